This is an optimization exercise on Yosys and OpenROAD, whose aim is small area, a short achievable clock period and few clock cycles, not a production implementation.
Where RTL was checked, it was by simulation tests only, not by an equivalence proof against the original.
Runs are listed by start time; runs that overlapped did not see each other's results, and the first one shown may already differ from the original design.
The series may have gaps, and a smaller design here may also do less where the tests do not look.
Function not checked in runs 3 to 13, 19 and 22: the RTL went through the layout flow alone.
Power and IR drop assume default switching activity.

[design/flow/config.mk]
export PLATFORM = sky130hd
export DESIGN_NAME = GenTrianglePoints
export DESIGN_NICKNAME = GenTrianglePoints
export VERILOG_FILES = /design/flow/design.v
export SDC_FILE = /design/flow/constraint.sdc
export NUM_CORES = 4
export LEC_CHECK = 0
export CAP_MARGIN = 30
export CORE_MARGIN = 2
export CORE_UTILIZATION = 30
export SLEW_MARGIN = 20
[design/flow/constraint.sdc]
create_clock -name core_clock -period 24.0 [get_ports {i_clk}]
set_input_delay 4.8000 -clock core_clock [delete_from_list [all_inputs] [get_ports {i_clk}]]
set_output_delay 4.8000 -clock core_clock [all_outputs]
set_load 0.01 [all_outputs]
[design/flow/design.v]
`default_nettype none
module GenTrianglePoints(
						 i_clk, i_rst, i_start, i_v1, i_v2, i_v3,
						 o_write, o_done, o_point
);
   parameter SCREEN_WIDTH = 640;
   parameter SCREEN_HEIGHT = 480;
   input	 i_clk, i_rst, i_start;
   input [63:0]	i_v1, i_v2, i_v3;  
   output reg	o_write, o_done;
   output reg [31:0] o_point;  
   reg signed [31:0] x1, x2, x3;
   reg signed [31:0] y1, y2, y3;
   reg signed [31:0] next_x1, next_x2, next_x3;
   reg signed [31:0] next_y1, next_y2, next_y3;
   wire				 order_expr;
   reg [3:0]		 state;
   reg [3:0]		 next_state;
   wire				 point_inside;
   reg				 next_o_write;
   reg				 next_o_done;
   reg [31:0]		 next_o_point;
   wire signed [31:0] minxf, minyf, maxxf, maxyf;
   wire signed [31:0] minx, miny, maxx, maxy;
   wire signed [31:0] dx21, dx32, dx13, dy21, dy32, dy13;
   wire signed [31:0] fdx21, fdx32, fdx13, fdy21, fdy32, fdy13;
   wire signed [31:0] eq1init, eq2init, eq3init;
   wire signed [31:0] eq1xinc, eq2xinc, eq3xinc;
   wire signed [31:0] eq1yinc, eq2yinc, eq3yinc;
   reg signed [31:0]  eq1y, eq2y, eq3y, eq1x, eq2x, eq3x;
   reg signed [31:0]  next_eq1y, next_eq2y, next_eq3y, next_eq1x, next_eq2x, next_eq3x;
   reg signed [31:0]  x, y;
   reg signed [31:0]  next_x, next_y;
   always @(posedge i_clk) begin
	  state <= next_state;
	  o_done <= next_o_done;
	  o_write <= next_o_write;
	  x1 <= next_x1;
	  x2 <= next_x2;
	  x3 <= next_x3;
	  y1 <= next_y1;
	  y2 <= next_y2;
	  y3 <= next_y3;
	  x <= next_x;
	  y <= next_y;
	  eq1y <= next_eq1y;
	  eq2y <= next_eq2y;
	  eq3y <= next_eq3y;
	  eq1x <= next_eq1x;
	  eq2x <= next_eq2x;
	  eq3x <= next_eq3x;
	  o_point <= next_o_point;
      if (i_start && state == 0) begin
		 state <= 1;
		 o_done <= 0;
		 o_write <= 0;
		 x1 <= i_v1[31:0];
		 x2 <= i_v2[31:0];
		 x3 <= i_v3[31:0];
		 y1 <= i_v1[63:32];
		 y2 <= i_v2[63:32];
		 y3 <= i_v3[63:32];
      end
      if (i_rst) begin
		 state <= 0;
		 o_done <= 1;
		 o_write <= 0;
      end
   end
   always @(*)  begin
	  if      (state == 1)   next_state = 2;
	  else if (state == 2)   next_state = 3;
	  else if (state == 3) next_state = 4;
	  else if (state == 4) begin
		 if (x + 1 >= maxx && y + 1 >= maxy) next_state = 0;
		 else                               next_state = 4;
	  end
	  else next_state = state;
   end
   assign point_inside = (eq1x > 0 && eq2x > 0 && eq3x > 0);
   always @(*) begin
	  if (state == 0 || (state == 4 && x + 1 >= maxx && y + 1 >= maxy))
		next_o_done = 1;
	  else next_o_done = 0;
	  if (state == 4 && point_inside) next_o_write = 1;
	  else next_o_write = 0;
	  if (state == 4 && point_inside) next_o_point = {y[15:0], x[15:0]};
	  else next_o_point = o_point;
   end 
   assign minxf = ((((x1) < (x2) ? (x1) : (x2))) < (x3) ? (((x1) < (x2) ? (x1) : (x2))) : (x3));
   assign minx = (((minxf + 32'sh0F) >>> 4) > (0) ? ((minxf + 32'sh0F) >>> 4) : (0));
   assign minyf = ((((y1) < (y2) ? (y1) : (y2))) < (y3) ? (((y1) < (y2) ? (y1) : (y2))) : (y3));
   assign miny = (((minyf + 32'sh0F) >>> 4) > (0) ? ((minyf + 32'sh0F) >>> 4) : (0));
   assign maxxf = ((((x1) > (x2) ? (x1) : (x2))) > (x3) ? (((x1) > (x2) ? (x1) : (x2))) : (x3));
   assign maxx = (((maxxf + 32'sh0F) >>> 4) < (SCREEN_WIDTH) ? ((maxxf + 32'sh0F) >>> 4) : (SCREEN_WIDTH));
   assign maxyf = ((((y1) > (y2) ? (y1) : (y2))) > (y3) ? (((y1) > (y2) ? (y1) : (y2))) : (y3));
   assign maxy = (((maxyf + 32'sh0F) >>> 4) < (SCREEN_HEIGHT) ? ((maxyf + 32'sh0F) >>> 4) : (SCREEN_HEIGHT));
   assign dx21 = x2 - x1;
   assign dx32 = x3 - x2;
   assign dx13 = x1 - x3;
   assign dy21 = y2 - y1;
   assign dy32 = y3 - y2;
   assign dy13 = y1 - y3;
   assign fdx21 = dx21 <<< 4;
   assign fdx32 = dx32 <<< 4;
   assign fdx13 = dx13 <<< 4;
   assign fdy21 = dy21 <<< 4;
   assign fdy32 = dy32 <<< 4;
   assign fdy13 = dy13 <<< 4;
   assign eq1xinc = eq1x - fdy21;
   assign eq2xinc = eq2x - fdy32;
   assign eq3xinc = eq3x - fdy13;
   assign eq1yinc = eq1y + fdx21;
   assign eq2yinc = eq2y + fdx32;
   assign eq3yinc = eq3y + fdx13;
   assign eq1init = dx21*((miny <<< 4) - y1) - dy21 * ((minx <<< 4) - x1);
   assign eq2init = dx32*((miny <<< 4) - y2) - dy32 * ((minx <<< 4) - x2);
   assign eq3init = dx13*((miny <<< 4) - y3) - dy13 * ((minx <<< 4) - x3);
   always @(*) begin
	  if (state == 3) begin 
		 next_x = minx;
		 next_y = miny;
		 next_eq1y = eq1init;
		 next_eq2y = eq2init;
		 next_eq3y = eq3init;
		 next_eq1x = eq1init;
		 next_eq2x = eq2init;
		 next_eq3x = eq3init;
	  end
	  else if (state == 4 && x + 1 >= maxx) begin
		 next_x = minx;
		 next_y = y + 1;
		 next_eq1y = eq1yinc;
		 next_eq2y = eq2yinc;
		 next_eq3y = eq3yinc;
		 next_eq1x = eq1yinc;
		 next_eq2x = eq2yinc;
		 next_eq3x = eq3yinc;
	  end
	  else if (state == 4) begin
		 next_x = x + 1;
		 next_y = y;
		 next_eq1y = eq1y;
		 next_eq2y = eq2y;
		 next_eq3y = eq3y;
		 next_eq1x = eq1xinc;
		 next_eq2x = eq2xinc;
		 next_eq3x = eq3xinc;
	  end
	  else begin
		 next_x = x;
		 next_y = y;
		 next_eq1y = eq1y;
		 next_eq2y = eq2y;
		 next_eq3y = eq3y;
		 next_eq1x = eq1x;
		 next_eq2x = eq2x;
		 next_eq3x = eq3x;
	  end
   end
   assign order_expr = (y2 - y1) * (x3 - x2) - (x2 - x1) * (y3 - y2) > 0;
   always @(*) begin
	  next_x1 = x1;
	  next_y1 = y1;
	  if (state == 2 && order_expr) begin
		 next_x2 = x3;
		 next_x3 = x2;
		 next_y2 = y3;
		 next_y3 = y2;
	  end
	  else begin
		 next_x2 = x2;
		 next_x3 = x3;
		 next_y2 = y2;
		 next_y3 = y3;
	  end
   end
endmodule
[design/flow/run.sh]
#!/bin/bash
# synth_recipe.tcl (not shown) runs the flow's synth.tcl, then flattens the netlist and writes it again
# the make line also repeats each setting of config.mk as NAME=value (left out here)
make -C /OpenROAD-flow-scripts/flow DESIGN_CONFIG=/design/flow/config.mk WORK_HOME=/design/flow/orfs CLKGATE_MAP_FILE= SYNTH_SCRIPT=/design/flow/synth_recipe.tcl finish
==> report_table.html, run 1 <==
<table>
<tr><th>Metric</th><th>Value</th></tr>
<tr><th colspan="2">Clock tree</th></tr>
<tr><td>Clk Tree Root Cell</td><td>clkbuf_16</td></tr>
<tr><td>TritonCTS clock tree</td><td>yes</td></tr>
<tr><td>Number of buffers created by CTS</td><td>77</td></tr>
<tr><td>Max Buffers Root-to-Sink</td><td>4</td></tr>
<tr><td>Clk sink count</td><td>485</td></tr>
<tr><td>Maximum level of the CTS H-tree</td><td>3</td></tr>
<tr><td>Latest clock arrival within the worst-skew pair</td><td>between 800 and 900 ps</td></tr>
<tr><td>Register clock-pin slew on the reported worst setup and hold paths</td><td>70 ps</td></tr>
<tr><th colspan="2">Layout</th></tr>
<tr><td>Filler cell count</td><td>61800</td></tr>
<tr><td>Layout Utilization</td><td>33.1%</td></tr>
<tr><td>Most common library cell in the layout ignoring fill and taps</td><td>inv_1</td></tr>
<tr><td>Ratio of cells with drive above 1 in the final layout</td><td>5.14%</td></tr>
<tr><td>Most used cells in the layout excluding fill and tap cells</td><td>inv_1 (4166), fa_1 (3519), nor2_1 (2710)</td></tr>
<tr><td>Register Area</td><td>14500 um^2</td></tr>
<tr><td>Total number of nets in the final design</td><td>roughly 26000</td></tr>
<tr><td>Filler-free cell count of the finished design</td><td>approximately 29000</td></tr>
<tr><td>Area of combinational cells with multiple inputs</td><td>147000 um^2</td></tr>
<tr><td>Synthesis-to-layout area growth</td><td>9.98%</td></tr>
<tr><th colspan="2">Floorplanning</th></tr>
<tr><td>Width of the die</td><td>776 um</td></tr>
<tr><td>Area of the core</td><td>a little under 600000 um^2</td></tr>
<tr><td>Vertical die dimension</td><td>776 um</td></tr>
<tr><td>Starting density of the core</td><td>30.1%</td></tr>
<tr><td>Top-Level Pins</td><td>229</td></tr>
<tr><td>Die Footprint</td><td>~600000 um^2</td></tr>
<tr><td>Number of standard-cell rows in the floorplan</td><td>around 280</td></tr>
<tr><th colspan="2">Logic synthesis</th></tr>
<tr><td>Count of flip-flops with a built-in enable after synthesis</td><td>480</td></tr>
<tr><td>Combined area of all synthesized cells</td><td>around 180000 um^2</td></tr>
<tr><td>Ys flop type</td><td>edfxtp_1</td></tr>
<tr><td>Cell types occupying the most area after synthesis</td><td>fa_1 (39%), ha_1 (12%), inv_1 (8.8%), edfxtp_1 (8.1%), nor2_1 (5.7%)</td></tr>
<tr><td>Fraction of post-synthesis cell area in the top cell type by area</td><td>roughly two fifths</td></tr>
<tr><td>Number of distinct library cells after synthesis</td><td>102</td></tr>
<tr><td>Asr flop ratio synth</td><td>0%</td></tr>
<tr><td>Mapped Cells</td><td>20600</td></tr>
<tr><td>Library cell with the largest summed area after synthesis</td><td>fa_1</td></tr>
<tr><td>Avg Synthesized Cell Area</td><td>~8.7 um^2</td></tr>
<tr><td>Portion of the post-synthesis area used by sequential elements</td><td>8.12%</td></tr>
<tr><td>Number of synthesized register bits</td><td>485</td></tr>
<tr><td>Total of warnings raised by yosys</td><td>1</td></tr>
<tr><th colspan="2">Setup path</th></tr>
<tr><td>Worst Path Required</td><td>24670 ps</td></tr>
<tr><td>Critical Path Slowest Stage Cell</td><td>xnor2_1</td></tr>
<tr><td>Crit path top cell by count</td><td>xnor2_1</td></tr>
<tr><td>Path type of the worst setup path</td><td>register to register</td></tr>
<tr><td>Setup crit start kind</td><td>register</td></tr>
<tr><td>Nature of the critical path endpoint</td><td>register</td></tr>
<tr><td>Crit-path max FO</td><td>30</td></tr>
<tr><td>CP peak stage delay</td><td>780 ps</td></tr>
<tr><td>CP Data Arrival Time</td><td>23590 ps</td></tr>
<tr><th colspan="2">Run status</th></tr>
<tr><td>Result of the run</td><td>timing/DRC/antenna clean</td></tr>
<tr><th colspan="2">Drt</th></tr>
<tr><td>Post-DRT Antenna Nets</td><td>0</td></tr>
<tr><td>Vias per cell</td><td>5.32</td></tr>
<tr><td>Via count</td><td>152000</td></tr>
<tr><td>Routed wire length</td><td>around 820000 um</td></tr>
<tr><td>Average wire per standard cell</td><td>28.5 um</td></tr>
<tr><td>Number of design-rule violations left by the first detailed-router iteration</td><td>16600</td></tr>
<tr><td>DR DRC count</td><td>0</td></tr>
<tr><td>Number of iterations in the first detailed-routing pass</td><td>6</td></tr>
<tr><th colspan="2">STA</th></tr>
<tr><td>Period Utilization, post-route</td><td>95.5%</td></tr>
<tr><td>Actual slew at the worst max-slew pin</td><td>1160 ps</td></tr>
<tr><td>Upper clock frequency limit</td><td>43.6 MHz</td></tr>
<tr><td>Rel. slew slack</td><td>between 20 and 25%</td></tr>
<tr><td>Final TNS setup</td><td>0 ps</td></tr>
<tr><td>Count of endpoints failing setup in the final report</td><td>0</td></tr>
<tr><td>Pins Over Slew Limit</td><td>0</td></tr>
<tr><td>Period minus WS final</td><td>approximately 23000 ps</td></tr>
<tr><td>Final hold violations</td><td>0</td></tr>
<tr><td>Worst clock skew on the final layout</td><td>104 ps</td></tr>
<tr><td>Worst Hold Margin</td><td>490 ps</td></tr>
<tr><td>Unrepaired setup endpoints after global routing</td><td>no</td></tr>
<tr><th colspan="2">Place</th></tr>
<tr><td>Final HPWL from detailed placement</td><td>673000 um</td></tr>
<tr><td>Number of instances in the placed design</td><td>~28000</td></tr>
<tr><td>Number of port buffers</td><td>228</td></tr>
<tr><td>Final GP Congestion</td><td>between 1 and 1.5</td></tr>
<tr><th colspan="2">Min path</th></tr>
<tr><td>Tightest Hold Check Type</td><td>register to register</td></tr>
<tr><th colspan="2">Global route</th></tr>
<tr><td>Overall overflow remaining after global route</td><td>0</td></tr>
<tr><td>Vias in the first global route</td><td>between 150k and 200k</td></tr>
<tr><td>Global routing met1 resource utilization</td><td>34.5%</td></tr>
<tr><td>Global-route usage over all layers</td><td>a little over a quarter</td></tr>
<tr><td>Largest net degree at the start of global routing</td><td>110</td></tr>
<tr><td>Global-route wire length before repair</td><td>1160000 um</td></tr>
<tr><td>Number of antenna violations at the first check in global routing</td><td>86</td></tr>
<tr><td>Fraction of met2 tracks used by global routing</td><td>around 42%</td></tr>
<tr><td>Most used routing layer in global routing</td><td>met2</td></tr>
<tr><td>Fraction of met3 tracks used by global routing</td><td>6.55%</td></tr>
<tr><th colspan="2">Run</th></tr>
<tr><td>Number of violations of the max-capacitance limit</td><td>0</td></tr>
</table>
final cells by class:
| class | instances | share of cell area (%) |
|---|---|---|
| flip-flops and latches | 485 | 7.38 |
| well taps | 7837 | 4.99 |
| inverters | 4229 | 8.08 |
| clock inverters | 46 | 0.248 |
| clock buffers | 88 | 1.02 |
| multi-input cells | 15100 | 74.8 |
| repair buffers | 821 | 3.50 |
| diodes | 26 | 0.0331 |
metal layers:
metal / vias up / part of all wire (%)
met1: 77900 / 39
met3: 2005 / 11
li1: 63500 / -
met2: 8934 / 43
met5: - / 0.041
met4: 36 / 7.0
repair_timing:
item / 4_1_cts / 5_1_grt
buffers inserted: 0 / 1
resized for setup: 0 / 1
endpoints found under the setup margin: 0 / 2
hold buffers: 0 / 0
stage by stage:
step / cell area [um^2] / setup slack [ps]
2_1_floorplan: 179000 / 2220
3_3_place_gp: 194000 / 1080
3_5_place_dp: 194000 / 1190
4_1_cts: 196000 / 1120
5_1_grt: 197000 / 100
6_report: 197000 / 1080
worst max-delay path, delay by kind of cell, from the launching register on:
family / cells / cell delay, ps
XOR/XNOR: 19 / 4900
AND/OR/NAND/NOR: 14 / 4760
flip-flops: 1 / 390
AO/OA/AOI/OAI: 21 / 5520
adder cells (fa/ha/maj): 14 / 6410
buffers and inverters: 4 / 710
cell families (layout without fill, tap and decap cells):
family / Yosys count / in the layout / share of synthesized area [%]
AO/OA/AOI/OAI: 2064 / 2064 / 7.20
XOR/XNOR: 1223 / 1223 / 6.45
adder cells (fa/ha/maj): 5260 / 5260 / 51.6
buffers and inverters: 5019 / 5184 / 10.5
flip-flops: 485 / 485 / 8.12
multiplexers: 100 / 100 / 0.569
other: 0 / 26 / 0
AND/OR/NAND/NOR: 6481 / 6481 / 15.5
synth_stat cells (22+ instances only):
cell	n
a211oi_1	44
a21boi_0	34
a21o_1	218
a21oi_1	524
a31o_2	22
a31oi_1	91
and2_1	298
and3_1	98
buf_1	45
clkbuf_1	738
clkinv_1	44
edfxtp_1	480
fa_1	3520
ha_1	1740
inv_1	4176
mux2i_1	87
nand2_1	2313
nand2b_1	182
nand3_1	168
nand4_1	100
nor2_1	2724
nor2b_1	108
nor3_1	181
nor3b_1	24
nor4_1	60
o211ai_1	37
o21a_1	72
o21ai_0	612
o21bai_1	91
o31ai_1	87
or2_2	60
or3_1	87
xnor2_1	837
xnor3_1	54
xor2_1	325
path summary, 6_finish.rpt:
path	start	endpoint	slack [ps]	cells past startpoint
hold / removal	x[14]$_DFFE_PN_	o_point[14]$_DFFE_PP_	490	0
hold reg to reg	x[14]$_DFFE_PN_	o_point[14]$_DFFE_PP_	490	0
setup reg to reg	x2[0]$_DFFE_PP_	eq1y[31]$_DFFE_PP_	1080	72
setup / recovery	x2[0]$_DFFE_PP_	eq1y[31]$_DFFE_PP_	1080	72
Testbench counts, summed over its fixed seeds: cycles 431,620.
Power of run 1 is not shown: default switching activity piles up to over one toggle a cycle in this logic, so the estimate is an artifact.
==> run 2: changes to the inputs <==
==> design/flow/design.v (replaced) <==
`default_nettype none
module GenTrianglePoints(
   i_clk, i_rst, i_start, i_v1, i_v2, i_v3,
   o_write, o_done, o_point
);
   parameter SCREEN_WIDTH = 640;
   parameter SCREEN_HEIGHT = 480;
   input         i_clk, i_rst, i_start;
   input [63:0]  i_v1, i_v2, i_v3;  
   output        o_write, o_done;
   output [31:0] o_point;           
   localparam S_IDLE  = 3'd0;
   localparam S_BOX   = 3'd1;
   localparam S_MUL   = 3'd2;
   localparam S_SHIFT = 3'd3;
   localparam S_ROW   = 3'd4;
   localparam S_WALK  = 3'd5;
   localparam S_SWEEP = 3'd6;
   localparam S_DOWN  = 3'd7;
   reg [2:0]  state;
   reg        ldown;      
   reg        dir;        
   reg        aflag;      
   reg        hb;         
   reg [3:0]  pos;        
   reg signed [14:0] vx0, vx1, vx2, vy0, vy1, vy2;
   reg [10:0] x, y, xlo, xhi, yhi;
   reg signed [19:0] mx0, mx1, mx2, my0, my1, my2;    
   reg signed [31:0] e0, e1, e2;
   wire signed [14:0] minxf = (vx0 < vx1) ? ((vx0 < vx2) ? vx0 : vx2) : ((vx1 < vx2) ? vx1 : vx2);
   wire signed [14:0] maxxf = (vx0 > vx1) ? ((vx0 > vx2) ? vx0 : vx2) : ((vx1 > vx2) ? vx1 : vx2);
   wire signed [14:0] minyf = (vy0 < vy1) ? ((vy0 < vy2) ? vy0 : vy2) : ((vy1 < vy2) ? vy1 : vy2);
   wire signed [14:0] maxyf = (vy0 > vy1) ? ((vy0 > vy2) ? vy0 : vy2) : ((vy1 > vy2) ? vy1 : vy2);
   wire signed [14:0] fminx = minxf >>> 4;
   wire signed [11:0] cminx = fminx[11:0] + {11'd0, |minxf[3:0]};
   wire signed [14:0] fmaxx = maxxf >>> 4;
   wire signed [11:0] cmaxx = fmaxx[11:0] + {11'd0, |maxxf[3:0]};
   wire signed [14:0] fminy = minyf >>> 4;
   wire signed [11:0] cminy = fminy[11:0] + {11'd0, |minyf[3:0]};
   wire signed [14:0] fmaxy = maxyf >>> 4;
   wire signed [11:0] cmaxy = fmaxy[11:0] + {11'd0, |maxyf[3:0]};
   wire signed [11:0] bx0 = cminx[11] ? 12'sd0 : cminx;
   wire signed [11:0] by0 = cminy[11] ? 12'sd0 : cminy;
   wire signed [11:0] mxx = (cmaxx > SCREEN_WIDTH)  ? SCREEN_WIDTH  : cmaxx;
   wire signed [11:0] mxy = (cmaxy > SCREEN_HEIGHT) ? SCREEN_HEIGHT : cmaxy;
   wire signed [11:0] bx1 = (mxx > bx0) ? mxx - 12'sd1 : bx0;
   wire signed [11:0] by1 = (mxy > by0) ? mxy - 12'sd1 : by0;
   wire top  = (pos == 4'd14);
   wire abit = hb ? (x[10] & (pos >= 4'd4)) : (y[10] & (pos >= 4'd4));
   wire b0 = hb ? vx0[14] : vy0[14];
   wire b1 = hb ? vx1[14] : vy1[14];
   wire b2 = hb ? vx2[14] : vy2[14];
   wire dp0 = top ? (abit | b0) : (abit & ~b0);
   wire dp1 = top ? (abit | b1) : (abit & ~b1);
   wire dp2 = top ? (abit | b2) : (abit & ~b2);
   wire dn0 = ~top & ~abit & b0;
   wire dn1 = ~top & ~abit & b1;
   wire dn2 = ~top & ~abit & b2;
   wire in_mul = (state == S_MUL);
   reg op_back, op_down;
   wire usey = in_mul ? hb : ~op_down;              
   wire tneg = op_down ? 1'b0 : (op_back ? ~dir : dir);
   wire g0 = in_mul ? (dp0 | dn0) : 1'b1;
   wire g1 = in_mul ? (dp1 | dn1) : 1'b1;
   wire g2 = in_mul ? (dp2 | dn2) : 1'b1;
   wire n0 = in_mul ? (hb ? dp0 : dn0) : tneg;
   wire n1 = in_mul ? (hb ? dp1 : dn1) : tneg;
   wire n2 = in_mul ? (hb ? dp2 : dn2) : tneg;
   wire clr = in_mul & ~hb & top;
   wire dbl = in_mul & ~hb;
   wire signed [31:0] a0 = clr ? 32'sd0 : (dbl ? {e0[30:0], 1'b0} : e0);
   wire signed [31:0] a1 = clr ? 32'sd0 : (dbl ? {e1[30:0], 1'b0} : e1);
   wire signed [31:0] a2 = clr ? 32'sd0 : (dbl ? {e2[30:0], 1'b0} : e2);
   wire signed [31:0] m0 = usey ? {{12{my0[19]}}, my0} : {{12{mx0[19]}}, mx0};
   wire signed [31:0] m1 = usey ? {{12{my1[19]}}, my1} : {{12{mx1[19]}}, mx1};
   wire signed [31:0] m2 = usey ? {{12{my2[19]}}, my2} : {{12{mx2[19]}}, mx2};
   wire signed [31:0] s0 = a0 + ((g0 ? (n0 ? ~m0 : m0) : 32'sd0) + {31'd0, g0 & n0});
   wire signed [31:0] s1 = a1 + ((g1 ? (n1 ? ~m1 : m1) : 32'sd0) + {31'd0, g1 & n1});
   wire signed [31:0] s2 = a2 + ((g2 ? (n2 ? ~m2 : m2) : 32'sd0) + {31'd0, g2 & n2});
   wire dyp0 = ~my0[19] & (|my0);
   wire dyp1 = ~my1[19] & (|my1);
   wire dyp2 = ~my2[19] & (|my2);
   wire dyn0 = my0[19];
   wire dyn1 = my1[19];
   wire dyn2 = my2[19];
   function out_test;
      input signed [31:0] f0, f1, f2;
      input               towards;    
      input               p0, p1, p2, q0, q1, q2;  
      reg le0, le1, le2, ge0, ge1, ge2, nd0, nd1, nd2, ni0, ni1, ni2;
      begin
         le0 = f0[31] | (f0 == 0);  ge0 = ~f0[31];
         le1 = f1[31] | (f1 == 0);  ge1 = ~f1[31];
         le2 = f2[31] | (f2 == 0);  ge2 = ~f2[31];
         nd0 = towards ? ~q0 : ~p0;  ni0 = towards ? ~p0 : ~q0;
         nd1 = towards ? ~q1 : ~p1;  ni1 = towards ? ~p1 : ~q1;
         nd2 = towards ? ~q2 : ~p2;  ni2 = towards ? ~p2 : ~q2;
         out_test = ((le0 & nd0) | (le1 & nd1) | (le2 & nd2)) &
                    ((ge0 & ni0) | (ge1 & ni1) | (ge2 & ni2));
      end
   endfunction
   wire is_in = ((e0 > 0) & (e1 > 0) & (e2 > 0)) | (e0[31] & e1[31] & e2[31]);
   wire [10:0] xb = dir ? xlo : xhi;           
   wire [10:0] xa = dir ? xhi : xlo;           
   wire at_b = (x == xb);
   wire at_a = (x == xa);
   wire last_row = (y == yhi);
   wire bo_here = out_test(e0, e1, e2, ~dir, dyp0, dyp1, dyp2, dyn0, dyn1, dyn2);
   wire ao_here = out_test(e0, e1, e2,  dir, dyp0, dyp1, dyp2, dyn0, dyn1, dyn2);
   wire bo_sum  = out_test(s0, s1, s2, ~dir, dyp0, dyp1, dyp2, dyn0, dyn1, dyn2);
   wire ao_sum  = out_test(s0, s1, s2,  dir, dyp0, dyp1, dyp2, dyn0, dyn1, dyn2);
   wire row_sweep = (state == S_ROW) & (at_b | bo_here);
   always @(*) begin
      op_back = 1'b0;
      op_down = 1'b0;
      case (state)
        S_ROW:   op_back = ~(at_b | bo_here);
        S_WALK:  op_back = 1'b1;
        S_DOWN:  op_down = 1'b1;
        default: ;
      endcase
   end
   wire sweeping = (state == S_SWEEP) | row_sweep;
   wire emit = is_in & (sweeping | ((state == S_DOWN) & ldown));
   assign o_write = emit;
   assign o_done  = (state == S_IDLE);
   assign o_point = {5'd0, y, 5'd0, x};
   wire fwd_ok  = ~at_a & ~ao_sum;
   wire walk_stop = at_b | bo_sum;
   always @(posedge i_clk) begin
      case (state)
        S_IDLE: begin
           if (i_start) begin
              vx0 <= i_v1[14:0];  vy0 <= i_v1[46:32];
              vx1 <= i_v2[14:0];  vy1 <= i_v2[46:32];
              vx2 <= i_v3[14:0];  vy2 <= i_v3[46:32];
              state <= S_BOX;
           end
        end
        S_BOX: begin
           xlo <= bx0[10:0];  x <= bx0[10:0];  xhi <= bx1[10:0];
           y <= by0[10:0];  yhi <= by1[10:0];
           mx0 <= vx1 - vx0;  mx1 <= vx2 - vx1;  mx2 <= vx0 - vx2;
           my0 <= vy1 - vy0;  my1 <= vy2 - vy1;  my2 <= vy0 - vy2;
           pos <= 4'd14;
           hb <= 1'b0;
           state <= S_MUL;
        end
        S_MUL: begin
           e0 <= s0;  e1 <= s1;  e2 <= s2;
           hb <= ~hb;
           if (~hb) begin
              vy0 <= vy0 << 1;  vy1 <= vy1 << 1;  vy2 <= vy2 << 1;
              if (pos >= 4'd4) y <= {y[9:0], y[10]};
           end else begin
              vx0 <= vx0 << 1;  vx1 <= vx1 << 1;  vx2 <= vx2 << 1;
              if (pos >= 4'd4) x <= {x[9:0], x[10]};
              pos <= pos - 4'd1;
              if (pos == 4'd0) state <= S_SHIFT;
           end
        end
        S_SHIFT: begin
           mx0 <= mx0 <<< 4;  mx1 <= mx1 <<< 4;  mx2 <= mx2 <<< 4;
           my0 <= my0 <<< 4;  my1 <= my1 <<< 4;  my2 <= my2 <<< 4;
           dir <= 1'b1;
           state <= S_ROW;
        end
        S_ROW: begin
           if (at_b | bo_here) begin
              if (fwd_ok) begin
                 e0 <= s0;  e1 <= s1;  e2 <= s2;
                 x <= dir ? x + 11'd1 : x - 11'd1;
                 state <= S_SWEEP;
              end else begin
                 ldown <= 1'b0;
                 state <= last_row ? S_IDLE : S_DOWN;
              end
           end else if (bo_sum) begin
              state <= S_SWEEP;            
           end else begin
              e0 <= s0;  e1 <= s1;  e2 <= s2;
              x <= dir ? x - 11'd1 : x + 11'd1;
              aflag <= ao_here;
              state <= S_WALK;
           end
        end
        S_WALK: begin
           if (walk_stop) begin
              if (aflag) begin
                 ldown <= 1'b1;
                 state <= S_DOWN;          
              end else
                state <= S_SWEEP;
           end else begin
              e0 <= s0;  e1 <= s1;  e2 <= s2;
              x <= dir ? x - 11'd1 : x + 11'd1;
              aflag <= ao_here;
           end
        end
        S_SWEEP: begin
           if (fwd_ok) begin
              e0 <= s0;  e1 <= s1;  e2 <= s2;
              x <= dir ? x + 11'd1 : x - 11'd1;
           end else begin
              ldown <= 1'b0;
              state <= last_row ? S_IDLE : S_DOWN;
           end
        end
        S_DOWN: begin
           if (ldown & last_row) begin
              state <= S_IDLE;
           end else begin
              e0 <= s0;  e1 <= s1;  e2 <= s2;
              y <= y + 11'd1;
              dir <= ~dir;
              ldown <= 1'b0;
              state <= S_ROW;
           end
        end
        default: state <= S_IDLE;
      endcase
      if (i_rst) state <= S_IDLE;
   end
endmodule
==> report_table.html, run 2 <==
<table>
<tr><th>Metric</th><th>Value</th></tr>
<tr><th colspan="2">Layout</th></tr>
<tr><td>Filler cell count</td><td>11800 (was 61800)</td></tr>
<tr><td>Most used cells in the layout excluding fill and tap cells</td><td>nand2_1 (713), o21ai_0 (371), edfxtp_1 (369) (was inv_1 (4166), fa_1 (3519), nor2_1 (2710))</td></tr>
<tr><td>Biggest regs</td><td>e0: 32 flops, e1: 32 flops, e2: 32 flops</td></tr>
<tr><td>Most common library cell in the layout ignoring fill and taps</td><td>nand2_1 (was inv_1)</td></tr>
<tr><td>Register Area</td><td>11100 um^2 (was 14500 um^2)</td></tr>
<tr><td>Area of combinational cells with multiple inputs</td><td>21300 um^2 (was 147000 um^2)</td></tr>
<tr><td>Post-Layout Inst Area</td><td>38100 um^2 (was 197000 um^2)</td></tr>
<tr><td>Ratio of cells with drive above 1 in the final layout</td><td>5.61% (was 5.14%)</td></tr>
<tr><td>Total number of nets in the final design</td><td>4525 (was 26200)</td></tr>
<tr><td>Synthesis-to-layout area growth</td><td>11.7% (was 9.98%)</td></tr>
<tr><th colspan="2">Clock tree</th></tr>
<tr><td>Latest clock arrival within the worst-skew pair</td><td>610 ps (was 880 ps)</td></tr>
<tr><td>Number of buffers created by CTS</td><td>48 (was 77)</td></tr>
<tr><td>Clk Tree Root Cell</td><td>clkbuf_16 (unchanged)</td></tr>
<tr><td>Register clock-pin slew on the reported worst setup and hold paths</td><td>60 ps (was 70 ps)</td></tr>
<tr><td>Hold Buf Count CTS</td><td>0 (unchanged)</td></tr>
<tr><td>Setup Buffers After CTS</td><td>0 (unchanged)</td></tr>
<tr><td>Max Buffers Root-to-Sink</td><td>3 (was 4)</td></tr>
<tr><td>Maximum level of the CTS H-tree</td><td>2 (was 3)</td></tr>
<tr><td>TritonCTS clock tree</td><td>yes (unchanged)</td></tr>
<tr><td>CTS-repair resized insts</td><td>0 (unchanged)</td></tr>
<tr><td>Clk sink count</td><td>372 (was 485)</td></tr>
<tr><th colspan="2">Setup path</th></tr>
<tr><td>Worst R2R Start</td><td>dir$_SDFFCE_PN1P_ (was x2[0]$_DFFE_PP_)</td></tr>
<tr><td>Crit-path max FO</td><td>59 (was 30)</td></tr>
<tr><td>Launching instance or port of the critical path</td><td>dir$_SDFFCE_PN1P_ (was x2[0]$_DFFE_PP_)</td></tr>
<tr><td>Critical Path Slowest Stage Cell</td><td>edfxtp_1 (was xnor2_1)</td></tr>
<tr><td>Worst Path Required</td><td>24340 ps (was 24670 ps)</td></tr>
<tr><td>CP Data Arrival Time</td><td>10860 ps (was 23590 ps)</td></tr>
<tr><td>Path type of the worst setup path</td><td>register to register (unchanged)</td></tr>
<tr><td>R2R cell count</td><td>27 (was 72)</td></tr>
<tr><td>Worst reg-to-reg setup slack</td><td>13480 ps (was 1080 ps)</td></tr>
<tr><td>Depth of the critical timing path with buffers and inverters included</td><td>27 (was 72)</td></tr>
<tr><td>Buf/Inv on CP</td><td>4 (unchanged)</td></tr>
<tr><td>CP peak stage delay</td><td>710 ps (was 780 ps)</td></tr>
<tr><td>Critical Path Sink</td><td>e0[17]$_DFFE_PP_ (was eq1y[31]$_DFFE_PP_)</td></tr>
<tr><td>Setup crit start kind</td><td>register (unchanged)</td></tr>
<tr><td>Endpoint of the lowest-slack register-to-register path</td><td>e0[17]$_DFFE_PP_ (was eq1y[31]$_DFFE_PP_)</td></tr>
<tr><td>Nature of the critical path endpoint</td><td>register (unchanged)</td></tr>
<tr><td>CP delay by family, top</td><td>compound AO/OA/AOI/OAI gates (was adder cells)</td></tr>
<tr><th colspan="2">Logic synthesis</th></tr>
<tr><td>Ys flop type</td><td>edfxtp_1 (unchanged)</td></tr>
<tr><td>Fraction of post-synthesis cell area in the top cell type by area</td><td>32.5% (was 39.4%)</td></tr>
<tr><td>Asr flop ratio synth</td><td>0% (unchanged)</td></tr>
<tr><td>Combined area of all synthesized cells</td><td>34100 um^2 (was 179000 um^2)</td></tr>
<tr><td>Number of synthesized register bits</td><td>372 (was 485)</td></tr>
<tr><td>Avg Synthesized Cell Area</td><td>8.32 um^2 (was 8.66 um^2)</td></tr>
<tr><td>Most frequent cells after synthesis</td><td>nand2_1 (717), o21ai_0 (371), edfxtp_1 (369), nor2_1 (309), a21oi_1 (241) (was inv_1 (4176), fa_1 (3520), nor2_1 (2724), nand2_1 (2313), ha_1 (1740))</td></tr>
<tr><td>Library cell with the largest summed area after synthesis</td><td>edfxtp_1 (was fa_1)</td></tr>
<tr><td>Portion of the post-synthesis area used by sequential elements</td><td>32.7% (was 8.12%)</td></tr>
<tr><td>Count of flip-flops with a built-in enable after synthesis</td><td>369 (was 480)</td></tr>
<tr><td>Number of distinct library cells after synthesis</td><td>131 (was 102)</td></tr>
<tr><td>Mapped Cells</td><td>4103 (was 20600)</td></tr>
<tr><td>Total of warnings raised by yosys</td><td>1 (unchanged)</td></tr>
<tr><td>Most common cell in the synthesized netlist</td><td>nand2_1 (was inv_1)</td></tr>
<tr><td>Cell types occupying the most area after synthesis</td><td>edfxtp_1 (32%), ha_1 (8.0%), nand2_1 (7.9%), o21ai_0 (5.4%), xnor2_1 (3.8%) (was fa_1 (39%), ha_1 (12%), inv_1 (8.8%), edfxtp_1 (8.1%), nor2_1 (5.7%))</td></tr>
<tr><th colspan="2">STA</th></tr>
<tr><td>Period minus WS final</td><td>10520 ps (was 22920 ps)</td></tr>
<tr><td>Unrepaired setup endpoints after global routing</td><td>no (unchanged)</td></tr>
<tr><td>Period Utilization, post-route</td><td>43.8% (was 95.5%)</td></tr>
<tr><td>Count of endpoints failing setup in the final report</td><td>0 (unchanged)</td></tr>
<tr><td>Actual slew at the worst max-slew pin</td><td>1030 ps (was 1160 ps)</td></tr>
<tr><td>Final hold violations</td><td>0 (unchanged)</td></tr>
<tr><td>Final TNS setup</td><td>0 ps (unchanged)</td></tr>
<tr><td>Worst clock skew on the final layout</td><td>25.0 ps (was 104 ps)</td></tr>
<tr><td>Upper clock frequency limit</td><td>95.1 MHz (was 43.6 MHz)</td></tr>
<tr><td>Rel. slew slack</td><td>31.1% (was 22.1%)</td></tr>
<tr><td>Pins Over Slew Limit</td><td>0 (unchanged)</td></tr>
<tr><th colspan="2">Global route</th></tr>
<tr><td>Number of antenna violations at the first check in global routing</td><td>2 (was 86)</td></tr>
<tr><td>Largest net degree at the start of global routing</td><td>103 (was 110)</td></tr>
<tr><td>Vias in the first global route</td><td>28400 (was 157000)</td></tr>
<tr><td>Global-route usage over all layers</td><td>18.1% (was 26.9%)</td></tr>
<tr><td>Global-route wire length before repair</td><td>167000 um (was 1160000 um)</td></tr>
<tr><td>Overall overflow remaining after global route</td><td>0 (unchanged)</td></tr>
<tr><th colspan="2">Floorplanning</th></tr>
<tr><td>Top-Level Pins</td><td>229 (unchanged)</td></tr>
<tr><td>Die Footprint</td><td>116000 um^2 (was 602000 um^2)</td></tr>
<tr><td>Number of standard-cell rows in the floorplan</td><td>123 (was 283)</td></tr>
<tr><td>Area of the core</td><td>113000 um^2 (was 594000 um^2)</td></tr>
<tr><td>Starting density of the core</td><td>30.3% (was 30.1%)</td></tr>
<tr><td>Width of the die</td><td>341 um (was 776 um)</td></tr>
<tr><td>Vertical die dimension</td><td>341 um (was 776 um)</td></tr>
<tr><th colspan="2">Drt</th></tr>
<tr><td>Number of iterations in the first detailed-routing pass</td><td>6 (unchanged)</td></tr>
<tr><td>DR DRC count</td><td>0 (unchanged)</td></tr>
<tr><td>Vias per cell</td><td>5.40 (was 5.32)</td></tr>
<tr><td>Post-DRT Antenna Nets</td><td>0 (unchanged)</td></tr>
<tr><td>Via count</td><td>30400 (was 152000)</td></tr>
<tr><td>Routed wire length</td><td>110000 um (was 818000 um)</td></tr>
<tr><td>Average wire per standard cell</td><td>19.5 um (was 28.5 um)</td></tr>
<tr><td>Number of design-rule violations left by the first detailed-router iteration</td><td>2805 (was 16600)</td></tr>
<tr><th colspan="2">Run</th></tr>
<tr><td>Number of violations of the max-capacitance limit</td><td>0 (unchanged)</td></tr>
<tr><th colspan="2">Place</th></tr>
<tr><td>Final GP Congestion</td><td>0.915 (was 1.03)</td></tr>
<tr><td>Total placed instance area</td><td>36500 um^2 (was 194000 um^2)</td></tr>
<tr><td>Number of port buffers</td><td>116 (was 228)</td></tr>
<tr><td>Final HPWL from detailed placement</td><td>84100 um (was 673000 um)</td></tr>
<tr><th colspan="2">Min path</th></tr>
<tr><td>Tightest Hold Check Type</td><td>register to register (unchanged)</td></tr>
<tr><td>Startpoint of the most critical hold path</td><td>mx1[15]$_DFFE_PP_ (was x[14]$_DFFE_PN_)</td></tr>
<tr><th colspan="2">Run status</th></tr>
<tr><td>Result of the run</td><td>timing/DRC/antenna clean (unchanged)</td></tr>
</table>
## run 2: cell count changes in the layout (fill, tap and decap cells not counted), moves of 153 or more
cell      previous run  this run
buf_4              566        29
ha_1              1734       217
nand2_1           2309       713
nor2_1            2710       307
xnor2_1            751       148
a21o_1             217        37
a21oi_1            524       241
and2_1             297        19
inv_1             4166       209
nand2b_1           182        29
o21ai_0            610       371
fa_1              3519        12
## run 2: final cells by class
cell class / instances / area share (%)
diodes: 1 / 0.00657
clock buffers: 53 / 3.20
clock inverters: 33 / 0.992
inverters: 212 / 2.09
multi-input cells: 3319 / 55.9
flip-flops and latches: 372 / 29.2
well taps: 1500 / 4.93
repair buffers: 148 / 3.67
## run 2: per-stage QoR
stage	setup slack, ps	hold slack [ps]	cells	util [%]
after floorplan	13070	509	4112	-
after global placement	13360	540	5546	32.4
after detailed placement	13430	550	5549	32.4
after CTS	13420	561	5635	33.8
after global routing	12760	588	5638	33.8
final	13480	570	5638	33.8
## run 2: per-layer routing
metal | wire [um] | global-route usage [%]
met5 | 13 | 0
met4 | 3890 | 6.08
met2 | 50000 | 29.3
met3 | 6410 | 2.19
met1 | 49500 | 25.0
## run 2: worst min-delay path by stage
stage | to | slack (ps) | cells past startpoint
final | mx1[19]$_DFFE_PP_ | 570 | 1
after global routing | mx1[11]$_DFFE_PP_ | 590 | 2
after CTS | mx1[19]$_DFFE_PP_ | 560 | 1
after detailed placement | mx1[19]$_DFFE_PP_ | 550 | 1
after global placement | mx1[18]$_DFFE_PP_ | 540 | 1
after floorplan | mx2[11]$_DFFE_PP_ | 510 | 2
## run 2: kinds of logic after synthesis
group	Yosys count	share of synthesized area, %
AOI/OAI and AO/OA	1130	21.7
xor gates and xnor gates	276	7.13
DFF	372	32.7
muxes	116	3.45
and+or+nand+nor	1558	21.1
adders and majority gates	229	8.66
other	1	0.0110
buffers and inverters	421	5.31
Testbench counts for the RTL of run 2, summed over its fixed seeds: cycles 174,622.
Power of run 2 is left out for the same reason.
==> run 3: changes to the inputs <==
==> design/flow/design.v (replaced) <==
`default_nettype none
module GenTrianglePoints(
   i_clk, i_rst, i_start, i_v1, i_v2, i_v3,
   o_write, o_done, o_point
);
   parameter SCREEN_WIDTH = 640;
   parameter SCREEN_HEIGHT = 480;
   input         i_clk, i_rst, i_start;
   input [63:0]  i_v1, i_v2, i_v3;  
   output        o_write, o_done;
   output [31:0] o_point;           
   localparam S_IDLE  = 3'd0;
   localparam S_BOX   = 3'd1;
   localparam S_MUL   = 3'd2;
   localparam S_ROW   = 3'd4;
   localparam S_WALK  = 3'd5;
   localparam S_SWEEP = 3'd6;
   localparam S_DOWN  = 3'd7;
   reg [2:0]  state;
   reg        ldown;      
   reg        dir;        
   reg        aflag;      
   reg        rsf;        
   reg        hb;         
   reg [3:0]  pos;        
   reg signed [14:0] vx0, vx1, vx2, vy0, vy1, vy2;
   reg [10:0] x, y, xlo, xhi, yhi;
   reg signed [15:0] mx0, mx1, mx2, my0, my1, my2;    
   reg signed [31:0] e0, e1, e2;
   wire st_idle  = (state == S_IDLE);
   wire st_box   = (state == S_BOX);
   wire st_mul   = (state == S_MUL);
   wire st_row   = (state == S_ROW);
   wire st_walk  = (state == S_WALK);
   wire st_sweep = (state == S_SWEEP);
   wire st_down  = (state == S_DOWN);
   wire trav     = state[2];
   wire signed [14:0] minxf = (vx0 < vx1) ? ((vx0 < vx2) ? vx0 : vx2) : ((vx1 < vx2) ? vx1 : vx2);
   wire signed [14:0] maxxf = (vx0 > vx1) ? ((vx0 > vx2) ? vx0 : vx2) : ((vx1 > vx2) ? vx1 : vx2);
   wire signed [14:0] minyf = (vy0 < vy1) ? ((vy0 < vy2) ? vy0 : vy2) : ((vy1 < vy2) ? vy1 : vy2);
   wire signed [14:0] maxyf = (vy0 > vy1) ? ((vy0 > vy2) ? vy0 : vy2) : ((vy1 > vy2) ? vy1 : vy2);
   wire signed [14:0] fminx = minxf >>> 4;
   wire signed [14:0] fmaxx = maxxf >>> 4;
   wire signed [14:0] fminy = minyf >>> 4;
   wire signed [14:0] fmaxy = maxyf >>> 4;
   wire signed [11:0] cminx = fminx[11:0] + {11'd0, |minxf[3:0]};
   wire signed [11:0] cmaxx = fmaxx[11:0] + {11'd0, |maxxf[3:0]};
   wire signed [11:0] cminy = fminy[11:0] + {11'd0, |minyf[3:0]};
   wire signed [11:0] cmaxy = fmaxy[11:0] + {11'd0, |maxyf[3:0]};
   wire signed [11:0] bx0 = cminx[11] ? 12'sd0 : cminx;
   wire signed [11:0] by0 = cminy[11] ? 12'sd0 : cminy;
   wire signed [11:0] mxx = (cmaxx > SCREEN_WIDTH)  ? SCREEN_WIDTH  : cmaxx;
   wire signed [11:0] mxy = (cmaxy > SCREEN_HEIGHT) ? SCREEN_HEIGHT : cmaxy;
   wire signed [11:0] bx1 = (mxx > bx0) ? mxx - 12'sd1 : bx0;
   wire signed [11:0] by1 = (mxy > by0) ? mxy - 12'sd1 : by0;
   wire top  = (pos == 4'd14);
   wire hi   = (pos >= 4'd4);
   wire abit = (hb ? x[10] : y[10]) & hi;
   wire b0 = hb ? vx0[14] : vy0[14];
   wire b1 = hb ? vx1[14] : vy1[14];
   wire b2 = hb ? vx2[14] : vy2[14];
   wire dp0 = top ? (abit | b0) : (abit & ~b0);
   wire dp1 = top ? (abit | b1) : (abit & ~b1);
   wire dp2 = top ? (abit | b2) : (abit & ~b2);
   wire dn0 = ~top & ~abit & b0;
   wire dn1 = ~top & ~abit & b1;
   wire dn2 = ~top & ~abit & b2;
   wire [10:0] xb = dir ? xlo : xhi;           
   wire [10:0] xa = dir ? xhi : xlo;           
   wire at_b = (x == xb);
   wire at_a = (x == xa);
   wire last_row = (y == yhi);
   wire op_back = (st_row & ~rsf) | st_walk;
   wire op_down = st_down;
   wire usey = st_mul ? hb : ~op_down;              
   wire tneg = ~op_down & (op_back ^ dir);          
   wire g0 = ~st_mul | dp0 | dn0;
   wire g1 = ~st_mul | dp1 | dn1;
   wire g2 = ~st_mul | dp2 | dn2;
   wire n0 = st_mul ? (hb ? dp0 : dn0) : tneg;
   wire n1 = st_mul ? (hb ? dp1 : dn1) : tneg;
   wire n2 = st_mul ? (hb ? dp2 : dn2) : tneg;
   wire dbl  = st_mul & ~hb & ~top;
   wire pass = ~(st_mul & ~hb);
   wire [15:0] mm0 = usey ? my0 : mx0;
   wire [15:0] mm1 = usey ? my1 : mx1;
   wire [15:0] mm2 = usey ? my2 : mx2;
   wire [19:0] ml0 = trav ? {mm0, 4'd0} : {{4{mm0[15]}}, mm0};
   wire [19:0] ml1 = trav ? {mm1, 4'd0} : {{4{mm1[15]}}, mm1};
   wire [19:0] ml2 = trav ? {mm2, 4'd0} : {{4{mm2[15]}}, mm2};
   wire [19:0] mb0 = (ml0 ^ {20{n0}}) & {20{g0}};
   wire [19:0] mb1 = (ml1 ^ {20{n1}}) & {20{g1}};
   wire [19:0] mb2 = (ml2 ^ {20{n2}}) & {20{g2}};
   wire [31:0] a0 = ({e0[30:0], 1'b0} & {32{dbl}}) | (e0 & {32{pass}});
   wire [31:0] a1 = ({e1[30:0], 1'b0} & {32{dbl}}) | (e1 & {32{pass}});
   wire [31:0] a2 = ({e2[30:0], 1'b0} & {32{dbl}}) | (e2 & {32{pass}});
   wire c0 = g0 & n0;
   wire c1 = g1 & n1;
   wire c2 = g2 & n2;
   wire [32:0] t0 = {a0, c0} + {{12{mb0[19]}}, mb0, c0};
   wire [32:0] t1 = {a1, c1} + {{12{mb1[19]}}, mb1, c1};
   wire [32:0] t2 = {a2, c2} + {{12{mb2[19]}}, mb2, c2};
   wire signed [31:0] s0 = t0[32:1];
   wire signed [31:0] s1 = t1[32:1];
   wire signed [31:0] s2 = t2[32:1];
   wire dyp0 = ~my0[15] & (|my0);
   wire dyp1 = ~my1[15] & (|my1);
   wire dyp2 = ~my2[15] & (|my2);
   wire dyn0 = my0[15];
   wire dyn1 = my1[15];
   wire dyn2 = my2[15];
   function out_test;
      input [31:0] f0, f1, f2;
      input        towards;    
      input        p0, p1, p2, q0, q1, q2;  
      reg le0, le1, le2, ge0, ge1, ge2, nd0, nd1, nd2, ni0, ni1, ni2;
      begin
         le0 = f0[31] | ~(|f0);  ge0 = ~f0[31];
         le1 = f1[31] | ~(|f1);  ge1 = ~f1[31];
         le2 = f2[31] | ~(|f2);  ge2 = ~f2[31];
         nd0 = towards ? ~q0 : ~p0;  ni0 = towards ? ~p0 : ~q0;
         nd1 = towards ? ~q1 : ~p1;  ni1 = towards ? ~p1 : ~q1;
         nd2 = towards ? ~q2 : ~p2;  ni2 = towards ? ~p2 : ~q2;
         out_test = ((le0 & nd0) | (le1 & nd1) | (le2 & nd2)) &
                    ((ge0 & ni0) | (ge1 & ni1) | (ge2 & ni2));
      end
   endfunction
   wire is_in = (~e0[31] & (|e0) & ~e1[31] & (|e1) & ~e2[31] & (|e2)) |
                (e0[31] & e1[31] & e2[31]);
   wire ao_here = out_test(e0, e1, e2,  dir, dyp0, dyp1, dyp2, dyn0, dyn1, dyn2);
   wire bo_sum  = out_test(s0, s1, s2, ~dir, dyp0, dyp1, dyp2, dyn0, dyn1, dyn2);
   wire ao_sum  = out_test(s0, s1, s2,  dir, dyp0, dyp1, dyp2, dyn0, dyn1, dyn2);
   wire fwd_ok    = ~at_a & ~ao_sum;
   wire walk_stop = at_b | bo_sum;
   wire emit = is_in & (st_sweep | (st_row & rsf) | (st_down & ldown));
   assign o_write = emit;
   assign o_done  = st_idle;
   assign o_point = {5'd0, y, 5'd0, x};
   wire row_fwd  = st_row & rsf & fwd_ok;
   wire row_back = st_row & ~rsf & ~bo_sum;
   wire walk_mv  = st_walk & ~walk_stop;
   wire sw_fwd   = st_sweep & fwd_ok;
   wire down_mv  = st_down & ~(ldown & last_row);
   wire row_end  = (st_row & rsf & ~fwd_ok) | (st_sweep & ~fwd_ok);
   wire e_en  = st_mul | row_fwd | row_back | walk_mv | sw_fwd | down_mv;
   wire x_mv  = row_fwd | row_back | walk_mv | sw_fwd;
   wire x_up  = (row_fwd | sw_fwd) ? dir : ~dir;
   wire [10:0] x_step = x + {{10{~x_up}}, 1'b1};
   always @(posedge i_clk) begin
      if (e_en) begin
         e0 <= s0;  e1 <= s1;  e2 <= s2;
      end
      if (st_idle) begin
         vx0 <= i_v1[14:0];  vy0 <= i_v1[46:32];
         vx1 <= i_v2[14:0];  vy1 <= i_v2[46:32];
         vx2 <= i_v3[14:0];  vy2 <= i_v3[46:32];
      end else if (st_mul) begin
         if (~hb) begin
            vy0 <= vy0 << 1;  vy1 <= vy1 << 1;  vy2 <= vy2 << 1;
         end else begin
            vx0 <= vx0 << 1;  vx1 <= vx1 << 1;  vx2 <= vx2 << 1;
         end
      end
      if (st_box) begin
         mx0 <= vx1 - vx0;  mx1 <= vx2 - vx1;  mx2 <= vx0 - vx2;
         my0 <= vy1 - vy0;  my1 <= vy2 - vy1;  my2 <= vy0 - vy2;
         xlo <= bx0[10:0];  xhi <= bx1[10:0];  yhi <= by1[10:0];
      end
      if (st_box)
        x <= bx0[10:0];
      else if (st_mul & hb & hi)
        x <= {x[9:0], x[10]};
      else if (x_mv)
        x <= x_step;
      if (st_box)
        y <= by0[10:0];
      else if (st_mul & ~hb & hi)
        y <= {y[9:0], y[10]};
      else if (down_mv)
        y <= y + 11'd1;
      if (st_box) begin
         pos <= 4'd14;
         hb <= 1'b0;
      end else if (st_mul) begin
         hb <= ~hb;
         if (hb) pos <= pos - 4'd1;
      end
      if (st_mul | st_down) dir <= st_mul | ~dir;
      if (st_mul | st_down) rsf <= st_mul | at_a | ao_sum;
      if (st_row | st_walk) aflag <= ao_here;
      if (st_walk) ldown <= walk_stop & aflag;
      else if (st_down | row_end) ldown <= 1'b0;
      case (state)
        S_IDLE:  if (i_start) state <= S_BOX;
        S_BOX:   state <= S_MUL;
        S_MUL:   if (hb && pos == 4'd0) state <= S_ROW;
        S_ROW:   if (rsf) begin
                    if (~fwd_ok) state <= last_row ? S_IDLE : S_DOWN;
                    else state <= S_SWEEP;
                 end else if (bo_sum) state <= S_SWEEP;
                 else state <= S_WALK;
        S_WALK:  if (walk_stop) state <= aflag ? S_DOWN : S_SWEEP;
        S_SWEEP: if (~fwd_ok) state <= last_row ? S_IDLE : S_DOWN;
        S_DOWN:  state <= (ldown & last_row) ? S_IDLE : S_ROW;
        default: state <= S_IDLE;
      endcase
      if (i_rst) state <= S_IDLE;
   end
endmodule
==> report_table.html, run 3 <==
<table>
<tr><th>Metric</th><th>Value</th></tr>
<tr><th colspan="2">Logic synthesis</th></tr>
<tr><td>Combined area of all synthesized cells</td><td>31800 um^2 (was 34100 um^2)</td></tr>
<tr><td>Cell types occupying the most area after synthesis</td><td>edfxtp_1 (32%), ha_1 (9.1%), mux2i_1 (4.1%), o21ai_0 (3.9%), nand2_1 (3.8%) (was edfxtp_1 (32%), ha_1 (8.0%), nand2_1 (7.9%), o21ai_0 (5.4%), xnor2_1 (3.8%))</td></tr>
<tr><td>Most common cell in the synthesized netlist</td><td>edfxtp_1 (was nand2_1)</td></tr>
<tr><td>Number of synthesized register bits</td><td>349 (was 372)</td></tr>
<tr><td>Library cell with the largest summed area after synthesis</td><td>edfxtp_1 (unchanged)</td></tr>
<tr><td>Asr flop ratio synth</td><td>0% (unchanged)</td></tr>
<tr><td>Count of flip-flops with a built-in enable after synthesis</td><td>341 (was 369)</td></tr>
<tr><td>Number of distinct library cells after synthesis</td><td>106 (was 131)</td></tr>
<tr><td>Portion of the post-synthesis area used by sequential elements</td><td>32.7% (about the same)</td></tr>
<tr><td>Ys flop type</td><td>edfxtp_1 (unchanged)</td></tr>
<tr><td>Avg Synthesized Cell Area</td><td>8.81 um^2 (was 8.32 um^2)</td></tr>
<tr><td>Fraction of post-synthesis cell area in the top cell type by area</td><td>32.2% (was 32.5%)</td></tr>
<tr><td>Total of warnings raised by yosys</td><td>1 (unchanged)</td></tr>
<tr><td>Most frequent cells after synthesis</td><td>edfxtp_1 (341), nand2_1 (319), nor2_1 (278), o21ai_0 (249), a21oi_1 (232) (was nand2_1 (717), o21ai_0 (371), edfxtp_1 (369), nor2_1 (309), a21oi_1 (241))</td></tr>
<tr><td>Mapped Cells</td><td>3612 (was 4103)</td></tr>
<tr><th colspan="2">Drt</th></tr>
<tr><td>Vias per cell</td><td>5.54 (was 5.40)</td></tr>
<tr><td>Post-DRT Antenna Nets</td><td>0 (unchanged)</td></tr>
<tr><td>Number of iterations in the first detailed-routing pass</td><td>6 (unchanged)</td></tr>
<tr><td>DR DRC count</td><td>0 (unchanged)</td></tr>
<tr><td>Routed wire length</td><td>103000 um (was 110000 um)</td></tr>
<tr><td>Via count</td><td>28100 (was 30400)</td></tr>
<tr><td>Number of design-rule violations left by the first detailed-router iteration</td><td>2409 (was 2805)</td></tr>
<tr><td>Average wire per standard cell</td><td>20.3 um (was 19.5 um)</td></tr>
<tr><th colspan="2">Run status</th></tr>
<tr><td>Result of the run</td><td>timing/DRC/antenna clean (unchanged)</td></tr>
<tr><th colspan="2">Setup path</th></tr>
<tr><td>CP Data Arrival Time</td><td>11210 ps (was 10860 ps)</td></tr>
<tr><td>Nature of the critical path endpoint</td><td>register (unchanged)</td></tr>
<tr><td>Critical Path Slowest Stage Cell</td><td>edfxtp_1 (unchanged)</td></tr>
<tr><td>Crit path top cell by count</td><td>a21oi_1</td></tr>
<tr><td>Buf/Inv on CP</td><td>3 (was 4)</td></tr>
<tr><td>CP delay by family, top</td><td>compound AO/OA/AOI/OAI gates (unchanged)</td></tr>
<tr><td>Setup crit start kind</td><td>register (unchanged)</td></tr>
<tr><td>Crit-path max FO</td><td>27 (was 59)</td></tr>
<tr><td>Worst Path Required</td><td>24450 ps (was 24340 ps)</td></tr>
<tr><td>Path type of the worst setup path</td><td>register to register (unchanged)</td></tr>
<tr><td>CP peak stage delay</td><td>800 ps (was 710 ps)</td></tr>
<tr><th colspan="2">Clock tree</th></tr>
<tr><td>Hold Buf Count CTS</td><td>0 (unchanged)</td></tr>
<tr><td>Clk sink count</td><td>349 (was 372)</td></tr>
<tr><td>CTS-repair resized insts</td><td>0 (unchanged)</td></tr>
<tr><td>Maximum level of the CTS H-tree</td><td>2 (unchanged)</td></tr>
<tr><td>Number of buffers created by CTS</td><td>44 (was 48)</td></tr>
<tr><td>TritonCTS clock tree</td><td>yes (unchanged)</td></tr>
<tr><td>Max Buffers Root-to-Sink</td><td>3 (unchanged)</td></tr>
<tr><td>Register clock-pin slew on the reported worst setup and hold paths</td><td>60 ps (about the same)</td></tr>
<tr><td>Setup Buffers After CTS</td><td>0 (unchanged)</td></tr>
<tr><td>Latest clock arrival within the worst-skew pair</td><td>620 ps (was 610 ps)</td></tr>
<tr><td>Clk Tree Root Cell</td><td>clkbuf_16 (unchanged)</td></tr>
<tr><th colspan="2">Global route</th></tr>
<tr><td>Largest net degree at the start of global routing</td><td>102 (was 103)</td></tr>
<tr><td>Global routing met1 resource utilization</td><td>24.5% (was 25.0%)</td></tr>
<tr><td>Global-route usage over all layers</td><td>18.5% (was 18.1%)</td></tr>
<tr><td>Number of antenna violations at the first check in global routing</td><td>2 (unchanged)</td></tr>
<tr><td>Most used routing layer in global routing</td><td>met2 (unchanged)</td></tr>
<tr><td>Global-route wire length before repair</td><td>157000 um (was 167000 um)</td></tr>
<tr><td>Fraction of met2 tracks used by global routing</td><td>30.9% (was 29.3%)</td></tr>
<tr><td>Vias in the first global route</td><td>26600 (was 28400)</td></tr>
<tr><td>Overall overflow remaining after global route</td><td>0 (unchanged)</td></tr>
<tr><td>Fraction of met3 tracks used by global routing</td><td>2.02% (was 2.19%)</td></tr>
<tr><th colspan="2">STA</th></tr>
<tr><td>Count of endpoints failing setup in the final report</td><td>0 (unchanged)</td></tr>
<tr><td>Final TNS setup</td><td>0 ps (unchanged)</td></tr>
<tr><td>Rel. slew slack</td><td>33.5% (was 31.1%)</td></tr>
<tr><td>Period Utilization, post-route</td><td>44.8% (was 43.8%)</td></tr>
<tr><td>Period minus WS final</td><td>10760 ps (was 10520 ps)</td></tr>
<tr><td>Worst clock skew on the final layout</td><td>50.5 ps (was 25.0 ps)</td></tr>
<tr><td>Worst Hold Margin</td><td>549 ps (was 570 ps)</td></tr>
<tr><td>Upper clock frequency limit</td><td>92.9 MHz (was 95.1 MHz)</td></tr>
<tr><td>Unrepaired setup endpoints after global routing</td><td>no (unchanged)</td></tr>
<tr><td>Pins Over Slew Limit</td><td>0 (unchanged)</td></tr>
<tr><td>Actual slew at the worst max-slew pin</td><td>988 ps (was 1030 ps)</td></tr>
<tr><td>Final hold violations</td><td>0 (unchanged)</td></tr>
<tr><th colspan="2">Floorplanning</th></tr>
<tr><td>Vertical die dimension</td><td>330 um (was 341 um)</td></tr>
<tr><td>Number of standard-cell rows in the floorplan</td><td>119 (was 123)</td></tr>
<tr><td>Die Footprint</td><td>109000 um^2 (was 116000 um^2)</td></tr>
<tr><td>Area of the core</td><td>105000 um^2 (was 113000 um^2)</td></tr>
<tr><td>Starting density of the core</td><td>30.2% (was 30.3%)</td></tr>
<tr><td>Width of the die</td><td>330 um (was 341 um)</td></tr>
<tr><td>Top-Level Pins</td><td>229 (unchanged)</td></tr>
<tr><th colspan="2">Layout</th></tr>
<tr><td>Most common library cell in the layout ignoring fill and taps</td><td>edfxtp_1 (was nand2_1)</td></tr>
<tr><td>Total number of nets in the final design</td><td>4094 (was 4525)</td></tr>
<tr><td>Most used cells in the layout excluding fill and tap cells</td><td>edfxtp_1 (341), nand2_1 (318), nor2_1 (277) (was nand2_1 (713), o21ai_0 (371), edfxtp_1 (369))</td></tr>
<tr><td>Filler cell count</td><td>10800 (was 11800)</td></tr>
<tr><td>Synthesis-to-layout area growth</td><td>12.9% (was 11.7%)</td></tr>
<tr><td>Ratio of cells with drive above 1 in the final layout</td><td>5.47% (was 5.61%)</td></tr>
<tr><td>Filler-free cell count of the finished design</td><td>5084 (was 5638)</td></tr>
<tr><td>Antenna fix cells</td><td>0 (was 1)</td></tr>
<tr><td>Biggest regs</td><td>e0: 32 flops, e1: 32 flops, e2: 32 flops (unchanged)</td></tr>
<tr><th colspan="2">Place</th></tr>
<tr><td>Number of port buffers</td><td>116 (unchanged)</td></tr>
<tr><td>Final GP Congestion</td><td>0.938 (was 0.915)</td></tr>
<tr><td>Number of instances in the placed design</td><td>5001 (was 5549)</td></tr>
<tr><td>Final HPWL from detailed placement</td><td>81800 um (was 84100 um)</td></tr>
<tr><th colspan="2">Run</th></tr>
<tr><td>Number of violations of the max-capacitance limit</td><td>0 (unchanged)</td></tr>
<tr><th colspan="2">Min path</th></tr>
<tr><td>Tightest Hold Check Type</td><td>register to register (unchanged)</td></tr>
</table>
run 3: tightest hold or removal path: cells and delay by family (launching register included):
kind | cells | cell delay [ps]
flip-flops | 1 | 340
AO/OA/AOI/OAI | 1 | 80
AND/OR/NAND/NOR | 1 | 60
run 3: layer usage:
metal | vias up | wire length, um
li1 | 13600 | -
met1 | 13500 | 45800
met2 | 879 | 48000
met3 | 180 | 5410
met4 | 0 | 4190
met5 | - | 0
run 3: final timing paths:
kind                                           from                  end  slack [ps]  depth (start not counted)
worst max-delay path                  dir$_DFFE_PP_      x[10]$_DFFE_PP_       13240                         36
worst min-delay path            pos[1]$_SDFFE_PP1P_  pos[1]$_SDFFE_PP1P_         550                          2
worst max register to register        dir$_DFFE_PP_      x[10]$_DFFE_PP_       13240                         36
worst min register to register  pos[1]$_SDFFE_PP1P_  pos[1]$_SDFFE_PP1P_         550                          2
run 3: per-stage QoR:
step	worst slack (ps)	area, um^2	util [%]
global placement	13330	34400	32.6
CTS	13230	35900	34.1
finish	13240	35900	34.1
global route	12570	35900	34.1
detailed placement	13220	34400	32.7
floorplan	15540	31800	-
run 3: logic make-up after synthesis:
family	after synthesis	synth area share (%)
flip-flops	349	32.7
adder cells (fa/ha/maj)	241	9.71
multiplexers	149	4.77
buffers and inverters	375	4.62
XOR/XNOR	261	7.27
AO/OA/AOI/OAI	1107	23.6
other	1	0.0118
AND/OR/NAND/NOR	1129	17.3
run 3: layout make-up:
type | count | area, um^2 | share of cell area (%)
multi-input cells | 2897 | 20000 | 55.8
flip-flops and latches | 349 | 10400 | 29.0
well taps | 1391 | 1740 | 4.85
repair buffers | 149 | 1410 | 3.94
clock buffers | 48 | 1120 | 3.11
inverters | 217 | 820 | 2.28
clock inverters | 33 | 387 | 1.08
Power of run 3 is left out for the same reason.
==> run 4: changes to the inputs <==
--- a/design/flow/design.v
+++ b/design/flow/design.v
@@ -9,14 +9,8 @@
    input [63:0]  i_v1, i_v2, i_v3;  
    output        o_write, o_done;
    output [31:0] o_point;           
-   localparam S_IDLE  = 3'd0;
-   localparam S_BOX   = 3'd1;
-   localparam S_MUL   = 3'd2;
-   localparam S_ROW   = 3'd4;
-   localparam S_WALK  = 3'd5;
-   localparam S_SWEEP = 3'd6;
-   localparam S_DOWN  = 3'd7;
-   reg [2:0]  state;
+   reg st_idle, st_box, st_mul, st_row, st_walk, st_sweep, st_down;
+   reg tneg;       
    reg        ldown;      
    reg        dir;        
    reg        aflag;      
@@ -27,14 +21,7 @@
    reg [10:0] x, y, xlo, xhi, yhi;
    reg signed [15:0] mx0, mx1, mx2, my0, my1, my2;    
    reg signed [31:0] e0, e1, e2;
-   wire st_idle  = (state == S_IDLE);
-   wire st_box   = (state == S_BOX);
-   wire st_mul   = (state == S_MUL);
-   wire st_row   = (state == S_ROW);
-   wire st_walk  = (state == S_WALK);
-   wire st_sweep = (state == S_SWEEP);
-   wire st_down  = (state == S_DOWN);
-   wire trav     = state[2];
+   wire trav = st_row | st_walk | st_sweep | st_down;
    wire signed [14:0] minxf = (vx0 < vx1) ? ((vx0 < vx2) ? vx0 : vx2) : ((vx1 < vx2) ? vx1 : vx2);
    wire signed [14:0] maxxf = (vx0 > vx1) ? ((vx0 > vx2) ? vx0 : vx2) : ((vx1 > vx2) ? vx1 : vx2);
    wire signed [14:0] minyf = (vy0 < vy1) ? ((vy0 < vy2) ? vy0 : vy2) : ((vy1 < vy2) ? vy1 : vy2);
@@ -73,13 +60,12 @@
    wire op_back = (st_row & ~rsf) | st_walk;
    wire op_down = st_down;
    wire usey = st_mul ? hb : ~op_down;              
-   wire tneg = ~op_down & (op_back ^ dir);          
    wire g0 = ~st_mul | dp0 | dn0;
    wire g1 = ~st_mul | dp1 | dn1;
    wire g2 = ~st_mul | dp2 | dn2;
-   wire n0 = st_mul ? (hb ? dp0 : dn0) : tneg;
-   wire n1 = st_mul ? (hb ? dp1 : dn1) : tneg;
-   wire n2 = st_mul ? (hb ? dp2 : dn2) : tneg;
+   wire n0 = st_mul ? (hb ? dp0 : dn0) : (tneg & ~st_down);
+   wire n1 = st_mul ? (hb ? dp1 : dn1) : (tneg & ~st_down);
+   wire n2 = st_mul ? (hb ? dp2 : dn2) : (tneg & ~st_down);
    wire dbl  = st_mul & ~hb & ~top;
    wire pass = ~(st_mul & ~hb);
    wire [15:0] mm0 = usey ? my0 : mx0;
@@ -103,6 +89,15 @@
    wire signed [31:0] s0 = t0[32:1];
    wire signed [31:0] s1 = t1[32:1];
    wire signed [31:0] s2 = t2[32:1];
+   wire [31:0] b0w = {{12{mb0[19]}}, mb0};
+   wire [31:0] b1w = {{12{mb1[19]}}, mb1};
+   wire [31:0] b2w = {{12{mb2[19]}}, mb2};
+   wire [31:0] p0w = a0 ^ b0w;
+   wire [31:0] p1w = a1 ^ b1w;
+   wire [31:0] p2w = a2 ^ b2w;
+   wire z0 = (p0w[0] == c0) & (&(p0w[31:1] ~^ (a0[30:0] | b0w[30:0])));
+   wire z1 = (p1w[0] == c1) & (&(p1w[31:1] ~^ (a1[30:0] | b1w[30:0])));
+   wire z2 = (p2w[0] == c2) & (&(p2w[31:1] ~^ (a2[30:0] | b2w[30:0])));
    wire dyp0 = ~my0[15] & (|my0);
    wire dyp1 = ~my1[15] & (|my1);
    wire dyp2 = ~my2[15] & (|my2);
@@ -110,14 +105,14 @@
    wire dyn1 = my1[15];
    wire dyn2 = my2[15];
    function out_test;
-      input [31:0] f0, f1, f2;
+      input        sg0, sg1, sg2, zr0, zr1, zr2;   
       input        towards;    
       input        p0, p1, p2, q0, q1, q2;  
       reg le0, le1, le2, ge0, ge1, ge2, nd0, nd1, nd2, ni0, ni1, ni2;
       begin
-         le0 = f0[31] | ~(|f0);  ge0 = ~f0[31];
-         le1 = f1[31] | ~(|f1);  ge1 = ~f1[31];
-         le2 = f2[31] | ~(|f2);  ge2 = ~f2[31];
+         le0 = sg0 | zr0;  ge0 = ~sg0;
+         le1 = sg1 | zr1;  ge1 = ~sg1;
+         le2 = sg2 | zr2;  ge2 = ~sg2;
          nd0 = towards ? ~q0 : ~p0;  ni0 = towards ? ~p0 : ~q0;
          nd1 = towards ? ~q1 : ~p1;  ni1 = towards ? ~p1 : ~q1;
          nd2 = towards ? ~q2 : ~p2;  ni2 = towards ? ~p2 : ~q2;
@@ -127,9 +122,9 @@
    endfunction
    wire is_in = (~e0[31] & (|e0) & ~e1[31] & (|e1) & ~e2[31] & (|e2)) |
                 (e0[31] & e1[31] & e2[31]);
-   wire ao_here = out_test(e0, e1, e2,  dir, dyp0, dyp1, dyp2, dyn0, dyn1, dyn2);
-   wire bo_sum  = out_test(s0, s1, s2, ~dir, dyp0, dyp1, dyp2, dyn0, dyn1, dyn2);
-   wire ao_sum  = out_test(s0, s1, s2,  dir, dyp0, dyp1, dyp2, dyn0, dyn1, dyn2);
+   wire ao_here = out_test(e0[31], e1[31], e2[31], ~(|e0), ~(|e1), ~(|e2),  dir, dyp0, dyp1, dyp2, dyn0, dyn1, dyn2);
+   wire bo_sum  = out_test(s0[31], s1[31], s2[31], z0, z1, z2, ~dir, dyp0, dyp1, dyp2, dyn0, dyn1, dyn2);
+   wire ao_sum  = out_test(s0[31], s1[31], s2[31], z0, z1, z2,  dir, dyp0, dyp1, dyp2, dyn0, dyn1, dyn2);
    wire fwd_ok    = ~at_a & ~ao_sum;
    wire walk_stop = at_b | bo_sum;
    wire emit = is_in & (st_sweep | (st_row & rsf) | (st_down & ldown));
@@ -190,20 +185,21 @@
       if (st_row | st_walk) aflag <= ao_here;
       if (st_walk) ldown <= walk_stop & aflag;
       else if (st_down | row_end) ldown <= 1'b0;
-      case (state)
-        S_IDLE:  if (i_start) state <= S_BOX;
-        S_BOX:   state <= S_MUL;
-        S_MUL:   if (hb && pos == 4'd0) state <= S_ROW;
-        S_ROW:   if (rsf) begin
-                    if (~fwd_ok) state <= last_row ? S_IDLE : S_DOWN;
-                    else state <= S_SWEEP;
-                 end else if (bo_sum) state <= S_SWEEP;
-                 else state <= S_WALK;
-        S_WALK:  if (walk_stop) state <= aflag ? S_DOWN : S_SWEEP;
-        S_SWEEP: if (~fwd_ok) state <= last_row ? S_IDLE : S_DOWN;
-        S_DOWN:  state <= (ldown & last_row) ? S_IDLE : S_ROW;
-        default: state <= S_IDLE;
-      endcase
-      if (i_rst) state <= S_IDLE;
+      st_box   <= st_idle & i_start;
+      st_mul   <= st_box | (st_mul & ~(hb & (pos == 4'd0)));
+      st_row   <= (st_mul & hb & (pos == 4'd0)) | (st_down & ~(ldown & last_row));
+      st_walk  <= (st_row & ~rsf & ~bo_sum) | (st_walk & ~walk_stop);
+      st_sweep <= (st_row & rsf & fwd_ok) | (st_row & ~rsf & bo_sum) |
+                  (st_walk & walk_stop & ~aflag) | (st_sweep & fwd_ok);
+      st_down  <= (row_end & ~last_row) | (st_walk & walk_stop & aflag);
+      st_idle  <= (st_idle & ~i_start) | (row_end & last_row) | (st_down & ldown & last_row);
+      tneg <= (st_mul & hb & (pos == 4'd0)) ? 1'b1 :                  
+              st_down ? ~(at_a | ao_sum) ^ ~dir :                        
+              (st_row & ~rsf & ~bo_sum) | (st_walk & ~walk_stop) ? ~dir :  
+              dir;                                                       
+      if (i_rst) begin
+         st_idle <= 1'b1;  st_box <= 1'b0;  st_mul <= 1'b0;  st_row <= 1'b0;
+         st_walk <= 1'b0;  st_sweep <= 1'b0;  st_down <= 1'b0;
+      end
    end
 endmodule
==> report_table.html, run 4 <==
<table>
<tr><th>Metric</th><th>Value</th></tr>
<tr><th colspan="2">STA</th></tr>
<tr><td>Worst clock skew on the final layout</td><td>35.4 ps (was 50.5 ps)</td></tr>
<tr><td>Upper clock frequency limit</td><td>107 MHz (was 92.9 MHz)</td></tr>
<tr><td>Pins Over Slew Limit</td><td>0 (unchanged)</td></tr>
<tr><td>Worst Hold Margin</td><td>525 ps (was 549 ps)</td></tr>
<tr><td>Unrepaired setup endpoints after global routing</td><td>no (unchanged)</td></tr>
<tr><td>Period minus WS final</td><td>9330 ps (was 10760 ps)</td></tr>
<tr><td>Count of endpoints failing setup in the final report</td><td>0 (unchanged)</td></tr>
<tr><td>Actual slew at the worst max-slew pin</td><td>958 ps (was 988 ps)</td></tr>
<tr><td>Final hold violations</td><td>0 (unchanged)</td></tr>
<tr><td>Final TNS setup</td><td>0 ps (unchanged)</td></tr>
<tr><td>Period Utilization, post-route</td><td>38.9% (was 44.8%)</td></tr>
<tr><td>Rel. slew slack</td><td>36.1% (was 33.5%)</td></tr>
<tr><td>Slack of the critical path</td><td>14670 ps (was 13240 ps)</td></tr>
<tr><th colspan="2">Drt</th></tr>
<tr><td>Met2 wire length</td><td>47200 um (was 48000 um)</td></tr>
<tr><td>Number of iterations in the first detailed-routing pass</td><td>6 (unchanged)</td></tr>
<tr><td>Highest metal layer with signal wires</td><td>met5 (was met4)</td></tr>
<tr><td>Average wire per standard cell</td><td>18.8 um (was 20.3 um)</td></tr>
<tr><td>Vias per cell</td><td>5.15 (was 5.54)</td></tr>
<tr><td>Post-DRT Antenna Nets</td><td>0 (unchanged)</td></tr>
<tr><td>Number of design-rule violations left by the first detailed-router iteration</td><td>2276 (was 2409)</td></tr>
<tr><td>Met1 routed wirelength after detailed routing</td><td>45800 um (about the same)</td></tr>
<tr><td>DR DRC count</td><td>0 (unchanged)</td></tr>
<tr><td>Via count</td><td>27700 (was 28100)</td></tr>
<tr><td>Total met3 wirelength after detailed routing</td><td>4400 um (was 5410 um)</td></tr>
<tr><td>Routed wire length</td><td>101000 um (was 103000 um)</td></tr>
<tr><th colspan="2">Setup path</th></tr>
<tr><td>Launching instance or port of the critical path</td><td>st_mul$_SDFF_PP0_ (was dir$_DFFE_PP_)</td></tr>
<tr><td>R2R cell count</td><td>26 (was 36)</td></tr>
<tr><td>Endpoint of the lowest-slack register-to-register path</td><td>x[10]$_DFFE_PP_ (unchanged)</td></tr>
<tr><td>Worst R2R Start</td><td>st_mul$_SDFF_PP0_ (was dir$_DFFE_PP_)</td></tr>
<tr><td>Path type of the worst setup path</td><td>register to register (unchanged)</td></tr>
<tr><td>CP Data Arrival Time</td><td>9660 ps (was 11210 ps)</td></tr>
<tr><td>Worst reg-to-reg setup slack</td><td>14670 ps (was 13240 ps)</td></tr>
<tr><td>Crit-path max FO</td><td>93 (was 27)</td></tr>
<tr><td>Setup crit start kind</td><td>register (unchanged)</td></tr>
<tr><td>Critical Path Sink</td><td>x[10]$_DFFE_PP_ (unchanged)</td></tr>
<tr><td>Worst Path Required</td><td>24340 ps (was 24450 ps)</td></tr>
<tr><td>Nature of the critical path endpoint</td><td>register (unchanged)</td></tr>
<tr><th colspan="2">Floorplanning</th></tr>
<tr><td>Die Footprint</td><td>113000 um^2 (was 109000 um^2)</td></tr>
<tr><td>Width of the die</td><td>336 um (was 330 um)</td></tr>
<tr><td>Starting density of the core</td><td>30.3% (was 30.2%)</td></tr>
<tr><td>Top-Level Pins</td><td>229 (unchanged)</td></tr>
<tr><td>Vertical die dimension</td><td>336 um (was 330 um)</td></tr>
<tr><td>Number of standard-cell rows in the floorplan</td><td>121 (was 119)</td></tr>
<tr><td>Area of the core</td><td>109000 um^2 (was 105000 um^2)</td></tr>
<tr><th colspan="2">Min path</th></tr>
<tr><td>Tightest Hold Check Type</td><td>register to register (unchanged)</td></tr>
<tr><th colspan="2">Clock tree</th></tr>
<tr><td>Hold Buf Count CTS</td><td>0 (unchanged)</td></tr>
<tr><td>Max Buffers Root-to-Sink</td><td>3 (unchanged)</td></tr>
<tr><td>Clk Tree Root Cell</td><td>clkbuf_16 (unchanged)</td></tr>
<tr><td>Setup Buffers After CTS</td><td>0 (unchanged)</td></tr>
<tr><td>Clk sink count</td><td>354 (was 349)</td></tr>
<tr><td>CTS-repair resized insts</td><td>0 (unchanged)</td></tr>
<tr><td>Number of buffers created by CTS</td><td>44 (unchanged)</td></tr>
<tr><td>Register clock-pin slew on the reported worst setup and hold paths</td><td>60 ps (about the same)</td></tr>
<tr><td>Latest clock arrival within the worst-skew pair</td><td>600 ps (was 620 ps)</td></tr>
<tr><td>Maximum level of the CTS H-tree</td><td>2 (unchanged)</td></tr>
<tr><td>TritonCTS clock tree</td><td>yes (unchanged)</td></tr>
<tr><th colspan="2">Logic synthesis</th></tr>
<tr><td>Number of synthesized register bits</td><td>354 (was 349)</td></tr>
<tr><td>Ys flop type</td><td>edfxtp_1 (unchanged)</td></tr>
<tr><td>Total of warnings raised by yosys</td><td>1 (unchanged)</td></tr>
<tr><td>Most common cell in the synthesized netlist</td><td>nand2_1 (was edfxtp_1)</td></tr>
<tr><td>Number of distinct library cells after synthesis</td><td>96 (was 106)</td></tr>
<tr><td>Asr flop ratio synth</td><td>0% (unchanged)</td></tr>
<tr><td>Mapped Cells</td><td>3858 (was 3612)</td></tr>
<tr><td>Combined area of all synthesized cells</td><td>33200 um^2 (was 31800 um^2)</td></tr>
<tr><td>Count of flip-flops with a built-in enable after synthesis</td><td>341 (unchanged)</td></tr>
<tr><td>Library cell with the largest summed area after synthesis</td><td>edfxtp_1 (unchanged)</td></tr>
<tr><td>Avg Synthesized Cell Area</td><td>8.59 um^2 (was 8.81 um^2)</td></tr>
<tr><td>Portion of the post-synthesis area used by sequential elements</td><td>31.7% (was 32.7%)</td></tr>
<tr><td>Fraction of post-synthesis cell area in the top cell type by area</td><td>30.9% (was 32.2%)</td></tr>
<tr><td>Most frequent cells after synthesis</td><td>nand2_1 (472), inv_1 (346), edfxtp_1 (341), o21ai_0 (323), ha_1 (316) (was edfxtp_1 (341), nand2_1 (319), nor2_1 (278), o21ai_0 (249), a21oi_1 (232))</td></tr>
<tr><td>Cell types occupying the most area after synthesis</td><td>edfxtp_1 (31%), ha_1 (12%), xnor2_1 (5.5%), nand2_1 (5.3%), o21ai_0 (4.9%) (was edfxtp_1 (32%), ha_1 (9.1%), mux2i_1 (4.1%), o21ai_0 (3.9%), nand2_1 (3.8%))</td></tr>
<tr><th colspan="2">Layout</th></tr>
<tr><td>Synthesis-to-layout area growth</td><td>11.8% (was 12.9%)</td></tr>
<tr><td>Antenna fix cells</td><td>0 (unchanged)</td></tr>
<tr><td>Most used cells in the layout excluding fill and tap cells</td><td>nand2_1 (469), inv_1 (346), edfxtp_1 (341) (was edfxtp_1 (341), nand2_1 (318), nor2_1 (277))</td></tr>
<tr><td>Most common library cell in the layout ignoring fill and taps</td><td>nand2_1 (was edfxtp_1)</td></tr>
<tr><td>Biggest regs</td><td>e0: 32 flops, e1: 32 flops, e2: 32 flops (unchanged)</td></tr>
<tr><td>Post-Layout Inst Area</td><td>37100 um^2 (was 35900 um^2)</td></tr>
<tr><td>Total number of nets in the final design</td><td>4396 (was 4094)</td></tr>
<tr><td>Filler-free cell count of the finished design</td><td>5382 (was 5084)</td></tr>
<tr><td>Layout Utilization</td><td>33.9% (was 34.1%)</td></tr>
<tr><td>Ratio of cells with drive above 1 in the final layout</td><td>3.87% (was 5.47%)</td></tr>
<tr><th colspan="2">Pwr</th></tr>
<tr><td>PD cells</td><td>105 nW/um^2</td></tr>
<tr><td>Power after layout</td><td>3.87 mW</td></tr>
<tr><td>Static power due to leakage</td><td>15.2 nW</td></tr>
<tr><td>IR Drop Worst-Case VDD</td><td>approximately 0.056 mV</td></tr>
<tr><th colspan="2">Global route</th></tr>
<tr><td>Global-route wire length before repair</td><td>153000 um (was 157000 um)</td></tr>
<tr><td>Largest net degree at the start of global routing</td><td>101 (was 102)</td></tr>
<tr><td>Number of antenna violations at the first check in global routing</td><td>2 (unchanged)</td></tr>
<tr><td>Global-route usage over all layers</td><td>17.3% (was 18.5%)</td></tr>
<tr><td>Overall overflow remaining after global route</td><td>0 (unchanged)</td></tr>
<tr><td>Vias in the first global route</td><td>26100 (was 26600)</td></tr>
<tr><th colspan="2">Run status</th></tr>
<tr><td>Result of the run</td><td>timing/DRC/antenna clean (unchanged)</td></tr>
<tr><th colspan="2">Place</th></tr>
<tr><td>Number of port buffers</td><td>116 (unchanged)</td></tr>
<tr><td>Worst slack after detailed placement</td><td>14820 ps (was 13220 ps)</td></tr>
<tr><td>Total placed instance area</td><td>35700 um^2 (was 34400 um^2)</td></tr>
<tr><td>Final HPWL from detailed placement</td><td>79300 um (was 81800 um)</td></tr>
<tr><td>Final GP Congestion</td><td>0.961 (was 0.938)</td></tr>
<tr><td>Number of instances in the placed design</td><td>5304 (was 5001)</td></tr>
<tr><th colspan="2">Run</th></tr>
<tr><td>Number of violations of the max-capacitance limit</td><td>0 (unchanged)</td></tr>
</table>
run 4: changes by cell type after synthesis, moves of 74 or more:
cell / previous run / this run
a22o_1: 92 / 4
ha_1: 231 / 316
inv_1: 214 / 346
nand2_1: 319 / 472
nor2_1: 278 / 176
o21ai_0: 249 / 323
run 4: cell type report:
| cell class | instances | area [um^2] |
|---|---|---|
| timing repair buffer | 142 | 1350 |
| multi-input combinational | 2985 | 20700 |
| tap | 1476 | 1850 |
| clock inverter | 21 | 180 |
| sequential | 354 | 10500 |
| fill | 11400 | 72200 |
| inverter | 349 | 1310 |
| clock buffer | 55 | 1190 |
run 4: worst max-delay path, stage by stage (launching register included):
cell,delay [ps]
dfxtp_1,740
nand2b_4,600
o21ai_4,190
buf_4,640
mux2_1,440
a21oi_1,250
or3_1,560
inv_1,400
ha_1,500
a21o_1,210
a21o_1,180
a21oi_1,220
nand2_1,90
o21ai_0,640
nand3_1,230
a31oi_1,260
o211a_1,240
o21bai_2,130
xnor2_4,580
xnor2_1,130
ha_1,310
nor4b_1,670
nor3_1,90
mux2i_1,180
xnor2_1,90
a211oi_1,270
o22ai_1,120
run 4: worst min-delay path by stage:
stage,start,endpoint,slack (ps),cells past startpoint
3_3_place_gp,pos[1]$_SDFFE_PP1P_,pos[1]$_SDFFE_PP1P_,510,2
2_1_floorplan,pos[1]$_SDFFE_PP1P_,pos[1]$_SDFFE_PP1P_,500,2
6_report,pos[1]$_SDFFE_PP1P_,pos[1]$_SDFFE_PP1P_,530,2
5_1_grt,pos[1]$_SDFFE_PP1P_,pos[1]$_SDFFE_PP1P_,560,2
4_1_cts,pos[1]$_SDFFE_PP1P_,pos[1]$_SDFFE_PP1P_,530,2
3_5_place_dp,pos[1]$_SDFFE_PP1P_,pos[1]$_SDFFE_PP1P_,520,2
run 4: logic make-up (layout without fill, tap and decap cells):
kind of cell / after synthesis / after routing / share of synthesized area, %
buf+inv: 528 / 567 / 6.20
other cells: 1 / 10 / 0.0113
compound gates: 951 / 951 / 17.9
flops: 354 / 354 / 31.7
mux: 146 / 146 / 4.50
xor+xnor: 383 / 383 / 10.2
simple gates: 1170 / 1170 / 17.1
fa+ha+maj: 325 / 325 / 12.5
run 4: where the power goes:
group | switching, mW | internal, mW
clock network | 0.281 | 0.374
logic | 1.37 | 0.883
registers | 0.0946 | 0.874
total | 1.74 | 2.13
run 4: per-layer routing:
metal  global-route usage (%)  up-vias
li1                         -    13700
met1                     23.1    13200
met2                     29.1      709
met3                     1.74      150
met4                     5.97        2
met5                        0        -
==> run 5: changes to the inputs <==
==> design/flow/design.v (replaced) <==
`default_nettype none
module GenTrianglePoints(
   i_clk, i_rst, i_start, i_v1, i_v2, i_v3,
   o_write, o_done, o_point
);
   parameter SCREEN_WIDTH = 640;
   parameter SCREEN_HEIGHT = 480;
   input         i_clk, i_rst, i_start;
   input [63:0]  i_v1, i_v2, i_v3;  
   output        o_write, o_done;
   output [31:0] o_point;           
   reg st_idle, st_box, st_mul, st_row, st_walk, st_sweep, st_down;
   reg        ldown;      
   reg        dir;        
   reg        aflag;      
   reg        rsf;        
   reg        hb;         
   reg [3:0]  pos;        
   reg        trav;       
   reg        cy0, cy1, cy2;      
   reg        cn0, cn1, cn2;      
   reg        cg0, cg1, cg2;      
   reg        cdbl, cpass;        
   reg signed [14:0] vx0, vx1, vx2, vy0, vy1, vy2;
   reg [10:0] x, y, xlo, xhi, yhi;
   reg signed [15:0] mx0, mx1, mx2, my0, my1, my2;    
   reg signed [31:0] e0, e1, e2;
   wire signed [14:0] minxf = (vx0 < vx1) ? ((vx0 < vx2) ? vx0 : vx2) : ((vx1 < vx2) ? vx1 : vx2);
   wire signed [14:0] maxxf = (vx0 > vx1) ? ((vx0 > vx2) ? vx0 : vx2) : ((vx1 > vx2) ? vx1 : vx2);
   wire signed [14:0] minyf = (vy0 < vy1) ? ((vy0 < vy2) ? vy0 : vy2) : ((vy1 < vy2) ? vy1 : vy2);
   wire signed [14:0] maxyf = (vy0 > vy1) ? ((vy0 > vy2) ? vy0 : vy2) : ((vy1 > vy2) ? vy1 : vy2);
   wire signed [14:0] fminx = minxf >>> 4;
   wire signed [14:0] fmaxx = maxxf >>> 4;
   wire signed [14:0] fminy = minyf >>> 4;
   wire signed [14:0] fmaxy = maxyf >>> 4;
   wire signed [11:0] cminx = fminx[11:0] + {11'd0, |minxf[3:0]};
   wire signed [11:0] cmaxx = fmaxx[11:0] + {11'd0, |maxxf[3:0]};
   wire signed [11:0] cminy = fminy[11:0] + {11'd0, |minyf[3:0]};
   wire signed [11:0] cmaxy = fmaxy[11:0] + {11'd0, |maxyf[3:0]};
   wire signed [11:0] bx0 = cminx[11] ? 12'sd0 : cminx;
   wire signed [11:0] by0 = cminy[11] ? 12'sd0 : cminy;
   wire signed [11:0] mxx = (cmaxx > SCREEN_WIDTH)  ? SCREEN_WIDTH  : cmaxx;
   wire signed [11:0] mxy = (cmaxy > SCREEN_HEIGHT) ? SCREEN_HEIGHT : cmaxy;
   wire signed [11:0] bx1 = (mxx > bx0) ? mxx - 12'sd1 : bx0;
   wire signed [11:0] by1 = (mxy > by0) ? mxy - 12'sd1 : by0;
   wire [15:0] mm0 = cy0 ? my0 : mx0;
   wire [15:0] mm1 = cy1 ? my1 : mx1;
   wire [15:0] mm2 = cy2 ? my2 : mx2;
   wire [19:0] ml0 = trav ? {mm0, 4'd0} : {{4{mm0[15]}}, mm0};
   wire [19:0] ml1 = trav ? {mm1, 4'd0} : {{4{mm1[15]}}, mm1};
   wire [19:0] ml2 = trav ? {mm2, 4'd0} : {{4{mm2[15]}}, mm2};
   wire [19:0] mb0 = (ml0 ^ {20{cn0}}) & {20{cg0}};
   wire [19:0] mb1 = (ml1 ^ {20{cn1}}) & {20{cg1}};
   wire [19:0] mb2 = (ml2 ^ {20{cn2}}) & {20{cg2}};
   wire [31:0] a0 = ({e0[30:0], 1'b0} & {32{cdbl}}) | (e0 & {32{cpass}});
   wire [31:0] a1 = ({e1[30:0], 1'b0} & {32{cdbl}}) | (e1 & {32{cpass}});
   wire [31:0] a2 = ({e2[30:0], 1'b0} & {32{cdbl}}) | (e2 & {32{cpass}});
   wire c0 = cg0 & cn0;
   wire c1 = cg1 & cn1;
   wire c2 = cg2 & cn2;
   wire [31:0] b0w = {{12{mb0[19]}}, mb0};
   wire [31:0] b1w = {{12{mb1[19]}}, mb1};
   wire [31:0] b2w = {{12{mb2[19]}}, mb2};
   wire [32:0] t0 = {a0, c0} + {b0w, c0};
   wire [32:0] t1 = {a1, c1} + {b1w, c1};
   wire [32:0] t2 = {a2, c2} + {b2w, c2};
   wire signed [31:0] s0 = t0[32:1];
   wire signed [31:0] s1 = t1[32:1];
   wire signed [31:0] s2 = t2[32:1];
   wire [31:0] p0w = a0 ^ b0w;
   wire [31:0] p1w = a1 ^ b1w;
   wire [31:0] p2w = a2 ^ b2w;
   wire z0 = (p0w[0] == c0) & (&(p0w[31:1] ~^ (a0[30:0] | b0w[30:0])));
   wire z1 = (p1w[0] == c1) & (&(p1w[31:1] ~^ (a1[30:0] | b1w[30:0])));
   wire z2 = (p2w[0] == c2) & (&(p2w[31:1] ~^ (a2[30:0] | b2w[30:0])));
   wire dyp0 = ~my0[15] & (|my0);
   wire dyp1 = ~my1[15] & (|my1);
   wire dyp2 = ~my2[15] & (|my2);
   wire dyn0 = my0[15];
   wire dyn1 = my1[15];
   wire dyn2 = my2[15];
   function out_test;
      input        sg0, sg1, sg2, zr0, zr1, zr2;   
      input        towards;    
      input        p0, p1, p2, q0, q1, q2;  
      reg le0, le1, le2, ge0, ge1, ge2, nd0, nd1, nd2, ni0, ni1, ni2;
      begin
         le0 = sg0 | zr0;  ge0 = ~sg0;
         le1 = sg1 | zr1;  ge1 = ~sg1;
         le2 = sg2 | zr2;  ge2 = ~sg2;
         nd0 = towards ? ~q0 : ~p0;  ni0 = towards ? ~p0 : ~q0;
         nd1 = towards ? ~q1 : ~p1;  ni1 = towards ? ~p1 : ~q1;
         nd2 = towards ? ~q2 : ~p2;  ni2 = towards ? ~p2 : ~q2;
         out_test = ((le0 & nd0) | (le1 & nd1) | (le2 & nd2)) &
                    ((ge0 & ni0) | (ge1 & ni1) | (ge2 & ni2));
      end
   endfunction
   wire ze0 = ~(|e0);
   wire ze1 = ~(|e1);
   wire ze2 = ~(|e2);
   wire is_in = (~e0[31] & ~ze0 & ~e1[31] & ~ze1 & ~e2[31] & ~ze2) |
                (e0[31] & e1[31] & e2[31]);
   wire ao_here = out_test(e0[31], e1[31], e2[31], ze0, ze1, ze2, dir,
                           dyp0, dyp1, dyp2, dyn0, dyn1, dyn2);
   wire bo_sum  = out_test(s0[31], s1[31], s2[31], z0, z1, z2, ~dir,
                           dyp0, dyp1, dyp2, dyn0, dyn1, dyn2);
   wire ao_sum  = out_test(s0[31], s1[31], s2[31], z0, z1, z2, dir,
                           dyp0, dyp1, dyp2, dyn0, dyn1, dyn2);
   wire [10:0] xb = dir ? xlo : xhi;           
   wire [10:0] xa = dir ? xhi : xlo;           
   wire at_b = (x == xb);
   wire at_a = (x == xa);
   wire last_row = (y == yhi);
   wire fwd_ok    = ~at_a & ~ao_sum;
   wire walk_stop = at_b | bo_sum;
   wire emit = is_in & (st_sweep | (st_row & rsf) | (st_down & ldown));
   assign o_write = emit;
   assign o_done  = st_idle;
   assign o_point = {5'd0, y, 5'd0, x};
   wire mul_end  = st_mul & hb & (pos == 4'd0);
   wire row_fwd  = st_row & rsf & fwd_ok;
   wire row_back = st_row & ~rsf & ~bo_sum;
   wire walk_mv  = st_walk & ~walk_stop;
   wire sw_fwd   = st_sweep & fwd_ok;
   wire down_mv  = st_down & ~(ldown & last_row);
   wire row_end  = (st_row & rsf & ~fwd_ok) | (st_sweep & ~fwd_ok);
   wire n_box   = st_idle & i_start;
   wire n_mul   = st_box | (st_mul & ~mul_end);
   wire n_row   = mul_end | down_mv;
   wire n_walk  = row_back | walk_mv;
   wire n_sweep = row_fwd | (st_row & ~rsf & bo_sum) | (st_walk & walk_stop & ~aflag) | sw_fwd;
   wire n_down  = (row_end & ~last_row) | (st_walk & walk_stop & aflag);
   wire n_idle  = (st_idle & ~i_start) | (row_end & last_row) | (st_down & ldown & last_row);
   wire n_dir = st_mul | (st_down ? ~dir : dir);
   wire n_rsf = st_mul | (st_down ? (at_a | ao_sum) : rsf);
   wire n_back = n_walk | (n_row & ~n_rsf);
   wire n_hb  = st_mul & ~hb;
   wire [3:0] n_pos = st_box ? 4'd14 : (hb ? pos - 4'd1 : pos);
   wire n_top = (n_pos == 4'd14);
   wire n_hi  = (n_pos >= 4'd4);
   wire nabit = (st_box ? by0[10] : (hb ? y[10] : x[10])) & n_hi;
   wire nb0 = hb | st_box ? vy0[14] : vx0[14];
   wire nb1 = hb | st_box ? vy1[14] : vx1[14];
   wire nb2 = hb | st_box ? vy2[14] : vx2[14];
   wire ndp0 = n_top ? (nabit | nb0) : (nabit & ~nb0);
   wire ndp1 = n_top ? (nabit | nb1) : (nabit & ~nb1);
   wire ndp2 = n_top ? (nabit | nb2) : (nabit & ~nb2);
   wire ndn0 = ~n_top & ~nabit & nb0;
   wire ndn1 = ~n_top & ~nabit & nb1;
   wire ndn2 = ~n_top & ~nabit & nb2;
   wire e_en  = st_mul | row_fwd | row_back | walk_mv | sw_fwd | down_mv;
   wire [10:0] x_inc = x + 11'd1;
   wire [10:0] x_dec = x - 11'd1;
   wire x_fwd_mv  = row_fwd | sw_fwd;
   wire x_back_mv = row_back | walk_mv;
   always @(posedge i_clk) begin
      if (e_en) begin
         e0 <= s0;  e1 <= s1;  e2 <= s2;
      end
      if (st_idle) begin
         vx0 <= i_v1[14:0];  vy0 <= i_v1[46:32];
         vx1 <= i_v2[14:0];  vy1 <= i_v2[46:32];
         vx2 <= i_v3[14:0];  vy2 <= i_v3[46:32];
      end else if (st_mul) begin
         if (~hb) begin
            vy0 <= vy0 << 1;  vy1 <= vy1 << 1;  vy2 <= vy2 << 1;
         end else begin
            vx0 <= vx0 << 1;  vx1 <= vx1 << 1;  vx2 <= vx2 << 1;
         end
      end
      if (st_box) begin
         mx0 <= vx1 - vx0;  mx1 <= vx2 - vx1;  mx2 <= vx0 - vx2;
         my0 <= vy1 - vy0;  my1 <= vy2 - vy1;  my2 <= vy0 - vy2;
         xlo <= bx0[10:0];  xhi <= bx1[10:0];  yhi <= by1[10:0];
      end
      if (st_box)
        x <= bx0[10:0];
      else if (st_mul & hb & (pos >= 4'd4))
        x <= {x[9:0], x[10]};
      else if (x_fwd_mv | x_back_mv)
        x <= (x_fwd_mv ^ dir) ? x_dec : x_inc;
      if (st_box)
        y <= by0[10:0];
      else if (st_mul & ~hb & (pos >= 4'd4))
        y <= {y[9:0], y[10]};
      else if (down_mv)
        y <= y + 11'd1;
      if (st_box | st_mul) begin
         pos <= n_pos;
         hb <= n_hb;
      end
      dir <= n_dir;
      rsf <= n_rsf;
      trav <= ~(n_idle | n_box | n_mul);
      if (st_row | st_walk) aflag <= ao_here;
      if (st_walk) ldown <= walk_stop & aflag;
      else if (st_down | row_end) ldown <= 1'b0;
      if (n_mul) begin
         cy0 <= n_hb;  cy1 <= n_hb;  cy2 <= n_hb;
         cg0 <= ndp0 | ndn0;  cg1 <= ndp1 | ndn1;  cg2 <= ndp2 | ndn2;
         cn0 <= n_hb ? ndp0 : ndn0;
         cn1 <= n_hb ? ndp1 : ndn1;
         cn2 <= n_hb ? ndp2 : ndn2;
         cdbl  <= ~n_hb & ~n_top;
         cpass <= n_hb;
      end else begin
         cy0 <= ~n_down;  cy1 <= ~n_down;  cy2 <= ~n_down;
         cg0 <= 1'b1;  cg1 <= 1'b1;  cg2 <= 1'b1;
         cn0 <= ~n_down & (n_back ^ n_dir);
         cn1 <= ~n_down & (n_back ^ n_dir);
         cn2 <= ~n_down & (n_back ^ n_dir);
         cdbl  <= 1'b0;
         cpass <= 1'b1;
      end
      st_box   <= n_box;
      st_mul   <= n_mul;
      st_row   <= n_row;
      st_walk  <= n_walk;
      st_sweep <= n_sweep;
      st_down  <= n_down;
      st_idle  <= n_idle;
      if (i_rst) begin
         st_idle <= 1'b1;  st_box <= 1'b0;  st_mul <= 1'b0;  st_row <= 1'b0;
         st_walk <= 1'b0;  st_sweep <= 1'b0;  st_down <= 1'b0;
      end
   end
endmodule
==> report_table.html, run 5 <==
<table>
<tr><th>Metric</th><th>Value</th></tr>
<tr><th colspan="2">Layout</th></tr>
<tr><td>Synthesis-to-layout area growth</td><td>12.7% (was 11.8%)</td></tr>
<tr><td>Filler cell count</td><td>11000 (was 11400)</td></tr>
<tr><td>Antenna fix cells</td><td>0 (unchanged)</td></tr>
<tr><td>Biggest regs</td><td>e0: 32 flops, e1: 32 flops, e2: 32 flops (unchanged)</td></tr>
<tr><td>Most common library cell in the layout ignoring fill and taps</td><td>inv_1 (was nand2_1)</td></tr>
<tr><td>Most used cells in the layout excluding fill and tap cells</td><td>inv_1 (364), edfxtp_1 (344), ha_1 (320) (was nand2_1 (469), inv_1 (346), edfxtp_1 (341))</td></tr>
<tr><td>Total number of nets in the final design</td><td>4109 (was 4396)</td></tr>
<tr><td>Ratio of cells with drive above 1 in the final layout</td><td>6.11% (was 3.87%)</td></tr>
<tr><td>Post-Layout Inst Area</td><td>36800 um^2 (was 37100 um^2)</td></tr>
<tr><th colspan="2">Drt</th></tr>
<tr><td>Average wire per standard cell</td><td>19.1 um (was 18.8 um)</td></tr>
<tr><td>Post-DRT Antenna Nets</td><td>0 (unchanged)</td></tr>
<tr><td>Number of iterations in the first detailed-routing pass</td><td>5 (was 6)</td></tr>
<tr><td>DR DRC count</td><td>0 (unchanged)</td></tr>
<tr><td>Vias per cell</td><td>5.20 (was 5.15)</td></tr>
<tr><td>Number of design-rule violations left by the first detailed-router iteration</td><td>1931 (was 2276)</td></tr>
<tr><td>Routed wire length</td><td>96000 um (was 101000 um)</td></tr>
<tr><td>Via count</td><td>26100 (was 27700)</td></tr>
<tr><th colspan="2">Clock tree</th></tr>
<tr><td>Register clock-pin slew on the reported worst setup and hold paths</td><td>60 ps (about the same)</td></tr>
<tr><td>Number of buffers created by CTS</td><td>46 (was 44)</td></tr>
<tr><td>CTS-repair resized insts</td><td>0 (unchanged)</td></tr>
<tr><td>Setup Buffers After CTS</td><td>0 (unchanged)</td></tr>
<tr><td>TritonCTS clock tree</td><td>yes (unchanged)</td></tr>
<tr><td>Max Buffers Root-to-Sink</td><td>3 (unchanged)</td></tr>
<tr><td>Latest clock arrival within the worst-skew pair</td><td>630 ps (was 600 ps)</td></tr>
<tr><td>Clk sink count</td><td>363 (was 354)</td></tr>
<tr><td>Hold Buf Count CTS</td><td>0 (unchanged)</td></tr>
<tr><td>Maximum level of the CTS H-tree</td><td>2 (unchanged)</td></tr>
<tr><td>Clk Tree Root Cell</td><td>clkbuf_16 (unchanged)</td></tr>
<tr><th colspan="2">Global route</th></tr>
<tr><td>Global-route usage over all layers</td><td>16.8% (was 17.3%)</td></tr>
<tr><td>Number of antenna violations at the first check in global routing</td><td>4 (was 2)</td></tr>
<tr><td>Vias in the first global route</td><td>25400 (was 26100)</td></tr>
<tr><td>Overall overflow remaining after global route</td><td>0 (unchanged)</td></tr>
<tr><td>Global-route wire length before repair</td><td>148000 um (was 153000 um)</td></tr>
<tr><td>Largest net degree at the start of global routing</td><td>102 (was 101)</td></tr>
<tr><th colspan="2">Min path</th></tr>
<tr><td>Startpoint of the most critical hold path</td><td>rsf$_DFF_P_ (was pos[1]$_SDFFE_PP1P_)</td></tr>
<tr><td>Terminating pin of the worst hold path</td><td>rsf$_DFF_P_ (was pos[1]$_SDFFE_PP1P_)</td></tr>
<tr><td>Tightest Hold Check Type</td><td>register to register (unchanged)</td></tr>
<tr><td>Number of stages on the worst hold path</td><td>1 (was 2)</td></tr>
<tr><th colspan="2">Place</th></tr>
<tr><td>Number of port buffers</td><td>116 (unchanged)</td></tr>
<tr><td>Total placed instance area</td><td>35200 um^2 (was 35700 um^2)</td></tr>
<tr><td>Final GP Congestion</td><td>0.942 (was 0.961)</td></tr>
<tr><td>Final HPWL from detailed placement</td><td>76200 um (was 79300 um)</td></tr>
<tr><td>Worst slack after detailed placement</td><td>14740 ps (was 14820 ps)</td></tr>
<tr><th colspan="2">Logic synthesis</th></tr>
<tr><td>Avg Synthesized Cell Area</td><td>9.26 um^2 (was 8.59 um^2)</td></tr>
<tr><td>Most common cell in the synthesized netlist</td><td>inv_1 (was nand2_1)</td></tr>
<tr><td>Most frequent cells after synthesis</td><td>inv_1 (364), edfxtp_1 (344), ha_1 (320), nand2_1 (253), xnor2_1 (233) (was nand2_1 (472), inv_1 (346), edfxtp_1 (341), o21ai_0 (323), ha_1 (316))</td></tr>
<tr><td>Fraction of post-synthesis cell area in the top cell type by area</td><td>31.7% (was 30.9%)</td></tr>
<tr><td>Portion of the post-synthesis area used by sequential elements</td><td>32.8% (was 31.7%)</td></tr>
<tr><td>Ys flop type</td><td>edfxtp_1 (unchanged)</td></tr>
<tr><td>Count of flip-flops with a built-in enable after synthesis</td><td>344 (was 341)</td></tr>
<tr><td>Cell types occupying the most area after synthesis</td><td>edfxtp_1 (32%), ha_1 (12%), xnor2_1 (6.3%), inv_1 (4.2%), xor2_1 (4.0%) (was edfxtp_1 (31%), ha_1 (12%), xnor2_1 (5.5%), nand2_1 (5.3%), o21ai_0 (4.9%))</td></tr>
<tr><td>Total of warnings raised by yosys</td><td>1 (unchanged)</td></tr>
<tr><td>Number of synthesized register bits</td><td>363 (was 354)</td></tr>
<tr><td>Mapped Cells</td><td>3523 (was 3858)</td></tr>
<tr><td>Asr flop ratio synth</td><td>0% (unchanged)</td></tr>
<tr><td>Combined area of all synthesized cells</td><td>32600 um^2 (was 33200 um^2)</td></tr>
<tr><td>Library cell with the largest summed area after synthesis</td><td>edfxtp_1 (unchanged)</td></tr>
<tr><td>Number of distinct library cells after synthesis</td><td>112 (was 96)</td></tr>
<tr><th colspan="2">Setup path</th></tr>
<tr><td>Worst R2R Start</td><td>cy2$_DFF_P_ (was st_mul$_SDFF_PP0_)</td></tr>
<tr><td>Worst Path Required</td><td>24310 ps (was 24340 ps)</td></tr>
<tr><td>R2R cell count</td><td>32 (was 26)</td></tr>
<tr><td>Setup crit start kind</td><td>register (unchanged)</td></tr>
<tr><td>CP peak stage delay</td><td>750 ps (was 740 ps)</td></tr>
<tr><td>Endpoint of the lowest-slack register-to-register path</td><td>x[10]$_DFFE_PP_ (unchanged)</td></tr>
<tr><td>Critical Path Slowest Stage Cell</td><td>a221oi_1 (was dfxtp_1)</td></tr>
<tr><td>Nature of the critical path endpoint</td><td>register (unchanged)</td></tr>
<tr><td>Crit-path max FO</td><td>26 (was 93)</td></tr>
<tr><td>Path type of the worst setup path</td><td>register to register (unchanged)</td></tr>
<tr><td>Worst reg-to-reg setup slack</td><td>15080 ps (was 14670 ps)</td></tr>
<tr><td>CP Data Arrival Time</td><td>9230 ps (was 9660 ps)</td></tr>
<tr><th colspan="2">Run status</th></tr>
<tr><td>Result of the run</td><td>timing/DRC/antenna clean (unchanged)</td></tr>
<tr><th colspan="2">STA</th></tr>
<tr><td>Final TNS setup</td><td>0 ps (unchanged)</td></tr>
<tr><td>Worst Hold Margin</td><td>532 ps (was 525 ps)</td></tr>
<tr><td>Upper clock frequency limit</td><td>112 MHz (was 107 MHz)</td></tr>
<tr><td>Period Utilization, post-route</td><td>37.2% (was 38.9%)</td></tr>
<tr><td>Worst clock skew on the final layout</td><td>50.2 ps (was 35.4 ps)</td></tr>
<tr><td>Pins Over Slew Limit</td><td>0 (unchanged)</td></tr>
<tr><td>Actual slew at the worst max-slew pin</td><td>898 ps (was 958 ps)</td></tr>
<tr><td>Final hold violations</td><td>0 (unchanged)</td></tr>
<tr><td>Slack of the critical path</td><td>15080 ps (was 14670 ps)</td></tr>
<tr><td>Count of endpoints failing setup in the final report</td><td>0 (unchanged)</td></tr>
<tr><td>Rel. slew slack</td><td>39.6% (was 36.1%)</td></tr>
<tr><td>Unrepaired setup endpoints after global routing</td><td>no (unchanged)</td></tr>
<tr><td>Period minus WS final</td><td>8920 ps (was 9330 ps)</td></tr>
<tr><th colspan="2">Run</th></tr>
<tr><td>Number of violations of the max-capacitance limit</td><td>0 (unchanged)</td></tr>
<tr><th colspan="2">Floorplanning</th></tr>
<tr><td>Area of the core</td><td>108000 um^2 (was 109000 um^2)</td></tr>
<tr><td>Number of standard-cell rows in the floorplan</td><td>120 (was 121)</td></tr>
<tr><td>Width of the die</td><td>334 um (was 336 um)</td></tr>
<tr><td>Die Footprint</td><td>111000 um^2 (was 113000 um^2)</td></tr>
<tr><td>Top-Level Pins</td><td>229 (unchanged)</td></tr>
<tr><td>Starting density of the core</td><td>30.4% (was 30.3%)</td></tr>
<tr><td>Vertical die dimension</td><td>334 um (was 336 um)</td></tr>
<tr><th colspan="2">Pwr</th></tr>
<tr><td>Static power due to leakage</td><td>15.2 nW (about the same)</td></tr>
<tr><td>PD cells</td><td>109 nW/um^2 (was 105 nW/um^2)</td></tr>
<tr><td>IR Drop Worst-Case VDD</td><td>0.0566 mV (was 0.0556 mV)</td></tr>
</table>
==> run 5: cell types whose count changed after synthesis, moves of 26 or more <==
| cell | before | now |
|---|---|---|
| nor2b_1 | 31 | 58 |
| clkbuf_1 | 138 | 110 |
| nand2_1 | 472 | 253 |
| a22o_1 | 4 | 93 |
| a21oi_1 | 213 | 181 |
| and2_1 | 89 | 63 |
| nor2_1 | 176 | 223 |
| o21ai_0 | 323 | 213 |
| mux2i_1 | 129 | 72 |
| mux4_2 | 0 | 45 |
==> run 5: cells by family (layout without fill, tap and decap cells) <==
logic type | count (synthesis) | after routing | synth area share, %
DFF | 363 | 363 | 32.8
buffers and inverters | 505 | 591 | 6.08
and+or+nand+nor | 980 | 980 | 15.1
other | 1 | 10 | 0.0115
adders and majority gates | 331 | 331 | 12.9
xor gates and xnor gates | 383 | 383 | 10.3
muxes | 129 | 129 | 5.74
AOI/OAI and AO/OA | 831 | 831 | 17.0
==> run 5: report_power, final <==
group          switching (mW)  internal [mW]  leakage [nW]  total (mW)
clock                   0.296          0.418         0.725       0.714
sequential              0.108          0.906          3.44        1.01
combinational            1.33          0.964          11.0        2.30
==> run 5: critical path: cells and delay by family (launching register included) <==
| family | cells | cell delay, ps |
|---|---|---|
| compound gates | 15 | 3920 |
| xor+xnor | 4 | 870 |
| buf+inv | 2 | 790 |
| mux | 1 | 280 |
| flops | 1 | 630 |
| fa+ha+maj | 2 | 670 |
| simple gates | 8 | 1440 |
==> run 5: worst max-delay path by stage <==
stage	startpoint	endpoint	slack, ps
final	cy2$_DFF_P_	x[10]$_DFFE_PP_	15080
after global routing	cy2$_DFF_P_	x[10]$_DFFE_PP_	14270
after CTS	cy2$_DFF_P_	x[10]$_DFFE_PP_	14690
after detailed placement	cy2$_DFF_P_	x[10]$_DFFE_PP_	14740
after global placement	cy2$_DFF_P_	x[10]$_DFFE_PP_	14830
after floorplan	cy2$_DFF_P_	e0[0]$_DFFE_PP_	14970
==> run 5: metrics by stage <==
step	util (%)	instances	power [mW]
2_1_floorplan	-	3532	2.74
3_3_place_gp	32.7	4934	3.26
3_5_place_dp	32.7	4935	3.30
4_1_cts	34.1	5017	4.03
5_1_grt	34.2	5021	4.33
6_report	34.2	5021	4.02
==> run 5: final cells by class <==
class                      instances  area [um^2]  share of cell area (%)
tap                             1403         1760                    4.77
multi-input combinational       2664        20000                    54.3
clock buffer                      50         1170                    3.17
timing repair buffer             145         1410                    3.84
inverter                         364         1370                    3.72
clock inverter                    32          358                   0.973
sequential                       363        10700                    29.2
==> run 5: per-layer routing <==
| layer | GRT usage [%] | vias to the layer above | share of wire (%) |
|---|---|---|---|
| met5 | 0 | - | 0 |
| li1 | - | 12800 | - |
| met1 | 21.8 | 12400 | 44 |
| met4 | 6.93 | 0 | 4.4 |
| met2 | 27.8 | 789 | 46 |
| met3 | 2.47 | 190 | 5.7 |
==> run 6: changes to the inputs <==
--- a/design/flow/design.v
+++ b/design/flow/design.v
@@ -10,9 +10,8 @@
    output        o_write, o_done;
    output [31:0] o_point;           
    reg st_idle, st_box, st_mul, st_row, st_walk, st_sweep, st_down;
-   reg        ldown;      
+   reg        inr;        
    reg        dir;        
-   reg        aflag;      
    reg        rsf;        
    reg        hb;         
    reg [3:0]  pos;        
@@ -95,13 +94,8 @@
                     ((ge0 & ni0) | (ge1 & ni1) | (ge2 & ni2));
       end
    endfunction
-   wire ze0 = ~(|e0);
-   wire ze1 = ~(|e1);
-   wire ze2 = ~(|e2);
-   wire is_in = (~e0[31] & ~ze0 & ~e1[31] & ~ze1 & ~e2[31] & ~ze2) |
-                (e0[31] & e1[31] & e2[31]);
-   wire ao_here = out_test(e0[31], e1[31], e2[31], ze0, ze1, ze2, dir,
-                           dyp0, dyp1, dyp2, dyn0, dyn1, dyn2);
+   wire s_in = (~s0[31] & ~z0 & ~s1[31] & ~z1 & ~s2[31] & ~z2) |
+               (s0[31] & s1[31] & s2[31]);
    wire bo_sum  = out_test(s0[31], s1[31], s2[31], z0, z1, z2, ~dir,
                            dyp0, dyp1, dyp2, dyn0, dyn1, dyn2);
    wire ao_sum  = out_test(s0[31], s1[31], s2[31], z0, z1, z2, dir,
@@ -113,24 +107,25 @@
    wire last_row = (y == yhi);
    wire fwd_ok    = ~at_a & ~ao_sum;
    wire walk_stop = at_b | bo_sum;
-   wire emit = is_in & (st_sweep | (st_row & rsf) | (st_down & ldown));
+   wire emit = inr & (st_sweep | (st_row & rsf));
    assign o_write = emit;
    assign o_done  = st_idle;
    assign o_point = {5'd0, y, 5'd0, x};
    wire mul_end  = st_mul & hb & (pos == 4'd0);
-   wire row_fwd  = st_row & rsf & fwd_ok;
-   wire row_back = st_row & ~rsf & ~bo_sum;
-   wire walk_mv  = st_walk & ~walk_stop;
-   wire sw_fwd   = st_sweep & fwd_ok;
-   wire down_mv  = st_down & ~(ldown & last_row);
+   wire row_fwd  = st_row & rsf & ~at_a;
+   wire row_back = st_row & ~rsf;
+   wire walk_mv  = st_walk & ~at_b;
+   wire sw_fwd   = st_sweep & ~at_a;
+   wire down_mv  = st_down;
    wire row_end  = (st_row & rsf & ~fwd_ok) | (st_sweep & ~fwd_ok);
    wire n_box   = st_idle & i_start;
    wire n_mul   = st_box | (st_mul & ~mul_end);
    wire n_row   = mul_end | down_mv;
-   wire n_walk  = row_back | walk_mv;
-   wire n_sweep = row_fwd | (st_row & ~rsf & bo_sum) | (st_walk & walk_stop & ~aflag) | sw_fwd;
-   wire n_down  = (row_end & ~last_row) | (st_walk & walk_stop & aflag);
-   wire n_idle  = (st_idle & ~i_start) | (row_end & last_row) | (st_down & ldown & last_row);
+   wire n_walk  = (st_row & ~rsf & ~bo_sum) | (st_walk & ~walk_stop);
+   wire n_sweep = (st_row & rsf & fwd_ok) | (st_row & ~rsf & bo_sum) | (st_walk & walk_stop) |
+                  (st_sweep & fwd_ok);
+   wire n_down  = (row_end & ~last_row);
+   wire n_idle  = (st_idle & ~i_start) | (row_end & last_row);
    wire n_dir = st_mul | (st_down ? ~dir : dir);
    wire n_rsf = st_mul | (st_down ? (at_a | ao_sum) : rsf);
    wire n_back = n_walk | (n_row & ~n_rsf);
@@ -192,9 +187,7 @@
       dir <= n_dir;
       rsf <= n_rsf;
       trav <= ~(n_idle | n_box | n_mul);
-      if (st_row | st_walk) aflag <= ao_here;
-      if (st_walk) ldown <= walk_stop & aflag;
-      else if (st_down | row_end) ldown <= 1'b0;
+      if (e_en) inr <= s_in;
       if (n_mul) begin
          cy0 <= n_hb;  cy1 <= n_hb;  cy2 <= n_hb;
          cg0 <= ndp0 | ndn0;  cg1 <= ndp1 | ndn1;  cg2 <= ndp2 | ndn2;
==> report_table.html, run 6 <==
<table>
<tr><th>Metric</th><th>Value</th></tr>
<tr><th colspan="2">Setup path</th></tr>
<tr><td>CP delay by family, top</td><td>compound AO/OA/AOI/OAI gates (unchanged)</td></tr>
<tr><td>Endpoint of the lowest-slack register-to-register path</td><td>yhi[7]$_DFFE_PP_ (was x[10]$_DFFE_PP_)</td></tr>
<tr><td>Setup crit start kind</td><td>register (unchanged)</td></tr>
<tr><td>CP Data Arrival Time</td><td>8930 ps (was 9230 ps)</td></tr>
<tr><td>Worst R2R Start</td><td>vy1[14]$_DFFE_PP_ (was cy2$_DFF_P_)</td></tr>
<tr><td>Worst reg-to-reg setup slack</td><td>15410 ps (was 15080 ps)</td></tr>
<tr><td>Crit path top cell by count</td><td>ha_1</td></tr>
<tr><td>Buf/Inv on CP</td><td>2 (unchanged)</td></tr>
<tr><td>Critical Path Slowest Stage Cell</td><td>a211oi_1 (was a221oi_1)</td></tr>
<tr><td>R2R cell count</td><td>29 (was 32)</td></tr>
<tr><td>Critical Path Sink</td><td>yhi[7]$_DFFE_PP_ (was x[10]$_DFFE_PP_)</td></tr>
<tr><td>Nature of the critical path endpoint</td><td>register (unchanged)</td></tr>
<tr><td>Launching instance or port of the critical path</td><td>vy1[14]$_DFFE_PP_ (was cy2$_DFF_P_)</td></tr>
<tr><td>Crit-path max FO</td><td>11 (was 26)</td></tr>
<tr><td>Worst Path Required</td><td>24330 ps (was 24310 ps)</td></tr>
<tr><td>Depth of the critical timing path with buffers and inverters included</td><td>29 (was 32)</td></tr>
<tr><td>CP peak stage delay</td><td>580 ps (was 750 ps)</td></tr>
<tr><td>Path type of the worst setup path</td><td>register to register (unchanged)</td></tr>
<tr><th colspan="2">STA</th></tr>
<tr><td>Count of endpoints failing setup in the final report</td><td>0 (unchanged)</td></tr>
<tr><td>Slack of the critical path</td><td>15410 ps (was 15080 ps)</td></tr>
<tr><td>Unrepaired setup endpoints after global routing</td><td>no (unchanged)</td></tr>
<tr><td>Actual slew at the worst max-slew pin</td><td>935 ps (was 898 ps)</td></tr>
<tr><td>Period minus WS final</td><td>8600 ps (was 8920 ps)</td></tr>
<tr><td>Rel. slew slack</td><td>37.7% (was 39.6%)</td></tr>
<tr><td>Worst Hold Margin</td><td>522 ps (was 532 ps)</td></tr>
<tr><td>Final TNS setup</td><td>0 ps (unchanged)</td></tr>
<tr><td>Upper clock frequency limit</td><td>116 MHz (was 112 MHz)</td></tr>
<tr><td>Period Utilization, post-route</td><td>35.8% (was 37.2%)</td></tr>
<tr><td>Worst clock skew on the final layout</td><td>28.7 ps (was 50.2 ps)</td></tr>
<tr><td>Final hold violations</td><td>0 (unchanged)</td></tr>
<tr><td>Pins Over Slew Limit</td><td>0 (unchanged)</td></tr>
<tr><th colspan="2">Logic synthesis</th></tr>
<tr><td>Ys flop type</td><td>edfxtp_1 (unchanged)</td></tr>
<tr><td>Number of distinct library cells after synthesis</td><td>103 (was 112)</td></tr>
<tr><td>Basic-gate share of the synthesized area counting and, or, nand and nor cells</td><td>15.5% (was 15.1%)</td></tr>
<tr><td>Most common cell in the synthesized netlist</td><td>inv_1 (unchanged)</td></tr>
<tr><td>Portion of the post-synthesis area used by sequential elements</td><td>32.2% (was 32.8%)</td></tr>
<tr><td>Share of cell area taken by muxes after synthesis</td><td>5.84% (was 5.74%)</td></tr>
<tr><td>Largest family of logic cells by synthesized area</td><td>compound AO/OA/AOI/OAI gates (unchanged)</td></tr>
<tr><td>Mapped Cells</td><td>3614 (was 3523)</td></tr>
<tr><td>Cell types occupying the most area after synthesis</td><td>edfxtp_1 (31%), ha_1 (12%), xnor2_1 (6.1%), inv_1 (3.9%), xor2_1 (3.8%) (was edfxtp_1 (32%), ha_1 (12%), xnor2_1 (6.3%), inv_1 (4.2%), xor2_1 (4.0%))</td></tr>
<tr><td>Most frequent cells after synthesis</td><td>inv_1 (349), edfxtp_1 (343), ha_1 (318), nand2_1 (289), nor2_1 (255) (was inv_1 (364), edfxtp_1 (344), ha_1 (320), nand2_1 (253), xnor2_1 (233))</td></tr>
<tr><td>Avg Synthesized Cell Area</td><td>9.19 um^2 (was 9.26 um^2)</td></tr>
<tr><td>Combined area of all synthesized cells</td><td>33200 um^2 (was 32600 um^2)</td></tr>
<tr><td>Number of synthesized register bits</td><td>362 (was 363)</td></tr>
<tr><td>Count of flip-flops with a built-in enable after synthesis</td><td>343 (was 344)</td></tr>
<tr><td>Synthesized-area fraction occupied by ao, oa, aoi and oai cells</td><td>18.1% (was 17.0%)</td></tr>
<tr><td>Post-Synth Adder-Cell Area</td><td>12.6% (was 12.9%)</td></tr>
<tr><td>Total of warnings raised by yosys</td><td>1 (unchanged)</td></tr>
<tr><td>Library cell with the largest summed area after synthesis</td><td>edfxtp_1 (unchanged)</td></tr>
<tr><td>Xor-xnor portion of the synthesized cell area</td><td>9.97% (was 10.3%)</td></tr>
<tr><td>Asr flop ratio synth</td><td>0% (unchanged)</td></tr>
<tr><td>Fraction of post-synthesis cell area in the top cell type by area</td><td>31.0% (was 31.7%)</td></tr>
<tr><th colspan="2">Clock tree</th></tr>
<tr><td>Clk sink count</td><td>362 (was 363)</td></tr>
<tr><td>Clk Tree Root Cell</td><td>clkbuf_16 (unchanged)</td></tr>
<tr><td>Maximum level of the CTS H-tree</td><td>2 (unchanged)</td></tr>
<tr><td>Hold Buf Count CTS</td><td>0 (unchanged)</td></tr>
<tr><td>Number of buffers created by CTS</td><td>46 (unchanged)</td></tr>
<tr><td>Max Buffers Root-to-Sink</td><td>3 (unchanged)</td></tr>
<tr><td>Latest clock arrival within the worst-skew pair</td><td>600 ps (was 630 ps)</td></tr>
<tr><td>Setup Buffers After CTS</td><td>0 (unchanged)</td></tr>
<tr><td>CTS-repair resized insts</td><td>0 (unchanged)</td></tr>
<tr><td>Register clock-pin slew on the reported worst setup and hold paths</td><td>60 ps (about the same)</td></tr>
<tr><td>TritonCTS clock tree</td><td>yes (unchanged)</td></tr>
<tr><th colspan="2">Drt</th></tr>
<tr><td>Post-DRT Antenna Nets</td><td>0 (unchanged)</td></tr>
<tr><td>Routed wire length</td><td>97800 um (was 96000 um)</td></tr>
<tr><td>DR DRC count</td><td>0 (unchanged)</td></tr>
<tr><td>Number of iterations in the first detailed-routing pass</td><td>5 (unchanged)</td></tr>
<tr><td>Average wire per standard cell</td><td>18.8 um (was 19.1 um)</td></tr>
<tr><td>Via count</td><td>27000 (was 26100)</td></tr>
<tr><td>Vias per cell</td><td>5.20 (about the same)</td></tr>
<tr><td>Number of design-rule violations left by the first detailed-router iteration</td><td>1843 (was 1931)</td></tr>
<tr><th colspan="2">Floorplanning</th></tr>
<tr><td>Vertical die dimension</td><td>337 um (was 334 um)</td></tr>
<tr><td>Starting density of the core</td><td>30.1% (was 30.4%)</td></tr>
<tr><td>Top-Level Pins</td><td>229 (unchanged)</td></tr>
<tr><td>Area of the core</td><td>110000 um^2 (was 108000 um^2)</td></tr>
<tr><td>Width of the die</td><td>337 um (was 334 um)</td></tr>
<tr><td>Number of standard-cell rows in the floorplan</td><td>122 (was 120)</td></tr>
<tr><td>Die Footprint</td><td>113000 um^2 (was 111000 um^2)</td></tr>
<tr><th colspan="2">Run status</th></tr>
<tr><td>Result of the run</td><td>timing/DRC/antenna clean (unchanged)</td></tr>
<tr><th colspan="2">Layout</th></tr>
<tr><td>Biggest regs</td><td>e0: 32 flops, e1: 32 flops, e2: 32 flops (unchanged)</td></tr>
<tr><td>Total number of nets in the final design</td><td>4187 (was 4109)</td></tr>
<tr><td>Area of combinational cells with multiple inputs</td><td>20600 um^2 (was 20000 um^2)</td></tr>
<tr><td>Synthesis-to-layout area growth</td><td>12.6% (was 12.7%)</td></tr>
<tr><td>Register Area</td><td>10700 um^2 (about the same)</td></tr>
<tr><td>Ratio of cells with drive above 1 in the final layout</td><td>5.84% (was 6.11%)</td></tr>
<tr><td>Most used cells in the layout excluding fill and tap cells</td><td>inv_1 (349), edfxtp_1 (343), ha_1 (318) (was inv_1 (364), edfxtp_1 (344), ha_1 (320))</td></tr>
<tr><td>Layout Utilization</td><td>33.9% (was 34.2%)</td></tr>
<tr><td>Filler cell count</td><td>11500 (was 11000)</td></tr>
<tr><td>Most common library cell in the layout ignoring fill and taps</td><td>inv_1 (unchanged)</td></tr>
<tr><th colspan="2">Global route</th></tr>
<tr><td>Overall overflow remaining after global route</td><td>0 (unchanged)</td></tr>
<tr><td>Fraction of met2 tracks used by global routing</td><td>28.9% (was 27.8%)</td></tr>
<tr><td>Global-route wire length before repair</td><td>151000 um (was 148000 um)</td></tr>
<tr><td>Fraction of met3 tracks used by global routing</td><td>1.92% (was 2.47%)</td></tr>
<tr><td>Number of antenna violations at the first check in global routing</td><td>1 (was 4)</td></tr>
<tr><td>Most used routing layer in global routing</td><td>met2 (unchanged)</td></tr>
<tr><td>Vias in the first global route</td><td>26100 (was 25400)</td></tr>
<tr><td>Global-route usage over all layers</td><td>17.0% (was 16.8%)</td></tr>
<tr><td>Global routing met1 resource utilization</td><td>22.1% (was 21.8%)</td></tr>
<tr><td>Largest net degree at the start of global routing</td><td>96 (was 102)</td></tr>
<tr><th colspan="2">Run</th></tr>
<tr><td>Number of violations of the max-capacitance limit</td><td>0 (unchanged)</td></tr>
<tr><th colspan="2">Place</th></tr>
<tr><td>Number of port buffers</td><td>116 (unchanged)</td></tr>
<tr><td>Final GP Congestion</td><td>0.973 (was 0.942)</td></tr>
<tr><td>Final HPWL from detailed placement</td><td>76800 um (was 76200 um)</td></tr>
<tr><td>Worst slack after detailed placement</td><td>15560 ps (was 14740 ps)</td></tr>
<tr><th colspan="2">Pwr</th></tr>
<tr><td>PD cells</td><td>109 nW/um^2 (about the same)</td></tr>
<tr><td>Power after layout</td><td>4.06 mW (was 4.02 mW)</td></tr>
<tr><td>Static power due to leakage</td><td>15.3 nW (was 15.2 nW)</td></tr>
<tr><td>IR Drop Worst-Case VDD</td><td>0.0493 mV (was 0.0566 mV)</td></tr>
<tr><th colspan="2">Min path</th></tr>
<tr><td>Tightest Hold Check Type</td><td>register to register (unchanged)</td></tr>
<tr><td>Number of stages on the worst hold path</td><td>2 (was 1)</td></tr>
</table>
run 6: kinds of logic after synthesis:
logic type / Yosys count
and+or+nand+nor: 1036
DFF: 362
muxes: 135
xor gates and xnor gates: 378
buffers and inverters: 496
adders and majority gates: 328
AOI/OAI and AO/OA: 878
other: 1
run 6: report_power, final:
group / switching [mW] / internal (mW) / leakage, nW
Clock: 0.304 / 0.417 / 0.737
Combinational: 1.39 / 0.966 / 11.2
Sequential: 0.0914 / 0.898 / 3.43
Total: 1.78 / 2.28 / 15.3
run 6: worst min path at each step:
stage | start | endpoint | slack (ps)
2_1_floorplan | st_walk$_SDFF_PP0_ | st_sweep$_SDFF_PP0_ | 510
4_1_cts | st_idle$_SDFF_PP1_ | st_box$_SDFF_PP0_ | 520
5_1_grt | st_idle$_SDFF_PP1_ | st_box$_SDFF_PP0_ | 540
3_5_place_dp | st_idle$_SDFF_PP1_ | st_box$_SDFF_PP0_ | 510
6_report | st_idle$_SDFF_PP1_ | st_box$_SDFF_PP0_ | 520
3_3_place_gp | st_idle$_SDFF_PP1_ | st_box$_SDFF_PP0_ | 510
run 6: area by class of cell:
cell class / count / share of cell area, %
multi-input cells: 2765 / 55.2
flip-flops and latches: 362 / 28.6
well taps: 1488 / 4.98
repair buffers: 138 / 3.55
inverters: 351 / 3.52
clock buffers: 53 / 3.21
clock inverters: 31 / 0.904
diodes: 2 / 0.0134
run 6: layer usage:
metal / up-vias / share of wire [%] / wire length [um]
li1: 13100 / - / -
met1: 12900 / 44 / 42800
met2: 781 / 48 / 46600
met3: 160 / 5.0 / 4930
met4: 0 / 3.6 / 3490
met5: - / 0 / 0
run 6: tightest hold or removal path, delay by kind of cell, from the launching register on:
kind             cells  cell delay, ps
flip-flops           1             390
AND/OR/NAND/NOR      2             100
run 6: stage by stage:
stage	area, um^2	cells
final	37400	5190
after global routing	37400	5188
after CTS	37400	5187
after detailed placement	35800	5103
after global placement	35800	5102
after floorplan	33200	3623
==> run 7: changes to the inputs <==
--- a/design/flow/design.v
+++ b/design/flow/design.v
@@ -72,12 +72,46 @@
    wire z0 = (p0w[0] == c0) & (&(p0w[31:1] ~^ (a0[30:0] | b0w[30:0])));
    wire z1 = (p1w[0] == c1) & (&(p1w[31:1] ~^ (a1[30:0] | b1w[30:0])));
    wire z2 = (p2w[0] == c2) & (&(p2w[31:1] ~^ (a2[30:0] | b2w[30:0])));
+   wire sg0 = p0w[31] ^ carry31(a0[30:0], b0w[30:0], c0);
+   wire sg1 = p1w[31] ^ carry31(a1[30:0], b1w[30:0], c1);
+   wire sg2 = p2w[31] ^ carry31(a2[30:0], b2w[30:0], c2);
    wire dyp0 = ~my0[15] & (|my0);
    wire dyp1 = ~my1[15] & (|my1);
    wire dyp2 = ~my2[15] & (|my2);
    wire dyn0 = my0[15];
    wire dyn1 = my1[15];
    wire dyn2 = my2[15];
+   function carry31;
+      input [30:0] fa, fb;
+      input        fc;
+      reg [31:0] g, p;
+      reg [15:0] g1, p1;
+      reg [7:0]  g2, p2;
+      reg [3:0]  g3, p3;
+      reg [1:0]  g4, p4;
+      integer i;
+      begin
+         g = {fa & fb, fc};
+         p = {fa ^ fb, 1'b0};
+         for (i = 0; i < 16; i = i + 1) begin
+            g1[i] = g[2*i+1] | (p[2*i+1] & g[2*i]);
+            p1[i] = p[2*i+1] & p[2*i];
+         end
+         for (i = 0; i < 8; i = i + 1) begin
+            g2[i] = g1[2*i+1] | (p1[2*i+1] & g1[2*i]);
+            p2[i] = p1[2*i+1] & p1[2*i];
+         end
+         for (i = 0; i < 4; i = i + 1) begin
+            g3[i] = g2[2*i+1] | (p2[2*i+1] & g2[2*i]);
+            p3[i] = p2[2*i+1] & p2[2*i];
+         end
+         for (i = 0; i < 2; i = i + 1) begin
+            g4[i] = g3[2*i+1] | (p3[2*i+1] & g3[2*i]);
+            p4[i] = p3[2*i+1] & p3[2*i];
+         end
+         carry31 = g4[1] | (p4[1] & g4[0]);
+      end
+   endfunction
    function out_test;
       input        sg0, sg1, sg2, zr0, zr1, zr2;   
       input        towards;    
@@ -94,11 +128,11 @@
                     ((ge0 & ni0) | (ge1 & ni1) | (ge2 & ni2));
       end
    endfunction
-   wire s_in = (~s0[31] & ~z0 & ~s1[31] & ~z1 & ~s2[31] & ~z2) |
-               (s0[31] & s1[31] & s2[31]);
-   wire bo_sum  = out_test(s0[31], s1[31], s2[31], z0, z1, z2, ~dir,
+   wire s_in = (~sg0 & ~z0 & ~sg1 & ~z1 & ~sg2 & ~z2) |
+               (sg0 & sg1 & sg2);
+   wire bo_sum  = out_test(sg0, sg1, sg2, z0, z1, z2, ~dir,
                            dyp0, dyp1, dyp2, dyn0, dyn1, dyn2);
-   wire ao_sum  = out_test(s0[31], s1[31], s2[31], z0, z1, z2, dir,
+   wire ao_sum  = out_test(sg0, sg1, sg2, z0, z1, z2, dir,
                            dyp0, dyp1, dyp2, dyn0, dyn1, dyn2);
    wire [10:0] xb = dir ? xlo : xhi;           
    wire [10:0] xa = dir ? xhi : xlo;           
==> report_table.html, run 7 <==
<table>
<tr><th>Metric</th><th>Value</th></tr>
<tr><th colspan="2">Run status</th></tr>
<tr><td>Result of the run</td><td>timing/DRC/antenna clean (unchanged)</td></tr>
<tr><th colspan="2">Logic synthesis</th></tr>
<tr><td>Cell types occupying the most area after synthesis</td><td>edfxtp_1 (31%), ha_1 (12%), xnor2_1 (5.7%), xor2_1 (4.3%), inv_1 (4.1%) (was edfxtp_1 (31%), ha_1 (12%), xnor2_1 (6.1%), inv_1 (3.9%), xor2_1 (3.8%))</td></tr>
<tr><td>Mapped Cells</td><td>3545 (was 3614)</td></tr>
<tr><td>Library cell with the largest summed area after synthesis</td><td>edfxtp_1 (unchanged)</td></tr>
<tr><td>Most common cell in the synthesized netlist</td><td>inv_1 (unchanged)</td></tr>
<tr><td>Synthesized-area fraction occupied by ao, oa, aoi and oai cells</td><td>18.6% (was 18.1%)</td></tr>
<tr><td>Avg Synthesized Cell Area</td><td>9.24 um^2 (was 9.19 um^2)</td></tr>
<tr><td>Number of synthesized register bits</td><td>362 (unchanged)</td></tr>
<tr><td>Most frequent cells after synthesis</td><td>inv_1 (361), edfxtp_1 (343), ha_1 (320), nand2_1 (273), o21ai_0 (230) (was inv_1 (349), edfxtp_1 (343), ha_1 (318), nand2_1 (289), nor2_1 (255))</td></tr>
<tr><td>Largest family of logic cells by synthesized area</td><td>compound AO/OA/AOI/OAI gates (unchanged)</td></tr>
<tr><td>Asr flop ratio synth</td><td>0% (unchanged)</td></tr>
<tr><td>Count of flip-flops with a built-in enable after synthesis</td><td>343 (unchanged)</td></tr>
<tr><td>Fraction of post-synthesis cell area in the top cell type by area</td><td>31.4% (was 31.0%)</td></tr>
<tr><td>Xor-xnor portion of the synthesized cell area</td><td>10.0% (was 9.97%)</td></tr>
<tr><td>Post-Synth Adder-Cell Area</td><td>12.8% (was 12.6%)</td></tr>
<tr><td>Share of cell area taken by muxes after synthesis</td><td>5.82% (was 5.84%)</td></tr>
<tr><td>Total of warnings raised by yosys</td><td>1 (unchanged)</td></tr>
<tr><td>Basic-gate share of the synthesized area counting and, or, nand and nor cells</td><td>13.9% (was 15.5%)</td></tr>
<tr><td>Number of distinct library cells after synthesis</td><td>95 (was 103)</td></tr>
<tr><td>Portion of the post-synthesis area used by sequential elements</td><td>32.6% (was 32.2%)</td></tr>
<tr><td>Ys flop type</td><td>edfxtp_1 (unchanged)</td></tr>
<tr><td>Combined area of all synthesized cells</td><td>32800 um^2 (was 33200 um^2)</td></tr>
<tr><th colspan="2">STA</th></tr>
<tr><td>Final TNS setup</td><td>0 ps (unchanged)</td></tr>
<tr><td>Worst Hold Margin</td><td>529 ps (was 522 ps)</td></tr>
<tr><td>Count of endpoints failing setup in the final report</td><td>0 (unchanged)</td></tr>
<tr><td>Upper clock frequency limit</td><td>118 MHz (was 116 MHz)</td></tr>
<tr><td>Unrepaired setup endpoints after global routing</td><td>no (unchanged)</td></tr>
<tr><td>Period minus WS final</td><td>8510 ps (was 8600 ps)</td></tr>
<tr><td>Worst clock skew on the final layout</td><td>30.8 ps (was 28.7 ps)</td></tr>
<tr><td>Period Utilization, post-route</td><td>35.5% (was 35.8%)</td></tr>
<tr><td>Final hold violations</td><td>0 (unchanged)</td></tr>
<tr><td>Pins Over Slew Limit</td><td>0 (unchanged)</td></tr>
<tr><td>Rel. slew slack</td><td>32.1% (was 37.7%)</td></tr>
<tr><td>Actual slew at the worst max-slew pin</td><td>1000 ps (was 935 ps)</td></tr>
<tr><th colspan="2">Place</th></tr>
<tr><td>Final GP Congestion</td><td>0.904 (was 0.973)</td></tr>
<tr><td>Number of port buffers</td><td>116 (unchanged)</td></tr>
<tr><td>Final HPWL from detailed placement</td><td>73000 um (was 76800 um)</td></tr>
<tr><th colspan="2">Drt</th></tr>
<tr><td>Vias per cell</td><td>5.21 (was 5.20)</td></tr>
<tr><td>DR DRC count</td><td>0 (unchanged)</td></tr>
<tr><td>Routed wire length</td><td>93400 um (was 97800 um)</td></tr>
<tr><td>Post-DRT Antenna Nets</td><td>0 (unchanged)</td></tr>
<tr><td>Number of design-rule violations left by the first detailed-router iteration</td><td>2100 (was 1843)</td></tr>
<tr><td>Via count</td><td>26200 (was 27000)</td></tr>
<tr><td>Average wire per standard cell</td><td>18.6 um (was 18.8 um)</td></tr>
<tr><td>Number of iterations in the first detailed-routing pass</td><td>6 (was 5)</td></tr>
<tr><th colspan="2">Layout</th></tr>
<tr><td>Biggest regs</td><td>e0: 32 flops, e1: 32 flops, e2: 32 flops (unchanged)</td></tr>
<tr><td>Most common library cell in the layout ignoring fill and taps</td><td>inv_1 (unchanged)</td></tr>
<tr><td>Synthesis-to-layout area growth</td><td>12.8% (was 12.6%)</td></tr>
<tr><td>Total number of nets in the final design</td><td>4108 (was 4187)</td></tr>
<tr><td>Filler cell count</td><td>11000 (was 11500)</td></tr>
<tr><td>Ratio of cells with drive above 1 in the final layout</td><td>6.27% (was 5.84%)</td></tr>
<tr><td>Most used cells in the layout excluding fill and tap cells</td><td>inv_1 (361), edfxtp_1 (343), ha_1 (320) (was inv_1 (349), edfxtp_1 (343), ha_1 (318))</td></tr>
<tr><td>Antenna fix cells</td><td>0 (was 2)</td></tr>
<tr><th colspan="2">Setup path</th></tr>
<tr><td>Path type of the worst setup path</td><td>register to register (unchanged)</td></tr>
<tr><td>Worst reg-to-reg setup slack</td><td>15490 ps (was 15410 ps)</td></tr>
<tr><td>Critical Path Sink</td><td>xhi[2]$_DFFE_PP_ (was yhi[7]$_DFFE_PP_)</td></tr>
<tr><td>Launching instance or port of the critical path</td><td>vx0[0]$_SDFFCE_PN0P_ (was vy1[14]$_DFFE_PP_)</td></tr>
<tr><td>Worst Path Required</td><td>24310 ps (was 24330 ps)</td></tr>
<tr><td>CP peak stage delay</td><td>550 ps (was 580 ps)</td></tr>
<tr><td>Endpoint of the lowest-slack register-to-register path</td><td>xhi[2]$_DFFE_PP_ (was yhi[7]$_DFFE_PP_)</td></tr>
<tr><td>CP Data Arrival Time</td><td>8820 ps (was 8930 ps)</td></tr>
<tr><td>Setup crit start kind</td><td>register (unchanged)</td></tr>
<tr><td>Worst R2R Start</td><td>vx0[0]$_SDFFCE_PN0P_ (was vy1[14]$_DFFE_PP_)</td></tr>
<tr><td>Nature of the critical path endpoint</td><td>register (unchanged)</td></tr>
<tr><td>Critical Path Slowest Stage Cell</td><td>ha_1 (was a211oi_1)</td></tr>
<tr><td>R2R cell count</td><td>35 (was 29)</td></tr>
<tr><td>Crit-path max FO</td><td>19 (was 11)</td></tr>
<tr><th colspan="2">Pwr</th></tr>
<tr><td>Power after layout</td><td>4.07 mW (was 4.06 mW)</td></tr>
<tr><td>Static power due to leakage</td><td>15.3 nW (about the same)</td></tr>
<tr><td>IR Drop Worst-Case VDD</td><td>0.0768 mV (was 0.0493 mV)</td></tr>
<tr><td>PD cells</td><td>110 nW/um^2 (was 109 nW/um^2)</td></tr>
<tr><th colspan="2">Clock tree</th></tr>
<tr><td>TritonCTS clock tree</td><td>yes (unchanged)</td></tr>
<tr><td>CTS-repair resized insts</td><td>0 (unchanged)</td></tr>
<tr><td>Register clock-pin slew on the reported worst setup and hold paths</td><td>60 ps (about the same)</td></tr>
<tr><td>Hold Buf Count CTS</td><td>0 (unchanged)</td></tr>
<tr><td>Latest clock arrival within the worst-skew pair</td><td>600 ps (about the same)</td></tr>
<tr><td>Number of buffers created by CTS</td><td>45 (was 46)</td></tr>
<tr><td>Clk Tree Root Cell</td><td>clkbuf_16 (unchanged)</td></tr>
<tr><td>Clk sink count</td><td>362 (unchanged)</td></tr>
<tr><td>Max Buffers Root-to-Sink</td><td>3 (unchanged)</td></tr>
<tr><td>Maximum level of the CTS H-tree</td><td>2 (unchanged)</td></tr>
<tr><td>Setup Buffers After CTS</td><td>0 (unchanged)</td></tr>
<tr><th colspan="2">Floorplanning</th></tr>
<tr><td>Die Footprint</td><td>112000 um^2 (was 113000 um^2)</td></tr>
<tr><td>Area of the core</td><td>109000 um^2 (was 110000 um^2)</td></tr>
<tr><td>Top-Level Pins</td><td>229 (unchanged)</td></tr>
<tr><td>Width of the die</td><td>334 um (was 337 um)</td></tr>
<tr><td>Vertical die dimension</td><td>334 um (was 337 um)</td></tr>
<tr><td>Number of standard-cell rows in the floorplan</td><td>121 (was 122)</td></tr>
<tr><td>Starting density of the core</td><td>30.2% (was 30.1%)</td></tr>
<tr><th colspan="2">Global route</th></tr>
<tr><td>Overall overflow remaining after global route</td><td>0 (unchanged)</td></tr>
<tr><td>Global-route wire length before repair</td><td>144000 um (was 151000 um)</td></tr>
<tr><td>Vias in the first global route</td><td>25200 (was 26100)</td></tr>
<tr><td>Largest net degree at the start of global routing</td><td>96 (unchanged)</td></tr>
<tr><td>Number of antenna violations at the first check in global routing</td><td>0 (was 1)</td></tr>
<tr><td>Global-route usage over all layers</td><td>16.2% (was 17.0%)</td></tr>
<tr><th colspan="2">Run</th></tr>
<tr><td>Number of violations of the max-capacitance limit</td><td>0 (unchanged)</td></tr>
<tr><th colspan="2">Min path</th></tr>
<tr><td>Tightest Hold Check Type</td><td>register to register (unchanged)</td></tr>
</table>
==> run 7: changes by cell type in the layout (fill, tap and decap cells not counted), sizes merged, moves of 12 or more <==
cell,delta
xor2,+15
o21ai,+25
a21o,+14
nand2,-15
xnor2,-19
nand3,-12
inv,+14
nor2b,-12
nor2,-33
a2111oi,-13
==> run 7: layer usage <==
layer,part of all wire [%],track usage (%),vias to the layer above
met5,0,0,-
met4,3.6,5.66,0
met3,4.9,1.86,152
met2,47,27.2,716
met1,45,21.6,12500
li1,-,-,12900
==> run 7: worst min-delay path by stage <==
stage,startpoint,endpoint,slack [ps],cells after the start
floorplan,st_walk$_SDFF_PP0_,st_sweep$_SDFF_PP0_,470,2
global placement,st_walk$_SDFF_PP0_,st_sweep$_SDFF_PP0_,520,2
detailed placement,st_walk$_SDFF_PP0_,st_sweep$_SDFF_PP0_,500,2
CTS,st_walk$_SDFF_PP0_,st_sweep$_SDFF_PP0_,520,2
global route,st_walk$_SDFF_PP0_,st_sweep$_SDFF_PP0_,530,2
finish,st_walk$_SDFF_PP0_,st_sweep$_SDFF_PP0_,530,2
==> run 7: cell families (layout without fill, tap and decap cells) <==
| family | Yosys count | in the layout |
|---|---|---|
| DFF | 362 | 362 |
| muxes | 132 | 132 |
| other | 1 | 10 |
| buffers and inverters | 518 | 583 |
| adders and majority gates | 330 | 330 |
| and+or+nand+nor | 941 | 941 |
| AOI/OAI and AO/OA | 887 | 887 |
| xor gates and xnor gates | 374 | 374 |
==> run 7: power by group <==
group          switching [mW]  internal, mW
logic                    1.35         0.939
clock network           0.306         0.486
registers              0.0932         0.895
total                    1.75          2.32
==> run 7: layout make-up <==
cell class | count | area (um^2) | area share [%]
Inverter | 362 | 1360 | 3.68
Timing Repair Buffer | 138 | 1340 | 3.62
Sequential cell | 362 | 10700 | 29.0
Multi-Input combinational cell | 2674 | 20100 | 54.4
Clock inverter | 35 | 548 | 1.48
Tap cell | 1414 | 1770 | 4.79
Clock buffer | 48 | 1160 | 3.13
==> run 7: critical path, delay by kind of cell, from the launching register on <==
family	cells	cell delay (ps)
xor gates and xnor gates	1	230
buffers and inverters	2	370
and+or+nand+nor	9	1730
adders and majority gates	5	1670
AOI/OAI and AO/OA	18	3740
DFF	1	450
==> run 7: per-stage QoR <==
step / utilization, % / setup slack (ps) / cell area [um^2] / instances
after floorplan: - / 17490 / 32800 / 3554
after global placement: 32.4 / 15790 / 35200 / 4947
after detailed placement: 32.5 / 15780 / 35300 / 4949
after CTS: 34.0 / 15740 / 37000 / 5032
after global routing: 34.1 / 15100 / 37000 / 5033
final: 34.1 / 15490 / 37000 / 5033
==> run 8: changes to the inputs <==
--- a/design/flow/design.v
+++ b/design/flow/design.v
@@ -9,7 +9,7 @@
    input [63:0]  i_v1, i_v2, i_v3;  
    output        o_write, o_done;
    output [31:0] o_point;           
-   reg st_idle, st_box, st_mul, st_row, st_walk, st_sweep, st_down;
+   reg st_idle, st_dx, st_dy, st_box, st_mul, st_row, st_walk, st_sweep, st_down;
    reg        inr;        
    reg        dir;        
    reg        rsf;        
@@ -20,27 +20,47 @@
    reg        cn0, cn1, cn2;      
    reg        cg0, cg1, cg2;      
    reg        cdbl, cpass;        
-   reg signed [14:0] vx0, vx1, vx2, vy0, vy1, vy2;
+   reg        cdel;               
+   reg [32:0] w0, w1, w2;
+   function [32:0] ilv;
+      input [14:0] fy, fx;
+      integer i;
+      begin
+         ilv[32:30] = 3'b000;
+         for (i = 0; i < 15; i = i + 1) begin
+            ilv[2*i+1] = fy[i];
+            ilv[2*i]   = fx[i];
+         end
+      end
+   endfunction
+   function [14:0] dly;    
+      input [32:0] fw;
+      integer i;
+      for (i = 0; i < 15; i = i + 1) dly[i] = fw[2*i+3];
+   endfunction
+   function [14:0] dlx;    
+      input [32:0] fw;
+      integer i;
+      for (i = 0; i < 15; i = i + 1) dlx[i] = fw[2*i+2];
+   endfunction
+   wire signed [14:0] vx0 = dlx(w0), vx1 = dlx(w1), vx2 = dlx(w2);
+   wire signed [14:0] vy0 = dly(w0), vy1 = dly(w1), vy2 = dly(w2);
    reg [10:0] x, y, xlo, xhi, yhi;
    reg signed [15:0] mx0, mx1, mx2, my0, my1, my2;    
    reg signed [31:0] e0, e1, e2;
-   wire signed [14:0] minxf = (vx0 < vx1) ? ((vx0 < vx2) ? vx0 : vx2) : ((vx1 < vx2) ? vx1 : vx2);
-   wire signed [14:0] maxxf = (vx0 > vx1) ? ((vx0 > vx2) ? vx0 : vx2) : ((vx1 > vx2) ? vx1 : vx2);
-   wire signed [14:0] minyf = (vy0 < vy1) ? ((vy0 < vy2) ? vy0 : vy2) : ((vy1 < vy2) ? vy1 : vy2);
-   wire signed [14:0] maxyf = (vy0 > vy1) ? ((vy0 > vy2) ? vy0 : vy2) : ((vy1 > vy2) ? vy1 : vy2);
+   wire signed [14:0] minxf = (~mx0[15] & mx2[15]) ? vx0 : ((mx0[15] & ~mx1[15]) ? vx1 : vx2);
+   wire signed [14:0] minyf = (~my0[15] & my2[15]) ? vy0 : ((my0[15] & ~my1[15]) ? vy1 : vy2);
+   wire signed [14:0] maxyf = (my0[15] & ~my2[15]) ? vy0 : ((~my0[15] & my1[15]) ? vy1 : vy2);
    wire signed [14:0] fminx = minxf >>> 4;
-   wire signed [14:0] fmaxx = maxxf >>> 4;
    wire signed [14:0] fminy = minyf >>> 4;
    wire signed [14:0] fmaxy = maxyf >>> 4;
    wire signed [11:0] cminx = fminx[11:0] + {11'd0, |minxf[3:0]};
-   wire signed [11:0] cmaxx = fmaxx[11:0] + {11'd0, |maxxf[3:0]};
    wire signed [11:0] cminy = fminy[11:0] + {11'd0, |minyf[3:0]};
    wire signed [11:0] cmaxy = fmaxy[11:0] + {11'd0, |maxyf[3:0]};
    wire signed [11:0] bx0 = cminx[11] ? 12'sd0 : cminx;
    wire signed [11:0] by0 = cminy[11] ? 12'sd0 : cminy;
-   wire signed [11:0] mxx = (cmaxx > SCREEN_WIDTH)  ? SCREEN_WIDTH  : cmaxx;
+   wire signed [11:0] bx1 = (bx0 > SCREEN_WIDTH - 1) ? bx0 : SCREEN_WIDTH - 1;
    wire signed [11:0] mxy = (cmaxy > SCREEN_HEIGHT) ? SCREEN_HEIGHT : cmaxy;
-   wire signed [11:0] bx1 = (mxx > bx0) ? mxx - 12'sd1 : bx0;
    wire signed [11:0] by1 = (mxy > by0) ? mxy - 12'sd1 : by0;
    wire [15:0] mm0 = cy0 ? my0 : mx0;
    wire [15:0] mm1 = cy1 ? my1 : mx1;
@@ -51,9 +71,12 @@
    wire [19:0] mb0 = (ml0 ^ {20{cn0}}) & {20{cg0}};
    wire [19:0] mb1 = (ml1 ^ {20{cn1}}) & {20{cg1}};
    wire [19:0] mb2 = (ml2 ^ {20{cn2}}) & {20{cg2}};
-   wire [31:0] a0 = ({e0[30:0], 1'b0} & {32{cdbl}}) | (e0 & {32{cpass}});
-   wire [31:0] a1 = ({e1[30:0], 1'b0} & {32{cdbl}}) | (e1 & {32{cpass}});
-   wire [31:0] a2 = ({e2[30:0], 1'b0} & {32{cdbl}}) | (e2 & {32{cpass}});
+   wire [31:0] a0 = ({e0[30:0], 1'b0} & {32{cdbl}}) | (e0 & {32{cpass}}) |
+                    ({{16{mm1[15]}}, mm1} & {32{cdel}});
+   wire [31:0] a1 = ({e1[30:0], 1'b0} & {32{cdbl}}) | (e1 & {32{cpass}}) |
+                    ({{16{mm2[15]}}, mm2} & {32{cdel}});
+   wire [31:0] a2 = ({e2[30:0], 1'b0} & {32{cdbl}}) | (e2 & {32{cpass}}) |
+                    ({{16{mm0[15]}}, mm0} & {32{cdel}});
    wire c0 = cg0 & cn0;
    wire c1 = cg1 & cn1;
    wire c2 = cg2 & cn2;
@@ -69,9 +92,9 @@
    wire [31:0] p0w = a0 ^ b0w;
    wire [31:0] p1w = a1 ^ b1w;
    wire [31:0] p2w = a2 ^ b2w;
-   wire z0 = (p0w[0] == c0) & (&(p0w[31:1] ~^ (a0[30:0] | b0w[30:0])));
-   wire z1 = (p1w[0] == c1) & (&(p1w[31:1] ~^ (a1[30:0] | b1w[30:0])));
-   wire z2 = (p2w[0] == c2) & (&(p2w[31:1] ~^ (a2[30:0] | b2w[30:0])));
+   wire z0 = ~(|s0);
+   wire z1 = ~(|s1);
+   wire z2 = ~(|s2);
    wire sg0 = p0w[31] ^ carry31(a0[30:0], b0w[30:0], c0);
    wire sg1 = p1w[31] ^ carry31(a1[30:0], b1w[30:0], c1);
    wire sg2 = p2w[31] ^ carry31(a2[30:0], b2w[30:0], c2);
@@ -113,14 +136,14 @@
       end
    endfunction
    function out_test;
-      input        sg0, sg1, sg2, zr0, zr1, zr2;   
+      input        sg0, sg1, sg2;   
       input        towards;    
       input        p0, p1, p2, q0, q1, q2;  
       reg le0, le1, le2, ge0, ge1, ge2, nd0, nd1, nd2, ni0, ni1, ni2;
       begin
-         le0 = sg0 | zr0;  ge0 = ~sg0;
-         le1 = sg1 | zr1;  ge1 = ~sg1;
-         le2 = sg2 | zr2;  ge2 = ~sg2;
+         le0 = sg0;  ge0 = ~sg0;
+         le1 = sg1;  ge1 = ~sg1;
+         le2 = sg2;  ge2 = ~sg2;
          nd0 = towards ? ~q0 : ~p0;  ni0 = towards ? ~p0 : ~q0;
          nd1 = towards ? ~q1 : ~p1;  ni1 = towards ? ~p1 : ~q1;
          nd2 = towards ? ~q2 : ~p2;  ni2 = towards ? ~p2 : ~q2;
@@ -130,9 +153,9 @@
    endfunction
    wire s_in = (~sg0 & ~z0 & ~sg1 & ~z1 & ~sg2 & ~z2) |
                (sg0 & sg1 & sg2);
-   wire bo_sum  = out_test(sg0, sg1, sg2, z0, z1, z2, ~dir,
+   wire bo_sum  = out_test(sg0, sg1, sg2, ~dir,
                            dyp0, dyp1, dyp2, dyn0, dyn1, dyn2);
-   wire ao_sum  = out_test(sg0, sg1, sg2, z0, z1, z2, dir,
+   wire ao_sum  = out_test(sg0, sg1, sg2, dir,
                            dyp0, dyp1, dyp2, dyn0, dyn1, dyn2);
    wire [10:0] xb = dir ? xlo : xhi;           
    wire [10:0] xa = dir ? xhi : xlo;           
@@ -152,7 +175,9 @@
    wire sw_fwd   = st_sweep & ~at_a;
    wire down_mv  = st_down;
    wire row_end  = (st_row & rsf & ~fwd_ok) | (st_sweep & ~fwd_ok);
-   wire n_box   = st_idle & i_start;
+   wire n_dx    = st_idle & i_start;
+   wire n_dy    = st_dx;
+   wire n_box   = st_dy;
    wire n_mul   = st_box | (st_mul & ~mul_end);
    wire n_row   = mul_end | down_mv;
    wire n_walk  = (st_row & ~rsf & ~bo_sum) | (st_walk & ~walk_stop);
@@ -160,6 +185,7 @@
                   (st_sweep & fwd_ok);
    wire n_down  = (row_end & ~last_row);
    wire n_idle  = (st_idle & ~i_start) | (row_end & last_row);
+   wire n_setup = n_dx | n_dy | n_box | n_mul;
    wire n_dir = st_mul | (st_down ? ~dir : dir);
    wire n_rsf = st_mul | (st_down ? (at_a | ao_sum) : rsf);
    wire n_back = n_walk | (n_row & ~n_rsf);
@@ -168,9 +194,9 @@
    wire n_top = (n_pos == 4'd14);
    wire n_hi  = (n_pos >= 4'd4);
    wire nabit = (st_box ? by0[10] : (hb ? y[10] : x[10])) & n_hi;
-   wire nb0 = hb | st_box ? vy0[14] : vx0[14];
-   wire nb1 = hb | st_box ? vy1[14] : vx1[14];
-   wire nb2 = hb | st_box ? vy2[14] : vx2[14];
+   wire nb0 = w0[31];
+   wire nb1 = w1[31];
+   wire nb2 = w2[31];
    wire ndp0 = n_top ? (nabit | nb0) : (nabit & ~nb0);
    wire ndp1 = n_top ? (nabit | nb1) : (nabit & ~nb1);
    wire ndp2 = n_top ? (nabit | nb2) : (nabit & ~nb2);
@@ -186,20 +212,24 @@
       if (e_en) begin
          e0 <= s0;  e1 <= s1;  e2 <= s2;
       end
+      if (st_idle | st_dx) begin
+         mx0 <= st_idle ? {i_v1[14], i_v1[14:0]} : s0[15:0];
+         mx1 <= st_idle ? {i_v2[14], i_v2[14:0]} : s1[15:0];
+         mx2 <= st_idle ? {i_v3[14], i_v3[14:0]} : s2[15:0];
+      end
+      if (st_idle | st_dy) begin
+         my0 <= st_idle ? {i_v1[46], i_v1[46:32]} : s0[15:0];
+         my1 <= st_idle ? {i_v2[46], i_v2[46:32]} : s1[15:0];
+         my2 <= st_idle ? {i_v3[46], i_v3[46:32]} : s2[15:0];
+      end
       if (st_idle) begin
-         vx0 <= i_v1[14:0];  vy0 <= i_v1[46:32];
-         vx1 <= i_v2[14:0];  vy1 <= i_v2[46:32];
-         vx2 <= i_v3[14:0];  vy2 <= i_v3[46:32];
-      end else if (st_mul) begin
-         if (~hb) begin
-            vy0 <= vy0 << 1;  vy1 <= vy1 << 1;  vy2 <= vy2 << 1;
-         end else begin
-            vx0 <= vx0 << 1;  vx1 <= vx1 << 1;  vx2 <= vx2 << 1;
-         end
+         w0 <= ilv(i_v1[46:32], i_v1[14:0]);
+         w1 <= ilv(i_v2[46:32], i_v2[14:0]);
+         w2 <= ilv(i_v3[46:32], i_v3[14:0]);
+      end else begin
+         w0 <= w0 << 1;  w1 <= w1 << 1;  w2 <= w2 << 1;
       end
       if (st_box) begin
-         mx0 <= vx1 - vx0;  mx1 <= vx2 - vx1;  mx2 <= vx0 - vx2;
-         my0 <= vy1 - vy0;  my1 <= vy2 - vy1;  my2 <= vy0 - vy2;
          xlo <= bx0[10:0];  xhi <= bx1[10:0];  yhi <= by1[10:0];
       end
       if (st_box)
@@ -220,9 +250,16 @@
       end
       dir <= n_dir;
       rsf <= n_rsf;
-      trav <= ~(n_idle | n_box | n_mul);
+      trav <= ~(n_idle | n_setup);
       if (e_en) inr <= s_in;
-      if (n_mul) begin
+      cdel <= n_dx | n_dy;
+      if (n_dx | n_dy) begin
+         cy0 <= n_dy;  cy1 <= n_dy;  cy2 <= n_dy;
+         cg0 <= 1'b1;  cg1 <= 1'b1;  cg2 <= 1'b1;
+         cn0 <= 1'b1;  cn1 <= 1'b1;  cn2 <= 1'b1;
+         cdbl  <= 1'b0;
+         cpass <= 1'b0;
+      end else if (n_mul) begin
          cy0 <= n_hb;  cy1 <= n_hb;  cy2 <= n_hb;
          cg0 <= ndp0 | ndn0;  cg1 <= ndp1 | ndn1;  cg2 <= ndp2 | ndn2;
          cn0 <= n_hb ? ndp0 : ndn0;
@@ -239,6 +276,8 @@
          cdbl  <= 1'b0;
          cpass <= 1'b1;
       end
+      st_dx    <= n_dx;
+      st_dy    <= n_dy;
       st_box   <= n_box;
       st_mul   <= n_mul;
       st_row   <= n_row;
@@ -247,7 +286,7 @@
       st_down  <= n_down;
       st_idle  <= n_idle;
       if (i_rst) begin
-         st_idle <= 1'b1;  st_box <= 1'b0;  st_mul <= 1'b0;  st_row <= 1'b0;
+         st_idle <= 1'b1;  st_dx <= 1'b0;  st_dy <= 1'b0;  st_box <= 1'b0;  st_mul <= 1'b0;  st_row <= 1'b0;
          st_walk <= 1'b0;  st_sweep <= 1'b0;  st_down <= 1'b0;
       end
    end
==> report_table.html, run 8 <==
<table>
<tr><th>Metric</th><th>Value</th></tr>
<tr><th colspan="2">Min path</th></tr>
<tr><td>Startpoint of the most critical hold path</td><td>w0[0]$_SDFF_PN0_ (was st_walk$_SDFF_PP0_)</td></tr>
<tr><td>Terminating pin of the worst hold path</td><td>w0[1]$_DFF_P_ (was st_sweep$_SDFF_PP0_)</td></tr>
<tr><td>Number of stages on the worst hold path</td><td>2 (unchanged)</td></tr>
<tr><td>Tightest Hold Check Type</td><td>register to register (unchanged)</td></tr>
<tr><th colspan="2">Setup path</th></tr>
<tr><td>Worst R2R Start</td><td>cy1$_DFF_P_ (was vx0[0]$_SDFFCE_PN0P_)</td></tr>
<tr><td>Critical Path Slowest Stage Cell</td><td>mux2i_1 (was ha_1)</td></tr>
<tr><td>Crit-path max FO</td><td>48 (was 19)</td></tr>
<tr><td>Setup crit start kind</td><td>register (unchanged)</td></tr>
<tr><td>CP delay by family, top</td><td>simple AND/OR/NAND/NOR gates (was compound AO/OA/AOI/OAI gates)</td></tr>
<tr><td>Chain of cells forming the critical path</td><td>buf_4 -&gt; mux2i_1 -&gt; nor2_2 -&gt; a221o_1 -&gt; ha_1 -&gt; nand4_1 -&gt; nor4_1 -&gt; o211ai_1 -&gt; nand3_1 -&gt; a31oi_1 -&gt; xor2_1 -&gt; inv_1 -&gt; nand3_1 -&gt; or4b_1 -&gt; or4_1 -&gt; or4b_1 -&gt; o211a_1</td></tr>
<tr><td>Worst reg-to-reg setup slack</td><td>17030 ps (was 15490 ps)</td></tr>
<tr><td>Depth of the critical timing path with buffers and inverters included</td><td>17 (was 35)</td></tr>
<tr><td>Endpoint of the lowest-slack register-to-register path</td><td>inr$_DFFE_PP_ (was xhi[2]$_DFFE_PP_)</td></tr>
<tr><td>Nature of the critical path endpoint</td><td>register (unchanged)</td></tr>
<tr><td>CP Data Arrival Time</td><td>7310 ps (was 8820 ps)</td></tr>
<tr><td>Path type of the worst setup path</td><td>register to register (unchanged)</td></tr>
<tr><td>Launching instance or port of the critical path</td><td>cy1$_DFF_P_ (was vx0[0]$_SDFFCE_PN0P_)</td></tr>
<tr><td>Buf/Inv on CP</td><td>2 (unchanged)</td></tr>
<tr><td>R2R cell count</td><td>17 (was 35)</td></tr>
<tr><td>Worst Path Required</td><td>24340 ps (was 24310 ps)</td></tr>
<tr><td>CP peak stage delay</td><td>810 ps (was 550 ps)</td></tr>
<tr><th colspan="2">Run</th></tr>
<tr><td>Number of violations of the max-capacitance limit</td><td>0 (unchanged)</td></tr>
<tr><th colspan="2">Global route</th></tr>
<tr><td>Vias in the first global route</td><td>19800 (was 25200)</td></tr>
<tr><td>Overall overflow remaining after global route</td><td>0 (unchanged)</td></tr>
<tr><td>Number of antenna violations at the first check in global routing</td><td>7 (was 0)</td></tr>
<tr><td>Largest net degree at the start of global routing</td><td>233 (was 96)</td></tr>
<tr><td>Global-route usage over all layers</td><td>18.0% (was 16.2%)</td></tr>
<tr><td>Global-route wire length before repair</td><td>121000 um (was 144000 um)</td></tr>
<tr><th colspan="2">Place</th></tr>
<tr><td>Final GP Congestion</td><td>0.899 (was 0.904)</td></tr>
<tr><td>Final HPWL from detailed placement</td><td>60800 um (was 73000 um)</td></tr>
<tr><td>Number of port buffers</td><td>116 (unchanged)</td></tr>
<tr><th colspan="2">STA</th></tr>
<tr><td>Final hold violations</td><td>0 (unchanged)</td></tr>
<tr><td>Count of endpoints failing setup in the final report</td><td>0 (unchanged)</td></tr>
<tr><td>Period minus WS final</td><td>6970 ps (was 8510 ps)</td></tr>
<tr><td>Period Utilization, post-route</td><td>29.0% (was 35.5%)</td></tr>
<tr><td>Worst clock skew on the final layout</td><td>22.7 ps (was 30.8 ps)</td></tr>
<tr><td>Upper clock frequency limit</td><td>143 MHz (was 118 MHz)</td></tr>
<tr><td>Pins Over Slew Limit</td><td>0 (unchanged)</td></tr>
<tr><td>Actual slew at the worst max-slew pin</td><td>1010 ps (was 1000 ps)</td></tr>
<tr><td>Rel. slew slack</td><td>32.7% (was 32.1%)</td></tr>
<tr><td>Final TNS setup</td><td>0 ps (unchanged)</td></tr>
<tr><td>Unrepaired setup endpoints after global routing</td><td>no (unchanged)</td></tr>
<tr><th colspan="2">Logic synthesis</th></tr>
<tr><td>Number of synthesized register bits</td><td>371 (was 362)</td></tr>
<tr><td>Asr flop ratio synth</td><td>0% (unchanged)</td></tr>
<tr><td>Avg Synthesized Cell Area</td><td>9.19 um^2 (was 9.24 um^2)</td></tr>
<tr><td>Ys flop type</td><td>edfxtp_1 (unchanged)</td></tr>
<tr><td>Post-Synth Adder-Cell Area</td><td>6.24% (was 12.8%)</td></tr>
<tr><td>Combined area of all synthesized cells</td><td>25500 um^2 (was 32800 um^2)</td></tr>
<tr><td>Number of distinct library cells after synthesis</td><td>90 (was 95)</td></tr>
<tr><td>Mapped Cells</td><td>2777 (was 3545)</td></tr>
<tr><td>Most common cell in the synthesized netlist</td><td>o21ai_0 (was inv_1)</td></tr>
<tr><td>Synthesized-area fraction occupied by ao, oa, aoi and oai cells</td><td>19.9% (was 18.6%)</td></tr>
<tr><td>Count of flip-flops with a built-in enable after synthesis</td><td>253 (was 343)</td></tr>
<tr><td>Total of warnings raised by yosys</td><td>1 (unchanged)</td></tr>
<tr><td>Fraction of post-synthesis cell area in the top cell type by area</td><td>29.8% (was 31.4%)</td></tr>
<tr><td>Library cell with the largest summed area after synthesis</td><td>edfxtp_1 (unchanged)</td></tr>
<tr><td>Largest family of logic cells by synthesized area</td><td>compound AO/OA/AOI/OAI gates (unchanged)</td></tr>
<tr><td>Most frequent cells after synthesis</td><td>o21ai_0 (262), nand2_1 (260), edfxtp_1 (253), inv_1 (189), a21oi_1 (173) (was inv_1 (361), edfxtp_1 (343), ha_1 (320), nand2_1 (273), o21ai_0 (230))</td></tr>
<tr><td>Xor-xnor portion of the synthesized cell area</td><td>7.33% (was 10.0%)</td></tr>
<tr><td>Cell types occupying the most area after synthesis</td><td>edfxtp_1 (30%), dfxtp_1 (9.3%), ha_1 (5.9%), mux2i_1 (5.6%), o21ai_0 (5.1%) (was edfxtp_1 (31%), ha_1 (12%), xnor2_1 (5.7%), xor2_1 (4.3%), inv_1 (4.1%))</td></tr>
<tr><td>Basic-gate share of the synthesized area counting and, or, nand and nor cells</td><td>14.7% (was 13.9%)</td></tr>
<tr><td>Share of cell area taken by muxes after synthesis</td><td>7.39% (was 5.82%)</td></tr>
<tr><td>Portion of the post-synthesis area used by sequential elements</td><td>39.0% (was 32.6%)</td></tr>
<tr><th colspan="2">Clock tree</th></tr>
<tr><td>Register clock-pin slew on the reported worst setup and hold paths</td><td>60 ps (about the same)</td></tr>
<tr><td>Hold Buf Count CTS</td><td>0 (unchanged)</td></tr>
<tr><td>Number of buffers created by CTS</td><td>44 (was 45)</td></tr>
<tr><td>Maximum level of the CTS H-tree</td><td>2 (unchanged)</td></tr>
<tr><td>Latest clock arrival within the worst-skew pair</td><td>590 ps (was 600 ps)</td></tr>
<tr><td>Setup Buffers After CTS</td><td>0 (unchanged)</td></tr>
<tr><td>Clk sink count</td><td>371 (was 362)</td></tr>
<tr><td>TritonCTS clock tree</td><td>yes (unchanged)</td></tr>
<tr><td>Max Buffers Root-to-Sink</td><td>3 (unchanged)</td></tr>
<tr><td>CTS-repair resized insts</td><td>0 (unchanged)</td></tr>
<tr><td>Clk Tree Root Cell</td><td>clkbuf_16 (unchanged)</td></tr>
<tr><th colspan="2">Floorplanning</th></tr>
<tr><td>Die Footprint</td><td>87400 um^2 (was 112000 um^2)</td></tr>
<tr><td>Number of standard-cell rows in the floorplan</td><td>106 (was 121)</td></tr>
<tr><td>Vertical die dimension</td><td>296 um (was 334 um)</td></tr>
<tr><td>Width of the die</td><td>296 um (was 334 um)</td></tr>
<tr><td>Starting density of the core</td><td>30.4% (was 30.2%)</td></tr>
<tr><td>Area of the core</td><td>84000 um^2 (was 109000 um^2)</td></tr>
<tr><td>Top-Level Pins</td><td>229 (unchanged)</td></tr>
<tr><th colspan="2">Drt</th></tr>
<tr><td>Average wire per standard cell</td><td>20.2 um (was 18.6 um)</td></tr>
<tr><td>Post-DRT Antenna Nets</td><td>0 (unchanged)</td></tr>
<tr><td>Via count</td><td>21500 (was 26200)</td></tr>
<tr><td>Number of iterations in the first detailed-routing pass</td><td>6 (unchanged)</td></tr>
<tr><td>Vias per cell</td><td>5.38 (was 5.21)</td></tr>
<tr><td>Routed wire length</td><td>80700 um (was 93400 um)</td></tr>
<tr><td>Number of design-rule violations left by the first detailed-router iteration</td><td>2362 (was 2100)</td></tr>
<tr><td>DR DRC count</td><td>0 (unchanged)</td></tr>
<tr><th colspan="2">Run status</th></tr>
<tr><td>Result of the run</td><td>timing/DRC/antenna clean (unchanged)</td></tr>
<tr><th colspan="2">Layout</th></tr>
<tr><td>Most used cells in the layout excluding fill and tap cells</td><td>o21ai_0 (262), nand2_1 (259), edfxtp_1 (253) (was inv_1 (361), edfxtp_1 (343), ha_1 (320))</td></tr>
<tr><td>Synthesis-to-layout area growth</td><td>14.6% (was 12.8%)</td></tr>
<tr><td>Ratio of cells with drive above 1 in the final layout</td><td>6.27% (about the same)</td></tr>
<tr><td>Filler cell count</td><td>8558 (was 11000)</td></tr>
<tr><td>Biggest regs</td><td>e0: 32 flops, e1: 32 flops, e2: 32 flops (unchanged)</td></tr>
<tr><td>Most common library cell in the layout ignoring fill and taps</td><td>o21ai_0 (was inv_1)</td></tr>
<tr><td>Total number of nets in the final design</td><td>3139 (was 4108)</td></tr>
<tr><td>Antenna fix cells</td><td>0 (unchanged)</td></tr>
</table>
==> run 8: cell count changes after synthesis, sizes merged, moves of 81 or more <==
cell,previous run,this run
a22o,91,2
dfxtp,19,118
edfxtp,343,253
ha,320,121
inv,361,191
nor2,222,132
xnor2,214,133
xor2,160,79
==> run 8: how the worst max path moves through the flow <==
stage | end | slack, ps
5_1_grt | inr$_DFFE_PP_ | 16660
6_report | inr$_DFFE_PP_ | 17030
3_5_place_dp | inr$_DFFE_PP_ | 17090
4_1_cts | inr$_DFFE_PP_ | 17060
2_1_floorplan | yhi[5]$_DFFE_PP_ | 18370
3_3_place_gp | inr$_DFFE_PP_ | 17040
==> run 8: cell families after synthesis <==
| kind of cell | after synthesis |
|---|---|
| buffers and inverters | 349 |
| muxes | 183 |
| other | 1 |
| adders and majority gates | 125 |
| AOI/OAI and AO/OA | 778 |
| DFF | 371 |
| and+or+nand+nor | 758 |
| xor gates and xnor gates | 212 |
==> run 8: routing by layer <==
layer	share of wire, %	up-vias	wire length (um)	track usage [%]
met5	0.012	-	10	0
met4	2.4	2	1930	4.36
met3	6.9	112	5590	2.74
met2	43	740	34600	27.5
met1	48	10400	38500	26.4
li1	-	10200	-	-
==> run 8: final cells by class <==
cell class	count	area, um^2	share of cell area (%)
repair buffers	144	1420	4.85
clock inverters	18	198	0.676
clock buffers	64	1270	4.34
multi-input cells	2066	14200	48.7
flip-flops and latches	371	9980	34.1
well taps	1134	1420	4.85
inverters	192	721	2.46
==> run 8: metrics by stage <==
stage                     hold slack, ps  cell area, um^2  std cells  setup WS [ps]  utilization, %
after floorplan                      415            25600       2786          18370               -
after global placement               428            27700       3903          17040            33.0
after detailed placement             430            27700       3903          17090            33.0
after CTS                            439            29200       3985          17060            34.8
after global routing                 466            29200       3989          16660            34.8
final                                436            29200       3989          17030            34.8
==> run 8: tightest hold or removal path, stage by stage (launching register included) <==
cell and delay [ps]:
dfxtp_1 290, inv_1 40, o21ai_0 50
Power of run 8 is not shown: the default activity estimate is doubtful for this run.
==> run 9: changes to the inputs <==
--- a/design/flow/design.v
+++ b/design/flow/design.v
@@ -46,6 +46,7 @@
    wire signed [14:0] vx0 = dlx(w0), vx1 = dlx(w1), vx2 = dlx(w2);
    wire signed [14:0] vy0 = dly(w0), vy1 = dly(w1), vy2 = dly(w2);
    reg [10:0] x, y, xlo, xhi, yhi;
+   reg        yhm;        
    reg signed [15:0] mx0, mx1, mx2, my0, my1, my2;    
    reg signed [31:0] e0, e1, e2;
    wire signed [14:0] minxf = (~mx0[15] & mx2[15]) ? vx0 : ((mx0[15] & ~mx1[15]) ? vx1 : vx2);
@@ -60,8 +61,9 @@
    wire signed [11:0] bx0 = cminx[11] ? 12'sd0 : cminx;
    wire signed [11:0] by0 = cminy[11] ? 12'sd0 : cminy;
    wire signed [11:0] bx1 = (bx0 > SCREEN_WIDTH - 1) ? bx0 : SCREEN_WIDTH - 1;
-   wire signed [11:0] mxy = (cmaxy > SCREEN_HEIGHT) ? SCREEN_HEIGHT : cmaxy;
-   wire signed [11:0] by1 = (mxy > by0) ? mxy - 12'sd1 : by0;
+   wire signed [11:0] ymx = {yhm, yhi};
+   wire signed [11:0] mxy = (ymx > SCREEN_HEIGHT) ? SCREEN_HEIGHT : ymx;
+   wire signed [11:0] by1 = (mxy > $signed({1'b0, y})) ? mxy - 12'sd1 : {1'b0, y};
    wire [15:0] mm0 = cy0 ? my0 : mx0;
    wire [15:0] mm1 = cy1 ? my1 : mx1;
    wire [15:0] mm2 = cy2 ? my2 : mx2;
@@ -176,6 +178,7 @@
    wire down_mv  = st_down;
    wire row_end  = (st_row & rsf & ~fwd_ok) | (st_sweep & ~fwd_ok);
    wire n_dx    = st_idle & i_start;
+   wire n_dxc   = st_idle;                
    wire n_dy    = st_dx;
    wire n_box   = st_dy;
    wire n_mul   = st_box | (st_mul & ~mul_end);
@@ -185,7 +188,7 @@
                   (st_sweep & fwd_ok);
    wire n_down  = (row_end & ~last_row);
    wire n_idle  = (st_idle & ~i_start) | (row_end & last_row);
-   wire n_setup = n_dx | n_dy | n_box | n_mul;
+   wire n_setup = st_idle | n_dy | n_box | n_mul;
    wire n_dir = st_mul | (st_down ? ~dir : dir);
    wire n_rsf = st_mul | (st_down ? (at_a | ao_sum) : rsf);
    wire n_back = n_walk | (n_row & ~n_rsf);
@@ -230,7 +233,7 @@
          w0 <= w0 << 1;  w1 <= w1 << 1;  w2 <= w2 << 1;
       end
       if (st_box) begin
-         xlo <= bx0[10:0];  xhi <= bx1[10:0];  yhi <= by1[10:0];
+         xlo <= bx0[10:0];  xhi <= bx1[10:0];  {yhm, yhi} <= cmaxy;
       end
       if (st_box)
         x <= bx0[10:0];
@@ -238,6 +241,7 @@
         x <= {x[9:0], x[10]};
       else if (x_fwd_mv | x_back_mv)
         x <= (x_fwd_mv ^ dir) ? x_dec : x_inc;
+      if (st_mul & ~hb & (pos == 4'd14)) yhi <= by1[10:0];
       if (st_box)
         y <= by0[10:0];
       else if (st_mul & ~hb & (pos >= 4'd4))
@@ -252,8 +256,8 @@
       rsf <= n_rsf;
       trav <= ~(n_idle | n_setup);
       if (e_en) inr <= s_in;
-      cdel <= n_dx | n_dy;
-      if (n_dx | n_dy) begin
+      cdel <= n_dxc | n_dy;
+      if (n_dxc | n_dy) begin
          cy0 <= n_dy;  cy1 <= n_dy;  cy2 <= n_dy;
          cg0 <= 1'b1;  cg1 <= 1'b1;  cg2 <= 1'b1;
          cn0 <= 1'b1;  cn1 <= 1'b1;  cn2 <= 1'b1;
--- a/design/flow/config.mk
+++ b/design/flow/config.mk
@@ -5,7 +5,9 @@
 export SDC_FILE = /design/flow/constraint.sdc
 export NUM_CORES = 4
 export LEC_CHECK = 0
-export CAP_MARGIN = 30
+export CAP_MARGIN = 20
 export CORE_MARGIN = 2
-export CORE_UTILIZATION = 30
+export CORE_UTILIZATION = 60
+export CTS_BUF_LIST = sky130_fd_sc_hd__clkbuf_8
+export CTS_CLUSTER_SIZE = 30
 export SLEW_MARGIN = 20
==> report_table.html, run 9 <==
<table>
<tr><th>Metric</th><th>Value</th></tr>
<tr><th colspan="2">Drt</th></tr>
<tr><td>Routed wire length</td><td>77300 um (was 80700 um)</td></tr>
<tr><td>DR DRC count</td><td>0 (unchanged)</td></tr>
<tr><td>Number of design-rule violations left by the first detailed-router iteration</td><td>2711 (was 2362)</td></tr>
<tr><td>Average wire per standard cell</td><td>22.8 um (was 20.2 um)</td></tr>
<tr><td>Via count</td><td>21600 (was 21500)</td></tr>
<tr><td>Vias per cell</td><td>6.37 (was 5.38)</td></tr>
<tr><td>Post-DRT Antenna Nets</td><td>0 (unchanged)</td></tr>
<tr><td>Number of iterations in the first detailed-routing pass</td><td>8 (was 6)</td></tr>
<tr><th colspan="2">Logic synthesis</th></tr>
<tr><td>Fraction of post-synthesis cell area in the top cell type by area</td><td>30.4% (was 29.8%)</td></tr>
<tr><td>Ys flop type</td><td>edfxtp_1 (unchanged)</td></tr>
<tr><td>Count of flip-flops with a built-in enable after synthesis</td><td>254 (was 253)</td></tr>
<tr><td>Most frequent cells after synthesis</td><td>o21ai_0 (265), nand2_1 (260), edfxtp_1 (254), inv_1 (198), a21oi_1 (186) (was o21ai_0 (262), nand2_1 (260), edfxtp_1 (253), inv_1 (189), a21oi_1 (173))</td></tr>
<tr><td>Total of warnings raised by yosys</td><td>1 (unchanged)</td></tr>
<tr><td>Avg Synthesized Cell Area</td><td>9.18 um^2 (was 9.19 um^2)</td></tr>
<tr><td>Mapped Cells</td><td>2734 (was 2777)</td></tr>
<tr><td>Cell types occupying the most area after synthesis</td><td>edfxtp_1 (30%), dfxtp_1 (9.4%), ha_1 (6.1%), o21ai_0 (5.3%), xnor2_1 (5.1%) (was edfxtp_1 (30%), dfxtp_1 (9.3%), ha_1 (5.9%), mux2i_1 (5.6%), o21ai_0 (5.1%))</td></tr>
<tr><td>Asr flop ratio synth</td><td>0% (unchanged)</td></tr>
<tr><td>Number of synthesized register bits</td><td>372 (was 371)</td></tr>
<tr><td>Library cell with the largest summed area after synthesis</td><td>edfxtp_1 (unchanged)</td></tr>
<tr><td>Most common cell in the synthesized netlist</td><td>o21ai_0 (unchanged)</td></tr>
<tr><td>Number of distinct library cells after synthesis</td><td>94 (was 90)</td></tr>
<tr><td>Portion of the post-synthesis area used by sequential elements</td><td>39.8% (was 39.0%)</td></tr>
<tr><td>Combined area of all synthesized cells</td><td>25100 um^2 (was 25500 um^2)</td></tr>
<tr><th colspan="2">Layout</th></tr>
<tr><td>Synthesis-to-layout area growth</td><td>11.0% (was 14.6%)</td></tr>
<tr><td>Most common library cell in the layout ignoring fill and taps</td><td>o21ai_0 (unchanged)</td></tr>
<tr><td>Register Area</td><td>10000 um^2 (was 9980 um^2)</td></tr>
<tr><td>Antenna fix cells</td><td>0 (unchanged)</td></tr>
<tr><td>Total number of nets in the final design</td><td>3132 (was 3139)</td></tr>
<tr><td>Biggest regs</td><td>e0: 32 flops, e1: 32 flops, e2: 32 flops (unchanged)</td></tr>
<tr><td>Area of combinational cells with multiple inputs</td><td>13700 um^2 (was 14200 um^2)</td></tr>
<tr><td>Ratio of cells with drive above 1 in the final layout</td><td>7.19% (was 6.27%)</td></tr>
<tr><td>Filler cell count</td><td>3383 (was 8558)</td></tr>
<tr><td>Most used cells in the layout excluding fill and tap cells</td><td>o21ai_0 (265), nand2_1 (259), edfxtp_1 (254) (was o21ai_0 (262), nand2_1 (259), edfxtp_1 (253))</td></tr>
<tr><th colspan="2">Global route</th></tr>
<tr><td>Global-route wire length before repair</td><td>117000 um (was 121000 um)</td></tr>
<tr><td>Global-route usage over all layers</td><td>35.0% (was 18.0%)</td></tr>
<tr><td>Largest net degree at the start of global routing</td><td>116 (was 233)</td></tr>
<tr><td>Overall overflow remaining after global route</td><td>0 (unchanged)</td></tr>
<tr><td>Vias in the first global route</td><td>20400 (was 19800)</td></tr>
<tr><td>Number of antenna violations at the first check in global routing</td><td>0 (was 7)</td></tr>
<tr><th colspan="2">STA</th></tr>
<tr><td>Worst clock skew on the final layout</td><td>38.2 ps (was 22.7 ps)</td></tr>
<tr><td>Pins Over Slew Limit</td><td>0 (unchanged)</td></tr>
<tr><td>Actual slew at the worst max-slew pin</td><td>1120 ps (was 1010 ps)</td></tr>
<tr><td>Final TNS setup</td><td>0 ps (unchanged)</td></tr>
<tr><td>Count of endpoints failing setup in the final report</td><td>0 (unchanged)</td></tr>
<tr><td>Unrepaired setup endpoints after global routing</td><td>no (unchanged)</td></tr>
<tr><td>Rel. slew slack</td><td>25.3% (was 32.7%)</td></tr>
<tr><td>Final hold violations</td><td>0 (unchanged)</td></tr>
<tr><td>Period minus WS final</td><td>6840 ps (was 6970 ps)</td></tr>
<tr><td>Upper clock frequency limit</td><td>146 MHz (was 143 MHz)</td></tr>
<tr><td>Period Utilization, post-route</td><td>28.5% (was 29.0%)</td></tr>
<tr><th colspan="2">Setup path</th></tr>
<tr><td>CP peak stage delay</td><td>740 ps (was 810 ps)</td></tr>
<tr><td>Worst Path Required</td><td>19200 ps (was 24340 ps)</td></tr>
<tr><td>Chain of cells forming the critical path</td><td>clkdlybuf4s50_1 (was buf_4 -&gt; mux2i_1 -&gt; nor2_2 -&gt; a221o_1 -&gt; ha_1 -&gt; nand4_1 -&gt; nor4_1 -&gt; o211ai_1 -&gt; nand3_1 -&gt; a31oi_1 -&gt; xor2_1 -&gt; inv_1 -&gt; nand3_1 -&gt; or4b_1 -&gt; or4_1 -&gt; or4b_1 -&gt; o211a_1)</td></tr>
<tr><td>Critical Path Slowest Stage Cell</td><td>dfxtp_4 (was mux2i_1)</td></tr>
<tr><td>CP Data Arrival Time</td><td>2040 ps (was 7310 ps)</td></tr>
<tr><td>Crit-path max FO</td><td>64 (was 48)</td></tr>
<tr><td>CP delay by family, top</td><td>flip-flops (was simple AND/OR/NAND/NOR gates)</td></tr>
<tr><td>Nature of the critical path endpoint</td><td>output pin (was register)</td></tr>
<tr><td>Path type of the worst setup path</td><td>register to output pin (was register to register)</td></tr>
<tr><td>Buf/Inv on CP</td><td>1 (was 2)</td></tr>
<tr><td>Setup crit start kind</td><td>register (unchanged)</td></tr>
<tr><th colspan="2">Clock tree</th></tr>
<tr><td>Latest clock arrival within the worst-skew pair</td><td>660 ps (was 590 ps)</td></tr>
<tr><td>Maximum level of the CTS H-tree</td><td>3 (was 2)</td></tr>
<tr><td>CTS-repair resized insts</td><td>0 (unchanged)</td></tr>
<tr><td>Max Buffers Root-to-Sink</td><td>3 (unchanged)</td></tr>
<tr><td>Hold Buf Count CTS</td><td>0 (unchanged)</td></tr>
<tr><td>Number of buffers created by CTS</td><td>70 (was 44)</td></tr>
<tr><td>Register clock-pin slew on the reported worst setup and hold paths</td><td>60 ps (about the same)</td></tr>
<tr><td>Clk sink count</td><td>372 (was 371)</td></tr>
<tr><td>Clk Tree Root Cell</td><td>clkbuf_8 (was clkbuf_16)</td></tr>
<tr><td>TritonCTS clock tree</td><td>yes (unchanged)</td></tr>
<tr><td>Setup Buffers After CTS</td><td>0 (unchanged)</td></tr>
<tr><th colspan="2">Place</th></tr>
<tr><td>Final GP Congestion</td><td>0.983 (was 0.899)</td></tr>
<tr><td>Final HPWL from detailed placement</td><td>58700 um (was 60800 um)</td></tr>
<tr><td>Number of port buffers</td><td>116 (unchanged)</td></tr>
<tr><th colspan="2">Floorplanning</th></tr>
<tr><td>Vertical die dimension</td><td>209 um (was 296 um)</td></tr>
<tr><td>Area of the core</td><td>41100 um^2 (was 84000 um^2)</td></tr>
<tr><td>Die Footprint</td><td>43500 um^2 (was 87400 um^2)</td></tr>
<tr><td>Top-Level Pins</td><td>229 (unchanged)</td></tr>
<tr><td>Starting density of the core</td><td>61.1% (was 30.4%)</td></tr>
<tr><td>Number of standard-cell rows in the floorplan</td><td>74 (was 106)</td></tr>
<tr><td>Width of the die</td><td>209 um (was 296 um)</td></tr>
<tr><th colspan="2">Run status</th></tr>
<tr><td>Result of the run</td><td>timing/DRC/antenna clean (unchanged)</td></tr>
<tr><th colspan="2">Min path</th></tr>
<tr><td>Tightest Hold Check Type</td><td>register to register (unchanged)</td></tr>
<tr><th colspan="2">Run</th></tr>
<tr><td>Number of violations of the max-capacitance limit</td><td>0 (unchanged)</td></tr>
</table>
==> run 9: kinds of logic after synthesis <==
family,synth area share (%)
muxes,5.32
adders and majority gates,6.45
and+or+nand+nor,14.3
DFF,39.8
AOI/OAI and AO/OA,20.9
buffers and inverters,5.60
xor gates and xnor gates,7.60
other,0.0149
==> run 9: final timing paths <==
| kind | start | end | slack [ps] | depth (start not counted) |
|---|---|---|---|---|
| setup / recovery | st_idle$_SDFF_PP1_ | o_done | 17160 | 1 |
| hold / removal | w1[0]$_SDFF_PN0_ | w1[1]$_DFF_P_ | 450 | 2 |
| setup reg to reg | cy2$_DFF_P_ | inr$_DFFE_PP_ | 17470 | 19 |
| hold reg to reg | w1[0]$_SDFF_PN0_ | w1[1]$_DFF_P_ | 450 | 2 |
==> run 9: final cells by class <==
cell class / count / area share (%)
multi-input cells: 2022 / 49.3
flip-flops and latches: 372 / 35.9
repair buffers: 143 / 4.89
clock buffers: 76 / 3.75
inverters: 201 / 2.71
well taps: 532 / 2.39
clock inverters: 50 / 1.02
==> run 9: metal layers <==
metal / GRT usage, % / up-vias / wire [um]
li1: - / 10100 / -
met1: 47.7 / 10400 / 32900
met2: 55.3 / 1010 / 35000
met3: 5.96 / 189 / 6160
met4: 14.8 / 0 / 3290
met5: 0 / - / 0
==> run 9: metrics by stage <==
step	area (um^2)	instances	hold WS, ps	setup WS [ps]	util [%]
final	27900	3396	446	17160	67.8
after global routing	27900	3396	474	17070	67.8
after CTS	27900	3396	450	17130	67.8
after detailed placement	26500	3270	442	17590	64.6
after global placement	26500	3270	429	17720	64.6
after floorplan	25100	2743	415	18490	-
Power of run 9 is not shown: the default activity estimate is doubtful for this run.
==> run 10: changes to the inputs <==
--- a/design/flow/design.v
+++ b/design/flow/design.v
@@ -7,20 +7,23 @@
    parameter SCREEN_HEIGHT = 480;
    input         i_clk, i_rst, i_start;
    input [63:0]  i_v1, i_v2, i_v3;  
-   output        o_write, o_done;
+   output reg    o_write;
+   output        o_done;
    output [31:0] o_point;           
    reg st_idle, st_dx, st_dy, st_box, st_mul, st_row, st_walk, st_sweep, st_down;
-   reg        inr;        
+   reg [10:0] px, py;     
    reg        dir;        
    reg        rsf;        
    reg        hb;         
    reg [3:0]  pos;        
    reg        trav;       
-   reg        cy0, cy1, cy2;      
+   reg        cxa0, cxa1, cxa2;   
+   reg        cya0, cya1, cya2;   
+   reg        cxr0, cxr1, cxr2;   
+   reg        cyr0, cyr1, cyr2;   
    reg        cn0, cn1, cn2;      
-   reg        cg0, cg1, cg2;      
    reg        cdbl, cpass;        
-   reg        cdel;               
+   reg        cdx, cdy;           
    reg [32:0] w0, w1, w2;
    function [32:0] ilv;
       input [14:0] fy, fx;
@@ -64,24 +67,24 @@
    wire signed [11:0] ymx = {yhm, yhi};
    wire signed [11:0] mxy = (ymx > SCREEN_HEIGHT) ? SCREEN_HEIGHT : ymx;
    wire signed [11:0] by1 = (mxy > $signed({1'b0, y})) ? mxy - 12'sd1 : {1'b0, y};
-   wire [15:0] mm0 = cy0 ? my0 : mx0;
-   wire [15:0] mm1 = cy1 ? my1 : mx1;
-   wire [15:0] mm2 = cy2 ? my2 : mx2;
-   wire [19:0] ml0 = trav ? {mm0, 4'd0} : {{4{mm0[15]}}, mm0};
-   wire [19:0] ml1 = trav ? {mm1, 4'd0} : {{4{mm1[15]}}, mm1};
-   wire [19:0] ml2 = trav ? {mm2, 4'd0} : {{4{mm2[15]}}, mm2};
-   wire [19:0] mb0 = (ml0 ^ {20{cn0}}) & {20{cg0}};
-   wire [19:0] mb1 = (ml1 ^ {20{cn1}}) & {20{cg1}};
-   wire [19:0] mb2 = (ml2 ^ {20{cn2}}) & {20{cg2}};
+   function [19:0] opnd;
+      input [15:0] fx, fy;
+      input        xa, ya, xr, yr;
+      opnd = ({fx, 4'd0} & {20{xa}}) | ({fy, 4'd0} & {20{ya}}) |
+             ({{4{fx[15]}}, fx} & {20{xr}}) | ({{4{fy[15]}}, fy} & {20{yr}});
+   endfunction
+   wire [19:0] mb0 = opnd(mx0, my0, cxa0, cya0, cxr0, cyr0) ^ {20{cn0}};
+   wire [19:0] mb1 = opnd(mx1, my1, cxa1, cya1, cxr1, cyr1) ^ {20{cn1}};
+   wire [19:0] mb2 = opnd(mx2, my2, cxa2, cya2, cxr2, cyr2) ^ {20{cn2}};
    wire [31:0] a0 = ({e0[30:0], 1'b0} & {32{cdbl}}) | (e0 & {32{cpass}}) |
-                    ({{16{mm1[15]}}, mm1} & {32{cdel}});
+                    ({{16{mx1[15]}}, mx1} & {32{cdx}}) | ({{16{my1[15]}}, my1} & {32{cdy}});
    wire [31:0] a1 = ({e1[30:0], 1'b0} & {32{cdbl}}) | (e1 & {32{cpass}}) |
-                    ({{16{mm2[15]}}, mm2} & {32{cdel}});
+                    ({{16{mx2[15]}}, mx2} & {32{cdx}}) | ({{16{my2[15]}}, my2} & {32{cdy}});
    wire [31:0] a2 = ({e2[30:0], 1'b0} & {32{cdbl}}) | (e2 & {32{cpass}}) |
-                    ({{16{mm0[15]}}, mm0} & {32{cdel}});
-   wire c0 = cg0 & cn0;
-   wire c1 = cg1 & cn1;
-   wire c2 = cg2 & cn2;
+                    ({{16{mx0[15]}}, mx0} & {32{cdx}}) | ({{16{my0[15]}}, my0} & {32{cdy}});
+   wire c0 = cn0;
+   wire c1 = cn1;
+   wire c2 = cn2;
    wire [31:0] b0w = {{12{mb0[19]}}, mb0};
    wire [31:0] b1w = {{12{mb1[19]}}, mb1};
    wire [31:0] b2w = {{12{mb2[19]}}, mb2};
@@ -94,9 +97,6 @@
    wire [31:0] p0w = a0 ^ b0w;
    wire [31:0] p1w = a1 ^ b1w;
    wire [31:0] p2w = a2 ^ b2w;
-   wire z0 = ~(|s0);
-   wire z1 = ~(|s1);
-   wire z2 = ~(|s2);
    wire sg0 = p0w[31] ^ carry31(a0[30:0], b0w[30:0], c0);
    wire sg1 = p1w[31] ^ carry31(a1[30:0], b1w[30:0], c1);
    wire sg2 = p2w[31] ^ carry31(a2[30:0], b2w[30:0], c2);
@@ -153,8 +153,8 @@
                     ((ge0 & ni0) | (ge1 & ni1) | (ge2 & ni2));
       end
    endfunction
-   wire s_in = (~sg0 & ~z0 & ~sg1 & ~z1 & ~sg2 & ~z2) |
-               (sg0 & sg1 & sg2);
+   wire is_in = (~e0[31] & (|e0) & ~e1[31] & (|e1) & ~e2[31] & (|e2)) |
+                (e0[31] & e1[31] & e2[31]);
    wire bo_sum  = out_test(sg0, sg1, sg2, ~dir,
                            dyp0, dyp1, dyp2, dyn0, dyn1, dyn2);
    wire ao_sum  = out_test(sg0, sg1, sg2, dir,
@@ -166,10 +166,9 @@
    wire last_row = (y == yhi);
    wire fwd_ok    = ~at_a & ~ao_sum;
    wire walk_stop = at_b | bo_sum;
-   wire emit = inr & (st_sweep | (st_row & rsf));
-   assign o_write = emit;
+   wire emit = is_in & (st_sweep | (st_row & rsf));
    assign o_done  = st_idle;
-   assign o_point = {5'd0, y, 5'd0, x};
+   assign o_point = {5'd0, py, 5'd0, px};
    wire mul_end  = st_mul & hb & (pos == 4'd0);
    wire row_fwd  = st_row & rsf & ~at_a;
    wire row_back = st_row & ~rsf;
@@ -255,25 +254,38 @@
       dir <= n_dir;
       rsf <= n_rsf;
       trav <= ~(n_idle | n_setup);
-      if (e_en) inr <= s_in;
-      cdel <= n_dxc | n_dy;
+      o_write <= emit & ~i_rst;
+      px <= x;
+      py <= y;
+      cdx <= n_dxc;
+      cdy <= n_dy;
       if (n_dxc | n_dy) begin
-         cy0 <= n_dy;  cy1 <= n_dy;  cy2 <= n_dy;
-         cg0 <= 1'b1;  cg1 <= 1'b1;  cg2 <= 1'b1;
-         cn0 <= 1'b1;  cn1 <= 1'b1;  cn2 <= 1'b1;
+         {cxa0, cxa1, cxa2} <= 3'b000;
+         {cya0, cya1, cya2} <= 3'b000;
+         {cxr0, cxr1, cxr2} <= {3{n_dxc}};
+         {cyr0, cyr1, cyr2} <= {3{n_dy}};
+         {cn0, cn1, cn2} <= 3'b111;
          cdbl  <= 1'b0;
          cpass <= 1'b0;
       end else if (n_mul) begin
-         cy0 <= n_hb;  cy1 <= n_hb;  cy2 <= n_hb;
-         cg0 <= ndp0 | ndn0;  cg1 <= ndp1 | ndn1;  cg2 <= ndp2 | ndn2;
+         {cxa0, cxa1, cxa2} <= 3'b000;
+         {cya0, cya1, cya2} <= 3'b000;
+         cxr0 <= ~n_hb & (ndp0 | ndn0);
+         cxr1 <= ~n_hb & (ndp1 | ndn1);
+         cxr2 <= ~n_hb & (ndp2 | ndn2);
+         cyr0 <= n_hb & (ndp0 | ndn0);
+         cyr1 <= n_hb & (ndp1 | ndn1);
+         cyr2 <= n_hb & (ndp2 | ndn2);
          cn0 <= n_hb ? ndp0 : ndn0;
          cn1 <= n_hb ? ndp1 : ndn1;
          cn2 <= n_hb ? ndp2 : ndn2;
          cdbl  <= ~n_hb & ~n_top;
          cpass <= n_hb;
       end else begin
-         cy0 <= ~n_down;  cy1 <= ~n_down;  cy2 <= ~n_down;
-         cg0 <= 1'b1;  cg1 <= 1'b1;  cg2 <= 1'b1;
+         {cxa0, cxa1, cxa2} <= {3{n_down}};
+         {cya0, cya1, cya2} <= {3{~n_down}};
+         {cxr0, cxr1, cxr2} <= 3'b000;
+         {cyr0, cyr1, cyr2} <= 3'b000;
          cn0 <= ~n_down & (n_back ^ n_dir);
          cn1 <= ~n_down & (n_back ^ n_dir);
          cn2 <= ~n_down & (n_back ^ n_dir);
==> design/flow/config.mk (replaced) <==
export PLATFORM = sky130hd
export DESIGN_NAME = GenTrianglePoints
export DESIGN_NICKNAME = GenTrianglePoints
export VERILOG_FILES = /design/flow/design.v
export SDC_FILE = /design/flow/constraint.sdc
export NUM_CORES = 4
export LEC_CHECK = 0
export CAP_MARGIN = 30
export CORE_MARGIN = 2
export CORE_UTILIZATION = 30
export SLEW_MARGIN = 20
==> report_table.html, run 10 <==
<table>
<tr><th>Metric</th><th>Value</th></tr>
<tr><th colspan="2">Run status</th></tr>
<tr><td>Result of the run</td><td>timing/DRC/antenna clean (unchanged)</td></tr>
<tr><th colspan="2">Place</th></tr>
<tr><td>Final HPWL from detailed placement</td><td>59100 um (was 58700 um)</td></tr>
<tr><td>Worst slack after detailed placement</td><td>17640 ps (was 17590 ps)</td></tr>
<tr><td>Final GP Congestion</td><td>0.915 (was 0.983)</td></tr>
<tr><td>Number of port buffers</td><td>116 (unchanged)</td></tr>
<tr><th colspan="2">Global route</th></tr>
<tr><td>Global routing met1 resource utilization</td><td>23.6% (was 47.7%)</td></tr>
<tr><td>Global-route usage over all layers</td><td>17.9% (was 35.0%)</td></tr>
<tr><td>Fraction of met2 tracks used by global routing</td><td>29.9% (was 55.3%)</td></tr>
<tr><td>Overall overflow remaining after global route</td><td>0 (unchanged)</td></tr>
<tr><td>Global-route wire length before repair</td><td>120000 um (was 117000 um)</td></tr>
<tr><td>Most used routing layer in global routing</td><td>met2 (unchanged)</td></tr>
<tr><td>Number of antenna violations at the first check in global routing</td><td>0 (unchanged)</td></tr>
<tr><td>Vias in the first global route</td><td>19800 (was 20400)</td></tr>
<tr><td>Largest net degree at the start of global routing</td><td>104 (was 116)</td></tr>
<tr><td>Fraction of met3 tracks used by global routing</td><td>2.36% (was 5.96%)</td></tr>
<tr><th colspan="2">Min path</th></tr>
<tr><td>Startpoint of the most critical hold path</td><td>w0[0]$_SDFF_PN0_ (was w1[0]$_SDFF_PN0_)</td></tr>
<tr><td>Tightest Hold Check Type</td><td>register to register (unchanged)</td></tr>
<tr><th colspan="2">Pwr</th></tr>
<tr><td>Clock network fraction of design power</td><td>between 15 and 20%</td></tr>
<tr><td>Power Internal</td><td>about 2.2 mW</td></tr>
<tr><td>Net Sw Power</td><td>1.62 mW</td></tr>
<tr><td>Combinational cell fraction of total power</td><td>51.6%</td></tr>
<tr><td>Switching Fraction</td><td>42.2%</td></tr>
<tr><td>Power after layout</td><td>approximately 3.8 mW</td></tr>
<tr><td>PD cells</td><td>132 nW/um^2</td></tr>
<tr><td>IR Drop Worst-Case VDD</td><td>0.0667 mV</td></tr>
<tr><td>Static power due to leakage</td><td>11.6 nW</td></tr>
<tr><td>Seq pwr share</td><td>28.5%</td></tr>
<tr><th colspan="2">Layout</th></tr>
<tr><td>Total number of nets in the final design</td><td>3047 (was 3132)</td></tr>
<tr><td>Most used cells in the layout excluding fill and tap cells</td><td>nand2_1 (290), edfxtp_1 (253), o21ai_0 (180) (was o21ai_0 (265), nand2_1 (259), edfxtp_1 (254))</td></tr>
<tr><td>Biggest regs</td><td>e0: 32 flops, e1: 32 flops, e2: 32 flops (unchanged)</td></tr>
<tr><td>Antenna fix cells</td><td>0 (unchanged)</td></tr>
<tr><td>Most common library cell in the layout ignoring fill and taps</td><td>nand2_1 (was o21ai_0)</td></tr>
<tr><td>Synthesis-to-layout area growth</td><td>15.1% (was 11.0%)</td></tr>
<tr><td>Ratio of cells with drive above 1 in the final layout</td><td>6.14% (was 7.19%)</td></tr>
<tr><th colspan="2">Setup path</th></tr>
<tr><td>Chain of cells forming the critical path</td><td>clkdlybuf4s50_1 (unchanged)</td></tr>
<tr><td>Worst Path Required</td><td>19200 ps (about the same)</td></tr>
<tr><td>Crit-path max FO</td><td>77 (was 64)</td></tr>
<tr><td>Critical Path Slowest Stage Cell</td><td>dfxtp_4 (unchanged)</td></tr>
<tr><td>CP delay by family, top</td><td>flip-flops (unchanged)</td></tr>
<tr><td>Nature of the critical path endpoint</td><td>output pin (unchanged)</td></tr>
<tr><td>Path type of the worst setup path</td><td>register to output pin (unchanged)</td></tr>
<tr><td>Setup crit start kind</td><td>register (unchanged)</td></tr>
<tr><td>CP Data Arrival Time</td><td>2100 ps (was 2040 ps)</td></tr>
<tr><td>Launching instance or port of the critical path</td><td>st_idle$_SDFF_PP1_ (unchanged)</td></tr>
<tr><td>Worst R2R Start</td><td>cpass$_SDFF_PP0_ (was cy2$_DFF_P_)</td></tr>
<tr><td>CP peak stage delay</td><td>810 ps (was 740 ps)</td></tr>
<tr><td>Buf/Inv on CP</td><td>1 (unchanged)</td></tr>
<tr><th colspan="2">STA</th></tr>
<tr><td>Period minus WS final</td><td>6900 ps (was 6840 ps)</td></tr>
<tr><td>Upper clock frequency limit</td><td>145 MHz (was 146 MHz)</td></tr>
<tr><td>Unrepaired setup endpoints after global routing</td><td>no (unchanged)</td></tr>
<tr><td>Final TNS setup</td><td>0 ps (unchanged)</td></tr>
<tr><td>Slack of the critical path</td><td>17100 ps (was 17160 ps)</td></tr>
<tr><td>Actual slew at the worst max-slew pin</td><td>1050 ps (was 1120 ps)</td></tr>
<tr><td>Worst clock skew on the final layout</td><td>30.9 ps (was 38.2 ps)</td></tr>
<tr><td>Count of endpoints failing setup in the final report</td><td>0 (unchanged)</td></tr>
<tr><td>Pins Over Slew Limit</td><td>0 (unchanged)</td></tr>
<tr><td>Rel. slew slack</td><td>29.5% (was 25.3%)</td></tr>
<tr><td>Final hold violations</td><td>0 (unchanged)</td></tr>
<tr><td>Period Utilization, post-route</td><td>28.8% (was 28.5%)</td></tr>
<tr><th colspan="2">Floorplanning</th></tr>
<tr><td>Starting density of the core</td><td>30.2% (was 61.1%)</td></tr>
<tr><td>Vertical die dimension</td><td>294 um (was 209 um)</td></tr>
<tr><td>Width of the die</td><td>294 um (was 209 um)</td></tr>
<tr><td>Die Footprint</td><td>86500 um^2 (was 43500 um^2)</td></tr>
<tr><td>Area of the core</td><td>83600 um^2 (was 41100 um^2)</td></tr>
<tr><td>Number of standard-cell rows in the floorplan</td><td>106 (was 74)</td></tr>
<tr><td>Top-Level Pins</td><td>229 (unchanged)</td></tr>
<tr><th colspan="2">Clock tree</th></tr>
<tr><td>TritonCTS clock tree</td><td>yes (unchanged)</td></tr>
<tr><td>Max Buffers Root-to-Sink</td><td>3 (unchanged)</td></tr>
<tr><td>Latest clock arrival within the worst-skew pair</td><td>600 ps (was 660 ps)</td></tr>
<tr><td>CTS-repair resized insts</td><td>0 (unchanged)</td></tr>
<tr><td>Clk Tree Root Cell</td><td>clkbuf_16 (was clkbuf_8)</td></tr>
<tr><td>Clk sink count</td><td>398 (was 372)</td></tr>
<tr><td>Number of buffers created by CTS</td><td>47 (was 70)</td></tr>
<tr><td>Register clock-pin slew on the reported worst setup and hold paths</td><td>60 ps (about the same)</td></tr>
<tr><td>Hold Buf Count CTS</td><td>0 (unchanged)</td></tr>
<tr><td>Setup Buffers After CTS</td><td>0 (unchanged)</td></tr>
<tr><td>Maximum level of the CTS H-tree</td><td>2 (was 3)</td></tr>
<tr><th colspan="2">Drt</th></tr>
<tr><td>Number of iterations in the first detailed-routing pass</td><td>5 (was 8)</td></tr>
<tr><td>Average wire per standard cell</td><td>20.5 um (was 22.8 um)</td></tr>
<tr><td>Number of design-rule violations left by the first detailed-router iteration</td><td>1820 (was 2711)</td></tr>
<tr><td>Via count</td><td>20800 (was 21600)</td></tr>
<tr><td>Post-DRT Antenna Nets</td><td>0 (unchanged)</td></tr>
<tr><td>Vias per cell</td><td>5.42 (was 6.37)</td></tr>
<tr><td>DR DRC count</td><td>0 (unchanged)</td></tr>
<tr><td>Routed wire length</td><td>79000 um (was 77300 um)</td></tr>
<tr><th colspan="2">Logic synthesis</th></tr>
<tr><td>Asr flop ratio synth</td><td>0% (unchanged)</td></tr>
<tr><td>Most common cell in the synthesized netlist</td><td>nand2_1 (was o21ai_0)</td></tr>
<tr><td>Number of synthesized register bits</td><td>398 (was 372)</td></tr>
<tr><td>Avg Synthesized Cell Area</td><td>9.43 um^2 (was 9.18 um^2)</td></tr>
<tr><td>Total of warnings raised by yosys</td><td>1 (unchanged)</td></tr>
<tr><td>Most frequent cells after synthesis</td><td>nand2_1 (290), edfxtp_1 (253), o21ai_0 (180), inv_1 (176), a21oi_1 (172) (was o21ai_0 (265), nand2_1 (260), edfxtp_1 (254), inv_1 (198), a21oi_1 (186))</td></tr>
<tr><td>Mapped Cells</td><td>2679 (was 2734)</td></tr>
<tr><td>Cell types occupying the most area after synthesis</td><td>edfxtp_1 (30%), dfxtp_1 (11%), ha_1 (6.1%), xnor2_1 (5.4%), nand2_1 (4.3%) (was edfxtp_1 (30%), dfxtp_1 (9.4%), ha_1 (6.1%), o21ai_0 (5.3%), xnor2_1 (5.1%))</td></tr>
<tr><td>Portion of the post-synthesis area used by sequential elements</td><td>41.6% (was 39.8%)</td></tr>
<tr><td>Combined area of all synthesized cells</td><td>25300 um^2 (was 25100 um^2)</td></tr>
<tr><td>Fraction of post-synthesis cell area in the top cell type by area</td><td>30.1% (was 30.4%)</td></tr>
<tr><td>Library cell with the largest summed area after synthesis</td><td>edfxtp_1 (unchanged)</td></tr>
<tr><td>Count of flip-flops with a built-in enable after synthesis</td><td>253 (was 254)</td></tr>
<tr><td>Number of distinct library cells after synthesis</td><td>86 (was 94)</td></tr>
<tr><td>Ys flop type</td><td>edfxtp_1 (unchanged)</td></tr>
<tr><th colspan="2">Run</th></tr>
<tr><td>Number of violations of the max-capacitance limit</td><td>0 (unchanged)</td></tr>
</table>
-- run 10: layout make-up --
type,instances,area (um^2)
Clock buffer,59,1270
Clock inverter,29,375
Tap cell,1080,1350
Multi-Input combinational cell,1962,13500
Inverter,176,661
Timing Repair Buffer,143,1360
Fill cell,8526,54500
Sequential cell,398,10500
-- run 10: power by group through the flow --
stage | combinational (mW) | clock [mW] | sequential (mW)
finish | 1.98 | 0.765 | 1.09
global placement | 1.93 | 0 | 1.10
global route | 2.19 | 0.802 | 1.10
detailed placement | 1.95 | 0 | 1.10
floorplan | 1.50 | 0 | 1.03
CTS | 1.96 | 0.776 | 1.09
-- run 10: worst paths after layout --
check	end	slack, ps	depth (start not counted)
max	o_done	17100	1
min	w0[1]$_DFF_P_	460	1
max reg2reg	cn2$_SDFF_PP1_	18680	16
min reg2reg	w0[1]$_DFF_P_	460	1
-- run 10: per-layer routing --
metal	routed length, um	share of wire, %
met5	0	0
met2	36900	47
met1	34700	44
met3	4200	5.3
met4	3190	4.0
-- run 10: per-stage QoR --
step | cells | hold WS [ps] | area, um^2 | utilization [%]
after floorplan | 2688 | 346 | 25300 | -
after global placement | 3759 | 438 | 27400 | 32.8
after detailed placement | 3759 | 443 | 27400 | 32.8
after CTS | 3847 | 451 | 29100 | 34.8
after global routing | 3847 | 466 | 29100 | 34.8
final | 3847 | 455 | 29100 | 34.8
-- run 10: cell families (layout without fill, tap and decap cells) --
kind of cell	after synthesis	after routing	share of synthesized area, %
mux	95	95	3.86
xor+xnor	234	234	8.17
compound gates	811	811	22.2
flops	398	398	41.6
buf+inv	328	407	5.03
simple gates	688	688	13.0
other cells	1	10	0.0148
fa+ha+maj	124	124	6.17
==> run 11: changes to the inputs <==
--- a/design/flow/design.v
+++ b/design/flow/design.v
@@ -16,7 +16,6 @@
    reg        rsf;        
    reg        hb;         
    reg [3:0]  pos;        
-   reg        trav;       
    reg        cxa0, cxa1, cxa2;   
    reg        cya0, cya1, cya2;   
    reg        cxr0, cxr1, cxr2;   
@@ -187,7 +186,6 @@
                   (st_sweep & fwd_ok);
    wire n_down  = (row_end & ~last_row);
    wire n_idle  = (st_idle & ~i_start) | (row_end & last_row);
-   wire n_setup = st_idle | n_dy | n_box | n_mul;
    wire n_dir = st_mul | (st_down ? ~dir : dir);
    wire n_rsf = st_mul | (st_down ? (at_a | ao_sum) : rsf);
    wire n_back = n_walk | (n_row & ~n_rsf);
@@ -205,6 +203,7 @@
    wire ndn0 = ~n_top & ~nabit & nb0;
    wire ndn1 = ~n_top & ~nabit & nb1;
    wire ndn2 = ~n_top & ~nabit & nb2;
+   wire cap = ~(st_dx | st_dy | st_box | st_mul | st_row | st_walk | st_sweep | st_down);
    wire e_en  = st_mul | row_fwd | row_back | walk_mv | sw_fwd | down_mv;
    wire [10:0] x_inc = x + 11'd1;
    wire [10:0] x_dec = x - 11'd1;
@@ -214,17 +213,17 @@
       if (e_en) begin
          e0 <= s0;  e1 <= s1;  e2 <= s2;
       end
-      if (st_idle | st_dx) begin
-         mx0 <= st_idle ? {i_v1[14], i_v1[14:0]} : s0[15:0];
-         mx1 <= st_idle ? {i_v2[14], i_v2[14:0]} : s1[15:0];
-         mx2 <= st_idle ? {i_v3[14], i_v3[14:0]} : s2[15:0];
-      end
-      if (st_idle | st_dy) begin
-         my0 <= st_idle ? {i_v1[46], i_v1[46:32]} : s0[15:0];
-         my1 <= st_idle ? {i_v2[46], i_v2[46:32]} : s1[15:0];
-         my2 <= st_idle ? {i_v3[46], i_v3[46:32]} : s2[15:0];
+      if (cap | st_dx) begin
+         mx0 <= cap ? {i_v1[14], i_v1[14:0]} : s0[15:0];
+         mx1 <= cap ? {i_v2[14], i_v2[14:0]} : s1[15:0];
+         mx2 <= cap ? {i_v3[14], i_v3[14:0]} : s2[15:0];
+      end
+      if (cap | st_dy) begin
+         my0 <= cap ? {i_v1[46], i_v1[46:32]} : s0[15:0];
+         my1 <= cap ? {i_v2[46], i_v2[46:32]} : s1[15:0];
+         my2 <= cap ? {i_v3[46], i_v3[46:32]} : s2[15:0];
       end
-      if (st_idle) begin
+      if (cap) begin
          w0 <= ilv(i_v1[46:32], i_v1[14:0]);
          w1 <= ilv(i_v2[46:32], i_v2[14:0]);
          w2 <= ilv(i_v3[46:32], i_v3[14:0]);
@@ -253,7 +252,6 @@
       end
       dir <= n_dir;
       rsf <= n_rsf;
-      trav <= ~(n_idle | n_setup);
       o_write <= emit & ~i_rst;
       px <= x;
       py <= y;
==> report_table.html, run 11 <==
<table>
<tr><th>Metric</th><th>Value</th></tr>
<tr><th colspan="2">Pwr</th></tr>
<tr><td>Static power due to leakage</td><td>11.8 nW (was 11.6 nW)</td></tr>
<tr><td>Switching Fraction</td><td>43.9% (was 42.2%)</td></tr>
<tr><td>Seq pwr share</td><td>27.4% (was 28.5%)</td></tr>
<tr><td>Power Internal</td><td>2.35 mW (was 2.22 mW)</td></tr>
<tr><td>Combinational cell fraction of total power</td><td>54.8% (was 51.6%)</td></tr>
<tr><td>Power after layout</td><td>4.18 mW (was 3.84 mW)</td></tr>
<tr><td>PD cells</td><td>142 nW/um^2 (was 132 nW/um^2)</td></tr>
<tr><td>IR Drop Worst-Case VDD</td><td>0.0757 mV (was 0.0667 mV)</td></tr>
<tr><td>Clock network fraction of design power</td><td>17.8% (was 19.9%)</td></tr>
<tr><td>Net Sw Power</td><td>1.84 mW (was 1.62 mW)</td></tr>
<tr><th colspan="2">Drt</th></tr>
<tr><td>Vias per cell</td><td>5.46 (was 5.42)</td></tr>
<tr><td>Number of iterations in the first detailed-routing pass</td><td>7 (was 5)</td></tr>
<tr><td>Post-DRT Antenna Nets</td><td>0 (unchanged)</td></tr>
<tr><td>Average wire per standard cell</td><td>21.5 um (was 20.5 um)</td></tr>
<tr><td>Number of design-rule violations left by the first detailed-router iteration</td><td>2407 (was 1820)</td></tr>
<tr><td>Routed wire length</td><td>85300 um (was 79000 um)</td></tr>
<tr><td>DR DRC count</td><td>0 (unchanged)</td></tr>
<tr><td>Via count</td><td>21600 (was 20800)</td></tr>
<tr><th colspan="2">Floorplanning</th></tr>
<tr><td>Number of standard-cell rows in the floorplan</td><td>107 (was 106)</td></tr>
<tr><td>Die Footprint</td><td>88000 um^2 (was 86500 um^2)</td></tr>
<tr><td>Starting density of the core</td><td>30.2% (about the same)</td></tr>
<tr><td>Top-Level Pins</td><td>229 (unchanged)</td></tr>
<tr><td>Area of the core</td><td>85000 um^2 (was 83600 um^2)</td></tr>
<tr><td>Vertical die dimension</td><td>297 um (was 294 um)</td></tr>
<tr><td>Width of the die</td><td>297 um (was 294 um)</td></tr>
<tr><th colspan="2">Logic synthesis</th></tr>
<tr><td>Asr flop ratio synth</td><td>0% (unchanged)</td></tr>
<tr><td>Library cell with the largest summed area after synthesis</td><td>edfxtp_1 (unchanged)</td></tr>
<tr><td>Most frequent cells after synthesis</td><td>nand2_1 (465), edfxtp_1 (253), xnor2_1 (180), dfxtp_1 (145), a21oi_1 (135) (was nand2_1 (290), edfxtp_1 (253), o21ai_0 (180), inv_1 (176), a21oi_1 (172))</td></tr>
<tr><td>Portion of the post-synthesis area used by sequential elements</td><td>40.9% (was 41.6%)</td></tr>
<tr><td>Ys flop type</td><td>edfxtp_1 (unchanged)</td></tr>
<tr><td>Most common cell in the synthesized netlist</td><td>nand2_1 (unchanged)</td></tr>
<tr><td>Combined area of all synthesized cells</td><td>25700 um^2 (was 25300 um^2)</td></tr>
<tr><td>Number of synthesized register bits</td><td>398 (unchanged)</td></tr>
<tr><td>Number of distinct library cells after synthesis</td><td>98 (was 86)</td></tr>
<tr><td>Avg Synthesized Cell Area</td><td>9.40 um^2 (was 9.43 um^2)</td></tr>
<tr><td>Mapped Cells</td><td>2734 (was 2679)</td></tr>
<tr><td>Fraction of post-synthesis cell area in the top cell type by area</td><td>29.6% (was 30.1%)</td></tr>
<tr><td>Cell types occupying the most area after synthesis</td><td>edfxtp_1 (30%), dfxtp_1 (11%), nand2_1 (6.8%), xnor2_1 (6.1%), ha_1 (6.0%) (was edfxtp_1 (30%), dfxtp_1 (11%), ha_1 (6.1%), xnor2_1 (5.4%), nand2_1 (4.3%))</td></tr>
<tr><td>Count of flip-flops with a built-in enable after synthesis</td><td>253 (unchanged)</td></tr>
<tr><td>Total of warnings raised by yosys</td><td>1 (unchanged)</td></tr>
<tr><th colspan="2">Place</th></tr>
<tr><td>Number of instances in the placed design</td><td>3875 (was 3759)</td></tr>
<tr><td>Final HPWL from detailed placement</td><td>63800 um (was 59100 um)</td></tr>
<tr><td>Number of port buffers</td><td>116 (unchanged)</td></tr>
<tr><td>Final GP Congestion</td><td>0.915 (about the same)</td></tr>
<tr><td>Worst slack after detailed placement</td><td>17940 ps (was 17640 ps)</td></tr>
<tr><td>Total placed instance area</td><td>27900 um^2 (was 27400 um^2)</td></tr>
<tr><th colspan="2">STA</th></tr>
<tr><td>Worst Hold Margin</td><td>422 ps (was 455 ps)</td></tr>
<tr><td>Count of endpoints failing setup in the final report</td><td>0 (unchanged)</td></tr>
<tr><td>Worst clock skew on the final layout</td><td>47.7 ps (was 30.9 ps)</td></tr>
<tr><td>Final TNS setup</td><td>0 ps (unchanged)</td></tr>
<tr><td>Pins Over Slew Limit</td><td>0 (unchanged)</td></tr>
<tr><td>Upper clock frequency limit</td><td>151 MHz (was 145 MHz)</td></tr>
<tr><td>Period Utilization, post-route</td><td>27.5% (was 28.8%)</td></tr>
<tr><td>Final hold violations</td><td>0 (unchanged)</td></tr>
<tr><td>Slack of the critical path</td><td>17390 ps (was 17100 ps)</td></tr>
<tr><td>Unrepaired setup endpoints after global routing</td><td>no (unchanged)</td></tr>
<tr><td>Actual slew at the worst max-slew pin</td><td>955 ps (was 1050 ps)</td></tr>
<tr><td>Period minus WS final</td><td>6610 ps (was 6900 ps)</td></tr>
<tr><td>Rel. slew slack</td><td>36.3% (was 29.5%)</td></tr>
<tr><th colspan="2">Layout</th></tr>
<tr><td>Filler cell count</td><td>8650 (was 8526)</td></tr>
<tr><td>Most used cells in the layout excluding fill and tap cells</td><td>nand2_1 (463), edfxtp_1 (253), xnor2_1 (179) (was nand2_1 (290), edfxtp_1 (253), o21ai_0 (180))</td></tr>
<tr><td>Filler-free cell count of the finished design</td><td>3958 (was 3847)</td></tr>
<tr><td>Post-Layout Inst Area</td><td>29600 um^2 (was 29100 um^2)</td></tr>
<tr><td>Layout Utilization</td><td>34.8% (about the same)</td></tr>
<tr><td>Antenna fix cells</td><td>0 (unchanged)</td></tr>
<tr><td>Most common library cell in the layout ignoring fill and taps</td><td>nand2_1 (unchanged)</td></tr>
<tr><td>Synthesis-to-layout area growth</td><td>15.0% (was 15.1%)</td></tr>
<tr><td>Total number of nets in the final design</td><td>3097 (was 3047)</td></tr>
<tr><td>Ratio of cells with drive above 1 in the final layout</td><td>6.11% (was 6.14%)</td></tr>
<tr><td>Biggest regs</td><td>e0: 32 flops, e1: 32 flops, e2: 32 flops (unchanged)</td></tr>
<tr><th colspan="2">Clock tree</th></tr>
<tr><td>TritonCTS clock tree</td><td>yes (unchanged)</td></tr>
<tr><td>Number of buffers created by CTS</td><td>44 (was 47)</td></tr>
<tr><td>Setup Buffers After CTS</td><td>0 (unchanged)</td></tr>
<tr><td>Max Buffers Root-to-Sink</td><td>3 (unchanged)</td></tr>
<tr><td>CTS-repair resized insts</td><td>0 (unchanged)</td></tr>
<tr><td>Register clock-pin slew on the reported worst setup and hold paths</td><td>60 ps (about the same)</td></tr>
<tr><td>Hold Buf Count CTS</td><td>0 (unchanged)</td></tr>
<tr><td>Clk sink count</td><td>398 (unchanged)</td></tr>
<tr><td>Maximum level of the CTS H-tree</td><td>2 (unchanged)</td></tr>
<tr><td>Clk Tree Root Cell</td><td>clkbuf_16 (unchanged)</td></tr>
<tr><td>Latest clock arrival within the worst-skew pair</td><td>610 ps (was 600 ps)</td></tr>
<tr><th colspan="2">Setup path</th></tr>
<tr><td>Buf/Inv on CP</td><td>1 (unchanged)</td></tr>
<tr><td>Critical Path Slowest Stage Cell</td><td>clkdlybuf4s50_1 (was dfxtp_4)</td></tr>
<tr><td>Worst Path Required</td><td>19200 ps (about the same)</td></tr>
<tr><td>CP Data Arrival Time</td><td>1810 ps (was 2100 ps)</td></tr>
<tr><td>Path type of the worst setup path</td><td>register to output pin (unchanged)</td></tr>
<tr><td>Setup crit start kind</td><td>register (unchanged)</td></tr>
<tr><td>CP peak stage delay</td><td>660 ps (was 810 ps)</td></tr>
<tr><td>Chain of cells forming the critical path</td><td>clkdlybuf4s50_1 (unchanged)</td></tr>
<tr><td>Nature of the critical path endpoint</td><td>output pin (unchanged)</td></tr>
<tr><td>CP delay by family, top</td><td>buffers and inverters (was flip-flops)</td></tr>
<tr><td>Crit-path max FO</td><td>10 (was 77)</td></tr>
<tr><th colspan="2">Global route</th></tr>
<tr><td>Fraction of met3 tracks used by global routing</td><td>3.38% (was 2.36%)</td></tr>
<tr><td>Vias in the first global route</td><td>20200 (was 19800)</td></tr>
<tr><td>Number of antenna violations at the first check in global routing</td><td>1 (was 0)</td></tr>
<tr><td>Global-route wire length before repair</td><td>128000 um (was 120000 um)</td></tr>
<tr><td>Overall overflow remaining after global route</td><td>0 (unchanged)</td></tr>
<tr><td>Global-route usage over all layers</td><td>19.1% (was 17.9%)</td></tr>
<tr><td>Global routing met1 resource utilization</td><td>26.0% (was 23.6%)</td></tr>
<tr><td>Largest net degree at the start of global routing</td><td>89 (was 104)</td></tr>
<tr><td>Fraction of met2 tracks used by global routing</td><td>30.3% (was 29.9%)</td></tr>
<tr><td>Most used routing layer in global routing</td><td>met2 (unchanged)</td></tr>
<tr><th colspan="2">Run</th></tr>
<tr><td>Number of violations of the max-capacitance limit</td><td>0 (unchanged)</td></tr>
<tr><th colspan="2">Run status</th></tr>
<tr><td>Result of the run</td><td>timing/DRC/antenna clean (unchanged)</td></tr>
<tr><th colspan="2">Min path</th></tr>
<tr><td>Tightest Hold Check Type</td><td>register to register (unchanged)</td></tr>
</table>
==> run 11: cell types whose count changed after synthesis, moves of 21 or more <==
cell      previous run  this run
and2_1              17        45
o21ai_0            180        68
a21o_1              63        97
xnor2_1            156       180
nand2_1            290       465
nand2b_1            49        28
inv_1              176        85
xor2_1              76        54
a21oi_1            172       135
==> run 11: cell families (layout without fill, tap and decap cells) <==
logic type / count (synthesis) / count (layout) / synth area share [%]
compound gates: 748 / 748 / 21.6
xor+xnor: 236 / 236 / 8.13
fa+ha+maj: 124 / 124 / 6.07
buf+inv: 245 / 316 / 3.86
flops: 398 / 398 / 40.9
mux: 91 / 91 / 3.57
other cells: 1 / 10 / 0.0146
simple gates: 891 / 891 / 15.9
==> run 11: power groups by stage <==
stage / Sequential [mW] / Combinational (mW) / Clock [mW]
2_1_floorplan: 1.08 / 1.70 / 0
3_5_place_dp: 1.15 / 2.24 / 0
6_report: 1.15 / 2.29 / 0.745
5_1_grt: 1.16 / 2.52 / 0.778
3_3_place_gp: 1.15 / 2.23 / 0
4_1_cts: 1.14 / 2.26 / 0.756
==> run 11: layout make-up <==
class                           instances  area [um^2]  share of cell area [%]
Multi-Input combinational cell       2100        14300                    48.3
Tap cell                             1144         1430                    4.84
Timing Repair Buffer                  148         1420                    4.79
Clock buffer                           57         1270                    4.31
Sequential cell                       398        10500                    35.6
Inverter                               86          323                    1.09
Clock inverter                         25          315                    1.07
==> run 11: final timing paths <==
check,slack (ps),endpoint,cells after the start,from
worst max-delay path,17390,o_done,1,st_idle$_SDFF_PP1_
worst min-delay path,420,vx1[0]$_DFF_P_,2,w1[1]$_DFF_P_
worst max register to register,18820,cn0$_SDFF_PP1_,15,cdx$_DFF_P_
worst min register to register,420,vx1[0]$_DFF_P_,2,w1[1]$_DFF_P_
==> run 11: routing by layer <==
metal  wire length [um]  vias to the layer above  part of all wire (%)
met5                 13                        -                 0.015
met4               3140                        2                   3.7
met3               6720                      138                   7.9
met2              38500                      852                    45
met1              36900                    10400                    43
li1                   -                    10200                     -
==> run 12: changes to the inputs <==
--- a/design/flow/config.mk
+++ b/design/flow/config.mk
@@ -5,7 +5,9 @@
 export SDC_FILE = /design/flow/constraint.sdc
 export NUM_CORES = 4
 export LEC_CHECK = 0
-export CAP_MARGIN = 30
+export CAP_MARGIN = 20
 export CORE_MARGIN = 2
-export CORE_UTILIZATION = 30
+export CORE_UTILIZATION = 60
+export CTS_BUF_LIST = sky130_fd_sc_hd__clkbuf_8
+export CTS_CLUSTER_SIZE = 30
 export SLEW_MARGIN = 20
==> report_table.html, run 12 <==
<table>
<tr><th>Metric</th><th>Value</th></tr>
<tr><th colspan="2">Run status</th></tr>
<tr><td>Result of the run</td><td>timing/DRC/antenna clean (unchanged)</td></tr>
<tr><th colspan="2">Setup path</th></tr>
<tr><td>CP Data Arrival Time</td><td>1850 ps (was 1810 ps)</td></tr>
<tr><td>Chain of cells forming the critical path</td><td>clkdlybuf4s50_1 (unchanged)</td></tr>
<tr><td>Nature of the critical path endpoint</td><td>output pin (unchanged)</td></tr>
<tr><td>Path type of the worst setup path</td><td>register to output pin (unchanged)</td></tr>
<tr><td>Critical Path Slowest Stage Cell</td><td>clkdlybuf4s50_1 (unchanged)</td></tr>
<tr><td>Worst Path Required</td><td>19200 ps (about the same)</td></tr>
<tr><td>CP delay by family, top</td><td>buffers and inverters (unchanged)</td></tr>
<tr><td>Buf/Inv on CP</td><td>1 (unchanged)</td></tr>
<tr><td>Crit-path max FO</td><td>10 (unchanged)</td></tr>
<tr><td>Setup crit start kind</td><td>register (unchanged)</td></tr>
<tr><td>CP peak stage delay</td><td>630 ps (was 660 ps)</td></tr>
<tr><th colspan="2">Layout</th></tr>
<tr><td>Biggest regs</td><td>e0: 32 flops, e1: 32 flops, e2: 32 flops (unchanged)</td></tr>
<tr><td>Total number of nets in the final design</td><td>3115 (was 3097)</td></tr>
<tr><td>Most common library cell in the layout ignoring fill and taps</td><td>nand2_1 (unchanged)</td></tr>
<tr><td>Ratio of cells with drive above 1 in the final layout</td><td>6.52% (was 6.11%)</td></tr>
<tr><td>Synthesis-to-layout area growth</td><td>11.2% (was 15.0%)</td></tr>
<tr><td>Most used cells in the layout excluding fill and tap cells</td><td>nand2_1 (463), edfxtp_1 (253), xnor2_1 (179) (unchanged)</td></tr>
<tr><td>Layout Utilization</td><td>67.8% (was 34.8%)</td></tr>
<tr><th colspan="2">Place</th></tr>
<tr><td>Number of port buffers</td><td>116 (unchanged)</td></tr>
<tr><td>Final GP Congestion</td><td>0.956 (was 0.915)</td></tr>
<tr><td>Final HPWL from detailed placement</td><td>61100 um (was 63800 um)</td></tr>
<tr><th colspan="2">Drt</th></tr>
<tr><td>Post-DRT Antenna Nets</td><td>0 (unchanged)</td></tr>
<tr><td>DR DRC count</td><td>0 (unchanged)</td></tr>
<tr><td>Via count</td><td>22500 (was 21600)</td></tr>
<tr><td>Number of design-rule violations left by the first detailed-router iteration</td><td>2760 (was 2407)</td></tr>
<tr><td>Met1 routed wirelength after detailed routing</td><td>34700 um (was 36900 um)</td></tr>
<tr><td>Vias per cell</td><td>6.64 (was 5.46)</td></tr>
<tr><td>Number of iterations in the first detailed-routing pass</td><td>6 (was 7)</td></tr>
<tr><td>Average wire per standard cell</td><td>24.3 um (was 21.5 um)</td></tr>
<tr><td>Total met3 wirelength after detailed routing</td><td>9040 um (was 6720 um)</td></tr>
<tr><td>Routed wire length</td><td>82500 um (was 85300 um)</td></tr>
<tr><td>Highest metal layer with signal wires</td><td>met4 (was met5)</td></tr>
<tr><td>Met2 wire length</td><td>35300 um (was 38500 um)</td></tr>
<tr><th colspan="2">Clock tree</th></tr>
<tr><td>Setup Buffers After CTS</td><td>0 (unchanged)</td></tr>
<tr><td>CTS-repair resized insts</td><td>0 (unchanged)</td></tr>
<tr><td>Latest clock arrival within the worst-skew pair</td><td>660 ps (was 610 ps)</td></tr>
<tr><td>Clk sink count</td><td>398 (unchanged)</td></tr>
<tr><td>Maximum level of the CTS H-tree</td><td>3 (was 2)</td></tr>
<tr><td>Clk Tree Root Cell</td><td>clkbuf_8 (was clkbuf_16)</td></tr>
<tr><td>Register clock-pin slew on the reported worst setup and hold paths</td><td>60 ps (about the same)</td></tr>
<tr><td>Number of buffers created by CTS</td><td>70 (was 44)</td></tr>
<tr><td>Hold Buf Count CTS</td><td>0 (unchanged)</td></tr>
<tr><td>Max Buffers Root-to-Sink</td><td>3 (unchanged)</td></tr>
<tr><td>TritonCTS clock tree</td><td>yes (unchanged)</td></tr>
<tr><th colspan="2">STA</th></tr>
<tr><td>Worst Hold Margin</td><td>423 ps (was 422 ps)</td></tr>
<tr><td>Upper clock frequency limit</td><td>150 MHz (was 151 MHz)</td></tr>
<tr><td>Worst clock skew on the final layout</td><td>43.0 ps (was 47.7 ps)</td></tr>
<tr><td>Rel. slew slack</td><td>22.9% (was 36.3%)</td></tr>
<tr><td>Count of endpoints failing setup in the final report</td><td>0 (unchanged)</td></tr>
<tr><td>Pins Over Slew Limit</td><td>0 (unchanged)</td></tr>
<tr><td>Period Utilization, post-route</td><td>27.7% (was 27.5%)</td></tr>
<tr><td>Final TNS setup</td><td>0 ps (unchanged)</td></tr>
<tr><td>Period minus WS final</td><td>6650 ps (was 6610 ps)</td></tr>
<tr><td>Final hold violations</td><td>0 (unchanged)</td></tr>
<tr><td>Actual slew at the worst max-slew pin</td><td>1150 ps (was 955 ps)</td></tr>
<tr><td>Unrepaired setup endpoints after global routing</td><td>no (unchanged)</td></tr>
<tr><th colspan="2">Floorplanning</th></tr>
<tr><td>Starting density of the core</td><td>61.0% (was 30.2%)</td></tr>
<tr><td>Area of the core</td><td>42100 um^2 (was 85000 um^2)</td></tr>
<tr><td>Vertical die dimension</td><td>211 um (was 297 um)</td></tr>
<tr><td>Number of standard-cell rows in the floorplan</td><td>75 (was 107)</td></tr>
<tr><td>Die Footprint</td><td>44500 um^2 (was 88000 um^2)</td></tr>
<tr><td>Width of the die</td><td>211 um (was 297 um)</td></tr>
<tr><td>Top-Level Pins</td><td>229 (unchanged)</td></tr>
<tr><th colspan="2">Logic synthesis</th></tr>
<tr><td>Combined area of all synthesized cells</td><td>25700 um^2 (unchanged)</td></tr>
<tr><td>Ys flop type</td><td>edfxtp_1 (unchanged)</td></tr>
<tr><td>Most frequent cells after synthesis</td><td>nand2_1 (465), edfxtp_1 (253), xnor2_1 (180), dfxtp_1 (145), a21oi_1 (135) (unchanged)</td></tr>
<tr><td>Cell types occupying the most area after synthesis</td><td>edfxtp_1 (30%), dfxtp_1 (11%), nand2_1 (6.8%), xnor2_1 (6.1%), ha_1 (6.0%) (unchanged)</td></tr>
<tr><td>Library cell with the largest summed area after synthesis</td><td>edfxtp_1 (unchanged)</td></tr>
<tr><td>Most common cell in the synthesized netlist</td><td>nand2_1 (unchanged)</td></tr>
<tr><td>Asr flop ratio synth</td><td>0% (unchanged)</td></tr>
<tr><td>Total of warnings raised by yosys</td><td>1 (unchanged)</td></tr>
<tr><td>Portion of the post-synthesis area used by sequential elements</td><td>40.9% (unchanged)</td></tr>
<tr><td>Number of distinct library cells after synthesis</td><td>98 (unchanged)</td></tr>
<tr><td>Fraction of post-synthesis cell area in the top cell type by area</td><td>29.6% (unchanged)</td></tr>
<tr><td>Avg Synthesized Cell Area</td><td>9.40 um^2 (unchanged)</td></tr>
<tr><td>Count of flip-flops with a built-in enable after synthesis</td><td>253 (unchanged)</td></tr>
<tr><td>Number of synthesized register bits</td><td>398 (unchanged)</td></tr>
<tr><td>Mapped Cells</td><td>2734 (unchanged)</td></tr>
<tr><th colspan="2">Global route</th></tr>
<tr><td>Global-route wire length before repair</td><td>125000 um (was 128000 um)</td></tr>
<tr><td>Overall overflow remaining after global route</td><td>0 (unchanged)</td></tr>
<tr><td>Vias in the first global route</td><td>21500 (was 20200)</td></tr>
<tr><td>Number of antenna violations at the first check in global routing</td><td>2 (was 1)</td></tr>
<tr><td>Largest net degree at the start of global routing</td><td>78 (was 89)</td></tr>
<tr><td>Global-route usage over all layers</td><td>37.0% (was 19.1%)</td></tr>
<tr><th colspan="2">Pwr</th></tr>
<tr><td>PD cells</td><td>143 nW/um^2 (was 142 nW/um^2)</td></tr>
<tr><td>IR Drop Worst-Case VDD</td><td>0.0727 mV (was 0.0757 mV)</td></tr>
<tr><td>Power after layout</td><td>4.09 mW (was 4.18 mW)</td></tr>
<tr><td>Static power due to leakage</td><td>11.8 nW (about the same)</td></tr>
<tr><th colspan="2">Run</th></tr>
<tr><td>Number of violations of the max-capacitance limit</td><td>0 (unchanged)</td></tr>
<tr><th colspan="2">Min path</th></tr>
<tr><td>Tightest Hold Check Type</td><td>register to register (unchanged)</td></tr>
</table>
==> run 12: cell count changes in the layout (fill, tap and decap cells not counted), moves of 9 or more <==
| cell | previous run | this run |
|---|---|---|
| inv_1 | 85 | 107 |
| clkbuf_8 | 4 | 80 |
| clkinv_1 | 1 | 10 |
| clkbuf_16 | 48 | 0 |
==> run 12: area by class of cell <==
type | instances | area, um^2
clock buffers | 80 | 1100
diodes | 5 | 12.5
repair buffers | 140 | 1340
fillers | 3389 | 13600
multi-input cells | 2100 | 14300
flip-flops and latches | 398 | 10500
well taps | 539 | 674
clock inverters | 48 | 312
inverters | 86 | 323
==> run 12: worst paths after layout <==
kind                       from               to  slack (ps)  depth (start not counted)
max          st_idle$_SDFF_PP1_           o_done       17350                          1
min               w1[1]$_DFF_P_   vx1[0]$_DFF_P_         420                          2
max reg2reg         dir$_DFF_P_  x[10]$_DFFE_PP_       18740                         18
min reg2reg       w1[1]$_DFF_P_   vx1[0]$_DFF_P_         420                          2
==> run 12: where the power goes <==
group	internal [mW]	switching, mW
clock network	0.348	0.296
registers	0.997	0.160
logic	0.914	1.38
==> run 12: layer usage <==
layer  GRT usage (%)  up-vias
li1                -    10300
met1            52.0    10800
met2            54.6     1279
met3            8.55      214
met4            16.6        0
met5               0        -
==> run 12: per-stage QoR <==
stage | setup WS [ps] | cells | instance area (um^2)
2_1_floorplan | 18640 | 2743 | 25700
3_3_place_gp | 18050 | 3263 | 27100
3_5_place_dp | 18040 | 3263 | 27100
4_1_cts | 17340 | 3391 | 28600
5_1_grt | 17290 | 3391 | 28600
6_report | 17350 | 3396 | 28600
==> run 12: logic make-up (layout without fill, tap and decap cells) <==
group	Yosys count	after routing	share of synthesized area [%]
DFF	398	398	40.9
other	1	15	0.0146
and+or+nand+nor	891	891	15.9
xor gates and xnor gates	236	236	8.13
AOI/OAI and AO/OA	748	748	21.6
adders and majority gates	124	124	6.07
buffers and inverters	245	354	3.86
muxes	91	91	3.57
==> run 13: changes to the inputs <==
--- a/design/flow/design.v
+++ b/design/flow/design.v
@@ -168,6 +168,7 @@
    wire emit = is_in & (st_sweep | (st_row & rsf));
    assign o_done  = st_idle;
    assign o_point = {5'd0, py, 5'd0, px};
+   wire cap = ~(st_dx | st_dy | st_box | st_mul | st_row | st_walk | st_sweep | st_down);
    wire mul_end  = st_mul & hb & (pos == 4'd0);
    wire row_fwd  = st_row & rsf & ~at_a;
    wire row_back = st_row & ~rsf;
@@ -175,8 +176,8 @@
    wire sw_fwd   = st_sweep & ~at_a;
    wire down_mv  = st_down;
    wire row_end  = (st_row & rsf & ~fwd_ok) | (st_sweep & ~fwd_ok);
-   wire n_dx    = st_idle & i_start;
-   wire n_dxc   = st_idle;                
+   wire n_dx    = cap & i_start;
+   wire n_dxc   = cap;                    
    wire n_dy    = st_dx;
    wire n_box   = st_dy;
    wire n_mul   = st_box | (st_mul & ~mul_end);
@@ -185,7 +186,7 @@
    wire n_sweep = (st_row & rsf & fwd_ok) | (st_row & ~rsf & bo_sum) | (st_walk & walk_stop) |
                   (st_sweep & fwd_ok);
    wire n_down  = (row_end & ~last_row);
-   wire n_idle  = (st_idle & ~i_start) | (row_end & last_row);
+   wire n_idle  = (cap & ~i_start) | (row_end & last_row);
    wire n_dir = st_mul | (st_down ? ~dir : dir);
    wire n_rsf = st_mul | (st_down ? (at_a | ao_sum) : rsf);
    wire n_back = n_walk | (n_row & ~n_rsf);
@@ -203,7 +204,6 @@
    wire ndn0 = ~n_top & ~nabit & nb0;
    wire ndn1 = ~n_top & ~nabit & nb1;
    wire ndn2 = ~n_top & ~nabit & nb2;
-   wire cap = ~(st_dx | st_dy | st_box | st_mul | st_row | st_walk | st_sweep | st_down);
    wire e_en  = st_mul | row_fwd | row_back | walk_mv | sw_fwd | down_mv;
    wire [10:0] x_inc = x + 11'd1;
    wire [10:0] x_dec = x - 11'd1;
==> design/flow/config.mk (replaced) <==
export PLATFORM = sky130hd
export DESIGN_NAME = GenTrianglePoints
export DESIGN_NICKNAME = GenTrianglePoints
export VERILOG_FILES = /design/flow/design.v
export SDC_FILE = /design/flow/constraint.sdc
export NUM_CORES = 4
export LEC_CHECK = 0
export CAP_MARGIN = 30
export CORE_MARGIN = 2
export CORE_UTILIZATION = 30
export SLEW_MARGIN = 20
==> report_table.html, run 13 <==
<table>
<tr><th>Metric</th><th>Value</th></tr>
<tr><th colspan="2">Global route</th></tr>
<tr><td>Global-route wire length before repair</td><td>126000 um (was 125000 um)</td></tr>
<tr><td>Overall overflow remaining after global route</td><td>0 (unchanged)</td></tr>
<tr><td>Global-route usage over all layers</td><td>18.7% (was 37.0%)</td></tr>
<tr><td>Vias in the first global route</td><td>20100 (was 21500)</td></tr>
<tr><td>Largest net degree at the start of global routing</td><td>86 (was 78)</td></tr>
<tr><td>Number of antenna violations at the first check in global routing</td><td>1 (was 2)</td></tr>
<tr><th colspan="2">Clock tree</th></tr>
<tr><td>TritonCTS clock tree</td><td>yes (unchanged)</td></tr>
<tr><td>Number of buffers created by CTS</td><td>44 (was 70)</td></tr>
<tr><td>Max Buffers Root-to-Sink</td><td>3 (unchanged)</td></tr>
<tr><td>Register clock-pin slew on the reported worst setup and hold paths</td><td>60 ps (about the same)</td></tr>
<tr><td>CTS-repair resized insts</td><td>0 (unchanged)</td></tr>
<tr><td>Setup Buffers After CTS</td><td>0 (unchanged)</td></tr>
<tr><td>Latest clock arrival within the worst-skew pair</td><td>600 ps (was 660 ps)</td></tr>
<tr><td>Clk Tree Root Cell</td><td>clkbuf_16 (was clkbuf_8)</td></tr>
<tr><td>Hold Buf Count CTS</td><td>0 (unchanged)</td></tr>
<tr><td>Clk sink count</td><td>398 (unchanged)</td></tr>
<tr><td>Maximum level of the CTS H-tree</td><td>2 (was 3)</td></tr>
<tr><th colspan="2">Run</th></tr>
<tr><td>Number of violations of the max-capacitance limit</td><td>0 (unchanged)</td></tr>
<tr><th colspan="2">Logic synthesis</th></tr>
<tr><td>Avg Synthesized Cell Area</td><td>9.39 um^2 (was 9.40 um^2)</td></tr>
<tr><td>Ys flop type</td><td>edfxtp_1 (unchanged)</td></tr>
<tr><td>Total of warnings raised by yosys</td><td>1 (unchanged)</td></tr>
<tr><td>Fraction of post-synthesis cell area in the top cell type by area</td><td>29.7% (was 29.6%)</td></tr>
<tr><td>Library cell with the largest summed area after synthesis</td><td>edfxtp_1 (unchanged)</td></tr>
<tr><td>Mapped Cells</td><td>2722 (was 2734)</td></tr>
<tr><td>Asr flop ratio synth</td><td>0% (unchanged)</td></tr>
<tr><td>Number of synthesized register bits</td><td>398 (unchanged)</td></tr>
<tr><td>Cell types occupying the most area after synthesis</td><td>edfxtp_1 (30%), dfxtp_1 (11%), nand2_1 (6.7%), xnor2_1 (6.0%), ha_1 (6.0%) (was edfxtp_1 (30%), dfxtp_1 (11%), nand2_1 (6.8%), xnor2_1 (6.1%), ha_1 (6.0%))</td></tr>
<tr><td>Combined area of all synthesized cells</td><td>25600 um^2 (was 25700 um^2)</td></tr>
<tr><td>Most frequent cells after synthesis</td><td>nand2_1 (453), edfxtp_1 (253), xnor2_1 (176), dfxtp_1 (145), a21oi_1 (135) (was nand2_1 (465), edfxtp_1 (253), xnor2_1 (180), dfxtp_1 (145), a21oi_1 (135))</td></tr>
<tr><td>Count of flip-flops with a built-in enable after synthesis</td><td>253 (unchanged)</td></tr>
<tr><td>Most common cell in the synthesized netlist</td><td>nand2_1 (unchanged)</td></tr>
<tr><td>Number of distinct library cells after synthesis</td><td>84 (was 98)</td></tr>
<tr><td>Portion of the post-synthesis area used by sequential elements</td><td>41.1% (was 40.9%)</td></tr>
<tr><th colspan="2">STA</th></tr>
<tr><td>Count of endpoints failing setup in the final report</td><td>0 (unchanged)</td></tr>
<tr><td>Worst Hold Margin</td><td>429 ps (was 423 ps)</td></tr>
<tr><td>Final hold violations</td><td>0 (unchanged)</td></tr>
<tr><td>Actual slew at the worst max-slew pin</td><td>952 ps (was 1150 ps)</td></tr>
<tr><td>Period Utilization, post-route</td><td>26.0% (was 27.7%)</td></tr>
<tr><td>Rel. slew slack</td><td>36.5% (was 22.9%)</td></tr>
<tr><td>Pins Over Slew Limit</td><td>0 (unchanged)</td></tr>
<tr><td>Period minus WS final</td><td>6250 ps (was 6650 ps)</td></tr>
<tr><td>Unrepaired setup endpoints after global routing</td><td>no (unchanged)</td></tr>
<tr><td>Final TNS setup</td><td>0 ps (unchanged)</td></tr>
<tr><td>Worst clock skew on the final layout</td><td>27.7 ps (was 43.0 ps)</td></tr>
<tr><td>Upper clock frequency limit</td><td>160 MHz (was 150 MHz)</td></tr>
<tr><th colspan="2">Drt</th></tr>
<tr><td>Routed wire length</td><td>83400 um (was 82500 um)</td></tr>
<tr><td>Via count</td><td>21500 (was 22500)</td></tr>
<tr><td>Number of iterations in the first detailed-routing pass</td><td>6 (unchanged)</td></tr>
<tr><td>Number of design-rule violations left by the first detailed-router iteration</td><td>2136 (was 2760)</td></tr>
<tr><td>Total met3 wirelength after detailed routing</td><td>5550 um (was 9040 um)</td></tr>
<tr><td>Vias per cell</td><td>5.44 (was 6.64)</td></tr>
<tr><td>Average wire per standard cell</td><td>21.1 um (was 24.3 um)</td></tr>
<tr><td>Post-DRT Antenna Nets</td><td>0 (unchanged)</td></tr>
<tr><td>DR DRC count</td><td>0 (unchanged)</td></tr>
<tr><td>Highest metal layer with signal wires</td><td>met4 (unchanged)</td></tr>
<tr><td>Met1 routed wirelength after detailed routing</td><td>35900 um (was 34700 um)</td></tr>
<tr><td>Met2 wire length</td><td>38000 um (was 35300 um)</td></tr>
<tr><th colspan="2">Floorplanning</th></tr>
<tr><td>Die Footprint</td><td>87600 um^2 (was 44500 um^2)</td></tr>
<tr><td>Width of the die</td><td>296 um (was 211 um)</td></tr>
<tr><td>Top-Level Pins</td><td>229 (unchanged)</td></tr>
<tr><td>Area of the core</td><td>84700 um^2 (was 42100 um^2)</td></tr>
<tr><td>Number of standard-cell rows in the floorplan</td><td>107 (was 75)</td></tr>
<tr><td>Vertical die dimension</td><td>296 um (was 211 um)</td></tr>
<tr><td>Starting density of the core</td><td>30.2% (was 61.0%)</td></tr>
<tr><th colspan="2">Place</th></tr>
<tr><td>Final GP Congestion</td><td>0.937 (was 0.956)</td></tr>
<tr><td>Number of port buffers</td><td>116 (unchanged)</td></tr>
<tr><td>Final HPWL from detailed placement</td><td>63000 um (was 61100 um)</td></tr>
<tr><th colspan="2">Layout</th></tr>
<tr><td>Filler cell count</td><td>8580 (was 3389)</td></tr>
<tr><td>Synthesis-to-layout area growth</td><td>15.1% (was 11.2%)</td></tr>
<tr><td>Antenna fix cells</td><td>0 (was 5)</td></tr>
<tr><td>Most used cells in the layout excluding fill and tap cells</td><td>nand2_1 (452), edfxtp_1 (253), xnor2_1 (176) (was nand2_1 (463), edfxtp_1 (253), xnor2_1 (179))</td></tr>
<tr><td>Total number of nets in the final design</td><td>3092 (was 3115)</td></tr>
<tr><td>Biggest regs</td><td>e0: 32 flops, e1: 32 flops, e2: 32 flops (unchanged)</td></tr>
<tr><td>Ratio of cells with drive above 1 in the final layout</td><td>5.98% (was 6.52%)</td></tr>
<tr><td>Most common library cell in the layout ignoring fill and taps</td><td>nand2_1 (unchanged)</td></tr>
<tr><td>Register Area</td><td>10500 um^2 (about the same)</td></tr>
<tr><td>Area of combinational cells with multiple inputs</td><td>14200 um^2 (was 14300 um^2)</td></tr>
<tr><th colspan="2">Min path</th></tr>
<tr><td>Tightest Hold Check Type</td><td>register to register (unchanged)</td></tr>
<tr><th colspan="2">Setup path</th></tr>
<tr><td>Chain of cells forming the critical path</td><td>clkdlybuf4s50_1 (unchanged)</td></tr>
<tr><td>Path type of the worst setup path</td><td>register to output pin (unchanged)</td></tr>
<tr><td>CP delay by family, top</td><td>buffers and inverters (unchanged)</td></tr>
<tr><td>Worst Path Required</td><td>19200 ps (about the same)</td></tr>
<tr><td>CP Data Arrival Time</td><td>1450 ps (was 1850 ps)</td></tr>
<tr><td>Nature of the critical path endpoint</td><td>output pin (unchanged)</td></tr>
<tr><td>Buf/Inv on CP</td><td>1 (unchanged)</td></tr>
<tr><td>Crit-path max FO</td><td>1 (was 10)</td></tr>
<tr><td>CP peak stage delay</td><td>550 ps (was 630 ps)</td></tr>
<tr><td>Setup crit start kind</td><td>register (unchanged)</td></tr>
<tr><td>Critical Path Slowest Stage Cell</td><td>clkdlybuf4s50_1 (unchanged)</td></tr>
<tr><th colspan="2">Run status</th></tr>
<tr><td>Result of the run</td><td>timing/DRC/antenna clean (unchanged)</td></tr>
</table>
[run 13: final timing paths]
path / start / end / slack, ps / depth (start not counted)
min: w1[1]$_DFF_P_ / vx1[0]$_DFF_P_ / 430 / 2
max: px[4]$_DFF_P_ / o_point[4] / 17750 / 1
min reg2reg: w1[1]$_DFF_P_ / vx1[0]$_DFF_P_ / 430 / 2
max reg2reg: dir$_DFF_P_ / x[10]$_DFFE_PP_ / 18550 / 21
[run 13: logic make-up after synthesis]
family,count (synthesis),synth area share [%]
simple gates,894,16.0
compound gates,745,21.2
mux,98,3.91
flops,398,41.1
other cells,1,0.0147
fa+ha+maj,124,6.10
buf+inv,231,3.66
xor+xnor,231,8.05
[run 13: cell type report]
type	instances	area share, %
multi-input cells	2102	48.2
flip-flops and latches	398	35.7
well taps	1144	4.86
repair buffers	152	4.85
clock buffers	62	4.36
clock inverters	20	1.04
inverters	75	0.965
[run 13: worst min-delay path: cells and delay by family, from the launching register on]
kind	cells	cell delay (ps)
simple gates	2	90
flops	1	310
[run 13: stage by stage]
stage	cells	utilization (%)	instance area (um^2)	worst slack [ps]
after floorplan	2731	-	25600	18730
after global placement	3870	32.9	27800	18100
after detailed placement	3871	32.9	27800	18080
after CTS	3953	34.7	29400	17690
after global routing	3953	34.7	29400	17670
final	3953	34.7	29400	17750
[run 13: per-layer routing]
| metal | vias to the layer above | global-route usage, % |
|---|---|---|
| li1 | 10200 | - |
| met1 | 10400 | 25.2 |
| met2 | 820 | 30.2 |
| met3 | 139 | 2.35 |
| met4 | 0 | 8.22 |
| met5 | - | 0 |
Power of run 13 is not shown: the default activity estimate is doubtful for this run.
==> run 14: changes to the inputs <==
--- a/design/flow/design.v
+++ b/design/flow/design.v
@@ -65,7 +65,8 @@
    wire signed [11:0] bx1 = (bx0 > SCREEN_WIDTH - 1) ? bx0 : SCREEN_WIDTH - 1;
    wire signed [11:0] ymx = {yhm, yhi};
    wire signed [11:0] mxy = (ymx > SCREEN_HEIGHT) ? SCREEN_HEIGHT : ymx;
-   wire signed [11:0] by1 = (mxy > $signed({1'b0, y})) ? mxy - 12'sd1 : {1'b0, y};
+   wire signed [11:0] y0s = {1'b0, y};
+   wire signed [11:0] by1 = (mxy > y0s) ? mxy - 12'sd1 : y0s;
    function [19:0] opnd;
       input [15:0] fx, fy;
       input        xa, ya, xr, yr;
==> report_table.html, run 14 <==
<table>
<tr><th>Metric</th><th>Value</th></tr>
<tr><th colspan="2">Layout</th></tr>
<tr><td>Filler cell count</td><td>8580 (unchanged)</td></tr>
<tr><td>Total number of nets in the final design</td><td>3092 (unchanged)</td></tr>
<tr><td>Biggest regs</td><td>e0: 32 flops, e1: 32 flops, e2: 32 flops (unchanged)</td></tr>
<tr><td>Most common library cell in the layout ignoring fill and taps</td><td>nand2_1 (unchanged)</td></tr>
<tr><td>Register Area</td><td>10500 um^2 (unchanged)</td></tr>
<tr><td>Synthesis-to-layout area growth</td><td>15.1% (unchanged)</td></tr>
<tr><td>Filler-free cell count of the finished design</td><td>3953 (unchanged)</td></tr>
<tr><td>Area of combinational cells with multiple inputs</td><td>14200 um^2 (unchanged)</td></tr>
<tr><td>Antenna fix cells</td><td>0 (unchanged)</td></tr>
<tr><td>Ratio of cells with drive above 1 in the final layout</td><td>5.98% (unchanged)</td></tr>
<tr><td>Most used cells in the layout excluding fill and tap cells</td><td>nand2_1 (452), edfxtp_1 (253), xnor2_1 (176) (unchanged)</td></tr>
<tr><th colspan="2">Clock tree</th></tr>
<tr><td>Register clock-pin slew on the reported worst setup and hold paths</td><td>60 ps (about the same)</td></tr>
<tr><td>Maximum level of the CTS H-tree</td><td>2 (unchanged)</td></tr>
<tr><td>Hold Buf Count CTS</td><td>0 (unchanged)</td></tr>
<tr><td>Setup Buffers After CTS</td><td>0 (unchanged)</td></tr>
<tr><td>Number of buffers created by CTS</td><td>44 (unchanged)</td></tr>
<tr><td>Clk sink count</td><td>398 (unchanged)</td></tr>
<tr><td>TritonCTS clock tree</td><td>yes (unchanged)</td></tr>
<tr><td>Latest clock arrival within the worst-skew pair</td><td>600 ps (about the same)</td></tr>
<tr><td>Max Buffers Root-to-Sink</td><td>3 (unchanged)</td></tr>
<tr><td>CTS-repair resized insts</td><td>0 (unchanged)</td></tr>
<tr><td>Clk Tree Root Cell</td><td>clkbuf_16 (unchanged)</td></tr>
<tr><th colspan="2">STA</th></tr>
<tr><td>Final hold violations</td><td>0 (unchanged)</td></tr>
<tr><td>Count of endpoints failing setup in the final report</td><td>0 (unchanged)</td></tr>
<tr><td>Rel. slew slack</td><td>36.5% (unchanged)</td></tr>
<tr><td>Pins Over Slew Limit</td><td>0 (unchanged)</td></tr>
<tr><td>Unrepaired setup endpoints after global routing</td><td>no (unchanged)</td></tr>
<tr><td>Upper clock frequency limit</td><td>160 MHz (unchanged)</td></tr>
<tr><td>Final TNS setup</td><td>0 ps (unchanged)</td></tr>
<tr><td>Period minus WS final</td><td>6250 ps (unchanged)</td></tr>
<tr><td>Worst clock skew on the final layout</td><td>27.7 ps (unchanged)</td></tr>
<tr><td>Period Utilization, post-route</td><td>26.0% (unchanged)</td></tr>
<tr><td>Actual slew at the worst max-slew pin</td><td>952 ps (unchanged)</td></tr>
<tr><th colspan="2">Drt</th></tr>
<tr><td>Vias per cell</td><td>5.44 (unchanged)</td></tr>
<tr><td>Post-DRT Antenna Nets</td><td>0 (unchanged)</td></tr>
<tr><td>Routed wire length</td><td>83400 um (unchanged)</td></tr>
<tr><td>Average wire per standard cell</td><td>21.1 um (unchanged)</td></tr>
<tr><td>DR DRC count</td><td>0 (unchanged)</td></tr>
<tr><td>Number of iterations in the first detailed-routing pass</td><td>6 (unchanged)</td></tr>
<tr><td>Number of design-rule violations left by the first detailed-router iteration</td><td>2136 (unchanged)</td></tr>
<tr><td>Via count</td><td>21500 (unchanged)</td></tr>
<tr><th colspan="2">Logic synthesis</th></tr>
<tr><td>Library cell with the largest summed area after synthesis</td><td>edfxtp_1 (unchanged)</td></tr>
<tr><td>Number of distinct library cells after synthesis</td><td>84 (unchanged)</td></tr>
<tr><td>Count of flip-flops with a built-in enable after synthesis</td><td>253 (unchanged)</td></tr>
<tr><td>Most frequent cells after synthesis</td><td>nand2_1 (453), edfxtp_1 (253), xnor2_1 (176), dfxtp_1 (145), a21oi_1 (135) (unchanged)</td></tr>
<tr><td>Portion of the post-synthesis area used by sequential elements</td><td>41.1% (unchanged)</td></tr>
<tr><td>Fraction of post-synthesis cell area in the top cell type by area</td><td>29.7% (unchanged)</td></tr>
<tr><td>Number of synthesized register bits</td><td>398 (unchanged)</td></tr>
<tr><td>Avg Synthesized Cell Area</td><td>9.39 um^2 (unchanged)</td></tr>
<tr><td>Total of warnings raised by yosys</td><td>1 (unchanged)</td></tr>
<tr><td>Most common cell in the synthesized netlist</td><td>nand2_1 (unchanged)</td></tr>
<tr><td>Asr flop ratio synth</td><td>0% (unchanged)</td></tr>
<tr><td>Mapped Cells</td><td>2722 (unchanged)</td></tr>
<tr><td>Ys flop type</td><td>edfxtp_1 (unchanged)</td></tr>
<tr><td>Combined area of all synthesized cells</td><td>25600 um^2 (unchanged)</td></tr>
<tr><td>Cell types occupying the most area after synthesis</td><td>edfxtp_1 (30%), dfxtp_1 (11%), nand2_1 (6.7%), xnor2_1 (6.0%), ha_1 (6.0%) (unchanged)</td></tr>
<tr><th colspan="2">Setup path</th></tr>
<tr><td>Worst Path Required</td><td>19200 ps (about the same)</td></tr>
<tr><td>Critical Path Slowest Stage Cell</td><td>clkdlybuf4s50_1 (unchanged)</td></tr>
<tr><td>Crit-path max FO</td><td>1 (unchanged)</td></tr>
<tr><td>Path type of the worst setup path</td><td>register to output pin (unchanged)</td></tr>
<tr><td>Buf/Inv on CP</td><td>1 (unchanged)</td></tr>
<tr><td>Setup crit start kind</td><td>register (unchanged)</td></tr>
<tr><td>CP delay by family, top</td><td>buffers and inverters (unchanged)</td></tr>
<tr><td>CP Data Arrival Time</td><td>1450 ps (about the same)</td></tr>
<tr><td>CP peak stage delay</td><td>550 ps (about the same)</td></tr>
<tr><td>Chain of cells forming the critical path</td><td>clkdlybuf4s50_1 (unchanged)</td></tr>
<tr><td>Nature of the critical path endpoint</td><td>output pin (unchanged)</td></tr>
<tr><td>Worst reg-to-reg setup slack</td><td>18550 ps (about the same)</td></tr>
<tr><th colspan="2">Run status</th></tr>
<tr><td>Result of the run</td><td>timing/DRC/antenna clean (unchanged)</td></tr>
<tr><th colspan="2">Run</th></tr>
<tr><td>Number of violations of the max-capacitance limit</td><td>0 (unchanged)</td></tr>
<tr><th colspan="2">Global route</th></tr>
<tr><td>Global-route usage over all layers</td><td>18.7% (unchanged)</td></tr>
<tr><td>Global-route wire length before repair</td><td>126000 um (unchanged)</td></tr>
<tr><td>Number of antenna violations at the first check in global routing</td><td>1 (unchanged)</td></tr>
<tr><td>Largest net degree at the start of global routing</td><td>86 (unchanged)</td></tr>
<tr><td>Overall overflow remaining after global route</td><td>0 (unchanged)</td></tr>
<tr><td>Vias in the first global route</td><td>20100 (unchanged)</td></tr>
<tr><th colspan="2">Floorplanning</th></tr>
<tr><td>Number of standard-cell rows in the floorplan</td><td>107 (unchanged)</td></tr>
<tr><td>Top-Level Pins</td><td>229 (unchanged)</td></tr>
<tr><td>Die Footprint</td><td>87600 um^2 (unchanged)</td></tr>
<tr><td>Width of the die</td><td>296 um (unchanged)</td></tr>
<tr><td>Area of the core</td><td>84700 um^2 (unchanged)</td></tr>
<tr><td>Vertical die dimension</td><td>296 um (unchanged)</td></tr>
<tr><td>Starting density of the core</td><td>30.2% (unchanged)</td></tr>
<tr><th colspan="2">Place</th></tr>
<tr><td>Number of port buffers</td><td>116 (unchanged)</td></tr>
<tr><td>Final HPWL from detailed placement</td><td>63000 um (unchanged)</td></tr>
<tr><td>Final GP Congestion</td><td>0.937 (unchanged)</td></tr>
<tr><td>Number of instances in the placed design</td><td>3871 (unchanged)</td></tr>
<tr><th colspan="2">Min path</th></tr>
<tr><td>Tightest Hold Check Type</td><td>register to register (unchanged)</td></tr>
</table>
-- run 14: cell counts in the layout (fill, tap and decap cells not counted) --
No cell type changed its count.
-- run 14: final timing paths --
kind / from / to / depth (start not counted)
hold / removal: w1[1]$_DFF_P_ / vx1[0]$_DFF_P_ / 2
hold reg to reg: w1[1]$_DFF_P_ / vx1[0]$_DFF_P_ / 2
setup reg to reg: dir$_DFF_P_ / x[10]$_DFFE_PP_ / 21
setup / recovery: px[4]$_DFF_P_ / o_point[4] / 1
-- run 14: kinds of logic (layout without fill, tap and decap cells) --
group / after synthesis / count (layout) / share of synthesized area [%]
AO/OA/AOI/OAI: 745 / 745 / 21.2
XOR/XNOR: 231 / 231 / 8.05
adder cells (fa/ha/maj): 124 / 124 / 6.10
buffers and inverters: 231 / 309 / 3.66
flip-flops: 398 / 398 / 41.1
multiplexers: 98 / 98 / 3.91
other: 1 / 10 / 0.0147
AND/OR/NAND/NOR: 894 / 894 / 16.0
-- run 14: area by class of cell --
class | count | share of cell area (%)
clock buffer | 62 | 4.36
timing repair buffer | 152 | 4.85
inverter | 75 | 0.965
clock inverter | 20 | 1.04
tap | 1144 | 4.86
multi-input combinational | 2102 | 48.2
sequential | 398 | 35.7
-- run 14: through the flow --
stage	worst slack [ps]	instance area (um^2)	utilization, %	hold slack (ps)
after floorplan	18730	25600	-	346
after global placement	18100	27800	32.9	411
after detailed placement	18080	27800	32.9	415
after CTS	17690	29400	34.7	430
after global routing	17670	29400	34.7	453
final	17750	29400	34.7	429
-- run 14: per-layer routing --
layer	GRT usage (%)	up-vias	share of wire [%]
met1	25.2	10400	43
met5	0	-	0
li1	-	10200	-
met3	2.35	139	6.7
met4	8.22	0	4.7
met2	30.2	820	46
Testbench counts for the RTL of run 14, summed over its fixed seeds: cycles 177,487.
Power of run 14 is not shown: the default activity estimate is doubtful for this run.
==> run 15: changes to the inputs <==
--- a/design/flow/design.v
+++ b/design/flow/design.v
@@ -47,7 +47,8 @@
    endfunction
    wire signed [14:0] vx0 = dlx(w0), vx1 = dlx(w1), vx2 = dlx(w2);
    wire signed [14:0] vy0 = dly(w0), vy1 = dly(w1), vy2 = dly(w2);
-   reg [10:0] x, y, xlo, xhi, yhi;
+   reg [10:0] x, y, xlo, yhi;
+   reg        xone;       
    reg        yhm;        
    reg signed [15:0] mx0, mx1, mx2, my0, my1, my2;    
    reg signed [31:0] e0, e1, e2;
@@ -62,7 +63,6 @@
    wire signed [11:0] cmaxy = fmaxy[11:0] + {11'd0, |maxyf[3:0]};
    wire signed [11:0] bx0 = cminx[11] ? 12'sd0 : cminx;
    wire signed [11:0] by0 = cminy[11] ? 12'sd0 : cminy;
-   wire signed [11:0] bx1 = (bx0 > SCREEN_WIDTH - 1) ? bx0 : SCREEN_WIDTH - 1;
    wire signed [11:0] ymx = {yhm, yhi};
    wire signed [11:0] mxy = (ymx > SCREEN_HEIGHT) ? SCREEN_HEIGHT : ymx;
    wire signed [11:0] y0s = {1'b0, y};
@@ -159,6 +159,7 @@
                            dyp0, dyp1, dyp2, dyn0, dyn1, dyn2);
    wire ao_sum  = out_test(sg0, sg1, sg2, dir,
                            dyp0, dyp1, dyp2, dyn0, dyn1, dyn2);
+   wire [10:0] xhi = xone ? xlo : SCREEN_WIDTH - 1;
    wire [10:0] xb = dir ? xlo : xhi;           
    wire [10:0] xa = dir ? xhi : xlo;           
    wire at_b = (x == xb);
@@ -232,7 +233,7 @@
          w0 <= w0 << 1;  w1 <= w1 << 1;  w2 <= w2 << 1;
       end
       if (st_box) begin
-         xlo <= bx0[10:0];  xhi <= bx1[10:0];  {yhm, yhi} <= cmaxy;
+         xlo <= bx0[10:0];  xone <= (bx0 > SCREEN_WIDTH - 1);  {yhm, yhi} <= cmaxy;
       end
       if (st_box)
         x <= bx0[10:0];
--- a/design/flow/config.mk
+++ b/design/flow/config.mk
@@ -8,4 +8,5 @@
 export CAP_MARGIN = 30
 export CORE_MARGIN = 2
 export CORE_UTILIZATION = 30
+export CTS_BUF_LIST = sky130_fd_sc_hd__clkbuf_4
 export SLEW_MARGIN = 20
==> report_table.html, run 15 <==
<table>
<tr><th>Metric</th><th>Value</th></tr>
<tr><th colspan="2">Run status</th></tr>
<tr><td>Result of the run</td><td>timing/DRC/antenna clean (unchanged)</td></tr>
<tr><th colspan="2">STA</th></tr>
<tr><td>Count of endpoints failing setup in the final report</td><td>0 (unchanged)</td></tr>
<tr><td>Actual slew at the worst max-slew pin</td><td>952 ps (about the same)</td></tr>
<tr><td>Worst clock skew on the final layout</td><td>85.6 ps (was 27.7 ps)</td></tr>
<tr><td>Slack of the critical path</td><td>17450 ps (was 17750 ps)</td></tr>
<tr><td>Unrepaired setup endpoints after global routing</td><td>no (unchanged)</td></tr>
<tr><td>Final TNS setup</td><td>0 ps (unchanged)</td></tr>
<tr><td>Rel. slew slack</td><td>36.0% (was 36.5%)</td></tr>
<tr><td>Final hold violations</td><td>0 (unchanged)</td></tr>
<tr><td>Pins Over Slew Limit</td><td>0 (unchanged)</td></tr>
<tr><td>Upper clock frequency limit</td><td>153 MHz (was 160 MHz)</td></tr>
<tr><td>Period minus WS final</td><td>6550 ps (was 6250 ps)</td></tr>
<tr><td>Period Utilization, post-route</td><td>27.3% (was 26.0%)</td></tr>
<tr><th colspan="2">Floorplanning</th></tr>
<tr><td>Area of the core</td><td>83400 um^2 (was 84700 um^2)</td></tr>
<tr><td>Starting density of the core</td><td>30.2% (about the same)</td></tr>
<tr><td>Die Footprint</td><td>86400 um^2 (was 87600 um^2)</td></tr>
<tr><td>Vertical die dimension</td><td>294 um (was 296 um)</td></tr>
<tr><td>Width of the die</td><td>294 um (was 296 um)</td></tr>
<tr><td>Number of standard-cell rows in the floorplan</td><td>106 (was 107)</td></tr>
<tr><td>Top-Level Pins</td><td>229 (unchanged)</td></tr>
<tr><th colspan="2">Logic synthesis</th></tr>
<tr><td>Avg Synthesized Cell Area</td><td>9.18 um^2 (was 9.39 um^2)</td></tr>
<tr><td>Ys flop type</td><td>edfxtp_1 (unchanged)</td></tr>
<tr><td>Combined area of all synthesized cells</td><td>25200 um^2 (was 25600 um^2)</td></tr>
<tr><td>Number of synthesized register bits</td><td>388 (was 398)</td></tr>
<tr><td>Fraction of post-synthesis cell area in the top cell type by area</td><td>29.0% (was 29.7%)</td></tr>
<tr><td>Library cell with the largest summed area after synthesis</td><td>edfxtp_1 (unchanged)</td></tr>
<tr><td>Total of warnings raised by yosys</td><td>1 (unchanged)</td></tr>
<tr><td>Mapped Cells</td><td>2746 (was 2722)</td></tr>
<tr><td>Asr flop ratio synth</td><td>0% (unchanged)</td></tr>
<tr><td>Portion of the post-synthesis area used by sequential elements</td><td>40.5% (was 41.1%)</td></tr>
<tr><td>Cell types occupying the most area after synthesis</td><td>edfxtp_1 (29%), dfxtp_1 (12%), nand2_1 (7.2%), ha_1 (5.9%), xnor2_1 (5.4%) (was edfxtp_1 (30%), dfxtp_1 (11%), nand2_1 (6.7%), xnor2_1 (6.0%), ha_1 (6.0%))</td></tr>
<tr><td>Count of flip-flops with a built-in enable after synthesis</td><td>243 (was 253)</td></tr>
<tr><td>Number of distinct library cells after synthesis</td><td>85 (was 84)</td></tr>
<tr><td>Most frequent cells after synthesis</td><td>nand2_1 (483), edfxtp_1 (243), xnor2_1 (154), dfxtp_1 (145), nor2_1 (142) (was nand2_1 (453), edfxtp_1 (253), xnor2_1 (176), dfxtp_1 (145), a21oi_1 (135))</td></tr>
<tr><td>Most common cell in the synthesized netlist</td><td>nand2_1 (unchanged)</td></tr>
<tr><th colspan="2">Setup path</th></tr>
<tr><td>Chain of cells forming the critical path</td><td>clkdlybuf4s50_1 (unchanged)</td></tr>
<tr><td>Nature of the critical path endpoint</td><td>output pin (unchanged)</td></tr>
<tr><td>Launching instance or port of the critical path</td><td>st_idle$_SDFF_PP1_ (was px[4]$_DFF_P_)</td></tr>
<tr><td>R2R cell count</td><td>20 (was 21)</td></tr>
<tr><td>CP delay by family, top</td><td>buffers and inverters (unchanged)</td></tr>
<tr><td>Worst Path Required</td><td>19200 ps (about the same)</td></tr>
<tr><td>Path type of the worst setup path</td><td>register to output pin (unchanged)</td></tr>
<tr><td>Buf/Inv on CP</td><td>1 (unchanged)</td></tr>
<tr><td>Worst R2R Start</td><td>dir$_DFF_P_ (unchanged)</td></tr>
<tr><td>Worst reg-to-reg setup slack</td><td>18530 ps (was 18550 ps)</td></tr>
<tr><td>CP Data Arrival Time</td><td>1750 ps (was 1450 ps)</td></tr>
<tr><td>Setup crit start kind</td><td>register (unchanged)</td></tr>
<tr><td>Critical Path Slowest Stage Cell</td><td>clkdlybuf4s50_1 (unchanged)</td></tr>
<tr><td>CP peak stage delay</td><td>550 ps (about the same)</td></tr>
<tr><td>Endpoint of the lowest-slack register-to-register path</td><td>x[10]$_DFFE_PP_ (unchanged)</td></tr>
<tr><td>Depth of the critical timing path with buffers and inverters included</td><td>1 (unchanged)</td></tr>
<tr><td>Crit-path max FO</td><td>1 (unchanged)</td></tr>
<tr><td>Critical Path Sink</td><td>o_done (was o_point[4])</td></tr>
<tr><th colspan="2">Global route</th></tr>
<tr><td>Largest net degree at the start of global routing</td><td>76 (was 86)</td></tr>
<tr><td>Number of antenna violations at the first check in global routing</td><td>4 (was 1)</td></tr>
<tr><td>Overall overflow remaining after global route</td><td>0 (unchanged)</td></tr>
<tr><td>Vias in the first global route</td><td>21100 (was 20100)</td></tr>
<tr><td>Global-route wire length before repair</td><td>129000 um (was 126000 um)</td></tr>
<tr><td>Global-route usage over all layers</td><td>19.5% (was 18.7%)</td></tr>
<tr><th colspan="2">Clock tree</th></tr>
<tr><td>TritonCTS clock tree</td><td>yes (unchanged)</td></tr>
<tr><td>Max Buffers Root-to-Sink</td><td>3 (unchanged)</td></tr>
<tr><td>Register clock-pin slew on the reported worst setup and hold paths</td><td>60 ps (about the same)</td></tr>
<tr><td>CTS-repair resized insts</td><td>0 (unchanged)</td></tr>
<tr><td>Number of buffers created by CTS</td><td>108 (was 44)</td></tr>
<tr><td>Maximum level of the CTS H-tree</td><td>3 (was 2)</td></tr>
<tr><td>Clk sink count</td><td>388 (was 398)</td></tr>
<tr><td>Setup Buffers After CTS</td><td>0 (unchanged)</td></tr>
<tr><td>Hold Buf Count CTS</td><td>0 (unchanged)</td></tr>
<tr><td>Latest clock arrival within the worst-skew pair</td><td>930 ps (was 600 ps)</td></tr>
<tr><td>Clk Tree Root Cell</td><td>clkbuf_4 (was clkbuf_16)</td></tr>
<tr><th colspan="2">Layout</th></tr>
<tr><td>Synthesis-to-layout area growth</td><td>14.7% (was 15.1%)</td></tr>
<tr><td>Ratio of cells with drive above 1 in the final layout</td><td>9.05% (was 5.98%)</td></tr>
<tr><td>Biggest regs</td><td>e0: 32 flops, e1: 32 flops, e2: 32 flops (unchanged)</td></tr>
<tr><td>Most common library cell in the layout ignoring fill and taps</td><td>nand2_1 (unchanged)</td></tr>
<tr><td>Most used cells in the layout excluding fill and tap cells</td><td>nand2_1 (482), edfxtp_1 (243), clkbuf_4 (166) (was nand2_1 (452), edfxtp_1 (253), xnor2_1 (176))</td></tr>
<tr><td>Total number of nets in the final design</td><td>3171 (was 3092)</td></tr>
<tr><td>Layout Utilization</td><td>34.6% (was 34.7%)</td></tr>
<tr><th colspan="2">Drt</th></tr>
<tr><td>Routed wire length</td><td>85200 um (was 83400 um)</td></tr>
<tr><td>DR DRC count</td><td>0 (unchanged)</td></tr>
<tr><td>Vias per cell</td><td>5.48 (was 5.44)</td></tr>
<tr><td>Post-DRT Antenna Nets</td><td>0 (unchanged)</td></tr>
<tr><td>Via count</td><td>22100 (was 21500)</td></tr>
<tr><td>Average wire per standard cell</td><td>21.1 um (about the same)</td></tr>
<tr><td>Number of iterations in the first detailed-routing pass</td><td>6 (unchanged)</td></tr>
<tr><td>Number of design-rule violations left by the first detailed-router iteration</td><td>2400 (was 2136)</td></tr>
<tr><th colspan="2">Place</th></tr>
<tr><td>Number of port buffers</td><td>116 (unchanged)</td></tr>
<tr><td>Final GP Congestion</td><td>0.927 (was 0.937)</td></tr>
<tr><td>Final HPWL from detailed placement</td><td>63400 um (was 63000 um)</td></tr>
<tr><td>Worst slack after detailed placement</td><td>18080 ps (about the same)</td></tr>
<tr><th colspan="2">Run</th></tr>
<tr><td>Number of violations of the max-capacitance limit</td><td>0 (unchanged)</td></tr>
<tr><th colspan="2">Min path</th></tr>
<tr><td>Tightest Hold Check Type</td><td>register to register (unchanged)</td></tr>
</table>
==> run 15: area by class of cell <==
cell class	count	area (um^2)
inverters	71	269
repair buffers	151	1450
diodes	2	5.00
flip-flops and latches	388	10200
fillers	8538	54500
clock inverters	37	208
clock buffers	166	1250
multi-input cells	2136	14200
well taps	1080	1350
==> run 15: worst min path at each step <==
stage | start | endpoint | depth (start not counted)
after global placement | w0[1]$_DFF_P_ | vx0[0]$_DFF_P_ | 2
after CTS | w0[1]$_DFF_P_ | vx0[0]$_DFF_P_ | 2
final | st_dx$_SDFF_PP0_ | cdy$_DFF_P_ | 0
after floorplan | x[10]$_DFFE_PP_ | px[10]$_DFF_P_ | 0
after detailed placement | w0[1]$_DFF_P_ | vx0[0]$_DFF_P_ | 2
after global routing | st_dx$_SDFF_PP0_ | cdy$_DFF_P_ | 0
==> run 15: per-layer routing <==
layer	vias up	global-route usage, %	share of wire, %
met5	-	0	0.015
li1	10500	-	-
met2	837	29.7	44
met3	175	3.46	7.4
met1	10600	26.9	45
met4	2	9.12	4.5
==> run 15: stage by stage <==
stage          area (um^2)  hold WS (ps)  std cells
2_1_floorplan        25200           346       2755
3_3_place_gp         27400           412       3824
3_5_place_dp         27400           415       3825
4_1_cts              28900           424       4028
5_1_grt              28900           434       4031
6_report             28900           424       4031
==> run 15: logic make-up (layout without fill, tap and decap cells) <==
group	Yosys count	in the layout	synth area share (%)
mux	86	86	3.49
fa+ha+maj	124	124	6.15
compound gates	765	765	21.7
flops	388	388	40.5
xor+xnor	218	218	7.68
simple gates	933	933	16.8
other cells	1	12	0.0149
buf+inv	231	425	3.62
Testbench counts for the RTL of run 15, summed over its fixed seeds: cycles 177,487.
Power of run 15 is not shown: the default activity estimate is doubtful for this run.
==> run 16: changes to the inputs <==
--- a/design/flow/design.v
+++ b/design/flow/design.v
@@ -211,6 +211,7 @@
    wire [10:0] x_dec = x - 11'd1;
    wire x_fwd_mv  = row_fwd | sw_fwd;
    wire x_back_mv = row_back | walk_mv;
+   wire x_up = dir ^ (st_walk | (st_row & ~rsf));
    always @(posedge i_clk) begin
       if (e_en) begin
          e0 <= s0;  e1 <= s1;  e2 <= s2;
@@ -240,7 +241,7 @@
       else if (st_mul & hb & (pos >= 4'd4))
         x <= {x[9:0], x[10]};
       else if (x_fwd_mv | x_back_mv)
-        x <= (x_fwd_mv ^ dir) ? x_dec : x_inc;
+        x <= x_up ? x_inc : x_dec;
       if (st_mul & ~hb & (pos == 4'd14)) yhi <= by1[10:0];
       if (st_box)
         y <= by0[10:0];
==> design/flow/flow/run.sh (new file) <==
#!/bin/bash
# The standard layout, with plain buffers (rather than delay buffers) on the ports.
set -euo pipefail
export BUFFER_PORTS_ARGS="-buffer_cell sky130_fd_sc_hd__buf_2"
bash standard.sh > standard.log 2>&1
==> design/flow/standard.sh (new file) <==
#!/bin/bash
# synth_recipe.tcl (not shown) runs the flow's synth.tcl, then flattens the netlist and writes it again
# the make line also repeats each setting of config.mk as NAME=value (left out here)
make -C /OpenROAD-flow-scripts/flow DESIGN_CONFIG=/design/flow/config.mk WORK_HOME=/design/flow/orfs CLKGATE_MAP_FILE= SYNTH_SCRIPT=/design/flow/synth_recipe.tcl "${@:-finish}"
--- a/design/flow/config.mk
+++ b/design/flow/config.mk
@@ -8,5 +8,4 @@
 export CAP_MARGIN = 30
 export CORE_MARGIN = 2
 export CORE_UTILIZATION = 30
-export CTS_BUF_LIST = sky130_fd_sc_hd__clkbuf_4
 export SLEW_MARGIN = 20
removed: design/flow/run.sh
==> report_table.html, run 16 <==
<table>
<tr><th>Metric</th><th>Value</th></tr>
<tr><th colspan="2">Drt</th></tr>
<tr><td>Post-DRT Antenna Nets</td><td>0 (unchanged)</td></tr>
<tr><td>Number of design-rule violations left by the first detailed-router iteration</td><td>2037 (was 2400)</td></tr>
<tr><td>Vias per cell</td><td>5.57 (was 5.48)</td></tr>
<tr><td>Average wire per standard cell</td><td>21.4 um (was 21.1 um)</td></tr>
<tr><td>Number of iterations in the first detailed-routing pass</td><td>8 (was 6)</td></tr>
<tr><td>Via count</td><td>21500 (was 22100)</td></tr>
<tr><td>DR DRC count</td><td>0 (unchanged)</td></tr>
<tr><td>Routed wire length</td><td>82500 um (was 85200 um)</td></tr>
<tr><th colspan="2">Layout</th></tr>
<tr><td>Synthesis-to-layout area growth</td><td>12.8% (was 14.7%)</td></tr>
<tr><td>Most used cells in the layout excluding fill and tap cells</td><td>nand2_1 (480), edfxtp_1 (243), xnor2_1 (156) (was nand2_1 (482), edfxtp_1 (243), clkbuf_4 (166))</td></tr>
<tr><td>Ratio of cells with drive above 1 in the final layout</td><td>9.87% (was 9.05%)</td></tr>
<tr><td>Biggest regs</td><td>e0: 32 flops, e1: 32 flops, e2: 32 flops (unchanged)</td></tr>
<tr><td>Most common library cell in the layout ignoring fill and taps</td><td>nand2_1 (unchanged)</td></tr>
<tr><td>Register Area</td><td>10200 um^2 (about the same)</td></tr>
<tr><td>Total number of nets in the final design</td><td>3060 (was 3171)</td></tr>
<tr><td>Filler cell count</td><td>8432 (was 8538)</td></tr>
<tr><td>Area of combinational cells with multiple inputs</td><td>13900 um^2 (was 14200 um^2)</td></tr>
<tr><td>Layout Utilization</td><td>34.2% (was 34.6%)</td></tr>
<tr><th colspan="2">Setup path</th></tr>
<tr><td>Launching instance or port of the critical path</td><td>cxa0$_SDFF_PP0_ (was st_idle$_SDFF_PP1_)</td></tr>
<tr><td>Crit-path max FO</td><td>48 (was 1)</td></tr>
<tr><td>Critical Path Sink</td><td>cn0$_SDFF_PP1_ (was o_done)</td></tr>
<tr><td>Chain of cells forming the critical path</td><td>buf_4 -&gt; o21ai_0 -&gt; a21o_1 -&gt; nand2_1 -&gt; clkinv_1 -&gt; ha_1 -&gt; and2_1 -&gt; o211ai_1 -&gt; a221oi_1 -&gt; o211ai_1 -&gt; and2_1 -&gt; o311a_1 -&gt; a22o_1 -&gt; a32oi_1 -&gt; a2bb2oi_2 -&gt; xnor2_1 -&gt; a311o_1 (was clkdlybuf4s50_1)</td></tr>
<tr><td>Worst R2R Start</td><td>cxa0$_SDFF_PP0_ (was dir$_DFF_P_)</td></tr>
<tr><td>CP Data Arrival Time</td><td>6770 ps (was 1750 ps)</td></tr>
<tr><td>Endpoint of the lowest-slack register-to-register path</td><td>cn0$_SDFF_PP1_ (was x[10]$_DFFE_PP_)</td></tr>
<tr><td>Depth of the critical timing path with buffers and inverters included</td><td>17 (was 1)</td></tr>
<tr><td>Buf/Inv on CP</td><td>2 (was 1)</td></tr>
<tr><td>Worst reg-to-reg setup slack</td><td>17680 ps (was 18530 ps)</td></tr>
<tr><td>Worst Path Required</td><td>24450 ps (was 19200 ps)</td></tr>
<tr><td>Setup crit start kind</td><td>register (unchanged)</td></tr>
<tr><td>Nature of the critical path endpoint</td><td>register (was output pin)</td></tr>
<tr><td>Path type of the worst setup path</td><td>register to register (was register to output pin)</td></tr>
<tr><td>CP delay by family, top</td><td>compound AO/OA/AOI/OAI gates (was buffers and inverters)</td></tr>
<tr><td>CP peak stage delay</td><td>640 ps (was 550 ps)</td></tr>
<tr><td>Critical Path Slowest Stage Cell</td><td>clkinv_1 (was clkdlybuf4s50_1)</td></tr>
<tr><td>R2R cell count</td><td>17 (was 20)</td></tr>
<tr><th colspan="2">Logic synthesis</th></tr>
<tr><td>Most frequent cells after synthesis</td><td>nand2_1 (482), edfxtp_1 (243), xnor2_1 (156), dfxtp_1 (145), a21oi_1 (141) (was nand2_1 (483), edfxtp_1 (243), xnor2_1 (154), dfxtp_1 (145), nor2_1 (142))</td></tr>
<tr><td>Fraction of post-synthesis cell area in the top cell type by area</td><td>29.3% (was 29.0%)</td></tr>
<tr><td>Count of flip-flops with a built-in enable after synthesis</td><td>243 (unchanged)</td></tr>
<tr><td>Number of distinct library cells after synthesis</td><td>82 (was 85)</td></tr>
<tr><td>Number of synthesized register bits</td><td>388 (unchanged)</td></tr>
<tr><td>Combined area of all synthesized cells</td><td>24900 um^2 (was 25200 um^2)</td></tr>
<tr><td>Library cell with the largest summed area after synthesis</td><td>edfxtp_1 (unchanged)</td></tr>
<tr><td>Asr flop ratio synth</td><td>0% (unchanged)</td></tr>
<tr><td>Mapped Cells</td><td>2701 (was 2746)</td></tr>
<tr><td>Avg Synthesized Cell Area</td><td>9.22 um^2 (was 9.18 um^2)</td></tr>
<tr><td>Total of warnings raised by yosys</td><td>1 (unchanged)</td></tr>
<tr><td>Portion of the post-synthesis area used by sequential elements</td><td>41.0% (was 40.5%)</td></tr>
<tr><td>Ys flop type</td><td>edfxtp_1 (unchanged)</td></tr>
<tr><td>Most common cell in the synthesized netlist</td><td>nand2_1 (unchanged)</td></tr>
<tr><td>Cell types occupying the most area after synthesis</td><td>edfxtp_1 (29%), dfxtp_1 (12%), nand2_1 (7.3%), ha_1 (5.8%), xnor2_1 (5.5%) (was edfxtp_1 (29%), dfxtp_1 (12%), nand2_1 (7.2%), ha_1 (5.9%), xnor2_1 (5.4%))</td></tr>
<tr><th colspan="2">STA</th></tr>
<tr><td>Final hold violations</td><td>0 (unchanged)</td></tr>
<tr><td>Count of endpoints failing setup in the final report</td><td>0 (unchanged)</td></tr>
<tr><td>Rel. slew slack</td><td>28.5% (was 36.0%)</td></tr>
<tr><td>Period Utilization, post-route</td><td>26.3% (was 27.3%)</td></tr>
<tr><td>Slack of the critical path</td><td>17680 ps (was 17450 ps)</td></tr>
<tr><td>Upper clock frequency limit</td><td>158 MHz (was 153 MHz)</td></tr>
<tr><td>Actual slew at the worst max-slew pin</td><td>1060 ps (was 952 ps)</td></tr>
<tr><td>Worst clock skew on the final layout</td><td>23.6 ps (was 85.6 ps)</td></tr>
<tr><td>Pins Over Slew Limit</td><td>0 (unchanged)</td></tr>
<tr><td>Unrepaired setup endpoints after global routing</td><td>no (unchanged)</td></tr>
<tr><td>Final TNS setup</td><td>0 ps (unchanged)</td></tr>
<tr><td>Period minus WS final</td><td>6320 ps (was 6550 ps)</td></tr>
<tr><th colspan="2">Clock tree</th></tr>
<tr><td>TritonCTS clock tree</td><td>yes (unchanged)</td></tr>
<tr><td>Hold Buf Count CTS</td><td>0 (unchanged)</td></tr>
<tr><td>Clk sink count</td><td>388 (unchanged)</td></tr>
<tr><td>Maximum level of the CTS H-tree</td><td>2 (was 3)</td></tr>
<tr><td>Number of buffers created by CTS</td><td>44 (was 108)</td></tr>
<tr><td>CTS-repair resized insts</td><td>0 (unchanged)</td></tr>
<tr><td>Clk Tree Root Cell</td><td>clkbuf_16 (was clkbuf_4)</td></tr>
<tr><td>Latest clock arrival within the worst-skew pair</td><td>580 ps (was 930 ps)</td></tr>
<tr><td>Register clock-pin slew on the reported worst setup and hold paths</td><td>60 ps (about the same)</td></tr>
<tr><td>Setup Buffers After CTS</td><td>0 (unchanged)</td></tr>
<tr><td>Max Buffers Root-to-Sink</td><td>3 (unchanged)</td></tr>
<tr><th colspan="2">Floorplanning</th></tr>
<tr><td>Die Footprint</td><td>85300 um^2 (was 86400 um^2)</td></tr>
<tr><td>Top-Level Pins</td><td>229 (unchanged)</td></tr>
<tr><td>Area of the core</td><td>82100 um^2 (was 83400 um^2)</td></tr>
<tr><td>Number of standard-cell rows in the floorplan</td><td>105 (was 106)</td></tr>
<tr><td>Vertical die dimension</td><td>292 um (was 294 um)</td></tr>
<tr><td>Width of the die</td><td>292 um (was 294 um)</td></tr>
<tr><td>Starting density of the core</td><td>30.3% (was 30.2%)</td></tr>
<tr><th colspan="2">Global route</th></tr>
<tr><td>Most used routing layer in global routing</td><td>met2 (unchanged)</td></tr>
<tr><td>Number of antenna violations at the first check in global routing</td><td>11 (was 4)</td></tr>
<tr><td>Global-route usage over all layers</td><td>18.8% (was 19.5%)</td></tr>
<tr><td>Fraction of met2 tracks used by global routing</td><td>29.1% (was 29.7%)</td></tr>
<tr><td>Global routing met1 resource utilization</td><td>25.4% (was 26.9%)</td></tr>
<tr><td>Global-route wire length before repair</td><td>124000 um (was 129000 um)</td></tr>
<tr><td>Largest net degree at the start of global routing</td><td>88 (was 76)</td></tr>
<tr><td>Overall overflow remaining after global route</td><td>0 (unchanged)</td></tr>
<tr><td>Vias in the first global route</td><td>20100 (was 21100)</td></tr>
<tr><td>Fraction of met3 tracks used by global routing</td><td>3.39% (was 3.46%)</td></tr>
<tr><th colspan="2">Place</th></tr>
<tr><td>Worst slack after detailed placement</td><td>17760 ps (was 18080 ps)</td></tr>
<tr><td>Final GP Congestion</td><td>0.926 (was 0.927)</td></tr>
<tr><td>Final HPWL from detailed placement</td><td>60700 um (was 63400 um)</td></tr>
<tr><td>Number of port buffers</td><td>116 (unchanged)</td></tr>
<tr><th colspan="2">Run status</th></tr>
<tr><td>Result of the run</td><td>timing/DRC/antenna clean (unchanged)</td></tr>
<tr><th colspan="2">Run</th></tr>
<tr><td>Number of violations of the max-capacitance limit</td><td>0 (unchanged)</td></tr>
<tr><th colspan="2">Min path</th></tr>
<tr><td>Tightest Hold Check Type</td><td>register to register (unchanged)</td></tr>
</table>
-- run 16: cell types whose count changed after synthesis, moves of 7 or more --
cell      previous run  this run
nor4_1              51        43
nor2b_1             37        45
o22ai_1             16        24
nor2_1             142       131
and3_1              17        25
a21o_1              73        93
o21a_1              35        25
a211oi_1            32        25
mux2i_1             71        59
o21ai_0            108        83
a21oi_1            128       141
-- run 16: layer usage --
metal	wire length [um]	part of all wire, %
met1	35700	43
met2	36300	44
met3	6090	7.4
met4	4390	5.3
met5	23	0.028
-- run 16: cell type report --
type,instances,area share [%]
Clock inverter,24,0.958
Sequential cell,388,36.4
Multi-Input combinational cell,2097,49.5
Clock buffer,58,4.40
Antenna cell,5,0.0446
Tap cell,1070,4.77
Timing Repair Buffer,150,3.04
Inverter,68,0.918
-- run 16: worst min-delay path by stage --
| stage | start | end | depth (start not counted) |
|---|---|---|---|
| after detailed placement | w1[1]$_DFF_P_ | vx1[0]$_DFF_P_ | 2 |
| after global routing | w0[0]$_SDFF_PN0_ | w0[1]$_DFF_P_ | 2 |
| after floorplan | y[2]$_DFFE_PP_ | py[2]$_DFF_P_ | 0 |
| after global placement | w0[0]$_SDFF_PN0_ | w0[1]$_DFF_P_ | 2 |
| after CTS | w0[0]$_SDFF_PN0_ | w0[1]$_DFF_P_ | 2 |
| final | w0[0]$_SDFF_PN0_ | w0[1]$_DFF_P_ | 2 |
-- run 16: per-stage QoR --
stage | cell area [um^2] | hold slack (ps) | instances
2_1_floorplan | 24900 | 346 | 2710
5_1_grt | 28100 | 453 | 3855
3_5_place_dp | 26500 | 413 | 3772
4_1_cts | 28000 | 434 | 3854
6_report | 28100 | 430 | 3860
3_3_place_gp | 26500 | 410 | 3771
-- run 16: worst min-delay path, stage by stage (launching register included) --
cell and delay (ps):
dfxtp_1 300, nand2_1 50, nand2_1 40
-- run 16: cells by family (layout without fill, tap and decap cells) --
group | count (synthesis) | after routing | synth area share (%)
simple gates | 921 | 921 | 16.8
compound gates | 756 | 756 | 21.9
flops | 388 | 388 | 41.0
buf+inv | 225 | 300 | 3.59
xor+xnor | 217 | 217 | 7.69
fa+ha+maj | 117 | 117 | 5.90
mux | 76 | 76 | 3.14
other cells | 1 | 15 | 0.0151
Testbench counts for the RTL of run 16, summed over its fixed seeds: cycles 177,487.
Power of run 16 is not shown: the default activity estimate is doubtful for this run.
==> run 17: changes to the inputs <==
--- a/design/flow/config.mk
+++ b/design/flow/config.mk
@@ -8,4 +8,6 @@
 export CAP_MARGIN = 30
 export CORE_MARGIN = 2
 export CORE_UTILIZATION = 30
+export CTS_CLUSTER_DIAMETER = 100
+export CTS_CLUSTER_SIZE = 30
 export SLEW_MARGIN = 20
==> report_table.html, run 17 <==
<table>
<tr><th>Metric</th><th>Value</th></tr>
<tr><th colspan="2">Global route</th></tr>
<tr><td>Overall overflow remaining after global route</td><td>0 (unchanged)</td></tr>
<tr><td>Vias in the first global route</td><td>19800 (was 20100)</td></tr>
<tr><td>Largest net degree at the start of global routing</td><td>88 (unchanged)</td></tr>
<tr><td>Global-route usage over all layers</td><td>18.6% (was 18.8%)</td></tr>
<tr><td>Number of antenna violations at the first check in global routing</td><td>11 (unchanged)</td></tr>
<tr><td>Global-route wire length before repair</td><td>123000 um (was 124000 um)</td></tr>
<tr><th colspan="2">Logic synthesis</th></tr>
<tr><td>Count of flip-flops with a built-in enable after synthesis</td><td>243 (unchanged)</td></tr>
<tr><td>Total of warnings raised by yosys</td><td>1 (unchanged)</td></tr>
<tr><td>Most frequent cells after synthesis</td><td>nand2_1 (482), edfxtp_1 (243), xnor2_1 (156), dfxtp_1 (145), a21oi_1 (141) (unchanged)</td></tr>
<tr><td>Avg Synthesized Cell Area</td><td>9.22 um^2 (unchanged)</td></tr>
<tr><td>Library cell with the largest summed area after synthesis</td><td>edfxtp_1 (unchanged)</td></tr>
<tr><td>Cell types occupying the most area after synthesis</td><td>edfxtp_1 (29%), dfxtp_1 (12%), nand2_1 (7.3%), ha_1 (5.8%), xnor2_1 (5.5%) (unchanged)</td></tr>
<tr><td>Asr flop ratio synth</td><td>0% (unchanged)</td></tr>
<tr><td>Mapped Cells</td><td>2701 (unchanged)</td></tr>
<tr><td>Fraction of post-synthesis cell area in the top cell type by area</td><td>29.3% (unchanged)</td></tr>
<tr><td>Number of synthesized register bits</td><td>388 (unchanged)</td></tr>
<tr><td>Most common cell in the synthesized netlist</td><td>nand2_1 (unchanged)</td></tr>
<tr><td>Combined area of all synthesized cells</td><td>24900 um^2 (unchanged)</td></tr>
<tr><td>Number of distinct library cells after synthesis</td><td>82 (unchanged)</td></tr>
<tr><td>Portion of the post-synthesis area used by sequential elements</td><td>41.0% (unchanged)</td></tr>
<tr><td>Ys flop type</td><td>edfxtp_1 (unchanged)</td></tr>
<tr><th colspan="2">Layout</th></tr>
<tr><td>Ratio of cells with drive above 1 in the final layout</td><td>8.52% (was 9.87%)</td></tr>
<tr><td>Area of combinational cells with multiple inputs</td><td>13900 um^2 (unchanged)</td></tr>
<tr><td>Total number of nets in the final design</td><td>3034 (was 3060)</td></tr>
<tr><td>Filler cell count</td><td>8512 (was 8432)</td></tr>
<tr><td>Register Area</td><td>10200 um^2 (unchanged)</td></tr>
<tr><td>Biggest regs</td><td>e0: 32 flops, e1: 32 flops, e2: 32 flops (unchanged)</td></tr>
<tr><td>Most common library cell in the layout ignoring fill and taps</td><td>nand2_1 (unchanged)</td></tr>
<tr><td>Most used cells in the layout excluding fill and tap cells</td><td>nand2_1 (480), edfxtp_1 (243), xnor2_1 (156) (unchanged)</td></tr>
<tr><td>Post-Layout Inst Area</td><td>27200 um^2 (was 28100 um^2)</td></tr>
<tr><td>Synthesis-to-layout area growth</td><td>9.08% (was 12.8%)</td></tr>
<tr><th colspan="2">Floorplanning</th></tr>
<tr><td>Width of the die</td><td>292 um (unchanged)</td></tr>
<tr><td>Die Footprint</td><td>85300 um^2 (unchanged)</td></tr>
<tr><td>Starting density of the core</td><td>30.3% (unchanged)</td></tr>
<tr><td>Vertical die dimension</td><td>292 um (unchanged)</td></tr>
<tr><td>Area of the core</td><td>82100 um^2 (unchanged)</td></tr>
<tr><td>Top-Level Pins</td><td>229 (unchanged)</td></tr>
<tr><td>Number of standard-cell rows in the floorplan</td><td>105 (unchanged)</td></tr>
<tr><th colspan="2">Run</th></tr>
<tr><td>Number of violations of the max-capacitance limit</td><td>0 (unchanged)</td></tr>
<tr><th colspan="2">STA</th></tr>
<tr><td>Period Utilization, post-route</td><td>26.5% (was 26.3%)</td></tr>
<tr><td>Worst clock skew on the final layout</td><td>37.2 ps (was 23.6 ps)</td></tr>
<tr><td>Worst Hold Margin</td><td>438 ps (was 430 ps)</td></tr>
<tr><td>Period minus WS final</td><td>6360 ps (was 6320 ps)</td></tr>
<tr><td>Final TNS setup</td><td>0 ps (unchanged)</td></tr>
<tr><td>Rel. slew slack</td><td>27.4% (was 28.5%)</td></tr>
<tr><td>Actual slew at the worst max-slew pin</td><td>1080 ps (was 1060 ps)</td></tr>
<tr><td>Count of endpoints failing setup in the final report</td><td>0 (unchanged)</td></tr>
<tr><td>Pins Over Slew Limit</td><td>0 (unchanged)</td></tr>
<tr><td>Final hold violations</td><td>0 (unchanged)</td></tr>
<tr><td>Slack of the critical path</td><td>17640 ps (was 17680 ps)</td></tr>
<tr><td>Unrepaired setup endpoints after global routing</td><td>no (unchanged)</td></tr>
<tr><td>Upper clock frequency limit</td><td>157 MHz (was 158 MHz)</td></tr>
<tr><th colspan="2">Setup path</th></tr>
<tr><td>Worst Path Required</td><td>24460 ps (was 24450 ps)</td></tr>
<tr><td>Crit-path max FO</td><td>48 (unchanged)</td></tr>
<tr><td>Nature of the critical path endpoint</td><td>register (unchanged)</td></tr>
<tr><td>CP Data Arrival Time</td><td>6810 ps (was 6770 ps)</td></tr>
<tr><td>Setup crit start kind</td><td>register (unchanged)</td></tr>
<tr><td>Path type of the worst setup path</td><td>register to register (unchanged)</td></tr>
<tr><th colspan="2">Drt</th></tr>
<tr><td>Number of iterations in the first detailed-routing pass</td><td>5 (was 8)</td></tr>
<tr><td>DR DRC count</td><td>0 (unchanged)</td></tr>
<tr><td>Post-DRT Antenna Nets</td><td>0 (unchanged)</td></tr>
<tr><td>Vias per cell</td><td>5.56 (was 5.57)</td></tr>
<tr><td>Average wire per standard cell</td><td>21.4 um (about the same)</td></tr>
<tr><td>Number of design-rule violations left by the first detailed-router iteration</td><td>1942 (was 2037)</td></tr>
<tr><td>Routed wire length</td><td>81600 um (was 82500 um)</td></tr>
<tr><td>Via count</td><td>21200 (was 21500)</td></tr>
<tr><th colspan="2">Min path</th></tr>
<tr><td>Tightest Hold Check Type</td><td>register to register (unchanged)</td></tr>
<tr><th colspan="2">Clock tree</th></tr>
<tr><td>CTS-repair resized insts</td><td>0 (unchanged)</td></tr>
<tr><td>Number of buffers created by CTS</td><td>19 (was 44)</td></tr>
<tr><td>TritonCTS clock tree</td><td>yes (unchanged)</td></tr>
<tr><td>Setup Buffers After CTS</td><td>0 (unchanged)</td></tr>
<tr><td>Maximum level of the CTS H-tree</td><td>1 (was 2)</td></tr>
<tr><td>Clk sink count</td><td>388 (unchanged)</td></tr>
<tr><td>Clk Tree Root Cell</td><td>clkbuf_16 (unchanged)</td></tr>
<tr><td>Register clock-pin slew on the reported worst setup and hold paths</td><td>120 ps (was 60 ps)</td></tr>
<tr><td>Max Buffers Root-to-Sink</td><td>3 (unchanged)</td></tr>
<tr><td>Latest clock arrival within the worst-skew pair</td><td>580 ps (about the same)</td></tr>
<tr><td>Hold Buf Count CTS</td><td>0 (unchanged)</td></tr>
<tr><th colspan="2">Place</th></tr>
<tr><td>Final HPWL from detailed placement</td><td>60700 um (unchanged)</td></tr>
<tr><td>Total placed instance area</td><td>26500 um^2 (unchanged)</td></tr>
<tr><td>Final GP Congestion</td><td>0.926 (unchanged)</td></tr>
<tr><td>Worst slack after detailed placement</td><td>17760 ps (unchanged)</td></tr>
<tr><td>Number of port buffers</td><td>116 (unchanged)</td></tr>
<tr><th colspan="2">Run status</th></tr>
<tr><td>Result of the run</td><td>timing/DRC/antenna clean (unchanged)</td></tr>
</table>
## run 17: cell counts after synthesis
No cell type changed its count.
## run 17: logic make-up (layout without fill, tap and decap cells)
kind of cell / Yosys count / after routing / share of synthesized area (%)
other: 1 / 13 / 0.0151
buffers and inverters: 225 / 250 / 3.59
xor gates and xnor gates: 217 / 217 / 7.69
and+or+nand+nor: 921 / 921 / 16.8
AOI/OAI and AO/OA: 756 / 756 / 21.9
DFF: 388 / 388 / 41.0
muxes: 76 / 76 / 3.14
adders and majority gates: 117 / 117 / 5.90
## run 17: layout make-up
cell class / instances / share of cell area [%]
antenna: 3 / 0.0276
clock buffer: 24 / 1.91
clock inverter: 9 / 0.378
inverter: 68 / 0.949
multi-input combinational: 2097 / 51.2
sequential: 388 / 37.6
tap: 1070 / 4.93
timing repair buffer: 149 / 3.04
## run 17: through the flow
stage | util (%) | std cells
after floorplan | - | 2710
after global placement | 32.3 | 3771
after detailed placement | 32.3 | 3772
after CTS | 33.1 | 3805
after global routing | 33.1 | 3805
final | 33.1 | 3808
## run 17: layer usage
metal	up-vias	routed length [um]	global-route usage (%)
met5	-	27	0
met4	6	3430	7.23
met3	142	6300	2.64
met2	796	36500	29.5
met1	10200	35300	25.4
li1	10000	-	-
## run 17: critical path: stages (launching register included)
cell and delay (ps):
dfxtp_1 320, buf_4 310, o21ai_0 480, nand3_1 340
nand2_1 520, clkinv_1 640, ha_1 630, and2_1 160
o211ai_1 100, a221oi_1 470, o211ai_1 250, and2_1 240
o311a_1 430, a22o_1 240, a32oi_1 400, a2bb2oi_2 120
xnor2_1 170, a311o_1 390
## run 17: path summary, 6_finish.rpt
kind                         start             end  cells after the start  slack (ps)
hold / removal    w0[0]$_SDFF_PN0_   w0[1]$_DFF_P_                      2         440
setup reg to reg   cxa0$_SDFF_PP0_  cn0$_SDFF_PP1_                     17       17640
hold reg to reg   w0[0]$_SDFF_PN0_   w0[1]$_DFF_P_                      2         440
setup / recovery   cxa0$_SDFF_PP0_  cn0$_SDFF_PP1_                     17       17640
Power of run 17 is not shown: the default activity estimate is doubtful for this run.
==> run 18: changes to the inputs <==
--- a/design/flow/design.v
+++ b/design/flow/design.v
@@ -211,7 +211,6 @@
    wire [10:0] x_dec = x - 11'd1;
    wire x_fwd_mv  = row_fwd | sw_fwd;
    wire x_back_mv = row_back | walk_mv;
-   wire x_up = dir ^ (st_walk | (st_row & ~rsf));
    always @(posedge i_clk) begin
       if (e_en) begin
          e0 <= s0;  e1 <= s1;  e2 <= s2;
@@ -241,7 +240,7 @@
       else if (st_mul & hb & (pos >= 4'd4))
         x <= {x[9:0], x[10]};
       else if (x_fwd_mv | x_back_mv)
-        x <= x_up ? x_inc : x_dec;
+        x <= (x_fwd_mv ^ dir) ? x_dec : x_inc;
       if (st_mul & ~hb & (pos == 4'd14)) yhi <= by1[10:0];
       if (st_box)
         y <= by0[10:0];
--- a/design/flow/config.mk
+++ b/design/flow/config.mk
@@ -8,6 +8,4 @@
 export CAP_MARGIN = 30
 export CORE_MARGIN = 2
 export CORE_UTILIZATION = 30
-export CTS_CLUSTER_DIAMETER = 100
-export CTS_CLUSTER_SIZE = 30
 export SLEW_MARGIN = 20
==> report_table.html, run 18 <==
<table>
<tr><th>Metric</th><th>Value</th></tr>
<tr><th colspan="2">Clock tree</th></tr>
<tr><td>Clk sink count</td><td>388 (unchanged)</td></tr>
<tr><td>Register clock-pin slew on the reported worst setup and hold paths</td><td>60 ps (was 120 ps)</td></tr>
<tr><td>CTS-repair resized insts</td><td>0 (unchanged)</td></tr>
<tr><td>TritonCTS clock tree</td><td>yes (unchanged)</td></tr>
<tr><td>Max Buffers Root-to-Sink</td><td>3 (unchanged)</td></tr>
<tr><td>Maximum level of the CTS H-tree</td><td>2 (was 1)</td></tr>
<tr><td>Latest clock arrival within the worst-skew pair</td><td>600 ps (was 580 ps)</td></tr>
<tr><td>Number of buffers created by CTS</td><td>46 (was 19)</td></tr>
<tr><td>Hold Buf Count CTS</td><td>0 (unchanged)</td></tr>
<tr><td>Clk Tree Root Cell</td><td>clkbuf_16 (unchanged)</td></tr>
<tr><td>Setup Buffers After CTS</td><td>0 (unchanged)</td></tr>
<tr><th colspan="2">STA</th></tr>
<tr><td>Final hold violations</td><td>0 (unchanged)</td></tr>
<tr><td>Worst clock skew on the final layout</td><td>30.9 ps (was 37.2 ps)</td></tr>
<tr><td>Rel. slew slack</td><td>35.9% (was 27.4%)</td></tr>
<tr><td>Period Utilization, post-route</td><td>24.3% (was 26.5%)</td></tr>
<tr><td>Unrepaired setup endpoints after global routing</td><td>no (unchanged)</td></tr>
<tr><td>Upper clock frequency limit</td><td>172 MHz (was 157 MHz)</td></tr>
<tr><td>Actual slew at the worst max-slew pin</td><td>948 ps (was 1080 ps)</td></tr>
<tr><td>Period minus WS final</td><td>5830 ps (was 6360 ps)</td></tr>
<tr><td>Final TNS setup</td><td>0 ps (unchanged)</td></tr>
<tr><td>Pins Over Slew Limit</td><td>0 (unchanged)</td></tr>
<tr><td>Count of endpoints failing setup in the final report</td><td>0 (unchanged)</td></tr>
<tr><th colspan="2">Layout</th></tr>
<tr><td>Biggest regs</td><td>e0: 32 flops, e1: 32 flops, e2: 32 flops (unchanged)</td></tr>
<tr><td>Ratio of cells with drive above 1 in the final layout</td><td>10.0% (was 8.52%)</td></tr>
<tr><td>Filler-free cell count of the finished design</td><td>3918 (was 3808)</td></tr>
<tr><td>Layout Utilization</td><td>34.2% (was 33.1%)</td></tr>
<tr><td>Most common library cell in the layout ignoring fill and taps</td><td>nand2_1 (unchanged)</td></tr>
<tr><td>Most used cells in the layout excluding fill and tap cells</td><td>nand2_1 (482), edfxtp_1 (243), xnor2_1 (154) (was nand2_1 (480), edfxtp_1 (243), xnor2_1 (156))</td></tr>
<tr><td>Synthesis-to-layout area growth</td><td>13.1% (was 9.08%)</td></tr>
<tr><td>Total number of nets in the final design</td><td>3109 (was 3034)</td></tr>
<tr><th colspan="2">Setup path</th></tr>
<tr><td>CP delay by family, top</td><td>flip-flops (was compound AO/OA/AOI/OAI gates)</td></tr>
<tr><td>Critical Path Slowest Stage Cell</td><td>dfxtp_1 (was clkinv_1)</td></tr>
<tr><td>CP peak stage delay</td><td>320 ps (was 640 ps)</td></tr>
<tr><td>Path type of the worst setup path</td><td>register to output pin (was register to register)</td></tr>
<tr><td>CP Data Arrival Time</td><td>1030 ps (was 6810 ps)</td></tr>
<tr><td>Nature of the critical path endpoint</td><td>output pin (was register)</td></tr>
<tr><td>Setup crit start kind</td><td>register (unchanged)</td></tr>
<tr><td>Worst reg-to-reg setup slack</td><td>18510 ps (was 17640 ps)</td></tr>
<tr><td>Worst Path Required</td><td>19200 ps (was 24460 ps)</td></tr>
<tr><td>Buf/Inv on CP</td><td>1 (was 2)</td></tr>
<tr><td>Chain of cells forming the critical path</td><td>buf_2 (was buf_4 -&gt; o21ai_0 -&gt; nand3_1 -&gt; nand2_1 -&gt; clkinv_1 -&gt; ha_1 -&gt; and2_1 -&gt; o211ai_1 -&gt; a221oi_1 -&gt; o211ai_1 -&gt; and2_1 -&gt; o311a_1 -&gt; a22o_1 -&gt; a32oi_1 -&gt; a2bb2oi_2 -&gt; xnor2_1 -&gt; a311o_1)</td></tr>
<tr><td>Crit-path max FO</td><td>1 (was 48)</td></tr>
<tr><th colspan="2">Global route</th></tr>
<tr><td>Overall overflow remaining after global route</td><td>0 (unchanged)</td></tr>
<tr><td>Global routing met1 resource utilization</td><td>26.3% (was 25.4%)</td></tr>
<tr><td>Number of antenna violations at the first check in global routing</td><td>7 (was 11)</td></tr>
<tr><td>Global-route wire length before repair</td><td>126000 um (was 123000 um)</td></tr>
<tr><td>Fraction of met3 tracks used by global routing</td><td>3.43% (was 2.64%)</td></tr>
<tr><td>Largest net degree at the start of global routing</td><td>82 (was 88)</td></tr>
<tr><td>Fraction of met2 tracks used by global routing</td><td>29.5% (about the same)</td></tr>
<tr><td>Vias in the first global route</td><td>20200 (was 19800)</td></tr>
<tr><td>Global-route usage over all layers</td><td>19.1% (was 18.6%)</td></tr>
<tr><td>Most used routing layer in global routing</td><td>met2 (unchanged)</td></tr>
<tr><th colspan="2">Logic synthesis</th></tr>
<tr><td>Most common cell in the synthesized netlist</td><td>nand2_1 (unchanged)</td></tr>
<tr><td>Share of cell area taken by muxes after synthesis</td><td>3.49% (was 3.14%)</td></tr>
<tr><td>Xor-xnor portion of the synthesized cell area</td><td>7.68% (was 7.69%)</td></tr>
<tr><td>Cell types occupying the most area after synthesis</td><td>edfxtp_1 (29%), dfxtp_1 (12%), nand2_1 (7.2%), ha_1 (5.9%), xnor2_1 (5.4%) (was edfxtp_1 (29%), dfxtp_1 (12%), nand2_1 (7.3%), ha_1 (5.8%), xnor2_1 (5.5%))</td></tr>
<tr><td>Most frequent cells after synthesis</td><td>nand2_1 (483), edfxtp_1 (243), xnor2_1 (154), dfxtp_1 (145), nor2_1 (142) (was nand2_1 (482), edfxtp_1 (243), xnor2_1 (156), dfxtp_1 (145), a21oi_1 (141))</td></tr>
<tr><td>Number of synthesized register bits</td><td>388 (unchanged)</td></tr>
<tr><td>Portion of the post-synthesis area used by sequential elements</td><td>40.5% (was 41.0%)</td></tr>
<tr><td>Mapped Cells</td><td>2746 (was 2701)</td></tr>
<tr><td>Number of distinct library cells after synthesis</td><td>85 (was 82)</td></tr>
<tr><td>Largest family of logic cells by synthesized area</td><td>compound AO/OA/AOI/OAI gates (unchanged)</td></tr>
<tr><td>Synthesized-area fraction occupied by ao, oa, aoi and oai cells</td><td>21.7% (was 21.9%)</td></tr>
<tr><td>Count of flip-flops with a built-in enable after synthesis</td><td>243 (unchanged)</td></tr>
<tr><td>Ys flop type</td><td>edfxtp_1 (unchanged)</td></tr>
<tr><td>Avg Synthesized Cell Area</td><td>9.18 um^2 (was 9.22 um^2)</td></tr>
<tr><td>Combined area of all synthesized cells</td><td>25200 um^2 (was 24900 um^2)</td></tr>
<tr><td>Asr flop ratio synth</td><td>0% (unchanged)</td></tr>
<tr><td>Fraction of post-synthesis cell area in the top cell type by area</td><td>29.0% (was 29.3%)</td></tr>
<tr><td>Library cell with the largest summed area after synthesis</td><td>edfxtp_1 (unchanged)</td></tr>
<tr><td>Post-Synth Adder-Cell Area</td><td>6.15% (was 5.90%)</td></tr>
<tr><td>Total of warnings raised by yosys</td><td>1 (unchanged)</td></tr>
<tr><td>Basic-gate share of the synthesized area counting and, or, nand and nor cells</td><td>16.8% (about the same)</td></tr>
<tr><th colspan="2">Floorplanning</th></tr>
<tr><td>Starting density of the core</td><td>30.2% (was 30.3%)</td></tr>
<tr><td>Width of the die</td><td>294 um (was 292 um)</td></tr>
<tr><td>Vertical die dimension</td><td>294 um (was 292 um)</td></tr>
<tr><td>Top-Level Pins</td><td>229 (unchanged)</td></tr>
<tr><td>Die Footprint</td><td>86400 um^2 (was 85300 um^2)</td></tr>
<tr><td>Area of the core</td><td>83400 um^2 (was 82100 um^2)</td></tr>
<tr><td>Number of standard-cell rows in the floorplan</td><td>106 (was 105)</td></tr>
<tr><th colspan="2">Drt</th></tr>
<tr><td>Routed wire length</td><td>84500 um (was 81600 um)</td></tr>
<tr><td>Vias per cell</td><td>5.51 (was 5.56)</td></tr>
<tr><td>Average wire per standard cell</td><td>21.6 um (was 21.4 um)</td></tr>
<tr><td>Post-DRT Antenna Nets</td><td>0 (unchanged)</td></tr>
<tr><td>Number of iterations in the first detailed-routing pass</td><td>5 (unchanged)</td></tr>
<tr><td>DR DRC count</td><td>0 (unchanged)</td></tr>
<tr><td>Via count</td><td>21600 (was 21200)</td></tr>
<tr><td>Number of design-rule violations left by the first detailed-router iteration</td><td>2185 (was 1942)</td></tr>
<tr><th colspan="2">Place</th></tr>
<tr><td>Number of port buffers</td><td>116 (unchanged)</td></tr>
<tr><td>Number of instances in the placed design</td><td>3824 (was 3772)</td></tr>
<tr><td>Final HPWL from detailed placement</td><td>62900 um (was 60700 um)</td></tr>
<tr><td>Final GP Congestion</td><td>0.922 (was 0.926)</td></tr>
<tr><th colspan="2">Min path</th></tr>
<tr><td>Tightest Hold Check Type</td><td>register to register (unchanged)</td></tr>
<tr><th colspan="2">Run status</th></tr>
<tr><td>Result of the run</td><td>timing/DRC/antenna clean (unchanged)</td></tr>
<tr><th colspan="2">Run</th></tr>
<tr><td>Number of violations of the max-capacitance limit</td><td>0 (unchanged)</td></tr>
</table>
run 18: final cells by class:
type / instances / area, um^2
Multi-Input combinational cell: 2136 / 14200
Sequential cell: 388 / 10200
Antenna cell: 6 / 15.0
Clock inverter: 23 / 282
Clock buffer: 63 / 1380
Timing Repair Buffer: 151 / 848
Fill cell: 8550 / 54900
Inverter: 71 / 269
Tap cell: 1080 / 1350
run 18: worst paths after layout:
kind                    startpoint                to  cells past startpoint
setup / recovery     py[5]$_DFF_P_       o_point[21]                      1
hold / removal       w0[1]$_DFF_P_    vx0[0]$_DFF_P_                      2
setup reg to reg  cpass$_SDFF_PP0_  e0[30]$_DFFE_PP_                     15
hold reg to reg      w0[1]$_DFF_P_    vx0[0]$_DFF_P_                      2
run 18: cell families after synthesis:
family / count (synthesis)
adder cells (fa/ha/maj): 124
buffers and inverters: 231
AO/OA/AOI/OAI: 765
XOR/XNOR: 218
flip-flops: 388
AND/OR/NAND/NOR: 933
other: 1
multiplexers: 86
run 18: layer usage:
layer,wire length (um),up-vias
li1,-,10300
met1,37400,10300
met2,37200,821
met3,6600,156
met4,3250,4
met5,16,-
run 18: per-stage QoR:
step | hold WS [ps] | instance area [um^2] | setup slack [ps]
5_1_grt | 437 | 28500 | 18120
3_5_place_dp | 407 | 26800 | 18460
2_1_floorplan | 346 | 25200 | 18740
4_1_cts | 425 | 28500 | 18130
6_report | 422 | 28500 | 18170
3_3_place_gp | 410 | 26800 | 18470
Testbench counts for the RTL of run 18, summed over its fixed seeds: cycles 177,487.
Power of run 18 is not shown: the default activity estimate is doubtful for this run.
==> run 19: changes to the inputs <==
--- a/design/flow/design.v
+++ b/design/flow/design.v
@@ -16,10 +16,9 @@
    reg        rsf;        
    reg        hb;         
    reg [3:0]  pos;        
-   reg        cxa0, cxa1, cxa2;   
-   reg        cya0, cya1, cya2;   
-   reg        cxr0, cxr1, cxr2;   
-   reg        cyr0, cyr1, cyr2;   
+   reg        trav;               
+   reg        cx0, cx1, cx2;      
+   reg        cy0, cy1, cy2;      
    reg        cn0, cn1, cn2;      
    reg        cdbl, cpass;        
    reg        cdx, cdy;           
@@ -51,7 +50,7 @@
    reg        xone;       
    reg        yhm;        
    reg signed [15:0] mx0, mx1, mx2, my0, my1, my2;    
-   reg signed [31:0] e0, e1, e2;
+   reg signed [30:0] e0, e1, e2;
    wire signed [14:0] minxf = (~mx0[15] & mx2[15]) ? vx0 : ((mx0[15] & ~mx1[15]) ? vx1 : vx2);
    wire signed [14:0] minyf = (~my0[15] & my2[15]) ? vy0 : ((my0[15] & ~my1[15]) ? vy1 : vy2);
    wire signed [14:0] maxyf = (my0[15] & ~my2[15]) ? vy0 : ((~my0[15] & my1[15]) ? vy1 : vy2);
@@ -67,39 +66,40 @@
    wire signed [11:0] mxy = (ymx > SCREEN_HEIGHT) ? SCREEN_HEIGHT : ymx;
    wire signed [11:0] y0s = {1'b0, y};
    wire signed [11:0] by1 = (mxy > y0s) ? mxy - 12'sd1 : y0s;
-   function [19:0] opnd;
-      input [15:0] fx, fy;
-      input        xa, ya, xr, yr;
-      opnd = ({fx, 4'd0} & {20{xa}}) | ({fy, 4'd0} & {20{ya}}) |
-             ({{4{fx[15]}}, fx} & {20{xr}}) | ({{4{fy[15]}}, fy} & {20{yr}});
+   function [19:0] algn;
+      input [15:0] f;
+      input        t;
+      algn = t ? {f, 4'd0} : {{4{f[15]}}, f};
    endfunction
-   wire [19:0] mb0 = opnd(mx0, my0, cxa0, cya0, cxr0, cyr0) ^ {20{cn0}};
-   wire [19:0] mb1 = opnd(mx1, my1, cxa1, cya1, cxr1, cyr1) ^ {20{cn1}};
-   wire [19:0] mb2 = opnd(mx2, my2, cxa2, cya2, cxr2, cyr2) ^ {20{cn2}};
-   wire [31:0] a0 = ({e0[30:0], 1'b0} & {32{cdbl}}) | (e0 & {32{cpass}}) |
-                    ({{16{mx1[15]}}, mx1} & {32{cdx}}) | ({{16{my1[15]}}, my1} & {32{cdy}});
-   wire [31:0] a1 = ({e1[30:0], 1'b0} & {32{cdbl}}) | (e1 & {32{cpass}}) |
-                    ({{16{mx2[15]}}, mx2} & {32{cdx}}) | ({{16{my2[15]}}, my2} & {32{cdy}});
-   wire [31:0] a2 = ({e2[30:0], 1'b0} & {32{cdbl}}) | (e2 & {32{cpass}}) |
-                    ({{16{mx0[15]}}, mx0} & {32{cdx}}) | ({{16{my0[15]}}, my0} & {32{cdy}});
+   wire [19:0] lx0 = algn(mx0, trav), lx1 = algn(mx1, trav), lx2 = algn(mx2, trav);
+   wire [19:0] ly0 = algn(my0, trav), ly1 = algn(my1, trav), ly2 = algn(my2, trav);
+   wire [19:0] mb0 = ((lx0 & {20{cx0}}) | (ly0 & {20{cy0}})) ^ {20{cn0}};
+   wire [19:0] mb1 = ((lx1 & {20{cx1}}) | (ly1 & {20{cy1}})) ^ {20{cn1}};
+   wire [19:0] mb2 = ((lx2 & {20{cx2}}) | (ly2 & {20{cy2}})) ^ {20{cn2}};
+   wire [30:0] a0 = ({e0[29:0], 1'b0} & {31{cdbl}}) | (e0 & {31{cpass}}) |
+                    ({{15{mx1[15]}}, mx1} & {31{cdx}}) | ({{15{my1[15]}}, my1} & {31{cdy}});
+   wire [30:0] a1 = ({e1[29:0], 1'b0} & {31{cdbl}}) | (e1 & {31{cpass}}) |
+                    ({{15{mx2[15]}}, mx2} & {31{cdx}}) | ({{15{my2[15]}}, my2} & {31{cdy}});
+   wire [30:0] a2 = ({e2[29:0], 1'b0} & {31{cdbl}}) | (e2 & {31{cpass}}) |
+                    ({{15{mx0[15]}}, mx0} & {31{cdx}}) | ({{15{my0[15]}}, my0} & {31{cdy}});
    wire c0 = cn0;
    wire c1 = cn1;
    wire c2 = cn2;
-   wire [31:0] b0w = {{12{mb0[19]}}, mb0};
-   wire [31:0] b1w = {{12{mb1[19]}}, mb1};
-   wire [31:0] b2w = {{12{mb2[19]}}, mb2};
-   wire [32:0] t0 = {a0, c0} + {b0w, c0};
-   wire [32:0] t1 = {a1, c1} + {b1w, c1};
-   wire [32:0] t2 = {a2, c2} + {b2w, c2};
-   wire signed [31:0] s0 = t0[32:1];
-   wire signed [31:0] s1 = t1[32:1];
-   wire signed [31:0] s2 = t2[32:1];
-   wire [31:0] p0w = a0 ^ b0w;
-   wire [31:0] p1w = a1 ^ b1w;
-   wire [31:0] p2w = a2 ^ b2w;
-   wire sg0 = p0w[31] ^ carry31(a0[30:0], b0w[30:0], c0);
-   wire sg1 = p1w[31] ^ carry31(a1[30:0], b1w[30:0], c1);
-   wire sg2 = p2w[31] ^ carry31(a2[30:0], b2w[30:0], c2);
+   wire [30:0] b0w = {{11{mb0[19]}}, mb0};
+   wire [30:0] b1w = {{11{mb1[19]}}, mb1};
+   wire [30:0] b2w = {{11{mb2[19]}}, mb2};
+   wire [31:0] t0 = {a0, c0} + {b0w, c0};
+   wire [31:0] t1 = {a1, c1} + {b1w, c1};
+   wire [31:0] t2 = {a2, c2} + {b2w, c2};
+   wire signed [30:0] s0 = t0[31:1];
+   wire signed [30:0] s1 = t1[31:1];
+   wire signed [30:0] s2 = t2[31:1];
+   wire [30:0] p0w = a0 ^ b0w;
+   wire [30:0] p1w = a1 ^ b1w;
+   wire [30:0] p2w = a2 ^ b2w;
+   wire sg0 = p0w[30] ^ carry31({1'b1, a0[29:0]}, {1'b0, b0w[29:0]}, c0);
+   wire sg1 = p1w[30] ^ carry31({1'b1, a1[29:0]}, {1'b0, b1w[29:0]}, c1);
+   wire sg2 = p2w[30] ^ carry31({1'b1, a2[29:0]}, {1'b0, b2w[29:0]}, c2);
    wire dyp0 = ~my0[15] & (|my0);
    wire dyp1 = ~my1[15] & (|my1);
    wire dyp2 = ~my2[15] & (|my2);
@@ -153,8 +153,8 @@
                     ((ge0 & ni0) | (ge1 & ni1) | (ge2 & ni2));
       end
    endfunction
-   wire is_in = (~e0[31] & (|e0) & ~e1[31] & (|e1) & ~e2[31] & (|e2)) |
-                (e0[31] & e1[31] & e2[31]);
+   wire is_in = (~e0[30] & (|e0) & ~e1[30] & (|e1) & ~e2[30] & (|e2)) |
+                (e0[30] & e1[30] & e2[30]);
    wire bo_sum  = out_test(sg0, sg1, sg2, ~dir,
                            dyp0, dyp1, dyp2, dyn0, dyn1, dyn2);
    wire ao_sum  = out_test(sg0, sg1, sg2, dir,
@@ -211,6 +211,7 @@
    wire [10:0] x_dec = x - 11'd1;
    wire x_fwd_mv  = row_fwd | sw_fwd;
    wire x_back_mv = row_back | walk_mv;
+   wire x_up = dir ^ (st_walk | (st_row & ~rsf));
    always @(posedge i_clk) begin
       if (e_en) begin
          e0 <= s0;  e1 <= s1;  e2 <= s2;
@@ -240,7 +241,7 @@
       else if (st_mul & hb & (pos >= 4'd4))
         x <= {x[9:0], x[10]};
       else if (x_fwd_mv | x_back_mv)
-        x <= (x_fwd_mv ^ dir) ? x_dec : x_inc;
+        x <= x_up ? x_inc : x_dec;
       if (st_mul & ~hb & (pos == 4'd14)) yhi <= by1[10:0];
       if (st_box)
         y <= by0[10:0];
@@ -259,33 +260,28 @@
       py <= y;
       cdx <= n_dxc;
       cdy <= n_dy;
+      trav <= mul_end | (trav & ~cap & ~(row_end & last_row));
       if (n_dxc | n_dy) begin
-         {cxa0, cxa1, cxa2} <= 3'b000;
-         {cya0, cya1, cya2} <= 3'b000;
-         {cxr0, cxr1, cxr2} <= {3{n_dxc}};
-         {cyr0, cyr1, cyr2} <= {3{n_dy}};
+         {cx0, cx1, cx2} <= {3{n_dxc}};
+         {cy0, cy1, cy2} <= {3{n_dy}};
          {cn0, cn1, cn2} <= 3'b111;
          cdbl  <= 1'b0;
          cpass <= 1'b0;
       end else if (n_mul) begin
-         {cxa0, cxa1, cxa2} <= 3'b000;
-         {cya0, cya1, cya2} <= 3'b000;
-         cxr0 <= ~n_hb & (ndp0 | ndn0);
-         cxr1 <= ~n_hb & (ndp1 | ndn1);
-         cxr2 <= ~n_hb & (ndp2 | ndn2);
-         cyr0 <= n_hb & (ndp0 | ndn0);
-         cyr1 <= n_hb & (ndp1 | ndn1);
-         cyr2 <= n_hb & (ndp2 | ndn2);
+         cx0 <= ~n_hb & (ndp0 | ndn0);
+         cx1 <= ~n_hb & (ndp1 | ndn1);
+         cx2 <= ~n_hb & (ndp2 | ndn2);
+         cy0 <= n_hb & (ndp0 | ndn0);
+         cy1 <= n_hb & (ndp1 | ndn1);
+         cy2 <= n_hb & (ndp2 | ndn2);
          cn0 <= n_hb ? ndp0 : ndn0;
          cn1 <= n_hb ? ndp1 : ndn1;
          cn2 <= n_hb ? ndp2 : ndn2;
          cdbl  <= ~n_hb & ~n_top;
          cpass <= n_hb;
       end else begin
-         {cxa0, cxa1, cxa2} <= {3{n_down}};
-         {cya0, cya1, cya2} <= {3{~n_down}};
-         {cxr0, cxr1, cxr2} <= 3'b000;
-         {cyr0, cyr1, cyr2} <= 3'b000;
+         {cx0, cx1, cx2} <= {3{n_down}};
+         {cy0, cy1, cy2} <= {3{~n_down}};
          cn0 <= ~n_down & (n_back ^ n_dir);
          cn1 <= ~n_down & (n_back ^ n_dir);
          cn2 <= ~n_down & (n_back ^ n_dir);
==> report_table.html, run 19 <==
<table>
<tr><th>Metric</th><th>Value</th></tr>
<tr><th colspan="2">Clock tree</th></tr>
<tr><td>Clk Tree Root Cell</td><td>clkbuf_16 (unchanged)</td></tr>
<tr><td>Maximum level of the CTS H-tree</td><td>2 (unchanged)</td></tr>
<tr><td>Setup Buffers After CTS</td><td>0 (unchanged)</td></tr>
<tr><td>TritonCTS clock tree</td><td>yes (unchanged)</td></tr>
<tr><td>Max Buffers Root-to-Sink</td><td>3 (unchanged)</td></tr>
<tr><td>Register clock-pin slew on the reported worst setup and hold paths</td><td>60 ps (about the same)</td></tr>
<tr><td>Clk sink count</td><td>384 (was 388)</td></tr>
<tr><td>CTS-repair resized insts</td><td>0 (unchanged)</td></tr>
<tr><td>Hold Buf Count CTS</td><td>0 (unchanged)</td></tr>
<tr><td>Number of buffers created by CTS</td><td>45 (was 46)</td></tr>
<tr><td>Latest clock arrival within the worst-skew pair</td><td>600 ps (about the same)</td></tr>
<tr><th colspan="2">STA</th></tr>
<tr><td>Actual slew at the worst max-slew pin</td><td>1020 ps (was 948 ps)</td></tr>
<tr><td>Rel. slew slack</td><td>31.3% (was 35.9%)</td></tr>
<tr><td>Unrepaired setup endpoints after global routing</td><td>no (unchanged)</td></tr>
<tr><td>Final hold violations</td><td>0 (unchanged)</td></tr>
<tr><td>Upper clock frequency limit</td><td>159 MHz (was 172 MHz)</td></tr>
<tr><td>Worst clock skew on the final layout</td><td>31.6 ps (was 30.9 ps)</td></tr>
<tr><td>Pins Over Slew Limit</td><td>0 (unchanged)</td></tr>
<tr><td>Count of endpoints failing setup in the final report</td><td>0 (unchanged)</td></tr>
<tr><td>Worst Hold Margin</td><td>428 ps (was 422 ps)</td></tr>
<tr><td>Period Utilization, post-route</td><td>26.1% (was 24.3%)</td></tr>
<tr><td>Period minus WS final</td><td>6270 ps (was 5830 ps)</td></tr>
<tr><td>Final TNS setup</td><td>0 ps (unchanged)</td></tr>
<tr><th colspan="2">Drt</th></tr>
<tr><td>Post-DRT Antenna Nets</td><td>0 (unchanged)</td></tr>
<tr><td>Highest metal layer with signal wires</td><td>met5 (unchanged)</td></tr>
<tr><td>Number of design-rule violations left by the first detailed-router iteration</td><td>2304 (was 2185)</td></tr>
<tr><td>DR DRC count</td><td>0 (unchanged)</td></tr>
<tr><td>Average wire per standard cell</td><td>20.8 um (was 21.6 um)</td></tr>
<tr><td>Total met3 wirelength after detailed routing</td><td>8510 um (was 6600 um)</td></tr>
<tr><td>Routed wire length</td><td>80600 um (was 84500 um)</td></tr>
<tr><td>Met2 wire length</td><td>32700 um (was 37200 um)</td></tr>
<tr><td>Via count</td><td>21000 (was 21600)</td></tr>
<tr><td>Vias per cell</td><td>5.41 (was 5.51)</td></tr>
<tr><td>Number of iterations in the first detailed-routing pass</td><td>8 (was 5)</td></tr>
<tr><td>Met1 routed wirelength after detailed routing</td><td>37900 um (was 37400 um)</td></tr>
<tr><th colspan="2">Floorplanning</th></tr>
<tr><td>Die Footprint</td><td>84300 um^2 (was 86400 um^2)</td></tr>
<tr><td>Area of the core</td><td>81600 um^2 (was 83400 um^2)</td></tr>
<tr><td>Starting density of the core</td><td>30.2% (about the same)</td></tr>
<tr><td>Number of standard-cell rows in the floorplan</td><td>105 (was 106)</td></tr>
<tr><td>Width of the die</td><td>290 um (was 294 um)</td></tr>
<tr><td>Vertical die dimension</td><td>290 um (was 294 um)</td></tr>
<tr><td>Top-Level Pins</td><td>229 (unchanged)</td></tr>
<tr><th colspan="2">Logic synthesis</th></tr>
<tr><td>Count of flip-flops with a built-in enable after synthesis</td><td>240 (was 243)</td></tr>
<tr><td>Library cell with the largest summed area after synthesis</td><td>edfxtp_1 (unchanged)</td></tr>
<tr><td>Portion of the post-synthesis area used by sequential elements</td><td>41.0% (was 40.5%)</td></tr>
<tr><td>Asr flop ratio synth</td><td>0% (unchanged)</td></tr>
<tr><td>Ys flop type</td><td>edfxtp_1 (unchanged)</td></tr>
<tr><td>Combined area of all synthesized cells</td><td>24600 um^2 (was 25200 um^2)</td></tr>
<tr><td>Number of distinct library cells after synthesis</td><td>77 (was 85)</td></tr>
<tr><td>Total of warnings raised by yosys</td><td>1 (unchanged)</td></tr>
<tr><td>Avg Synthesized Cell Area</td><td>9.04 um^2 (was 9.18 um^2)</td></tr>
<tr><td>Number of synthesized register bits</td><td>384 (was 388)</td></tr>
<tr><td>Most common cell in the synthesized netlist</td><td>nand2_1 (unchanged)</td></tr>
<tr><td>Fraction of post-synthesis cell area in the top cell type by area</td><td>29.3% (was 29.0%)</td></tr>
<tr><td>Cell types occupying the most area after synthesis</td><td>edfxtp_1 (29%), dfxtp_1 (12%), nand2_1 (8.1%), ha_1 (6.1%), xnor2_1 (4.9%) (was edfxtp_1 (29%), dfxtp_1 (12%), nand2_1 (7.2%), ha_1 (5.9%), xnor2_1 (5.4%))</td></tr>
<tr><td>Most frequent cells after synthesis</td><td>nand2_1 (530), edfxtp_1 (240), nor2_1 (164), dfxtp_1 (144) (was nand2_1 (483), edfxtp_1 (243), xnor2_1 (154), dfxtp_1 (145), nor2_1 (142))</td></tr>
<tr><td>Mapped Cells</td><td>2722 (was 2746)</td></tr>
<tr><th colspan="2">Place</th></tr>
<tr><td>Final GP Congestion</td><td>0.951 (was 0.922)</td></tr>
<tr><td>Final HPWL from detailed placement</td><td>61300 um (was 62900 um)</td></tr>
<tr><td>Number of port buffers</td><td>116 (unchanged)</td></tr>
<tr><th colspan="2">Layout</th></tr>
<tr><td>Most used cells in the layout excluding fill and tap cells</td><td>nand2_1 (529), edfxtp_1 (240), nor2_1 (164) (was nand2_1 (482), edfxtp_1 (243), xnor2_1 (154))</td></tr>
<tr><td>Biggest regs</td><td>e0: 31 flops, e1: 31 flops, e2: 31 flops (was e0: 32 flops, e1: 32 flops, e2: 32 flops)</td></tr>
<tr><td>Synthesis-to-layout area growth</td><td>12.9% (was 13.1%)</td></tr>
<tr><td>Antenna fix cells</td><td>0 (was 6)</td></tr>
<tr><td>Register Area</td><td>10100 um^2 (was 10200 um^2)</td></tr>
<tr><td>Most common library cell in the layout ignoring fill and taps</td><td>nand2_1 (unchanged)</td></tr>
<tr><td>Filler cell count</td><td>8350 (was 8550)</td></tr>
<tr><td>Area of combinational cells with multiple inputs</td><td>13700 um^2 (was 14200 um^2)</td></tr>
<tr><td>Ratio of cells with drive above 1 in the final layout</td><td>10.5% (was 10.0%)</td></tr>
<tr><td>Total number of nets in the final design</td><td>3089 (was 3109)</td></tr>
<tr><th colspan="2">Run</th></tr>
<tr><td>Number of violations of the max-capacitance limit</td><td>0 (unchanged)</td></tr>
<tr><th colspan="2">Run status</th></tr>
<tr><td>Result of the run</td><td>timing/DRC/antenna clean (unchanged)</td></tr>
<tr><th colspan="2">Pwr</th></tr>
<tr><td>PD cells</td><td>roughly 160 nW/um^2</td></tr>
<tr><td>Static power due to leakage</td><td>roughly 11 nW</td></tr>
<tr><td>Power after layout</td><td>between 4 and 5 mW</td></tr>
<tr><td>IR Drop Worst-Case VDD</td><td>slightly below 0.06 mV</td></tr>
<tr><th colspan="2">Setup path</th></tr>
<tr><td>Setup crit start kind</td><td>register (unchanged)</td></tr>
<tr><td>Worst reg-to-reg setup slack</td><td>17730 ps (was 18510 ps)</td></tr>
<tr><td>Worst Path Required</td><td>24410 ps (was 19200 ps)</td></tr>
<tr><td>CP Data Arrival Time</td><td>6680 ps (was 1030 ps)</td></tr>
<tr><td>Nature of the critical path endpoint</td><td>register (was output pin)</td></tr>
<tr><td>Endpoint of the lowest-slack register-to-register path</td><td>cn2$_SDFF_PP1_ (was e0[30]$_DFFE_PP_)</td></tr>
<tr><td>CP peak stage delay</td><td>760 ps (was 320 ps)</td></tr>
<tr><td>Worst R2R Start</td><td>cdbl$_SDFF_PP0_ (was cpass$_SDFF_PP0_)</td></tr>
<tr><td>Critical Path Slowest Stage Cell</td><td>dfxtp_2 (was dfxtp_1)</td></tr>
<tr><td>Crit-path max FO</td><td>60 (was 1)</td></tr>
<tr><td>Path type of the worst setup path</td><td>register to register (was register to output pin)</td></tr>
<tr><td>Launching instance or port of the critical path</td><td>cdbl$_SDFF_PP0_ (was py[5]$_DFF_P_)</td></tr>
<tr><td>R2R cell count</td><td>16 (was 15)</td></tr>
<tr><td>Critical Path Sink</td><td>cn2$_SDFF_PP1_ (was o_point[21])</td></tr>
<tr><td>Chain of cells forming the critical path</td><td>buf_4 -&gt; a221o_1 -&gt; ha_1 -&gt; and3_1 -&gt; a221oi_1 -&gt; nand3b_1 -&gt; a31oi_1 -&gt; a21bo_1 -&gt; a2111oi_2 -&gt; o21bai_2 -&gt; a211oi_2 -&gt; xnor2_1 -&gt; mux2_4 -&gt; or4_4 -&gt; and4_4 -&gt; nor3_1 (was buf_2)</td></tr>
<tr><th colspan="2">Global route</th></tr>
<tr><td>Vias in the first global route</td><td>19400 (was 20200)</td></tr>
<tr><td>Global-route usage over all layers</td><td>18.5% (was 19.1%)</td></tr>
<tr><td>Number of antenna violations at the first check in global routing</td><td>3 (was 7)</td></tr>
<tr><td>Overall overflow remaining after global route</td><td>0 (unchanged)</td></tr>
<tr><td>Largest net degree at the start of global routing</td><td>86 (was 82)</td></tr>
<tr><td>Global-route wire length before repair</td><td>120000 um (was 126000 um)</td></tr>
<tr><th colspan="2">Min path</th></tr>
<tr><td>Tightest Hold Check Type</td><td>register to register (unchanged)</td></tr>
<tr><td>Startpoint of the most critical hold path</td><td>w0[0]$_SDFF_PN0_ (was w0[1]$_DFF_P_)</td></tr>
</table>
-- run 19: changes by cell type in the layout (fill, tap and decap cells not counted), sizes merged, moves of 10 or more --
cell / delta
a22o: -43
mux2: +24
xnor2: -15
nor4: -11
nor2: +22
a221oi: -40
xor2: +15
nand2: +46
a21oi: +11
o211ai: -10
o22ai: +11
a22oi: +35
-- run 19: cells by family after synthesis --
logic type	synth area share, %
and+or+nand+nor	17.8
muxes	4.44
AOI/OAI and AO/OA	19.2
adders and majority gates	6.18
xor gates and xnor gates	7.69
buffers and inverters	3.64
other	0.0152
DFF	41.0
-- run 19: worst min path at each step --
stage,to,cells past startpoint,slack [ps]
detailed placement,w2[1]$_DFF_P_,2,410
global route,w0[1]$_DFF_P_,2,450
finish,w0[1]$_DFF_P_,2,430
CTS,vy2[1]$_DFF_P_,2,420
global placement,w0[1]$_DFF_P_,2,410
floorplan,px[10]$_DFF_P_,0,350
-- run 19: report_power, final --
| group | switching, mW | total, mW | internal, mW |
|---|---|---|---|
| Clock | 0.299 | 0.713 | 0.415 |
| Combinational | 1.51 | 2.54 | 1.04 |
| Sequential | 0.168 | 1.19 | 1.02 |
| Total | 1.97 | 4.45 | 2.47 |
-- run 19: area by class of cell --
| cell class | instances | share of cell area, % |
|---|---|---|
| clock buffer | 60 | 4.63 |
| clock inverter | 24 | 0.892 |
| inverter | 76 | 1.04 |
| multi-input combinational | 2120 | 49.2 |
| sequential | 384 | 36.4 |
| tap | 1070 | 4.82 |
| timing repair buffer | 146 | 3.03 |
-- run 19: worst max-delay path, delay by kind of cell (launching register included) --
kind / cells / cell delay (ps)
multiplexers: 1 / 360
adder cells (fa/ha/maj): 1 / 310
flip-flops: 1 / 760
AND/OR/NAND/NOR: 5 / 1760
AO/OA/AOI/OAI: 7 / 1840
buffers and inverters: 1 / 700
XOR/XNOR: 1 / 290
-- run 19: stage by stage --
step / util (%) / area [um^2] / std cells / worst slack, ps
global route: 34.0 / 27800 / 3880 / 17530
finish: 34.0 / 27800 / 3880 / 17730
global placement: 32.1 / 26200 / 3790 / 17680
CTS: 34.0 / 27700 / 3878 / 17620
floorplan: - / 24600 / 2731 / 18540
detailed placement: 32.1 / 26200 / 3794 / 17650
-- run 19: metal layers --
metal / track usage (%) / vias up
met5: 0 / -
met4: 4.23 / 4
met3: 4.40 / 108
met2: 26.1 / 876
met1: 28.0 / 10000
li1: - / 9990
==> run 20: changes to the inputs <==
--- a/design/flow/design.v
+++ b/design/flow/design.v
@@ -16,9 +16,10 @@
    reg        rsf;        
    reg        hb;         
    reg [3:0]  pos;        
-   reg        trav;               
-   reg        cx0, cx1, cx2;      
-   reg        cy0, cy1, cy2;      
+   reg        cxa0, cxa1, cxa2;   
+   reg        cya0, cya1, cya2;   
+   reg        cxr0, cxr1, cxr2;   
+   reg        cyr0, cyr1, cyr2;   
    reg        cn0, cn1, cn2;      
    reg        cdbl, cpass;        
    reg        cdx, cdy;           
@@ -66,16 +67,15 @@
    wire signed [11:0] mxy = (ymx > SCREEN_HEIGHT) ? SCREEN_HEIGHT : ymx;
    wire signed [11:0] y0s = {1'b0, y};
    wire signed [11:0] by1 = (mxy > y0s) ? mxy - 12'sd1 : y0s;
-   function [19:0] algn;
-      input [15:0] f;
-      input        t;
-      algn = t ? {f, 4'd0} : {{4{f[15]}}, f};
+   function [19:0] opnd;
+      input [15:0] fx, fy;
+      input        xa, ya, xr, yr;
+      opnd = ({fx, 4'd0} & {20{xa}}) | ({fy, 4'd0} & {20{ya}}) |
+             ({{4{fx[15]}}, fx} & {20{xr}}) | ({{4{fy[15]}}, fy} & {20{yr}});
    endfunction
-   wire [19:0] lx0 = algn(mx0, trav), lx1 = algn(mx1, trav), lx2 = algn(mx2, trav);
-   wire [19:0] ly0 = algn(my0, trav), ly1 = algn(my1, trav), ly2 = algn(my2, trav);
-   wire [19:0] mb0 = ((lx0 & {20{cx0}}) | (ly0 & {20{cy0}})) ^ {20{cn0}};
-   wire [19:0] mb1 = ((lx1 & {20{cx1}}) | (ly1 & {20{cy1}})) ^ {20{cn1}};
-   wire [19:0] mb2 = ((lx2 & {20{cx2}}) | (ly2 & {20{cy2}})) ^ {20{cn2}};
+   wire [19:0] mb0 = opnd(mx0, my0, cxa0, cya0, cxr0, cyr0) ^ {20{cn0}};
+   wire [19:0] mb1 = opnd(mx1, my1, cxa1, cya1, cxr1, cyr1) ^ {20{cn1}};
+   wire [19:0] mb2 = opnd(mx2, my2, cxa2, cya2, cxr2, cyr2) ^ {20{cn2}};
    wire [30:0] a0 = ({e0[29:0], 1'b0} & {31{cdbl}}) | (e0 & {31{cpass}}) |
                     ({{15{mx1[15]}}, mx1} & {31{cdx}}) | ({{15{my1[15]}}, my1} & {31{cdy}});
    wire [30:0] a1 = ({e1[29:0], 1'b0} & {31{cdbl}}) | (e1 & {31{cpass}}) |
@@ -211,7 +211,6 @@
    wire [10:0] x_dec = x - 11'd1;
    wire x_fwd_mv  = row_fwd | sw_fwd;
    wire x_back_mv = row_back | walk_mv;
-   wire x_up = dir ^ (st_walk | (st_row & ~rsf));
    always @(posedge i_clk) begin
       if (e_en) begin
          e0 <= s0;  e1 <= s1;  e2 <= s2;
@@ -241,7 +240,7 @@
       else if (st_mul & hb & (pos >= 4'd4))
         x <= {x[9:0], x[10]};
       else if (x_fwd_mv | x_back_mv)
-        x <= x_up ? x_inc : x_dec;
+        x <= (x_fwd_mv ^ dir) ? x_dec : x_inc;
       if (st_mul & ~hb & (pos == 4'd14)) yhi <= by1[10:0];
       if (st_box)
         y <= by0[10:0];
@@ -260,28 +259,33 @@
       py <= y;
       cdx <= n_dxc;
       cdy <= n_dy;
-      trav <= mul_end | (trav & ~cap & ~(row_end & last_row));
       if (n_dxc | n_dy) begin
-         {cx0, cx1, cx2} <= {3{n_dxc}};
-         {cy0, cy1, cy2} <= {3{n_dy}};
+         {cxa0, cxa1, cxa2} <= 3'b000;
+         {cya0, cya1, cya2} <= 3'b000;
+         {cxr0, cxr1, cxr2} <= {3{n_dxc}};
+         {cyr0, cyr1, cyr2} <= {3{n_dy}};
          {cn0, cn1, cn2} <= 3'b111;
          cdbl  <= 1'b0;
          cpass <= 1'b0;
       end else if (n_mul) begin
-         cx0 <= ~n_hb & (ndp0 | ndn0);
-         cx1 <= ~n_hb & (ndp1 | ndn1);
-         cx2 <= ~n_hb & (ndp2 | ndn2);
-         cy0 <= n_hb & (ndp0 | ndn0);
-         cy1 <= n_hb & (ndp1 | ndn1);
-         cy2 <= n_hb & (ndp2 | ndn2);
+         {cxa0, cxa1, cxa2} <= 3'b000;
+         {cya0, cya1, cya2} <= 3'b000;
+         cxr0 <= ~n_hb & (ndp0 | ndn0);
+         cxr1 <= ~n_hb & (ndp1 | ndn1);
+         cxr2 <= ~n_hb & (ndp2 | ndn2);
+         cyr0 <= n_hb & (ndp0 | ndn0);
+         cyr1 <= n_hb & (ndp1 | ndn1);
+         cyr2 <= n_hb & (ndp2 | ndn2);
          cn0 <= n_hb ? ndp0 : ndn0;
          cn1 <= n_hb ? ndp1 : ndn1;
          cn2 <= n_hb ? ndp2 : ndn2;
          cdbl  <= ~n_hb & ~n_top;
          cpass <= n_hb;
       end else begin
-         {cx0, cx1, cx2} <= {3{n_down}};
-         {cy0, cy1, cy2} <= {3{~n_down}};
+         {cxa0, cxa1, cxa2} <= {3{n_down}};
+         {cya0, cya1, cya2} <= {3{~n_down}};
+         {cxr0, cxr1, cxr2} <= 3'b000;
+         {cyr0, cyr1, cyr2} <= 3'b000;
          cn0 <= ~n_down & (n_back ^ n_dir);
          cn1 <= ~n_down & (n_back ^ n_dir);
          cn2 <= ~n_down & (n_back ^ n_dir);
--- a/design/flow/config.mk
+++ b/design/flow/config.mk
@@ -8,4 +8,5 @@
 export CAP_MARGIN = 30
 export CORE_MARGIN = 2
 export CORE_UTILIZATION = 30
+export PLACE_DENSITY = 0.8
 export SLEW_MARGIN = 20
==> report_table.html, run 20 <==
<table>
<tr><th>Metric</th><th>Value</th></tr>
<tr><th colspan="2">Logic synthesis</th></tr>
<tr><td>Number of synthesized register bits</td><td>385 (was 384)</td></tr>
<tr><td>Ys flop type</td><td>edfxtp_1 (unchanged)</td></tr>
<tr><td>Portion of the post-synthesis area used by sequential elements</td><td>41.0% (about the same)</td></tr>
<tr><td>Count of flip-flops with a built-in enable after synthesis</td><td>240 (unchanged)</td></tr>
<tr><td>Most frequent cells after synthesis</td><td>nand2_1 (484), edfxtp_1 (240), xnor2_1 (148), dfxtp_1 (145), nor2_1 (140) (was nand2_1 (530), edfxtp_1 (240), nor2_1 (164), dfxtp_1 (144))</td></tr>
<tr><td>Number of distinct library cells after synthesis</td><td>84 (was 77)</td></tr>
<tr><td>Asr flop ratio synth</td><td>0% (unchanged)</td></tr>
<tr><td>Mapped Cells</td><td>2682 (was 2722)</td></tr>
<tr><td>Total of warnings raised by yosys</td><td>1 (unchanged)</td></tr>
<tr><td>Cell types occupying the most area after synthesis</td><td>edfxtp_1 (29%), dfxtp_1 (12%), nand2_1 (7.4%), ha_1 (6.1%), xnor2_1 (5.3%) (was edfxtp_1 (29%), dfxtp_1 (12%), nand2_1 (8.1%), ha_1 (6.1%), xnor2_1 (4.9%))</td></tr>
<tr><td>Most common cell in the synthesized netlist</td><td>nand2_1 (unchanged)</td></tr>
<tr><td>Fraction of post-synthesis cell area in the top cell type by area</td><td>29.2% (was 29.3%)</td></tr>
<tr><td>Combined area of all synthesized cells</td><td>24700 um^2 (was 24600 um^2)</td></tr>
<tr><td>Avg Synthesized Cell Area</td><td>9.20 um^2 (was 9.04 um^2)</td></tr>
<tr><td>Library cell with the largest summed area after synthesis</td><td>edfxtp_1 (unchanged)</td></tr>
<tr><th colspan="2">STA</th></tr>
<tr><td>Upper clock frequency limit</td><td>171 MHz (was 159 MHz)</td></tr>
<tr><td>Final hold violations</td><td>0 (unchanged)</td></tr>
<tr><td>Actual slew at the worst max-slew pin</td><td>1120 ps (was 1020 ps)</td></tr>
<tr><td>Period minus WS final</td><td>5840 ps (was 6270 ps)</td></tr>
<tr><td>Rel. slew slack</td><td>25.0% (was 31.3%)</td></tr>
<tr><td>Count of endpoints failing setup in the final report</td><td>0 (unchanged)</td></tr>
<tr><td>Unrepaired setup endpoints after global routing</td><td>no (unchanged)</td></tr>
<tr><td>Worst Hold Margin</td><td>430 ps (was 428 ps)</td></tr>
<tr><td>Pins Over Slew Limit</td><td>0 (unchanged)</td></tr>
<tr><td>Final TNS setup</td><td>0 ps (unchanged)</td></tr>
<tr><td>Worst clock skew on the final layout</td><td>25.0 ps (was 31.6 ps)</td></tr>
<tr><td>Period Utilization, post-route</td><td>24.3% (was 26.1%)</td></tr>
<tr><th colspan="2">Floorplanning</th></tr>
<tr><td>Die Footprint</td><td>84600 um^2 (was 84300 um^2)</td></tr>
<tr><td>Top-Level Pins</td><td>229 (unchanged)</td></tr>
<tr><td>Width of the die</td><td>291 um (was 290 um)</td></tr>
<tr><td>Area of the core</td><td>81700 um^2 (was 81600 um^2)</td></tr>
<tr><td>Starting density of the core</td><td>30.2% (about the same)</td></tr>
<tr><td>Number of standard-cell rows in the floorplan</td><td>105 (unchanged)</td></tr>
<tr><td>Vertical die dimension</td><td>291 um (was 290 um)</td></tr>
<tr><th colspan="2">Drt</th></tr>
<tr><td>Number of design-rule violations left by the first detailed-router iteration</td><td>2584 (was 2304)</td></tr>
<tr><td>Post-DRT Antenna Nets</td><td>0 (unchanged)</td></tr>
<tr><td>Total met3 wirelength after detailed routing</td><td>7070 um (was 8510 um)</td></tr>
<tr><td>Number of iterations in the first detailed-routing pass</td><td>6 (was 8)</td></tr>
<tr><td>Met2 wire length</td><td>35700 um (was 32700 um)</td></tr>
<tr><td>Via count</td><td>21500 (was 21000)</td></tr>
<tr><td>Met1 routed wirelength after detailed routing</td><td>30000 um (was 37900 um)</td></tr>
<tr><td>Highest metal layer with signal wires</td><td>met5 (unchanged)</td></tr>
<tr><td>Vias per cell</td><td>5.61 (was 5.41)</td></tr>
<tr><td>DR DRC count</td><td>0 (unchanged)</td></tr>
<tr><td>Routed wire length</td><td>78100 um (was 80600 um)</td></tr>
<tr><td>Average wire per standard cell</td><td>20.4 um (was 20.8 um)</td></tr>
<tr><th colspan="2">Clock tree</th></tr>
<tr><td>Number of buffers created by CTS</td><td>39 (was 45)</td></tr>
<tr><td>Latest clock arrival within the worst-skew pair</td><td>560 ps (was 600 ps)</td></tr>
<tr><td>CTS-repair resized insts</td><td>0 (unchanged)</td></tr>
<tr><td>Clk sink count</td><td>385 (was 384)</td></tr>
<tr><td>Clk Tree Root Cell</td><td>clkbuf_16 (unchanged)</td></tr>
<tr><td>Max Buffers Root-to-Sink</td><td>3 (unchanged)</td></tr>
<tr><td>Hold Buf Count CTS</td><td>0 (unchanged)</td></tr>
<tr><td>TritonCTS clock tree</td><td>yes (unchanged)</td></tr>
<tr><td>Register clock-pin slew on the reported worst setup and hold paths</td><td>70 ps (was 60 ps)</td></tr>
<tr><td>Maximum level of the CTS H-tree</td><td>2 (unchanged)</td></tr>
<tr><td>Setup Buffers After CTS</td><td>0 (unchanged)</td></tr>
<tr><th colspan="2">Layout</th></tr>
<tr><td>Ratio of cells with drive above 1 in the final layout</td><td>9.57% (was 10.5%)</td></tr>
<tr><td>Biggest regs</td><td>e0: 31 flops, e1: 31 flops, e2: 31 flops (unchanged)</td></tr>
<tr><td>Total number of nets in the final design</td><td>3047 (was 3089)</td></tr>
<tr><td>Synthesis-to-layout area growth</td><td>12.0% (was 12.9%)</td></tr>
<tr><td>Most common library cell in the layout ignoring fill and taps</td><td>nand2_1 (unchanged)</td></tr>
<tr><td>Most used cells in the layout excluding fill and tap cells</td><td>nand2_1 (482), edfxtp_1 (240), xnor2_1 (148) (was nand2_1 (529), edfxtp_1 (240), nor2_1 (164))</td></tr>
<tr><td>Filler cell count</td><td>8238 (was 8350)</td></tr>
<tr><th colspan="2">Setup path</th></tr>
<tr><td>Crit-path max FO</td><td>1 (was 60)</td></tr>
<tr><td>Chain of cells forming the critical path</td><td>buf_2 (was buf_4 -&gt; a221o_1 -&gt; ha_1 -&gt; and3_1 -&gt; a221oi_1 -&gt; nand3b_1 -&gt; a31oi_1 -&gt; a21bo_1 -&gt; a2111oi_2 -&gt; o21bai_2 -&gt; a211oi_2 -&gt; xnor2_1 -&gt; mux2_4 -&gt; or4_4 -&gt; and4_4 -&gt; nor3_1)</td></tr>
<tr><td>CP peak stage delay</td><td>350 ps (was 760 ps)</td></tr>
<tr><td>Critical Path Slowest Stage Cell</td><td>dfxtp_1 (was dfxtp_2)</td></tr>
<tr><td>CP Data Arrival Time</td><td>1040 ps (was 6680 ps)</td></tr>
<tr><td>Buf/Inv on CP</td><td>1 (unchanged)</td></tr>
<tr><td>Setup crit start kind</td><td>register (unchanged)</td></tr>
<tr><td>Worst Path Required</td><td>19200 ps (was 24410 ps)</td></tr>
<tr><td>Path type of the worst setup path</td><td>register to output pin (was register to register)</td></tr>
<tr><td>Nature of the critical path endpoint</td><td>output pin (was register)</td></tr>
<tr><td>CP delay by family, top</td><td>flip-flops (was compound AO/OA/AOI/OAI gates)</td></tr>
<tr><th colspan="2">Place</th></tr>
<tr><td>Final HPWL from detailed placement</td><td>58800 um (was 61300 um)</td></tr>
<tr><td>Final GP Congestion</td><td>1.00 (was 0.951)</td></tr>
<tr><td>Number of port buffers</td><td>116 (unchanged)</td></tr>
<tr><th colspan="2">Global route</th></tr>
<tr><td>Global-route wire length before repair</td><td>119000 um (was 120000 um)</td></tr>
<tr><td>Vias in the first global route</td><td>20300 (was 19400)</td></tr>
<tr><td>Largest net degree at the start of global routing</td><td>92 (was 86)</td></tr>
<tr><td>Global-route usage over all layers</td><td>17.8% (was 18.5%)</td></tr>
<tr><td>Overall overflow remaining after global route</td><td>0 (unchanged)</td></tr>
<tr><td>Number of antenna violations at the first check in global routing</td><td>7 (was 3)</td></tr>
<tr><th colspan="2">Run status</th></tr>
<tr><td>Result of the run</td><td>timing/DRC/antenna clean (unchanged)</td></tr>
<tr><th colspan="2">Min path</th></tr>
<tr><td>Tightest Hold Check Type</td><td>register to register (unchanged)</td></tr>
<tr><th colspan="2">Run</th></tr>
<tr><td>Number of violations of the max-capacitance limit</td><td>0 (unchanged)</td></tr>
</table>
-- run 20: cell types whose count changed after synthesis, moves of 24 or more --
| cell | before | now |
|---|---|---|
| a22o_1 | 3 | 46 |
| a221oi_1 | 16 | 51 |
| nand2_1 | 530 | 484 |
| a22oi_1 | 134 | 96 |
| mux2_2 | 38 | 6 |
| nor2_1 | 164 | 140 |
-- run 20: kinds of logic after synthesis --
family | synth area share [%]
simple gates | 16.9
xor+xnor | 7.57
flops | 41.0
mux | 2.58
fa+ha+maj | 6.16
other cells | 0.0152
compound gates | 22.1
buf+inv | 3.75
-- run 20: stage by stage --
| stage | util, % | worst slack (ps) | cells | cell area [um^2] |
|---|---|---|---|---|
| detailed placement | 32.1 | 18470 | 3756 | 26300 |
| finish | 33.8 | 18160 | 3833 | 27600 |
| global route | 33.8 | 18110 | 3832 | 27600 |
| floorplan | - | 18650 | 2691 | 24700 |
| CTS | 33.7 | 18090 | 3826 | 27600 |
| global placement | 32.1 | 18470 | 3755 | 26300 |
-- run 20: layout make-up --
type	count	area, um^2	share of cell area (%)
multi-input cells	2079	13700	49.6
flip-flops and latches	385	10100	36.6
well taps	1070	1340	4.84
clock buffers	52	1120	4.05
repair buffers	152	891	3.22
inverters	74	280	1.01
clock inverters	18	175	0.634
diodes	3	7.51	0.0272
-- run 20: layer usage --
metal  vias to the layer above  track usage (%)
met5                         -                0
met3                       245             3.47
li1                       9995                -
met2                      1056             29.2
met4                        12             10.6
met1                     10200             21.6
-- run 20: worst paths after layout --
check | from | to | slack (ps) | cells past startpoint
setup / recovery | o_write$_DFF_P_ | o_write | 18160 | 1
hold / removal | w1[1]$_DFF_P_ | vx1[0]$_DFF_P_ | 430 | 2
setup reg to reg | cdbl$_SDFF_PP0_ | e2[30]$_DFFE_PP_ | 18660 | 16
hold reg to reg | w1[1]$_DFF_P_ | vx1[0]$_DFF_P_ | 430 | 2
Testbench counts for the RTL of run 20, summed over its fixed seeds: cycles 177,487.
Power of run 20 is not shown: the default activity estimate is doubtful for this run.
==> run 21: changes to the inputs <==
--- a/design/flow/config.mk
+++ b/design/flow/config.mk
@@ -8,5 +8,4 @@
 export CAP_MARGIN = 30
 export CORE_MARGIN = 2
 export CORE_UTILIZATION = 30
-export PLACE_DENSITY = 0.8
 export SLEW_MARGIN = 20
==> report_table.html, run 21 <==
<table>
<tr><th>Metric</th><th>Value</th></tr>
<tr><th colspan="2">Place</th></tr>
<tr><td>Number of port buffers</td><td>116 (unchanged)</td></tr>
<tr><td>Final HPWL from detailed placement</td><td>61500 um (was 58800 um)</td></tr>
<tr><td>Final GP Congestion</td><td>0.941 (was 1.00)</td></tr>
<tr><th colspan="2">Layout</th></tr>
<tr><td>Filler cell count</td><td>8497 (was 8238)</td></tr>
<tr><td>Ratio of cells with drive above 1 in the final layout</td><td>9.90% (was 9.57%)</td></tr>
<tr><td>Synthesis-to-layout area growth</td><td>12.6% (was 12.0%)</td></tr>
<tr><td>Most used cells in the layout excluding fill and tap cells</td><td>nand2_1 (482), edfxtp_1 (240), xnor2_1 (148) (unchanged)</td></tr>
<tr><td>Most common library cell in the layout ignoring fill and taps</td><td>nand2_1 (unchanged)</td></tr>
<tr><td>Total number of nets in the final design</td><td>3051 (was 3047)</td></tr>
<tr><td>Layout Utilization</td><td>34.0% (was 33.8%)</td></tr>
<tr><td>Biggest regs</td><td>e0: 31 flops, e1: 31 flops, e2: 31 flops (unchanged)</td></tr>
<tr><th colspan="2">STA</th></tr>
<tr><td>Worst Hold Margin</td><td>422 ps (was 430 ps)</td></tr>
<tr><td>Unrepaired setup endpoints after global routing</td><td>no (unchanged)</td></tr>
<tr><td>Rel. slew slack</td><td>41.1% (was 25.0%)</td></tr>
<tr><td>Worst clock skew on the final layout</td><td>28.7 ps (was 25.0 ps)</td></tr>
<tr><td>Final TNS setup</td><td>0 ps (unchanged)</td></tr>
<tr><td>Period Utilization, post-route</td><td>24.4% (was 24.3%)</td></tr>
<tr><td>Upper clock frequency limit</td><td>171 MHz (about the same)</td></tr>
<tr><td>Period minus WS final</td><td>5850 ps (was 5840 ps)</td></tr>
<tr><td>Count of endpoints failing setup in the final report</td><td>0 (unchanged)</td></tr>
<tr><td>Pins Over Slew Limit</td><td>0 (unchanged)</td></tr>
<tr><td>Actual slew at the worst max-slew pin</td><td>883 ps (was 1120 ps)</td></tr>
<tr><td>Final hold violations</td><td>0 (unchanged)</td></tr>
<tr><th colspan="2">Clock tree</th></tr>
<tr><td>Register clock-pin slew on the reported worst setup and hold paths</td><td>60 ps (was 70 ps)</td></tr>
<tr><td>Latest clock arrival within the worst-skew pair</td><td>590 ps (was 560 ps)</td></tr>
<tr><td>CTS-repair resized insts</td><td>0 (unchanged)</td></tr>
<tr><td>Max Buffers Root-to-Sink</td><td>3 (unchanged)</td></tr>
<tr><td>Hold Buf Count CTS</td><td>0 (unchanged)</td></tr>
<tr><td>Clk sink count</td><td>385 (unchanged)</td></tr>
<tr><td>Number of buffers created by CTS</td><td>42 (was 39)</td></tr>
<tr><td>Setup Buffers After CTS</td><td>0 (unchanged)</td></tr>
<tr><td>TritonCTS clock tree</td><td>yes (unchanged)</td></tr>
<tr><td>Clk Tree Root Cell</td><td>clkbuf_16 (unchanged)</td></tr>
<tr><td>Maximum level of the CTS H-tree</td><td>2 (unchanged)</td></tr>
<tr><th colspan="2">Drt</th></tr>
<tr><td>DR DRC count</td><td>0 (unchanged)</td></tr>
<tr><td>Routed wire length</td><td>81400 um (was 78100 um)</td></tr>
<tr><td>Average wire per standard cell</td><td>21.2 um (was 20.4 um)</td></tr>
<tr><td>Number of iterations in the first detailed-routing pass</td><td>5 (was 6)</td></tr>
<tr><td>Vias per cell</td><td>5.46 (was 5.61)</td></tr>
<tr><td>Post-DRT Antenna Nets</td><td>0 (unchanged)</td></tr>
<tr><td>Via count</td><td>21000 (was 21500)</td></tr>
<tr><td>Number of design-rule violations left by the first detailed-router iteration</td><td>1970 (was 2584)</td></tr>
<tr><th colspan="2">Floorplanning</th></tr>
<tr><td>Starting density of the core</td><td>30.2% (unchanged)</td></tr>
<tr><td>Area of the core</td><td>81700 um^2 (unchanged)</td></tr>
<tr><td>Number of standard-cell rows in the floorplan</td><td>105 (unchanged)</td></tr>
<tr><td>Vertical die dimension</td><td>291 um (unchanged)</td></tr>
<tr><td>Width of the die</td><td>291 um (unchanged)</td></tr>
<tr><td>Top-Level Pins</td><td>229 (unchanged)</td></tr>
<tr><td>Die Footprint</td><td>84600 um^2 (unchanged)</td></tr>
<tr><th colspan="2">Logic synthesis</th></tr>
<tr><td>Count of flip-flops with a built-in enable after synthesis</td><td>240 (unchanged)</td></tr>
<tr><td>Total of warnings raised by yosys</td><td>1 (unchanged)</td></tr>
<tr><td>Ys flop type</td><td>edfxtp_1 (unchanged)</td></tr>
<tr><td>Basic-gate share of the synthesized area counting and, or, nand and nor cells</td><td>16.9% (unchanged)</td></tr>
<tr><td>Xor-xnor portion of the synthesized cell area</td><td>7.57% (unchanged)</td></tr>
<tr><td>Post-Synth Adder-Cell Area</td><td>6.16% (unchanged)</td></tr>
<tr><td>Combined area of all synthesized cells</td><td>24700 um^2 (unchanged)</td></tr>
<tr><td>Mapped Cells</td><td>2682 (unchanged)</td></tr>
<tr><td>Synthesized-area fraction occupied by ao, oa, aoi and oai cells</td><td>22.1% (unchanged)</td></tr>
<tr><td>Most frequent cells after synthesis</td><td>nand2_1 (484), edfxtp_1 (240), xnor2_1 (148), dfxtp_1 (145), nor2_1 (140) (unchanged)</td></tr>
<tr><td>Number of synthesized register bits</td><td>385 (unchanged)</td></tr>
<tr><td>Asr flop ratio synth</td><td>0% (unchanged)</td></tr>
<tr><td>Cell types occupying the most area after synthesis</td><td>edfxtp_1 (29%), dfxtp_1 (12%), nand2_1 (7.4%), ha_1 (6.1%), xnor2_1 (5.3%) (unchanged)</td></tr>
<tr><td>Avg Synthesized Cell Area</td><td>9.20 um^2 (unchanged)</td></tr>
<tr><td>Share of cell area taken by muxes after synthesis</td><td>2.58% (unchanged)</td></tr>
<tr><td>Largest family of logic cells by synthesized area</td><td>compound AO/OA/AOI/OAI gates (unchanged)</td></tr>
<tr><td>Number of distinct library cells after synthesis</td><td>84 (unchanged)</td></tr>
<tr><td>Fraction of post-synthesis cell area in the top cell type by area</td><td>29.2% (unchanged)</td></tr>
<tr><td>Library cell with the largest summed area after synthesis</td><td>edfxtp_1 (unchanged)</td></tr>
<tr><td>Portion of the post-synthesis area used by sequential elements</td><td>41.0% (unchanged)</td></tr>
<tr><td>Most common cell in the synthesized netlist</td><td>nand2_1 (unchanged)</td></tr>
<tr><th colspan="2">Setup path</th></tr>
<tr><td>Path type of the worst setup path</td><td>register to output pin (unchanged)</td></tr>
<tr><td>CP peak stage delay</td><td>330 ps (was 350 ps)</td></tr>
<tr><td>Critical Path Slowest Stage Cell</td><td>dfxtp_1 (unchanged)</td></tr>
<tr><td>Worst Path Required</td><td>19200 ps (about the same)</td></tr>
<tr><td>Buf/Inv on CP</td><td>1 (unchanged)</td></tr>
<tr><td>Nature of the critical path endpoint</td><td>output pin (unchanged)</td></tr>
<tr><td>CP Data Arrival Time</td><td>1050 ps (was 1040 ps)</td></tr>
<tr><td>Chain of cells forming the critical path</td><td>buf_2 (unchanged)</td></tr>
<tr><td>CP delay by family, top</td><td>flip-flops (unchanged)</td></tr>
<tr><td>Setup crit start kind</td><td>register (unchanged)</td></tr>
<tr><td>Crit-path max FO</td><td>1 (unchanged)</td></tr>
<tr><th colspan="2">Run status</th></tr>
<tr><td>Result of the run</td><td>timing/DRC/antenna clean (unchanged)</td></tr>
<tr><th colspan="2">Min path</th></tr>
<tr><td>Tightest Hold Check Type</td><td>register to register (unchanged)</td></tr>
<tr><th colspan="2">Run</th></tr>
<tr><td>Number of violations of the max-capacitance limit</td><td>0 (unchanged)</td></tr>
<tr><th colspan="2">Global route</th></tr>
<tr><td>Overall overflow remaining after global route</td><td>0 (unchanged)</td></tr>
<tr><td>Number of antenna violations at the first check in global routing</td><td>1 (was 7)</td></tr>
<tr><td>Vias in the first global route</td><td>19600 (was 20300)</td></tr>
<tr><td>Global-route wire length before repair</td><td>122000 um (was 119000 um)</td></tr>
<tr><td>Global-route usage over all layers</td><td>18.7% (was 17.8%)</td></tr>
<tr><td>Largest net degree at the start of global routing</td><td>85 (was 92)</td></tr>
</table>
## run 21: cell counts after synthesis
Identical to the previous run, type by type.
## run 21: cell type report
cell class	count	area (um^2)	share of cell area (%)
multi-input cells	2079	13700	49.4
diodes	1	2.50	0.00900
repair buffers	153	887	3.19
flip-flops and latches	385	10100	36.4
clock inverters	23	259	0.931
well taps	1070	1340	4.81
clock buffers	55	1190	4.29
inverters	74	280	1.01
## run 21: final timing paths
path | start | to | slack (ps) | cells past startpoint
min | w0[0]$_SDFF_PN0_ | w0[1]$_DFF_P_ | 420 | 2
max | py[9]$_DFF_P_ | o_point[25] | 18150 | 1
min reg2reg | w0[0]$_SDFF_PN0_ | w0[1]$_DFF_P_ | 420 | 2
max reg2reg | dir$_DFF_P_ | x[10]$_DFFE_PP_ | 18730 | 21
## run 21: per-stage QoR
stage	cells	area, um^2	setup WS, ps
4_1_cts	3836	27800	18100
2_1_floorplan	2691	24700	18650
3_3_place_gp	3755	26300	18380
6_report	3840	27800	18150
3_5_place_dp	3758	26300	18380
5_1_grt	3839	27800	18110
## run 21: per-layer routing
metal | GRT usage (%) | vias to the layer above | wire [um]
met4 | 8.76 | 2 | 4140
met3 | 3.15 | 170 | 5770
met2 | 29.7 | 769 | 36600
li1 | - | 10000 | -
met5 | 0 | - | 8
met1 | 24.7 | 10000 | 34900
## run 21: kinds of logic after synthesis
logic type / after synthesis
and+or+nand+nor: 922
AOI/OAI and AO/OA: 753
DFF: 385
buffers and inverters: 227
xor gates and xnor gates: 210
adders and majority gates: 121
muxes: 63
other: 1
Power of run 21 is not shown: the default activity estimate is doubtful for this run.
==> run 22: changes to the inputs <==
--- a/design/flow/design.v
+++ b/design/flow/design.v
@@ -206,15 +206,17 @@
    wire ndn0 = ~n_top & ~nabit & nb0;
    wire ndn1 = ~n_top & ~nabit & nb1;
    wire ndn2 = ~n_top & ~nabit & nb2;
-   wire e_en  = st_mul | row_fwd | row_back | walk_mv | sw_fwd | down_mv;
    wire [10:0] x_inc = x + 11'd1;
    wire [10:0] x_dec = x - 11'd1;
    wire x_fwd_mv  = row_fwd | sw_fwd;
    wire x_back_mv = row_back | walk_mv;
+   wire [10:0] x_nx = st_box ? bx0[10:0] :
+                      (x_fwd_mv | x_back_mv) ? ((x_fwd_mv ^ dir) ? x_dec : x_inc) : x;
+   wire [10:0] xa_n = n_dir ? xhi : xlo;
+   wire [10:0] xb_n = n_dir ? xlo : xhi;
+   wire hz_n = ((n_sweep | (n_row & n_rsf)) & (x_nx == xa_n)) | (n_walk & (x_nx == xb_n));
    always @(posedge i_clk) begin
-      if (e_en) begin
-         e0 <= s0;  e1 <= s1;  e2 <= s2;
-      end
+      e0 <= s0;  e1 <= s1;  e2 <= s2;
       if (cap | st_dx) begin
          mx0 <= cap ? {i_v1[14], i_v1[14:0]} : s0[15:0];
          mx1 <= cap ? {i_v2[14], i_v2[14:0]} : s1[15:0];
@@ -283,7 +285,7 @@
          cpass <= n_hb;
       end else begin
          {cxa0, cxa1, cxa2} <= {3{n_down}};
-         {cya0, cya1, cya2} <= {3{~n_down}};
+         {cya0, cya1, cya2} <= {3{~n_down & ~hz_n}};
          {cxr0, cxr1, cxr2} <= 3'b000;
          {cyr0, cyr1, cyr2} <= 3'b000;
          cn0 <= ~n_down & (n_back ^ n_dir);
==> report_table.html, run 22 <==
<table>
<tr><th>Metric</th><th>Value</th></tr>
<tr><th colspan="2">Run status</th></tr>
<tr><td>Result of the run</td><td>timing/DRC/antenna clean (unchanged)</td></tr>
<tr><th colspan="2">Global route</th></tr>
<tr><td>Largest net degree at the start of global routing</td><td>75 (was 85)</td></tr>
<tr><td>Number of antenna violations at the first check in global routing</td><td>16 (was 1)</td></tr>
<tr><td>Global-route wire length before repair</td><td>130000 um (was 122000 um)</td></tr>
<tr><td>Vias in the first global route</td><td>20900 (was 19600)</td></tr>
<tr><td>Overall overflow remaining after global route</td><td>0 (unchanged)</td></tr>
<tr><td>Global-route usage over all layers</td><td>19.4% (was 18.7%)</td></tr>
<tr><th colspan="2">Logic synthesis</th></tr>
<tr><td>Fraction of post-synthesis cell area in the top cell type by area</td><td>19.8% (was 29.2%)</td></tr>
<tr><td>Count of flip-flops with a built-in enable after synthesis</td><td>136 (was 240)</td></tr>
<tr><td>Avg Synthesized Cell Area</td><td>8.58 um^2 (was 9.20 um^2)</td></tr>
<tr><td>Number of synthesized register bits</td><td>385 (unchanged)</td></tr>
<tr><td>Library cell with the largest summed area after synthesis</td><td>dfxtp_1 (was edfxtp_1)</td></tr>
<tr><td>Most common cell in the synthesized netlist</td><td>nand2_1 (unchanged)</td></tr>
<tr><td>Total of warnings raised by yosys</td><td>1 (unchanged)</td></tr>
<tr><td>Asr flop ratio synth</td><td>0% (unchanged)</td></tr>
<tr><td>Share of cell area taken by muxes after synthesis</td><td>3.58% (was 2.58%)</td></tr>
<tr><td>Synthesized-area fraction occupied by ao, oa, aoi and oai cells</td><td>23.1% (was 22.1%)</td></tr>
<tr><td>Portion of the post-synthesis area used by sequential elements</td><td>36.1% (was 41.0%)</td></tr>
<tr><td>Number of distinct library cells after synthesis</td><td>105 (was 84)</td></tr>
<tr><td>Cell types occupying the most area after synthesis</td><td>dfxtp_1 (20%), edfxtp_1 (16%), nand2_1 (7.6%), ha_1 (6.0%), xnor2_1 (5.7%) (was edfxtp_1 (29%), dfxtp_1 (12%), nand2_1 (7.4%), ha_1 (6.1%), xnor2_1 (5.3%))</td></tr>
<tr><td>Largest family of logic cells by synthesized area</td><td>compound AO/OA/AOI/OAI gates (unchanged)</td></tr>
<tr><td>Mapped Cells</td><td>2930 (was 2682)</td></tr>
<tr><td>Combined area of all synthesized cells</td><td>25100 um^2 (was 24700 um^2)</td></tr>
<tr><td>Most frequent cells after synthesis</td><td>nand2_1 (506), dfxtp_1 (249), nor2_1 (188), xnor2_1 (163), a21oi_1 (139) (was nand2_1 (484), edfxtp_1 (240), xnor2_1 (148), dfxtp_1 (145), nor2_1 (140))</td></tr>
<tr><td>Ys flop type</td><td>dfxtp_1 (was edfxtp_1)</td></tr>
<tr><td>Xor-xnor portion of the synthesized cell area</td><td>7.54% (was 7.57%)</td></tr>
<tr><td>Post-Synth Adder-Cell Area</td><td>6.05% (was 6.16%)</td></tr>
<tr><td>Basic-gate share of the synthesized area counting and, or, nand and nor cells</td><td>19.4% (was 16.9%)</td></tr>
<tr><th colspan="2">Drt</th></tr>
<tr><td>Vias per cell</td><td>5.56 (was 5.46)</td></tr>
<tr><td>DR DRC count</td><td>0 (unchanged)</td></tr>
<tr><td>Number of design-rule violations left by the first detailed-router iteration</td><td>2078 (was 1970)</td></tr>
<tr><td>Number of iterations in the first detailed-routing pass</td><td>6 (was 5)</td></tr>
<tr><td>Via count</td><td>22700 (was 21000)</td></tr>
<tr><td>Post-DRT Antenna Nets</td><td>0 (unchanged)</td></tr>
<tr><td>Average wire per standard cell</td><td>21.1 um (was 21.2 um)</td></tr>
<tr><td>Routed wire length</td><td>86000 um (was 81400 um)</td></tr>
<tr><th colspan="2">Setup path</th></tr>
<tr><td>Path type of the worst setup path</td><td>register to register (was register to output pin)</td></tr>
<tr><td>Setup crit start kind</td><td>register (unchanged)</td></tr>
<tr><td>Crit-path max FO</td><td>14 (was 1)</td></tr>
<tr><td>Crit path top cell by count</td><td>nor2b_1</td></tr>
<tr><td>CP peak stage delay</td><td>660 ps (was 330 ps)</td></tr>
<tr><td>Buf/Inv on CP</td><td>0 (was 1)</td></tr>
<tr><td>Worst reg-to-reg setup slack</td><td>17480 ps (was 18730 ps)</td></tr>
<tr><td>CP delay by family, top</td><td>compound AO/OA/AOI/OAI gates (was flip-flops)</td></tr>
<tr><td>R2R cell count</td><td>19 (was 21)</td></tr>
<tr><td>Critical Path Slowest Stage Cell</td><td>nor2b_1 (was dfxtp_1)</td></tr>
<tr><td>Worst Path Required</td><td>24520 ps (was 19200 ps)</td></tr>
<tr><td>CP Data Arrival Time</td><td>7040 ps (was 1050 ps)</td></tr>
<tr><td>Endpoint of the lowest-slack register-to-register path</td><td>cya0$_SDFF_PP0_ (was x[10]$_DFFE_PP_)</td></tr>
<tr><td>Chain of cells forming the critical path</td><td>nor2b_1 -&gt; o21ai_0 -&gt; o21a_1 -&gt; or3_4 -&gt; o211ai_2 -&gt; nand3_2 -&gt; ha_1 -&gt; nor2b_1 -&gt; o21ai_1 -&gt; a21oi_1 -&gt; a211o_1 -&gt; a41oi_1 -&gt; a311o_1 -&gt; o2111ai_1 -&gt; a311oi_2 -&gt; mux2_2 -&gt; or4_1 -&gt; a41o_1 -&gt; a31oi_1 (was buf_2)</td></tr>
<tr><td>Nature of the critical path endpoint</td><td>register (was output pin)</td></tr>
<tr><td>Worst R2R Start</td><td>dir$_DFF_P_ (unchanged)</td></tr>
<tr><th colspan="2">Floorplanning</th></tr>
<tr><td>Width of the die</td><td>294 um (was 291 um)</td></tr>
<tr><td>Number of standard-cell rows in the floorplan</td><td>106 (was 105)</td></tr>
<tr><td>Top-Level Pins</td><td>229 (unchanged)</td></tr>
<tr><td>Starting density of the core</td><td>30.2% (about the same)</td></tr>
<tr><td>Die Footprint</td><td>86200 um^2 (was 84600 um^2)</td></tr>
<tr><td>Vertical die dimension</td><td>294 um (was 291 um)</td></tr>
<tr><td>Area of the core</td><td>83300 um^2 (was 81700 um^2)</td></tr>
<tr><th colspan="2">STA</th></tr>
<tr><td>Actual slew at the worst max-slew pin</td><td>1030 ps (was 883 ps)</td></tr>
<tr><td>Unrepaired setup endpoints after global routing</td><td>no (unchanged)</td></tr>
<tr><td>Count of endpoints failing setup in the final report</td><td>0 (unchanged)</td></tr>
<tr><td>Slack of the critical path</td><td>17480 ps (was 18150 ps)</td></tr>
<tr><td>Period Utilization, post-route</td><td>27.2% (was 24.4%)</td></tr>
<tr><td>Period minus WS final</td><td>6520 ps (was 5850 ps)</td></tr>
<tr><td>Rel. slew slack</td><td>31.6% (was 41.1%)</td></tr>
<tr><td>Pins Over Slew Limit</td><td>0 (unchanged)</td></tr>
<tr><td>Final hold violations</td><td>0 (unchanged)</td></tr>
<tr><td>Worst clock skew on the final layout</td><td>27.8 ps (was 28.7 ps)</td></tr>
<tr><td>Upper clock frequency limit</td><td>153 MHz (was 171 MHz)</td></tr>
<tr><td>Final TNS setup</td><td>0 ps (unchanged)</td></tr>
<tr><th colspan="2">Layout</th></tr>
<tr><td>Layout Utilization</td><td>33.7% (was 34.0%)</td></tr>
<tr><td>Ratio of cells with drive above 1 in the final layout</td><td>9.32% (was 9.90%)</td></tr>
<tr><td>Register Area</td><td>9080 um^2 (was 10100 um^2)</td></tr>
<tr><td>Most common library cell in the layout ignoring fill and taps</td><td>nand2_1 (unchanged)</td></tr>
<tr><td>Most used cells in the layout excluding fill and tap cells</td><td>nand2_1 (505), dfxtp_1 (243), nor2_1 (188) (was nand2_1 (482), edfxtp_1 (240), xnor2_1 (148))</td></tr>
<tr><td>Filler cell count</td><td>8643 (was 8497)</td></tr>
<tr><td>Synthesis-to-layout area growth</td><td>11.6% (was 12.6%)</td></tr>
<tr><td>Total number of nets in the final design</td><td>3271 (was 3051)</td></tr>
<tr><td>Biggest regs</td><td>e0: 31 flops, e1: 31 flops, e2: 31 flops (unchanged)</td></tr>
<tr><td>Filler-free cell count of the finished design</td><td>4076 (was 3840)</td></tr>
<tr><td>Area of combinational cells with multiple inputs</td><td>15100 um^2 (was 13700 um^2)</td></tr>
<tr><th colspan="2">Clock tree</th></tr>
<tr><td>Max Buffers Root-to-Sink</td><td>3 (unchanged)</td></tr>
<tr><td>TritonCTS clock tree</td><td>yes (unchanged)</td></tr>
<tr><td>Hold Buf Count CTS</td><td>0 (unchanged)</td></tr>
<tr><td>CTS-repair resized insts</td><td>0 (unchanged)</td></tr>
<tr><td>Number of buffers created by CTS</td><td>46 (was 42)</td></tr>
<tr><td>Register clock-pin slew on the reported worst setup and hold paths</td><td>60 ps (about the same)</td></tr>
<tr><td>Clk sink count</td><td>385 (unchanged)</td></tr>
<tr><td>Setup Buffers After CTS</td><td>0 (unchanged)</td></tr>
<tr><td>Maximum level of the CTS H-tree</td><td>2 (unchanged)</td></tr>
<tr><td>Latest clock arrival within the worst-skew pair</td><td>610 ps (was 590 ps)</td></tr>
<tr><td>Clk Tree Root Cell</td><td>clkbuf_16 (unchanged)</td></tr>
<tr><th colspan="2">Min path</th></tr>
<tr><td>Number of stages on the worst hold path</td><td>2 (unchanged)</td></tr>
<tr><td>Tightest Hold Check Type</td><td>register to register (unchanged)</td></tr>
<tr><td>Startpoint of the most critical hold path</td><td>w2[1]$_DFF_P_ (was w0[0]$_SDFF_PN0_)</td></tr>
<tr><td>Terminating pin of the worst hold path</td><td>vx2[0]$_DFF_P_ (was w0[1]$_DFF_P_)</td></tr>
<tr><th colspan="2">Run</th></tr>
<tr><td>Number of violations of the max-capacitance limit</td><td>0 (unchanged)</td></tr>
<tr><th colspan="2">Place</th></tr>
<tr><td>Final HPWL from detailed placement</td><td>65200 um (was 61500 um)</td></tr>
<tr><td>Number of instances in the placed design</td><td>3986 (was 3758)</td></tr>
<tr><td>Worst slack after detailed placement</td><td>17520 ps (was 18380 ps)</td></tr>
<tr><td>Final GP Congestion</td><td>0.889 (was 0.941)</td></tr>
<tr><td>Number of port buffers</td><td>116 (unchanged)</td></tr>
</table>
[run 22: cell types whose count changed in the layout (fill, tap and decap cells not counted), moves of 15 or more]
cell      change
o21ai_0      +34
nor3_1       +18
edfxtp_1    -104
dfxtp_1     +103
a211oi_1     -17
nor2_1       +48
nand2_1      +23
xnor2_1      +15
[run 22: stage by stage]
step                hold slack [ps]  cell area [um^2]
floorplan                       326             25200
global placement                411             26600
detailed placement              409             26600
CTS                             424             28100
global route                    434             28100
finish                          425             28100
[run 22: cell type report]
class                      instances  area share, %
inverter                          71          0.958
tap                             1080           4.81
clock inverter                    18          0.588
timing repair buffer             150           2.95
clock buffer                      68           4.68
sequential                       385           32.3
antenna                            3         0.0267
multi-input combinational       2301           53.6
[run 22: worst max path at each step]
stage	startpoint	to	slack, ps	cells past startpoint
after global routing	dir$_DFF_P_	cya0$_SDFF_PP0_	17000	19
after detailed placement	dir$_DFF_P_	cya0$_SDFF_PP0_	17520	19
after CTS	dir$_DFF_P_	cya0$_SDFF_PP0_	17490	19
after global placement	dir$_DFF_P_	cya0$_SDFF_PP0_	17570	19
final	dir$_DFF_P_	cya0$_SDFF_PP0_	17480	19
after floorplan	i_rst	st_idle$_SDFF_PP1_	18680	2
[run 22: layer usage]
| metal | global-route usage [%] | part of all wire, % | vias up |
|---|---|---|---|
| met2 | 30.4 | 44 | 792 |
| met4 | 5.81 | 3.0 | 16 |
| li1 | - | - | 10800 |
| met1 | 27.1 | 45 | 10900 |
| met5 | 0 | 0.12 | - |
| met3 | 3.69 | 8.2 | 158 |
[run 22: logic make-up after synthesis]
| group | count (synthesis) |
|---|---|
| other | 1 |
| adder cells (fa/ha/maj) | 121 |
| AO/OA/AOI/OAI | 809 |
| AND/OR/NAND/NOR | 1061 |
| buffers and inverters | 253 |
| XOR/XNOR | 214 |
| flip-flops | 385 |
| multiplexers | 86 |
[run 22: worst reg2reg max path, delay by kind of cell (launching register included)]
kind	cells	cell delay [ps]
compound gates	12	2900
fa+ha+maj	1	460
flops	1	650
mux	1	410
simple gates	5	2020
Power of run 22 is not shown: the default activity estimate is doubtful for this run.
==> run 23: changes to the inputs <==
--- a/design/flow/design.v
+++ b/design/flow/design.v
@@ -206,17 +206,15 @@
    wire ndn0 = ~n_top & ~nabit & nb0;
    wire ndn1 = ~n_top & ~nabit & nb1;
    wire ndn2 = ~n_top & ~nabit & nb2;
+   wire e_en  = st_mul | row_fwd | row_back | walk_mv | sw_fwd | down_mv;
    wire [10:0] x_inc = x + 11'd1;
    wire [10:0] x_dec = x - 11'd1;
    wire x_fwd_mv  = row_fwd | sw_fwd;
    wire x_back_mv = row_back | walk_mv;
-   wire [10:0] x_nx = st_box ? bx0[10:0] :
-                      (x_fwd_mv | x_back_mv) ? ((x_fwd_mv ^ dir) ? x_dec : x_inc) : x;
-   wire [10:0] xa_n = n_dir ? xhi : xlo;
-   wire [10:0] xb_n = n_dir ? xlo : xhi;
-   wire hz_n = ((n_sweep | (n_row & n_rsf)) & (x_nx == xa_n)) | (n_walk & (x_nx == xb_n));
    always @(posedge i_clk) begin
-      e0 <= s0;  e1 <= s1;  e2 <= s2;
+      if (e_en) begin
+         e0 <= s0;  e1 <= s1;  e2 <= s2;
+      end
       if (cap | st_dx) begin
          mx0 <= cap ? {i_v1[14], i_v1[14:0]} : s0[15:0];
          mx1 <= cap ? {i_v2[14], i_v2[14:0]} : s1[15:0];
@@ -285,7 +283,7 @@
          cpass <= n_hb;
       end else begin
          {cxa0, cxa1, cxa2} <= {3{n_down}};
-         {cya0, cya1, cya2} <= {3{~n_down & ~hz_n}};
+         {cya0, cya1, cya2} <= {3{~n_down}};
          {cxr0, cxr1, cxr2} <= 3'b000;
          {cyr0, cyr1, cyr2} <= 3'b000;
          cn0 <= ~n_down & (n_back ^ n_dir);
--- a/design/flow/config.mk
+++ b/design/flow/config.mk
@@ -8,4 +8,7 @@
 export CAP_MARGIN = 30
 export CORE_MARGIN = 2
 export CORE_UTILIZATION = 30
+export CTS_CLUSTER_DIAMETER = 60
+export CTS_CLUSTER_SIZE = 20
+export PLACE_DENSITY = 0.8
 export SLEW_MARGIN = 20
==> report_table.html, run 23 <==
<table>
<tr><th>Metric</th><th>Value</th></tr>
<tr><th colspan="2">Logic synthesis</th></tr>
<tr><td>Asr flop ratio synth</td><td>0% (unchanged)</td></tr>
<tr><td>Most common cell in the synthesized netlist</td><td>nand2_1 (unchanged)</td></tr>
<tr><td>Count of flip-flops with a built-in enable after synthesis</td><td>240 (was 136)</td></tr>
<tr><td>Avg Synthesized Cell Area</td><td>9.20 um^2 (was 8.58 um^2)</td></tr>
<tr><td>Mapped Cells</td><td>2682 (was 2930)</td></tr>
<tr><td>Portion of the post-synthesis area used by sequential elements</td><td>41.0% (was 36.1%)</td></tr>
<tr><td>Number of distinct library cells after synthesis</td><td>84 (was 105)</td></tr>
<tr><td>Ys flop type</td><td>edfxtp_1 (was dfxtp_1)</td></tr>
<tr><td>Most frequent cells after synthesis</td><td>nand2_1 (484), edfxtp_1 (240), xnor2_1 (148), dfxtp_1 (145), nor2_1 (140) (was nand2_1 (506), dfxtp_1 (249), nor2_1 (188), xnor2_1 (163), a21oi_1 (139))</td></tr>
<tr><td>Library cell with the largest summed area after synthesis</td><td>edfxtp_1 (was dfxtp_1)</td></tr>
<tr><td>Fraction of post-synthesis cell area in the top cell type by area</td><td>29.2% (was 19.8%)</td></tr>
<tr><td>Combined area of all synthesized cells</td><td>24700 um^2 (was 25100 um^2)</td></tr>
<tr><td>Cell types occupying the most area after synthesis</td><td>edfxtp_1 (29%), dfxtp_1 (12%), nand2_1 (7.4%), ha_1 (6.1%), xnor2_1 (5.3%) (was dfxtp_1 (20%), edfxtp_1 (16%), nand2_1 (7.6%), ha_1 (6.0%), xnor2_1 (5.7%))</td></tr>
<tr><td>Number of synthesized register bits</td><td>385 (unchanged)</td></tr>
<tr><td>Total of warnings raised by yosys</td><td>1 (unchanged)</td></tr>
<tr><th colspan="2">Place</th></tr>
<tr><td>Number of port buffers</td><td>116 (unchanged)</td></tr>
<tr><td>Number of instances in the placed design</td><td>3756 (was 3986)</td></tr>
<tr><td>Final GP Congestion</td><td>1.00 (was 0.889)</td></tr>
<tr><td>Final HPWL from detailed placement</td><td>58800 um (was 65200 um)</td></tr>
<tr><th colspan="2">Global route</th></tr>
<tr><td>Largest net degree at the start of global routing</td><td>92 (was 75)</td></tr>
<tr><td>Vias in the first global route</td><td>20200 (was 20900)</td></tr>
<tr><td>Number of antenna violations at the first check in global routing</td><td>6 (was 16)</td></tr>
<tr><td>Global-route wire length before repair</td><td>118000 um (was 130000 um)</td></tr>
<tr><td>Global-route usage over all layers</td><td>17.6% (was 19.4%)</td></tr>
<tr><td>Overall overflow remaining after global route</td><td>0 (unchanged)</td></tr>
<tr><th colspan="2">Drt</th></tr>
<tr><td>Number of design-rule violations left by the first detailed-router iteration</td><td>2365 (was 2078)</td></tr>
<tr><td>Vias per cell</td><td>5.63 (was 5.56)</td></tr>
<tr><td>Average wire per standard cell</td><td>20.4 um (was 21.1 um)</td></tr>
<tr><td>Via count</td><td>21500 (was 22700)</td></tr>
<tr><td>Post-DRT Antenna Nets</td><td>0 (unchanged)</td></tr>
<tr><td>Routed wire length</td><td>77700 um (was 86000 um)</td></tr>
<tr><td>DR DRC count</td><td>0 (unchanged)</td></tr>
<tr><td>Number of iterations in the first detailed-routing pass</td><td>5 (was 6)</td></tr>
<tr><th colspan="2">Layout</th></tr>
<tr><td>Biggest regs</td><td>e0: 31 flops, e1: 31 flops, e2: 31 flops (unchanged)</td></tr>
<tr><td>Layout Utilization</td><td>33.4% (was 33.7%)</td></tr>
<tr><td>Ratio of cells with drive above 1 in the final layout</td><td>9.04% (was 9.32%)</td></tr>
<tr><td>Most used cells in the layout excluding fill and tap cells</td><td>nand2_1 (482), edfxtp_1 (240), xnor2_1 (148) (was nand2_1 (505), dfxtp_1 (243), nor2_1 (188))</td></tr>
<tr><td>Filler-free cell count of the finished design</td><td>3815 (was 4076)</td></tr>
<tr><td>Total number of nets in the final design</td><td>3036 (was 3271)</td></tr>
<tr><td>Most common library cell in the layout ignoring fill and taps</td><td>nand2_1 (unchanged)</td></tr>
<tr><td>Synthesis-to-layout area growth</td><td>10.6% (was 11.6%)</td></tr>
<tr><th colspan="2">Clock tree</th></tr>
<tr><td>Register clock-pin slew on the reported worst setup and hold paths</td><td>80 ps (was 60 ps)</td></tr>
<tr><td>Clk sink count</td><td>385 (unchanged)</td></tr>
<tr><td>TritonCTS clock tree</td><td>yes (unchanged)</td></tr>
<tr><td>Hold Buf Count CTS</td><td>0 (unchanged)</td></tr>
<tr><td>Max Buffers Root-to-Sink</td><td>3 (unchanged)</td></tr>
<tr><td>Setup Buffers After CTS</td><td>0 (unchanged)</td></tr>
<tr><td>Latest clock arrival within the worst-skew pair</td><td>630 ps (was 610 ps)</td></tr>
<tr><td>CTS-repair resized insts</td><td>0 (unchanged)</td></tr>
<tr><td>Clk Tree Root Cell</td><td>clkbuf_16 (unchanged)</td></tr>
<tr><td>Number of buffers created by CTS</td><td>30 (was 46)</td></tr>
<tr><td>Maximum level of the CTS H-tree</td><td>1 (was 2)</td></tr>
<tr><th colspan="2">STA</th></tr>
<tr><td>Actual slew at the worst max-slew pin</td><td>1130 ps (was 1030 ps)</td></tr>
<tr><td>Count of endpoints failing setup in the final report</td><td>0 (unchanged)</td></tr>
<tr><td>Rel. slew slack</td><td>24.8% (was 31.6%)</td></tr>
<tr><td>Upper clock frequency limit</td><td>170 MHz (was 153 MHz)</td></tr>
<tr><td>Worst clock skew on the final layout</td><td>45.8 ps (was 27.8 ps)</td></tr>
<tr><td>Worst Hold Margin</td><td>431 ps (was 425 ps)</td></tr>
<tr><td>Period minus WS final</td><td>5890 ps (was 6520 ps)</td></tr>
<tr><td>Final TNS setup</td><td>0 ps (unchanged)</td></tr>
<tr><td>Unrepaired setup endpoints after global routing</td><td>no (unchanged)</td></tr>
<tr><td>Final hold violations</td><td>0 (unchanged)</td></tr>
<tr><td>Period Utilization, post-route</td><td>24.5% (was 27.2%)</td></tr>
<tr><td>Pins Over Slew Limit</td><td>0 (unchanged)</td></tr>
<tr><th colspan="2">Setup path</th></tr>
<tr><td>Buf/Inv on CP</td><td>1 (was 0)</td></tr>
<tr><td>Nature of the critical path endpoint</td><td>output pin (was register)</td></tr>
<tr><td>Worst R2R Start</td><td>dir$_DFF_P_ (unchanged)</td></tr>
<tr><td>CP Data Arrival Time</td><td>1090 ps (was 7040 ps)</td></tr>
<tr><td>Crit-path max FO</td><td>1 (was 14)</td></tr>
<tr><td>Launching instance or port of the critical path</td><td>st_idle$_SDFF_PP1_ (was dir$_DFF_P_)</td></tr>
<tr><td>Critical Path Slowest Stage Cell</td><td>dfxtp_1 (was nor2b_1)</td></tr>
<tr><td>Chain of cells forming the critical path</td><td>buf_2 (was nor2b_1 -&gt; o21ai_0 -&gt; o21a_1 -&gt; or3_4 -&gt; o211ai_2 -&gt; nand3_2 -&gt; ha_1 -&gt; nor2b_1 -&gt; o21ai_1 -&gt; a21oi_1 -&gt; a211o_1 -&gt; a41oi_1 -&gt; a311o_1 -&gt; o2111ai_1 -&gt; a311oi_2 -&gt; mux2_2 -&gt; or4_1 -&gt; a41o_1 -&gt; a31oi_1)</td></tr>
<tr><td>CP delay by family, top</td><td>flip-flops (was compound AO/OA/AOI/OAI gates)</td></tr>
<tr><td>Setup crit start kind</td><td>register (unchanged)</td></tr>
<tr><td>Worst Path Required</td><td>19200 ps (was 24520 ps)</td></tr>
<tr><td>CP peak stage delay</td><td>360 ps (was 660 ps)</td></tr>
<tr><td>Path type of the worst setup path</td><td>register to output pin (was register to register)</td></tr>
<tr><th colspan="2">Floorplanning</th></tr>
<tr><td>Width of the die</td><td>291 um (was 294 um)</td></tr>
<tr><td>Die Footprint</td><td>84600 um^2 (was 86200 um^2)</td></tr>
<tr><td>Starting density of the core</td><td>30.2% (about the same)</td></tr>
<tr><td>Top-Level Pins</td><td>229 (unchanged)</td></tr>
<tr><td>Area of the core</td><td>81700 um^2 (was 83300 um^2)</td></tr>
<tr><td>Vertical die dimension</td><td>291 um (was 294 um)</td></tr>
<tr><td>Number of standard-cell rows in the floorplan</td><td>105 (was 106)</td></tr>
<tr><th colspan="2">Run</th></tr>
<tr><td>Number of violations of the max-capacitance limit</td><td>0 (unchanged)</td></tr>
<tr><th colspan="2">Run status</th></tr>
<tr><td>Result of the run</td><td>timing/DRC/antenna clean (unchanged)</td></tr>
<tr><th colspan="2">Min path</th></tr>
<tr><td>Startpoint of the most critical hold path</td><td>vy2[1]$_DFF_P_ (was w2[1]$_DFF_P_)</td></tr>
<tr><td>Tightest Hold Check Type</td><td>register to register (unchanged)</td></tr>
</table>
run 23: changes by cell type after synthesis, sizes merged, moves of 14 or more:
| cell | delta |
|---|---|
| a211oi | +17 |
| a21o | +14 |
| clkbuf | -16 |
| dfxtp | -104 |
| edfxtp | +104 |
| mux2i | -16 |
| nand2 | -24 |
| nor2 | -48 |
| nor3 | -18 |
| o21ai | -43 |
run 23: worst paths after layout:
path	endpoint	slack [ps]	depth (start not counted)
worst max-delay path	o_done	18110	1
worst min-delay path	vx2[2]$_DFF_P_	430	2
worst max register to register	x[10]$_DFFE_PP_	18640	21
worst min register to register	vx2[2]$_DFF_P_	430	2
run 23: kinds of logic after synthesis:
| family | share of synthesized area (%) |
|---|---|
| XOR/XNOR | 7.57 |
| buffers and inverters | 3.75 |
| multiplexers | 2.58 |
| flip-flops | 41.0 |
| AO/OA/AOI/OAI | 22.1 |
| adder cells (fa/ha/maj) | 6.16 |
| AND/OR/NAND/NOR | 16.9 |
| other | 0.0152 |
run 23: metrics by stage:
stage / area, um^2 / worst slack (ps)
2_1_floorplan: 24700 / 18650
3_3_place_gp: 26300 / 18470
3_5_place_dp: 26300 / 18470
4_1_cts: 27300 / 18030
5_1_grt: 27300 / 18040
6_report: 27300 / 18110
run 23: metal layers:
layer / global-route usage, % / vias up / part of all wire [%]
li1: - / 9978 / -
met1: 21.5 / 10200 / 38
met2: 29.5 / 1079 / 47
met3: 3.18 / 202 / 9.5
met4: 9.33 / 12 / 5.8
met5: 0 / - / 0.089
run 23: final cells by class:
cell class,count,area (um^2)
Tap cell,1070,1340
Clock inverter,16,199
Antenna cell,1,2.50
Fill cell,8274,54400
Sequential cell,385,10100
Inverter,74,280
Multi-Input combinational cell,2079,13700
Timing Repair Buffer,150,836
Clock buffer,40,820
Testbench counts for the RTL of run 23, summed over its fixed seeds: cycles 177,487.
Power of run 23 is not shown: the default activity estimate is doubtful for this run.
==> run 24: changes to the inputs <==
--- a/design/flow/config.mk
+++ b/design/flow/config.mk
@@ -7,8 +7,8 @@
 export LEC_CHECK = 0
 export CAP_MARGIN = 30
 export CORE_MARGIN = 2
-export CORE_UTILIZATION = 30
+export CORE_UTILIZATION = 50
 export CTS_CLUSTER_DIAMETER = 60
 export CTS_CLUSTER_SIZE = 20
-export PLACE_DENSITY = 0.8
+export PLACE_DENSITY = 0.75
 export SLEW_MARGIN = 20
==> report_table.html, run 24 <==
<table>
<tr><th>Metric</th><th>Value</th></tr>
<tr><th colspan="2">Logic synthesis</th></tr>
<tr><td>Avg Synthesized Cell Area</td><td>9.20 um^2 (unchanged)</td></tr>
<tr><td>Total of warnings raised by yosys</td><td>1 (unchanged)</td></tr>
<tr><td>Ys flop type</td><td>edfxtp_1 (unchanged)</td></tr>
<tr><td>Combined area of all synthesized cells</td><td>24700 um^2 (unchanged)</td></tr>
<tr><td>Number of synthesized register bits</td><td>385 (unchanged)</td></tr>
<tr><td>Fraction of post-synthesis cell area in the top cell type by area</td><td>29.2% (unchanged)</td></tr>
<tr><td>Library cell with the largest summed area after synthesis</td><td>edfxtp_1 (unchanged)</td></tr>
<tr><td>Most common cell in the synthesized netlist</td><td>nand2_1 (unchanged)</td></tr>
<tr><td>Portion of the post-synthesis area used by sequential elements</td><td>41.0% (unchanged)</td></tr>
<tr><td>Number of distinct library cells after synthesis</td><td>84 (unchanged)</td></tr>
<tr><td>Cell types occupying the most area after synthesis</td><td>edfxtp_1 (29%), dfxtp_1 (12%), nand2_1 (7.4%), ha_1 (6.1%), xnor2_1 (5.3%) (unchanged)</td></tr>
<tr><td>Count of flip-flops with a built-in enable after synthesis</td><td>240 (unchanged)</td></tr>
<tr><td>Mapped Cells</td><td>2682 (unchanged)</td></tr>
<tr><td>Asr flop ratio synth</td><td>0% (unchanged)</td></tr>
<tr><td>Most frequent cells after synthesis</td><td>nand2_1 (484), edfxtp_1 (240), xnor2_1 (148), dfxtp_1 (145), nor2_1 (140) (unchanged)</td></tr>
<tr><th colspan="2">Setup path</th></tr>
<tr><td>Nature of the critical path endpoint</td><td>output pin (unchanged)</td></tr>
<tr><td>CP delay by family, top</td><td>flip-flops (unchanged)</td></tr>
<tr><td>Buf/Inv on CP</td><td>1 (unchanged)</td></tr>
<tr><td>Crit-path max FO</td><td>1 (unchanged)</td></tr>
<tr><td>CP peak stage delay</td><td>320 ps (was 360 ps)</td></tr>
<tr><td>Critical Path Slowest Stage Cell</td><td>dfxtp_1 (unchanged)</td></tr>
<tr><td>CP Data Arrival Time</td><td>1040 ps (was 1090 ps)</td></tr>
<tr><td>Chain of cells forming the critical path</td><td>buf_2 (unchanged)</td></tr>
<tr><td>Setup crit start kind</td><td>register (unchanged)</td></tr>
<tr><td>Worst Path Required</td><td>19200 ps (about the same)</td></tr>
<tr><td>Path type of the worst setup path</td><td>register to output pin (unchanged)</td></tr>
<tr><th colspan="2">Drt</th></tr>
<tr><td>Post-DRT Antenna Nets</td><td>0 (unchanged)</td></tr>
<tr><td>Vias per cell</td><td>6.39 (was 5.63)</td></tr>
<tr><td>Number of design-rule violations left by the first detailed-router iteration</td><td>2775 (was 2365)</td></tr>
<tr><td>Number of iterations in the first detailed-routing pass</td><td>6 (was 5)</td></tr>
<tr><td>Routed wire length</td><td>78400 um (was 77700 um)</td></tr>
<tr><td>Via count</td><td>21800 (was 21500)</td></tr>
<tr><td>Average wire per standard cell</td><td>22.9 um (was 20.4 um)</td></tr>
<tr><td>DR DRC count</td><td>0 (unchanged)</td></tr>
<tr><th colspan="2">Min path</th></tr>
<tr><td>Tightest Hold Check Type</td><td>register to register (unchanged)</td></tr>
<tr><th colspan="2">STA</th></tr>
<tr><td>Period minus WS final</td><td>5840 ps (was 5890 ps)</td></tr>
<tr><td>Rel. slew slack</td><td>31.4% (was 24.8%)</td></tr>
<tr><td>Final hold violations</td><td>0 (unchanged)</td></tr>
<tr><td>Actual slew at the worst max-slew pin</td><td>1020 ps (was 1130 ps)</td></tr>
<tr><td>Upper clock frequency limit</td><td>171 MHz (was 170 MHz)</td></tr>
<tr><td>Period Utilization, post-route</td><td>24.3% (was 24.5%)</td></tr>
<tr><td>Count of endpoints failing setup in the final report</td><td>0 (unchanged)</td></tr>
<tr><td>Worst clock skew on the final layout</td><td>47.2 ps (was 45.8 ps)</td></tr>
<tr><td>Unrepaired setup endpoints after global routing</td><td>no (unchanged)</td></tr>
<tr><td>Final TNS setup</td><td>0 ps (unchanged)</td></tr>
<tr><td>Pins Over Slew Limit</td><td>0 (unchanged)</td></tr>
<tr><th colspan="2">Clock tree</th></tr>
<tr><td>Number of buffers created by CTS</td><td>37 (was 30)</td></tr>
<tr><td>Register clock-pin slew on the reported worst setup and hold paths</td><td>80 ps (about the same)</td></tr>
<tr><td>Hold Buf Count CTS</td><td>0 (unchanged)</td></tr>
<tr><td>Clk sink count</td><td>385 (unchanged)</td></tr>
<tr><td>Maximum level of the CTS H-tree</td><td>2 (was 1)</td></tr>
<tr><td>Setup Buffers After CTS</td><td>0 (unchanged)</td></tr>
<tr><td>Clk Tree Root Cell</td><td>clkbuf_16 (unchanged)</td></tr>
<tr><td>Latest clock arrival within the worst-skew pair</td><td>600 ps (was 630 ps)</td></tr>
<tr><td>CTS-repair resized insts</td><td>0 (unchanged)</td></tr>
<tr><td>TritonCTS clock tree</td><td>yes (unchanged)</td></tr>
<tr><td>Max Buffers Root-to-Sink</td><td>3 (unchanged)</td></tr>
<tr><th colspan="2">Floorplanning</th></tr>
<tr><td>Area of the core</td><td>48800 um^2 (was 81700 um^2)</td></tr>
<tr><td>Top-Level Pins</td><td>229 (unchanged)</td></tr>
<tr><td>Die Footprint</td><td>51200 um^2 (was 84600 um^2)</td></tr>
<tr><td>Width of the die</td><td>226 um (was 291 um)</td></tr>
<tr><td>Number of standard-cell rows in the floorplan</td><td>81 (was 105)</td></tr>
<tr><td>Vertical die dimension</td><td>226 um (was 291 um)</td></tr>
<tr><td>Starting density of the core</td><td>50.5% (was 30.2%)</td></tr>
<tr><th colspan="2">Global route</th></tr>
<tr><td>Number of antenna violations at the first check in global routing</td><td>4 (was 6)</td></tr>
<tr><td>Vias in the first global route</td><td>20600 (was 20200)</td></tr>
<tr><td>Global-route usage over all layers</td><td>30.6% (was 17.6%)</td></tr>
<tr><td>Largest net degree at the start of global routing</td><td>84 (was 92)</td></tr>
<tr><td>Overall overflow remaining after global route</td><td>0 (unchanged)</td></tr>
<tr><td>Global-route wire length before repair</td><td>120000 um (was 118000 um)</td></tr>
<tr><th colspan="2">Layout</th></tr>
<tr><td>Area of combinational cells with multiple inputs</td><td>13700 um^2 (about the same)</td></tr>
<tr><td>Most used cells in the layout excluding fill and tap cells</td><td>nand2_1 (482), edfxtp_1 (240), xnor2_1 (147) (was nand2_1 (482), edfxtp_1 (240), xnor2_1 (148))</td></tr>
<tr><td>Filler cell count</td><td>4423 (was 8274)</td></tr>
<tr><td>Ratio of cells with drive above 1 in the final layout</td><td>9.48% (was 9.04%)</td></tr>
<tr><td>Total number of nets in the final design</td><td>3040 (was 3036)</td></tr>
<tr><td>Biggest regs</td><td>e0: 31 flops, e1: 31 flops, e2: 31 flops (unchanged)</td></tr>
<tr><td>Most common library cell in the layout ignoring fill and taps</td><td>nand2_1 (unchanged)</td></tr>
<tr><td>Register Area</td><td>10100 um^2 (about the same)</td></tr>
<tr><td>Synthesis-to-layout area growth</td><td>9.70% (was 10.6%)</td></tr>
<tr><th colspan="2">Run</th></tr>
<tr><td>Number of violations of the max-capacitance limit</td><td>0 (unchanged)</td></tr>
<tr><th colspan="2">Place</th></tr>
<tr><td>Final HPWL from detailed placement</td><td>58300 um (was 58800 um)</td></tr>
<tr><td>Number of port buffers</td><td>116 (unchanged)</td></tr>
<tr><td>Final GP Congestion</td><td>1.01 (was 1.00)</td></tr>
<tr><th colspan="2">Run status</th></tr>
<tr><td>Result of the run</td><td>timing/DRC/antenna clean (unchanged)</td></tr>
</table>
## run 24: cell counts after synthesis
No cell type changed its count.
## run 24: routing by layer
layer	track usage, %	vias to the layer above	share of wire (%)
li1	-	9985	-
met1	40.4	10500	40
met2	48.1	1190	45
met3	6.17	213	9.7
met4	14.6	6	5.3
met5	0	-	0.062
## run 24: logic make-up after synthesis
family | synth area share, %
mux | 2.58
other cells | 0.0152
compound gates | 22.1
xor+xnor | 7.57
simple gates | 16.9
buf+inv | 3.75
fa+ha+maj | 6.16
flops | 41.0
## run 24: worst reg2reg max path, delay by kind of cell, from the launching register on
family	cells	cell delay, ps
multiplexers	1	270
adder cells (fa/ha/maj)	1	410
XOR/XNOR	2	750
AO/OA/AOI/OAI	11	1990
flip-flops	1	710
AND/OR/NAND/NOR	6	1350
## run 24: per-stage QoR
step / setup WS (ps) / hold slack, ps / utilization, % / area [um^2] / instances
after floorplan: 18650 / 346 / - / 24700 / 2691
after global placement: 18340 / 410 / 52.7 / 25700 / 3346
after detailed placement: 18090 / 410 / 52.7 / 25700 / 3347
after CTS: 18100 / 432 / 55.3 / 27000 / 3415
after global routing: 17790 / 453 / 55.4 / 27100 / 3417
final: 18160 / 436 / 55.4 / 27100 / 3419
## run 24: area by class of cell
class	instances	area share, %
multi-input cells	2079	50.7
clock inverters	25	1.07
diodes	2	0.0185
flip-flops and latches	385	37.3
clock buffers	43	3.70
repair buffers	147	3.10
inverters	74	1.03
well taps	664	3.07
## run 24: worst paths after layout
kind,startpoint,endpoint,slack (ps),cells after the start
setup reg to reg,dir$_DFF_P_,x[10]$_DFFE_PP_,18330,21
hold / removal,w0[1]$_DFF_P_,vx0[0]$_DFF_P_,440,2
hold reg to reg,w0[1]$_DFF_P_,vx0[0]$_DFF_P_,440,2
setup / recovery,px[10]$_DFF_P_,o_point[10],18160,1
Power of run 24 is not shown: the default activity estimate is doubtful for this run.
==> run 25: changes to the inputs <==
--- a/design/flow/config.mk
+++ b/design/flow/config.mk
@@ -7,8 +7,8 @@
 export LEC_CHECK = 0
 export CAP_MARGIN = 30
 export CORE_MARGIN = 2
-export CORE_UTILIZATION = 50
+export CORE_UTILIZATION = 65
 export CTS_CLUSTER_DIAMETER = 60
 export CTS_CLUSTER_SIZE = 20
-export PLACE_DENSITY = 0.75
+export PLACE_DENSITY = 0.8
 export SLEW_MARGIN = 20
==> report_table.html, run 25 <==
<table>
<tr><th>Metric</th><th>Value</th></tr>
<tr><th colspan="2">Place</th></tr>
<tr><td>Final HPWL from detailed placement</td><td>56800 um (was 58300 um)</td></tr>
<tr><td>Final GP Congestion</td><td>0.994 (was 1.01)</td></tr>
<tr><td>Number of port buffers</td><td>116 (unchanged)</td></tr>
<tr><th colspan="2">Clock tree</th></tr>
<tr><td>Clk sink count</td><td>385 (unchanged)</td></tr>
<tr><td>Setup Buffers After CTS</td><td>0 (unchanged)</td></tr>
<tr><td>Maximum level of the CTS H-tree</td><td>2 (unchanged)</td></tr>
<tr><td>CTS-repair resized insts</td><td>0 (unchanged)</td></tr>
<tr><td>Max Buffers Root-to-Sink</td><td>3 (unchanged)</td></tr>
<tr><td>Hold Buf Count CTS</td><td>0 (unchanged)</td></tr>
<tr><td>Clk Tree Root Cell</td><td>clkbuf_16 (unchanged)</td></tr>
<tr><td>TritonCTS clock tree</td><td>yes (unchanged)</td></tr>
<tr><td>Number of buffers created by CTS</td><td>36 (was 37)</td></tr>
<tr><td>Register clock-pin slew on the reported worst setup and hold paths</td><td>80 ps (about the same)</td></tr>
<tr><td>Latest clock arrival within the worst-skew pair</td><td>570 ps (was 600 ps)</td></tr>
<tr><th colspan="2">Layout</th></tr>
<tr><td>Antenna fix cells</td><td>0 (was 2)</td></tr>
<tr><td>Biggest regs</td><td>e0: 31 flops, e1: 31 flops, e2: 31 flops (unchanged)</td></tr>
<tr><td>Synthesis-to-layout area growth</td><td>8.70% (was 9.70%)</td></tr>
<tr><td>Most common library cell in the layout ignoring fill and taps</td><td>nand2_1 (unchanged)</td></tr>
<tr><td>Most used cells in the layout excluding fill and tap cells</td><td>nand2_1 (482), edfxtp_1 (240), xnor2_1 (148) (was nand2_1 (482), edfxtp_1 (240), xnor2_1 (147))</td></tr>
<tr><td>Total number of nets in the final design</td><td>3041 (was 3040)</td></tr>
<tr><td>Ratio of cells with drive above 1 in the final layout</td><td>9.46% (was 9.48%)</td></tr>
<tr><th colspan="2">STA</th></tr>
<tr><td>Period minus WS final</td><td>5820 ps (was 5840 ps)</td></tr>
<tr><td>Final hold violations</td><td>0 (unchanged)</td></tr>
<tr><td>Pins Over Slew Limit</td><td>0 (unchanged)</td></tr>
<tr><td>Period Utilization, post-route</td><td>24.2% (was 24.3%)</td></tr>
<tr><td>Rel. slew slack</td><td>35.7% (was 31.4%)</td></tr>
<tr><td>Worst clock skew on the final layout</td><td>29.3 ps (was 47.2 ps)</td></tr>
<tr><td>Actual slew at the worst max-slew pin</td><td>965 ps (was 1020 ps)</td></tr>
<tr><td>Count of endpoints failing setup in the final report</td><td>0 (unchanged)</td></tr>
<tr><td>Upper clock frequency limit</td><td>172 MHz (was 171 MHz)</td></tr>
<tr><td>Unrepaired setup endpoints after global routing</td><td>no (unchanged)</td></tr>
<tr><td>Final TNS setup</td><td>0 ps (unchanged)</td></tr>
<tr><th colspan="2">Floorplanning</th></tr>
<tr><td>Width of the die</td><td>199 um (was 226 um)</td></tr>
<tr><td>Vertical die dimension</td><td>199 um (was 226 um)</td></tr>
<tr><td>Starting density of the core</td><td>65.7% (was 50.5%)</td></tr>
<tr><td>Die Footprint</td><td>39600 um^2 (was 51200 um^2)</td></tr>
<tr><td>Number of standard-cell rows in the floorplan</td><td>71 (was 81)</td></tr>
<tr><td>Area of the core</td><td>37600 um^2 (was 48800 um^2)</td></tr>
<tr><td>Top-Level Pins</td><td>229 (unchanged)</td></tr>
<tr><th colspan="2">Logic synthesis</th></tr>
<tr><td>Mapped Cells</td><td>2682 (unchanged)</td></tr>
<tr><td>Fraction of post-synthesis cell area in the top cell type by area</td><td>29.2% (unchanged)</td></tr>
<tr><td>Combined area of all synthesized cells</td><td>24700 um^2 (unchanged)</td></tr>
<tr><td>Asr flop ratio synth</td><td>0% (unchanged)</td></tr>
<tr><td>Ys flop type</td><td>edfxtp_1 (unchanged)</td></tr>
<tr><td>Count of flip-flops with a built-in enable after synthesis</td><td>240 (unchanged)</td></tr>
<tr><td>Most common cell in the synthesized netlist</td><td>nand2_1 (unchanged)</td></tr>
<tr><td>Most frequent cells after synthesis</td><td>nand2_1 (484), edfxtp_1 (240), xnor2_1 (148), dfxtp_1 (145), nor2_1 (140) (unchanged)</td></tr>
<tr><td>Avg Synthesized Cell Area</td><td>9.20 um^2 (unchanged)</td></tr>
<tr><td>Cell types occupying the most area after synthesis</td><td>edfxtp_1 (29%), dfxtp_1 (12%), nand2_1 (7.4%), ha_1 (6.1%), xnor2_1 (5.3%) (unchanged)</td></tr>
<tr><td>Portion of the post-synthesis area used by sequential elements</td><td>41.0% (unchanged)</td></tr>
<tr><td>Number of synthesized register bits</td><td>385 (unchanged)</td></tr>
<tr><td>Total of warnings raised by yosys</td><td>1 (unchanged)</td></tr>
<tr><td>Number of distinct library cells after synthesis</td><td>84 (unchanged)</td></tr>
<tr><td>Library cell with the largest summed area after synthesis</td><td>edfxtp_1 (unchanged)</td></tr>
<tr><th colspan="2">Drt</th></tr>
<tr><td>Via count</td><td>21700 (was 21800)</td></tr>
<tr><td>Routed wire length</td><td>76600 um (was 78400 um)</td></tr>
<tr><td>Number of iterations in the first detailed-routing pass</td><td>6 (unchanged)</td></tr>
<tr><td>Post-DRT Antenna Nets</td><td>0 (unchanged)</td></tr>
<tr><td>DR DRC count</td><td>0 (unchanged)</td></tr>
<tr><td>Number of design-rule violations left by the first detailed-router iteration</td><td>2614 (was 2775)</td></tr>
<tr><td>Average wire per standard cell</td><td>23.5 um (was 22.9 um)</td></tr>
<tr><td>Vias per cell</td><td>6.65 (was 6.39)</td></tr>
<tr><th colspan="2">Setup path</th></tr>
<tr><td>Chain of cells forming the critical path</td><td>buf_2 (unchanged)</td></tr>
<tr><td>CP peak stage delay</td><td>320 ps (about the same)</td></tr>
<tr><td>Worst Path Required</td><td>19200 ps (about the same)</td></tr>
<tr><td>Setup crit start kind</td><td>register (unchanged)</td></tr>
<tr><td>Nature of the critical path endpoint</td><td>output pin (unchanged)</td></tr>
<tr><td>CP delay by family, top</td><td>flip-flops (unchanged)</td></tr>
<tr><td>Buf/Inv on CP</td><td>1 (unchanged)</td></tr>
<tr><td>Crit-path max FO</td><td>1 (unchanged)</td></tr>
<tr><td>Path type of the worst setup path</td><td>register to output pin (unchanged)</td></tr>
<tr><td>Critical Path Slowest Stage Cell</td><td>dfxtp_1 (unchanged)</td></tr>
<tr><td>CP Data Arrival Time</td><td>1020 ps (was 1040 ps)</td></tr>
<tr><th colspan="2">Min path</th></tr>
<tr><td>Tightest Hold Check Type</td><td>register to register (unchanged)</td></tr>
<tr><th colspan="2">Global route</th></tr>
<tr><td>Vias in the first global route</td><td>20200 (was 20600)</td></tr>
<tr><td>Global-route usage over all layers</td><td>38.6% (was 30.6%)</td></tr>
<tr><td>Overall overflow remaining after global route</td><td>0 (unchanged)</td></tr>
<tr><td>Global-route wire length before repair</td><td>116000 um (was 120000 um)</td></tr>
<tr><td>Largest net degree at the start of global routing</td><td>81 (was 84)</td></tr>
<tr><td>Number of antenna violations at the first check in global routing</td><td>1 (was 4)</td></tr>
<tr><th colspan="2">Run</th></tr>
<tr><td>Number of violations of the max-capacitance limit</td><td>0 (unchanged)</td></tr>
<tr><th colspan="2">Run status</th></tr>
<tr><td>Result of the run</td><td>timing/DRC/antenna clean (unchanged)</td></tr>
</table>
## run 25: cell count changes in the layout (fill, tap and decap cells not counted), moves of 2 or more
cell,before,now
buf_4,29,31
clkbuf_1,3,0
clkbuf_16,39,37
clkbuf_8,1,3
clkinv_2,3,1
diode_2,2,0
inv_12,1,4
inv_6,7,4
## run 25: per-stage QoR
step / util, % / instance area (um^2) / std cells / worst slack [ps] / hold WS [ps]
floorplan: - / 24700 / 2691 / 18650 / 346
global placement: 68.0 / 25500 / 3194 / 18390 / 413
detailed placement: 68.0 / 25500 / 3195 / 18170 / 419
CTS: 71.3 / 26800 / 3257 / 18140 / 436
global route: 71.4 / 26800 / 3260 / 17880 / 453
finish: 71.4 / 26800 / 3260 / 18180 / 435
## run 25: logic make-up after synthesis
group / after synthesis / share of synthesized area [%]
muxes: 63 / 2.58
and+or+nand+nor: 922 / 16.9
xor gates and xnor gates: 210 / 7.57
adders and majority gates: 121 / 6.16
buffers and inverters: 227 / 3.75
other: 1 / 0.0152
DFF: 385 / 41.0
AOI/OAI and AO/OA: 753 / 22.1
## run 25: area by class of cell
class	count	area (um^2)
Multi-Input combinational cell	2079	13700
Clock buffer	40	967
Fill cell	2892	10700
Clock inverter	22	275
Tap cell	511	639
Inverter	74	280
Sequential cell	385	10100
Timing Repair Buffer	149	846
## run 25: final timing paths
check	start	to	slack (ps)	cells after the start
max	py[3]$_DFF_P_	o_point[19]	18180	1
min reg2reg	w2[0]$_SDFF_PN0_	w2[1]$_DFF_P_	440	2
max reg2reg	dir$_DFF_P_	x[10]$_DFFE_PP_	18320	20
min	w2[0]$_SDFF_PN0_	w2[1]$_DFF_P_	440	2
## run 25: per-layer routing
layer | global-route usage [%] | share of wire [%] | vias to the layer above
li1 | - | - | 9993
met1 | 53.5 | 40 | 10300
met2 | 59.7 | 45 | 1181
met3 | 7.49 | 11 | 166
met4 | 15.4 | 4.1 | 2
met5 | 0 | 0.017 | -
Power of run 25 is not shown: the default activity estimate is doubtful for this run.
==> run 26: changes to the inputs <==
--- a/design/flow/design.v
+++ b/design/flow/design.v
@@ -47,7 +47,7 @@
    endfunction
    wire signed [14:0] vx0 = dlx(w0), vx1 = dlx(w1), vx2 = dlx(w2);
    wire signed [14:0] vy0 = dly(w0), vy1 = dly(w1), vy2 = dly(w2);
-   reg [10:0] x, y, xlo, yhi;
+   reg [10:0] x, y, yhi;
    reg        xone;       
    reg        yhm;        
    reg signed [15:0] mx0, mx1, mx2, my0, my1, my2;    
@@ -159,7 +159,8 @@
                            dyp0, dyp1, dyp2, dyn0, dyn1, dyn2);
    wire ao_sum  = out_test(sg0, sg1, sg2, dir,
                            dyp0, dyp1, dyp2, dyn0, dyn1, dyn2);
-   wire [10:0] xhi = xone ? xlo : SCREEN_WIDTH - 1;
+   wire [10:0] xlo = xone ? x : 11'd0;
+   wire [10:0] xhi = xone ? x : SCREEN_WIDTH - 1;
    wire [10:0] xb = dir ? xlo : xhi;           
    wire [10:0] xa = dir ? xhi : xlo;           
    wire at_b = (x == xb);
@@ -233,7 +234,7 @@
          w0 <= w0 << 1;  w1 <= w1 << 1;  w2 <= w2 << 1;
       end
       if (st_box) begin
-         xlo <= bx0[10:0];  xone <= (bx0 > SCREEN_WIDTH - 1);  {yhm, yhi} <= cmaxy;
+         xone <= (bx0 > SCREEN_WIDTH - 1);  {yhm, yhi} <= cmaxy;
       end
       if (st_box)
         x <= bx0[10:0];
--- a/design/flow/config.mk
+++ b/design/flow/config.mk
@@ -7,7 +7,7 @@
 export LEC_CHECK = 0
 export CAP_MARGIN = 30
 export CORE_MARGIN = 2
-export CORE_UTILIZATION = 65
+export CORE_UTILIZATION = 30
 export CTS_CLUSTER_DIAMETER = 60
 export CTS_CLUSTER_SIZE = 20
 export PLACE_DENSITY = 0.8
==> report_table.html, run 26 <==
<table>
<tr><th>Metric</th><th>Value</th></tr>
<tr><th colspan="2">Run status</th></tr>
<tr><td>Result of the run</td><td>timing/DRC/antenna clean (unchanged)</td></tr>
<tr><th colspan="2">Logic synthesis</th></tr>
<tr><td>Number of distinct library cells after synthesis</td><td>96 (was 84)</td></tr>
<tr><td>Library cell with the largest summed area after synthesis</td><td>edfxtp_1 (unchanged)</td></tr>
<tr><td>Total of warnings raised by yosys</td><td>1 (unchanged)</td></tr>
<tr><td>Combined area of all synthesized cells</td><td>24100 um^2 (was 24700 um^2)</td></tr>
<tr><td>Most frequent cells after synthesis</td><td>nand2_1 (474), edfxtp_1 (229), xnor2_1 (164), dfxtp_1 (145), a21oi_1 (135) (was nand2_1 (484), edfxtp_1 (240), xnor2_1 (148), dfxtp_1 (145), nor2_1 (140))</td></tr>
<tr><td>Asr flop ratio synth</td><td>0% (unchanged)</td></tr>
<tr><td>Portion of the post-synthesis area used by sequential elements</td><td>40.6% (was 41.0%)</td></tr>
<tr><td>Fraction of post-synthesis cell area in the top cell type by area</td><td>28.5% (was 29.2%)</td></tr>
<tr><td>Ys flop type</td><td>edfxtp_1 (unchanged)</td></tr>
<tr><td>Cell types occupying the most area after synthesis</td><td>edfxtp_1 (29%), dfxtp_1 (12%), nand2_1 (7.4%), ha_1 (6.2%), xnor2_1 (6.0%) (was edfxtp_1 (29%), dfxtp_1 (12%), nand2_1 (7.4%), ha_1 (6.1%), xnor2_1 (5.3%))</td></tr>
<tr><td>Mapped Cells</td><td>2617 (was 2682)</td></tr>
<tr><td>Number of synthesized register bits</td><td>374 (was 385)</td></tr>
<tr><td>Most common cell in the synthesized netlist</td><td>nand2_1 (unchanged)</td></tr>
<tr><td>Count of flip-flops with a built-in enable after synthesis</td><td>229 (was 240)</td></tr>
<tr><td>Avg Synthesized Cell Area</td><td>9.21 um^2 (was 9.20 um^2)</td></tr>
<tr><th colspan="2">Setup path</th></tr>
<tr><td>CP Data Arrival Time</td><td>1080 ps (was 1020 ps)</td></tr>
<tr><td>Crit-path max FO</td><td>1 (unchanged)</td></tr>
<tr><td>Nature of the critical path endpoint</td><td>output pin (unchanged)</td></tr>
<tr><td>CP peak stage delay</td><td>350 ps (was 320 ps)</td></tr>
<tr><td>CP delay by family, top</td><td>flip-flops (unchanged)</td></tr>
<tr><td>Path type of the worst setup path</td><td>register to output pin (unchanged)</td></tr>
<tr><td>Buf/Inv on CP</td><td>1 (unchanged)</td></tr>
<tr><td>Critical Path Slowest Stage Cell</td><td>dfxtp_1 (unchanged)</td></tr>
<tr><td>Setup crit start kind</td><td>register (unchanged)</td></tr>
<tr><td>Worst Path Required</td><td>19200 ps (about the same)</td></tr>
<tr><td>Chain of cells forming the critical path</td><td>buf_2 (unchanged)</td></tr>
<tr><th colspan="2">Drt</th></tr>
<tr><td>Number of design-rule violations left by the first detailed-router iteration</td><td>2479 (was 2614)</td></tr>
<tr><td>DR DRC count</td><td>0 (unchanged)</td></tr>
<tr><td>Post-DRT Antenna Nets</td><td>0 (unchanged)</td></tr>
<tr><td>Via count</td><td>21000 (was 21700)</td></tr>
<tr><td>Routed wire length</td><td>75000 um (was 76600 um)</td></tr>
<tr><td>Average wire per standard cell</td><td>20.1 um (was 23.5 um)</td></tr>
<tr><td>Vias per cell</td><td>5.62 (was 6.65)</td></tr>
<tr><td>Number of iterations in the first detailed-routing pass</td><td>7 (was 6)</td></tr>
<tr><th colspan="2">Place</th></tr>
<tr><td>Worst slack after detailed placement</td><td>18430 ps (was 18170 ps)</td></tr>
<tr><td>Final GP Congestion</td><td>0.966 (was 0.994)</td></tr>
<tr><td>Number of port buffers</td><td>116 (unchanged)</td></tr>
<tr><td>Final HPWL from detailed placement</td><td>56400 um (was 56800 um)</td></tr>
<tr><td>Total placed instance area</td><td>25700 um^2 (was 25500 um^2)</td></tr>
<tr><th colspan="2">STA</th></tr>
<tr><td>Final TNS setup</td><td>0 ps (unchanged)</td></tr>
<tr><td>Slack of the critical path</td><td>18120 ps (was 18180 ps)</td></tr>
<tr><td>Final hold violations</td><td>0 (unchanged)</td></tr>
<tr><td>Period Utilization, post-route</td><td>24.5% (was 24.2%)</td></tr>
<tr><td>Pins Over Slew Limit</td><td>0 (unchanged)</td></tr>
<tr><td>Upper clock frequency limit</td><td>170 MHz (was 172 MHz)</td></tr>
<tr><td>Rel. slew slack</td><td>32.6% (was 35.7%)</td></tr>
<tr><td>Count of endpoints failing setup in the final report</td><td>0 (unchanged)</td></tr>
<tr><td>Unrepaired setup endpoints after global routing</td><td>no (unchanged)</td></tr>
<tr><td>Worst clock skew on the final layout</td><td>33.1 ps (was 29.3 ps)</td></tr>
<tr><td>Actual slew at the worst max-slew pin</td><td>1000 ps (was 965 ps)</td></tr>
<tr><td>Period minus WS final</td><td>5880 ps (was 5820 ps)</td></tr>
<tr><th colspan="2">Clock tree</th></tr>
<tr><td>Clk Tree Root Cell</td><td>clkbuf_16 (unchanged)</td></tr>
<tr><td>Register clock-pin slew on the reported worst setup and hold paths</td><td>80 ps (about the same)</td></tr>
<tr><td>Maximum level of the CTS H-tree</td><td>1 (was 2)</td></tr>
<tr><td>Number of buffers created by CTS</td><td>28 (was 36)</td></tr>
<tr><td>Hold Buf Count CTS</td><td>0 (unchanged)</td></tr>
<tr><td>Max Buffers Root-to-Sink</td><td>3 (unchanged)</td></tr>
<tr><td>Clk sink count</td><td>374 (was 385)</td></tr>
<tr><td>Setup Buffers After CTS</td><td>0 (unchanged)</td></tr>
<tr><td>TritonCTS clock tree</td><td>yes (unchanged)</td></tr>
<tr><td>Latest clock arrival within the worst-skew pair</td><td>610 ps (was 570 ps)</td></tr>
<tr><td>CTS-repair resized insts</td><td>0 (unchanged)</td></tr>
<tr><th colspan="2">Floorplanning</th></tr>
<tr><td>Vertical die dimension</td><td>287 um (was 199 um)</td></tr>
<tr><td>Area of the core</td><td>79300 um^2 (was 37600 um^2)</td></tr>
<tr><td>Number of standard-cell rows in the floorplan</td><td>103 (was 71)</td></tr>
<tr><td>Starting density of the core</td><td>30.4% (was 65.7%)</td></tr>
<tr><td>Top-Level Pins</td><td>229 (unchanged)</td></tr>
<tr><td>Die Footprint</td><td>82600 um^2 (was 39600 um^2)</td></tr>
<tr><td>Width of the die</td><td>287 um (was 199 um)</td></tr>
<tr><th colspan="2">Layout</th></tr>
<tr><td>Layout Utilization</td><td>33.6% (was 71.4%)</td></tr>
<tr><td>Post-Layout Inst Area</td><td>26600 um^2 (was 26800 um^2)</td></tr>
<tr><td>Filler cell count</td><td>7964 (was 2892)</td></tr>
<tr><td>Biggest regs</td><td>e0: 31 flops, e1: 31 flops, e2: 31 flops (unchanged)</td></tr>
<tr><td>Most common library cell in the layout ignoring fill and taps</td><td>nand2_1 (unchanged)</td></tr>
<tr><td>Antenna fix cells</td><td>0 (unchanged)</td></tr>
<tr><td>Synthesis-to-layout area growth</td><td>10.4% (was 8.70%)</td></tr>
<tr><td>Ratio of cells with drive above 1 in the final layout</td><td>9.25% (was 9.46%)</td></tr>
<tr><td>Most used cells in the layout excluding fill and tap cells</td><td>nand2_1 (473), edfxtp_1 (229), xnor2_1 (164) (was nand2_1 (482), edfxtp_1 (240), xnor2_1 (148))</td></tr>
<tr><td>Total number of nets in the final design</td><td>2975 (was 3041)</td></tr>
<tr><th colspan="2">Global route</th></tr>
<tr><td>Number of antenna violations at the first check in global routing</td><td>0 (was 1)</td></tr>
<tr><td>Global-route usage over all layers</td><td>17.7% (was 38.6%)</td></tr>
<tr><td>Global-route wire length before repair</td><td>115000 um (was 116000 um)</td></tr>
<tr><td>Largest net degree at the start of global routing</td><td>91 (was 81)</td></tr>
<tr><td>Overall overflow remaining after global route</td><td>0 (unchanged)</td></tr>
<tr><td>Vias in the first global route</td><td>19800 (was 20200)</td></tr>
<tr><th colspan="2">Min path</th></tr>
<tr><td>Tightest Hold Check Type</td><td>register to register (unchanged)</td></tr>
<tr><th colspan="2">Run</th></tr>
<tr><td>Number of violations of the max-capacitance limit</td><td>0 (unchanged)</td></tr>
</table>
==> run 26: cell count changes after synthesis, sizes merged, moves of 12 or more <==
cell    previous run  this run
xnor2            150       165
o21bai            11        23
o21ai             85       101
xor2              59        42
a21o              92        75
nor2             140       124
a31oi             18         6
==> run 26: metal layers <==
metal	GRT usage [%]	routed length, um
met5	0	0
met4	10.1	4640
met3	3.38	7170
met2	28.8	34200
met1	22.0	29000
==> run 26: final cells by class <==
cell class | instances | area, um^2 | area share (%)
clock inverter | 16 | 164 | 0.616
multi-input combinational | 2034 | 13500 | 50.6
clock buffer | 35 | 748 | 2.81
sequential | 374 | 9780 | 36.8
tap | 1050 | 1310 | 4.94
inverter | 69 | 262 | 0.983
timing repair buffer | 152 | 865 | 3.25
==> run 26: worst paths after layout <==
path,cells after the start,from,slack [ps],end
worst min register to register,2,w2[1]$_DFF_P_,430,vx2[0]$_DFF_P_
worst max register to register,17,cpass$_SDFF_PP0_,18760,e2[28]$_DFFE_PP_
worst max-delay path,1,st_idle$_SDFF_PP1_,18120,o_done
worst min-delay path,2,w2[1]$_DFF_P_,430,vx2[0]$_DFF_P_
==> run 26: kinds of logic after synthesis <==
kind of cell               count (synthesis)  synth area share (%)
xor gates and xnor gates                 209                  7.75
muxes                                     58                  2.43
and+or+nand+nor                          907                  17.2
AOI/OAI and AO/OA                        729                  21.9
DFF                                      374                  40.6
adders and majority gates                121                  6.31
buffers and inverters                    218                  3.78
other                                      1                0.0156
==> run 26: metrics by stage <==
stage                     instances  hold slack, ps
final                          3730             431
after global routing           3730             463
after CTS                      3727             436
after detailed placement       3676             418
after global placement         3672             412
after floorplan                2626             346
Testbench counts for the RTL of run 26, summed over its fixed seeds: cycles 177,751.
Power of run 26 is not shown: the default activity estimate is doubtful for this run.
==> run 27: changes to the inputs <==
--- a/design/flow/config.mk
+++ b/design/flow/config.mk
@@ -8,7 +8,7 @@
 export CAP_MARGIN = 30
 export CORE_MARGIN = 2
 export CORE_UTILIZATION = 30
-export CTS_CLUSTER_DIAMETER = 60
-export CTS_CLUSTER_SIZE = 20
+export CTS_CLUSTER_DIAMETER = 70
+export CTS_CLUSTER_SIZE = 24
 export PLACE_DENSITY = 0.8
 export SLEW_MARGIN = 20
==> report_table.html, run 27 <==
<table>
<tr><th>Metric</th><th>Value</th></tr>
<tr><th colspan="2">Layout</th></tr>
<tr><td>Total number of nets in the final design</td><td>2972 (was 2975)</td></tr>
<tr><td>Most used cells in the layout excluding fill and tap cells</td><td>nand2_1 (473), edfxtp_1 (229), xnor2_1 (164) (unchanged)</td></tr>
<tr><td>Ratio of cells with drive above 1 in the final layout</td><td>9.08% (was 9.25%)</td></tr>
<tr><td>Synthesis-to-layout area growth</td><td>10.3% (was 10.4%)</td></tr>
<tr><td>Most common library cell in the layout ignoring fill and taps</td><td>nand2_1 (unchanged)</td></tr>
<tr><td>Filler cell count</td><td>7988 (was 7964)</td></tr>
<tr><td>Area of combinational cells with multiple inputs</td><td>13500 um^2 (unchanged)</td></tr>
<tr><td>Layout Utilization</td><td>33.5% (was 33.6%)</td></tr>
<tr><td>Biggest regs</td><td>e0: 31 flops, e1: 31 flops, e2: 31 flops (unchanged)</td></tr>
<tr><td>Register Area</td><td>9780 um^2 (unchanged)</td></tr>
<tr><th colspan="2">Clock tree</th></tr>
<tr><td>Clk sink count</td><td>374 (unchanged)</td></tr>
<tr><td>TritonCTS clock tree</td><td>yes (unchanged)</td></tr>
<tr><td>Setup Buffers After CTS</td><td>0 (unchanged)</td></tr>
<tr><td>Clk Tree Root Cell</td><td>clkbuf_16 (unchanged)</td></tr>
<tr><td>CTS-repair resized insts</td><td>0 (unchanged)</td></tr>
<tr><td>Latest clock arrival within the worst-skew pair</td><td>610 ps (about the same)</td></tr>
<tr><td>Max Buffers Root-to-Sink</td><td>3 (unchanged)</td></tr>
<tr><td>Number of buffers created by CTS</td><td>25 (was 28)</td></tr>
<tr><td>Hold Buf Count CTS</td><td>0 (unchanged)</td></tr>
<tr><td>Maximum level of the CTS H-tree</td><td>1 (unchanged)</td></tr>
<tr><td>Register clock-pin slew on the reported worst setup and hold paths</td><td>90 ps (was 80 ps)</td></tr>
<tr><th colspan="2">Setup path</th></tr>
<tr><td>Setup crit start kind</td><td>register (unchanged)</td></tr>
<tr><td>Critical Path Slowest Stage Cell</td><td>dfxtp_1 (unchanged)</td></tr>
<tr><td>Chain of cells forming the critical path</td><td>buf_2 (unchanged)</td></tr>
<tr><td>Buf/Inv on CP</td><td>1 (unchanged)</td></tr>
<tr><td>Nature of the critical path endpoint</td><td>output pin (unchanged)</td></tr>
<tr><td>Crit-path max FO</td><td>1 (unchanged)</td></tr>
<tr><td>Worst R2R Start</td><td>cpass$_SDFF_PP0_ (unchanged)</td></tr>
<tr><td>CP peak stage delay</td><td>350 ps (about the same)</td></tr>
<tr><td>Path type of the worst setup path</td><td>register to output pin (unchanged)</td></tr>
<tr><td>CP Data Arrival Time</td><td>1080 ps (about the same)</td></tr>
<tr><td>Launching instance or port of the critical path</td><td>st_idle$_SDFF_PP1_ (unchanged)</td></tr>
<tr><td>Worst Path Required</td><td>19200 ps (about the same)</td></tr>
<tr><td>CP delay by family, top</td><td>flip-flops (unchanged)</td></tr>
<tr><th colspan="2">STA</th></tr>
<tr><td>Period Utilization, post-route</td><td>24.5% (about the same)</td></tr>
<tr><td>Count of endpoints failing setup in the final report</td><td>0 (unchanged)</td></tr>
<tr><td>Actual slew at the worst max-slew pin</td><td>978 ps (was 1000 ps)</td></tr>
<tr><td>Rel. slew slack</td><td>34.3% (was 32.6%)</td></tr>
<tr><td>Worst clock skew on the final layout</td><td>39.5 ps (was 33.1 ps)</td></tr>
<tr><td>Unrepaired setup endpoints after global routing</td><td>no (unchanged)</td></tr>
<tr><td>Period minus WS final</td><td>5880 ps (about the same)</td></tr>
<tr><td>Pins Over Slew Limit</td><td>0 (unchanged)</td></tr>
<tr><td>Final TNS setup</td><td>0 ps (unchanged)</td></tr>
<tr><td>Upper clock frequency limit</td><td>170 MHz (about the same)</td></tr>
<tr><td>Final hold violations</td><td>0 (unchanged)</td></tr>
<tr><th colspan="2">Min path</th></tr>
<tr><td>Startpoint of the most critical hold path</td><td>w2[1]$_DFF_P_ (unchanged)</td></tr>
<tr><td>Tightest Hold Check Type</td><td>register to register (unchanged)</td></tr>
<tr><th colspan="2">Place</th></tr>
<tr><td>Final GP Congestion</td><td>0.966 (unchanged)</td></tr>
<tr><td>Number of port buffers</td><td>116 (unchanged)</td></tr>
<tr><td>Final HPWL from detailed placement</td><td>56400 um (unchanged)</td></tr>
<tr><th colspan="2">Floorplanning</th></tr>
<tr><td>Vertical die dimension</td><td>287 um (unchanged)</td></tr>
<tr><td>Area of the core</td><td>79300 um^2 (unchanged)</td></tr>
<tr><td>Width of the die</td><td>287 um (unchanged)</td></tr>
<tr><td>Top-Level Pins</td><td>229 (unchanged)</td></tr>
<tr><td>Starting density of the core</td><td>30.4% (unchanged)</td></tr>
<tr><td>Number of standard-cell rows in the floorplan</td><td>103 (unchanged)</td></tr>
<tr><td>Die Footprint</td><td>82600 um^2 (unchanged)</td></tr>
<tr><th colspan="2">Global route</th></tr>
<tr><td>Global-route wire length before repair</td><td>115000 um (about the same)</td></tr>
<tr><td>Global-route usage over all layers</td><td>17.7% (about the same)</td></tr>
<tr><td>Largest net degree at the start of global routing</td><td>91 (unchanged)</td></tr>
<tr><td>Overall overflow remaining after global route</td><td>0 (unchanged)</td></tr>
<tr><td>Number of antenna violations at the first check in global routing</td><td>1 (was 0)</td></tr>
<tr><td>Vias in the first global route</td><td>19800 (about the same)</td></tr>
<tr><th colspan="2">Logic synthesis</th></tr>
<tr><td>Total of warnings raised by yosys</td><td>1 (unchanged)</td></tr>
<tr><td>Combined area of all synthesized cells</td><td>24100 um^2 (unchanged)</td></tr>
<tr><td>Count of flip-flops with a built-in enable after synthesis</td><td>229 (unchanged)</td></tr>
<tr><td>Mapped Cells</td><td>2617 (unchanged)</td></tr>
<tr><td>Asr flop ratio synth</td><td>0% (unchanged)</td></tr>
<tr><td>Number of synthesized register bits</td><td>374 (unchanged)</td></tr>
<tr><td>Ys flop type</td><td>edfxtp_1 (unchanged)</td></tr>
<tr><td>Library cell with the largest summed area after synthesis</td><td>edfxtp_1 (unchanged)</td></tr>
<tr><td>Avg Synthesized Cell Area</td><td>9.21 um^2 (unchanged)</td></tr>
<tr><td>Number of distinct library cells after synthesis</td><td>96 (unchanged)</td></tr>
<tr><td>Fraction of post-synthesis cell area in the top cell type by area</td><td>28.5% (unchanged)</td></tr>
<tr><td>Cell types occupying the most area after synthesis</td><td>edfxtp_1 (29%), dfxtp_1 (12%), nand2_1 (7.4%), ha_1 (6.2%), xnor2_1 (6.0%) (unchanged)</td></tr>
<tr><td>Most common cell in the synthesized netlist</td><td>nand2_1 (unchanged)</td></tr>
<tr><td>Portion of the post-synthesis area used by sequential elements</td><td>40.6% (unchanged)</td></tr>
<tr><td>Most frequent cells after synthesis</td><td>nand2_1 (474), edfxtp_1 (229), xnor2_1 (164), dfxtp_1 (145), a21oi_1 (135) (unchanged)</td></tr>
<tr><th colspan="2">Drt</th></tr>
<tr><td>Number of design-rule violations left by the first detailed-router iteration</td><td>2181 (was 2479)</td></tr>
<tr><td>Post-DRT Antenna Nets</td><td>0 (unchanged)</td></tr>
<tr><td>Number of iterations in the first detailed-routing pass</td><td>6 (was 7)</td></tr>
<tr><td>Vias per cell</td><td>5.59 (was 5.62)</td></tr>
<tr><td>Via count</td><td>20800 (was 21000)</td></tr>
<tr><td>DR DRC count</td><td>0 (unchanged)</td></tr>
<tr><td>Average wire per standard cell</td><td>20.0 um (was 20.1 um)</td></tr>
<tr><td>Routed wire length</td><td>74600 um (was 75000 um)</td></tr>
<tr><th colspan="2">Run</th></tr>
<tr><td>Number of violations of the max-capacitance limit</td><td>0 (unchanged)</td></tr>
<tr><th colspan="2">Run status</th></tr>
<tr><td>Result of the run</td><td>timing/DRC/antenna clean (unchanged)</td></tr>
</table>
run 27: cell count changes in the layout (fill, tap and decap cells not counted), sizes merged:
cell          before  now
dlymetal6s2s       0    1
diode              0    1
clkbuf            36   33
inv               77   79
clkinv             7    3
clkinvlp           1    0
run 27: final timing paths:
kind | to | slack [ps] | cells after the start
max | o_done | 18120 | 1
min | vx2[0]$_DFF_P_ | 440 | 2
max reg2reg | e2[28]$_DFFE_PP_ | 18690 | 17
min reg2reg | vx2[0]$_DFF_P_ | 440 | 2
run 27: cells by family (layout without fill, tap and decap cells):
logic type,Yosys count,after routing,synth area share (%)
mux,58,58,2.43
fa+ha+maj,121,121,6.31
buf+inv,218,267,3.78
flops,374,374,40.6
xor+xnor,209,209,7.75
simple gates,907,907,17.2
other cells,1,11,0.0156
compound gates,729,729,21.9
run 27: stage by stage:
stage	cells	setup slack [ps]	instance area [um^2]	hold WS, ps
final	3726	18120	26600	435
after global routing	3725	18060	26600	463
after CTS	3722	18040	26500	440
after detailed placement	3676	18430	25700	418
after global placement	3672	18430	25600	412
after floorplan	2626	18690	24100	346
run 27: layout make-up:
type / count / area share [%]
Inverter: 69 / 0.984
Clock buffer: 33 / 2.58
Sequential cell: 374 / 36.8
Multi-Input combinational cell: 2034 / 50.7
Antenna cell: 1 / 0.00942
Tap cell: 1050 / 4.94
Timing Repair Buffer: 152 / 3.29
Clock inverter: 13 / 0.687
run 27: metal layers:
layer  global-route usage (%)  share of wire, %
met4                     10.2               6.5
met2                     28.5                45
met1                     21.9                38
met3                     3.70               9.9
met5                        0             0.017
Power of run 27 is not shown: the default activity estimate is doubtful for this run.
==> run 28: changes to the inputs <==
==> design/flow/config.mk (replaced) <==
export PLATFORM = sky130hd
export DESIGN_NAME = GenTrianglePoints
export DESIGN_NICKNAME = GenTrianglePoints
export VERILOG_FILES = /design/flow/design.v
export SDC_FILE = /design/flow/constraint.sdc
export NUM_CORES = 4
export LEC_CHECK = 0
export CAP_MARGIN = 15
export CORE_MARGIN = 2
export CORE_UTILIZATION = 30
export CTS_CLUSTER_DIAMETER = 60
export CTS_CLUSTER_SIZE = 20
export PLACE_DENSITY = 0.8
export SLEW_MARGIN = 10
==> report_table.html, run 28 <==
<table>
<tr><th>Metric</th><th>Value</th></tr>
<tr><th colspan="2">Run status</th></tr>
<tr><td>Result of the run</td><td>timing/DRC/antenna clean (unchanged)</td></tr>
<tr><th colspan="2">Global route</th></tr>
<tr><td>Global-route wire length before repair</td><td>114000 um (was 115000 um)</td></tr>
<tr><td>Largest net degree at the start of global routing</td><td>91 (unchanged)</td></tr>
<tr><td>Global-route usage over all layers</td><td>17.6% (was 17.7%)</td></tr>
<tr><td>Number of antenna violations at the first check in global routing</td><td>0 (was 1)</td></tr>
<tr><td>Vias in the first global route</td><td>19700 (was 19800)</td></tr>
<tr><td>Overall overflow remaining after global route</td><td>0 (unchanged)</td></tr>
<tr><th colspan="2">Place</th></tr>
<tr><td>Total placed instance area</td><td>25600 um^2 (was 25700 um^2)</td></tr>
<tr><td>Number of port buffers</td><td>116 (unchanged)</td></tr>
<tr><td>Final GP Congestion</td><td>0.966 (unchanged)</td></tr>
<tr><td>Final HPWL from detailed placement</td><td>56300 um (was 56400 um)</td></tr>
<tr><th colspan="2">Clock tree</th></tr>
<tr><td>TritonCTS clock tree</td><td>yes (unchanged)</td></tr>
<tr><td>Latest clock arrival within the worst-skew pair</td><td>630 ps (was 610 ps)</td></tr>
<tr><td>Clk Tree Root Cell</td><td>clkbuf_16 (unchanged)</td></tr>
<tr><td>Register clock-pin slew on the reported worst setup and hold paths</td><td>80 ps (was 90 ps)</td></tr>
<tr><td>Setup Buffers After CTS</td><td>0 (unchanged)</td></tr>
<tr><td>Max Buffers Root-to-Sink</td><td>3 (unchanged)</td></tr>
<tr><td>Maximum level of the CTS H-tree</td><td>1 (unchanged)</td></tr>
<tr><td>Number of buffers created by CTS</td><td>30 (was 25)</td></tr>
<tr><td>CTS-repair resized insts</td><td>0 (unchanged)</td></tr>
<tr><td>Clk sink count</td><td>374 (unchanged)</td></tr>
<tr><td>Hold Buf Count CTS</td><td>0 (unchanged)</td></tr>
<tr><th colspan="2">Min path</th></tr>
<tr><td>Tightest Hold Check Type</td><td>register to register (unchanged)</td></tr>
<tr><td>Startpoint of the most critical hold path</td><td>w2[1]$_DFF_P_ (unchanged)</td></tr>
<tr><td>Terminating pin of the worst hold path</td><td>vx2[0]$_DFF_P_ (unchanged)</td></tr>
<tr><td>Number of stages on the worst hold path</td><td>2 (unchanged)</td></tr>
<tr><th colspan="2">Drt</th></tr>
<tr><td>DR DRC count</td><td>0 (unchanged)</td></tr>
<tr><td>Number of iterations in the first detailed-routing pass</td><td>6 (unchanged)</td></tr>
<tr><td>Average wire per standard cell</td><td>20.0 um (about the same)</td></tr>
<tr><td>Post-DRT Antenna Nets</td><td>0 (unchanged)</td></tr>
<tr><td>Via count</td><td>20900 (was 20800)</td></tr>
<tr><td>Routed wire length</td><td>74700 um (was 74600 um)</td></tr>
<tr><td>Vias per cell</td><td>5.60 (was 5.59)</td></tr>
<tr><td>Number of design-rule violations left by the first detailed-router iteration</td><td>2288 (was 2181)</td></tr>
<tr><th colspan="2">Setup path</th></tr>
<tr><td>CP peak stage delay</td><td>350 ps (about the same)</td></tr>
<tr><td>CP delay by family, top</td><td>flip-flops (unchanged)</td></tr>
<tr><td>Worst reg-to-reg setup slack</td><td>18670 ps (was 18690 ps)</td></tr>
<tr><td>Worst R2R Start</td><td>cpass$_SDFF_PP0_ (unchanged)</td></tr>
<tr><td>Path type of the worst setup path</td><td>register to output pin (unchanged)</td></tr>
<tr><td>Nature of the critical path endpoint</td><td>output pin (unchanged)</td></tr>
<tr><td>Crit-path max FO</td><td>1 (unchanged)</td></tr>
<tr><td>Chain of cells forming the critical path</td><td>buf_2 (unchanged)</td></tr>
<tr><td>CP Data Arrival Time</td><td>1090 ps (was 1080 ps)</td></tr>
<tr><td>Worst Path Required</td><td>19200 ps (about the same)</td></tr>
<tr><td>Setup crit start kind</td><td>register (unchanged)</td></tr>
<tr><td>R2R cell count</td><td>17 (unchanged)</td></tr>
<tr><td>Endpoint of the lowest-slack register-to-register path</td><td>e2[28]$_DFFE_PP_ (unchanged)</td></tr>
<tr><td>Buf/Inv on CP</td><td>1 (unchanged)</td></tr>
<tr><td>Critical Path Slowest Stage Cell</td><td>dfxtp_1 (unchanged)</td></tr>
<tr><th colspan="2">STA</th></tr>
<tr><td>Rel. slew slack</td><td>22.8% (was 34.3%)</td></tr>
<tr><td>Worst Hold Margin</td><td>432 ps (was 435 ps)</td></tr>
<tr><td>Worst clock skew on the final layout</td><td>34.2 ps (was 39.5 ps)</td></tr>
<tr><td>Final TNS setup</td><td>0 ps (unchanged)</td></tr>
<tr><td>Actual slew at the worst max-slew pin</td><td>1150 ps (was 978 ps)</td></tr>
<tr><td>Period minus WS final</td><td>5890 ps (was 5880 ps)</td></tr>
<tr><td>Count of endpoints failing setup in the final report</td><td>0 (unchanged)</td></tr>
<tr><td>Final hold violations</td><td>0 (unchanged)</td></tr>
<tr><td>Period Utilization, post-route</td><td>24.6% (was 24.5%)</td></tr>
<tr><td>Unrepaired setup endpoints after global routing</td><td>no (unchanged)</td></tr>
<tr><td>Pins Over Slew Limit</td><td>0 (unchanged)</td></tr>
<tr><td>Upper clock frequency limit</td><td>170 MHz (about the same)</td></tr>
<tr><th colspan="2">Layout</th></tr>
<tr><td>Area of combinational cells with multiple inputs</td><td>13500 um^2 (unchanged)</td></tr>
<tr><td>Antenna fix cells</td><td>0 (was 1)</td></tr>
<tr><td>Post-Layout Inst Area</td><td>26600 um^2 (about the same)</td></tr>
<tr><td>Most common library cell in the layout ignoring fill and taps</td><td>nand2_1 (unchanged)</td></tr>
<tr><td>Biggest regs</td><td>e0: 31 flops, e1: 31 flops, e2: 31 flops (unchanged)</td></tr>
<tr><td>Most used cells in the layout excluding fill and tap cells</td><td>nand2_1 (473), edfxtp_1 (229), xnor2_1 (164) (unchanged)</td></tr>
<tr><td>Ratio of cells with drive above 1 in the final layout</td><td>9.33% (was 9.08%)</td></tr>
<tr><td>Total number of nets in the final design</td><td>2972 (unchanged)</td></tr>
<tr><td>Filler cell count</td><td>7986 (was 7988)</td></tr>
<tr><td>Register Area</td><td>9780 um^2 (unchanged)</td></tr>
<tr><td>Synthesis-to-layout area growth</td><td>10.6% (was 10.3%)</td></tr>
<tr><th colspan="2">Floorplanning</th></tr>
<tr><td>Width of the die</td><td>287 um (unchanged)</td></tr>
<tr><td>Area of the core</td><td>79300 um^2 (unchanged)</td></tr>
<tr><td>Number of standard-cell rows in the floorplan</td><td>103 (unchanged)</td></tr>
<tr><td>Starting density of the core</td><td>30.4% (unchanged)</td></tr>
<tr><td>Vertical die dimension</td><td>287 um (unchanged)</td></tr>
<tr><td>Top-Level Pins</td><td>229 (unchanged)</td></tr>
<tr><td>Die Footprint</td><td>82600 um^2 (unchanged)</td></tr>
<tr><th colspan="2">Logic synthesis</th></tr>
<tr><td>Mapped Cells</td><td>2617 (unchanged)</td></tr>
<tr><td>Library cell with the largest summed area after synthesis</td><td>edfxtp_1 (unchanged)</td></tr>
<tr><td>Number of distinct library cells after synthesis</td><td>96 (unchanged)</td></tr>
<tr><td>Total of warnings raised by yosys</td><td>1 (unchanged)</td></tr>
<tr><td>Basic-gate share of the synthesized area counting and, or, nand and nor cells</td><td>17.2% (unchanged)</td></tr>
<tr><td>Ys flop type</td><td>edfxtp_1 (unchanged)</td></tr>
<tr><td>Largest family of logic cells by synthesized area</td><td>compound AO/OA/AOI/OAI gates (unchanged)</td></tr>
<tr><td>Fraction of post-synthesis cell area in the top cell type by area</td><td>28.5% (unchanged)</td></tr>
<tr><td>Asr flop ratio synth</td><td>0% (unchanged)</td></tr>
<tr><td>Most common cell in the synthesized netlist</td><td>nand2_1 (unchanged)</td></tr>
<tr><td>Xor-xnor portion of the synthesized cell area</td><td>7.75% (unchanged)</td></tr>
<tr><td>Most frequent cells after synthesis</td><td>nand2_1 (474), edfxtp_1 (229), xnor2_1 (164), dfxtp_1 (145), a21oi_1 (135) (unchanged)</td></tr>
<tr><td>Number of synthesized register bits</td><td>374 (unchanged)</td></tr>
<tr><td>Count of flip-flops with a built-in enable after synthesis</td><td>229 (unchanged)</td></tr>
<tr><td>Avg Synthesized Cell Area</td><td>9.21 um^2 (unchanged)</td></tr>
<tr><td>Portion of the post-synthesis area used by sequential elements</td><td>40.6% (unchanged)</td></tr>
<tr><td>Synthesized-area fraction occupied by ao, oa, aoi and oai cells</td><td>21.9% (unchanged)</td></tr>
<tr><td>Cell types occupying the most area after synthesis</td><td>edfxtp_1 (29%), dfxtp_1 (12%), nand2_1 (7.4%), ha_1 (6.2%), xnor2_1 (6.0%) (unchanged)</td></tr>
<tr><td>Combined area of all synthesized cells</td><td>24100 um^2 (unchanged)</td></tr>
<tr><td>Post-Synth Adder-Cell Area</td><td>6.31% (unchanged)</td></tr>
<tr><td>Share of cell area taken by muxes after synthesis</td><td>2.43% (unchanged)</td></tr>
<tr><th colspan="2">Run</th></tr>
<tr><td>Number of violations of the max-capacitance limit</td><td>0 (unchanged)</td></tr>
</table>
run 28: worst max path at each step:
stage | slack (ps) | start | endpoint | cells after the start
floorplan | 18690 | i_rst | st_idle$_SDFF_PP1_ | 2
global placement | 18430 | i_v2[46] | my1[15]$_DFFE_PP_ | 3
detailed placement | 18440 | i_v2[14] | mx1[15]$_DFFE_PP_ | 3
CTS | 18030 | st_idle$_SDFF_PP1_ | o_done | 1
global route | 18050 | st_idle$_SDFF_PP1_ | o_done | 1
finish | 18110 | st_idle$_SDFF_PP1_ | o_done | 1
run 28: cell type report:
class	instances	area share, %
multi-input cells	2034	50.6
flip-flops and latches	374	36.7
well taps	1050	4.93
repair buffers	147	3.04
clock buffers	36	2.94
inverters	69	0.981
clock inverters	20	0.840
run 28: metal layers:
| metal | vias up | track usage [%] | part of all wire (%) |
|---|---|---|---|
| met2 | 1004 | 28.9 | 46 |
| met5 | - | 0 | 0 |
| met4 | 0 | 9.62 | 5.9 |
| li1 | 9718 | - | - |
| met1 | 9961 | 21.9 | 39 |
| met3 | 198 | 3.21 | 8.9 |
run 28: cell families (layout without fill, tap and decap cells):
kind of cell             after synthesis  count (layout)
AND/OR/NAND/NOR                      907             907
AO/OA/AOI/OAI                        729             729
flip-flops                           374             374
buffers and inverters                218             272
XOR/XNOR                             209             209
adder cells (fa/ha/maj)              121             121
multiplexers                          58              58
other                                  1              10
run 28: through the flow:
step / setup slack, ps / util, % / std cells
floorplan: 18690 / - / 2626
global placement: 18430 / 32.3 / 3672
detailed placement: 18440 / 32.3 / 3672
CTS: 18030 / 33.6 / 3728
global route: 18050 / 33.6 / 3730
finish: 18110 / 33.6 / 3730
Power of run 28 is not shown: the default activity estimate is doubtful for this run.

-- port drivers added, routing unchanged --
In the flow no input, the clock included, has a driving cell. The finished layouts below were timed again as built, in two steps. Step 1, drivers: a clkbuf_16 drives i_clk and a buf_2 each remaining input, both assumed. Step 2 also shifts input and output timing later by t, the mid clock arrival at the registers, as if the neighbouring blocks saw the same clock. Slacks: ideal / step 1 / step 2; pairs: ideal / step 1.
run	shift t [ns]	setup slack, ns	worst register clock-pin slew, ns	cell pins on the clock port's net
run 1	0.928	1.080 / 1.080 / 1.080	0.10 / 0.10	1
run 2	0.662	13.483 / 13.483 / 13.483	0.07 / 0.07	1
run 3	0.661	13.236 / 13.236 / 13.236	0.07 / 0.07	1
run 4	0.648	14.674 / 14.674 / 14.674	0.07 / 0.07	1
run 5	0.672	15.078 / 15.078 / 15.078	0.07 / 0.07	1
run 6	0.659	15.405 / 15.405 / 15.405	0.07 / 0.07	1
run 7	0.656	15.491 / 15.491 / 15.491	0.07 / 0.07	1
run 8	0.644	17.030 / 17.030 / 17.030	0.07 / 0.07	1
run 9	0.694	17.162 / 17.105 / 17.466	0.06 / 0.06	1
run 10	0.651	17.096 / 17.030 / 17.681	0.06 / 0.06	1
run 11	0.660	17.392 / 17.322 / 17.982	0.07 / 0.07	1
run 12	0.695	17.350 / 17.295 / 17.990	0.07 / 0.07	1
run 13	0.650	17.752 / 17.685 / 18.044	0.07 / 0.07	1
run 14	0.650	17.752 / 17.685 / 18.044	0.07 / 0.07	1
run 15	0.955	17.451 / 17.385 / 18.075	0.08 / 0.08	1
run 16	0.641	17.681 / 17.681 / 17.681	0.07 / 0.07	1
run 17	0.628	17.642 / 17.642 / 17.642	0.12 / 0.12	1
run 18	0.647	18.171 / 18.104 / 18.440	0.06 / 0.06	1
run 19	0.643	17.730 / 17.730 / 17.730	0.07 / 0.07	1
run 20	0.607	18.164 / 18.106 / 18.451	0.07 / 0.07	1
run 21	0.647	18.152 / 18.082 / 18.361	0.07 / 0.07	1
run 22	0.662	17.478 / 17.478 / 17.478	0.06 / 0.06	1
run 23	0.662	18.112 / 18.055 / 18.454	0.09 / 0.09	1
run 24	0.631	18.156 / 18.097 / 18.331	0.08 / 0.08	1
run 25	0.612	18.183 / 18.127 / 18.321	0.08 / 0.08	1
run 26	0.655	18.122 / 18.056 / 18.415	0.09 / 0.09	1
run 27	0.651	18.124 / 18.057 / 18.418	0.10 / 0.10	1
run 28	0.675	18.106 / 18.039 / 18.420	0.09 / 0.09	1
After both steps every run listed still meets setup and hold.
